Context: an optimization exercise on an open-source flow, tuned for small area. The choices shown serve that exercise and are no tape-out recipe. At most, simulation tests tie the RTL to the original design; equivalence was not proved. Order is by start time. A run may have started before the one above it ended, and the first run may already hold edits. Some runs may be left out. An edit can pass the tests and still lose a function that they never use. The RTL of runs 1, 3, 4, 7 and 8 was laid out without a check of its function.

$ cat design/flow/design.v
module fir_fa (input a, input b, input c, output s, output co);
   assign s = a ^ b ^ c;
   assign co = (a & b) | (a & c) | (b & c);
endmodule
module fir_ha (input a, input b, output s, output co);
   assign s = a ^ b;
   assign co = a & b;
endmodule
module FIR_pipeline #(
   parameter N_taps = 33
)(
   input  clk,
   input  reset_n,
   input  [23:0] data_in,
   output [23:0] data_out
);
   reg [23:0] h0;
   reg [23:0] h1;
   reg [23:0] h2;
   reg [23:0] h3;
   reg [23:0] h4;
   reg [23:0] h5;
   reg [23:0] h6;
   reg [23:0] h7;
   reg [23:0] h8;
   reg [23:0] h9;
   reg [23:0] h10;
   reg [23:0] h11;
   reg [23:0] h12;
   reg [23:0] h13;
   reg [23:0] h14;
   reg [23:0] h15;
   reg [23:0] h16;
   reg [23:0] h17;
   reg [23:0] h18;
   reg [23:0] h19;
   reg [23:0] h20;
   reg [23:0] h21;
   reg [23:0] h22;
   reg [23:0] h23;
   reg [23:0] h24;
   reg [23:0] h25;
   reg [23:0] h26;
   reg [23:0] h27;
   reg [23:0] h28;
   reg [23:0] h29;
   reg [23:0] h30;
   reg [23:0] h31;
   reg [23:0] h32;
   wire [23:0] sum_hi;
  wire s1, c2;
  fir_ha us1 (h0[0], h32[0], s1, c2);
  wire s3, c4;
  fir_fa us3 (h0[1], h32[1], c2, s3, c4);
  wire s5, c6;
  fir_fa us5 (h0[2], h32[2], c4, s5, c6);
  wire s7, c8;
  fir_fa us7 (h0[3], h32[3], c6, s7, c8);
  wire s9, c10;
  fir_fa us9 (h0[4], h32[4], c8, s9, c10);
  wire s11, c12;
  fir_fa us11 (h0[5], h32[5], c10, s11, c12);
  wire s13, c14;
  fir_fa us13 (h0[6], h32[6], c12, s13, c14);
  wire s15, c16;
  fir_fa us15 (h0[7], h32[7], c14, s15, c16);
  wire s17, c18;
  fir_ha us17 (h0[8], h32[8], s17, c18);
  wire s19, c20;
  fir_fa us19 (h0[9], h32[9], c18, s19, c20);
  wire s21, c22;
  fir_fa us21 (h0[10], h32[10], c20, s21, c22);
  wire s23, c24;
  fir_fa us23 (h0[11], h32[11], c22, s23, c24);
  wire s25, c26;
  fir_fa us25 (h0[12], h32[12], c24, s25, c26);
  wire s27, c28;
  fir_fa us27 (h0[13], h32[13], c26, s27, c28);
  wire s29, c30;
  fir_fa us29 (h0[14], h32[14], c28, s29, c30);
  wire s31, c32;
  fir_fa us31 (h0[15], h32[15], c30, s31, c32);
  wire s33, c34;
  fir_ha us33 (h0[16], h32[16], s33, c34);
  wire s35, c36;
  fir_fa us35 (h0[17], h32[17], c34, s35, c36);
  wire s37, c38;
  fir_fa us37 (h0[18], h32[18], c36, s37, c38);
  wire s39, c40;
  fir_fa us39 (h0[19], h32[19], c38, s39, c40);
  wire s41, c42;
  fir_fa us41 (h0[20], h32[20], c40, s41, c42);
  wire s43, c44;
  fir_fa us43 (h0[21], h32[21], c42, s43, c44);
  wire s45, c46;
  fir_fa us45 (h0[22], h32[22], c44, s45, c46);
  wire s47, c48;
  fir_fa us47 (h0[23], h32[23], c46, s47, c48);
  wire s49, c50;
  fir_ha us49 (h1[0], h31[0], s49, c50);
  wire s51, c52;
  fir_fa us51 (h1[1], h31[1], c50, s51, c52);
  wire s53, c54;
  fir_fa us53 (h1[2], h31[2], c52, s53, c54);
  wire s55, c56;
  fir_fa us55 (h1[3], h31[3], c54, s55, c56);
  wire s57, c58;
  fir_fa us57 (h1[4], h31[4], c56, s57, c58);
  wire s59, c60;
  fir_fa us59 (h1[5], h31[5], c58, s59, c60);
  wire s61, c62;
  fir_fa us61 (h1[6], h31[6], c60, s61, c62);
  wire s63, c64;
  fir_fa us63 (h1[7], h31[7], c62, s63, c64);
  wire s65, c66;
  fir_ha us65 (h1[8], h31[8], s65, c66);
  wire s67, c68;
  fir_fa us67 (h1[9], h31[9], c66, s67, c68);
  wire s69, c70;
  fir_fa us69 (h1[10], h31[10], c68, s69, c70);
  wire s71, c72;
  fir_fa us71 (h1[11], h31[11], c70, s71, c72);
  wire s73, c74;
  fir_fa us73 (h1[12], h31[12], c72, s73, c74);
  wire s75, c76;
  fir_fa us75 (h1[13], h31[13], c74, s75, c76);
  wire s77, c78;
  fir_fa us77 (h1[14], h31[14], c76, s77, c78);
  wire s79, c80;
  fir_fa us79 (h1[15], h31[15], c78, s79, c80);
  wire s81, c82;
  fir_ha us81 (h1[16], h31[16], s81, c82);
  wire s83, c84;
  fir_fa us83 (h1[17], h31[17], c82, s83, c84);
  wire s85, c86;
  fir_fa us85 (h1[18], h31[18], c84, s85, c86);
  wire s87, c88;
  fir_fa us87 (h1[19], h31[19], c86, s87, c88);
  wire s89, c90;
  fir_fa us89 (h1[20], h31[20], c88, s89, c90);
  wire s91, c92;
  fir_fa us91 (h1[21], h31[21], c90, s91, c92);
  wire s93, c94;
  fir_fa us93 (h1[22], h31[22], c92, s93, c94);
  wire s95, c96;
  fir_fa us95 (h1[23], h31[23], c94, s95, c96);
  wire s97, c98;
  fir_ha us97 (h2[0], h30[0], s97, c98);
  wire s99, c100;
  fir_fa us99 (h2[1], h30[1], c98, s99, c100);
  wire s101, c102;
  fir_fa us101 (h2[2], h30[2], c100, s101, c102);
  wire s103, c104;
  fir_fa us103 (h2[3], h30[3], c102, s103, c104);
  wire s105, c106;
  fir_fa us105 (h2[4], h30[4], c104, s105, c106);
  wire s107, c108;
  fir_fa us107 (h2[5], h30[5], c106, s107, c108);
  wire s109, c110;
  fir_fa us109 (h2[6], h30[6], c108, s109, c110);
  wire s111, c112;
  fir_fa us111 (h2[7], h30[7], c110, s111, c112);
  wire s113, c114;
  fir_ha us113 (h2[8], h30[8], s113, c114);
  wire s115, c116;
  fir_fa us115 (h2[9], h30[9], c114, s115, c116);
  wire s117, c118;
  fir_fa us117 (h2[10], h30[10], c116, s117, c118);
  wire s119, c120;
  fir_fa us119 (h2[11], h30[11], c118, s119, c120);
  wire s121, c122;
  fir_fa us121 (h2[12], h30[12], c120, s121, c122);
  wire s123, c124;
  fir_fa us123 (h2[13], h30[13], c122, s123, c124);
  wire s125, c126;
  fir_fa us125 (h2[14], h30[14], c124, s125, c126);
  wire s127, c128;
  fir_fa us127 (h2[15], h30[15], c126, s127, c128);
  wire s129, c130;
  fir_ha us129 (h2[16], h30[16], s129, c130);
  wire s131, c132;
  fir_fa us131 (h2[17], h30[17], c130, s131, c132);
  wire s133, c134;
  fir_fa us133 (h2[18], h30[18], c132, s133, c134);
  wire s135, c136;
  fir_fa us135 (h2[19], h30[19], c134, s135, c136);
  wire s137, c138;
  fir_fa us137 (h2[20], h30[20], c136, s137, c138);
  wire s139, c140;
  fir_fa us139 (h2[21], h30[21], c138, s139, c140);
  wire s141, c142;
  fir_fa us141 (h2[22], h30[22], c140, s141, c142);
  wire s143, c144;
  fir_fa us143 (h2[23], h30[23], c142, s143, c144);
  wire s145, c146;
  fir_ha us145 (h3[0], h29[0], s145, c146);
  wire s147, c148;
  fir_fa us147 (h3[1], h29[1], c146, s147, c148);
  wire s149, c150;
  fir_fa us149 (h3[2], h29[2], c148, s149, c150);
  wire s151, c152;
  fir_fa us151 (h3[3], h29[3], c150, s151, c152);
  wire s153, c154;
  fir_fa us153 (h3[4], h29[4], c152, s153, c154);
  wire s155, c156;
  fir_fa us155 (h3[5], h29[5], c154, s155, c156);
  wire s157, c158;
  fir_fa us157 (h3[6], h29[6], c156, s157, c158);
  wire s159, c160;
  fir_fa us159 (h3[7], h29[7], c158, s159, c160);
  wire s161, c162;
  fir_ha us161 (h3[8], h29[8], s161, c162);
  wire s163, c164;
  fir_fa us163 (h3[9], h29[9], c162, s163, c164);
  wire s165, c166;
  fir_fa us165 (h3[10], h29[10], c164, s165, c166);
  wire s167, c168;
  fir_fa us167 (h3[11], h29[11], c166, s167, c168);
  wire s169, c170;
  fir_fa us169 (h3[12], h29[12], c168, s169, c170);
  wire s171, c172;
  fir_fa us171 (h3[13], h29[13], c170, s171, c172);
  wire s173, c174;
  fir_fa us173 (h3[14], h29[14], c172, s173, c174);
  wire s175, c176;
  fir_fa us175 (h3[15], h29[15], c174, s175, c176);
  wire s177, c178;
  fir_ha us177 (h3[16], h29[16], s177, c178);
  wire s179, c180;
  fir_fa us179 (h3[17], h29[17], c178, s179, c180);
  wire s181, c182;
  fir_fa us181 (h3[18], h29[18], c180, s181, c182);
  wire s183, c184;
  fir_fa us183 (h3[19], h29[19], c182, s183, c184);
  wire s185, c186;
  fir_fa us185 (h3[20], h29[20], c184, s185, c186);
  wire s187, c188;
  fir_fa us187 (h3[21], h29[21], c186, s187, c188);
  wire s189, c190;
  fir_fa us189 (h3[22], h29[22], c188, s189, c190);
  wire s191, c192;
  fir_fa us191 (h3[23], h29[23], c190, s191, c192);
  wire s193, c194;
  fir_ha us193 (h4[0], h28[0], s193, c194);
  wire s195, c196;
  fir_fa us195 (h4[1], h28[1], c194, s195, c196);
  wire s197, c198;
  fir_fa us197 (h4[2], h28[2], c196, s197, c198);
  wire s199, c200;
  fir_fa us199 (h4[3], h28[3], c198, s199, c200);
  wire s201, c202;
  fir_fa us201 (h4[4], h28[4], c200, s201, c202);
  wire s203, c204;
  fir_fa us203 (h4[5], h28[5], c202, s203, c204);
  wire s205, c206;
  fir_fa us205 (h4[6], h28[6], c204, s205, c206);
  wire s207, c208;
  fir_fa us207 (h4[7], h28[7], c206, s207, c208);
  wire s209, c210;
  fir_ha us209 (h4[8], h28[8], s209, c210);
  wire s211, c212;
  fir_fa us211 (h4[9], h28[9], c210, s211, c212);
  wire s213, c214;
  fir_fa us213 (h4[10], h28[10], c212, s213, c214);
  wire s215, c216;
  fir_fa us215 (h4[11], h28[11], c214, s215, c216);
  wire s217, c218;
  fir_fa us217 (h4[12], h28[12], c216, s217, c218);
  wire s219, c220;
  fir_fa us219 (h4[13], h28[13], c218, s219, c220);
  wire s221, c222;
  fir_fa us221 (h4[14], h28[14], c220, s221, c222);
  wire s223, c224;
  fir_fa us223 (h4[15], h28[15], c222, s223, c224);
  wire s225, c226;
  fir_ha us225 (h4[16], h28[16], s225, c226);
  wire s227, c228;
  fir_fa us227 (h4[17], h28[17], c226, s227, c228);
  wire s229, c230;
  fir_fa us229 (h4[18], h28[18], c228, s229, c230);
  wire s231, c232;
  fir_fa us231 (h4[19], h28[19], c230, s231, c232);
  wire s233, c234;
  fir_fa us233 (h4[20], h28[20], c232, s233, c234);
  wire s235, c236;
  fir_fa us235 (h4[21], h28[21], c234, s235, c236);
  wire s237, c238;
  fir_fa us237 (h4[22], h28[22], c236, s237, c238);
  wire s239, c240;
  fir_fa us239 (h4[23], h28[23], c238, s239, c240);
  wire s241, c242;
  fir_ha us241 (h5[0], h27[0], s241, c242);
  wire s243, c244;
  fir_fa us243 (h5[1], h27[1], c242, s243, c244);
  wire s245, c246;
  fir_fa us245 (h5[2], h27[2], c244, s245, c246);
  wire s247, c248;
  fir_fa us247 (h5[3], h27[3], c246, s247, c248);
  wire s249, c250;
  fir_fa us249 (h5[4], h27[4], c248, s249, c250);
  wire s251, c252;
  fir_fa us251 (h5[5], h27[5], c250, s251, c252);
  wire s253, c254;
  fir_fa us253 (h5[6], h27[6], c252, s253, c254);
  wire s255, c256;
  fir_fa us255 (h5[7], h27[7], c254, s255, c256);
  wire s257, c258;
  fir_ha us257 (h5[8], h27[8], s257, c258);
  wire s259, c260;
  fir_fa us259 (h5[9], h27[9], c258, s259, c260);
  wire s261, c262;
  fir_fa us261 (h5[10], h27[10], c260, s261, c262);
  wire s263, c264;
  fir_fa us263 (h5[11], h27[11], c262, s263, c264);
  wire s265, c266;
  fir_fa us265 (h5[12], h27[12], c264, s265, c266);
  wire s267, c268;
  fir_fa us267 (h5[13], h27[13], c266, s267, c268);
  wire s269, c270;
  fir_fa us269 (h5[14], h27[14], c268, s269, c270);
  wire s271, c272;
  fir_fa us271 (h5[15], h27[15], c270, s271, c272);
  wire s273, c274;
  fir_ha us273 (h5[16], h27[16], s273, c274);
  wire s275, c276;
  fir_fa us275 (h5[17], h27[17], c274, s275, c276);
  wire s277, c278;
  fir_fa us277 (h5[18], h27[18], c276, s277, c278);
  wire s279, c280;
  fir_fa us279 (h5[19], h27[19], c278, s279, c280);
  wire s281, c282;
  fir_fa us281 (h5[20], h27[20], c280, s281, c282);
  wire s283, c284;
  fir_fa us283 (h5[21], h27[21], c282, s283, c284);
  wire s285, c286;
  fir_fa us285 (h5[22], h27[22], c284, s285, c286);
  wire s287, c288;
  fir_fa us287 (h5[23], h27[23], c286, s287, c288);
  wire s289, c290;
  fir_ha us289 (h6[0], h26[0], s289, c290);
  wire s291, c292;
  fir_fa us291 (h6[1], h26[1], c290, s291, c292);
  wire s293, c294;
  fir_fa us293 (h6[2], h26[2], c292, s293, c294);
  wire s295, c296;
  fir_fa us295 (h6[3], h26[3], c294, s295, c296);
  wire s297, c298;
  fir_fa us297 (h6[4], h26[4], c296, s297, c298);
  wire s299, c300;
  fir_fa us299 (h6[5], h26[5], c298, s299, c300);
  wire s301, c302;
  fir_fa us301 (h6[6], h26[6], c300, s301, c302);
  wire s303, c304;
  fir_fa us303 (h6[7], h26[7], c302, s303, c304);
  wire s305, c306;
  fir_ha us305 (h6[8], h26[8], s305, c306);
  wire s307, c308;
  fir_fa us307 (h6[9], h26[9], c306, s307, c308);
  wire s309, c310;
  fir_fa us309 (h6[10], h26[10], c308, s309, c310);
  wire s311, c312;
  fir_fa us311 (h6[11], h26[11], c310, s311, c312);
  wire s313, c314;
  fir_fa us313 (h6[12], h26[12], c312, s313, c314);
  wire s315, c316;
  fir_fa us315 (h6[13], h26[13], c314, s315, c316);
  wire s317, c318;
  fir_fa us317 (h6[14], h26[14], c316, s317, c318);
  wire s319, c320;
  fir_fa us319 (h6[15], h26[15], c318, s319, c320);
  wire s321, c322;
  fir_ha us321 (h6[16], h26[16], s321, c322);
  wire s323, c324;
  fir_fa us323 (h6[17], h26[17], c322, s323, c324);
  wire s325, c326;
  fir_fa us325 (h6[18], h26[18], c324, s325, c326);
  wire s327, c328;
  fir_fa us327 (h6[19], h26[19], c326, s327, c328);
  wire s329, c330;
  fir_fa us329 (h6[20], h26[20], c328, s329, c330);
  wire s331, c332;
  fir_fa us331 (h6[21], h26[21], c330, s331, c332);
  wire s333, c334;
  fir_fa us333 (h6[22], h26[22], c332, s333, c334);
  wire s335, c336;
  fir_fa us335 (h6[23], h26[23], c334, s335, c336);
  wire s337, c338;
  fir_ha us337 (h7[0], h25[0], s337, c338);
  wire s339, c340;
  fir_fa us339 (h7[1], h25[1], c338, s339, c340);
  wire s341, c342;
  fir_fa us341 (h7[2], h25[2], c340, s341, c342);
  wire s343, c344;
  fir_fa us343 (h7[3], h25[3], c342, s343, c344);
  wire s345, c346;
  fir_fa us345 (h7[4], h25[4], c344, s345, c346);
  wire s347, c348;
  fir_fa us347 (h7[5], h25[5], c346, s347, c348);
  wire s349, c350;
  fir_fa us349 (h7[6], h25[6], c348, s349, c350);
  wire s351, c352;
  fir_fa us351 (h7[7], h25[7], c350, s351, c352);
  wire s353, c354;
  fir_ha us353 (h7[8], h25[8], s353, c354);
  wire s355, c356;
  fir_fa us355 (h7[9], h25[9], c354, s355, c356);
  wire s357, c358;
  fir_fa us357 (h7[10], h25[10], c356, s357, c358);
  wire s359, c360;
  fir_fa us359 (h7[11], h25[11], c358, s359, c360);
  wire s361, c362;
  fir_fa us361 (h7[12], h25[12], c360, s361, c362);
  wire s363, c364;
  fir_fa us363 (h7[13], h25[13], c362, s363, c364);
  wire s365, c366;
  fir_fa us365 (h7[14], h25[14], c364, s365, c366);
  wire s367, c368;
  fir_fa us367 (h7[15], h25[15], c366, s367, c368);
  wire s369, c370;
  fir_ha us369 (h7[16], h25[16], s369, c370);
  wire s371, c372;
  fir_fa us371 (h7[17], h25[17], c370, s371, c372);
  wire s373, c374;
  fir_fa us373 (h7[18], h25[18], c372, s373, c374);
  wire s375, c376;
  fir_fa us375 (h7[19], h25[19], c374, s375, c376);
  wire s377, c378;
  fir_fa us377 (h7[20], h25[20], c376, s377, c378);
  wire s379, c380;
  fir_fa us379 (h7[21], h25[21], c378, s379, c380);
  wire s381, c382;
  fir_fa us381 (h7[22], h25[22], c380, s381, c382);
  wire s383, c384;
  fir_fa us383 (h7[23], h25[23], c382, s383, c384);
  wire s385, c386;
  fir_ha us385 (h8[0], h24[0], s385, c386);
  wire s387, c388;
  fir_fa us387 (h8[1], h24[1], c386, s387, c388);
  wire s389, c390;
  fir_fa us389 (h8[2], h24[2], c388, s389, c390);
  wire s391, c392;
  fir_fa us391 (h8[3], h24[3], c390, s391, c392);
  wire s393, c394;
  fir_fa us393 (h8[4], h24[4], c392, s393, c394);
  wire s395, c396;
  fir_fa us395 (h8[5], h24[5], c394, s395, c396);
  wire s397, c398;
  fir_fa us397 (h8[6], h24[6], c396, s397, c398);
  wire s399, c400;
  fir_fa us399 (h8[7], h24[7], c398, s399, c400);
  wire s401, c402;
  fir_ha us401 (h8[8], h24[8], s401, c402);
  wire s403, c404;
  fir_fa us403 (h8[9], h24[9], c402, s403, c404);
  wire s405, c406;
  fir_fa us405 (h8[10], h24[10], c404, s405, c406);
  wire s407, c408;
  fir_fa us407 (h8[11], h24[11], c406, s407, c408);
  wire s409, c410;
  fir_fa us409 (h8[12], h24[12], c408, s409, c410);
  wire s411, c412;
  fir_fa us411 (h8[13], h24[13], c410, s411, c412);
  wire s413, c414;
  fir_fa us413 (h8[14], h24[14], c412, s413, c414);
  wire s415, c416;
  fir_fa us415 (h8[15], h24[15], c414, s415, c416);
  wire s417, c418;
  fir_ha us417 (h8[16], h24[16], s417, c418);
  wire s419, c420;
  fir_fa us419 (h8[17], h24[17], c418, s419, c420);
  wire s421, c422;
  fir_fa us421 (h8[18], h24[18], c420, s421, c422);
  wire s423, c424;
  fir_fa us423 (h8[19], h24[19], c422, s423, c424);
  wire s425, c426;
  fir_fa us425 (h8[20], h24[20], c424, s425, c426);
  wire s427, c428;
  fir_fa us427 (h8[21], h24[21], c426, s427, c428);
  wire s429, c430;
  fir_fa us429 (h8[22], h24[22], c428, s429, c430);
  wire s431, c432;
  fir_fa us431 (h8[23], h24[23], c430, s431, c432);
  wire s433, c434;
  fir_ha us433 (h9[0], h23[0], s433, c434);
  wire s435, c436;
  fir_fa us435 (h9[1], h23[1], c434, s435, c436);
  wire s437, c438;
  fir_fa us437 (h9[2], h23[2], c436, s437, c438);
  wire s439, c440;
  fir_fa us439 (h9[3], h23[3], c438, s439, c440);
  wire s441, c442;
  fir_fa us441 (h9[4], h23[4], c440, s441, c442);
  wire s443, c444;
  fir_fa us443 (h9[5], h23[5], c442, s443, c444);
  wire s445, c446;
  fir_fa us445 (h9[6], h23[6], c444, s445, c446);
  wire s447, c448;
  fir_fa us447 (h9[7], h23[7], c446, s447, c448);
  wire s449, c450;
  fir_ha us449 (h9[8], h23[8], s449, c450);
  wire s451, c452;
  fir_fa us451 (h9[9], h23[9], c450, s451, c452);
  wire s453, c454;
  fir_fa us453 (h9[10], h23[10], c452, s453, c454);
  wire s455, c456;
  fir_fa us455 (h9[11], h23[11], c454, s455, c456);
  wire s457, c458;
  fir_fa us457 (h9[12], h23[12], c456, s457, c458);
  wire s459, c460;
  fir_fa us459 (h9[13], h23[13], c458, s459, c460);
  wire s461, c462;
  fir_fa us461 (h9[14], h23[14], c460, s461, c462);
  wire s463, c464;
  fir_fa us463 (h9[15], h23[15], c462, s463, c464);
  wire s465, c466;
  fir_ha us465 (h9[16], h23[16], s465, c466);
  wire s467, c468;
  fir_fa us467 (h9[17], h23[17], c466, s467, c468);
  wire s469, c470;
  fir_fa us469 (h9[18], h23[18], c468, s469, c470);
  wire s471, c472;
  fir_fa us471 (h9[19], h23[19], c470, s471, c472);
  wire s473, c474;
  fir_fa us473 (h9[20], h23[20], c472, s473, c474);
  wire s475, c476;
  fir_fa us475 (h9[21], h23[21], c474, s475, c476);
  wire s477, c478;
  fir_fa us477 (h9[22], h23[22], c476, s477, c478);
  wire s479, c480;
  fir_fa us479 (h9[23], h23[23], c478, s479, c480);
  wire s481, c482;
  fir_ha us481 (h10[0], h22[0], s481, c482);
  wire s483, c484;
  fir_fa us483 (h10[1], h22[1], c482, s483, c484);
  wire s485, c486;
  fir_fa us485 (h10[2], h22[2], c484, s485, c486);
  wire s487, c488;
  fir_fa us487 (h10[3], h22[3], c486, s487, c488);
  wire s489, c490;
  fir_fa us489 (h10[4], h22[4], c488, s489, c490);
  wire s491, c492;
  fir_fa us491 (h10[5], h22[5], c490, s491, c492);
  wire s493, c494;
  fir_fa us493 (h10[6], h22[6], c492, s493, c494);
  wire s495, c496;
  fir_fa us495 (h10[7], h22[7], c494, s495, c496);
  wire s497, c498;
  fir_ha us497 (h10[8], h22[8], s497, c498);
  wire s499, c500;
  fir_fa us499 (h10[9], h22[9], c498, s499, c500);
  wire s501, c502;
  fir_fa us501 (h10[10], h22[10], c500, s501, c502);
  wire s503, c504;
  fir_fa us503 (h10[11], h22[11], c502, s503, c504);
  wire s505, c506;
  fir_fa us505 (h10[12], h22[12], c504, s505, c506);
  wire s507, c508;
  fir_fa us507 (h10[13], h22[13], c506, s507, c508);
  wire s509, c510;
  fir_fa us509 (h10[14], h22[14], c508, s509, c510);
  wire s511, c512;
  fir_fa us511 (h10[15], h22[15], c510, s511, c512);
  wire s513, c514;
  fir_ha us513 (h10[16], h22[16], s513, c514);
  wire s515, c516;
  fir_fa us515 (h10[17], h22[17], c514, s515, c516);
  wire s517, c518;
  fir_fa us517 (h10[18], h22[18], c516, s517, c518);
  wire s519, c520;
  fir_fa us519 (h10[19], h22[19], c518, s519, c520);
  wire s521, c522;
  fir_fa us521 (h10[20], h22[20], c520, s521, c522);
  wire s523, c524;
  fir_fa us523 (h10[21], h22[21], c522, s523, c524);
  wire s525, c526;
  fir_fa us525 (h10[22], h22[22], c524, s525, c526);
  wire s527, c528;
  fir_fa us527 (h10[23], h22[23], c526, s527, c528);
  wire s529, c530;
  fir_ha us529 (h11[0], h21[0], s529, c530);
  wire s531, c532;
  fir_fa us531 (h11[1], h21[1], c530, s531, c532);
  wire s533, c534;
  fir_fa us533 (h11[2], h21[2], c532, s533, c534);
  wire s535, c536;
  fir_fa us535 (h11[3], h21[3], c534, s535, c536);
  wire s537, c538;
  fir_fa us537 (h11[4], h21[4], c536, s537, c538);
  wire s539, c540;
  fir_fa us539 (h11[5], h21[5], c538, s539, c540);
  wire s541, c542;
  fir_fa us541 (h11[6], h21[6], c540, s541, c542);
  wire s543, c544;
  fir_fa us543 (h11[7], h21[7], c542, s543, c544);
  wire s545, c546;
  fir_ha us545 (h11[8], h21[8], s545, c546);
  wire s547, c548;
  fir_fa us547 (h11[9], h21[9], c546, s547, c548);
  wire s549, c550;
  fir_fa us549 (h11[10], h21[10], c548, s549, c550);
  wire s551, c552;
  fir_fa us551 (h11[11], h21[11], c550, s551, c552);
  wire s553, c554;
  fir_fa us553 (h11[12], h21[12], c552, s553, c554);
  wire s555, c556;
  fir_fa us555 (h11[13], h21[13], c554, s555, c556);
  wire s557, c558;
  fir_fa us557 (h11[14], h21[14], c556, s557, c558);
  wire s559, c560;
  fir_fa us559 (h11[15], h21[15], c558, s559, c560);
  wire s561, c562;
  fir_ha us561 (h11[16], h21[16], s561, c562);
  wire s563, c564;
  fir_fa us563 (h11[17], h21[17], c562, s563, c564);
  wire s565, c566;
  fir_fa us565 (h11[18], h21[18], c564, s565, c566);
  wire s567, c568;
  fir_fa us567 (h11[19], h21[19], c566, s567, c568);
  wire s569, c570;
  fir_fa us569 (h11[20], h21[20], c568, s569, c570);
  wire s571, c572;
  fir_fa us571 (h11[21], h21[21], c570, s571, c572);
  wire s573, c574;
  fir_fa us573 (h11[22], h21[22], c572, s573, c574);
  wire s575, c576;
  fir_fa us575 (h11[23], h21[23], c574, s575, c576);
  wire s577, c578;
  fir_ha us577 (h12[0], h20[0], s577, c578);
  wire s579, c580;
  fir_fa us579 (h12[1], h20[1], c578, s579, c580);
  wire s581, c582;
  fir_fa us581 (h12[2], h20[2], c580, s581, c582);
  wire s583, c584;
  fir_fa us583 (h12[3], h20[3], c582, s583, c584);
  wire s585, c586;
  fir_fa us585 (h12[4], h20[4], c584, s585, c586);
  wire s587, c588;
  fir_fa us587 (h12[5], h20[5], c586, s587, c588);
  wire s589, c590;
  fir_fa us589 (h12[6], h20[6], c588, s589, c590);
  wire s591, c592;
  fir_fa us591 (h12[7], h20[7], c590, s591, c592);
  wire s593, c594;
  fir_ha us593 (h12[8], h20[8], s593, c594);
  wire s595, c596;
  fir_fa us595 (h12[9], h20[9], c594, s595, c596);
  wire s597, c598;
  fir_fa us597 (h12[10], h20[10], c596, s597, c598);
  wire s599, c600;
  fir_fa us599 (h12[11], h20[11], c598, s599, c600);
  wire s601, c602;
  fir_fa us601 (h12[12], h20[12], c600, s601, c602);
  wire s603, c604;
  fir_fa us603 (h12[13], h20[13], c602, s603, c604);
  wire s605, c606;
  fir_fa us605 (h12[14], h20[14], c604, s605, c606);
  wire s607, c608;
  fir_fa us607 (h12[15], h20[15], c606, s607, c608);
  wire s609, c610;
  fir_ha us609 (h12[16], h20[16], s609, c610);
  wire s611, c612;
  fir_fa us611 (h12[17], h20[17], c610, s611, c612);
  wire s613, c614;
  fir_fa us613 (h12[18], h20[18], c612, s613, c614);
  wire s615, c616;
  fir_fa us615 (h12[19], h20[19], c614, s615, c616);
  wire s617, c618;
  fir_fa us617 (h12[20], h20[20], c616, s617, c618);
  wire s619, c620;
  fir_fa us619 (h12[21], h20[21], c618, s619, c620);
  wire s621, c622;
  fir_fa us621 (h12[22], h20[22], c620, s621, c622);
  wire s623, c624;
  fir_fa us623 (h12[23], h20[23], c622, s623, c624);
  wire s625, c626;
  fir_ha us625 (h13[0], h19[0], s625, c626);
  wire s627, c628;
  fir_fa us627 (h13[1], h19[1], c626, s627, c628);
  wire s629, c630;
  fir_fa us629 (h13[2], h19[2], c628, s629, c630);
  wire s631, c632;
  fir_fa us631 (h13[3], h19[3], c630, s631, c632);
  wire s633, c634;
  fir_fa us633 (h13[4], h19[4], c632, s633, c634);
  wire s635, c636;
  fir_fa us635 (h13[5], h19[5], c634, s635, c636);
  wire s637, c638;
  fir_fa us637 (h13[6], h19[6], c636, s637, c638);
  wire s639, c640;
  fir_fa us639 (h13[7], h19[7], c638, s639, c640);
  wire s641, c642;
  fir_ha us641 (h13[8], h19[8], s641, c642);
  wire s643, c644;
  fir_fa us643 (h13[9], h19[9], c642, s643, c644);
  wire s645, c646;
  fir_fa us645 (h13[10], h19[10], c644, s645, c646);
  wire s647, c648;
  fir_fa us647 (h13[11], h19[11], c646, s647, c648);
  wire s649, c650;
  fir_fa us649 (h13[12], h19[12], c648, s649, c650);
  wire s651, c652;
  fir_fa us651 (h13[13], h19[13], c650, s651, c652);
  wire s653, c654;
  fir_fa us653 (h13[14], h19[14], c652, s653, c654);
  wire s655, c656;
  fir_fa us655 (h13[15], h19[15], c654, s655, c656);
  wire s657, c658;
  fir_ha us657 (h13[16], h19[16], s657, c658);
  wire s659, c660;
  fir_fa us659 (h13[17], h19[17], c658, s659, c660);
  wire s661, c662;
  fir_fa us661 (h13[18], h19[18], c660, s661, c662);
  wire s663, c664;
  fir_fa us663 (h13[19], h19[19], c662, s663, c664);
  wire s665, c666;
  fir_fa us665 (h13[20], h19[20], c664, s665, c666);
  wire s667, c668;
  fir_fa us667 (h13[21], h19[21], c666, s667, c668);
  wire s669, c670;
  fir_fa us669 (h13[22], h19[22], c668, s669, c670);
  wire s671, c672;
  fir_fa us671 (h13[23], h19[23], c670, s671, c672);
  wire s673, c674;
  fir_ha us673 (h14[0], h18[0], s673, c674);
  wire s675, c676;
  fir_fa us675 (h14[1], h18[1], c674, s675, c676);
  wire s677, c678;
  fir_fa us677 (h14[2], h18[2], c676, s677, c678);
  wire s679, c680;
  fir_fa us679 (h14[3], h18[3], c678, s679, c680);
  wire s681, c682;
  fir_fa us681 (h14[4], h18[4], c680, s681, c682);
  wire s683, c684;
  fir_fa us683 (h14[5], h18[5], c682, s683, c684);
  wire s685, c686;
  fir_fa us685 (h14[6], h18[6], c684, s685, c686);
  wire s687, c688;
  fir_fa us687 (h14[7], h18[7], c686, s687, c688);
  wire s689, c690;
  fir_ha us689 (h14[8], h18[8], s689, c690);
  wire s691, c692;
  fir_fa us691 (h14[9], h18[9], c690, s691, c692);
  wire s693, c694;
  fir_fa us693 (h14[10], h18[10], c692, s693, c694);
  wire s695, c696;
  fir_fa us695 (h14[11], h18[11], c694, s695, c696);
  wire s697, c698;
  fir_fa us697 (h14[12], h18[12], c696, s697, c698);
  wire s699, c700;
  fir_fa us699 (h14[13], h18[13], c698, s699, c700);
  wire s701, c702;
  fir_fa us701 (h14[14], h18[14], c700, s701, c702);
  wire s703, c704;
  fir_fa us703 (h14[15], h18[15], c702, s703, c704);
  wire s705, c706;
  fir_ha us705 (h14[16], h18[16], s705, c706);
  wire s707, c708;
  fir_fa us707 (h14[17], h18[17], c706, s707, c708);
  wire s709, c710;
  fir_fa us709 (h14[18], h18[18], c708, s709, c710);
  wire s711, c712;
  fir_fa us711 (h14[19], h18[19], c710, s711, c712);
  wire s713, c714;
  fir_fa us713 (h14[20], h18[20], c712, s713, c714);
  wire s715, c716;
  fir_fa us715 (h14[21], h18[21], c714, s715, c716);
  wire s717, c718;
  fir_fa us717 (h14[22], h18[22], c716, s717, c718);
  wire s719, c720;
  fir_fa us719 (h14[23], h18[23], c718, s719, c720);
  wire s721, c722;
  fir_ha us721 (h15[0], h17[0], s721, c722);
  wire s723, c724;
  fir_fa us723 (h15[1], h17[1], c722, s723, c724);
  wire s725, c726;
  fir_fa us725 (h15[2], h17[2], c724, s725, c726);
  wire s727, c728;
  fir_fa us727 (h15[3], h17[3], c726, s727, c728);
  wire s729, c730;
  fir_fa us729 (h15[4], h17[4], c728, s729, c730);
  wire s731, c732;
  fir_fa us731 (h15[5], h17[5], c730, s731, c732);
  wire s733, c734;
  fir_fa us733 (h15[6], h17[6], c732, s733, c734);
  wire s735, c736;
  fir_fa us735 (h15[7], h17[7], c734, s735, c736);
  wire s737, c738;
  fir_ha us737 (h15[8], h17[8], s737, c738);
  wire s739, c740;
  fir_fa us739 (h15[9], h17[9], c738, s739, c740);
  wire s741, c742;
  fir_fa us741 (h15[10], h17[10], c740, s741, c742);
  wire s743, c744;
  fir_fa us743 (h15[11], h17[11], c742, s743, c744);
  wire s745, c746;
  fir_fa us745 (h15[12], h17[12], c744, s745, c746);
  wire s747, c748;
  fir_fa us747 (h15[13], h17[13], c746, s747, c748);
  wire s749, c750;
  fir_fa us749 (h15[14], h17[14], c748, s749, c750);
  wire s751, c752;
  fir_fa us751 (h15[15], h17[15], c750, s751, c752);
  wire s753, c754;
  fir_ha us753 (h15[16], h17[16], s753, c754);
  wire s755, c756;
  fir_fa us755 (h15[17], h17[17], c754, s755, c756);
  wire s757, c758;
  fir_fa us757 (h15[18], h17[18], c756, s757, c758);
  wire s759, c760;
  fir_fa us759 (h15[19], h17[19], c758, s759, c760);
  wire s761, c762;
  fir_fa us761 (h15[20], h17[20], c760, s761, c762);
  wire s763, c764;
  fir_fa us763 (h15[21], h17[21], c762, s763, c764);
  wire s765, c766;
  fir_fa us765 (h15[22], h17[22], c764, s765, c766);
  wire s767, c768;
  fir_fa us767 (h15[23], h17[23], c766, s767, c768);
  wire s769, c770;
  fir_fa us769 (s241, s337, s49, s769, c770);
  wire s771, c772;
  fir_fa us771 (s529, s577, s97, s771, c772);
  wire s773, c774;
  fir_fa us773 (s385, c770, c772, s773, c774);
  wire s775, c776;
  fir_fa us775 (s243, s339, s51, s775, c776);
  wire s777, c778;
  fir_fa us777 (s531, s579, s99, s777, c778);
  wire s779, c780;
  fir_fa us779 (s773, s775, s777, s779, c780);
  wire s781, c782;
  fir_fa us781 (h16[0], s193, s49, s781, c782);
  wire s783, c784;
  fir_fa us783 (s387, s781, c774, s783, c784);
  wire s785, c786;
  fir_fa us785 (c776, c778, s101, s785, c786);
  wire s787, c788;
  fir_fa us787 (s245, s341, s53, s787, c788);
  wire s789, c790;
  fir_fa us789 (s533, s581, s783, s789, c790);
  wire s791, c792;
  fir_fa us791 (c780, s785, s787, s791, c792);
  wire s793, c794;
  fir_fa us793 (h16[1], s145, s241, s793, c794);
  wire s795, c796;
  fir_fa us795 (s721, s97, c782, s795, c796);
  wire s797, c798;
  fir_fa us797 (s195, s51, s793, s797, c798);
  wire s799, c800;
  fir_fa us799 (s389, s795, s797, s799, c800);
  wire s801, c802;
  fir_fa us801 (c784, s103, s247, s801, c802);
  wire s803, c804;
  fir_fa us803 (s343, s535, s55, s803, c804);
  wire s805, c806;
  fir_fa us805 (s583, c786, c788, s805, c806);
  wire s807, c808;
  fir_fa us807 (s799, c790, s801, s807, c808);
  wire s809, c810;
  fir_fa us809 (s803, c792, s805, s809, c810);
  wire s811, c812;
  fir_fa us811 (h16[2], s193, s433, s811, c812);
  wire s813, c814;
  fir_fa us813 (c794, s147, s243, s813, c814);
  wire s815, c816;
  fir_fa us815 (s723, s99, s811, s815, c816);
  wire s817, c818;
  fir_fa us817 (c796, s197, s53, s817, c818);
  wire s819, c820;
  fir_fa us819 (c798, s813, s815, s819, c820);
  wire s821, c822;
  fir_fa us821 (s391, s817, c800, s821, c822);
  wire s823, c824;
  fir_fa us823 (s819, c802, c804, s823, c824);
  wire s825, c826;
  fir_fa us825 (s105, s249, s345, s825, c826);
  wire s827, c828;
  fir_fa us827 (s537, s57, s585, s827, c828);
  wire s829, c830;
  fir_fa us829 (c806, s821, c808, s829, c830);
  wire s831, c832;
  fir_fa us831 (s823, s825, s827, s831, c832);
  wire s833, c834;
  fir_fa us833 (c810, s829, s831, s833, c834);
  wire s835, c836;
  fir_fa us835 (h16[0], h16[3], s241, s835, c836);
  wire s837, c838;
  fir_fa us837 (s529, c812, s195, s837, c838);
  wire s839, c840;
  fir_fa us839 (s435, s835, c814, s839, c840);
  wire s841, c842;
  fir_fa us841 (s101, s149, s245, s841, c842);
  wire s843, c844;
  fir_fa us843 (s725, c816, s837, s843, c844);
  wire s845, c846;
  fir_fa us845 (s199, s55, c818, s845, c846);
  wire s847, c848;
  fir_fa us847 (s839, s841, c820, s847, c848);
  wire s849, c850;
  fir_fa us849 (s843, s393, s845, s849, c850);
  wire s851, c852;
  fir_fa us851 (c822, s847, c824, s851, c852);
  wire s853, c854;
  fir_fa us853 (c826, c828, s107, s853, c854);
  wire s855, c856;
  fir_fa us855 (s251, s347, s539, s855, c856);
  wire s857, c858;
  fir_fa us857 (s587, s59, s849, s857, c858);
  wire s859, c860;
  fir_fa us859 (c830, c832, s851, s859, c860);
  wire s861, c862;
  fir_fa us861 (s853, s855, s857, s861, c862);
  wire s863, c864;
  fir_fa us863 (c834, s859, s861, s863, c864);
  wire s865, c866;
  fir_fa us865 (h16[1], h16[4], s193, s865, c866);
  wire s867, c868;
  fir_fa us867 (c836, s243, s531, s867, c868);
  wire s869, c870;
  fir_fa us869 (s865, c838, s197, s869, c870);
  wire s871, c872;
  fir_fa us871 (s437, s867, s103, s871, c872);
  wire s873, c874;
  fir_fa us873 (s151, s247, s727, s873, c874);
  wire s875, c876;
  fir_fa us875 (c840, c842, c844, s875, c876);
  wire s877, c878;
  fir_fa us877 (s869, s201, s57, s877, c878);
  wire s879, c880;
  fir_fa us879 (c846, s871, s873, s879, c880);
  wire s881, c882;
  fir_fa us881 (c848, s875, s395, s881, c882);
  wire s883, c884;
  fir_fa us883 (s877, c850, s879, s883, c884);
  wire s885, c886;
  fir_fa us885 (c852, c854, c856, s885, c886);
  wire s887, c888;
  fir_fa us887 (s109, s253, s349, s887, c888);
  wire s889, c890;
  fir_fa us889 (s541, s589, s61, s889, c890);
  wire s891, c892;
  fir_fa us891 (s881, c858, s883, s891, c892);
  wire s893, c894;
  fir_fa us893 (c860, s885, s887, s893, c894);
  wire s895, c896;
  fir_fa us895 (s889, c862, s891, s895, c896);
  wire s897, c898;
  fir_fa us897 (s893, c864, s895, s897, c898);
  wire s899, c900;
  fir_fa us899 (h16[2], h16[5], s337, s899, c900);
  wire s901, c902;
  fir_fa us901 (s673, s721, c866, s901, c902);
  wire s903, c904;
  fir_fa us903 (s195, s899, c868, s903, c904);
  wire s905, c906;
  fir_fa us905 (s245, s533, s901, s905, c906);
  wire s907, c908;
  fir_fa us907 (s199, s439, c870, s907, c908);
  wire s909, c910;
  fir_fa us909 (s903, s905, c872, s909, c910);
  wire s911, c912;
  fir_fa us911 (c874, s105, s153, s911, c912);
  wire s913, c914;
  fir_fa us913 (s249, s729, c876, s913, c914);
  wire s915, c916;
  fir_fa us915 (s907, c878, s203, s915, c916);
  wire s917, c918;
  fir_fa us917 (s59, c880, s909, s917, c918);
  wire s919, c920;
  fir_fa us919 (s911, s913, c882, s919, c920);
  wire s921, c922;
  fir_fa us921 (s397, s915, c884, s921, c922);
  wire s923, c924;
  fir_fa us923 (s917, c886, c888, s923, c924);
  wire s925, c926;
  fir_fa us925 (c890, s111, s255, s925, c926);
  wire s927, c928;
  fir_fa us927 (s351, s543, s591, s927, c928);
  wire s929, c930;
  fir_fa us929 (s63, s919, c892, s929, c930);
  wire s931, c932;
  fir_fa us931 (s921, c894, s923, s931, c932);
  wire s933, c934;
  fir_fa us933 (s925, s927, c896, s933, c934);
  wire s935, c936;
  fir_fa us935 (s929, s931, c898, s935, c936);
  wire s937, c938;
  fir_fa us937 (h16[0], h16[3], h16[6], s937, c938);
  wire s939, c940;
  fir_fa us939 (s113, s241, s257, s939, c940);
  wire s941, c942;
  fir_fa us941 (s353, s433, s481, s941, c942);
  wire s943, c944;
  fir_fa us943 (s545, s593, s65, s943, c944);
  wire s945, c946;
  fir_fa us945 (s937, c900, s339, s945, c946);
  wire s947, c948;
  fir_fa us947 (s675, s723, s939, s947, c948);
  wire s949, c950;
  fir_fa us949 (s941, s943, c902, s949, c950);
  wire s951, c952;
  fir_fa us951 (s197, s945, s947, s951, c952);
  wire s953, c954;
  fir_fa us953 (s247, s535, c904, s953, c954);
  wire s955, c956;
  fir_fa us955 (c906, s949, s951, s955, c956);
  wire s957, c958;
  fir_fa us957 (s201, s441, c908, s957, c958);
  wire s959, c960;
  fir_fa us959 (s953, s955, c910, s959, c960);
  wire s961, c962;
  fir_fa us961 (c912, s107, s155, s961, c962);
  wire s963, c964;
  fir_fa us963 (s251, s731, c914, s963, c964);
  wire s965, c966;
  fir_fa us965 (s957, c916, s205, s965, c966);
  wire s967, c968;
  fir_fa us967 (s61, c918, s959, s967, c968);
  wire s969, c970;
  fir_fa us969 (s961, s963, c112, s969, c970);
  wire s971, c972;
  fir_fa us971 (c256, c352, c544, s971, c972);
  wire s973, c974;
  fir_fa us973 (c592, c64, c920, s973, c974);
  wire s975, c976;
  fir_fa us975 (s399, s965, c922, s975, c976);
  wire s977, c978;
  fir_fa us977 (s967, c924, c926, s977, c978);
  wire s979, c980;
  fir_fa us979 (c928, s969, s971, s979, c980);
  wire s981, c982;
  fir_fa us981 (s973, c930, s975, s981, c982);
  wire s983, c984;
  fir_fa us983 (c932, s977, s979, s983, c984);
  wire s985, c986;
  fir_fa us985 (c934, s981, s983, s985, c986);
  wire s987, c988;
  fir_fa us987 (h16[1], h16[4], h16[7], s987, c988);
  wire s989, c990;
  fir_fa us989 (s401, c938, s987, s989, c990);
  wire s991, c992;
  fir_fa us991 (c940, c942, c944, s991, c992);
  wire s993, c994;
  fir_fa us993 (s115, s243, s259, s993, c994);
  wire s995, c996;
  fir_fa us995 (s355, s435, s483, s995, c996);
  wire s997, c998;
  fir_fa us997 (s547, s595, s67, s997, c998);
  wire s999, c1000;
  fir_fa us999 (s989, c946, s341, s999, c1000);
  wire s1001, c1002;
  fir_fa us1001 (s677, s725, c948, s1001, c1002);
  wire s1003, c1004;
  fir_fa us1003 (s991, s993, s995, s1003, c1004);
  wire s1005, c1006;
  fir_fa us1005 (s997, c950, s199, s1005, c1006);
  wire s1007, c1008;
  fir_fa us1007 (s999, s1001, c952, s1007, c1008);
  wire s1009, c1010;
  fir_fa us1009 (s1003, s249, s537, s1009, c1010);
  wire s1011, c1012;
  fir_fa us1011 (c954, s1005, c956, s1011, c1012);
  wire s1013, c1014;
  fir_fa us1013 (s1007, s203, s443, s1013, c1014);
  wire s1015, c1016;
  fir_fa us1015 (c958, s1009, s1011, s1015, c1016);
  wire s1017, c1018;
  fir_fa us1017 (c960, c962, s109, s1017, c1018);
  wire s1019, c1020;
  fir_fa us1019 (s157, s253, s733, s1019, c1020);
  wire s1021, c1022;
  fir_fa us1021 (s1013, c964, s1015, s1021, c1022);
  wire s1023, c1024;
  fir_fa us1023 (c400, c966, s207, s1023, c1024);
  wire s1025, c1026;
  fir_fa us1025 (s63, c968, s1017, s1025, c1026);
  wire s1027, c1028;
  fir_fa us1027 (s1019, c970, c972, s1027, c1028);
  wire s1029, c1030;
  fir_fa us1029 (s1021, c974, s1023, s1029, c1030);
  wire s1031, c1032;
  fir_fa us1031 (c976, s1025, c978, s1031, c1032);
  wire s1033, c1034;
  fir_fa us1033 (c980, s1027, s1029, s1033, c1034);
  wire s1035, c1036;
  fir_fa us1035 (c982, s1031, c984, s1035, c1036);
  wire s1037, c1038;
  fir_fa us1037 (s1033, c986, s1035, s1037, c1038);
  wire s1039, c1040;
  fir_fa us1039 (h16[2], h16[5], h16[8], s1039, c1040);
  wire s1041, c1042;
  fir_fa us1041 (s1, s209, s337, s1041, c1042);
  wire s1043, c1044;
  fir_fa us1043 (s433, s529, s65, s1043, c1044);
  wire s1045, c1046;
  fir_fa us1045 (c988, s1039, s403, s1045, c1046);
  wire s1047, c1048;
  fir_fa us1047 (s1041, s1043, c990, s1047, c1048);
  wire s1049, c1050;
  fir_fa us1049 (c992, c994, c996, s1049, c1050);
  wire s1051, c1052;
  fir_fa us1051 (c998, s117, s245, s1051, c1052);
  wire s1053, c1054;
  fir_fa us1053 (s261, s357, s437, s1053, c1054);
  wire s1055, c1056;
  fir_fa us1055 (s485, s549, s597, s1055, c1056);
  wire s1057, c1058;
  fir_fa us1057 (s69, s1045, s1047, s1057, c1058);
  wire s1059, c1060;
  fir_fa us1059 (s343, s679, s727, s1059, c1060);
  wire s1061, c1062;
  fir_fa us1061 (c1000, c1002, c1004, s1061, c1062);
  wire s1063, c1064;
  fir_fa us1063 (s1049, s1051, s1053, s1063, c1064);
  wire s1065, c1066;
  fir_fa us1065 (s1055, s1057, c1006, s1065, c1066);
  wire s1067, c1068;
  fir_fa us1067 (s201, s1059, c1008, s1067, c1068);
  wire s1069, c1070;
  fir_fa us1069 (s1061, s1063, c1010, s1069, c1070);
  wire s1071, c1072;
  fir_fa us1071 (s251, s539, s1065, s1071, c1072);
  wire s1073, c1074;
  fir_fa us1073 (c1012, s1067, c1014, s1073, c1074);
  wire s1075, c1076;
  fir_fa us1075 (s205, s445, s1069, s1075, c1076);
  wire s1077, c1078;
  fir_fa us1077 (s1071, c1016, c208, s1077, c1078);
  wire s1079, c1080;
  fir_fa us1079 (c64, c1018, c1020, s1079, c1080);
  wire s1081, c1082;
  fir_fa us1081 (s111, s159, s255, s1081, c1082);
  wire s1083, c1084;
  fir_fa us1083 (s735, s1073, s1075, s1083, c1084);
  wire s1085, c1086;
  fir_fa us1085 (c1022, c1024, s1077, s1085, c1086);
  wire s1087, c1088;
  fir_fa us1087 (c1026, s1079, s1081, s1087, c1088);
  wire s1089, c1090;
  fir_fa us1089 (s1083, c1028, c1030, s1089, c1090);
  wire s1091, c1092;
  fir_fa us1091 (s1085, s1087, c1032, s1091, c1092);
  wire s1093, c1094;
  fir_fa us1093 (c1034, s1089, s1091, s1093, c1094);
  wire s1095, c1096;
  fir_fa us1095 (c1036, s1093, c1038, s1095, c1096);
  wire s1097, c1098;
  fir_fa us1097 (h16[3], h16[6], h16[9], s1097, c1098);
  wire s1099, c1100;
  fir_fa us1099 (s113, s161, s257, s1099, c1100);
  wire s1101, c1102;
  fir_fa us1101 (s481, s49, s625, s1101, c1102);
  wire s1103, c1104;
  fir_fa us1103 (s673, s737, c1040, s1103, c1104);
  wire s1105, c1106;
  fir_fa us1105 (s1097, c1042, c1044, s1105, c1106);
  wire s1107, c1108;
  fir_fa us1107 (s211, s3, s339, s1107, c1108);
  wire s1109, c1110;
  fir_fa us1109 (s435, s531, s67, s1109, c1110);
  wire s1111, c1112;
  fir_fa us1111 (s1099, s1101, s1103, s1111, c1112);
  wire s1113, c1114;
  fir_fa us1113 (c1046, s405, s1105, s1113, c1114);
  wire s1115, c1116;
  fir_fa us1115 (s1107, s1109, c1048, s1115, c1116);
  wire s1117, c1118;
  fir_fa us1117 (s1111, s119, s247, s1117, c1118);
  wire s1119, c1120;
  fir_fa us1119 (s263, s359, s439, s1119, c1120);
  wire s1121, c1122;
  fir_fa us1121 (s487, s551, s599, s1121, c1122);
  wire s1123, c1124;
  fir_fa us1123 (s71, c1050, c1052, s1123, c1124);
  wire s1125, c1126;
  fir_fa us1125 (c1054, c1056, s1113, s1125, c1126);
  wire s1127, c1128;
  fir_fa us1127 (s1115, c1058, c1060, s1127, c1128);
  wire s1129, c1130;
  fir_fa us1129 (s345, s681, s729, s1129, c1130);
  wire s1131, c1132;
  fir_fa us1131 (s1117, s1119, s1121, s1131, c1132);
  wire s1133, c1134;
  fir_fa us1133 (c1062, c1064, s1123, s1133, c1134);
  wire s1135, c1136;
  fir_fa us1135 (s1125, c1066, s203, s1135, c1136);
  wire s1137, c1138;
  fir_fa us1137 (s1127, s1129, c1068, s1137, c1138);
  wire s1139, c1140;
  fir_fa us1139 (s1131, s1133, c1070, s1139, c1140);
  wire s1141, c1142;
  fir_fa us1141 (s253, s541, c1072, s1141, c1142);
  wire s1143, c1144;
  fir_fa us1143 (s1135, s1137, c112, s1143, c1144);
  wire s1145, c1146;
  fir_fa us1145 (c160, c256, c736, s1145, c1146);
  wire s1147, c1148;
  fir_fa us1147 (c1074, s207, s447, s1147, c1148);
  wire s1149, c1150;
  fir_fa us1149 (c1076, s1139, s1141, s1149, c1150);
  wire s1151, c1152;
  fir_fa us1151 (c1078, c1080, c1082, s1151, c1152);
  wire s1153, c1154;
  fir_fa us1153 (s1143, s1145, s1147, s1153, c1154);
  wire s1155, c1156;
  fir_fa us1155 (c1084, s1149, c1086, s1155, c1156);
  wire s1157, c1158;
  fir_fa us1157 (c1088, s1151, s1153, s1157, c1158);
  wire s1159, c1160;
  fir_fa us1159 (c1090, s1155, s1157, s1159, c1160);
  wire s1161, c1162;
  fir_fa us1161 (c1092, s1159, c1094, s1161, c1162);
  wire s1163, c1164;
  fir_fa us1163 (h16[10], h16[4], h16[7], s1163, c1164);
  wire s1165, c1166;
  fir_fa us1165 (s145, s209, s449, s1165, c1166);
  wire s1167, c1168;
  fir_fa us1167 (s529, s577, c1098, s1167, c1168);
  wire s1169, c1170;
  fir_fa us1169 (s1163, c1100, c1102, s1169, c1170);
  wire s1171, c1172;
  fir_fa us1171 (s115, s163, s259, s1171, c1172);
  wire s1173, c1174;
  fir_fa us1173 (s483, s51, s627, s1173, c1174);
  wire s1175, c1176;
  fir_fa us1175 (s675, s739, s1165, s1175, c1176);
  wire s1177, c1178;
  fir_fa us1177 (c1104, s1167, c1106, s1177, c1178);
  wire s1179, c1180;
  fir_fa us1179 (c1108, c1110, s213, s1179, c1180);
  wire s1181, c1182;
  fir_fa us1181 (s341, s437, s5, s1181, c1182);
  wire s1183, c1184;
  fir_fa us1183 (s533, s69, s1169, s1183, c1184);
  wire s1185, c1186;
  fir_fa us1185 (s1171, s1173, s1175, s1185, c1186);
  wire s1187, c1188;
  fir_fa us1187 (c1112, s407, c1114, s1187, c1188);
  wire s1189, c1190;
  fir_fa us1189 (s1177, s1179, s1181, s1189, c1190);
  wire s1191, c1192;
  fir_fa us1191 (s1183, c1116, s1185, s1191, c1192);
  wire s1193, c1194;
  fir_fa us1193 (c1118, c1120, c1122, s1193, c1194);
  wire s1195, c1196;
  fir_fa us1195 (s121, s249, s265, s1195, c1196);
  wire s1197, c1198;
  fir_fa us1197 (s361, s441, s489, s1197, c1198);
  wire s1199, c1200;
  fir_fa us1199 (s553, s601, s73, s1199, c1200);
  wire s1201, c1202;
  fir_fa us1201 (c1124, c1126, s1187, s1201, c1202);
  wire s1203, c1204;
  fir_fa us1203 (s1189, s1191, c1128, s1203, c1204);
  wire s1205, c1206;
  fir_fa us1205 (c1130, s347, s683, s1205, c1206);
  wire s1207, c1208;
  fir_fa us1207 (s731, c1132, s1193, s1207, c1208);
  wire s1209, c1210;
  fir_fa us1209 (s1195, s1197, s1199, s1209, c1210);
  wire s1211, c1212;
  fir_fa us1211 (c1134, s1201, c1136, s1211, c1212);
  wire s1213, c1214;
  fir_fa us1213 (s205, s1203, s1205, s1213, c1214);
  wire s1215, c1216;
  fir_fa us1215 (c1138, s1207, s1209, s1215, c1216);
  wire s1217, c1218;
  fir_fa us1217 (c208, c448, c1140, s1217, c1218);
  wire s1219, c1220;
  fir_fa us1219 (s255, s543, c1142, s1219, c1220);
  wire s1221, c1222;
  fir_fa us1221 (s1211, s1213, s1215, s1221, c1222);
  wire s1223, c1224;
  fir_fa us1223 (c1144, c1146, c1148, s1223, c1224);
  wire s1225, c1226;
  fir_fa us1225 (s1217, c1150, s1219, s1225, c1226);
  wire s1227, c1228;
  fir_fa us1227 (s1221, c1152, c1154, s1227, c1228);
  wire s1229, c1230;
  fir_fa us1229 (s1223, s1225, c1156, s1229, c1230);
  wire s1231, c1232;
  fir_fa us1231 (c1158, s1227, s1229, s1231, c1232);
  wire s1233, c1234;
  fir_fa us1233 (c1160, s1231, c1162, s1233, c1234);
  wire s1235, c1236;
  fir_fa us1235 (h16[11], h16[5], h16[8], s1235, c1236);
  wire s1237, c1238;
  fir_fa us1237 (s257, s337, s481, s1237, c1238);
  wire s1239, c1240;
  fir_fa us1239 (s545, s721, s97, s1239, c1240);
  wire s1241, c1242;
  fir_fa us1241 (c1164, s1235, c1166, s1241, c1242);
  wire s1243, c1244;
  fir_fa us1243 (s147, s211, s451, s1243, c1244);
  wire s1245, c1246;
  fir_fa us1245 (s531, s579, s1237, s1245, c1246);
  wire s1247, c1248;
  fir_fa us1247 (s1239, c1168, c1170, s1247, c1248);
  wire s1249, c1250;
  fir_fa us1249 (c1172, c1174, s117, s1249, c1250);
  wire s1251, c1252;
  fir_fa us1251 (s165, s261, s485, s1251, c1252);
  wire s1253, c1254;
  fir_fa us1253 (s53, s629, s677, s1253, c1254);
  wire s1255, c1256;
  fir_fa us1255 (s741, c1176, s1241, s1255, c1256);
  wire s1257, c1258;
  fir_fa us1257 (s1243, s1245, c1178, s1257, c1258);
  wire s1259, c1260;
  fir_fa us1259 (s215, s343, s439, s1259, c1260);
  wire s1261, c1262;
  fir_fa us1261 (s535, s7, s71, s1261, c1262);
  wire s1263, c1264;
  fir_fa us1263 (c1180, c1182, c1184, s1263, c1264);
  wire s1265, c1266;
  fir_fa us1265 (s1247, s1249, s1251, s1265, c1266);
  wire s1267, c1268;
  fir_fa us1267 (s1253, s1255, c1186, s1267, c1268);
  wire s1269, c1270;
  fir_fa us1269 (s409, c1188, s1257, s1269, c1270);
  wire s1271, c1272;
  fir_fa us1271 (s1259, s1261, c1190, s1271, c1272);
  wire s1273, c1274;
  fir_fa us1273 (s1263, s1265, c1192, s1273, c1274);
  wire s1275, c1276;
  fir_fa us1275 (s1267, c1194, c1196, s1275, c1276);
  wire s1277, c1278;
  fir_fa us1277 (c1198, c1200, s123, s1277, c1278);
  wire s1279, c1280;
  fir_fa us1279 (s251, s267, s363, s1279, c1280);
  wire s1281, c1282;
  fir_fa us1281 (s443, s491, s555, s1281, c1282);
  wire s1283, c1284;
  fir_fa us1283 (s603, s75, c1202, s1283, c1284);
  wire s1285, c1286;
  fir_fa us1285 (s1269, s1271, s1273, s1285, c1286);
  wire s1287, c1288;
  fir_fa us1287 (c1204, c1206, s349, s1287, c1288);
  wire s1289, c1290;
  fir_fa us1289 (s685, s733, c1208, s1289, c1290);
  wire s1291, c1292;
  fir_fa us1291 (c1210, s1275, s1277, s1291, c1292);
  wire s1293, c1294;
  fir_fa us1293 (s1279, s1281, s1283, s1293, c1294);
  wire s1295, c1296;
  fir_fa us1295 (s1285, c256, c544, s1295, c1296);
  wire s1297, c1298;
  fir_fa us1297 (c1212, s207, c1214, s1297, c1298);
  wire s1299, c1300;
  fir_fa us1299 (s1287, c1216, s1289, s1299, c1300);
  wire s1301, c1302;
  fir_fa us1301 (s1291, s1293, c1218, s1301, c1302);
  wire s1303, c1304;
  fir_fa us1303 (s1295, c1220, s1297, s1303, c1304);
  wire s1305, c1306;
  fir_fa us1305 (c1222, s1299, c1224, s1305, c1306);
  wire s1307, c1308;
  fir_fa us1307 (s1301, c1226, s1303, s1307, c1308);
  wire s1309, c1310;
  fir_fa us1309 (c1228, s1305, s1307, s1309, c1310);
  wire s1311, c1312;
  fir_fa us1311 (c1230, s1309, c1232, s1311, c1312);
  wire s1313, c1314;
  fir_fa us1313 (h16[12], h16[6], h16[9], s1313, c1314);
  wire s1315, c1316;
  fir_fa us1315 (s145, s209, c1236, s1315, c1316);
  wire s1317, c1318;
  fir_fa us1317 (s1313, c1238, c1240, s1317, c1318);
  wire s1319, c1320;
  fir_fa us1319 (s259, s339, s483, s1319, c1320);
  wire s1321, c1322;
  fir_fa us1321 (s547, s723, s99, s1321, c1322);
  wire s1323, c1324;
  fir_fa us1323 (s1315, c1242, c1244, s1323, c1324);
  wire s1325, c1326;
  fir_fa us1325 (s149, s213, s453, s1325, c1326);
  wire s1327, c1328;
  fir_fa us1327 (s533, s581, c1246, s1327, c1328);
  wire s1329, c1330;
  fir_fa us1329 (s1317, s1319, s1321, s1329, c1330);
  wire s1331, c1332;
  fir_fa us1331 (c1248, s119, s167, s1331, c1332);
  wire s1333, c1334;
  fir_fa us1333 (s263, s487, s55, s1333, c1334);
  wire s1335, c1336;
  fir_fa us1335 (s631, s679, s743, s1335, c1336);
  wire s1337, c1338;
  fir_fa us1337 (c1250, c1252, c1254, s1337, c1338);
  wire s1339, c1340;
  fir_fa us1339 (c1256, s1323, s1325, s1339, c1340);
  wire s1341, c1342;
  fir_fa us1341 (s1327, s1329, c1258, s1341, c1342);
  wire s1343, c1344;
  fir_fa us1343 (c1260, c1262, s217, s1343, c1344);
  wire s1345, c1346;
  fir_fa us1345 (s345, s441, s537, s1345, c1346);
  wire s1347, c1348;
  fir_fa us1347 (s73, s9, c1264, s1347, c1348);
  wire s1349, c1350;
  fir_fa us1349 (s1331, s1333, s1335, s1349, c1350);
  wire s1351, c1352;
  fir_fa us1351 (c1266, s1337, c1268, s1351, c1352);
  wire s1353, c1354;
  fir_fa us1353 (s1339, s411, c1270, s1353, c1354);
  wire s1355, c1356;
  fir_fa us1355 (s1341, s1343, s1345, s1355, c1356);
  wire s1357, c1358;
  fir_fa us1357 (c1272, s1347, s1349, s1357, c1358);
  wire s1359, c1360;
  fir_fa us1359 (c1274, s1351, c1276, s1359, c1360);
  wire s1361, c1362;
  fir_fa us1361 (c1278, c1280, c1282, s1361, c1362);
  wire s1363, c1364;
  fir_fa us1363 (s125, s253, s269, s1363, c1364);
  wire s1365, c1366;
  fir_fa us1365 (s365, s445, s493, s1365, c1366);
  wire s1367, c1368;
  fir_fa us1367 (s557, s605, s77, s1367, c1368);
  wire s1369, c1370;
  fir_fa us1369 (c1284, s1353, s1355, s1369, c1370);
  wire s1371, c1372;
  fir_fa us1371 (s1357, c1286, c208, s1371, c1372);
  wire s1373, c1374;
  fir_fa us1373 (c1288, s351, s687, s1373, c1374);
  wire s1375, c1376;
  fir_fa us1375 (s735, c1290, c1292, s1375, c1376);
  wire s1377, c1378;
  fir_fa us1377 (s1359, s1361, s1363, s1377, c1378);
  wire s1379, c1380;
  fir_fa us1379 (s1365, s1367, c1294, s1379, c1380);
  wire s1381, c1382;
  fir_fa us1381 (s1369, c1296, s1371, s1381, c1382);
  wire s1383, c1384;
  fir_fa us1383 (c1298, s1373, c1300, s1383, c1384);
  wire s1385, c1386;
  fir_fa us1385 (s1375, s1377, s1379, s1385, c1386);
  wire s1387, c1388;
  fir_fa us1387 (c1302, s1381, c1304, s1387, c1388);
  wire s1389, c1390;
  fir_fa us1389 (s1383, s1385, c1306, s1389, c1390);
  wire s1391, c1392;
  fir_fa us1391 (c1308, s1387, s1389, s1391, c1392);
  wire s1393, c1394;
  fir_fa us1393 (c1310, s1391, c1312, s1393, c1394);
  wire s1395, c1396;
  fir_fa us1395 (h16[10], h16[13], h16[7], s1395, c1396);
  wire s1397, c1398;
  fir_fa us1397 (s241, s353, s385, s1397, c1398);
  wire s1399, c1400;
  fir_fa us1399 (s481, s625, s689, s1399, c1400);
  wire s1401, c1402;
  fir_fa us1401 (s737, c1314, s1395, s1401, c1402);
  wire s1403, c1404;
  fir_fa us1403 (s147, s211, s1397, s1403, c1404);
  wire s1405, c1406;
  fir_fa us1405 (s1399, c1316, s1401, s1405, c1406);
  wire s1407, c1408;
  fir_fa us1407 (c1318, c1320, c1322, s1407, c1408);
  wire s1409, c1410;
  fir_fa us1409 (s101, s261, s341, s1409, c1410);
  wire s1411, c1412;
  fir_fa us1411 (s485, s549, s725, s1411, c1412);
  wire s1413, c1414;
  fir_fa us1413 (s1403, s1405, s151, s1413, c1414);
  wire s1415, c1416;
  fir_fa us1415 (s215, s455, s535, s1415, c1416);
  wire s1417, c1418;
  fir_fa us1417 (s583, c1324, c1326, s1417, c1418);
  wire s1419, c1420;
  fir_fa us1419 (c1328, c1330, s1407, s1419, c1420);
  wire s1421, c1422;
  fir_fa us1421 (s1409, s1411, c1332, s1421, c1422);
  wire s1423, c1424;
  fir_fa us1423 (c1334, c1336, s121, s1423, c1424);
  wire s1425, c1426;
  fir_fa us1425 (s169, s265, s489, s1425, c1426);
  wire s1427, c1428;
  fir_fa us1427 (s57, s633, s681, s1427, c1428);
  wire s1429, c1430;
  fir_fa us1429 (s745, c1338, s1413, s1429, c1430);
  wire s1431, c1432;
  fir_fa us1431 (s1415, c1340, s1417, s1431, c1432);
  wire s1433, c1434;
  fir_fa us1433 (s1419, c1342, c1344, s1433, c1434);
  wire s1435, c1436;
  fir_fa us1435 (c1346, s11, s219, s1435, c1436);
  wire s1437, c1438;
  fir_fa us1437 (s347, s443, s539, s1437, c1438);
  wire s1439, c1440;
  fir_fa us1439 (s75, c1348, c1350, s1439, c1440);
  wire s1441, c1442;
  fir_fa us1441 (s1421, s1423, s1425, s1441, c1442);
  wire s1443, c1444;
  fir_fa us1443 (s1427, c1352, s1429, s1443, c1444);
  wire s1445, c1446;
  fir_fa us1445 (s1431, s413, c1354, s1445, c1446);
  wire s1447, c1448;
  fir_fa us1447 (c1356, s1433, s1435, s1447, c1448);
  wire s1449, c1450;
  fir_fa us1449 (s1437, c1358, s1439, s1449, c1450);
  wire s1451, c1452;
  fir_fa us1451 (s1441, s1443, c352, s1451, c1452);
  wire s1453, c1454;
  fir_fa us1453 (c688, c736, c1360, s1453, c1454);
  wire s1455, c1456;
  fir_fa us1455 (c1362, c1364, c1366, s1455, c1456);
  wire s1457, c1458;
  fir_fa us1457 (c1368, s127, s255, s1457, c1458);
  wire s1459, c1460;
  fir_fa us1459 (s271, s367, s447, s1459, c1460);
  wire s1461, c1462;
  fir_fa us1461 (s495, s559, s607, s1461, c1462);
  wire s1463, c1464;
  fir_fa us1463 (s79, s1445, c1370, s1463, c1464);
  wire s1465, c1466;
  fir_fa us1465 (s1447, s1449, c1372, s1465, c1466);
  wire s1467, c1468;
  fir_fa us1467 (c1374, s1451, c1376, s1467, c1468);
  wire s1469, c1470;
  fir_fa us1469 (c1378, s1453, s1455, s1469, c1470);
  wire s1471, c1472;
  fir_fa us1471 (s1457, s1459, s1461, s1471, c1472);
  wire s1473, c1474;
  fir_fa us1473 (c1380, s1463, c1382, s1473, c1474);
  wire s1475, c1476;
  fir_fa us1475 (s1465, c1384, s1467, s1475, c1476);
  wire s1477, c1478;
  fir_fa us1477 (s1469, s1471, c1386, s1477, c1478);
  wire s1479, c1480;
  fir_fa us1479 (s1473, c1388, s1475, s1479, c1480);
  wire s1481, c1482;
  fir_fa us1481 (s1477, c1390, s1479, s1481, c1482);
  wire s1483, c1484;
  fir_fa us1483 (c1392, s1481, c1394, s1483, c1484);
  wire s1485, c1486;
  fir_fa us1485 (h16[11], h16[14], h16[8], s1485, c1486);
  wire s1487, c1488;
  fir_fa us1487 (s129, s257, s273, s1487, c1488);
  wire s1489, c1490;
  fir_fa us1489 (s337, s369, s449, s1489, c1490);
  wire s1491, c1492;
  fir_fa us1491 (s497, s561, s577, s1491, c1492);
  wire s1493, c1494;
  fir_fa us1493 (s609, s81, c1396, s1493, c1494);
  wire s1495, c1496;
  fir_fa us1495 (s1485, c1398, c1400, s1495, c1496);
  wire s1497, c1498;
  fir_fa us1497 (s243, s355, s387, s1497, c1498);
  wire s1499, c1500;
  fir_fa us1499 (s483, s627, s691, s1499, c1500);
  wire s1501, c1502;
  fir_fa us1501 (s739, s1487, s1489, s1501, c1502);
  wire s1503, c1504;
  fir_fa us1503 (s1491, c1402, s1493, s1503, c1504);
  wire s1505, c1506;
  fir_fa us1505 (s149, s213, c1404, s1505, c1506);
  wire s1507, c1508;
  fir_fa us1507 (s1495, s1497, s1499, s1507, c1508);
  wire s1509, c1510;
  fir_fa us1509 (s1501, c1406, s1503, s1509, c1510);
  wire s1511, c1512;
  fir_fa us1511 (s103, s263, s343, s1511, c1512);
  wire s1513, c1514;
  fir_fa us1513 (s487, s551, s727, s1513, c1514);
  wire s1515, c1516;
  fir_fa us1515 (c1408, c1410, c1412, s1515, c1516);
  wire s1517, c1518;
  fir_fa us1517 (s1505, s1507, s1509, s1517, c1518);
  wire s1519, c1520;
  fir_fa us1519 (c1414, c1416, s153, s1519, c1520);
  wire s1521, c1522;
  fir_fa us1521 (s217, s457, s537, s1521, c1522);
  wire s1523, c1524;
  fir_fa us1523 (s585, c1418, s1511, s1523, c1524);
  wire s1525, c1526;
  fir_fa us1525 (s1513, c1420, s1515, s1525, c1526);
  wire s1527, c1528;
  fir_fa us1527 (s1517, c1422, c1424, s1527, c1528);
  wire s1529, c1530;
  fir_fa us1529 (c1426, c1428, s123, s1529, c1530);
  wire s1531, c1532;
  fir_fa us1531 (s171, s267, s491, s1531, c1532);
  wire s1533, c1534;
  fir_fa us1533 (s59, s635, s683, s1533, c1534);
  wire s1535, c1536;
  fir_fa us1535 (s747, c1430, s1519, s1535, c1536);
  wire s1537, c1538;
  fir_fa us1537 (s1521, c1432, s1523, s1537, c1538);
  wire s1539, c1540;
  fir_fa us1539 (s1525, c1434, c1436, s1539, c1540);
  wire s1541, c1542;
  fir_fa us1541 (c1438, s13, s221, s1541, c1542);
  wire s1543, c1544;
  fir_fa us1543 (s349, s445, s541, s1543, c1544);
  wire s1545, c1546;
  fir_fa us1545 (s77, c1440, c1442, s1545, c1546);
  wire s1547, c1548;
  fir_fa us1547 (s1527, s1529, s1531, s1547, c1548);
  wire s1549, c1550;
  fir_fa us1549 (s1533, c1444, s1535, s1549, c1550);
  wire s1551, c1552;
  fir_fa us1551 (s1537, c128, c256, s1551, c1552);
  wire s1553, c1554;
  fir_fa us1553 (c272, c368, c448, s1553, c1554);
  wire s1555, c1556;
  fir_fa us1555 (c496, c560, c608, s1555, c1556);
  wire s1557, c1558;
  fir_fa us1557 (c80, s415, c1446, s1557, c1558);
  wire s1559, c1560;
  fir_fa us1559 (c1448, s1539, s1541, s1559, c1560);
  wire s1561, c1562;
  fir_fa us1561 (s1543, c1450, s1545, s1561, c1562);
  wire s1563, c1564;
  fir_fa us1563 (s1547, s1549, c1452, s1563, c1564);
  wire s1565, c1566;
  fir_fa us1565 (c1454, c1456, c1458, s1565, c1566);
  wire s1567, c1568;
  fir_fa us1567 (c1460, c1462, s1551, s1567, c1568);
  wire s1569, c1570;
  fir_fa us1569 (s1553, s1555, s1557, s1569, c1570);
  wire s1571, c1572;
  fir_fa us1571 (c1464, s1559, s1561, s1571, c1572);
  wire s1573, c1574;
  fir_fa us1573 (c1466, s1563, c1468, s1573, c1574);
  wire s1575, c1576;
  fir_fa us1575 (c1470, c1472, s1565, s1575, c1576);
  wire s1577, c1578;
  fir_fa us1577 (s1567, s1569, s1571, s1577, c1578);
  wire s1579, c1580;
  fir_fa us1579 (c1474, c1476, s1573, s1579, c1580);
  wire s1581, c1582;
  fir_fa us1581 (s1575, c1478, s1577, s1581, c1582);
  wire s1583, c1584;
  fir_fa us1583 (c1480, s1579, s1581, s1583, c1584);
  wire s1585, c1586;
  fir_fa us1585 (c1482, s1583, c1484, s1585, c1586);
  wire s1587, c1588;
  fir_fa us1587 (h16[12], h16[15], h16[9], s1587, c1588);
  wire s1589, c1590;
  fir_fa us1589 (s417, s481, s529, s1589, c1590);
  wire s1591, c1592;
  fir_fa us1591 (c1486, s1587, c1488, s1591, c1592);
  wire s1593, c1594;
  fir_fa us1593 (c1490, c1492, s131, s1593, c1594);
  wire s1595, c1596;
  fir_fa us1595 (s259, s275, s339, s1595, c1596);
  wire s1597, c1598;
  fir_fa us1597 (s371, s451, s499, s1597, c1598);
  wire s1599, c1600;
  fir_fa us1599 (s563, s579, s611, s1599, c1600);
  wire s1601, c1602;
  fir_fa us1601 (s83, s1589, c1494, s1601, c1602);
  wire s1603, c1604;
  fir_fa us1603 (c1496, c1498, c1500, s1603, c1604);
  wire s1605, c1606;
  fir_fa us1605 (s245, s357, s389, s1605, c1606);
  wire s1607, c1608;
  fir_fa us1607 (s485, s629, s693, s1607, c1608);
  wire s1609, c1610;
  fir_fa us1609 (s741, c1502, s1591, s1609, c1610);
  wire s1611, c1612;
  fir_fa us1611 (s1593, s1595, s1597, s1611, c1612);
  wire s1613, c1614;
  fir_fa us1613 (s1599, c1504, s1601, s1613, c1614);
  wire s1615, c1616;
  fir_fa us1615 (s151, s215, c1506, s1615, c1616);
  wire s1617, c1618;
  fir_fa us1617 (c1508, s1603, s1605, s1617, c1618);
  wire s1619, c1620;
  fir_fa us1619 (s1607, s1609, s1611, s1619, c1620);
  wire s1621, c1622;
  fir_fa us1621 (c1510, s1613, c1512, s1621, c1622);
  wire s1623, c1624;
  fir_fa us1623 (c1514, s105, s265, s1623, c1624);
  wire s1625, c1626;
  fir_fa us1625 (s345, s489, s553, s1625, c1626);
  wire s1627, c1628;
  fir_fa us1627 (s729, c1516, s1615, s1627, c1628);
  wire s1629, c1630;
  fir_fa us1629 (s1617, s1619, c1518, s1629, c1630);
  wire s1631, c1632;
  fir_fa us1631 (c1520, c1522, s155, s1631, c1632);
  wire s1633, c1634;
  fir_fa us1633 (s219, s459, s539, s1633, c1634);
  wire s1635, c1636;
  fir_fa us1635 (s587, c1524, s1621, s1635, c1636);
  wire s1637, c1638;
  fir_fa us1637 (s1623, s1625, c1526, s1637, c1638);
  wire s1639, c1640;
  fir_fa us1639 (s1627, s1629, c1528, s1639, c1640);
  wire s1641, c1642;
  fir_fa us1641 (c1530, c1532, c1534, s1641, c1642);
  wire s1643, c1644;
  fir_fa us1643 (s125, s173, s269, s1643, c1644);
  wire s1645, c1646;
  fir_fa us1645 (s493, s61, s637, s1645, c1646);
  wire s1647, c1648;
  fir_fa us1647 (s685, s749, c1536, s1647, c1648);
  wire s1649, c1650;
  fir_fa us1649 (s1631, s1633, c1538, s1649, c1650);
  wire s1651, c1652;
  fir_fa us1651 (s1635, s1637, c416, s1651, c1652);
  wire s1653, c1654;
  fir_fa us1653 (c1540, c1542, c1544, s1653, c1654);
  wire s1655, c1656;
  fir_fa us1655 (s15, s223, s351, s1655, c1656);
  wire s1657, c1658;
  fir_fa us1657 (s447, s543, s79, s1657, c1658);
  wire s1659, c1660;
  fir_fa us1659 (c1546, c1548, s1639, s1659, c1660);
  wire s1661, c1662;
  fir_fa us1661 (s1641, s1643, s1645, s1661, c1662);
  wire s1663, c1664;
  fir_fa us1663 (c1550, s1647, s1649, s1663, c1664);
  wire s1665, c1666;
  fir_fa us1665 (c1552, c1554, c1556, s1665, c1666);
  wire s1667, c1668;
  fir_fa us1667 (s1651, c1558, c1560, s1667, c1668);
  wire s1669, c1670;
  fir_fa us1669 (s1653, s1655, s1657, s1669, c1670);
  wire s1671, c1672;
  fir_fa us1671 (c1562, s1659, s1661, s1671, c1672);
  wire s1673, c1674;
  fir_fa us1673 (s1663, c1564, c1566, s1673, c1674);
  wire s1675, c1676;
  fir_fa us1675 (c1568, s1665, c1570, s1675, c1676);
  wire s1677, c1678;
  fir_fa us1677 (s1667, s1669, c1572, s1677, c1678);
  wire s1679, c1680;
  fir_fa us1679 (s1671, c1574, c1576, s1679, c1680);
  wire s1681, c1682;
  fir_fa us1681 (s1673, s1675, c1578, s1681, c1682);
  wire s1683, c1684;
  fir_fa us1683 (s1677, c1580, s1679, s1683, c1684);
  wire s1685, c1686;
  fir_fa us1685 (c1582, s1681, s1683, s1685, c1686);
  wire s1687, c1688;
  fir_fa us1687 (c1584, s1685, c1586, s1687, c1688);
  wire s1689, c1690;
  fir_fa us1689 (h16[10], h16[13], h16[16], s1689, c1690);
  wire s1691, c1692;
  fir_fa us1691 (s17, s225, s353, s1691, c1692);
  wire s1693, c1694;
  fir_fa us1693 (s449, s545, s81, s1693, c1694);
  wire s1695, c1696;
  fir_fa us1695 (c1588, s1689, c1590, s1695, c1696);
  wire s1697, c1698;
  fir_fa us1697 (s419, s483, s531, s1697, c1698);
  wire s1699, c1700;
  fir_fa us1699 (s1691, s1693, c1592, s1699, c1700);
  wire s1701, c1702;
  fir_fa us1701 (c1594, c1596, c1598, s1701, c1702);
  wire s1703, c1704;
  fir_fa us1703 (c1600, s133, s261, s1703, c1704);
  wire s1705, c1706;
  fir_fa us1705 (s277, s341, s373, s1705, c1706);
  wire s1707, c1708;
  fir_fa us1707 (s453, s501, s565, s1707, c1708);
  wire s1709, c1710;
  fir_fa us1709 (s581, s613, s85, s1709, c1710);
  wire s1711, c1712;
  fir_fa us1711 (s1695, s1697, c1602, s1711, c1712);
  wire s1713, c1714;
  fir_fa us1713 (s247, s359, s391, s1713, c1714);
  wire s1715, c1716;
  fir_fa us1715 (s487, s631, s695, s1715, c1716);
  wire s1717, c1718;
  fir_fa us1717 (s743, c1604, c1606, s1717, c1718);
  wire s1719, c1720;
  fir_fa us1719 (c1608, c1610, s1699, s1719, c1720);
  wire s1721, c1722;
  fir_fa us1721 (c1612, s1701, s1703, s1721, c1722);
  wire s1723, c1724;
  fir_fa us1723 (s1705, s1707, s1709, s1723, c1724);
  wire s1725, c1726;
  fir_fa us1725 (c1614, s1711, s153, s1725, c1726);
  wire s1727, c1728;
  fir_fa us1727 (s217, c1616, s1713, s1727, c1728);
  wire s1729, c1730;
  fir_fa us1729 (s1715, c1618, s1717, s1729, c1730);
  wire s1731, c1732;
  fir_fa us1731 (s1719, s1721, s1723, s1731, c1732);
  wire s1733, c1734;
  fir_fa us1733 (c1620, c1622, c1624, s1733, c1734);
  wire s1735, c1736;
  fir_fa us1735 (c1626, s107, s267, s1735, c1736);
  wire s1737, c1738;
  fir_fa us1737 (s347, s491, s555, s1737, c1738);
  wire s1739, c1740;
  fir_fa us1739 (s731, s1725, c1628, s1739, c1740);
  wire s1741, c1742;
  fir_fa us1741 (s1727, s1729, s1731, s1741, c1742);
  wire s1743, c1744;
  fir_fa us1743 (c1630, c1632, c1634, s1743, c1744);
  wire s1745, c1746;
  fir_fa us1745 (s157, s221, s461, s1745, c1746);
  wire s1747, c1748;
  fir_fa us1747 (s541, s589, c1636, s1747, c1748);
  wire s1749, c1750;
  fir_fa us1749 (s1733, s1735, s1737, s1749, c1750);
  wire s1751, c1752;
  fir_fa us1751 (c1638, s1739, s1741, s1751, c1752);
  wire s1753, c1754;
  fir_fa us1753 (c16, c224, c352, s1753, c1754);
  wire s1755, c1756;
  fir_fa us1755 (c448, c544, c80, s1755, c1756);
  wire s1757, c1758;
  fir_fa us1757 (c1640, c1642, c1644, s1757, c1758);
  wire s1759, c1760;
  fir_fa us1759 (c1646, s127, s175, s1759, c1760);
  wire s1761, c1762;
  fir_fa us1761 (s271, s495, s63, s1761, c1762);
  wire s1763, c1764;
  fir_fa us1763 (s639, s687, s751, s1763, c1764);
  wire s1765, c1766;
  fir_fa us1765 (c1648, s1743, s1745, s1765, c1766);
  wire s1767, c1768;
  fir_fa us1767 (c1650, s1747, s1749, s1767, c1768);
  wire s1769, c1770;
  fir_fa us1769 (s1751, c1652, c1654, s1769, c1770);
  wire s1771, c1772;
  fir_fa us1771 (c1656, c1658, s1753, s1771, c1772);
  wire s1773, c1774;
  fir_fa us1773 (s1755, c1660, c1662, s1773, c1774);
  wire s1775, c1776;
  fir_fa us1775 (s1757, s1759, s1761, s1775, c1776);
  wire s1777, c1778;
  fir_fa us1777 (s1763, s1765, c1664, s1777, c1778);
  wire s1779, c1780;
  fir_fa us1779 (s1767, c1666, c1668, s1779, c1780);
  wire s1781, c1782;
  fir_fa us1781 (c1670, s1769, s1771, s1781, c1782);
  wire s1783, c1784;
  fir_fa us1783 (c1672, s1773, s1775, s1783, c1784);
  wire s1785, c1786;
  fir_fa us1785 (s1777, c1674, c1676, s1785, c1786);
  wire s1787, c1788;
  fir_fa us1787 (s1779, s1781, c1678, s1787, c1788);
  wire s1789, c1790;
  fir_fa us1789 (s1783, c1680, s1785, s1789, c1790);
  wire s1791, c1792;
  fir_fa us1791 (c1682, s1787, c1684, s1791, c1792);
  wire s1793, c1794;
  fir_fa us1793 (s1789, c1686, s1791, s1793, c1794);
  wire s1795, c1796;
  fir_fa us1795 (h16[11], h16[14], h16[17], s1795, c1796);
  wire s1797, c1798;
  fir_fa us1797 (s129, s177, s273, s1797, c1798);
  wire s1799, c1800;
  fir_fa us1799 (s497, s641, s65, s1799, c1800);
  wire s1801, c1802;
  fir_fa us1801 (s689, s753, c1690, s1801, c1802);
  wire s1803, c1804;
  fir_fa us1803 (s1795, c1692, c1694, s1803, c1804);
  wire s1805, c1806;
  fir_fa us1805 (s19, s227, s355, s1805, c1806);
  wire s1807, c1808;
  fir_fa us1807 (s451, s547, s83, s1807, c1808);
  wire s1809, c1810;
  fir_fa us1809 (s1797, s1799, s1801, s1809, c1810);
  wire s1811, c1812;
  fir_fa us1811 (c1696, c1698, s421, s1811, c1812);
  wire s1813, c1814;
  fir_fa us1813 (s485, s533, s1803, s1813, c1814);
  wire s1815, c1816;
  fir_fa us1815 (s1805, s1807, s1809, s1815, c1816);
  wire s1817, c1818;
  fir_fa us1817 (c1700, s135, s263, s1817, c1818);
  wire s1819, c1820;
  fir_fa us1819 (s279, s343, s375, s1819, c1820);
  wire s1821, c1822;
  fir_fa us1821 (s455, s503, s567, s1821, c1822);
  wire s1823, c1824;
  fir_fa us1823 (s583, s615, s87, s1823, c1824);
  wire s1825, c1826;
  fir_fa us1825 (c1702, c1704, c1706, s1825, c1826);
  wire s1827, c1828;
  fir_fa us1827 (c1708, c1710, s1811, s1827, c1828);
  wire s1829, c1830;
  fir_fa us1829 (c1712, s1813, s1815, s1829, c1830);
  wire s1831, c1832;
  fir_fa us1831 (c1714, c1716, s249, s1831, c1832);
  wire s1833, c1834;
  fir_fa us1833 (s361, s393, s489, s1833, c1834);
  wire s1835, c1836;
  fir_fa us1835 (s633, s697, s745, s1835, c1836);
  wire s1837, c1838;
  fir_fa us1837 (c1718, c1720, s1817, s1837, c1838);
  wire s1839, c1840;
  fir_fa us1839 (s1819, s1821, s1823, s1839, c1840);
  wire s1841, c1842;
  fir_fa us1841 (c1722, c1724, s1825, s1841, c1842);
  wire s1843, c1844;
  fir_fa us1843 (s1827, s1829, c1726, s1843, c1844);
  wire s1845, c1846;
  fir_fa us1845 (s155, s219, c1728, s1845, c1846);
  wire s1847, c1848;
  fir_fa us1847 (s1831, s1833, s1835, s1847, c1848);
  wire s1849, c1850;
  fir_fa us1849 (c1730, s1837, s1839, s1849, c1850);
  wire s1851, c1852;
  fir_fa us1851 (c1732, s1841, c1734, s1851, c1852);
  wire s1853, c1854;
  fir_fa us1853 (c1736, c1738, s109, s1853, c1854);
  wire s1855, c1856;
  fir_fa us1855 (s269, s349, s493, s1855, c1856);
  wire s1857, c1858;
  fir_fa us1857 (s557, s733, s1843, s1857, c1858);
  wire s1859, c1860;
  fir_fa us1859 (c1740, s1845, s1847, s1859, c1860);
  wire s1861, c1862;
  fir_fa us1861 (s1849, c1742, c128, s1861, c1862);
  wire s1863, c1864;
  fir_fa us1863 (c176, c272, c496, s1863, c1864);
  wire s1865, c1866;
  fir_fa us1865 (c64, c640, c688, s1865, c1866);
  wire s1867, c1868;
  fir_fa us1867 (c752, c1744, c1746, s1867, c1868);
  wire s1869, c1870;
  fir_fa us1869 (s159, s223, s463, s1869, c1870);
  wire s1871, c1872;
  fir_fa us1871 (s543, s591, c1748, s1871, c1872);
  wire s1873, c1874;
  fir_fa us1873 (c1750, s1851, s1853, s1873, c1874);
  wire s1875, c1876;
  fir_fa us1875 (s1855, s1857, s1859, s1875, c1876);
  wire s1877, c1878;
  fir_fa us1877 (c1752, c1754, c1756, s1877, c1878);
  wire s1879, c1880;
  fir_fa us1879 (c1758, c1760, c1762, s1879, c1880);
  wire s1881, c1882;
  fir_fa us1881 (c1764, s1861, s1863, s1881, c1882);
  wire s1883, c1884;
  fir_fa us1883 (s1865, c1766, s1867, s1883, c1884);
  wire s1885, c1886;
  fir_fa us1885 (s1869, c1768, s1871, s1885, c1886);
  wire s1887, c1888;
  fir_fa us1887 (s1873, s1875, c1770, s1887, c1888);
  wire s1889, c1890;
  fir_fa us1889 (c1772, s1877, c1774, s1889, c1890);
  wire s1891, c1892;
  fir_fa us1891 (c1776, s1879, s1881, s1891, c1892);
  wire s1893, c1894;
  fir_fa us1893 (s1883, c1778, s1885, s1893, c1894);
  wire s1895, c1896;
  fir_fa us1895 (c1780, s1887, c1782, s1895, c1896);
  wire s1897, c1898;
  fir_fa us1897 (c1784, s1889, s1891, s1897, c1898);
  wire s1899, c1900;
  fir_fa us1899 (s1893, c1786, s1895, s1899, c1900);
  wire s1901, c1902;
  fir_fa us1901 (c1788, s1897, c1790, s1901, c1902);
  wire s1903, c1904;
  fir_fa us1903 (s1899, c1792, s1901, s1903, c1904);
  wire s1905, c1906;
  fir_fa us1905 (h16[12], h16[15], h16[18], s1905, c1906);
  wire s1907, c1908;
  fir_fa us1907 (s161, s225, s465, s1907, c1908);
  wire s1909, c1910;
  fir_fa us1909 (s545, s593, c1796, s1909, c1910);
  wire s1911, c1912;
  fir_fa us1911 (s1905, c1798, c1800, s1911, c1912);
  wire s1913, c1914;
  fir_fa us1913 (s131, s179, s275, s1913, c1914);
  wire s1915, c1916;
  fir_fa us1915 (s499, s643, s67, s1915, c1916);
  wire s1917, c1918;
  fir_fa us1917 (s691, s755, s1907, s1917, c1918);
  wire s1919, c1920;
  fir_fa us1919 (c1802, s1909, c1804, s1919, c1920);
  wire s1921, c1922;
  fir_fa us1921 (c1806, c1808, s21, s1921, c1922);
  wire s1923, c1924;
  fir_fa us1923 (s229, s357, s453, s1923, c1924);
  wire s1925, c1926;
  fir_fa us1925 (s549, s85, s1911, s1925, c1926);
  wire s1927, c1928;
  fir_fa us1927 (s1913, s1915, s1917, s1927, c1928);
  wire s1929, c1930;
  fir_fa us1929 (c1810, s423, s487, s1929, c1930);
  wire s1931, c1932;
  fir_fa us1931 (s535, c1812, c1814, s1931, c1932);
  wire s1933, c1934;
  fir_fa us1933 (s1919, s1921, s1923, s1933, c1934);
  wire s1935, c1936;
  fir_fa us1935 (s1925, s1927, c1816, s1935, c1936);
  wire s1937, c1938;
  fir_fa us1937 (c1818, c1820, c1822, s1937, c1938);
  wire s1939, c1940;
  fir_fa us1939 (c1824, s137, s265, s1939, c1940);
  wire s1941, c1942;
  fir_fa us1941 (s281, s345, s377, s1941, c1942);
  wire s1943, c1944;
  fir_fa us1943 (s457, s505, s569, s1943, c1944);
  wire s1945, c1946;
  fir_fa us1945 (s585, s617, s89, s1945, c1946);
  wire s1947, c1948;
  fir_fa us1947 (c1826, s1929, c1828, s1947, c1948);
  wire s1949, c1950;
  fir_fa us1949 (s1931, s1933, c1830, s1949, c1950);
  wire s1951, c1952;
  fir_fa us1951 (s1935, c1832, c1834, s1951, c1952);
  wire s1953, c1954;
  fir_fa us1953 (c1836, s251, s363, s1953, c1954);
  wire s1955, c1956;
  fir_fa us1955 (s395, s491, s635, s1955, c1956);
  wire s1957, c1958;
  fir_fa us1957 (s699, s747, c1838, s1957, c1958);
  wire s1959, c1960;
  fir_fa us1959 (c1840, s1937, s1939, s1959, c1960);
  wire s1961, c1962;
  fir_fa us1961 (s1941, s1943, s1945, s1961, c1962);
  wire s1963, c1964;
  fir_fa us1963 (c1842, s1947, s1949, s1963, c1964);
  wire s1965, c1966;
  fir_fa us1965 (c1844, s157, s221, s1965, c1966);
  wire s1967, c1968;
  fir_fa us1967 (c1846, c1848, s1951, s1967, c1968);
  wire s1969, c1970;
  fir_fa us1969 (s1953, s1955, c1850, s1969, c1970);
  wire s1971, c1972;
  fir_fa us1971 (s1957, s1959, s1961, s1971, c1972);
  wire s1973, c1974;
  fir_fa us1973 (c160, c224, c464, s1973, c1974);
  wire s1975, c1976;
  fir_fa us1975 (c544, c592, c1852, s1975, c1976);
  wire s1977, c1978;
  fir_fa us1977 (c1854, c1856, s111, s1977, c1978);
  wire s1979, c1980;
  fir_fa us1979 (s271, s351, s495, s1979, c1980);
  wire s1981, c1982;
  fir_fa us1981 (s559, s735, s1963, s1981, c1982);
  wire s1983, c1984;
  fir_fa us1983 (c1858, s1965, c1860, s1983, c1984);
  wire s1985, c1986;
  fir_fa us1985 (s1967, s1969, s1971, s1985, c1986);
  wire s1987, c1988;
  fir_fa us1987 (c1862, c1864, c1866, s1987, c1988);
  wire s1989, c1990;
  fir_fa us1989 (c1868, c1870, s1973, s1989, c1990);
  wire s1991, c1992;
  fir_fa us1991 (c1872, c1874, s1975, s1991, c1992);
  wire s1993, c1994;
  fir_fa us1993 (s1977, s1979, s1981, s1993, c1994);
  wire s1995, c1996;
  fir_fa us1995 (c1876, s1983, s1985, s1995, c1996);
  wire s1997, c1998;
  fir_fa us1997 (c1878, c1880, c1882, s1997, c1998);
  wire s1999, c2000;
  fir_fa us1999 (s1987, c1884, s1989, s1999, c2000);
  wire s2001, c2002;
  fir_fa us2001 (c1886, s1991, s1993, s2001, c2002);
  wire s2003, c2004;
  fir_fa us2003 (s1995, c1888, c1890, s2003, c2004);
  wire s2005, c2006;
  fir_fa us2005 (c1892, s1997, s1999, s2005, c2006);
  wire s2007, c2008;
  fir_fa us2007 (c1894, s2001, c1896, s2007, c2008);
  wire s2009, c2010;
  fir_fa us2009 (s2003, c1898, s2005, s2009, c2010);
  wire s2011, c2012;
  fir_fa us2011 (c1900, s2007, s2009, s2011, c2012);
  wire s2013, c2014;
  fir_fa us2013 (c1902, s2011, c1904, s2013, c2014);
  wire s2015, c2016;
  fir_fa us2015 (h16[13], h16[16], h16[19], s2015, c2016);
  wire s2017, c2018;
  fir_fa us2017 (s113, s273, s353, s2017, c2018);
  wire s2019, c2020;
  fir_fa us2019 (s497, s561, s737, s2019, c2020);
  wire s2021, c2022;
  fir_fa us2021 (c1906, s2015, c1908, s2021, c2022);
  wire s2023, c2024;
  fir_fa us2023 (s163, s227, s467, s2023, c2024);
  wire s2025, c2026;
  fir_fa us2025 (s547, s595, s2017, s2025, c2026);
  wire s2027, c2028;
  fir_fa us2027 (s2019, c1910, c1912, s2027, c2028);
  wire s2029, c2030;
  fir_fa us2029 (c1914, c1916, s133, s2029, c2030);
  wire s2031, c2032;
  fir_fa us2031 (s181, s277, s501, s2031, c2032);
  wire s2033, c2034;
  fir_fa us2033 (s645, s69, s693, s2033, c2034);
  wire s2035, c2036;
  fir_fa us2035 (s757, c1918, s2021, s2035, c2036);
  wire s2037, c2038;
  fir_fa us2037 (s2023, s2025, c1920, s2037, c2038);
  wire s2039, c2040;
  fir_fa us2039 (s23, s231, s359, s2039, c2040);
  wire s2041, c2042;
  fir_fa us2041 (s455, s551, s87, s2041, c2042);
  wire s2043, c2044;
  fir_fa us2043 (c1922, c1924, c1926, s2043, c2044);
  wire s2045, c2046;
  fir_fa us2045 (s2027, s2029, s2031, s2045, c2046);
  wire s2047, c2048;
  fir_fa us2047 (s2033, s2035, c1928, s2047, c2048);
  wire s2049, c2050;
  fir_fa us2049 (c1930, s425, s489, s2049, c2050);
  wire s2051, c2052;
  fir_fa us2051 (s537, c1932, s2037, s2051, c2052);
  wire s2053, c2054;
  fir_fa us2053 (s2039, s2041, c1934, s2053, c2054);
  wire s2055, c2056;
  fir_fa us2055 (s2043, s2045, s2047, s2055, c2056);
  wire s2057, c2058;
  fir_fa us2057 (c1936, c1938, c1940, s2057, c2058);
  wire s2059, c2060;
  fir_fa us2059 (c1942, c1944, c1946, s2059, c2060);
  wire s2061, c2062;
  fir_fa us2061 (s139, s267, s283, s2061, c2062);
  wire s2063, c2064;
  fir_fa us2063 (s347, s379, s459, s2063, c2064);
  wire s2065, c2066;
  fir_fa us2065 (s507, s571, s587, s2065, c2066);
  wire s2067, c2068;
  fir_fa us2067 (s619, s91, s2049, s2067, c2068);
  wire s2069, c2070;
  fir_fa us2069 (c1948, s2051, s2053, s2069, c2070);
  wire s2071, c2072;
  fir_fa us2071 (s2055, c1950, c1952, s2071, c2072);
  wire s2073, c2074;
  fir_fa us2073 (c1954, c1956, s253, s2073, c2074);
  wire s2075, c2076;
  fir_fa us2075 (s365, s397, s493, s2075, c2076);
  wire s2077, c2078;
  fir_fa us2077 (s637, s701, s749, s2077, c2078);
  wire s2079, c2080;
  fir_fa us2079 (c1958, c1960, c1962, s2079, c2080);
  wire s2081, c2082;
  fir_fa us2081 (s2057, s2059, s2061, s2081, c2082);
  wire s2083, c2084;
  fir_fa us2083 (s2063, s2065, s2067, s2083, c2084);
  wire s2085, c2086;
  fir_fa us2085 (s2069, c112, c272, s2085, c2086);
  wire s2087, c2088;
  fir_fa us2087 (c352, c496, c560, s2087, c2088);
  wire s2089, c2090;
  fir_fa us2089 (c736, c1964, c1966, s2089, c2090);
  wire s2091, c2092;
  fir_fa us2091 (s159, s223, c1968, s2091, c2092);
  wire s2093, c2094;
  fir_fa us2093 (s2071, s2073, s2075, s2093, c2094);
  wire s2095, c2096;
  fir_fa us2095 (s2077, c1970, c1972, s2095, c2096);
  wire s2097, c2098;
  fir_fa us2097 (s2079, s2081, s2083, s2097, c2098);
  wire s2099, c2100;
  fir_fa us2099 (c1974, c1976, c1978, s2099, c2100);
  wire s2101, c2102;
  fir_fa us2101 (c1980, s2085, s2087, s2101, c2102);
  wire s2103, c2104;
  fir_fa us2103 (c1982, s2089, c1984, s2103, c2104);
  wire s2105, c2106;
  fir_fa us2105 (s2091, s2093, c1986, s2105, c2106);
  wire s2107, c2108;
  fir_fa us2107 (s2095, s2097, c1988, s2107, c2108);
  wire s2109, c2110;
  fir_fa us2109 (c1990, c1992, s2099, s2109, c2110);
  wire s2111, c2112;
  fir_fa us2111 (s2101, c1994, s2103, s2111, c2112);
  wire s2113, c2114;
  fir_fa us2113 (c1996, s2105, c1998, s2113, c2114);
  wire s2115, c2116;
  fir_fa us2115 (s2107, c2000, s2109, s2115, c2116);
  wire s2117, c2118;
  fir_fa us2117 (c2002, s2111, c2004, s2117, c2118);
  wire s2119, c2120;
  fir_fa us2119 (s2113, c2006, s2115, s2119, c2120);
  wire s2121, c2122;
  fir_fa us2121 (c2008, s2117, c2010, s2121, c2122);
  wire s2123, c2124;
  fir_fa us2123 (s2119, c2012, s2121, s2123, c2124);
  wire s2125, c2126;
  fir_fa us2125 (h16[14], h16[17], h16[20], s2125, c2126);
  wire s2127, c2128;
  fir_fa us2127 (s161, s225, c2016, s2127, c2128);
  wire s2129, c2130;
  fir_fa us2129 (s2125, c2018, c2020, s2129, c2130);
  wire s2131, c2132;
  fir_fa us2131 (s115, s275, s355, s2131, c2132);
  wire s2133, c2134;
  fir_fa us2133 (s499, s563, s739, s2133, c2134);
  wire s2135, c2136;
  fir_fa us2135 (s2127, c2022, c2024, s2135, c2136);
  wire s2137, c2138;
  fir_fa us2137 (s165, s229, s469, s2137, c2138);
  wire s2139, c2140;
  fir_fa us2139 (s549, s597, c2026, s2139, c2140);
  wire s2141, c2142;
  fir_fa us2141 (s2129, s2131, s2133, s2141, c2142);
  wire s2143, c2144;
  fir_fa us2143 (c2028, s135, s183, s2143, c2144);
  wire s2145, c2146;
  fir_fa us2145 (s279, s503, s647, s2145, c2146);
  wire s2147, c2148;
  fir_fa us2147 (s695, s71, s759, s2147, c2148);
  wire s2149, c2150;
  fir_fa us2149 (c2030, c2032, c2034, s2149, c2150);
  wire s2151, c2152;
  fir_fa us2151 (c2036, s2135, s2137, s2151, c2152);
  wire s2153, c2154;
  fir_fa us2153 (s2139, s2141, c2038, s2153, c2154);
  wire s2155, c2156;
  fir_fa us2155 (c2040, c2042, s233, s2155, c2156);
  wire s2157, c2158;
  fir_fa us2157 (s25, s361, s457, s2157, c2158);
  wire s2159, c2160;
  fir_fa us2159 (s553, s89, c2044, s2159, c2160);
  wire s2161, c2162;
  fir_fa us2161 (s2143, s2145, s2147, s2161, c2162);
  wire s2163, c2164;
  fir_fa us2163 (c2046, s2149, c2048, s2163, c2164);
  wire s2165, c2166;
  fir_fa us2165 (s2151, c2050, s427, s2165, c2166);
  wire s2167, c2168;
  fir_fa us2167 (s491, s539, c2052, s2167, c2168);
  wire s2169, c2170;
  fir_fa us2169 (s2153, s2155, s2157, s2169, c2170);
  wire s2171, c2172;
  fir_fa us2171 (c2054, s2159, s2161, s2171, c2172);
  wire s2173, c2174;
  fir_fa us2173 (c2056, s2163, c2058, s2173, c2174);
  wire s2175, c2176;
  fir_fa us2175 (c2060, c2062, c2064, s2175, c2176);
  wire s2177, c2178;
  fir_fa us2177 (c2066, s141, s269, s2177, c2178);
  wire s2179, c2180;
  fir_fa us2179 (s285, s349, s381, s2179, c2180);
  wire s2181, c2182;
  fir_fa us2181 (s461, s509, s573, s2181, c2182);
  wire s2183, c2184;
  fir_fa us2183 (s589, s621, s93, s2183, c2184);
  wire s2185, c2186;
  fir_fa us2185 (c2068, s2165, s2167, s2185, c2186);
  wire s2187, c2188;
  fir_fa us2187 (s2169, c2070, s2171, s2187, c2188);
  wire s2189, c2190;
  fir_fa us2189 (c160, c224, c2072, s2189, c2190);
  wire s2191, c2192;
  fir_fa us2191 (c2074, c2076, c2078, s2191, c2192);
  wire s2193, c2194;
  fir_fa us2193 (s255, s367, s399, s2193, c2194);
  wire s2195, c2196;
  fir_fa us2195 (s495, s639, s703, s2195, c2196);
  wire s2197, c2198;
  fir_fa us2197 (s751, c2080, c2082, s2197, c2198);
  wire s2199, c2200;
  fir_fa us2199 (s2173, s2175, s2177, s2199, c2200);
  wire s2201, c2202;
  fir_fa us2201 (s2179, s2181, s2183, s2201, c2202);
  wire s2203, c2204;
  fir_fa us2203 (c2084, s2185, s2187, s2203, c2204);
  wire s2205, c2206;
  fir_fa us2205 (c2086, c2088, c2090, s2205, c2206);
  wire s2207, c2208;
  fir_fa us2207 (c2092, c2094, s2189, s2207, c2208);
  wire s2209, c2210;
  fir_fa us2209 (s2191, s2193, s2195, s2209, c2210);
  wire s2211, c2212;
  fir_fa us2211 (c2096, s2197, s2199, s2211, c2212);
  wire s2213, c2214;
  fir_fa us2213 (s2201, c2098, s2203, s2213, c2214);
  wire s2215, c2216;
  fir_fa us2215 (c2100, c2102, s2205, s2215, c2216);
  wire s2217, c2218;
  fir_fa us2217 (c2104, s2207, s2209, s2217, c2218);
  wire s2219, c2220;
  fir_fa us2219 (c2106, s2211, c2108, s2219, c2220);
  wire s2221, c2222;
  fir_fa us2221 (s2213, c2110, s2215, s2221, c2222);
  wire s2223, c2224;
  fir_fa us2223 (c2112, s2217, c2114, s2223, c2224);
  wire s2225, c2226;
  fir_fa us2225 (s2219, c2116, s2221, s2225, c2226);
  wire s2227, c2228;
  fir_fa us2227 (c2118, s2223, c2120, s2227, c2228);
  wire s2229, c2230;
  fir_fa us2229 (s2225, c2122, s2227, s2229, c2230);
  wire s2231, c2232;
  fir_fa us2231 (h16[15], h16[18], h16[21], s2231, c2232);
  wire s2233, c2234;
  fir_fa us2233 (s257, s369, s401, s2233, c2234);
  wire s2235, c2236;
  fir_fa us2235 (s497, s641, s705, s2235, c2236);
  wire s2237, c2238;
  fir_fa us2237 (s753, c2126, s2231, s2237, c2238);
  wire s2239, c2240;
  fir_fa us2239 (s163, s227, s2233, s2239, c2240);
  wire s2241, c2242;
  fir_fa us2241 (s2235, c2128, s2237, s2241, c2242);
  wire s2243, c2244;
  fir_fa us2243 (c2130, c2132, c2134, s2243, c2244);
  wire s2245, c2246;
  fir_fa us2245 (s117, s277, s357, s2245, c2246);
  wire s2247, c2248;
  fir_fa us2247 (s501, s565, s741, s2247, c2248);
  wire s2249, c2250;
  fir_fa us2249 (s2239, s2241, s167, s2249, c2250);
  wire s2251, c2252;
  fir_fa us2251 (s231, s471, s551, s2251, c2252);
  wire s2253, c2254;
  fir_fa us2253 (s599, c2136, c2138, s2253, c2254);
  wire s2255, c2256;
  fir_fa us2255 (c2140, c2142, s2243, s2255, c2256);
  wire s2257, c2258;
  fir_fa us2257 (s2245, s2247, c2144, s2257, c2258);
  wire s2259, c2260;
  fir_fa us2259 (c2146, c2148, s137, s2259, c2260);
  wire s2261, c2262;
  fir_fa us2261 (s185, s281, s505, s2261, c2262);
  wire s2263, c2264;
  fir_fa us2263 (s649, s697, s73, s2263, c2264);
  wire s2265, c2266;
  fir_fa us2265 (s761, c2150, s2249, s2265, c2266);
  wire s2267, c2268;
  fir_fa us2267 (s2251, c2152, s2253, s2267, c2268);
  wire s2269, c2270;
  fir_fa us2269 (s2255, c2154, c2156, s2269, c2270);
  wire s2271, c2272;
  fir_fa us2271 (c2158, s235, s27, s2271, c2272);
  wire s2273, c2274;
  fir_fa us2273 (s363, s459, s555, s2273, c2274);
  wire s2275, c2276;
  fir_fa us2275 (s91, c2160, c2162, s2275, c2276);
  wire s2277, c2278;
  fir_fa us2277 (s2257, s2259, s2261, s2277, c2278);
  wire s2279, c2280;
  fir_fa us2279 (s2263, c2164, s2265, s2279, c2280);
  wire s2281, c2282;
  fir_fa us2281 (s2267, c2166, s429, s2281, c2282);
  wire s2283, c2284;
  fir_fa us2283 (s493, s541, c2168, s2283, c2284);
  wire s2285, c2286;
  fir_fa us2285 (c2170, s2269, s2271, s2285, c2286);
  wire s2287, c2288;
  fir_fa us2287 (s2273, c2172, s2275, s2287, c2288);
  wire s2289, c2290;
  fir_fa us2289 (s2277, s2279, c256, s2289, c2290);
  wire s2291, c2292;
  fir_fa us2291 (c368, c400, c496, s2291, c2292);
  wire s2293, c2294;
  fir_fa us2293 (c640, c704, c752, s2293, c2294);
  wire s2295, c2296;
  fir_fa us2295 (c2174, c2176, c2178, s2295, c2296);
  wire s2297, c2298;
  fir_fa us2297 (c2180, c2182, c2184, s2297, c2298);
  wire s2299, c2300;
  fir_fa us2299 (s143, s271, s287, s2299, c2300);
  wire s2301, c2302;
  fir_fa us2301 (s351, s383, s463, s2301, c2302);
  wire s2303, c2304;
  fir_fa us2303 (s511, s575, s591, s2303, c2304);
  wire s2305, c2306;
  fir_fa us2305 (s623, s95, s2281, s2305, c2306);
  wire s2307, c2308;
  fir_fa us2307 (c2186, s2283, s2285, s2307, c2308);
  wire s2309, c2310;
  fir_fa us2309 (c2188, s2287, c2190, s2309, c2310);
  wire s2311, c2312;
  fir_fa us2311 (c2192, c2194, c2196, s2311, c2312);
  wire s2313, c2314;
  fir_fa us2313 (s2289, s2291, s2293, s2313, c2314);
  wire s2315, c2316;
  fir_fa us2315 (c2198, c2200, c2202, s2315, c2316);
  wire s2317, c2318;
  fir_fa us2317 (s2295, s2297, s2299, s2317, c2318);
  wire s2319, c2320;
  fir_fa us2319 (s2301, s2303, s2305, s2319, c2320);
  wire s2321, c2322;
  fir_fa us2321 (s2307, c2204, c2206, s2321, c2322);
  wire s2323, c2324;
  fir_fa us2323 (c2208, c2210, s2309, s2323, c2324);
  wire s2325, c2326;
  fir_fa us2325 (s2311, s2313, c2212, s2325, c2326);
  wire s2327, c2328;
  fir_fa us2327 (s2315, s2317, s2319, s2327, c2328);
  wire s2329, c2330;
  fir_fa us2329 (c2214, c2216, s2321, s2329, c2330);
  wire s2331, c2332;
  fir_fa us2331 (c2218, s2323, s2325, s2331, c2332);
  wire s2333, c2334;
  fir_fa us2333 (s2327, c2220, c2222, s2333, c2334);
  wire s2335, c2336;
  fir_fa us2335 (s2329, s2331, c2224, s2335, c2336);
  wire s2337, c2338;
  fir_fa us2337 (c2226, s2333, s2335, s2337, c2338);
  wire s2339, c2340;
  fir_fa us2339 (c2228, s2337, c2230, s2339, c2340);
  wire s2341, c2342;
  fir_fa us2341 (h16[16], h16[19], h16[22], s2341, c2342);
  wire s2343, c2344;
  fir_fa us2343 (s273, s353, s465, s2343, c2344);
  wire s2345, c2346;
  fir_fa us2345 (s513, s593, c2232, s2345, c2346);
  wire s2347, c2348;
  fir_fa us2347 (s2341, c2234, c2236, s2347, c2348);
  wire s2349, c2350;
  fir_fa us2349 (s259, s371, s403, s2349, c2350);
  wire s2351, c2352;
  fir_fa us2351 (s499, s643, s707, s2351, c2352);
  wire s2353, c2354;
  fir_fa us2353 (s755, s2343, c2238, s2353, c2354);
  wire s2355, c2356;
  fir_fa us2355 (s2345, s165, s229, s2355, c2356);
  wire s2357, c2358;
  fir_fa us2357 (c2240, s2347, s2349, s2357, c2358);
  wire s2359, c2360;
  fir_fa us2359 (s2351, c2242, s2353, s2359, c2360);
  wire s2361, c2362;
  fir_fa us2361 (s119, s279, s359, s2361, c2362);
  wire s2363, c2364;
  fir_fa us2363 (s503, s567, s743, s2363, c2364);
  wire s2365, c2366;
  fir_fa us2365 (c2244, c2246, c2248, s2365, c2366);
  wire s2367, c2368;
  fir_fa us2367 (s2355, s2357, s2359, s2367, c2368);
  wire s2369, c2370;
  fir_fa us2369 (c2250, c2252, s169, s2369, c2370);
  wire s2371, c2372;
  fir_fa us2371 (s233, s473, s553, s2371, c2372);
  wire s2373, c2374;
  fir_fa us2373 (s601, c2254, s2361, s2373, c2374);
  wire s2375, c2376;
  fir_fa us2375 (s2363, c2256, s2365, s2375, c2376);
  wire s2377, c2378;
  fir_fa us2377 (s2367, c2258, c2260, s2377, c2378);
  wire s2379, c2380;
  fir_fa us2379 (c2262, c2264, s139, s2379, c2380);
  wire s2381, c2382;
  fir_fa us2381 (s187, s283, s507, s2381, c2382);
  wire s2383, c2384;
  fir_fa us2383 (s651, s699, s75, s2383, c2384);
  wire s2385, c2386;
  fir_fa us2385 (s763, c2266, s2369, s2385, c2386);
  wire s2387, c2388;
  fir_fa us2387 (s2371, c2268, s2373, s2387, c2388);
  wire s2389, c2390;
  fir_fa us2389 (s2375, c2270, c2272, s2389, c2390);
  wire s2391, c2392;
  fir_fa us2391 (c2274, s237, s29, s2391, c2392);
  wire s2393, c2394;
  fir_fa us2393 (s365, s461, s557, s2393, c2394);
  wire s2395, c2396;
  fir_fa us2395 (s93, c2276, c2278, s2395, c2396);
  wire s2397, c2398;
  fir_fa us2397 (s2377, s2379, s2381, s2397, c2398);
  wire s2399, c2400;
  fir_fa us2399 (s2383, c2280, s2385, s2399, c2400);
  wire s2401, c2402;
  fir_fa us2401 (s2387, c144, c272, s2401, c2402);
  wire s2403, c2404;
  fir_fa us2403 (c288, c352, c384, s2403, c2404);
  wire s2405, c2406;
  fir_fa us2405 (c464, c512, c576, s2405, c2406);
  wire s2407, c2408;
  fir_fa us2407 (c592, c624, c96, s2407, c2408);
  wire s2409, c2410;
  fir_fa us2409 (c2282, s431, s495, s2409, c2410);
  wire s2411, c2412;
  fir_fa us2411 (s543, c2284, c2286, s2411, c2412);
  wire s2413, c2414;
  fir_fa us2413 (s2389, s2391, s2393, s2413, c2414);
  wire s2415, c2416;
  fir_fa us2415 (c2288, s2395, s2397, s2415, c2416);
  wire s2417, c2418;
  fir_fa us2417 (s2399, c2290, c2292, s2417, c2418);
  wire s2419, c2420;
  fir_fa us2419 (c2294, c2296, c2298, s2419, c2420);
  wire s2421, c2422;
  fir_fa us2421 (c2300, c2302, c2304, s2421, c2422);
  wire s2423, c2424;
  fir_fa us2423 (s2401, s2403, s2405, s2423, c2424);
  wire s2425, c2426;
  fir_fa us2425 (s2407, c2306, s2409, s2425, c2426);
  wire s2427, c2428;
  fir_fa us2427 (c2308, s2411, s2413, s2427, c2428);
  wire s2429, c2430;
  fir_fa us2429 (s2415, c2310, c2312, s2429, c2430);
  wire s2431, c2432;
  fir_fa us2431 (c2314, s2417, c2316, s2431, c2432);
  wire s2433, c2434;
  fir_fa us2433 (c2318, s2419, s2421, s2433, c2434);
  wire s2435, c2436;
  fir_fa us2435 (s2423, c2320, s2425, s2435, c2436);
  wire s2437, c2438;
  fir_fa us2437 (s2427, c2322, c2324, s2437, c2438);
  wire s2439, c2440;
  fir_fa us2439 (s2429, c2326, s2431, s2439, c2440);
  wire s2441, c2442;
  fir_fa us2441 (s2433, c2328, s2435, s2441, c2442);
  wire s2443, c2444;
  fir_fa us2443 (c2330, s2437, c2332, s2443, c2444);
  wire s2445, c2446;
  fir_fa us2445 (s2439, s2441, c2334, s2445, c2446);
  wire s2447, c2448;
  fir_fa us2447 (s2443, c2336, s2445, s2447, c2448);
  wire s2449, c2450;
  fir_fa us2449 (c2338, s2447, c2340, s2449, c2450);
  wire s2451, c2452;
  fir_fa us2451 (h16[17], h16[20], h16[23], s2451, c2452);
  wire s2453, c2454;
  fir_fa us2453 (s497, s545, c2342, s2453, c2454);
  wire s2455, c2456;
  fir_fa us2455 (s2451, c2344, s275, s2455, c2456);
  wire s2457, c2458;
  fir_fa us2457 (s355, s467, s515, s2457, c2458);
  wire s2459, c2460;
  fir_fa us2459 (s595, c2346, s2453, s2459, c2460);
  wire s2461, c2462;
  fir_fa us2461 (c2348, c2350, c2352, s2461, c2462);
  wire s2463, c2464;
  fir_fa us2463 (s261, s373, s405, s2463, c2464);
  wire s2465, c2466;
  fir_fa us2465 (s501, s645, s709, s2465, c2466);
  wire s2467, c2468;
  fir_fa us2467 (s757, s2455, s2457, s2467, c2468);
  wire s2469, c2470;
  fir_fa us2469 (c2354, s2459, s167, s2469, c2470);
  wire s2471, c2472;
  fir_fa us2471 (s231, c2356, c2358, s2471, c2472);
  wire s2473, c2474;
  fir_fa us2473 (s2461, s2463, s2465, s2473, c2474);
  wire s2475, c2476;
  fir_fa us2475 (s2467, c2360, c2362, s2475, c2476);
  wire s2477, c2478;
  fir_fa us2477 (c2364, s121, s281, s2477, c2478);
  wire s2479, c2480;
  fir_fa us2479 (s361, s505, s569, s2479, c2480);
  wire s2481, c2482;
  fir_fa us2481 (s745, c2366, s2469, s2481, c2482);
  wire s2483, c2484;
  fir_fa us2483 (s2471, s2473, c2368, s2483, c2484);
  wire s2485, c2486;
  fir_fa us2485 (c2370, c2372, s171, s2485, c2486);
  wire s2487, c2488;
  fir_fa us2487 (s235, s475, s555, s2487, c2488);
  wire s2489, c2490;
  fir_fa us2489 (s603, c2374, s2475, s2489, c2490);
  wire s2491, c2492;
  fir_fa us2491 (s2477, s2479, c2376, s2491, c2492);
  wire s2493, c2494;
  fir_fa us2493 (s2481, s2483, c2378, s2493, c2494);
  wire s2495, c2496;
  fir_fa us2495 (c2380, c2382, c2384, s2495, c2496);
  wire s2497, c2498;
  fir_fa us2497 (s141, s189, s285, s2497, c2498);
  wire s2499, c2500;
  fir_fa us2499 (s509, s653, s701, s2499, c2500);
  wire s2501, c2502;
  fir_fa us2501 (s765, s77, c2386, s2501, c2502);
  wire s2503, c2504;
  fir_fa us2503 (s2485, s2487, c2388, s2503, c2504);
  wire s2505, c2506;
  fir_fa us2505 (s2489, s2491, c432, s2505, c2506);
  wire s2507, c2508;
  fir_fa us2507 (c496, c544, c2390, s2507, c2508);
  wire s2509, c2510;
  fir_fa us2509 (c2392, c2394, s239, s2509, c2510);
  wire s2511, c2512;
  fir_fa us2511 (s31, s367, s463, s2511, c2512);
  wire s2513, c2514;
  fir_fa us2513 (s559, s95, c2396, s2513, c2514);
  wire s2515, c2516;
  fir_fa us2515 (c2398, s2493, s2495, s2515, c2516);
  wire s2517, c2518;
  fir_fa us2517 (s2497, s2499, c2400, s2517, c2518);
  wire s2519, c2520;
  fir_fa us2519 (s2501, s2503, c2402, s2519, c2520);
  wire s2521, c2522;
  fir_fa us2521 (c2404, c2406, c2408, s2521, c2522);
  wire s2523, c2524;
  fir_fa us2523 (c2410, s2505, c2412, s2523, c2524);
  wire s2525, c2526;
  fir_fa us2525 (c2414, s2507, s2509, s2525, c2526);
  wire s2527, c2528;
  fir_fa us2527 (s2511, c2416, s2513, s2527, c2528);
  wire s2529, c2530;
  fir_fa us2529 (s2515, s2517, c2418, s2529, c2530);
  wire s2531, c2532;
  fir_fa us2531 (c2420, c2422, c2424, s2531, c2532);
  wire s2533, c2534;
  fir_fa us2533 (s2519, s2521, c2426, s2533, c2534);
  wire s2535, c2536;
  fir_fa us2535 (c2428, s2523, s2525, s2535, c2536);
  wire s2537, c2538;
  fir_fa us2537 (s2527, c2430, s2529, s2537, c2538);
  wire s2539, c2540;
  fir_fa us2539 (c2432, c2434, s2531, s2539, c2540);
  wire s2541, c2542;
  fir_fa us2541 (c2436, s2533, s2535, s2541, c2542);
  wire s2543, c2544;
  fir_fa us2543 (c2438, s2537, c2440, s2543, c2544);
  wire s2545, c2546;
  fir_fa us2545 (s2539, c2442, s2541, s2545, c2546);
  wire s2547, c2548;
  fir_fa us2547 (c2444, s2543, s2545, s2547, c2548);
  wire s2549, c2550;
  fir_fa us2549 (c2446, s2547, c2448, s2549, c2550);
  wire s2551, c2552;
  fir_fa us2551 (h16[18], h16[21], s33, s2551, c2552);
  wire s2553, c2554;
  fir_fa us2553 (s369, s465, s561, s2553, c2554);
  wire s2555, c2556;
  fir_fa us2555 (c2452, s499, s547, s2555, c2556);
  wire s2557, c2558;
  fir_fa us2557 (s2551, s2553, c2454, s2557, c2558);
  wire s2559, c2560;
  fir_fa us2559 (c2456, c2458, s277, s2559, c2560);
  wire s2561, c2562;
  fir_fa us2561 (s357, s469, s517, s2561, c2562);
  wire s2563, c2564;
  fir_fa us2563 (s597, s2555, c2460, s2563, c2564);
  wire s2565, c2566;
  fir_fa us2565 (s2557, s263, s375, s2565, c2566);
  wire s2567, c2568;
  fir_fa us2567 (s407, s503, s647, s2567, c2568);
  wire s2569, c2570;
  fir_fa us2569 (s711, s759, c2462, s2569, c2570);
  wire s2571, c2572;
  fir_fa us2571 (c2464, c2466, c2468, s2571, c2572);
  wire s2573, c2574;
  fir_fa us2573 (s2559, s2561, s2563, s2573, c2574);
  wire s2575, c2576;
  fir_fa us2575 (c2470, s169, s233, s2575, c2576);
  wire s2577, c2578;
  fir_fa us2577 (s2565, s2567, c2472, s2577, c2578);
  wire s2579, c2580;
  fir_fa us2579 (c2474, s2569, s2571, s2579, c2580);
  wire s2581, c2582;
  fir_fa us2581 (s2573, c2476, c2478, s2581, c2582);
  wire s2583, c2584;
  fir_fa us2583 (c2480, s123, s283, s2583, c2584);
  wire s2585, c2586;
  fir_fa us2585 (s363, s507, s571, s2585, c2586);
  wire s2587, c2588;
  fir_fa us2587 (s747, c2482, s2575, s2587, c2588);
  wire s2589, c2590;
  fir_fa us2589 (s2577, s2579, c2484, s2589, c2590);
  wire s2591, c2592;
  fir_fa us2591 (c2486, c2488, s173, s2591, c2592);
  wire s2593, c2594;
  fir_fa us2593 (s237, s477, s557, s2593, c2594);
  wire s2595, c2596;
  fir_fa us2595 (s605, c2490, s2581, s2595, c2596);
  wire s2597, c2598;
  fir_fa us2597 (s2583, s2585, c2492, s2597, c2598);
  wire s2599, c2600;
  fir_fa us2599 (s2587, c240, c32, s2599, c2600);
  wire s2601, c2602;
  fir_fa us2601 (c368, c464, c560, s2601, c2602);
  wire s2603, c2604;
  fir_fa us2603 (c96, s2589, c2494, s2603, c2604);
  wire s2605, c2606;
  fir_fa us2605 (c2496, c2498, c2500, s2605, c2606);
  wire s2607, c2608;
  fir_fa us2607 (s143, s191, s287, s2607, c2608);
  wire s2609, c2610;
  fir_fa us2609 (s511, s655, s703, s2609, c2610);
  wire s2611, c2612;
  fir_fa us2611 (s767, s79, c2502, s2611, c2612);
  wire s2613, c2614;
  fir_fa us2613 (s2591, s2593, c2504, s2613, c2614);
  wire s2615, c2616;
  fir_fa us2615 (s2595, s2597, c2506, s2615, c2616);
  wire s2617, c2618;
  fir_fa us2617 (c2508, c2510, c2512, s2617, c2618);
  wire s2619, c2620;
  fir_fa us2619 (s2599, s2601, c2514, s2619, c2620);
  wire s2621, c2622;
  fir_fa us2621 (c2516, s2603, s2605, s2621, c2622);
  wire s2623, c2624;
  fir_fa us2623 (s2607, s2609, c2518, s2623, c2624);
  wire s2625, c2626;
  fir_fa us2625 (s2611, s2613, c2520, s2625, c2626);
  wire s2627, c2628;
  fir_fa us2627 (c2522, s2615, c2524, s2627, c2628);
  wire s2629, c2630;
  fir_fa us2629 (c2526, s2617, c2528, s2629, c2630);
  wire s2631, c2632;
  fir_fa us2631 (s2619, s2621, s2623, s2631, c2632);
  wire s2633, c2634;
  fir_fa us2633 (c2530, c2532, s2625, s2633, c2634);
  wire s2635, c2636;
  fir_fa us2635 (c2534, c2536, s2627, s2635, c2636);
  wire s2637, c2638;
  fir_fa us2637 (s2629, s2631, c2538, s2637, c2638);
  wire s2639, c2640;
  fir_fa us2639 (c2540, s2633, c2542, s2639, c2640);
  wire s2641, c2642;
  fir_fa us2641 (s2635, s2637, c2544, s2641, c2642);
  wire s2643, c2644;
  fir_fa us2643 (c2546, s2639, s2641, s2643, c2644);
  wire s2645, c2646;
  fir_fa us2645 (c2548, s2643, c2550, s2645, c2646);
  wire s2647, c2648;
  fir_fa us2647 (h16[19], h16[22], s513, s2647, c2648);
  wire s2649, c2650;
  fir_fa us2649 (s657, s705, s81, s2649, c2650);
  wire s2651, c2652;
  fir_fa us2651 (c2552, c2554, s35, s2651, c2652);
  wire s2653, c2654;
  fir_fa us2653 (s371, s467, s563, s2653, c2654);
  wire s2655, c2656;
  fir_fa us2655 (s2647, s2649, c2556, s2655, c2656);
  wire s2657, c2658;
  fir_fa us2657 (s501, s549, s2651, s2657, c2658);
  wire s2659, c2660;
  fir_fa us2659 (s2653, c2558, s279, s2659, c2660);
  wire s2661, c2662;
  fir_fa us2661 (s359, s471, s519, s2661, c2662);
  wire s2663, c2664;
  fir_fa us2663 (s599, c2560, c2562, s2663, c2664);
  wire s2665, c2666;
  fir_fa us2665 (s2655, s2657, c2564, s2665, c2666);
  wire s2667, c2668;
  fir_fa us2667 (c2566, c2568, s265, s2667, c2668);
  wire s2669, c2670;
  fir_fa us2669 (s377, s409, s505, s2669, c2670);
  wire s2671, c2672;
  fir_fa us2671 (s649, s713, s761, s2671, c2672);
  wire s2673, c2674;
  fir_fa us2673 (c2570, s2659, s2661, s2673, c2674);
  wire s2675, c2676;
  fir_fa us2675 (c2572, s2663, c2574, s2675, c2676);
  wire s2677, c2678;
  fir_fa us2677 (s2665, c2576, s171, s2677, c2678);
  wire s2679, c2680;
  fir_fa us2679 (s235, s2667, s2669, s2679, c2680);
  wire s2681, c2682;
  fir_fa us2681 (s2671, c2578, s2673, s2681, c2682);
  wire s2683, c2684;
  fir_fa us2683 (c2580, s2675, c2582, s2683, c2684);
  wire s2685, c2686;
  fir_fa us2685 (c2584, c2586, s125, s2685, c2686);
  wire s2687, c2688;
  fir_fa us2687 (s285, s365, s509, s2687, c2688);
  wire s2689, c2690;
  fir_fa us2689 (s573, s749, c2588, s2689, c2690);
  wire s2691, c2692;
  fir_fa us2691 (s2677, s2679, s2681, s2691, c2692);
  wire s2693, c2694;
  fir_fa us2693 (c2590, c144, c192, s2693, c2694);
  wire s2695, c2696;
  fir_fa us2695 (c288, c512, c656, s2695, c2696);
  wire s2697, c2698;
  fir_fa us2697 (c704, c768, c80, s2697, c2698);
  wire s2699, c2700;
  fir_fa us2699 (c2592, c2594, s175, s2699, c2700);
  wire s2701, c2702;
  fir_fa us2701 (s239, s479, s559, s2701, c2702);
  wire s2703, c2704;
  fir_fa us2703 (s607, c2596, s2683, s2703, c2704);
  wire s2705, c2706;
  fir_fa us2705 (s2685, s2687, c2598, s2705, c2706);
  wire s2707, c2708;
  fir_fa us2707 (s2689, s2691, c2600, s2707, c2708);
  wire s2709, c2710;
  fir_fa us2709 (c2602, c2604, c2606, s2709, c2710);
  wire s2711, c2712;
  fir_fa us2711 (c2608, c2610, s2693, s2711, c2712);
  wire s2713, c2714;
  fir_fa us2713 (s2695, s2697, c2612, s2713, c2714);
  wire s2715, c2716;
  fir_fa us2715 (s2699, s2701, c2614, s2715, c2716);
  wire s2717, c2718;
  fir_fa us2717 (s2703, s2705, c2616, s2717, c2718);
  wire s2719, c2720;
  fir_fa us2719 (c2618, s2707, c2620, s2719, c2720);
  wire s2721, c2722;
  fir_fa us2721 (c2622, s2709, s2711, s2721, c2722);
  wire s2723, c2724;
  fir_fa us2723 (c2624, s2713, s2715, s2723, c2724);
  wire s2725, c2726;
  fir_fa us2725 (c2626, s2717, c2628, s2725, c2726);
  wire s2727, c2728;
  fir_fa us2727 (c2630, s2719, s2721, s2727, c2728);
  wire s2729, c2730;
  fir_fa us2729 (c2632, s2723, c2634, s2729, c2730);
  wire s2731, c2732;
  fir_fa us2731 (c2636, s2725, s2727, s2731, c2732);
  wire s2733, c2734;
  fir_fa us2733 (c2638, s2729, c2640, s2733, c2734);
  wire s2735, c2736;
  fir_fa us2735 (s2731, c2642, s2733, s2735, c2736);
  wire s2737, c2738;
  fir_fa us2737 (c2644, s2735, c2646, s2737, c2738);
  wire s2739, c2740;
  fir_fa us2739 (h16[20], h16[23], s177, s2739, c2740);
  wire s2741, c2742;
  fir_fa us2741 (s561, s609, c2648, s2741, c2742);
  wire s2743, c2744;
  fir_fa us2743 (c2650, s515, s659, s2743, c2744);
  wire s2745, c2746;
  fir_fa us2745 (s707, s83, s2739, s2745, c2746);
  wire s2747, c2748;
  fir_fa us2747 (c2652, c2654, s37, s2747, c2748);
  wire s2749, c2750;
  fir_fa us2749 (s373, s469, s565, s2749, c2750);
  wire s2751, c2752;
  fir_fa us2751 (s2741, s2743, s2745, s2751, c2752);
  wire s2753, c2754;
  fir_fa us2753 (s503, s551, c2656, s2753, c2754);
  wire s2755, c2756;
  fir_fa us2755 (c2658, s2747, s2749, s2755, c2756);
  wire s2757, c2758;
  fir_fa us2757 (s2751, c2660, c2662, s2757, c2758);
  wire s2759, c2760;
  fir_fa us2759 (s281, s361, s473, s2759, c2760);
  wire s2761, c2762;
  fir_fa us2761 (s521, s601, c2664, s2761, c2762);
  wire s2763, c2764;
  fir_fa us2763 (s2753, s2755, c2666, s2763, c2764);
  wire s2765, c2766;
  fir_fa us2765 (c2668, c2670, c2672, s2765, c2766);
  wire s2767, c2768;
  fir_fa us2767 (s267, s379, s411, s2767, c2768);
  wire s2769, c2770;
  fir_fa us2769 (s507, s651, s715, s2769, c2770);
  wire s2771, c2772;
  fir_fa us2771 (s763, c2674, s2757, s2771, c2772);
  wire s2773, c2774;
  fir_fa us2773 (s2759, s2761, c2676, s2773, c2774);
  wire s2775, c2776;
  fir_fa us2775 (s2763, c2678, s173, s2775, c2776);
  wire s2777, c2778;
  fir_fa us2777 (s237, c2680, s2765, s2777, c2778);
  wire s2779, c2780;
  fir_fa us2779 (s2767, s2769, c2682, s2779, c2780);
  wire s2781, c2782;
  fir_fa us2781 (s2771, s2773, c176, s2781, c2782);
  wire s2783, c2784;
  fir_fa us2783 (c240, c480, c560, s2783, c2784);
  wire s2785, c2786;
  fir_fa us2785 (c608, c2684, c2686, s2785, c2786);
  wire s2787, c2788;
  fir_fa us2787 (c2688, s127, s287, s2787, c2788);
  wire s2789, c2790;
  fir_fa us2789 (s367, s511, s575, s2789, c2790);
  wire s2791, c2792;
  fir_fa us2791 (s751, c2690, s2775, s2791, c2792);
  wire s2793, c2794;
  fir_fa us2793 (s2777, c2692, s2779, s2793, c2794);
  wire s2795, c2796;
  fir_fa us2795 (c2694, c2696, c2698, s2795, c2796);
  wire s2797, c2798;
  fir_fa us2797 (c2700, c2702, s2781, s2797, c2798);
  wire s2799, c2800;
  fir_fa us2799 (s2783, c2704, c2706, s2799, c2800);
  wire s2801, c2802;
  fir_fa us2801 (s2785, s2787, s2789, s2801, c2802);
  wire s2803, c2804;
  fir_fa us2803 (s2791, s2793, c2708, s2803, c2804);
  wire s2805, c2806;
  fir_fa us2805 (c2710, c2712, s2795, s2805, c2806);
  wire s2807, c2808;
  fir_fa us2807 (c2714, s2797, c2716, s2807, c2808);
  wire s2809, c2810;
  fir_fa us2809 (s2799, s2801, c2718, s2809, c2810);
  wire s2811, c2812;
  fir_fa us2811 (s2803, c2720, c2722, s2811, c2812);
  wire s2813, c2814;
  fir_fa us2813 (s2805, c2724, s2807, s2813, c2814);
  wire s2815, c2816;
  fir_fa us2815 (s2809, c2726, c2728, s2815, c2816);
  wire s2817, c2818;
  fir_fa us2817 (s2811, s2813, c2730, s2817, c2818);
  wire s2819, c2820;
  fir_fa us2819 (c2732, s2815, s2817, s2819, c2820);
  wire s2821, c2822;
  fir_fa us2821 (c2734, s2819, c2736, s2821, c2822);
  wire s2823, c2824;
  fir_fa us2823 (h16[21], s129, s369, s2823, c2824);
  wire s2825, c2826;
  fir_fa us2825 (s513, s753, c2740, s2825, c2826);
  wire s2827, c2828;
  fir_fa us2827 (s179, s563, s611, s2827, c2828);
  wire s2829, c2830;
  fir_fa us2829 (s2823, c2742, c2744, s2829, c2830);
  wire s2831, c2832;
  fir_fa us2831 (s517, s661, s709, s2831, c2832);
  wire s2833, c2834;
  fir_fa us2833 (s85, c2746, s2825, s2833, c2834);
  wire s2835, c2836;
  fir_fa us2835 (s2827, s375, s39, s2835, c2836);
  wire s2837, c2838;
  fir_fa us2837 (s471, s567, c2748, s2837, c2838);
  wire s2839, c2840;
  fir_fa us2839 (c2750, s2829, s2831, s2839, c2840);
  wire s2841, c2842;
  fir_fa us2841 (s2833, c2752, s505, s2841, c2842);
  wire s2843, c2844;
  fir_fa us2843 (s553, c2754, s2835, s2843, c2844);
  wire s2845, c2846;
  fir_fa us2845 (c2756, s2837, s2839, s2845, c2846);
  wire s2847, c2848;
  fir_fa us2847 (c2758, c2760, s283, s2847, c2848);
  wire s2849, c2850;
  fir_fa us2849 (s363, s475, s523, s2849, c2850);
  wire s2851, c2852;
  fir_fa us2851 (s603, c2762, s2841, s2851, c2852);
  wire s2853, c2854;
  fir_fa us2853 (s2843, c2764, s2845, s2853, c2854);
  wire s2855, c2856;
  fir_fa us2855 (c2766, c2768, c2770, s2855, c2856);
  wire s2857, c2858;
  fir_fa us2857 (s269, s381, s413, s2857, c2858);
  wire s2859, c2860;
  fir_fa us2859 (s509, s653, s717, s2859, c2860);
  wire s2861, c2862;
  fir_fa us2861 (s765, c2772, s2847, s2861, c2862);
  wire s2863, c2864;
  fir_fa us2863 (s2849, s2851, c2774, s2863, c2864);
  wire s2865, c2866;
  fir_fa us2865 (s2853, c128, c288, s2865, c2866);
  wire s2867, c2868;
  fir_fa us2867 (c368, c512, c576, s2867, c2868);
  wire s2869, c2870;
  fir_fa us2869 (c752, c2776, s175, s2869, c2870);
  wire s2871, c2872;
  fir_fa us2871 (s239, c2778, s2855, s2871, c2872);
  wire s2873, c2874;
  fir_fa us2873 (s2857, s2859, c2780, s2873, c2874);
  wire s2875, c2876;
  fir_fa us2875 (s2861, s2863, c2782, s2875, c2876);
  wire s2877, c2878;
  fir_fa us2877 (c2784, c2786, c2788, s2877, c2878);
  wire s2879, c2880;
  fir_fa us2879 (c2790, s2865, s2867, s2879, c2880);
  wire s2881, c2882;
  fir_fa us2881 (c2792, s2869, s2871, s2881, c2882);
  wire s2883, c2884;
  fir_fa us2883 (c2794, s2873, c2796, s2883, c2884);
  wire s2885, c2886;
  fir_fa us2885 (c2798, s2875, c2800, s2885, c2886);
  wire s2887, c2888;
  fir_fa us2887 (c2802, s2877, s2879, s2887, c2888);
  wire s2889, c2890;
  fir_fa us2889 (s2881, c2804, c2806, s2889, c2890);
  wire s2891, c2892;
  fir_fa us2891 (s2883, c2808, s2885, s2891, c2892);
  wire s2893, c2894;
  fir_fa us2893 (s2887, c2810, c2812, s2893, c2894);
  wire s2895, c2896;
  fir_fa us2895 (s2889, c2814, s2891, s2895, c2896);
  wire s2897, c2898;
  fir_fa us2897 (c2816, s2893, s2895, s2897, c2898);
  wire s2899, c2900;
  fir_fa us2899 (c2818, s2897, c2820, s2899, c2900);
  wire s2901, c2902;
  fir_fa us2901 (h16[22], s177, c2824, s2901, c2902);
  wire s2903, c2904;
  fir_fa us2903 (s131, s371, s515, s2903, c2904);
  wire s2905, c2906;
  fir_fa us2905 (s755, c2826, c2828, s2905, c2906);
  wire s2907, c2908;
  fir_fa us2907 (s181, s565, s613, s2907, c2908);
  wire s2909, c2910;
  fir_fa us2909 (s2901, s2903, s519, s2909, c2910);
  wire s2911, c2912;
  fir_fa us2911 (s663, s711, s87, s2911, c2912);
  wire s2913, c2914;
  fir_fa us2913 (c2830, c2832, c2834, s2913, c2914);
  wire s2915, c2916;
  fir_fa us2915 (s2905, s2907, c2836, s2915, c2916);
  wire s2917, c2918;
  fir_fa us2917 (s377, s41, s473, s2917, c2918);
  wire s2919, c2920;
  fir_fa us2919 (s569, c2838, s2909, s2919, c2920);
  wire s2921, c2922;
  fir_fa us2921 (s2911, c2840, s2913, s2921, c2922);
  wire s2923, c2924;
  fir_fa us2923 (c2842, s507, s555, s2923, c2924);
  wire s2925, c2926;
  fir_fa us2925 (c2844, s2915, s2917, s2925, c2926);
  wire s2927, c2928;
  fir_fa us2927 (s2919, c2846, s2921, s2927, c2928);
  wire s2929, c2930;
  fir_fa us2929 (c2848, c2850, s285, s2929, c2930);
  wire s2931, c2932;
  fir_fa us2931 (s365, s477, s525, s2931, c2932);
  wire s2933, c2934;
  fir_fa us2933 (s605, c2852, s2923, s2933, c2934);
  wire s2935, c2936;
  fir_fa us2935 (s2925, c2854, s2927, s2935, c2936);
  wire s2937, c2938;
  fir_fa us2937 (c176, c240, c2856, s2937, c2938);
  wire s2939, c2940;
  fir_fa us2939 (c2858, c2860, s271, s2939, c2940);
  wire s2941, c2942;
  fir_fa us2941 (s383, s415, s511, s2941, c2942);
  wire s2943, c2944;
  fir_fa us2943 (s655, s719, s767, s2943, c2944);
  wire s2945, c2946;
  fir_fa us2945 (c2862, s2929, s2931, s2945, c2946);
  wire s2947, c2948;
  fir_fa us2947 (s2933, c2864, s2935, s2947, c2948);
  wire s2949, c2950;
  fir_fa us2949 (c2866, c2868, c2870, s2949, c2950);
  wire s2951, c2952;
  fir_fa us2951 (c2872, s2937, s2939, s2951, c2952);
  wire s2953, c2954;
  fir_fa us2953 (s2941, s2943, c2874, s2953, c2954);
  wire s2955, c2956;
  fir_fa us2955 (s2945, c2876, s2947, s2955, c2956);
  wire s2957, c2958;
  fir_fa us2957 (c2878, c2880, s2949, s2957, c2958);
  wire s2959, c2960;
  fir_fa us2959 (c2882, s2951, s2953, s2959, c2960);
  wire s2961, c2962;
  fir_fa us2961 (c2884, s2955, c2886, s2961, c2962);
  wire s2963, c2964;
  fir_fa us2963 (c2888, s2957, s2959, s2963, c2964);
  wire s2965, c2966;
  fir_fa us2965 (c2890, c2892, s2961, s2965, c2966);
  wire s2967, c2968;
  fir_fa us2967 (s2963, c2894, c2896, s2967, c2968);
  wire s2969, c2970;
  fir_fa us2969 (s2965, c2898, s2967, s2969, c2970);
  wire s2971, c2972;
  fir_fa us2971 (h16[23], s273, s417, s2971, c2972);
  wire s2973, c2974;
  fir_fa us2973 (s513, s657, s179, s2973, c2974);
  wire s2975, c2976;
  fir_fa us2975 (s2971, c2902, c2904, s2975, c2976);
  wire s2977, c2978;
  fir_fa us2977 (s133, s373, s517, s2977, c2978);
  wire s2979, c2980;
  fir_fa us2979 (s757, s2973, s183, s2979, c2980);
  wire s2981, c2982;
  fir_fa us2981 (s567, s615, c2906, s2981, c2982);
  wire s2983, c2984;
  fir_fa us2983 (c2908, s2975, s2977, s2983, c2984);
  wire s2985, c2986;
  fir_fa us2985 (c2910, c2912, s521, s2985, c2986);
  wire s2987, c2988;
  fir_fa us2987 (s665, s713, s89, s2987, c2988);
  wire s2989, c2990;
  fir_fa us2989 (c2914, s2979, s2981, s2989, c2990);
  wire s2991, c2992;
  fir_fa us2991 (s2983, c2916, c2918, s2991, c2992);
  wire s2993, c2994;
  fir_fa us2993 (s379, s43, s475, s2993, c2994);
  wire s2995, c2996;
  fir_fa us2995 (s571, c2920, s2985, s2995, c2996);
  wire s2997, c2998;
  fir_fa us2997 (s2987, c2922, s2989, s2997, c2998);
  wire s2999, c3000;
  fir_fa us2999 (c2924, s509, s557, s2999, c3000);
  wire s3001, c3002;
  fir_fa us3001 (c2926, s2991, s2993, s3001, c3002);
  wire s3003, c3004;
  fir_fa us3003 (s2995, c2928, s2997, s3003, c3004);
  wire s3005, c3006;
  fir_fa us3005 (c272, c384, c416, s3005, c3006);
  wire s3007, c3008;
  fir_fa us3007 (c512, c656, c720, s3007, c3008);
  wire s3009, c3010;
  fir_fa us3009 (c768, c2930, c2932, s3009, c3010);
  wire s3011, c3012;
  fir_fa us3011 (s287, s367, s479, s3011, c3012);
  wire s3013, c3014;
  fir_fa us3013 (s527, s607, c2934, s3013, c3014);
  wire s3015, c3016;
  fir_fa us3015 (s2999, s3001, c2936, s3015, c3016);
  wire s3017, c3018;
  fir_fa us3017 (s3003, c2938, c2940, s3017, c3018);
  wire s3019, c3020;
  fir_fa us3019 (c2942, c2944, s3005, s3019, c3020);
  wire s3021, c3022;
  fir_fa us3021 (s3007, c2946, s3009, s3021, c3022);
  wire s3023, c3024;
  fir_fa us3023 (s3011, s3013, c2948, s3023, c3024);
  wire s3025, c3026;
  fir_fa us3025 (s3015, c2950, c2952, s3025, c3026);
  wire s3027, c3028;
  fir_fa us3027 (s3017, s3019, c2954, s3027, c3028);
  wire s3029, c3030;
  fir_fa us3029 (s3021, c2956, s3023, s3029, c3030);
  wire s3031, c3032;
  fir_fa us3031 (c2958, s3025, c2960, s3031, c3032);
  wire s3033, c3034;
  fir_fa us3033 (s3027, s3029, c2962, s3033, c3034);
  wire s3035, c3036;
  fir_fa us3035 (c2964, s3031, c2966, s3035, c3036);
  wire s3037, c3038;
  fir_fa us3037 (s3033, c2968, s3035, s3037, c3038);
  wire s3039, c3040;
  fir_fa us3039 (s369, s609, c2972, s3039, c3040);
  wire s3041, c3042;
  fir_fa us3041 (s275, s419, s515, s3041, c3042);
  wire s3043, c3044;
  fir_fa us3043 (s659, c2974, s181, s3043, c3044);
  wire s3045, c3046;
  fir_fa us3045 (s3039, s3041, s135, s3045, c3046);
  wire s3047, c3048;
  fir_fa us3047 (s375, s519, s759, s3047, c3048);
  wire s3049, c3050;
  fir_fa us3049 (c2976, c2978, s3043, s3049, c3050);
  wire s3051, c3052;
  fir_fa us3051 (c2980, s185, s569, s3051, c3052);
  wire s3053, c3054;
  fir_fa us3053 (s617, c2982, s3045, s3053, c3054);
  wire s3055, c3056;
  fir_fa us3055 (s3047, c2984, s3049, s3055, c3056);
  wire s3057, c3058;
  fir_fa us3057 (c2986, c2988, s523, s3057, c3058);
  wire s3059, c3060;
  fir_fa us3059 (s667, s715, s91, s3059, c3060);
  wire s3061, c3062;
  fir_fa us3061 (s3051, c2990, s3053, s3061, c3062);
  wire s3063, c3064;
  fir_fa us3063 (s3055, c2992, c2994, s3063, c3064);
  wire s3065, c3066;
  fir_fa us3065 (s381, s45, s477, s3065, c3066);
  wire s3067, c3068;
  fir_fa us3067 (s573, c2996, s3057, s3067, c3068);
  wire s3069, c3070;
  fir_fa us3069 (s3059, c2998, s3061, s3069, c3070);
  wire s3071, c3072;
  fir_fa us3071 (c288, c368, c480, s3071, c3072);
  wire s3073, c3074;
  fir_fa us3073 (c528, c608, c3000, s3073, c3074);
  wire s3075, c3076;
  fir_fa us3075 (s511, s559, c3002, s3075, c3076);
  wire s3077, c3078;
  fir_fa us3077 (s3063, s3065, s3067, s3077, c3078);
  wire s3079, c3080;
  fir_fa us3079 (c3004, s3069, c3006, s3079, c3080);
  wire s3081, c3082;
  fir_fa us3081 (c3008, c3010, c3012, s3081, c3082);
  wire s3083, c3084;
  fir_fa us3083 (s3071, c3014, s3073, s3083, c3084);
  wire s3085, c3086;
  fir_fa us3085 (s3075, s3077, c3016, s3085, c3086);
  wire s3087, c3088;
  fir_fa us3087 (c3018, c3020, s3079, s3087, c3088);
  wire s3089, c3090;
  fir_fa us3089 (c3022, s3081, s3083, s3089, c3090);
  wire s3091, c3092;
  fir_fa us3091 (c3024, s3085, c3026, s3091, c3092);
  wire s3093, c3094;
  fir_fa us3093 (s3087, c3028, s3089, s3093, c3094);
  wire s3095, c3096;
  fir_fa us3095 (c3030, s3091, c3032, s3095, c3096);
  wire s3097, c3098;
  fir_fa us3097 (s3093, c3034, s3095, s3097, c3098);
  wire s3099, c3100;
  fir_fa us3099 (c3036, s3097, c3038, s3099, c3100);
  wire s3101, c3102;
  fir_fa us3101 (s513, s561, s371, s3101, c3102);
  wire s3103, c3104;
  fir_fa us3103 (s611, c3040, c3042, s3103, c3104);
  wire s3105, c3106;
  fir_fa us3105 (s277, s421, s517, s3105, c3106);
  wire s3107, c3108;
  fir_fa us3107 (s661, s3101, s183, s3107, c3108);
  wire s3109, c3110;
  fir_fa us3109 (c3044, s3103, s3105, s3109, c3110);
  wire s3111, c3112;
  fir_fa us3111 (c3046, c3048, s137, s3111, c3112);
  wire s3113, c3114;
  fir_fa us3113 (s377, s521, s761, s3113, c3114);
  wire s3115, c3116;
  fir_fa us3115 (s3107, c3050, s3109, s3115, c3116);
  wire s3117, c3118;
  fir_fa us3117 (c3052, s187, s571, s3117, c3118);
  wire s3119, c3120;
  fir_fa us3119 (s619, c3054, s3111, s3119, c3120);
  wire s3121, c3122;
  fir_fa us3121 (s3113, c3056, s3115, s3121, c3122);
  wire s3123, c3124;
  fir_fa us3123 (c3058, c3060, s525, s3123, c3124);
  wire s3125, c3126;
  fir_fa us3125 (s669, s717, s93, s3125, c3126);
  wire s3127, c3128;
  fir_fa us3127 (s3117, c3062, s3119, s3127, c3128);
  wire s3129, c3130;
  fir_fa us3129 (s3121, c512, c560, s3129, c3130);
  wire s3131, c3132;
  fir_fa us3131 (c3064, c3066, s383, s3131, c3132);
  wire s3133, c3134;
  fir_fa us3133 (s47, s479, s575, s3133, c3134);
  wire s3135, c3136;
  fir_fa us3135 (c3068, s3123, s3125, s3135, c3136);
  wire s3137, c3138;
  fir_fa us3137 (c3070, s3127, c3072, s3137, c3138);
  wire s3139, c3140;
  fir_fa us3139 (c3074, s3129, c3076, s3139, c3140);
  wire s3141, c3142;
  fir_fa us3141 (s3131, s3133, c3078, s3141, c3142);
  wire s3143, c3144;
  fir_fa us3143 (s3135, c3080, c3082, s3143, c3144);
  wire s3145, c3146;
  fir_fa us3145 (s3137, c3084, s3139, s3145, c3146);
  wire s3147, c3148;
  fir_fa us3147 (s3141, c3086, c3088, s3147, c3148);
  wire s3149, c3150;
  fir_fa us3149 (s3143, c3090, s3145, s3149, c3150);
  wire s3151, c3152;
  fir_fa us3151 (c3092, s3147, c3094, s3151, c3152);
  wire s3153, c3154;
  fir_fa us3153 (s3149, c3096, s3151, s3153, c3154);
  wire s3155, c3156;
  fir_fa us3155 (c3098, s3153, c3100, s3155, c3156);
  wire s3157, c3158;
  fir_fa us3157 (s515, s563, c3102, s3157, c3158);
  wire s3159, c3160;
  fir_fa us3159 (s373, s613, s279, s3159, c3160);
  wire s3161, c3162;
  fir_fa us3161 (s423, s519, s663, s3161, c3162);
  wire s3163, c3164;
  fir_fa us3163 (c3104, c3106, s3157, s3163, c3164);
  wire s3165, c3166;
  fir_fa us3165 (c3108, s185, s3159, s3165, c3166);
  wire s3167, c3168;
  fir_fa us3167 (s3161, c3110, s3163, s3167, c3168);
  wire s3169, c3170;
  fir_fa us3169 (c3112, c3114, s139, s3169, c3170);
  wire s3171, c3172;
  fir_fa us3171 (s379, s523, s763, s3171, c3172);
  wire s3173, c3174;
  fir_fa us3173 (s3165, c3116, s3167, s3173, c3174);
  wire s3175, c3176;
  fir_fa us3175 (c3118, s189, s573, s3175, c3176);
  wire s3177, c3178;
  fir_fa us3177 (s621, c3120, s3169, s3177, c3178);
  wire s3179, c3180;
  fir_fa us3179 (s3171, c3122, s3173, s3179, c3180);
  wire s3181, c3182;
  fir_fa us3181 (c384, c48, c480, s3181, c3182);
  wire s3183, c3184;
  fir_fa us3183 (c576, c3124, c3126, s3183, c3184);
  wire s3185, c3186;
  fir_fa us3185 (s527, s671, s719, s3185, c3186);
  wire s3187, c3188;
  fir_fa us3187 (s95, s3175, c3128, s3187, c3188);
  wire s3189, c3190;
  fir_fa us3189 (s3177, s3179, c3130, s3189, c3190);
  wire s3191, c3192;
  fir_fa us3191 (c3132, c3134, s3181, s3191, c3192);
  wire s3193, c3194;
  fir_fa us3193 (c3136, s3183, s3185, s3193, c3194);
  wire s3195, c3196;
  fir_fa us3195 (s3187, c3138, s3189, s3195, c3196);
  wire s3197, c3198;
  fir_fa us3197 (c3140, s3191, c3142, s3197, c3198);
  wire s3199, c3200;
  fir_fa us3199 (s3193, c3144, s3195, s3199, c3200);
  wire s3201, c3202;
  fir_fa us3201 (c3146, s3197, c3148, s3201, c3202);
  wire s3203, c3204;
  fir_fa us3203 (s3199, c3150, s3201, s3203, c3204);
  wire s3205, c3206;
  fir_fa us3205 (c3152, s3203, c3154, s3205, c3206);
  wire s3207, c3208;
  fir_fa us3207 (s517, s565, s375, s3207, c3208);
  wire s3209, c3210;
  fir_fa us3209 (s615, c3158, c3160, s3209, c3210);
  wire s3211, c3212;
  fir_fa us3211 (c3162, s281, s425, s3211, c3212);
  wire s3213, c3214;
  fir_fa us3213 (s521, s665, s3207, s3213, c3214);
  wire s3215, c3216;
  fir_fa us3215 (c3164, s187, c3166, s3215, c3216);
  wire s3217, c3218;
  fir_fa us3217 (s3209, s3211, s3213, s3217, c3218);
  wire s3219, c3220;
  fir_fa us3219 (c3168, c3170, c3172, s3219, c3220);
  wire s3221, c3222;
  fir_fa us3221 (s141, s381, s525, s3221, c3222);
  wire s3223, c3224;
  fir_fa us3223 (s765, s3215, s3217, s3223, c3224);
  wire s3225, c3226;
  fir_fa us3225 (c3174, c528, c672, s3225, c3226);
  wire s3227, c3228;
  fir_fa us3227 (c720, c96, c3176, s3227, c3228);
  wire s3229, c3230;
  fir_fa us3229 (s191, s575, s623, s3229, c3230);
  wire s3231, c3232;
  fir_fa us3231 (c3178, s3219, s3221, s3231, c3232);
  wire s3233, c3234;
  fir_fa us3233 (c3180, s3223, c3182, s3233, c3234);
  wire s3235, c3236;
  fir_fa us3235 (c3184, c3186, s3225, s3235, c3236);
  wire s3237, c3238;
  fir_fa us3237 (s3227, s3229, c3188, s3237, c3238);
  wire s3239, c3240;
  fir_fa us3239 (s3231, c3190, c3192, s3239, c3240);
  wire s3241, c3242;
  fir_fa us3241 (s3233, c3194, s3235, s3241, c3242);
  wire s3243, c3244;
  fir_fa us3243 (s3237, c3196, s3239, s3243, c3244);
  wire s3245, c3246;
  fir_fa us3245 (c3198, s3241, c3200, s3245, c3246);
  wire s3247, c3248;
  fir_fa us3247 (s3243, c3202, s3245, s3247, c3248);
  wire s3249, c3250;
  fir_fa us3249 (c3204, s3247, c3206, s3249, c3250);
  wire s3251, c3252;
  fir_fa us3251 (s519, s567, c3208, s3251, c3252);
  wire s3253, c3254;
  fir_fa us3253 (s377, s617, c3210, s3253, c3254);
  wire s3255, c3256;
  fir_fa us3255 (c3212, s283, s427, s3255, c3256);
  wire s3257, c3258;
  fir_fa us3257 (s523, s667, c3214, s3257, c3258);
  wire s3259, c3260;
  fir_fa us3259 (s3251, s189, c3216, s3259, c3260);
  wire s3261, c3262;
  fir_fa us3261 (s3253, s3255, c3218, s3261, c3262);
  wire s3263, c3264;
  fir_fa us3263 (s3257, c192, c576, s3263, c3264);
  wire s3265, c3266;
  fir_fa us3265 (c624, c3220, c3222, s3265, c3266);
  wire s3267, c3268;
  fir_fa us3267 (s143, s383, s527, s3267, c3268);
  wire s3269, c3270;
  fir_fa us3269 (s767, s3259, c3224, s3269, c3270);
  wire s3271, c3272;
  fir_fa us3271 (s3261, c3226, c3228, s3271, c3272);
  wire s3273, c3274;
  fir_fa us3273 (c3230, s3263, c3232, s3273, c3274);
  wire s3275, c3276;
  fir_fa us3275 (s3265, s3267, s3269, s3275, c3276);
  wire s3277, c3278;
  fir_fa us3277 (c3234, c3236, s3271, s3277, c3278);
  wire s3279, c3280;
  fir_fa us3279 (c3238, s3273, s3275, s3279, c3280);
  wire s3281, c3282;
  fir_fa us3281 (c3240, c3242, s3277, s3281, c3282);
  wire s3283, c3284;
  fir_fa us3283 (s3279, c3244, s3281, s3283, c3284);
  wire s3285, c3286;
  fir_fa us3285 (c3246, s3283, c3248, s3285, c3286);
  wire s3287, c3288;
  fir_fa us3287 (s521, s569, c3252, s3287, c3288);
  wire s3289, c3290;
  fir_fa us3289 (s379, s619, c3254, s3289, c3290);
  wire s3291, c3292;
  fir_fa us3291 (c3256, s285, s429, s3291, c3292);
  wire s3293, c3294;
  fir_fa us3293 (s525, s669, c3258, s3293, c3294);
  wire s3295, c3296;
  fir_fa us3295 (s3287, c144, c384, s3295, c3296);
  wire s3297, c3298;
  fir_fa us3297 (c528, c768, s191, s3297, c3298);
  wire s3299, c3300;
  fir_fa us3299 (c3260, s3289, s3291, s3299, c3300);
  wire s3301, c3302;
  fir_fa us3301 (c3262, s3293, c3264, s3301, c3302);
  wire s3303, c3304;
  fir_fa us3303 (c3266, c3268, s3295, s3303, c3304);
  wire s3305, c3306;
  fir_fa us3305 (s3297, s3299, c3270, s3305, c3306);
  wire s3307, c3308;
  fir_fa us3307 (c3272, s3301, c3274, s3307, c3308);
  wire s3309, c3310;
  fir_fa us3309 (s3303, c3276, s3305, s3309, c3310);
  wire s3311, c3312;
  fir_fa us3311 (c3278, s3307, c3280, s3311, c3312);
  wire s3313, c3314;
  fir_fa us3313 (s3309, c3282, s3311, s3313, c3314);
  wire s3315, c3316;
  fir_fa us3315 (c3284, s3313, c3286, s3315, c3316);
  wire s3317, c3318;
  fir_fa us3317 (s523, s571, c3288, s3317, c3318);
  wire s3319, c3320;
  fir_fa us3319 (s381, s621, c192, s3319, c3320);
  wire s3321, c3322;
  fir_fa us3321 (c3290, c3292, s287, s3321, c3322);
  wire s3323, c3324;
  fir_fa us3323 (s431, s527, s671, s3323, c3324);
  wire s3325, c3326;
  fir_fa us3325 (c3294, s3317, c3296, s3325, c3326);
  wire s3327, c3328;
  fir_fa us3327 (c3298, s3319, c3300, s3327, c3328);
  wire s3329, c3330;
  fir_fa us3329 (s3321, s3323, c3302, s3329, c3330);
  wire s3331, c3332;
  fir_fa us3331 (c3304, s3325, s3327, s3331, c3332);
  wire s3333, c3334;
  fir_fa us3333 (c3306, s3329, c3308, s3333, c3334);
  wire s3335, c3336;
  fir_fa us3335 (s3331, c3310, s3333, s3335, c3336);
  wire s3337, c3338;
  fir_fa us3337 (c3312, s3335, c3314, s3337, c3338);
  wire s3339, c3340;
  fir_fa us3339 (s525, s573, c288, s3339, c3340);
  wire s3341, c3342;
  fir_fa us3341 (c432, c528, c672, s3341, c3342);
  wire s3343, c3344;
  fir_fa us3343 (c3318, s383, s623, s3343, c3344);
  wire s3345, c3346;
  fir_fa us3345 (c3320, c3322, c3324, s3345, c3346);
  wire s3347, c3348;
  fir_fa us3347 (s3339, s3341, s3343, s3347, c3348);
  wire s3349, c3350;
  fir_fa us3349 (c3326, c3328, s3345, s3349, c3350);
  wire s3351, c3352;
  fir_fa us3351 (s3347, c3330, c3332, s3351, c3352);
  wire s3353, c3354;
  fir_fa us3353 (s3349, c3334, s3351, s3353, c3354);
  wire s3355, c3356;
  fir_fa us3355 (c3336, s3353, c3338, s3355, c3356);
  wire s3357, c3358;
  fir_fa us3357 (c384, c624, s527, s3357, c3358);
  wire s3359, c3360;
  fir_fa us3359 (s575, c3340, c3342, s3359, c3360);
  wire s3361, c3362;
  fir_fa us3361 (c3344, s3357, c3346, s3361, c3362);
  wire s3363, c3364;
  fir_fa us3363 (s3359, c3348, c3350, s3363, c3364);
  wire s3365, c3366;
  fir_fa us3365 (s3361, c3352, s3363, s3365, c3366);
  wire s3367, c3368;
  fir_fa us3367 (c3354, s3365, c3356, s3367, c3368);
  wire s3369, c3370;
  fir_fa us3369 (c528, c576, c3358, s3369, c3370);
  wire s3371, c3372;
  fir_fa us3371 (c3360, s3369, c3362, s3371, c3372);
  wire s3373, c3374;
  fir_fa us3373 (c3364, s3371, c3366, s3373, c3374);
  wire s3375, c3376;
  fir_fa us3375 (c3370, c3372, c3374, s3375, c3376);
  wire s3377, c3378;
  fir_fa us3377 (s145, s193, s289, s3377, c3378);
  wire s3379, c3380;
  fir_fa us3379 (s433, s3377, ~s769, s3379, c3380);
  wire s3381, c3382;
  fir_fa us3381 (s481, s625, s673, s3381, c3382);
  wire s3383, c3384;
  fir_fa us3383 (s721, c3378, s147, s3383, c3384);
  wire s3385, c3386;
  fir_fa us3385 (s195, s291, s435, s3385, c3386);
  wire s3387, c3388;
  fir_fa us3387 (s3381, s3383, s3385, s3387, c3388);
  wire s3389, c3390;
  fir_fa us3389 (c3380, s3387, ~s779, s3389, c3390);
  wire s3391, c3392;
  fir_fa us3391 (1'b1, s1, s337, s3391, c3392);
  wire s3393, c3394;
  fir_fa us3393 (c3382, s483, s627, s3393, c3394);
  wire s3395, c3396;
  fir_fa us3395 (s675, s723, s3391, s3395, c3396);
  wire s3397, c3398;
  fir_fa us3397 (c3384, c3386, s149, s3397, c3398);
  wire s3399, c3400;
  fir_fa us3399 (s197, s293, s437, s3399, c3400);
  wire s3401, c3402;
  fir_fa us3401 (s3393, s3395, c3388, s3401, c3402);
  wire s3403, c3404;
  fir_fa us3403 (s3397, s3399, s3401, s3403, c3404);
  wire s3405, c3406;
  fir_fa us3405 (~s789, ~s791, c3390, s3405, c3406);
  wire s3407, c3408;
  fir_fa us3407 (s289, s481, s577, s3407, c3408);
  wire s3409, c3410;
  fir_fa us3409 (c3392, s3, s339, s3409, c3410);
  wire s3411, c3412;
  fir_fa us3411 (s3407, c3394, s485, s3411, c3412);
  wire s3413, c3414;
  fir_fa us3413 (s629, s677, s725, s3413, c3414);
  wire s3415, c3416;
  fir_fa us3415 (c3396, s3409, s151, s3415, c3416);
  wire s3417, c3418;
  fir_fa us3417 (s199, s295, s439, s3417, c3418);
  wire s3419, c3420;
  fir_fa us3419 (c3398, c3400, s3411, s3419, c3420);
  wire s3421, c3422;
  fir_fa us3421 (s3413, s3415, s3417, s3421, c3422);
  wire s3423, c3424;
  fir_fa us3423 (c3402, s3419, s3421, s3423, c3424);
  wire s3425, c3426;
  fir_fa us3425 (c3404, ~s807, ~s809, s3425, c3426);
  wire s3427, c3428;
  fir_fa us3427 (c3406, s3423, s3425, s3427, c3428);
  wire s3429, c3430;
  fir_fa us3429 (1'b1, s49, s673, s3429, c3430);
  wire s3431, c3432;
  fir_fa us3431 (c3408, s291, s483, s3431, c3432);
  wire s3433, c3434;
  fir_fa us3433 (s579, s3429, c3410, s3433, c3434);
  wire s3435, c3436;
  fir_fa us3435 (s341, s5, s3431, s3435, c3436);
  wire s3437, c3438;
  fir_fa us3437 (s487, s631, s679, s3437, c3438);
  wire s3439, c3440;
  fir_fa us3439 (s727, c3412, c3414, s3439, c3440);
  wire s3441, c3442;
  fir_fa us3441 (s3433, s3435, c3416, s3441, c3442);
  wire s3443, c3444;
  fir_fa us3443 (c3418, s153, s201, s3443, c3444);
  wire s3445, c3446;
  fir_fa us3445 (s297, s441, s3437, s3445, c3446);
  wire s3447, c3448;
  fir_fa us3447 (c3420, s3439, c3422, s3447, c3448);
  wire s3449, c3450;
  fir_fa us3449 (s3441, s3443, s3445, s3449, c3450);
  wire s3451, c3452;
  fir_fa us3451 (c3424, s3447, s3449, s3451, c3452);
  wire s3453, c3454;
  fir_fa us3453 (c3426, s3451, c3428, s3453, c3454);
  wire s3455, c3456;
  fir_fa us3455 (1'b1, s289, s721, s3455, c3456);
  wire s3457, c3458;
  fir_fa us3457 (s97, c3430, s51, s3457, c3458);
  wire s3459, c3460;
  fir_fa us3459 (s675, s3455, c3432, s3459, c3460);
  wire s3461, c3462;
  fir_fa us3461 (s293, s485, s581, s3461, c3462);
  wire s3463, c3464;
  fir_fa us3463 (s3457, s343, s7, s3463, c3464);
  wire s3465, c3466;
  fir_fa us3465 (c3434, c3436, s3459, s3465, c3466);
  wire s3467, c3468;
  fir_fa us3467 (s3461, c3438, s489, s3467, c3468);
  wire s3469, c3470;
  fir_fa us3469 (s633, s681, s729, s3469, c3470);
  wire s3471, c3472;
  fir_fa us3471 (c3440, s3463, s3465, s3471, c3472);
  wire s3473, c3474;
  fir_fa us3473 (c3442, c3444, s155, s3473, c3474);
  wire s3475, c3476;
  fir_fa us3475 (s203, s299, s443, s3475, c3476);
  wire s3477, c3478;
  fir_fa us3477 (c3446, s3467, s3469, s3477, c3478);
  wire s3479, c3480;
  fir_fa us3479 (s3471, c3448, s3473, s3479, c3480);
  wire s3481, c3482;
  fir_fa us3481 (s3475, c3450, s3477, s3481, c3482);
  wire s3483, c3484;
  fir_fa us3483 (s3479, c3452, s3481, s3483, c3484);
  wire s3485, c3486;
  fir_fa us3485 (s3483, c3454, ~s863, s3485, c3486);
  wire s3487, c3488;
  fir_fa us3487 (1'b1, s385, s433, s3487, c3488);
  wire s3489, c3490;
  fir_fa us3489 (c3456, s291, s723, s3489, c3490);
  wire s3491, c3492;
  fir_fa us3491 (s99, s3487, c3458, s3491, c3492);
  wire s3493, c3494;
  fir_fa us3493 (s53, s677, s3489, s3493, c3494);
  wire s3495, c3496;
  fir_fa us3495 (s295, s487, s583, s3495, c3496);
  wire s3497, c3498;
  fir_fa us3497 (c3460, c3462, s3491, s3497, c3498);
  wire s3499, c3500;
  fir_fa us3499 (s3493, c3464, s345, s3499, c3500);
  wire s3501, c3502;
  fir_fa us3501 (s9, s3495, c3466, s3501, c3502);
  wire s3503, c3504;
  fir_fa us3503 (s3497, c3468, c3470, s3503, c3504);
  wire s3505, c3506;
  fir_fa us3505 (s491, s635, s683, s3505, c3506);
  wire s3507, c3508;
  fir_fa us3507 (s731, s3499, c3472, s3507, c3508);
  wire s3509, c3510;
  fir_fa us3509 (s3501, c3474, c3476, s3509, c3510);
  wire s3511, c3512;
  fir_fa us3511 (s157, s205, s301, s3511, c3512);
  wire s3513, c3514;
  fir_fa us3513 (s445, c3478, s3503, s3513, c3514);
  wire s3515, c3516;
  fir_fa us3515 (s3505, s3507, c3480, s3515, c3516);
  wire s3517, c3518;
  fir_fa us3517 (s3509, s3511, c3482, s3517, c3518);
  wire s3519, c3520;
  fir_fa us3519 (s3513, s3515, c3484, s3519, c3520);
  wire s3521, c3522;
  fir_fa us3521 (s3517, s3519, c3486, s3521, c3522);
  wire s3523, c3524;
  fir_fa us3523 (s145, c3488, s387, s3523, c3524);
  wire s3525, c3526;
  fir_fa us3525 (s435, c3490, s101, s3525, c3526);
  wire s3527, c3528;
  fir_fa us3527 (s293, s725, s3523, s3527, c3528);
  wire s3529, c3530;
  fir_fa us3529 (s55, s679, c3492, s3529, c3530);
  wire s3531, c3532;
  fir_fa us3531 (c3494, s3525, s3527, s3531, c3532);
  wire s3533, c3534;
  fir_fa us3533 (c3496, s297, s489, s3533, c3534);
  wire s3535, c3536;
  fir_fa us3535 (s585, c3498, s3529, s3535, c3536);
  wire s3537, c3538;
  fir_fa us3537 (s3531, c3500, s11, s3537, c3538);
  wire s3539, c3540;
  fir_fa us3539 (s347, s3533, c3502, s3539, c3540);
  wire s3541, c3542;
  fir_fa us3541 (s3535, c3504, c3506, s3541, c3542);
  wire s3543, c3544;
  fir_fa us3543 (s493, s637, s685, s3543, c3544);
  wire s3545, c3546;
  fir_fa us3545 (s733, s3537, c3508, s3545, c3546);
  wire s3547, c3548;
  fir_fa us3547 (s3539, c3510, c3512, s3547, c3548);
  wire s3549, c3550;
  fir_fa us3549 (s159, s207, s303, s3549, c3550);
  wire s3551, c3552;
  fir_fa us3551 (s447, c3514, s3541, s3551, c3552);
  wire s3553, c3554;
  fir_fa us3553 (s3543, s3545, c3516, s3553, c3554);
  wire s3555, c3556;
  fir_fa us3555 (s3547, s3549, c3518, s3555, c3556);
  wire s3557, c3558;
  fir_fa us3557 (s3551, s3553, c3520, s3557, c3558);
  wire s3559, c3560;
  fir_fa us3559 (s3555, ~s933, s3557, s3559, c3560);
  wire s3561, c3562;
  fir_fa us3561 (c3522, ~s935, s3559, s3561, c3562);
  wire s3563, c3564;
  fir_fa us3563 (s1, s161, s209, s3563, c3564);
  wire s3565, c3566;
  fir_fa us3565 (s305, s449, s529, s3565, c3566);
  wire s3567, c3568;
  fir_fa us3567 (s577, s97, s147, s3567, c3568);
  wire s3569, c3570;
  fir_fa us3569 (s3563, s3565, c3524, s3569, c3570);
  wire s3571, c3572;
  fir_fa us3571 (s389, s437, s3567, s3571, c3572);
  wire s3573, c3574;
  fir_fa us3573 (s103, s295, s727, s3573, c3574);
  wire s3575, c3576;
  fir_fa us3575 (c3526, c3528, s3569, s3575, c3576);
  wire s3577, c3578;
  fir_fa us3577 (s3571, s57, s681, s3577, c3578);
  wire s3579, c3580;
  fir_fa us3579 (c3530, s3573, s3575, s3579, c3580);
  wire s3581, c3582;
  fir_fa us3581 (c3532, c3534, s299, s3581, c3582);
  wire s3583, c3584;
  fir_fa us3583 (s491, s587, s3577, s3583, c3584);
  wire s3585, c3586;
  fir_fa us3585 (c3536, s3579, c3538, s3585, c3586);
  wire s3587, c3588;
  fir_fa us3587 (s13, s349, s3581, s3587, c3588);
  wire s3589, c3590;
  fir_fa us3589 (c3540, s3583, c160, s3589, c3590);
  wire s3591, c3592;
  fir_fa us3591 (c208, c304, c448, s3591, c3592);
  wire s3593, c3594;
  fir_fa us3593 (c3542, c3544, s495, s3593, c3594);
  wire s3595, c3596;
  fir_fa us3595 (s639, s687, s735, s3595, c3596);
  wire s3597, c3598;
  fir_fa us3597 (s3585, s3587, c3546, s3597, c3598);
  wire s3599, c3600;
  fir_fa us3599 (c3548, c3550, s3589, s3599, c3600);
  wire s3601, c3602;
  fir_fa us3601 (s3591, c3552, s3593, s3601, c3602);
  wire s3603, c3604;
  fir_fa us3603 (s3595, s3597, c3554, s3603, c3604);
  wire s3605, c3606;
  fir_fa us3605 (s3599, c3556, s3601, s3605, c3606);
  wire s3607, c3608;
  fir_fa us3607 (s3603, c3558, s3605, s3607, c3608);
  wire s3609, c3610;
  fir_fa us3609 (~c936, c3560, s3607, s3609, c3610);
  wire s3611, c3612;
  fir_fa us3611 (~s985, c3562, s3609, s3611, c3612);
  wire s3613, c3614;
  fir_fa us3613 (1'b1, s193, s497, s3613, c3614);
  wire s3615, c3616;
  fir_fa us3615 (s641, s689, s737, s3615, c3616);
  wire s3617, c3618;
  fir_fa us3617 (c3564, c3566, s163, s3617, c3618);
  wire s3619, c3620;
  fir_fa us3619 (s211, s3, s307, s3619, c3620);
  wire s3621, c3622;
  fir_fa us3621 (s451, s531, s579, s3621, c3622);
  wire s3623, c3624;
  fir_fa us3623 (s99, s3613, s3615, s3623, c3624);
  wire s3625, c3626;
  fir_fa us3625 (c3568, s149, s3617, s3625, c3626);
  wire s3627, c3628;
  fir_fa us3627 (s3619, s3621, s3623, s3627, c3628);
  wire s3629, c3630;
  fir_fa us3629 (s391, s439, c3570, s3629, c3630);
  wire s3631, c3632;
  fir_fa us3631 (c3572, s3625, s3627, s3631, c3632);
  wire s3633, c3634;
  fir_fa us3633 (c3574, s105, s297, s3633, c3634);
  wire s3635, c3636;
  fir_fa us3635 (s729, c3576, s3629, s3635, c3636);
  wire s3637, c3638;
  fir_fa us3637 (s3631, c3578, s59, s3637, c3638);
  wire s3639, c3640;
  fir_fa us3639 (s683, s3633, c3580, s3639, c3640);
  wire s3641, c3642;
  fir_fa us3641 (s3635, c3582, s301, s3641, c3642);
  wire s3643, c3644;
  fir_fa us3643 (s493, s589, c3584, s3643, c3644);
  wire s3645, c3646;
  fir_fa us3645 (s3637, s3639, c496, s3645, c3646);
  wire s3647, c3648;
  fir_fa us3647 (c640, c688, c736, s3647, c3648);
  wire s3649, c3650;
  fir_fa us3649 (c3586, s15, s351, s3649, c3650);
  wire s3651, c3652;
  fir_fa us3651 (c3588, s3641, s3643, s3651, c3652);
  wire s3653, c3654;
  fir_fa us3653 (c3590, c3592, c3594, s3653, c3654);
  wire s3655, c3656;
  fir_fa us3655 (c3596, s3645, s3647, s3655, c3656);
  wire s3657, c3658;
  fir_fa us3657 (s3649, c3598, s3651, s3657, c3658);
  wire s3659, c3660;
  fir_fa us3659 (c3600, c3602, s3653, s3659, c3660);
  wire s3661, c3662;
  fir_fa us3661 (s3655, s3657, c3604, s3661, c3662);
  wire s3663, c3664;
  fir_fa us3663 (c3606, s3659, s3661, s3663, c3664);
  wire s3665, c3666;
  fir_fa us3665 (c3608, s3663, c3610, s3665, c3666);
  wire s3667, c3668;
  fir_fa us3667 (~s1037, c3612, s3665, s3667, c3668);
  wire s3669, c3670;
  fir_fa us3669 (1'b1, h16[0], s17, s3669, c3670);
  wire s3671, c3672;
  fir_fa us3671 (s353, s385, c3614, s3671, c3672);
  wire s3673, c3674;
  fir_fa us3673 (c3616, s195, s499, s3673, c3674);
  wire s3675, c3676;
  fir_fa us3675 (s643, s691, s739, s3675, c3676);
  wire s3677, c3678;
  fir_fa us3677 (s3669, c3618, c3620, s3677, c3678);
  wire s3679, c3680;
  fir_fa us3679 (c3622, s101, s165, s3679, c3680);
  wire s3681, c3682;
  fir_fa us3681 (s213, s309, s453, s3681, c3682);
  wire s3683, c3684;
  fir_fa us3683 (s5, s533, s581, s3683, c3684);
  wire s3685, c3686;
  fir_fa us3685 (c3624, s3671, s3673, s3685, c3686);
  wire s3687, c3688;
  fir_fa us3687 (s3675, s151, c3626, s3687, c3688);
  wire s3689, c3690;
  fir_fa us3689 (s3677, s3679, s3681, s3689, c3690);
  wire s3691, c3692;
  fir_fa us3691 (s3683, c3628, s3685, s3691, c3692);
  wire s3693, c3694;
  fir_fa us3693 (s393, s441, c3630, s3693, c3694);
  wire s3695, c3696;
  fir_fa us3695 (s3687, s3689, c3632, s3695, c3696);
  wire s3697, c3698;
  fir_fa us3697 (s3691, c3634, s107, s3697, c3698);
  wire s3699, c3700;
  fir_fa us3699 (s299, s731, c3636, s3699, c3700);
  wire s3701, c3702;
  fir_fa us3701 (s3693, s3695, c3638, s3701, c3702);
  wire s3703, c3704;
  fir_fa us3703 (s61, s685, s3697, s3703, c3704);
  wire s3705, c3706;
  fir_fa us3705 (c3640, s3699, c16, s3705, c3706);
  wire s3707, c3708;
  fir_fa us3707 (c352, c3642, s303, s3707, c3708);
  wire s3709, c3710;
  fir_fa us3709 (s495, s591, c3644, s3709, c3710);
  wire s3711, c3712;
  fir_fa us3711 (s3701, s3703, c3646, s3711, c3712);
  wire s3713, c3714;
  fir_fa us3713 (c3648, c3650, s3705, s3713, c3714);
  wire s3715, c3716;
  fir_fa us3715 (s3707, c3652, s3709, s3715, c3716);
  wire s3717, c3718;
  fir_fa us3717 (c3654, c3656, s3711, s3717, c3718);
  wire s3719, c3720;
  fir_fa us3719 (s3713, c3658, s3715, s3719, c3720);
  wire s3721, c3722;
  fir_fa us3721 (c3660, s3717, s3719, s3721, c3722);
  wire s3723, c3724;
  fir_fa us3723 (c3662, s3721, c3664, s3723, c3724);
  wire s3725, c3726;
  fir_fa us3725 (s3723, c3666, ~s1095, s3725, c3726);
  wire s3727, c3728;
  fir_fa us3727 (h16[1], s289, s305, s3727, c3728);
  wire s3729, c3730;
  fir_fa us3729 (s497, s593, s721, s3729, c3730);
  wire s3731, c3732;
  fir_fa us3731 (s97, c3670, s19, s3731, c3732);
  wire s3733, c3734;
  fir_fa us3733 (s355, s387, s3727, s3733, c3734);
  wire s3735, c3736;
  fir_fa us3735 (s3729, c3672, c3674, s3735, c3736);
  wire s3737, c3738;
  fir_fa us3737 (c3676, s197, s501, s3737, c3738);
  wire s3739, c3740;
  fir_fa us3739 (s645, s693, s741, s3739, c3740);
  wire s3741, c3742;
  fir_fa us3741 (s3731, s3733, s103, s3741, c3742);
  wire s3743, c3744;
  fir_fa us3743 (s167, s215, s311, s3743, c3744);
  wire s3745, c3746;
  fir_fa us3745 (s455, s535, s583, s3745, c3746);
  wire s3747, c3748;
  fir_fa us3747 (s7, c3678, c3680, s3747, c3748);
  wire s3749, c3750;
  fir_fa us3749 (c3682, c3684, c3686, s3749, c3750);
  wire s3751, c3752;
  fir_fa us3751 (s3735, s3737, s3739, s3751, c3752);
  wire s3753, c3754;
  fir_fa us3753 (s153, s3741, s3743, s3753, c3754);
  wire s3755, c3756;
  fir_fa us3755 (s3745, c3688, c3690, s3755, c3756);
  wire s3757, c3758;
  fir_fa us3757 (s3747, s3749, s3751, s3757, c3758);
  wire s3759, c3760;
  fir_fa us3759 (c3692, s395, s443, s3759, c3760);
  wire s3761, c3762;
  fir_fa us3761 (c3694, s3753, s3755, s3761, c3762);
  wire s3763, c3764;
  fir_fa us3763 (c3696, s3757, c3698, s3763, c3764);
  wire s3765, c3766;
  fir_fa us3765 (s109, s301, s733, s3765, c3766);
  wire s3767, c3768;
  fir_fa us3767 (s3759, c3700, s3761, s3767, c3768);
  wire s3769, c3770;
  fir_fa us3769 (c304, c496, c592, s3769, c3770);
  wire s3771, c3772;
  fir_fa us3771 (c3702, s63, s687, s3771, c3772);
  wire s3773, c3774;
  fir_fa us3773 (c3704, s3763, s3765, s3773, c3774);
  wire s3775, c3776;
  fir_fa us3775 (s3767, c3706, c3708, s3775, c3776);
  wire s3777, c3778;
  fir_fa us3777 (s3769, c3710, s3771, s3777, c3778);
  wire s3779, c3780;
  fir_fa us3779 (s3773, c3712, c3714, s3779, c3780);
  wire s3781, c3782;
  fir_fa us3781 (s3775, c3716, s3777, s3781, c3782);
  wire s3783, c3784;
  fir_fa us3783 (c3718, s3779, c3720, s3783, c3784);
  wire s3785, c3786;
  fir_fa us3785 (s3781, c3722, s3783, s3785, c3786);
  wire s3787, c3788;
  fir_fa us3787 (s3785, c3724, ~s1161, s3787, c3788);
  wire s3789, c3790;
  fir_fa us3789 (~c1096, s3787, c3726, s3789, c3790);
  wire s3791, c3792;
  fir_fa us3791 (1'b1, h16[2], s193, s3791, c3792);
  wire s3793, c3794;
  fir_fa us3793 (s241, s65, s689, s3793, c3794);
  wire s3795, c3796;
  fir_fa us3795 (c3728, c3730, s291, s3795, c3796);
  wire s3797, c3798;
  fir_fa us3797 (s307, s499, s595, s3797, c3798);
  wire s3799, c3800;
  fir_fa us3799 (s723, s99, s3791, s3799, c3800);
  wire s3801, c3802;
  fir_fa us3801 (s3793, c3732, s21, s3801, c3802);
  wire s3803, c3804;
  fir_fa us3803 (s357, s389, c3734, s3803, c3804);
  wire s3805, c3806;
  fir_fa us3805 (s3795, s3797, s3799, s3805, c3806);
  wire s3807, c3808;
  fir_fa us3807 (s199, s503, s647, s3807, c3808);
  wire s3809, c3810;
  fir_fa us3809 (s695, s743, c3736, s3809, c3810);
  wire s3811, c3812;
  fir_fa us3811 (c3738, c3740, s3801, s3811, c3812);
  wire s3813, c3814;
  fir_fa us3813 (s3803, s3805, c3742, s3813, c3814);
  wire s3815, c3816;
  fir_fa us3815 (c3744, c3746, s105, s3815, c3816);
  wire s3817, c3818;
  fir_fa us3817 (s169, s217, s313, s3817, c3818);
  wire s3819, c3820;
  fir_fa us3819 (s457, s537, s585, s3819, c3820);
  wire s3821, c3822;
  fir_fa us3821 (s9, c3748, s3807, s3821, c3822);
  wire s3823, c3824;
  fir_fa us3823 (c3750, c3752, s3809, s3823, c3824);
  wire s3825, c3826;
  fir_fa us3825 (s3811, s155, c3754, s3825, c3826);
  wire s3827, c3828;
  fir_fa us3827 (s3813, s3815, s3817, s3827, c3828);
  wire s3829, c3830;
  fir_fa us3829 (s3819, c3756, s3821, s3829, c3830);
  wire s3831, c3832;
  fir_fa us3831 (c3758, s3823, c3760, s3831, c3832);
  wire s3833, c3834;
  fir_fa us3833 (s397, s445, s3825, s3833, c3834);
  wire s3835, c3836;
  fir_fa us3835 (s3827, c3762, s3829, s3835, c3836);
  wire s3837, c3838;
  fir_fa us3837 (c64, c688, c3764, s3837, c3838);
  wire s3839, c3840;
  fir_fa us3839 (c3766, s111, s303, s3839, c3840);
  wire s3841, c3842;
  fir_fa us3841 (s735, s3831, s3833, s3841, c3842);
  wire s3843, c3844;
  fir_fa us3843 (c3768, s3835, c3770, s3843, c3844);
  wire s3845, c3846;
  fir_fa us3845 (c3772, c3774, s3837, s3845, c3846);
  wire s3847, c3848;
  fir_fa us3847 (s3839, s3841, c3776, s3847, c3848);
  wire s3849, c3850;
  fir_fa us3849 (s3843, c3778, s3845, s3849, c3850);
  wire s3851, c3852;
  fir_fa us3851 (c3780, s3847, c3782, s3851, c3852);
  wire s3853, c3854;
  fir_fa us3853 (s3849, c3784, s3851, s3853, c3854);
  wire s3855, c3856;
  fir_fa us3855 (c3786, s3853, c3788, s3855, c3856);
  wire s3857, c3858;
  fir_fa us3857 (~s1233, s3855, c3790, s3857, c3858);
  wire s3859, c3860;
  fir_fa us3859 (h16[3], s1, s113, s3859, c3860);
  wire s3861, c3862;
  fir_fa us3861 (s289, s305, s385, s3861, c3862);
  wire s3863, c3864;
  fir_fa us3863 (s625, s673, s737, s3863, c3864);
  wire s3865, c3866;
  fir_fa us3865 (c3792, c3794, s195, s3865, c3866);
  wire s3867, c3868;
  fir_fa us3867 (s243, s67, s691, s3867, c3868);
  wire s3869, c3870;
  fir_fa us3869 (s3859, s3861, s3863, s3869, c3870);
  wire s3871, c3872;
  fir_fa us3871 (c3796, c3798, s101, s3871, c3872);
  wire s3873, c3874;
  fir_fa us3873 (s293, s309, s501, s3873, c3874);
  wire s3875, c3876;
  fir_fa us3875 (s597, s725, c3800, s3875, c3876);
  wire s3877, c3878;
  fir_fa us3877 (s3865, s3867, s3869, s3877, c3878);
  wire s3879, c3880;
  fir_fa us3879 (s23, s359, s391, s3879, c3880);
  wire s3881, c3882;
  fir_fa us3881 (c3802, c3804, s3871, s3881, c3882);
  wire s3883, c3884;
  fir_fa us3883 (s3873, s3875, c3806, s3883, c3884);
  wire s3885, c3886;
  fir_fa us3885 (s3877, c3808, s201, s3885, c3886);
  wire s3887, c3888;
  fir_fa us3887 (s505, s649, s697, s3887, c3888);
  wire s3889, c3890;
  fir_fa us3889 (s745, c3810, s3879, s3889, c3890);
  wire s3891, c3892;
  fir_fa us3891 (c3812, s3881, s3883, s3891, c3892);
  wire s3893, c3894;
  fir_fa us3893 (c3814, c3816, c3818, s3893, c3894);
  wire s3895, c3896;
  fir_fa us3895 (c3820, s107, s11, s3895, c3896);
  wire s3897, c3898;
  fir_fa us3897 (s171, s219, s315, s3897, c3898);
  wire s3899, c3900;
  fir_fa us3899 (s459, s539, s587, s3899, c3900);
  wire s3901, c3902;
  fir_fa us3901 (c3822, s3885, s3887, s3901, c3902);
  wire s3903, c3904;
  fir_fa us3903 (c3824, s3889, s3891, s3903, c3904);
  wire s3905, c3906;
  fir_fa us3905 (s157, c3826, c3828, s3905, c3906);
  wire s3907, c3908;
  fir_fa us3907 (s3893, s3895, s3897, s3907, c3908);
  wire s3909, c3910;
  fir_fa us3909 (s3899, c3830, s3901, s3909, c3910);
  wire s3911, c3912;
  fir_fa us3911 (s3903, c112, c304, s3911, c3912);
  wire s3913, c3914;
  fir_fa us3913 (c736, c3832, s399, s3913, c3914);
  wire s3915, c3916;
  fir_fa us3915 (s447, c3834, s3905, s3915, c3916);
  wire s3917, c3918;
  fir_fa us3917 (s3907, c3836, s3909, s3917, c3918);
  wire s3919, c3920;
  fir_fa us3919 (c3838, c3840, s3911, s3919, c3920);
  wire s3921, c3922;
  fir_fa us3921 (s3913, c3842, s3915, s3921, c3922);
  wire s3923, c3924;
  fir_fa us3923 (s3917, c3844, c3846, s3923, c3924);
  wire s3925, c3926;
  fir_fa us3925 (s3919, s3921, c3848, s3925, c3926);
  wire s3927, c3928;
  fir_fa us3927 (c3850, s3923, s3925, s3927, c3928);
  wire s3929, c3930;
  fir_fa us3929 (c3852, s3927, c3854, s3929, c3930);
  wire s3931, c3932;
  fir_fa us3931 (~s1311, s3929, ~c1234, s3931, c3932);
  wire s3933, c3934;
  fir_fa us3933 (c3856, s3931, c3858, s3933, c3934);
  wire s3935, c3936;
  fir_fa us3935 (1'b1, h16[4], s401, s3935, c3936);
  wire s3937, c3938;
  fir_fa us3937 (s449, s49, s529, s3937, c3938);
  wire s3939, c3940;
  fir_fa us3939 (c3860, c3862, c3864, s3939, c3940);
  wire s3941, c3942;
  fir_fa us3941 (s115, s291, s3, s3941, c3942);
  wire s3943, c3944;
  fir_fa us3943 (s307, s387, s627, s3943, c3944);
  wire s3945, c3946;
  fir_fa us3945 (s675, s739, s3935, s3945, c3946);
  wire s3947, c3948;
  fir_fa us3947 (s3937, c3866, c3868, s3947, c3948);
  wire s3949, c3950;
  fir_fa us3949 (s197, s245, s69, s3949, c3950);
  wire s3951, c3952;
  fir_fa us3951 (s693, c3870, s3939, s3951, c3952);
  wire s3953, c3954;
  fir_fa us3953 (s3941, s3943, s3945, s3953, c3954);
  wire s3955, c3956;
  fir_fa us3955 (s103, s295, s311, s3955, c3956);
  wire s3957, c3958;
  fir_fa us3957 (s503, s599, s727, s3957, c3958);
  wire s3959, c3960;
  fir_fa us3959 (c3872, c3874, c3876, s3959, c3960);
  wire s3961, c3962;
  fir_fa us3961 (s3947, s3949, s3951, s3961, c3962);
  wire s3963, c3964;
  fir_fa us3963 (c3878, s3953, c3880, s3963, c3964);
  wire s3965, c3966;
  fir_fa us3965 (s25, s361, s393, s3965, c3966);
  wire s3967, c3968;
  fir_fa us3967 (s3955, s3957, c3882, s3967, c3968);
  wire s3969, c3970;
  fir_fa us3969 (s3959, c3884, s3961, s3969, c3970);
  wire s3971, c3972;
  fir_fa us3971 (c3886, c3888, s203, s3971, c3972);
  wire s3973, c3974;
  fir_fa us3973 (s507, s651, s699, s3973, c3974);
  wire s3975, c3976;
  fir_fa us3975 (s747, c3890, s3963, s3975, c3976);
  wire s3977, c3978;
  fir_fa us3977 (s3965, s3967, c3892, s3977, c3978);
  wire s3979, c3980;
  fir_fa us3979 (s3969, c3894, c3896, s3979, c3980);
  wire s3981, c3982;
  fir_fa us3981 (c3898, c3900, s109, s3981, c3982);
  wire s3983, c3984;
  fir_fa us3983 (s13, s173, s221, s3983, c3984);
  wire s3985, c3986;
  fir_fa us3985 (s317, s461, s541, s3985, c3986);
  wire s3987, c3988;
  fir_fa us3987 (s589, c3902, s3971, s3987, c3988);
  wire s3989, c3990;
  fir_fa us3989 (s3973, s3975, c3904, s3989, c3990);
  wire s3991, c3992;
  fir_fa us3991 (s3977, c400, c448, s3991, c3992);
  wire s3993, c3994;
  fir_fa us3993 (s159, c3906, c3908, s3993, c3994);
  wire s3995, c3996;
  fir_fa us3995 (s3979, s3981, s3983, s3995, c3996);
  wire s3997, c3998;
  fir_fa us3997 (s3985, c3910, s3987, s3997, c3998);
  wire s3999, c4000;
  fir_fa us3999 (s3989, c3912, c3914, s3999, c4000);
  wire s4001, c4002;
  fir_fa us4001 (s3991, c3916, s3993, s4001, c4002);
  wire s4003, c4004;
  fir_fa us4003 (s3995, c3918, s3997, s4003, c4004);
  wire s4005, c4006;
  fir_fa us4005 (c3920, s3999, c3922, s4005, c4006);
  wire s4007, c4008;
  fir_fa us4007 (s4001, s4003, c3924, s4007, c4008);
  wire s4009, c4010;
  fir_fa us4009 (s4005, c3926, s4007, s4009, c4010);
  wire s4011, c4012;
  fir_fa us4011 (c3928, s4009, c3930, s4011, c4012);
  wire s4013, c4014;
  fir_fa us4013 (~s1393, s4011, c3932, s4013, c4014);
  wire s4015, c4016;
  fir_fa us4015 (1'b1, h16[0], h16[5], s4015, c4016);
  wire s4017, c4018;
  fir_fa us4017 (s161, s433, s721, s4017, c4018);
  wire s4019, c4020;
  fir_fa us4019 (s97, s4015, c3936, s4019, c4020);
  wire s4021, c4022;
  fir_fa us4021 (c3938, s403, s451, s4021, c4022);
  wire s4023, c4024;
  fir_fa us4023 (s51, s531, s4017, s4023, c4024);
  wire s4025, c4026;
  fir_fa us4025 (c3940, c3942, c3944, s4025, c4026);
  wire s4027, c4028;
  fir_fa us4027 (s117, s293, s309, s4027, c4028);
  wire s4029, c4030;
  fir_fa us4029 (s389, s5, s629, s4029, c4030);
  wire s4031, c4032;
  fir_fa us4031 (s677, s741, c3946, s4031, c4032);
  wire s4033, c4034;
  fir_fa us4033 (s4019, s4021, s4023, s4033, c4034);
  wire s4035, c4036;
  fir_fa us4035 (s199, s247, s695, s4035, c4036);
  wire s4037, c4038;
  fir_fa us4037 (s71, c3948, c3950, s4037, c4038);
  wire s4039, c4040;
  fir_fa us4039 (c3952, s4025, s4027, s4039, c4040);
  wire s4041, c4042;
  fir_fa us4041 (s4029, s4031, c3954, s4041, c4042);
  wire s4043, c4044;
  fir_fa us4043 (s4033, c3956, c3958, s4043, c4044);
  wire s4045, c4046;
  fir_fa us4045 (s105, s297, s313, s4045, c4046);
  wire s4047, c4048;
  fir_fa us4047 (s505, s601, s729, s4047, c4048);
  wire s4049, c4050;
  fir_fa us4049 (c3960, s4035, s4037, s4049, c4050);
  wire s4051, c4052;
  fir_fa us4051 (c3962, s4039, s4041, s4051, c4052);
  wire s4053, c4054;
  fir_fa us4053 (c3964, c3966, s27, s4053, c4054);
  wire s4055, c4056;
  fir_fa us4055 (s363, s395, s4043, s4055, c4056);
  wire s4057, c4058;
  fir_fa us4057 (s4045, s4047, c3968, s4057, c4058);
  wire s4059, c4060;
  fir_fa us4059 (s4049, c3970, s4051, s4059, c4060);
  wire s4061, c4062;
  fir_fa us4061 (c3972, c3974, s205, s4061, c4062);
  wire s4063, c4064;
  fir_fa us4063 (s509, s653, s701, s4063, c4064);
  wire s4065, c4066;
  fir_fa us4065 (s749, c3976, s4053, s4065, c4066);
  wire s4067, c4068;
  fir_fa us4067 (s4055, s4057, c3978, s4067, c4068);
  wire s4069, c4070;
  fir_fa us4069 (s4059, c160, c3980, s4069, c4070);
  wire s4071, c4072;
  fir_fa us4071 (c3982, c3984, c3986, s4071, c4072);
  wire s4073, c4074;
  fir_fa us4073 (s111, s15, s175, s4073, c4074);
  wire s4075, c4076;
  fir_fa us4075 (s223, s319, s463, s4075, c4076);
  wire s4077, c4078;
  fir_fa us4077 (s543, s591, c3988, s4077, c4078);
  wire s4079, c4080;
  fir_fa us4079 (s4061, s4063, s4065, s4079, c4080);
  wire s4081, c4082;
  fir_fa us4081 (c3990, s4067, c3992, s4081, c4082);
  wire s4083, c4084;
  fir_fa us4083 (c3994, c3996, s4069, s4083, c4084);
  wire s4085, c4086;
  fir_fa us4085 (s4071, s4073, s4075, s4085, c4086);
  wire s4087, c4088;
  fir_fa us4087 (c3998, s4077, s4079, s4087, c4088);
  wire s4089, c4090;
  fir_fa us4089 (c4000, s4081, c4002, s4089, c4090);
  wire s4091, c4092;
  fir_fa us4091 (s4083, s4085, c4004, s4091, c4092);
  wire s4093, c4094;
  fir_fa us4093 (s4087, c4006, s4089, s4093, c4094);
  wire s4095, c4096;
  fir_fa us4095 (s4091, c4008, s4093, s4095, c4096);
  wire s4097, c4098;
  fir_fa us4097 (c4010, s4095, c4012, s4097, c4098);
  wire s4099, c4100;
  fir_fa us4099 (~s1483, s4097, c4014, s4099, c4100);
  wire s4101, c4102;
  fir_fa us4101 (1'b1, h16[1], h16[6], s4101, c4102);
  wire s4103, c4104;
  fir_fa us4103 (s113, s145, s17, s4103, c4104);
  wire s4105, c4106;
  fir_fa us4105 (s177, s193, s225, s4105, c4106);
  wire s4107, c4108;
  fir_fa us4107 (s321, s465, s545, s4107, c4108);
  wire s4109, c4110;
  fir_fa us4109 (s593, c4016, s4101, s4109, c4110);
  wire s4111, c4112;
  fir_fa us4111 (c4018, s163, s435, s4111, c4112);
  wire s4113, c4114;
  fir_fa us4113 (s723, s99, s4103, s4113, c4114);
  wire s4115, c4116;
  fir_fa us4115 (s4105, s4107, s4109, s4115, c4116);
  wire s4117, c4118;
  fir_fa us4117 (c4020, c4022, s405, s4117, c4118);
  wire s4119, c4120;
  fir_fa us4119 (s453, s53, s533, s4119, c4120);
  wire s4121, c4122;
  fir_fa us4121 (c4024, s4111, s4113, s4121, c4122);
  wire s4123, c4124;
  fir_fa us4123 (s4115, s119, s295, s4123, c4124);
  wire s4125, c4126;
  fir_fa us4125 (s311, s391, s631, s4125, c4126);
  wire s4127, c4128;
  fir_fa us4127 (s679, s7, s743, s4127, c4128);
  wire s4129, c4130;
  fir_fa us4129 (c4026, c4028, c4030, s4129, c4130);
  wire s4131, c4132;
  fir_fa us4131 (c4032, s4117, s4119, s4131, c4132);
  wire s4133, c4134;
  fir_fa us4133 (c4034, s4121, c4036, s4133, c4134);
  wire s4135, c4136;
  fir_fa us4135 (s201, s249, s697, s4135, c4136);
  wire s4137, c4138;
  fir_fa us4137 (s73, c4038, s4123, s4137, c4138);
  wire s4139, c4140;
  fir_fa us4139 (s4125, s4127, c4040, s4139, c4140);
  wire s4141, c4142;
  fir_fa us4141 (s4129, c4042, s4131, s4141, c4142);
  wire s4143, c4144;
  fir_fa us4143 (c4044, c4046, c4048, s4143, c4144);
  wire s4145, c4146;
  fir_fa us4145 (s107, s299, s315, s4145, c4146);
  wire s4147, c4148;
  fir_fa us4147 (s507, s603, s731, s4147, c4148);
  wire s4149, c4150;
  fir_fa us4149 (s4133, s4135, c4050, s4149, c4150);
  wire s4151, c4152;
  fir_fa us4151 (s4137, s4139, c4052, s4151, c4152);
  wire s4153, c4154;
  fir_fa us4153 (s4141, c4054, s29, s4153, c4154);
  wire s4155, c4156;
  fir_fa us4155 (s365, s397, c4056, s4155, c4156);
  wire s4157, c4158;
  fir_fa us4157 (s4143, s4145, s4147, s4157, c4158);
  wire s4159, c4160;
  fir_fa us4159 (c4058, s4149, c4060, s4159, c4160);
  wire s4161, c4162;
  fir_fa us4161 (s4151, c112, c16, s4161, c4162);
  wire s4163, c4164;
  fir_fa us4163 (c176, c224, c320, s4163, c4164);
  wire s4165, c4166;
  fir_fa us4165 (c464, c544, c592, s4165, c4166);
  wire s4167, c4168;
  fir_fa us4167 (c4062, c4064, s207, s4167, c4168);
  wire s4169, c4170;
  fir_fa us4169 (s511, s655, s703, s4169, c4170);
  wire s4171, c4172;
  fir_fa us4171 (s751, c4066, s4153, s4171, c4172);
  wire s4173, c4174;
  fir_fa us4173 (s4155, s4157, c4068, s4173, c4174);
  wire s4175, c4176;
  fir_fa us4175 (s4159, c4070, c4072, s4175, c4176);
  wire s4177, c4178;
  fir_fa us4177 (c4074, c4076, s4161, s4177, c4178);
  wire s4179, c4180;
  fir_fa us4179 (s4163, s4165, c4078, s4179, c4180);
  wire s4181, c4182;
  fir_fa us4181 (s4167, s4169, c4080, s4181, c4182);
  wire s4183, c4184;
  fir_fa us4183 (s4171, s4173, c4082, s4183, c4184);
  wire s4185, c4186;
  fir_fa us4185 (c4084, c4086, s4175, s4185, c4186);
  wire s4187, c4188;
  fir_fa us4187 (s4177, s4179, c4088, s4187, c4188);
  wire s4189, c4190;
  fir_fa us4189 (s4181, s4183, c4090, s4189, c4190);
  wire s4191, c4192;
  fir_fa us4191 (s4185, c4092, s4187, s4191, c4192);
  wire s4193, c4194;
  fir_fa us4193 (c4094, s4189, s4191, s4193, c4194);
  wire s4195, c4196;
  fir_fa us4195 (c4096, s4193, c4098, s4195, c4196);
  wire s4197, c4198;
  fir_fa us4197 (~s1585, s4195, c4100, s4197, c4198);
  wire s4199, c4200;
  fir_fa us4199 (1'b1, h16[2], h16[7], s4199, c4200);
  wire s4201, c4202;
  fir_fa us4201 (s209, s241, s289, s4201, c4202);
  wire s4203, c4204;
  fir_fa us4203 (s513, s657, s705, s4203, c4204);
  wire s4205, c4206;
  fir_fa us4205 (s753, c4102, s4199, s4205, c4206);
  wire s4207, c4208;
  fir_fa us4207 (c4104, c4106, c4108, s4207, c4208);
  wire s4209, c4210;
  fir_fa us4209 (s115, s147, s179, s4209, c4210);
  wire s4211, c4212;
  fir_fa us4211 (s19, s195, s227, s4211, c4212);
  wire s4213, c4214;
  fir_fa us4213 (s323, s467, s547, s4213, c4214);
  wire s4215, c4216;
  fir_fa us4215 (s595, s4201, s4203, s4215, c4216);
  wire s4217, c4218;
  fir_fa us4217 (c4110, s4205, c4112, s4217, c4218);
  wire s4219, c4220;
  fir_fa us4219 (s101, s165, s437, s4219, c4220);
  wire s4221, c4222;
  fir_fa us4221 (s725, c4114, s4207, s4221, c4222);
  wire s4223, c4224;
  fir_fa us4223 (s4209, s4211, s4213, s4223, c4224);
  wire s4225, c4226;
  fir_fa us4225 (s4215, c4116, s407, s4225, c4226);
  wire s4227, c4228;
  fir_fa us4227 (s455, s535, s55, s4227, c4228);
  wire s4229, c4230;
  fir_fa us4229 (c4118, c4120, s4217, s4229, c4230);
  wire s4231, c4232;
  fir_fa us4231 (s4219, s4221, c4122, s4231, c4232);
  wire s4233, c4234;
  fir_fa us4233 (s4223, c4124, c4126, s4233, c4234);
  wire s4235, c4236;
  fir_fa us4235 (c4128, s121, s297, s4235, c4236);
  wire s4237, c4238;
  fir_fa us4237 (s313, s393, s633, s4237, c4238);
  wire s4239, c4240;
  fir_fa us4239 (s681, s745, s9, s4239, c4240);
  wire s4241, c4242;
  fir_fa us4241 (c4130, s4225, s4227, s4241, c4242);
  wire s4243, c4244;
  fir_fa us4243 (c4132, s4229, s4231, s4243, c4244);
  wire s4245, c4246;
  fir_fa us4245 (c4134, c4136, s203, s4245, c4246);
  wire s4247, c4248;
  fir_fa us4247 (s251, s699, s75, s4247, c4248);
  wire s4249, c4250;
  fir_fa us4249 (c4138, s4233, s4235, s4249, c4250);
  wire s4251, c4252;
  fir_fa us4251 (s4237, s4239, c4140, s4251, c4252);
  wire s4253, c4254;
  fir_fa us4253 (s4241, c4142, s4243, s4253, c4254);
  wire s4255, c4256;
  fir_fa us4255 (c4144, c4146, c4148, s4255, c4256);
  wire s4257, c4258;
  fir_fa us4257 (s109, s301, s317, s4257, c4258);
  wire s4259, c4260;
  fir_fa us4259 (s509, s605, s733, s4259, c4260);
  wire s4261, c4262;
  fir_fa us4261 (s4245, s4247, c4150, s4261, c4262);
  wire s4263, c4264;
  fir_fa us4263 (s4249, s4251, c4152, s4263, c4264);
  wire s4265, c4266;
  fir_fa us4265 (s4253, c208, c512, s4265, c4266);
  wire s4267, c4268;
  fir_fa us4267 (c656, c704, c752, s4267, c4268);
  wire s4269, c4270;
  fir_fa us4269 (c4154, s31, s367, s4269, c4270);
  wire s4271, c4272;
  fir_fa us4271 (s399, c4156, c4158, s4271, c4272);
  wire s4273, c4274;
  fir_fa us4273 (s4255, s4257, s4259, s4273, c4274);
  wire s4275, c4276;
  fir_fa us4275 (s4261, c4160, s4263, s4275, c4276);
  wire s4277, c4278;
  fir_fa us4277 (c4162, c4164, c4166, s4277, c4278);
  wire s4279, c4280;
  fir_fa us4279 (c4168, c4170, s4265, s4279, c4280);
  wire s4281, c4282;
  fir_fa us4281 (s4267, c4172, s4269, s4281, c4282);
  wire s4283, c4284;
  fir_fa us4283 (s4271, s4273, c4174, s4283, c4284);
  wire s4285, c4286;
  fir_fa us4285 (s4275, c4176, c4178, s4285, c4286);
  wire s4287, c4288;
  fir_fa us4287 (s4277, c4180, s4279, s4287, c4288);
  wire s4289, c4290;
  fir_fa us4289 (c4182, s4281, s4283, s4289, c4290);
  wire s4291, c4292;
  fir_fa us4291 (c4184, c4186, s4285, s4291, c4292);
  wire s4293, c4294;
  fir_fa us4293 (s4287, c4188, s4289, s4293, c4294);
  wire s4295, c4296;
  fir_fa us4295 (c4190, s4291, c4192, s4295, c4296);
  wire s4297, c4298;
  fir_fa us4297 (s4293, c4194, s4295, s4297, c4298);
  wire s4299, c4300;
  fir_fa us4299 (s4297, c4196, ~s1687, s4299, c4300);
  wire s4301, c4302;
  fir_fa us4301 (h16[3], h16[8], s33, s4301, c4302);
  wire s4303, c4304;
  fir_fa us4303 (s337, s369, s385, s4303, c4304);
  wire s4305, c4306;
  fir_fa us4305 (s401, s433, c4200, s4305, c4306);
  wire s4307, c4308;
  fir_fa us4307 (c4202, c4204, s211, s4307, c4308);
  wire s4309, c4310;
  fir_fa us4309 (s243, s291, s515, s4309, c4310);
  wire s4311, c4312;
  fir_fa us4311 (s659, s707, s755, s4311, c4312);
  wire s4313, c4314;
  fir_fa us4313 (s4301, s4303, c4206, s4313, c4314);
  wire s4315, c4316;
  fir_fa us4315 (s4305, c4208, c4210, s4315, c4316);
  wire s4317, c4318;
  fir_fa us4317 (c4212, c4214, s117, s4317, c4318);
  wire s4319, c4320;
  fir_fa us4319 (s149, s181, s197, s4319, c4320);
  wire s4321, c4322;
  fir_fa us4321 (s21, s229, s325, s4321, c4322);
  wire s4323, c4324;
  fir_fa us4323 (s469, s549, s597, s4323, c4324);
  wire s4325, c4326;
  fir_fa us4325 (c4216, s4307, s4309, s4325, c4326);
  wire s4327, c4328;
  fir_fa us4327 (s4311, s4313, s103, s4327, c4328);
  wire s4329, c4330;
  fir_fa us4329 (s167, s439, s727, s4329, c4330);
  wire s4331, c4332;
  fir_fa us4331 (c4218, c4220, c4222, s4331, c4332);
  wire s4333, c4334;
  fir_fa us4333 (c4224, s4315, s4317, s4333, c4334);
  wire s4335, c4336;
  fir_fa us4335 (s4319, s4321, s4323, s4335, c4336);
  wire s4337, c4338;
  fir_fa us4337 (s4325, c4226, c4228, s4337, c4338);
  wire s4339, c4340;
  fir_fa us4339 (s409, s457, s537, s4339, c4340);
  wire s4341, c4342;
  fir_fa us4341 (s57, s4327, s4329, s4341, c4342);
  wire s4343, c4344;
  fir_fa us4343 (c4230, s4331, c4232, s4343, c4344);
  wire s4345, c4346;
  fir_fa us4345 (s4333, s4335, c4234, s4345, c4346);
  wire s4347, c4348;
  fir_fa us4347 (c4236, c4238, c4240, s4347, c4348);
  wire s4349, c4350;
  fir_fa us4349 (s11, s123, s299, s4349, c4350);
  wire s4351, c4352;
  fir_fa us4351 (s315, s395, s635, s4351, c4352);
  wire s4353, c4354;
  fir_fa us4353 (s683, s747, c4242, s4353, c4354);
  wire s4355, c4356;
  fir_fa us4355 (s4337, s4339, s4341, s4355, c4356);
  wire s4357, c4358;
  fir_fa us4357 (c4244, s4343, c4246, s4357, c4358);
  wire s4359, c4360;
  fir_fa us4359 (c4248, s205, s253, s4359, c4360);
  wire s4361, c4362;
  fir_fa us4361 (s701, s77, c4250, s4361, c4362);
  wire s4363, c4364;
  fir_fa us4363 (s4345, s4347, s4349, s4363, c4364);
  wire s4365, c4366;
  fir_fa us4365 (s4351, c4252, s4353, s4365, c4366);
  wire s4367, c4368;
  fir_fa us4367 (s4355, c4254, c32, s4367, c4368);
  wire s4369, c4370;
  fir_fa us4369 (c368, c400, c4256, s4369, c4370);
  wire s4371, c4372;
  fir_fa us4371 (c4258, c4260, s111, s4371, c4372);
  wire s4373, c4374;
  fir_fa us4373 (s303, s319, s511, s4373, c4374);
  wire s4375, c4376;
  fir_fa us4375 (s607, s735, s4357, s4375, c4376);
  wire s4377, c4378;
  fir_fa us4377 (s4359, c4262, s4361, s4377, c4378);
  wire s4379, c4380;
  fir_fa us4379 (s4363, c4264, s4365, s4379, c4380);
  wire s4381, c4382;
  fir_fa us4381 (c4266, c4268, c4270, s4381, c4382);
  wire s4383, c4384;
  fir_fa us4383 (s4367, c4272, c4274, s4383, c4384);
  wire s4385, c4386;
  fir_fa us4385 (s4369, s4371, s4373, s4385, c4386);
  wire s4387, c4388;
  fir_fa us4387 (s4375, s4377, c4276, s4387, c4388);
  wire s4389, c4390;
  fir_fa us4389 (s4379, c4278, c4280, s4389, c4390);
  wire s4391, c4392;
  fir_fa us4391 (c4282, s4381, s4383, s4391, c4392);
  wire s4393, c4394;
  fir_fa us4393 (s4385, c4284, s4387, s4393, c4394);
  wire s4395, c4396;
  fir_fa us4395 (c4286, c4288, s4389, s4395, c4396);
  wire s4397, c4398;
  fir_fa us4397 (s4391, c4290, s4393, s4397, c4398);
  wire s4399, c4400;
  fir_fa us4399 (c4292, s4395, c4294, s4399, c4400);
  wire s4401, c4402;
  fir_fa us4401 (s4397, c4296, s4399, s4401, c4402);
  wire s4403, c4404;
  fir_fa us4403 (c4298, s4401, ~s1793, s4403, c4404);
  wire s4405, c4406;
  fir_fa us4405 (s4403, ~c1688, c4300, s4405, c4406);
  wire s4407, c4408;
  fir_fa us4407 (h16[0], h16[4], h16[9], s4407, c4408);
  wire s4409, c4410;
  fir_fa us4409 (s113, s305, s321, s4409, c4410);
  wire s4411, c4412;
  fir_fa us4411 (s481, s513, s529, s4411, c4412);
  wire s4413, c4414;
  fir_fa us4413 (s577, s609, s625, s4413, c4414);
  wire s4415, c4416;
  fir_fa us4415 (s673, s721, s737, s4415, c4416);
  wire s4417, c4418;
  fir_fa us4417 (s4407, c4302, c4304, s4417, c4418);
  wire s4419, c4420;
  fir_fa us4419 (s339, s35, s371, s4419, c4420);
  wire s4421, c4422;
  fir_fa us4421 (s387, s403, s435, s4421, c4422);
  wire s4423, c4424;
  fir_fa us4423 (s4409, s4411, s4413, s4423, c4424);
  wire s4425, c4426;
  fir_fa us4425 (s4415, c4306, c4308, s4425, c4426);
  wire s4427, c4428;
  fir_fa us4427 (c4310, c4312, s213, s4427, c4428);
  wire s4429, c4430;
  fir_fa us4429 (s245, s293, s517, s4429, c4430);
  wire s4431, c4432;
  fir_fa us4431 (s661, s709, s757, s4431, c4432);
  wire s4433, c4434;
  fir_fa us4433 (s4417, s4419, s4421, s4433, c4434);
  wire s4435, c4436;
  fir_fa us4435 (s4423, c4314, s119, s4435, c4436);
  wire s4437, c4438;
  fir_fa us4437 (s151, s183, s199, s4437, c4438);
  wire s4439, c4440;
  fir_fa us4439 (s23, s231, s327, s4439, c4440);
  wire s4441, c4442;
  fir_fa us4441 (s471, s551, s599, s4441, c4442);
  wire s4443, c4444;
  fir_fa us4443 (c4316, c4318, c4320, s4443, c4444);
  wire s4445, c4446;
  fir_fa us4445 (c4322, c4324, c4326, s4445, c4446);
  wire s4447, c4448;
  fir_fa us4447 (s4425, s4427, s4429, s4447, c4448);
  wire s4449, c4450;
  fir_fa us4449 (s4431, s4433, c4328, s4449, c4450);
  wire s4451, c4452;
  fir_fa us4451 (c4330, s105, s169, s4451, c4452);
  wire s4453, c4454;
  fir_fa us4453 (s441, s729, c4332, s4453, c4454);
  wire s4455, c4456;
  fir_fa us4455 (s4435, s4437, s4439, s4455, c4456);
  wire s4457, c4458;
  fir_fa us4457 (s4441, c4334, c4336, s4457, c4458);
  wire s4459, c4460;
  fir_fa us4459 (s4443, s4445, s4447, s4459, c4460);
  wire s4461, c4462;
  fir_fa us4461 (c4338, c4340, s411, s4461, c4462);
  wire s4463, c4464;
  fir_fa us4463 (s459, s539, s59, s4463, c4464);
  wire s4465, c4466;
  fir_fa us4465 (c4342, s4449, s4451, s4465, c4466);
  wire s4467, c4468;
  fir_fa us4467 (s4453, c4344, s4455, s4467, c4468);
  wire s4469, c4470;
  fir_fa us4469 (s4457, s4459, c4346, s4469, c4470);
  wire s4471, c4472;
  fir_fa us4471 (c4348, c4350, c4352, s4471, c4472);
  wire s4473, c4474;
  fir_fa us4473 (s125, s13, s301, s4473, c4474);
  wire s4475, c4476;
  fir_fa us4475 (s317, s397, s637, s4475, c4476);
  wire s4477, c4478;
  fir_fa us4477 (s685, s749, c4354, s4477, c4478);
  wire s4479, c4480;
  fir_fa us4479 (s4461, s4463, c4356, s4479, c4480);
  wire s4481, c4482;
  fir_fa us4481 (s4465, s4467, c112, s4481, c4482);
  wire s4483, c4484;
  fir_fa us4483 (c304, c320, c512, s4483, c4484);
  wire s4485, c4486;
  fir_fa us4485 (c608, c736, c4358, s4485, c4486);
  wire s4487, c4488;
  fir_fa us4487 (c4360, s207, s255, s4487, c4488);
  wire s4489, c4490;
  fir_fa us4489 (s703, s79, c4362, s4489, c4490);
  wire s4491, c4492;
  fir_fa us4491 (c4364, s4469, s4471, s4491, c4492);
  wire s4493, c4494;
  fir_fa us4493 (s4473, s4475, c4366, s4493, c4494);
  wire s4495, c4496;
  fir_fa us4495 (s4477, s4479, c4368, s4495, c4496);
  wire s4497, c4498;
  fir_fa us4497 (c4370, c4372, c4374, s4497, c4498);
  wire s4499, c4500;
  fir_fa us4499 (s4481, s4483, c4376, s4499, c4500);
  wire s4501, c4502;
  fir_fa us4501 (s4485, s4487, c4378, s4501, c4502);
  wire s4503, c4504;
  fir_fa us4503 (s4489, s4491, c4380, s4503, c4504);
  wire s4505, c4506;
  fir_fa us4505 (s4493, c4382, s4495, s4505, c4506);
  wire s4507, c4508;
  fir_fa us4507 (c4384, c4386, s4497, s4507, c4508);
  wire s4509, c4510;
  fir_fa us4509 (s4499, s4501, c4388, s4509, c4510);
  wire s4511, c4512;
  fir_fa us4511 (s4503, c4390, s4505, s4511, c4512);
  wire s4513, c4514;
  fir_fa us4513 (c4392, s4507, c4394, s4513, c4514);
  wire s4515, c4516;
  fir_fa us4515 (s4509, c4396, s4511, s4515, c4516);
  wire s4517, c4518;
  fir_fa us4517 (c4398, s4513, s4515, s4517, c4518);
  wire s4519, c4520;
  fir_fa us4519 (c4400, s4517, c4402, s4519, c4520);
  wire s4521, c4522;
  fir_fa us4521 (~c1794, ~s1903, s4519, s4521, c4522);
  wire s4523, c4524;
  fir_fa us4523 (c4404, s4521, c4406, s4523, c4524);
  wire s4525, c4526;
  fir_fa us4525 (1'b1, h16[10], h16[1], s4525, c4526);
  wire s4527, c4528;
  fir_fa us4527 (h16[5], s209, s257, s4527, c4528);
  wire s4529, c4530;
  fir_fa us4529 (s705, s81, c4408, s4529, c4530);
  wire s4531, c4532;
  fir_fa us4531 (s4525, c4410, c4412, s4531, c4532);
  wire s4533, c4534;
  fir_fa us4533 (c4414, c4416, s115, s4533, c4534);
  wire s4535, c4536;
  fir_fa us4535 (s307, s323, s483, s4535, c4536);
  wire s4537, c4538;
  fir_fa us4537 (s515, s531, s579, s4537, c4538);
  wire s4539, c4540;
  fir_fa us4539 (s611, s627, s675, s4539, c4540);
  wire s4541, c4542;
  fir_fa us4541 (s723, s739, s4527, s4541, c4542);
  wire s4543, c4544;
  fir_fa us4543 (s4529, c4418, c4420, s4543, c4544);
  wire s4545, c4546;
  fir_fa us4545 (c4422, s341, s37, s4545, c4546);
  wire s4547, c4548;
  fir_fa us4547 (s373, s389, s405, s4547, c4548);
  wire s4549, c4550;
  fir_fa us4549 (s437, c4424, s4531, s4549, c4550);
  wire s4551, c4552;
  fir_fa us4551 (s4533, s4535, s4537, s4551, c4552);
  wire s4553, c4554;
  fir_fa us4553 (s4539, s4541, s215, s4553, c4554);
  wire s4555, c4556;
  fir_fa us4555 (s247, s295, s519, s4555, c4556);
  wire s4557, c4558;
  fir_fa us4557 (s663, s711, s759, s4557, c4558);
  wire s4559, c4560;
  fir_fa us4559 (c4426, c4428, c4430, s4559, c4560);
  wire s4561, c4562;
  fir_fa us4561 (c4432, c4434, s4543, s4561, c4562);
  wire s4563, c4564;
  fir_fa us4563 (s4545, s4547, s4549, s4563, c4564);
  wire s4565, c4566;
  fir_fa us4565 (s4551, c4436, c4438, s4565, c4566);
  wire s4567, c4568;
  fir_fa us4567 (c4440, c4442, s121, s4567, c4568);
  wire s4569, c4570;
  fir_fa us4569 (s153, s185, s201, s4569, c4570);
  wire s4571, c4572;
  fir_fa us4571 (s233, s25, s329, s4571, c4572);
  wire s4573, c4574;
  fir_fa us4573 (s473, s553, s601, s4573, c4574);
  wire s4575, c4576;
  fir_fa us4575 (c4444, s4553, s4555, s4575, c4576);
  wire s4577, c4578;
  fir_fa us4577 (s4557, c4446, c4448, s4577, c4578);
  wire s4579, c4580;
  fir_fa us4579 (s4559, s4561, s4563, s4579, c4580);
  wire s4581, c4582;
  fir_fa us4581 (c4450, c4452, s107, s4581, c4582);
  wire s4583, c4584;
  fir_fa us4583 (s171, s443, s731, s4583, c4584);
  wire s4585, c4586;
  fir_fa us4585 (c4454, c4456, s4565, s4585, c4586);
  wire s4587, c4588;
  fir_fa us4587 (s4567, s4569, s4571, s4587, c4588);
  wire s4589, c4590;
  fir_fa us4589 (s4573, c4458, s4575, s4589, c4590);
  wire s4591, c4592;
  fir_fa us4591 (c4460, s4577, s4579, s4591, c4592);
  wire s4593, c4594;
  fir_fa us4593 (c4462, c4464, s413, s4593, c4594);
  wire s4595, c4596;
  fir_fa us4595 (s461, s541, s61, s4595, c4596);
  wire s4597, c4598;
  fir_fa us4597 (c4466, s4581, s4583, s4597, c4598);
  wire s4599, c4600;
  fir_fa us4599 (c4468, s4585, s4587, s4599, c4600);
  wire s4601, c4602;
  fir_fa us4601 (s4589, s4591, c208, s4601, c4602);
  wire s4603, c4604;
  fir_fa us4603 (c256, c704, c80, s4603, c4604);
  wire s4605, c4606;
  fir_fa us4605 (c4470, c4472, c4474, s4605, c4606);
  wire s4607, c4608;
  fir_fa us4607 (c4476, s127, s15, s4607, c4608);
  wire s4609, c4610;
  fir_fa us4609 (s303, s319, s399, s4609, c4610);
  wire s4611, c4612;
  fir_fa us4611 (s639, s687, s751, s4611, c4612);
  wire s4613, c4614;
  fir_fa us4613 (c4478, s4593, s4595, s4613, c4614);
  wire s4615, c4616;
  fir_fa us4615 (c4480, s4597, s4599, s4615, c4616);
  wire s4617, c4618;
  fir_fa us4617 (c4482, c4484, c4486, s4617, c4618);
  wire s4619, c4620;
  fir_fa us4619 (c4488, s4601, s4603, s4619, c4620);
  wire s4621, c4622;
  fir_fa us4621 (c4490, c4492, s4605, s4621, c4622);
  wire s4623, c4624;
  fir_fa us4623 (s4607, s4609, s4611, s4623, c4624);
  wire s4625, c4626;
  fir_fa us4625 (c4494, s4613, s4615, s4625, c4626);
  wire s4627, c4628;
  fir_fa us4627 (c4496, c4498, c4500, s4627, c4628);
  wire s4629, c4630;
  fir_fa us4629 (s4617, s4619, c4502, s4629, c4630);
  wire s4631, c4632;
  fir_fa us4631 (s4621, s4623, c4504, s4631, c4632);
  wire s4633, c4634;
  fir_fa us4633 (s4625, c4506, c4508, s4633, c4634);
  wire s4635, c4636;
  fir_fa us4635 (s4627, s4629, c4510, s4635, c4636);
  wire s4637, c4638;
  fir_fa us4637 (s4631, c4512, s4633, s4637, c4638);
  wire s4639, c4640;
  fir_fa us4639 (c4514, s4635, c4516, s4639, c4640);
  wire s4641, c4642;
  fir_fa us4641 (s4637, c4518, s4639, s4641, c4642);
  wire s4643, c4644;
  fir_fa us4643 (s4641, c4520, ~s2013, s4643, c4644);
  wire s4645, c4646;
  fir_fa us4645 (c4522, s4643, c4524, s4645, c4646);
  wire s4647, c4648;
  fir_fa us4647 (h16[11], h16[2], h16[6], s4647, c4648);
  wire s4649, c4650;
  fir_fa us4649 (s129, s17, s305, s4649, c4650);
  wire s4651, c4652;
  fir_fa us4651 (s321, s401, s641, s4651, c4652);
  wire s4653, c4654;
  fir_fa us4653 (s689, s753, c4526, s4653, c4654);
  wire s4655, c4656;
  fir_fa us4655 (s4647, c4528, s211, s4655, c4656);
  wire s4657, c4658;
  fir_fa us4657 (s259, s707, s83, s4657, c4658);
  wire s4659, c4660;
  fir_fa us4659 (s4649, s4651, c4530, s4659, c4660);
  wire s4661, c4662;
  fir_fa us4661 (s4653, c4532, c4534, s4661, c4662);
  wire s4663, c4664;
  fir_fa us4663 (c4536, c4538, c4540, s4663, c4664);
  wire s4665, c4666;
  fir_fa us4665 (s117, s309, s325, s4665, c4666);
  wire s4667, c4668;
  fir_fa us4667 (s485, s517, s533, s4667, c4668);
  wire s4669, c4670;
  fir_fa us4669 (s581, s613, s629, s4669, c4670);
  wire s4671, c4672;
  fir_fa us4671 (s677, s725, s741, s4671, c4672);
  wire s4673, c4674;
  fir_fa us4673 (c4542, s4655, s4657, s4673, c4674);
  wire s4675, c4676;
  fir_fa us4675 (s4659, s343, s375, s4675, c4676);
  wire s4677, c4678;
  fir_fa us4677 (s39, s391, s407, s4677, c4678);
  wire s4679, c4680;
  fir_fa us4679 (s439, c4544, c4546, s4679, c4680);
  wire s4681, c4682;
  fir_fa us4681 (c4548, c4550, c4552, s4681, c4682);
  wire s4683, c4684;
  fir_fa us4683 (s4661, s4663, s4665, s4683, c4684);
  wire s4685, c4686;
  fir_fa us4685 (s4667, s4669, s4671, s4685, c4686);
  wire s4687, c4688;
  fir_fa us4687 (s4673, c4554, c4556, s4687, c4688);
  wire s4689, c4690;
  fir_fa us4689 (c4558, s217, s249, s4689, c4690);
  wire s4691, c4692;
  fir_fa us4691 (s297, s521, s665, s4691, c4692);
  wire s4693, c4694;
  fir_fa us4693 (s713, s761, c4560, s4693, c4694);
  wire s4695, c4696;
  fir_fa us4695 (s4675, s4677, c4562, s4695, c4696);
  wire s4697, c4698;
  fir_fa us4697 (s4679, c4564, s4681, s4697, c4698);
  wire s4699, c4700;
  fir_fa us4699 (s4683, s4685, c4566, s4699, c4700);
  wire s4701, c4702;
  fir_fa us4701 (c4568, c4570, c4572, s4701, c4702);
  wire s4703, c4704;
  fir_fa us4703 (c4574, s123, s155, s4703, c4704);
  wire s4705, c4706;
  fir_fa us4705 (s187, s203, s235, s4705, c4706);
  wire s4707, c4708;
  fir_fa us4707 (s27, s331, s475, s4707, c4708);
  wire s4709, c4710;
  fir_fa us4709 (s555, s603, c4576, s4709, c4710);
  wire s4711, c4712;
  fir_fa us4711 (s4687, s4689, s4691, s4711, c4712);
  wire s4713, c4714;
  fir_fa us4713 (c4578, s4693, s4695, s4713, c4714);
  wire s4715, c4716;
  fir_fa us4715 (c4580, s4697, c4582, s4715, c4716);
  wire s4717, c4718;
  fir_fa us4717 (c4584, s109, s173, s4717, c4718);
  wire s4719, c4720;
  fir_fa us4719 (s445, s733, c4586, s4719, c4720);
  wire s4721, c4722;
  fir_fa us4721 (c4588, s4699, s4701, s4721, c4722);
  wire s4723, c4724;
  fir_fa us4723 (s4703, s4705, s4707, s4723, c4724);
  wire s4725, c4726;
  fir_fa us4725 (c4590, s4709, s4711, s4725, c4726);
  wire s4727, c4728;
  fir_fa us4727 (s4713, c4592, c128, s4727, c4728);
  wire s4729, c4730;
  fir_fa us4729 (c16, c304, c320, s4729, c4730);
  wire s4731, c4732;
  fir_fa us4731 (c400, c640, c688, s4731, c4732);
  wire s4733, c4734;
  fir_fa us4733 (c752, c4594, c4596, s4733, c4734);
  wire s4735, c4736;
  fir_fa us4735 (s415, s463, s543, s4735, c4736);
  wire s4737, c4738;
  fir_fa us4737 (s63, c4598, s4715, s4737, c4738);
  wire s4739, c4740;
  fir_fa us4739 (s4717, c4600, s4719, s4739, c4740);
  wire s4741, c4742;
  fir_fa us4741 (s4721, s4723, s4725, s4741, c4742);
  wire s4743, c4744;
  fir_fa us4743 (c4602, c4604, c4606, s4743, c4744);
  wire s4745, c4746;
  fir_fa us4745 (c4608, c4610, c4612, s4745, c4746);
  wire s4747, c4748;
  fir_fa us4747 (s4727, s4729, s4731, s4747, c4748);
  wire s4749, c4750;
  fir_fa us4749 (c4614, s4733, s4735, s4749, c4750);
  wire s4751, c4752;
  fir_fa us4751 (s4737, c4616, s4739, s4751, c4752);
  wire s4753, c4754;
  fir_fa us4753 (s4741, c4618, c4620, s4753, c4754);
  wire s4755, c4756;
  fir_fa us4755 (c4622, c4624, s4743, s4755, c4756);
  wire s4757, c4758;
  fir_fa us4757 (s4745, s4747, s4749, s4757, c4758);
  wire s4759, c4760;
  fir_fa us4759 (c4626, s4751, c4628, s4759, c4760);
  wire s4761, c4762;
  fir_fa us4761 (s4753, c4630, s4755, s4761, c4762);
  wire s4763, c4764;
  fir_fa us4763 (c4632, s4757, c4634, s4763, c4764);
  wire s4765, c4766;
  fir_fa us4765 (s4759, s4761, c4636, s4765, c4766);
  wire s4767, c4768;
  fir_fa us4767 (c4638, s4763, s4765, s4767, c4768);
  wire s4769, c4770;
  fir_fa us4769 (c4640, s4767, c4642, s4769, c4770);
  wire s4771, c4772;
  fir_fa us4771 (~s2123, s4769, ~c2014, s4771, c4772);
  wire s4773, c4774;
  fir_fa us4773 (c4644, s4771, c4646, s4773, c4774);
  wire s4775, c4776;
  fir_fa us4775 (h16[12], h16[3], h16[7], s4775, c4776);
  wire s4777, c4778;
  fir_fa us4777 (s417, s465, s545, s4777, c4778);
  wire s4779, c4780;
  fir_fa us4779 (s65, c4648, s4775, s4779, c4780);
  wire s4781, c4782;
  fir_fa us4781 (c4650, c4652, s131, s4781, c4782);
  wire s4783, c4784;
  fir_fa us4783 (s19, s307, s323, s4783, c4784);
  wire s4785, c4786;
  fir_fa us4785 (s403, s643, s691, s4785, c4786);
  wire s4787, c4788;
  fir_fa us4787 (s755, s4777, c4654, s4787, c4788);
  wire s4789, c4790;
  fir_fa us4789 (s4779, c4656, c4658, s4789, c4790);
  wire s4791, c4792;
  fir_fa us4791 (s213, s261, s709, s4791, c4792);
  wire s4793, c4794;
  fir_fa us4793 (s85, s4781, s4783, s4793, c4794);
  wire s4795, c4796;
  fir_fa us4795 (s4785, c4660, s4787, s4795, c4796);
  wire s4797, c4798;
  fir_fa us4797 (s119, s311, s327, s4797, c4798);
  wire s4799, c4800;
  fir_fa us4799 (s487, s519, s535, s4799, c4800);
  wire s4801, c4802;
  fir_fa us4801 (s583, s615, s631, s4801, c4802);
  wire s4803, c4804;
  fir_fa us4803 (s679, s727, s743, s4803, c4804);
  wire s4805, c4806;
  fir_fa us4805 (c4662, c4664, c4666, s4805, c4806);
  wire s4807, c4808;
  fir_fa us4807 (c4668, c4670, c4672, s4807, c4808);
  wire s4809, c4810;
  fir_fa us4809 (c4674, s4789, s4791, s4809, c4810);
  wire s4811, c4812;
  fir_fa us4811 (s4793, s4795, c4676, s4811, c4812);
  wire s4813, c4814;
  fir_fa us4813 (c4678, s345, s377, s4813, c4814);
  wire s4815, c4816;
  fir_fa us4815 (s393, s409, s41, s4815, c4816);
  wire s4817, c4818;
  fir_fa us4817 (s441, c4680, s4797, s4817, c4818);
  wire s4819, c4820;
  fir_fa us4819 (s4799, s4801, s4803, s4819, c4820);
  wire s4821, c4822;
  fir_fa us4821 (c4682, c4684, c4686, s4821, c4822);
  wire s4823, c4824;
  fir_fa us4823 (s4805, s4807, s4809, s4823, c4824);
  wire s4825, c4826;
  fir_fa us4825 (c4688, c4690, c4692, s4825, c4826);
  wire s4827, c4828;
  fir_fa us4827 (s219, s251, s299, s4827, c4828);
  wire s4829, c4830;
  fir_fa us4829 (s523, s667, s715, s4829, c4830);
  wire s4831, c4832;
  fir_fa us4831 (s763, c4694, s4811, s4831, c4832);
  wire s4833, c4834;
  fir_fa us4833 (s4813, s4815, c4696, s4833, c4834);
  wire s4835, c4836;
  fir_fa us4835 (s4817, s4819, c4698, s4835, c4836);
  wire s4837, c4838;
  fir_fa us4837 (s4821, s4823, c4700, s4837, c4838);
  wire s4839, c4840;
  fir_fa us4839 (c4702, c4704, c4706, s4839, c4840);
  wire s4841, c4842;
  fir_fa us4841 (c4708, s125, s157, s4841, c4842);
  wire s4843, c4844;
  fir_fa us4843 (s189, s205, s237, s4843, c4844);
  wire s4845, c4846;
  fir_fa us4845 (s29, s333, s477, s4845, c4846);
  wire s4847, c4848;
  fir_fa us4847 (s557, s605, c4710, s4847, c4848);
  wire s4849, c4850;
  fir_fa us4849 (c4712, s4825, s4827, s4849, c4850);
  wire s4851, c4852;
  fir_fa us4851 (s4829, s4831, c4714, s4851, c4852);
  wire s4853, c4854;
  fir_fa us4853 (s4833, s4835, c416, s4853, c4854);
  wire s4855, c4856;
  fir_fa us4855 (c464, c544, c64, s4855, c4856);
  wire s4857, c4858;
  fir_fa us4857 (c4716, c4718, s111, s4857, c4858);
  wire s4859, c4860;
  fir_fa us4859 (s175, s447, s735, s4859, c4860);
  wire s4861, c4862;
  fir_fa us4861 (c4720, c4722, c4724, s4861, c4862);
  wire s4863, c4864;
  fir_fa us4863 (s4837, s4839, s4841, s4863, c4864);
  wire s4865, c4866;
  fir_fa us4865 (s4843, s4845, c4726, s4865, c4866);
  wire s4867, c4868;
  fir_fa us4867 (s4847, s4849, s4851, s4867, c4868);
  wire s4869, c4870;
  fir_fa us4869 (c4728, c4730, c4732, s4869, c4870);
  wire s4871, c4872;
  fir_fa us4871 (c4734, c4736, s4853, s4871, c4872);
  wire s4873, c4874;
  fir_fa us4873 (s4855, c4738, s4857, s4873, c4874);
  wire s4875, c4876;
  fir_fa us4875 (s4859, c4740, s4861, s4875, c4876);
  wire s4877, c4878;
  fir_fa us4877 (s4863, c4742, s4865, s4877, c4878);
  wire s4879, c4880;
  fir_fa us4879 (s4867, c4744, c4746, s4879, c4880);
  wire s4881, c4882;
  fir_fa us4881 (c4748, s4869, c4750, s4881, c4882);
  wire s4883, c4884;
  fir_fa us4883 (s4871, s4873, c4752, s4883, c4884);
  wire s4885, c4886;
  fir_fa us4885 (s4875, s4877, c4754, s4885, c4886);
  wire s4887, c4888;
  fir_fa us4887 (c4756, s4879, c4758, s4887, c4888);
  wire s4889, c4890;
  fir_fa us4889 (s4881, s4883, c4760, s4889, c4890);
  wire s4891, c4892;
  fir_fa us4891 (s4885, c4762, s4887, s4891, c4892);
  wire s4893, c4894;
  fir_fa us4893 (c4764, s4889, c4766, s4893, c4894);
  wire s4895, c4896;
  fir_fa us4895 (s4891, c4768, s4893, s4895, c4896);
  wire s4897, c4898;
  fir_fa us4897 (~c2124, s4895, ~s2229, s4897, c4898);
  wire s4899, c4900;
  fir_fa us4899 (c4770, s4897, c4772, s4899, c4900);
  wire s4901, c4902;
  fir_fa us4901 (1'b1, h16[13], h16[4], s4901, c4902);
  wire s4903, c4904;
  fir_fa us4903 (h16[8], s113, s177, s4903, c4904);
  wire s4905, c4906;
  fir_fa us4905 (s449, s737, c4776, s4905, c4906);
  wire s4907, c4908;
  fir_fa us4907 (s4901, c4778, s419, s4907, c4908);
  wire s4909, c4910;
  fir_fa us4909 (s467, s547, s67, s4909, c4910);
  wire s4911, c4912;
  fir_fa us4911 (s4903, c4780, s4905, s4911, c4912);
  wire s4913, c4914;
  fir_fa us4913 (c4782, c4784, c4786, s4913, c4914);
  wire s4915, c4916;
  fir_fa us4915 (s133, s21, s309, s4915, c4916);
  wire s4917, c4918;
  fir_fa us4917 (s325, s405, s645, s4917, c4918);
  wire s4919, c4920;
  fir_fa us4919 (s693, s757, s4907, s4919, c4920);
  wire s4921, c4922;
  fir_fa us4921 (s4909, c4788, s4911, s4921, c4922);
  wire s4923, c4924;
  fir_fa us4923 (s215, s263, s711, s4923, c4924);
  wire s4925, c4926;
  fir_fa us4925 (s87, c4790, c4792, s4925, c4926);
  wire s4927, c4928;
  fir_fa us4927 (c4794, s4913, s4915, s4927, c4928);
  wire s4929, c4930;
  fir_fa us4929 (s4917, s4919, c4796, s4929, c4930);
  wire s4931, c4932;
  fir_fa us4931 (s4921, c4798, c4800, s4931, c4932);
  wire s4933, c4934;
  fir_fa us4933 (c4802, c4804, s121, s4933, c4934);
  wire s4935, c4936;
  fir_fa us4935 (s313, s329, s489, s4935, c4936);
  wire s4937, c4938;
  fir_fa us4937 (s521, s537, s585, s4937, c4938);
  wire s4939, c4940;
  fir_fa us4939 (s617, s633, s681, s4939, c4940);
  wire s4941, c4942;
  fir_fa us4941 (s729, s745, c4806, s4941, c4942);
  wire s4943, c4944;
  fir_fa us4943 (c4808, s4923, c4810, s4943, c4944);
  wire s4945, c4946;
  fir_fa us4945 (s4925, s4927, s4929, s4945, c4946);
  wire s4947, c4948;
  fir_fa us4947 (c4812, c4814, c4816, s4947, c4948);
  wire s4949, c4950;
  fir_fa us4949 (s347, s379, s395, s4949, c4950);
  wire s4951, c4952;
  fir_fa us4951 (s411, s43, s443, s4951, c4952);
  wire s4953, c4954;
  fir_fa us4953 (c4818, c4820, s4931, s4953, c4954);
  wire s4955, c4956;
  fir_fa us4955 (s4933, s4935, s4937, s4955, c4956);
  wire s4957, c4958;
  fir_fa us4957 (s4939, c4822, s4941, s4957, c4958);
  wire s4959, c4960;
  fir_fa us4959 (c4824, s4943, s4945, s4959, c4960);
  wire s4961, c4962;
  fir_fa us4961 (c4826, c4828, c4830, s4961, c4962);
  wire s4963, c4964;
  fir_fa us4963 (s221, s253, s301, s4963, c4964);
  wire s4965, c4966;
  fir_fa us4965 (s525, s669, s717, s4965, c4966);
  wire s4967, c4968;
  fir_fa us4967 (s765, c4832, s4947, s4967, c4968);
  wire s4969, c4970;
  fir_fa us4969 (s4949, s4951, c4834, s4969, c4970);
  wire s4971, c4972;
  fir_fa us4971 (s4953, s4955, c4836, s4971, c4972);
  wire s4973, c4974;
  fir_fa us4973 (s4957, c112, c176, s4973, c4974);
  wire s4975, c4976;
  fir_fa us4975 (c448, c736, s4959, s4975, c4976);
  wire s4977, c4978;
  fir_fa us4977 (c4838, c4840, c4842, s4977, c4978);
  wire s4979, c4980;
  fir_fa us4979 (c4844, c4846, s127, s4979, c4980);
  wire s4981, c4982;
  fir_fa us4981 (s159, s191, s207, s4981, c4982);
  wire s4983, c4984;
  fir_fa us4983 (s239, s31, s335, s4983, c4984);
  wire s4985, c4986;
  fir_fa us4985 (s479, s559, s607, s4985, c4986);
  wire s4987, c4988;
  fir_fa us4987 (c4848, c4850, s4961, s4987, c4988);
  wire s4989, c4990;
  fir_fa us4989 (s4963, s4965, s4967, s4989, c4990);
  wire s4991, c4992;
  fir_fa us4991 (c4852, s4969, s4971, s4991, c4992);
  wire s4993, c4994;
  fir_fa us4993 (c4854, c4856, c4858, s4993, c4994);
  wire s4995, c4996;
  fir_fa us4995 (c4860, s4973, s4975, s4995, c4996);
  wire s4997, c4998;
  fir_fa us4997 (c4862, c4864, s4977, s4997, c4998);
  wire s4999, c5000;
  fir_fa us4999 (s4979, s4981, s4983, s4999, c5000);
  wire s5001, c5002;
  fir_fa us5001 (s4985, c4866, s4987, s5001, c5002);
  wire s5003, c5004;
  fir_fa us5003 (c4868, s4989, s4991, s5003, c5004);
  wire s5005, c5006;
  fir_fa us5005 (c4870, c4872, c4874, s5005, c5006);
  wire s5007, c5008;
  fir_fa us5007 (s4993, s4995, c4876, s5007, c5008);
  wire s5009, c5010;
  fir_fa us5009 (s4997, s4999, c4878, s5009, c5010);
  wire s5011, c5012;
  fir_fa us5011 (s5001, s5003, c4880, s5011, c5012);
  wire s5013, c5014;
  fir_fa us5013 (c4882, s5005, c4884, s5013, c5014);
  wire s5015, c5016;
  fir_fa us5015 (s5007, s5009, c4886, s5015, c5016);
  wire s5017, c5018;
  fir_fa us5017 (s5011, c4888, s5013, s5017, c5018);
  wire s5019, c5020;
  fir_fa us5019 (c4890, s5015, c4892, s5019, c5020);
  wire s5021, c5022;
  fir_fa us5021 (s5017, c4894, s5019, s5021, c5022);
  wire s5023, c5024;
  fir_fa us5023 (c4896, s5021, c4898, s5023, c5024);
  wire s5025, c5026;
  fir_fa us5025 (~s2339, s5023, c4900, s5025, c5026);
  wire s5027, c5028;
  fir_fa us5027 (1'b1, h16[14], h16[5], s5027, c5028);
  wire s5029, c5030;
  fir_fa us5029 (h16[9], s129, s161, s5029, c5030);
  wire s5031, c5032;
  fir_fa us5031 (s209, s33, s561, s5031, c5032);
  wire s5033, c5034;
  fir_fa us5033 (s609, c4902, s5027, s5033, c5034);
  wire s5035, c5036;
  fir_fa us5035 (c4904, s115, s179, s5035, c5036);
  wire s5037, c5038;
  fir_fa us5037 (s451, s739, s5029, s5037, c5038);
  wire s5039, c5040;
  fir_fa us5039 (s5031, c4906, s5033, s5039, c5040);
  wire s5041, c5042;
  fir_fa us5041 (c4908, c4910, s421, s5041, c5042);
  wire s5043, c5044;
  fir_fa us5043 (s469, s549, s69, s5043, c5044);
  wire s5045, c5046;
  fir_fa us5045 (s5035, s5037, c4912, s5045, c5046);
  wire s5047, c5048;
  fir_fa us5047 (s5039, s135, s23, s5047, c5048);
  wire s5049, c5050;
  fir_fa us5049 (s311, s327, s407, s5049, c5050);
  wire s5051, c5052;
  fir_fa us5051 (s647, s695, s759, s5051, c5052);
  wire s5053, c5054;
  fir_fa us5053 (c4914, c4916, c4918, s5053, c5054);
  wire s5055, c5056;
  fir_fa us5055 (c4920, s5041, s5043, s5055, c5056);
  wire s5057, c5058;
  fir_fa us5057 (s5045, c4922, c4924, s5057, c5058);
  wire s5059, c5060;
  fir_fa us5059 (s217, s265, s713, s5059, c5060);
  wire s5061, c5062;
  fir_fa us5061 (s89, c4926, s5047, s5061, c5062);
  wire s5063, c5064;
  fir_fa us5063 (s5049, s5051, c4928, s5063, c5064);
  wire s5065, c5066;
  fir_fa us5065 (s5053, s5055, c4930, s5065, c5066);
  wire s5067, c5068;
  fir_fa us5067 (c4932, c4934, c4936, s5067, c5068);
  wire s5069, c5070;
  fir_fa us5069 (c4938, c4940, s123, s5069, c5070);
  wire s5071, c5072;
  fir_fa us5071 (s315, s331, s491, s5071, c5072);
  wire s5073, c5074;
  fir_fa us5073 (s523, s539, s587, s5073, c5074);
  wire s5075, c5076;
  fir_fa us5075 (s619, s635, s683, s5075, c5076);
  wire s5077, c5078;
  fir_fa us5077 (s731, s747, c4942, s5077, c5078);
  wire s5079, c5080;
  fir_fa us5079 (s5057, s5059, c4944, s5079, c5080);
  wire s5081, c5082;
  fir_fa us5081 (s5061, s5063, c4946, s5081, c5082);
  wire s5083, c5084;
  fir_fa us5083 (s5065, c4948, c4950, s5083, c5084);
  wire s5085, c5086;
  fir_fa us5085 (c4952, s349, s381, s5085, c5086);
  wire s5087, c5088;
  fir_fa us5087 (s397, s413, s445, s5087, c5088);
  wire s5089, c5090;
  fir_fa us5089 (s45, c4954, c4956, s5089, c5090);
  wire s5091, c5092;
  fir_fa us5091 (s5067, s5069, s5071, s5091, c5092);
  wire s5093, c5094;
  fir_fa us5093 (s5073, s5075, c4958, s5093, c5094);
  wire s5095, c5096;
  fir_fa us5095 (s5077, s5079, c4960, s5095, c5096);
  wire s5097, c5098;
  fir_fa us5097 (s5081, c128, c160, s5097, c5098);
  wire s5099, c5100;
  fir_fa us5099 (c192, c208, c240, s5099, c5100);
  wire s5101, c5102;
  fir_fa us5101 (c32, c336, c480, s5101, c5102);
  wire s5103, c5104;
  fir_fa us5103 (c560, c608, c4962, s5103, c5104);
  wire s5105, c5106;
  fir_fa us5105 (c4964, c4966, s223, s5105, c5106);
  wire s5107, c5108;
  fir_fa us5107 (s255, s303, s527, s5107, c5108);
  wire s5109, c5110;
  fir_fa us5109 (s671, s719, s767, s5109, c5110);
  wire s5111, c5112;
  fir_fa us5111 (c4968, s5083, s5085, s5111, c5112);
  wire s5113, c5114;
  fir_fa us5113 (s5087, c4970, s5089, s5113, c5114);
  wire s5115, c5116;
  fir_fa us5115 (s5091, c4972, s5093, s5115, c5116);
  wire s5117, c5118;
  fir_fa us5117 (c4974, c4976, s5095, s5117, c5118);
  wire s5119, c5120;
  fir_fa us5119 (c4978, c4980, c4982, s5119, c5120);
  wire s5121, c5122;
  fir_fa us5121 (c4984, c4986, s5097, s5121, c5122);
  wire s5123, c5124;
  fir_fa us5123 (s5099, s5101, c4988, s5123, c5124);
  wire s5125, c5126;
  fir_fa us5125 (s5103, s5105, s5107, s5125, c5126);
  wire s5127, c5128;
  fir_fa us5127 (s5109, c4990, s5111, s5127, c5128);
  wire s5129, c5130;
  fir_fa us5129 (c4992, s5113, s5115, s5129, c5130);
  wire s5131, c5132;
  fir_fa us5131 (c4994, c4996, s5117, s5131, c5132);
  wire s5133, c5134;
  fir_fa us5133 (c4998, c5000, s5119, s5133, c5134);
  wire s5135, c5136;
  fir_fa us5135 (s5121, c5002, s5123, s5135, c5136);
  wire s5137, c5138;
  fir_fa us5137 (s5125, s5127, c5004, s5137, c5138);
  wire s5139, c5140;
  fir_fa us5139 (s5129, c5006, s5131, s5139, c5140);
  wire s5141, c5142;
  fir_fa us5141 (c5008, s5133, c5010, s5141, c5142);
  wire s5143, c5144;
  fir_fa us5143 (s5135, s5137, c5012, s5143, c5144);
  wire s5145, c5146;
  fir_fa us5145 (s5139, c5014, s5141, s5145, c5146);
  wire s5147, c5148;
  fir_fa us5147 (c5016, s5143, c5018, s5147, c5148);
  wire s5149, c5150;
  fir_fa us5149 (s5145, c5020, s5147, s5149, c5150);
  wire s5151, c5152;
  fir_fa us5151 (c5022, s5149, c5024, s5151, c5152);
  wire s5153, c5154;
  fir_fa us5153 (~s2449, s5151, c5026, s5153, c5154);
  wire s5155, c5156;
  fir_fa us5155 (1'b1, h16[10], h16[15], s5155, c5156);
  wire s5157, c5158;
  fir_fa us5157 (h16[6], s225, s257, s5157, c5158);
  wire s5159, c5160;
  fir_fa us5159 (s305, c5028, s5155, s5159, c5160);
  wire s5161, c5162;
  fir_fa us5161 (c5030, c5032, s131, s5161, c5162);
  wire s5163, c5164;
  fir_fa us5163 (s163, s211, s35, s5163, c5164);
  wire s5165, c5166;
  fir_fa us5165 (s563, s611, s5157, s5165, c5166);
  wire s5167, c5168;
  fir_fa us5167 (c5034, s5159, c5036, s5167, c5168);
  wire s5169, c5170;
  fir_fa us5169 (s117, s181, s453, s5169, c5170);
  wire s5171, c5172;
  fir_fa us5171 (s741, c5038, s5161, s5171, c5172);
  wire s5173, c5174;
  fir_fa us5173 (s5163, s5165, c5040, s5173, c5174);
  wire s5175, c5176;
  fir_fa us5175 (s423, s471, s551, s5175, c5176);
  wire s5177, c5178;
  fir_fa us5177 (s71, c5042, c5044, s5177, c5178);
  wire s5179, c5180;
  fir_fa us5179 (s5167, s5169, s5171, s5179, c5180);
  wire s5181, c5182;
  fir_fa us5181 (c5046, s5173, c5048, s5181, c5182);
  wire s5183, c5184;
  fir_fa us5183 (c5050, c5052, s137, s5183, c5184);
  wire s5185, c5186;
  fir_fa us5185 (s25, s313, s329, s5185, c5186);
  wire s5187, c5188;
  fir_fa us5187 (s409, s649, s697, s5187, c5188);
  wire s5189, c5190;
  fir_fa us5189 (s761, c5054, s5175, s5189, c5190);
  wire s5191, c5192;
  fir_fa us5191 (c5056, s5177, s5179, s5191, c5192);
  wire s5193, c5194;
  fir_fa us5193 (c5058, c5060, s219, s5193, c5194);
  wire s5195, c5196;
  fir_fa us5195 (s267, s715, s91, s5195, c5196);
  wire s5197, c5198;
  fir_fa us5197 (c5062, s5181, s5183, s5197, c5198);
  wire s5199, c5200;
  fir_fa us5199 (s5185, s5187, c5064, s5199, c5200);
  wire s5201, c5202;
  fir_fa us5201 (s5189, c5066, s5191, s5201, c5202);
  wire s5203, c5204;
  fir_fa us5203 (c5068, c5070, c5072, s5203, c5204);
  wire s5205, c5206;
  fir_fa us5205 (c5074, c5076, s125, s5205, c5206);
  wire s5207, c5208;
  fir_fa us5207 (s317, s333, s493, s5207, c5208);
  wire s5209, c5210;
  fir_fa us5209 (s525, s541, s589, s5209, c5210);
  wire s5211, c5212;
  fir_fa us5211 (s621, s637, s685, s5211, c5212);
  wire s5213, c5214;
  fir_fa us5213 (s733, s749, c5078, s5213, c5214);
  wire s5215, c5216;
  fir_fa us5215 (s5193, s5195, c5080, s5215, c5216);
  wire s5217, c5218;
  fir_fa us5217 (s5197, s5199, c5082, s5217, c5218);
  wire s5219, c5220;
  fir_fa us5219 (s5201, c224, c256, s5219, c5220);
  wire s5221, c5222;
  fir_fa us5221 (c304, c528, c672, s5221, c5222);
  wire s5223, c5224;
  fir_fa us5223 (c720, c768, c5084, s5223, c5224);
  wire s5225, c5226;
  fir_fa us5225 (c5086, c5088, s351, s5225, c5226);
  wire s5227, c5228;
  fir_fa us5227 (s383, s399, s415, s5227, c5228);
  wire s5229, c5230;
  fir_fa us5229 (s447, s47, c5090, s5229, c5230);
  wire s5231, c5232;
  fir_fa us5231 (c5092, s5203, s5205, s5231, c5232);
  wire s5233, c5234;
  fir_fa us5233 (s5207, s5209, s5211, s5233, c5234);
  wire s5235, c5236;
  fir_fa us5235 (c5094, s5213, s5215, s5235, c5236);
  wire s5237, c5238;
  fir_fa us5237 (c5096, s5217, c5098, s5237, c5238);
  wire s5239, c5240;
  fir_fa us5239 (c5100, c5102, c5104, s5239, c5240);
  wire s5241, c5242;
  fir_fa us5241 (c5106, c5108, c5110, s5241, c5242);
  wire s5243, c5244;
  fir_fa us5243 (s5219, s5221, c5112, s5243, c5244);
  wire s5245, c5246;
  fir_fa us5245 (s5223, s5225, s5227, s5245, c5246);
  wire s5247, c5248;
  fir_fa us5247 (c5114, s5229, s5231, s5247, c5248);
  wire s5249, c5250;
  fir_fa us5249 (s5233, c5116, s5235, s5249, c5250);
  wire s5251, c5252;
  fir_fa us5251 (c5118, c5120, c5122, s5251, c5252);
  wire s5253, c5254;
  fir_fa us5253 (s5237, c5124, c5126, s5253, c5254);
  wire s5255, c5256;
  fir_fa us5255 (s5239, s5241, c5128, s5255, c5256);
  wire s5257, c5258;
  fir_fa us5257 (s5243, s5245, c5130, s5257, c5258);
  wire s5259, c5260;
  fir_fa us5259 (s5247, s5249, c5132, s5259, c5260);
  wire s5261, c5262;
  fir_fa us5261 (c5134, s5251, c5136, s5261, c5262);
  wire s5263, c5264;
  fir_fa us5263 (s5253, s5255, c5138, s5263, c5264);
  wire s5265, c5266;
  fir_fa us5265 (s5257, c5140, s5259, s5265, c5266);
  wire s5267, c5268;
  fir_fa us5267 (c5142, s5261, s5263, s5267, c5268);
  wire s5269, c5270;
  fir_fa us5269 (c5144, s5265, c5146, s5269, c5270);
  wire s5271, c5272;
  fir_fa us5271 (s5267, c5148, s5269, s5271, c5272);
  wire s5273, c5274;
  fir_fa us5273 (c5150, s5271, ~s2549, s5273, c5274);
  wire s5275, c5276;
  fir_fa us5275 (~c2450, s5273, c5152, s5275, c5276);
  wire s5277, c5278;
  fir_fa us5277 (h16[11], h16[16], h16[7], s5277, c5278);
  wire s5279, c5280;
  fir_fa us5279 (s353, s401, s417, s5279, c5280);
  wire s5281, c5282;
  fir_fa us5281 (s449, c5156, s5277, s5281, c5282);
  wire s5283, c5284;
  fir_fa us5283 (c5158, s227, s259, s5283, c5284);
  wire s5285, c5286;
  fir_fa us5285 (s307, s5279, c5160, s5285, c5286);
  wire s5287, c5288;
  fir_fa us5287 (s5281, c5162, c5164, s5287, c5288);
  wire s5289, c5290;
  fir_fa us5289 (s133, s165, s213, s5289, c5290);
  wire s5291, c5292;
  fir_fa us5291 (s37, s565, s613, s5291, c5292);
  wire s5293, c5294;
  fir_fa us5293 (c5166, s5283, s5285, s5293, c5294);
  wire s5295, c5296;
  fir_fa us5295 (s119, s183, s455, s5295, c5296);
  wire s5297, c5298;
  fir_fa us5297 (s743, c5168, c5170, s5297, c5298);
  wire s5299, c5300;
  fir_fa us5299 (c5172, s5287, s5289, s5299, c5300);
  wire s5301, c5302;
  fir_fa us5301 (s5291, c5174, s5293, s5301, c5302);
  wire s5303, c5304;
  fir_fa us5303 (c5176, s425, s473, s5303, c5304);
  wire s5305, c5306;
  fir_fa us5305 (s553, s73, c5178, s5305, c5306);
  wire s5307, c5308;
  fir_fa us5307 (s5295, s5297, s5299, s5307, c5308);
  wire s5309, c5310;
  fir_fa us5309 (c5180, s5301, c5182, s5309, c5310);
  wire s5311, c5312;
  fir_fa us5311 (c5184, c5186, c5188, s5311, c5312);
  wire s5313, c5314;
  fir_fa us5313 (s139, s27, s315, s5313, c5314);
  wire s5315, c5316;
  fir_fa us5315 (s331, s411, s651, s5315, c5316);
  wire s5317, c5318;
  fir_fa us5317 (s699, s763, c5190, s5317, c5318);
  wire s5319, c5320;
  fir_fa us5319 (s5303, s5305, s5307, s5319, c5320);
  wire s5321, c5322;
  fir_fa us5321 (c5192, c5194, c5196, s5321, c5322);
  wire s5323, c5324;
  fir_fa us5323 (s221, s269, s717, s5323, c5324);
  wire s5325, c5326;
  fir_fa us5325 (s93, c5198, s5309, s5325, c5326);
  wire s5327, c5328;
  fir_fa us5327 (s5311, s5313, s5315, s5327, c5328);
  wire s5329, c5330;
  fir_fa us5329 (c5200, s5317, s5319, s5329, c5330);
  wire s5331, c5332;
  fir_fa us5331 (c5202, c352, c384, s5331, c5332);
  wire s5333, c5334;
  fir_fa us5333 (c400, c416, c448, s5333, c5334);
  wire s5335, c5336;
  fir_fa us5335 (c48, c5204, c5206, s5335, c5336);
  wire s5337, c5338;
  fir_fa us5337 (c5208, c5210, c5212, s5337, c5338);
  wire s5339, c5340;
  fir_fa us5339 (s127, s319, s335, s5339, c5340);
  wire s5341, c5342;
  fir_fa us5341 (s495, s527, s543, s5341, c5342);
  wire s5343, c5344;
  fir_fa us5343 (s591, s623, s639, s5343, c5344);
  wire s5345, c5346;
  fir_fa us5345 (s687, s735, s751, s5345, c5346);
  wire s5347, c5348;
  fir_fa us5347 (c5214, s5321, s5323, s5347, c5348);
  wire s5349, c5350;
  fir_fa us5349 (c5216, s5325, s5327, s5349, c5350);
  wire s5351, c5352;
  fir_fa us5351 (c5218, s5329, c5220, s5351, c5352);
  wire s5353, c5354;
  fir_fa us5353 (c5222, c5224, c5226, s5353, c5354);
  wire s5355, c5356;
  fir_fa us5355 (c5228, s5331, s5333, s5355, c5356);
  wire s5357, c5358;
  fir_fa us5357 (c5230, c5232, c5234, s5357, c5358);
  wire s5359, c5360;
  fir_fa us5359 (s5335, s5337, s5339, s5359, c5360);
  wire s5361, c5362;
  fir_fa us5361 (s5341, s5343, s5345, s5361, c5362);
  wire s5363, c5364;
  fir_fa us5363 (s5347, c5236, s5349, s5363, c5364);
  wire s5365, c5366;
  fir_fa us5365 (c5238, c5240, c5242, s5365, c5366);
  wire s5367, c5368;
  fir_fa us5367 (s5351, c5244, c5246, s5367, c5368);
  wire s5369, c5370;
  fir_fa us5369 (s5353, s5355, c5248, s5369, c5370);
  wire s5371, c5372;
  fir_fa us5371 (s5357, s5359, s5361, s5371, c5372);
  wire s5373, c5374;
  fir_fa us5373 (c5250, s5363, c5252, s5373, c5374);
  wire s5375, c5376;
  fir_fa us5375 (c5254, s5365, c5256, s5375, c5376);
  wire s5377, c5378;
  fir_fa us5377 (s5367, c5258, s5369, s5377, c5378);
  wire s5379, c5380;
  fir_fa us5379 (s5371, c5260, s5373, s5379, c5380);
  wire s5381, c5382;
  fir_fa us5381 (c5262, s5375, c5264, s5381, c5382);
  wire s5383, c5384;
  fir_fa us5383 (s5377, c5266, s5379, s5383, c5384);
  wire s5385, c5386;
  fir_fa us5385 (c5268, s5381, s5383, s5385, c5386);
  wire s5387, c5388;
  fir_fa us5387 (c5270, s5385, c5272, s5387, c5388);
  wire s5389, c5390;
  fir_fa us5389 (s5387, c5274, ~s2645, s5389, c5390);
  wire s5391, c5392;
  fir_fa us5391 (h16[12], h16[17], h16[8], s5391, c5392);
  wire s5393, c5394;
  fir_fa us5393 (s129, s321, s497, s5393, c5394);
  wire s5395, c5396;
  fir_fa us5395 (s545, s593, s641, s5395, c5396);
  wire s5397, c5398;
  fir_fa us5397 (s689, s737, s753, s5397, c5398);
  wire s5399, c5400;
  fir_fa us5399 (c5278, s5391, c5280, s5399, c5400);
  wire s5401, c5402;
  fir_fa us5401 (s355, s403, s419, s5401, c5402);
  wire s5403, c5404;
  fir_fa us5403 (s451, s5393, s5395, s5403, c5404);
  wire s5405, c5406;
  fir_fa us5405 (s5397, c5282, c5284, s5405, c5406);
  wire s5407, c5408;
  fir_fa us5407 (s229, s261, s309, s5407, c5408);
  wire s5409, c5410;
  fir_fa us5409 (s5399, s5401, s5403, s5409, c5410);
  wire s5411, c5412;
  fir_fa us5411 (c5286, s135, s167, s5411, c5412);
  wire s5413, c5414;
  fir_fa us5413 (s215, s39, s567, s5413, c5414);
  wire s5415, c5416;
  fir_fa us5415 (s615, c5288, c5290, s5415, c5416);
  wire s5417, c5418;
  fir_fa us5417 (c5292, s5405, s5407, s5417, c5418);
  wire s5419, c5420;
  fir_fa us5419 (s5409, c5294, c5296, s5419, c5420);
  wire s5421, c5422;
  fir_fa us5421 (s121, s185, s457, s5421, c5422);
  wire s5423, c5424;
  fir_fa us5423 (s745, c5298, s5411, s5423, c5424);
  wire s5425, c5426;
  fir_fa us5425 (s5413, c5300, s5415, s5425, c5426);
  wire s5427, c5428;
  fir_fa us5427 (s5417, c5302, c5304, s5427, c5428);
  wire s5429, c5430;
  fir_fa us5429 (s427, s475, s555, s5429, c5430);
  wire s5431, c5432;
  fir_fa us5431 (s75, c5306, s5419, s5431, c5432);
  wire s5433, c5434;
  fir_fa us5433 (s5421, s5423, c5308, s5433, c5434);
  wire s5435, c5436;
  fir_fa us5435 (s5425, c5310, c5312, s5435, c5436);
  wire s5437, c5438;
  fir_fa us5437 (c5314, c5316, s141, s5437, c5438);
  wire s5439, c5440;
  fir_fa us5439 (s29, s317, s333, s5439, c5440);
  wire s5441, c5442;
  fir_fa us5441 (s413, s653, s701, s5441, c5442);
  wire s5443, c5444;
  fir_fa us5443 (s765, c5318, s5427, s5443, c5444);
  wire s5445, c5446;
  fir_fa us5445 (s5429, s5431, c5320, s5445, c5446);
  wire s5447, c5448;
  fir_fa us5447 (s5433, c128, c320, s5447, c5448);
  wire s5449, c5450;
  fir_fa us5449 (c336, c496, c528, s5449, c5450);
  wire s5451, c5452;
  fir_fa us5451 (c544, c592, c624, s5451, c5452);
  wire s5453, c5454;
  fir_fa us5453 (c640, c688, c736, s5453, c5454);
  wire s5455, c5456;
  fir_fa us5455 (c752, c5322, c5324, s5455, c5456);
  wire s5457, c5458;
  fir_fa us5457 (s223, s271, s719, s5457, c5458);
  wire s5459, c5460;
  fir_fa us5459 (s95, c5326, c5328, s5459, c5460);
  wire s5461, c5462;
  fir_fa us5461 (s5435, s5437, s5439, s5461, c5462);
  wire s5463, c5464;
  fir_fa us5463 (s5441, s5443, c5330, s5463, c5464);
  wire s5465, c5466;
  fir_fa us5465 (s5445, c5332, c5334, s5465, c5466);
  wire s5467, c5468;
  fir_fa us5467 (c5336, c5338, c5340, s5467, c5468);
  wire s5469, c5470;
  fir_fa us5469 (c5342, c5344, c5346, s5469, c5470);
  wire s5471, c5472;
  fir_fa us5471 (s5447, s5449, s5451, s5471, c5472);
  wire s5473, c5474;
  fir_fa us5473 (s5453, c5348, s5455, s5473, c5474);
  wire s5475, c5476;
  fir_fa us5475 (s5457, c5350, s5459, s5475, c5476);
  wire s5477, c5478;
  fir_fa us5477 (s5461, s5463, c5352, s5477, c5478);
  wire s5479, c5480;
  fir_fa us5479 (c5354, c5356, s5465, s5479, c5480);
  wire s5481, c5482;
  fir_fa us5481 (c5358, c5360, c5362, s5481, c5482);
  wire s5483, c5484;
  fir_fa us5483 (s5467, s5469, s5471, s5483, c5484);
  wire s5485, c5486;
  fir_fa us5485 (s5473, c5364, s5475, s5485, c5486);
  wire s5487, c5488;
  fir_fa us5487 (c5366, s5477, c5368, s5487, c5488);
  wire s5489, c5490;
  fir_fa us5489 (s5479, c5370, c5372, s5489, c5490);
  wire s5491, c5492;
  fir_fa us5491 (s5481, s5483, s5485, s5491, c5492);
  wire s5493, c5494;
  fir_fa us5493 (c5374, c5376, s5487, s5493, c5494);
  wire s5495, c5496;
  fir_fa us5495 (c5378, s5489, s5491, s5495, c5496);
  wire s5497, c5498;
  fir_fa us5497 (c5380, s5493, c5382, s5497, c5498);
  wire s5499, c5500;
  fir_fa us5499 (s5495, c5384, s5497, s5499, c5500);
  wire s5501, c5502;
  fir_fa us5501 (c5386, s5499, c5388, s5501, c5502);
  wire s5503, c5504;
  fir_fa us5503 (s5501, c5390, ~s2737, s5503, c5504);
  wire s5505, c5506;
  fir_fa us5505 (h16[13], h16[18], h16[9], s5505, c5506);
  wire s5507, c5508;
  fir_fa us5507 (s225, s273, c5392, s5507, c5508);
  wire s5509, c5510;
  fir_fa us5509 (s5505, c5394, c5396, s5509, c5510);
  wire s5511, c5512;
  fir_fa us5511 (c5398, s131, s323, s5511, c5512);
  wire s5513, c5514;
  fir_fa us5513 (s499, s547, s595, s5513, c5514);
  wire s5515, c5516;
  fir_fa us5515 (s643, s691, s739, s5515, c5516);
  wire s5517, c5518;
  fir_fa us5517 (s755, s5507, c5400, s5517, c5518);
  wire s5519, c5520;
  fir_fa us5519 (c5402, s357, s405, s5519, c5520);
  wire s5521, c5522;
  fir_fa us5521 (s421, s453, c5404, s5521, c5522);
  wire s5523, c5524;
  fir_fa us5523 (s5509, s5511, s5513, s5523, c5524);
  wire s5525, c5526;
  fir_fa us5525 (s5515, s231, s263, s5525, c5526);
  wire s5527, c5528;
  fir_fa us5527 (s311, c5406, c5408, s5527, c5528);
  wire s5529, c5530;
  fir_fa us5529 (s5517, s5519, s5521, s5529, c5530);
  wire s5531, c5532;
  fir_fa us5531 (c5410, s5523, c5412, s5531, c5532);
  wire s5533, c5534;
  fir_fa us5533 (c5414, s137, s169, s5533, c5534);
  wire s5535, c5536;
  fir_fa us5535 (s217, s41, s569, s5535, c5536);
  wire s5537, c5538;
  fir_fa us5537 (s617, c5416, s5525, s5537, c5538);
  wire s5539, c5540;
  fir_fa us5539 (c5418, s5527, s5529, s5539, c5540);
  wire s5541, c5542;
  fir_fa us5541 (c5420, c5422, s123, s5541, c5542);
  wire s5543, c5544;
  fir_fa us5543 (s187, s459, s747, s5543, c5544);
  wire s5545, c5546;
  fir_fa us5545 (c5424, s5531, s5533, s5545, c5546);
  wire s5547, c5548;
  fir_fa us5547 (s5535, c5426, s5537, s5547, c5548);
  wire s5549, c5550;
  fir_fa us5549 (s5539, c5428, c5430, s5549, c5550);
  wire s5551, c5552;
  fir_fa us5551 (s429, s477, s557, s5551, c5552);
  wire s5553, c5554;
  fir_fa us5553 (s77, c5432, s5541, s5553, c5554);
  wire s5555, c5556;
  fir_fa us5555 (s5543, s5545, c5434, s5555, c5556);
  wire s5557, c5558;
  fir_fa us5557 (s5547, c224, c272, s5557, c5558);
  wire s5559, c5560;
  fir_fa us5559 (c720, c96, c5436, s5559, c5560);
  wire s5561, c5562;
  fir_fa us5561 (c5438, c5440, c5442, s5561, c5562);
  wire s5563, c5564;
  fir_fa us5563 (s143, s31, s319, s5563, c5564);
  wire s5565, c5566;
  fir_fa us5565 (s335, s415, s655, s5565, c5566);
  wire s5567, c5568;
  fir_fa us5567 (s703, s767, c5444, s5567, c5568);
  wire s5569, c5570;
  fir_fa us5569 (s5549, s5551, s5553, s5569, c5570);
  wire s5571, c5572;
  fir_fa us5571 (c5446, s5555, c5448, s5571, c5572);
  wire s5573, c5574;
  fir_fa us5573 (c5450, c5452, c5454, s5573, c5574);
  wire s5575, c5576;
  fir_fa us5575 (c5456, c5458, s5557, s5575, c5576);
  wire s5577, c5578;
  fir_fa us5577 (c5460, c5462, s5559, s5577, c5578);
  wire s5579, c5580;
  fir_fa us5579 (s5561, s5563, s5565, s5579, c5580);
  wire s5581, c5582;
  fir_fa us5581 (s5567, s5569, c5464, s5581, c5582);
  wire s5583, c5584;
  fir_fa us5583 (c5466, c5468, c5470, s5583, c5584);
  wire s5585, c5586;
  fir_fa us5585 (c5472, s5571, s5573, s5585, c5586);
  wire s5587, c5588;
  fir_fa us5587 (c5474, s5575, c5476, s5587, c5588);
  wire s5589, c5590;
  fir_fa us5589 (s5577, s5579, s5581, s5589, c5590);
  wire s5591, c5592;
  fir_fa us5591 (c5478, c5480, c5482, s5591, c5592);
  wire s5593, c5594;
  fir_fa us5593 (s5583, c5484, s5585, s5593, c5594);
  wire s5595, c5596;
  fir_fa us5595 (c5486, s5587, s5589, s5595, c5596);
  wire s5597, c5598;
  fir_fa us5597 (c5488, c5490, s5591, s5597, c5598);
  wire s5599, c5600;
  fir_fa us5599 (s5593, c5492, s5595, s5599, c5600);
  wire s5601, c5602;
  fir_fa us5601 (c5494, s5597, c5496, s5601, c5602);
  wire s5603, c5604;
  fir_fa us5603 (s5599, c5498, s5601, s5603, c5604);
  wire s5605, c5606;
  fir_fa us5605 (c5500, s5603, ~s2821, s5605, c5606);
  wire s5607, c5608;
  fir_fa us5607 (c5502, s5605, ~c2738, s5607, c5608);
  wire s5609, c5610;
  fir_fa us5609 (h16[10], h16[14], h16[19], s5609, c5610);
  wire s5611, c5612;
  fir_fa us5611 (s321, s33, s417, s5611, c5612);
  wire s5613, c5614;
  fir_fa us5613 (s657, s705, c5506, s5613, c5614);
  wire s5615, c5616;
  fir_fa us5615 (s5609, s227, s275, s5615, c5616);
  wire s5617, c5618;
  fir_fa us5617 (s5611, c5508, s5613, s5617, c5618);
  wire s5619, c5620;
  fir_fa us5619 (c5510, c5512, c5514, s5619, c5620);
  wire s5621, c5622;
  fir_fa us5621 (c5516, s133, s325, s5621, c5622);
  wire s5623, c5624;
  fir_fa us5623 (s501, s549, s597, s5623, c5624);
  wire s5625, c5626;
  fir_fa us5625 (s645, s693, s741, s5625, c5626);
  wire s5627, c5628;
  fir_fa us5627 (s757, s5615, s5617, s5627, c5628);
  wire s5629, c5630;
  fir_fa us5629 (c5518, s359, s407, s5629, c5630);
  wire s5631, c5632;
  fir_fa us5631 (s423, s455, c5520, s5631, c5632);
  wire s5633, c5634;
  fir_fa us5633 (c5522, c5524, s5619, s5633, c5634);
  wire s5635, c5636;
  fir_fa us5635 (s5621, s5623, s5625, s5635, c5636);
  wire s5637, c5638;
  fir_fa us5637 (s5627, c5526, s233, s5637, c5638);
  wire s5639, c5640;
  fir_fa us5639 (s265, s313, c5528, s5639, c5640);
  wire s5641, c5642;
  fir_fa us5641 (s5629, s5631, c5530, s5641, c5642);
  wire s5643, c5644;
  fir_fa us5643 (s5633, s5635, c5532, s5643, c5644);
  wire s5645, c5646;
  fir_fa us5645 (c5534, c5536, s139, s5645, c5646);
  wire s5647, c5648;
  fir_fa us5647 (s171, s219, s43, s5647, c5648);
  wire s5649, c5650;
  fir_fa us5649 (s571, s619, c5538, s5649, c5650);
  wire s5651, c5652;
  fir_fa us5651 (s5637, s5639, c5540, s5651, c5652);
  wire s5653, c5654;
  fir_fa us5653 (s5641, c5542, c5544, s5653, c5654);
  wire s5655, c5656;
  fir_fa us5655 (s125, s189, s461, s5655, c5656);
  wire s5657, c5658;
  fir_fa us5657 (s749, c5546, s5643, s5657, c5658);
  wire s5659, c5660;
  fir_fa us5659 (s5645, s5647, c5548, s5659, c5660);
  wire s5661, c5662;
  fir_fa us5661 (s5649, s5651, c144, s5661, c5662);
  wire s5663, c5664;
  fir_fa us5663 (c32, c320, c336, s5663, c5664);
  wire s5665, c5666;
  fir_fa us5665 (c416, c656, c704, s5665, c5666);
  wire s5667, c5668;
  fir_fa us5667 (c768, c5550, c5552, s5667, c5668);
  wire s5669, c5670;
  fir_fa us5669 (s431, s479, s559, s5669, c5670);
  wire s5671, c5672;
  fir_fa us5671 (s79, c5554, s5653, s5671, c5672);
  wire s5673, c5674;
  fir_fa us5673 (s5655, s5657, c5556, s5673, c5674);
  wire s5675, c5676;
  fir_fa us5675 (s5659, c5558, c5560, s5675, c5676);
  wire s5677, c5678;
  fir_fa us5677 (c5562, c5564, c5566, s5677, c5678);
  wire s5679, c5680;
  fir_fa us5679 (s5661, s5663, s5665, s5679, c5680);
  wire s5681, c5682;
  fir_fa us5681 (c5568, s5667, s5669, s5681, c5682);
  wire s5683, c5684;
  fir_fa us5683 (c5570, s5671, s5673, s5683, c5684);
  wire s5685, c5686;
  fir_fa us5685 (c5572, c5574, c5576, s5685, c5686);
  wire s5687, c5688;
  fir_fa us5687 (c5578, c5580, s5675, s5687, c5688);
  wire s5689, c5690;
  fir_fa us5689 (s5677, s5679, s5681, s5689, c5690);
  wire s5691, c5692;
  fir_fa us5691 (c5582, s5683, c5584, s5691, c5692);
  wire s5693, c5694;
  fir_fa us5693 (c5586, s5685, c5588, s5693, c5694);
  wire s5695, c5696;
  fir_fa us5695 (s5687, s5689, c5590, s5695, c5696);
  wire s5697, c5698;
  fir_fa us5697 (c5592, s5691, c5594, s5697, c5698);
  wire s5699, c5700;
  fir_fa us5699 (s5693, c5596, s5695, s5699, c5700);
  wire s5701, c5702;
  fir_fa us5701 (c5598, s5697, c5600, s5701, c5702);
  wire s5703, c5704;
  fir_fa us5703 (s5699, c5602, s5701, s5703, c5704);
  wire s5705, c5706;
  fir_fa us5705 (c5604, s5703, ~s2899, s5705, c5706);
  wire s5707, c5708;
  fir_fa us5707 (~c2822, s5705, c5606, s5707, c5708);
  wire s5709, c5710;
  fir_fa us5709 (1'b1, h16[11], h16[15], s5709, c5710);
  wire s5711, c5712;
  fir_fa us5711 (h16[20], s561, s81, s5711, c5712);
  wire s5713, c5714;
  fir_fa us5713 (c5610, s5709, c5612, s5713, c5714);
  wire s5715, c5716;
  fir_fa us5715 (s323, s35, s419, s5715, c5716);
  wire s5717, c5718;
  fir_fa us5717 (s659, s707, s5711, s5717, c5718);
  wire s5719, c5720;
  fir_fa us5719 (c5614, c5616, s229, s5719, c5720);
  wire s5721, c5722;
  fir_fa us5721 (s277, s5713, s5715, s5721, c5722);
  wire s5723, c5724;
  fir_fa us5723 (s5717, c5618, s135, s5723, c5724);
  wire s5725, c5726;
  fir_fa us5725 (s327, s503, s551, s5725, c5726);
  wire s5727, c5728;
  fir_fa us5727 (s599, s647, s695, s5727, c5728);
  wire s5729, c5730;
  fir_fa us5729 (s743, s759, c5620, s5729, c5730);
  wire s5731, c5732;
  fir_fa us5731 (c5622, c5624, c5626, s5731, c5732);
  wire s5733, c5734;
  fir_fa us5733 (s5719, s5721, c5628, s5733, c5734);
  wire s5735, c5736;
  fir_fa us5735 (c5630, s361, s409, s5735, c5736);
  wire s5737, c5738;
  fir_fa us5737 (s425, s457, c5632, s5737, c5738);
  wire s5739, c5740;
  fir_fa us5739 (s5723, s5725, s5727, s5739, c5740);
  wire s5741, c5742;
  fir_fa us5741 (c5634, c5636, s5729, s5741, c5742);
  wire s5743, c5744;
  fir_fa us5743 (s5731, s5733, c5638, s5743, c5744);
  wire s5745, c5746;
  fir_fa us5745 (s235, s267, s315, s5745, c5746);
  wire s5747, c5748;
  fir_fa us5747 (c5640, s5735, s5737, s5747, c5748);
  wire s5749, c5750;
  fir_fa us5749 (c5642, s5739, s5741, s5749, c5750);
  wire s5751, c5752;
  fir_fa us5751 (c5644, c5646, c5648, s5751, c5752);
  wire s5753, c5754;
  fir_fa us5753 (s141, s173, s221, s5753, c5754);
  wire s5755, c5756;
  fir_fa us5755 (s45, s573, s621, s5755, c5756);
  wire s5757, c5758;
  fir_fa us5757 (c5650, s5743, s5745, s5757, c5758);
  wire s5759, c5760;
  fir_fa us5759 (s5747, c5652, s5749, s5759, c5760);
  wire s5761, c5762;
  fir_fa us5761 (c432, c480, c560, s5761, c5762);
  wire s5763, c5764;
  fir_fa us5763 (c80, c5654, c5656, s5763, c5764);
  wire s5765, c5766;
  fir_fa us5765 (s127, s191, s463, s5765, c5766);
  wire s5767, c5768;
  fir_fa us5767 (s751, c5658, s5751, s5767, c5768);
  wire s5769, c5770;
  fir_fa us5769 (s5753, s5755, c5660, s5769, c5770);
  wire s5771, c5772;
  fir_fa us5771 (s5757, s5759, c5662, s5771, c5772);
  wire s5773, c5774;
  fir_fa us5773 (c5664, c5666, c5668, s5773, c5774);
  wire s5775, c5776;
  fir_fa us5775 (c5670, s5761, c5672, s5775, c5776);
  wire s5777, c5778;
  fir_fa us5777 (s5763, s5765, s5767, s5777, c5778);
  wire s5779, c5780;
  fir_fa us5779 (c5674, s5769, c5676, s5779, c5780);
  wire s5781, c5782;
  fir_fa us5781 (c5678, c5680, s5771, s5781, c5782);
  wire s5783, c5784;
  fir_fa us5783 (c5682, s5773, s5775, s5783, c5784);
  wire s5785, c5786;
  fir_fa us5785 (c5684, s5777, c5686, s5785, c5786);
  wire s5787, c5788;
  fir_fa us5787 (c5688, s5779, s5781, s5787, c5788);
  wire s5789, c5790;
  fir_fa us5789 (c5690, s5783, c5692, s5789, c5790);
  wire s5791, c5792;
  fir_fa us5791 (s5785, c5694, s5787, s5791, c5792);
  wire s5793, c5794;
  fir_fa us5793 (c5696, s5789, c5698, s5793, c5794);
  wire s5795, c5796;
  fir_fa us5795 (s5791, c5700, s5793, s5795, c5796);
  wire s5797, c5798;
  fir_fa us5797 (c5702, s5795, ~s2969, s5797, c5798);
  wire s5799, c5800;
  fir_fa us5799 (c5704, ~c2900, s5797, s5799, c5800);
  wire s5801, c5802;
  fir_fa us5801 (c5706, s5799, c5708, s5801, c5802);
  wire s5803, c5804;
  fir_fa us5803 (h16[12], h16[16], h16[21], s5803, c5804);
  wire s5805, c5806;
  fir_fa us5805 (s129, s465, s753, s5805, c5806);
  wire s5807, c5808;
  fir_fa us5807 (c5710, s5803, c5712, s5807, c5808);
  wire s5809, c5810;
  fir_fa us5809 (s563, s83, s5805, s5809, c5810);
  wire s5811, c5812;
  fir_fa us5811 (c5714, c5716, s325, s5811, c5812);
  wire s5813, c5814;
  fir_fa us5813 (s37, s421, s661, s5813, c5814);
  wire s5815, c5816;
  fir_fa us5815 (s709, c5718, s5807, s5815, c5816);
  wire s5817, c5818;
  fir_fa us5817 (s5809, s231, s279, s5817, c5818);
  wire s5819, c5820;
  fir_fa us5819 (c5720, c5722, s5811, s5819, c5820);
  wire s5821, c5822;
  fir_fa us5821 (s5813, s5815, c5724, s5821, c5822);
  wire s5823, c5824;
  fir_fa us5823 (c5726, c5728, s137, s5823, c5824);
  wire s5825, c5826;
  fir_fa us5825 (s329, s505, s553, s5825, c5826);
  wire s5827, c5828;
  fir_fa us5827 (s601, s649, s697, s5827, c5828);
  wire s5829, c5830;
  fir_fa us5829 (s745, s761, c5730, s5829, c5830);
  wire s5831, c5832;
  fir_fa us5831 (c5732, s5817, s5819, s5831, c5832);
  wire s5833, c5834;
  fir_fa us5833 (c5734, c5736, s363, s5833, c5834);
  wire s5835, c5836;
  fir_fa us5835 (s411, s427, s459, s5835, c5836);
  wire s5837, c5838;
  fir_fa us5837 (c5738, c5740, s5821, s5837, c5838);
  wire s5839, c5840;
  fir_fa us5839 (s5823, s5825, s5827, s5839, c5840);
  wire s5841, c5842;
  fir_fa us5841 (c5742, s5829, s5831, s5841, c5842);
  wire s5843, c5844;
  fir_fa us5843 (c5744, c5746, s237, s5843, c5844);
  wire s5845, c5846;
  fir_fa us5845 (s269, s317, s5833, s5845, c5846);
  wire s5847, c5848;
  fir_fa us5847 (s5835, c5748, s5837, s5847, c5848);
  wire s5849, c5850;
  fir_fa us5849 (s5839, c5750, s5841, s5849, c5850);
  wire s5851, c5852;
  fir_fa us5851 (c128, c192, c464, s5851, c5852);
  wire s5853, c5854;
  fir_fa us5853 (c752, c5752, c5754, s5853, c5854);
  wire s5855, c5856;
  fir_fa us5855 (c5756, s143, s175, s5855, c5856);
  wire s5857, c5858;
  fir_fa us5857 (s223, s47, s575, s5857, c5858);
  wire s5859, c5860;
  fir_fa us5859 (s623, c5758, s5843, s5859, c5860);
  wire s5861, c5862;
  fir_fa us5861 (s5845, s5847, c5760, s5861, c5862);
  wire s5863, c5864;
  fir_fa us5863 (s5849, c5762, c5764, s5863, c5864);
  wire s5865, c5866;
  fir_fa us5865 (c5766, s5851, c5768, s5865, c5866);
  wire s5867, c5868;
  fir_fa us5867 (s5853, s5855, s5857, s5867, c5868);
  wire s5869, c5870;
  fir_fa us5869 (c5770, s5859, s5861, s5869, c5870);
  wire s5871, c5872;
  fir_fa us5871 (c5772, c5774, c5776, s5871, c5872);
  wire s5873, c5874;
  fir_fa us5873 (s5863, c5778, s5865, s5873, c5874);
  wire s5875, c5876;
  fir_fa us5875 (s5867, s5869, c5780, s5875, c5876);
  wire s5877, c5878;
  fir_fa us5877 (c5782, c5784, s5871, s5877, c5878);
  wire s5879, c5880;
  fir_fa us5879 (s5873, c5786, s5875, s5879, c5880);
  wire s5881, c5882;
  fir_fa us5881 (c5788, s5877, c5790, s5881, c5882);
  wire s5883, c5884;
  fir_fa us5883 (s5879, c5792, s5881, s5883, c5884);
  wire s5885, c5886;
  fir_fa us5885 (c5794, s5883, c5796, s5885, c5886);
  wire s5887, c5888;
  fir_fa us5887 (~c2970, ~s3037, s5885, s5887, c5888);
  wire s5889, c5890;
  fir_fa us5889 (c5798, s5887, c5800, s5889, c5890);
  wire s5891, c5892;
  fir_fa us5891 (1'b1, h16[13], h16[17], s5891, c5892);
  wire s5893, c5894;
  fir_fa us5893 (h16[22], s177, s225, s5893, c5894);
  wire s5895, c5896;
  fir_fa us5895 (c5804, s5891, c5806, s5895, c5896);
  wire s5897, c5898;
  fir_fa us5897 (s131, s467, s755, s5897, c5898);
  wire s5899, c5900;
  fir_fa us5899 (s5893, c5808, s565, s5899, c5900);
  wire s5901, c5902;
  fir_fa us5901 (s85, c5810, s5895, s5901, c5902);
  wire s5903, c5904;
  fir_fa us5903 (s5897, s327, s39, s5903, c5904);
  wire s5905, c5906;
  fir_fa us5905 (s423, s663, s711, s5905, c5906);
  wire s5907, c5908;
  fir_fa us5907 (c5812, c5814, c5816, s5907, c5908);
  wire s5909, c5910;
  fir_fa us5909 (s5899, s5901, c5818, s5909, c5910);
  wire s5911, c5912;
  fir_fa us5911 (s233, s281, s5903, s5911, c5912);
  wire s5913, c5914;
  fir_fa us5913 (s5905, c5820, s5907, s5913, c5914);
  wire s5915, c5916;
  fir_fa us5915 (c5822, c5824, c5826, s5915, c5916);
  wire s5917, c5918;
  fir_fa us5917 (c5828, s139, s331, s5917, c5918);
  wire s5919, c5920;
  fir_fa us5919 (s507, s555, s603, s5919, c5920);
  wire s5921, c5922;
  fir_fa us5921 (s651, s699, s747, s5921, c5922);
  wire s5923, c5924;
  fir_fa us5923 (s763, c5830, s5909, s5923, c5924);
  wire s5925, c5926;
  fir_fa us5925 (s5911, c5832, s5913, s5925, c5926);
  wire s5927, c5928;
  fir_fa us5927 (c5834, c5836, s365, s5927, c5928);
  wire s5929, c5930;
  fir_fa us5929 (s413, s429, s461, s5929, c5930);
  wire s5931, c5932;
  fir_fa us5931 (c5838, c5840, s5915, s5931, c5932);
  wire s5933, c5934;
  fir_fa us5933 (s5917, s5919, s5921, s5933, c5934);
  wire s5935, c5936;
  fir_fa us5935 (s5923, c5842, s5925, s5935, c5936);
  wire s5937, c5938;
  fir_fa us5937 (c144, c176, c224, s5937, c5938);
  wire s5939, c5940;
  fir_fa us5939 (c48, c576, c624, s5939, c5940);
  wire s5941, c5942;
  fir_fa us5941 (c5844, s239, s271, s5941, c5942);
  wire s5943, c5944;
  fir_fa us5943 (s319, c5846, s5927, s5943, c5944);
  wire s5945, c5946;
  fir_fa us5945 (s5929, c5848, s5931, s5945, c5946);
  wire s5947, c5948;
  fir_fa us5947 (s5933, c5850, s5935, s5947, c5948);
  wire s5949, c5950;
  fir_fa us5949 (c5852, c5854, c5856, s5949, c5950);
  wire s5951, c5952;
  fir_fa us5951 (c5858, s5937, s5939, s5951, c5952);
  wire s5953, c5954;
  fir_fa us5953 (c5860, s5941, s5943, s5953, c5954);
  wire s5955, c5956;
  fir_fa us5955 (c5862, s5945, s5947, s5955, c5956);
  wire s5957, c5958;
  fir_fa us5957 (c5864, c5866, c5868, s5957, c5958);
  wire s5959, c5960;
  fir_fa us5959 (s5949, s5951, s5953, s5959, c5960);
  wire s5961, c5962;
  fir_fa us5961 (c5870, s5955, c5872, s5961, c5962);
  wire s5963, c5964;
  fir_fa us5963 (c5874, s5957, s5959, s5963, c5964);
  wire s5965, c5966;
  fir_fa us5965 (c5876, c5878, s5961, s5965, c5966);
  wire s5967, c5968;
  fir_fa us5967 (s5963, c5880, s5965, s5967, c5968);
  wire s5969, c5970;
  fir_fa us5969 (c5882, s5967, c5884, s5969, c5970);
  wire s5971, c5972;
  fir_fa us5971 (s5969, c5886, ~s3099, s5971, c5972);
  wire s5973, c5974;
  fir_fa us5973 (c5888, s5971, c5890, s5973, c5974);
  wire s5975, c5976;
  fir_fa us5975 (1'b1, h16[14], h16[18], s5975, c5976);
  wire s5977, c5978;
  fir_fa us5977 (h16[23], s273, s321, s5977, c5978);
  wire s5979, c5980;
  fir_fa us5979 (c5892, s5975, c5894, s5979, c5980);
  wire s5981, c5982;
  fir_fa us5981 (s179, s227, s5977, s5981, c5982);
  wire s5983, c5984;
  fir_fa us5983 (c5896, c5898, s133, s5983, c5984);
  wire s5985, c5986;
  fir_fa us5985 (s469, s757, s5979, s5985, c5986);
  wire s5987, c5988;
  fir_fa us5987 (s5981, s567, s87, s5987, c5988);
  wire s5989, c5990;
  fir_fa us5989 (c5900, c5902, s5983, s5989, c5990);
  wire s5991, c5992;
  fir_fa us5991 (s5985, c5904, c5906, s5991, c5992);
  wire s5993, c5994;
  fir_fa us5993 (s329, s41, s425, s5993, c5994);
  wire s5995, c5996;
  fir_fa us5995 (s665, s713, c5908, s5995, c5996);
  wire s5997, c5998;
  fir_fa us5997 (s5987, s5989, c5910, s5997, c5998);
  wire s5999, c6000;
  fir_fa us5999 (s235, s283, c5912, s5999, c6000);
  wire s6001, c6002;
  fir_fa us6001 (s5991, s5993, c5914, s6001, c6002);
  wire s6003, c6004;
  fir_fa us6003 (s5995, c5916, c5918, s6003, c6004);
  wire s6005, c6006;
  fir_fa us6005 (c5920, c5922, s141, s6005, c6006);
  wire s6007, c6008;
  fir_fa us6007 (s333, s509, s557, s6007, c6008);
  wire s6009, c6010;
  fir_fa us6009 (s605, s653, s701, s6009, c6010);
  wire s6011, c6012;
  fir_fa us6011 (s749, s765, c5924, s6011, c6012);
  wire s6013, c6014;
  fir_fa us6013 (s5997, s5999, c5926, s6013, c6014);
  wire s6015, c6016;
  fir_fa us6015 (s6001, c240, c272, s6015, c6016);
  wire s6017, c6018;
  fir_fa us6017 (c320, c5928, c5930, s6017, c6018);
  wire s6019, c6020;
  fir_fa us6019 (s367, s415, s431, s6019, c6020);
  wire s6021, c6022;
  fir_fa us6021 (s463, c5932, c5934, s6021, c6022);
  wire s6023, c6024;
  fir_fa us6023 (s6003, s6005, s6007, s6023, c6024);
  wire s6025, c6026;
  fir_fa us6025 (s6009, s6011, c5936, s6025, c6026);
  wire s6027, c6028;
  fir_fa us6027 (s6013, c5938, c5940, s6027, c6028);
  wire s6029, c6030;
  fir_fa us6029 (c5942, s6015, c5944, s6029, c6030);
  wire s6031, c6032;
  fir_fa us6031 (s6017, s6019, c5946, s6031, c6032);
  wire s6033, c6034;
  fir_fa us6033 (s6021, s6023, c5948, s6033, c6034);
  wire s6035, c6036;
  fir_fa us6035 (s6025, c5950, c5952, s6035, c6036);
  wire s6037, c6038;
  fir_fa us6037 (s6027, c5954, s6029, s6037, c6038);
  wire s6039, c6040;
  fir_fa us6039 (s6031, c5956, s6033, s6039, c6040);
  wire s6041, c6042;
  fir_fa us6041 (c5958, s6035, c5960, s6041, c6042);
  wire s6043, c6044;
  fir_fa us6043 (s6037, s6039, c5962, s6043, c6044);
  wire s6045, c6046;
  fir_fa us6045 (c5964, s6041, c5966, s6045, c6046);
  wire s6047, c6048;
  fir_fa us6047 (s6043, c5968, s6045, s6047, c6048);
  wire s6049, c6050;
  fir_fa us6049 (s6047, c5970, c5972, s6049, c6050);
  wire s6051, c6052;
  fir_fa us6051 (~s3155, s6049, c5974, s6051, c6052);
  wire s6053, c6054;
  fir_fa us6053 (h16[15], h16[19], s369, s6053, c6054);
  wire s6055, c6056;
  fir_fa us6055 (s417, s465, c5976, s6055, c6056);
  wire s6057, c6058;
  fir_fa us6057 (c5978, s275, s323, s6057, c6058);
  wire s6059, c6060;
  fir_fa us6059 (s6053, s6055, c5980, s6059, c6060);
  wire s6061, c6062;
  fir_fa us6061 (s181, s229, c5982, s6061, c6062);
  wire s6063, c6064;
  fir_fa us6063 (s6057, s135, s471, s6063, c6064);
  wire s6065, c6066;
  fir_fa us6065 (s759, c5984, c5986, s6065, c6066);
  wire s6067, c6068;
  fir_fa us6067 (s6059, s6061, c5988, s6067, c6068);
  wire s6069, c6070;
  fir_fa us6069 (s569, s89, s6063, s6069, c6070);
  wire s6071, c6072;
  fir_fa us6071 (c5990, s6065, c5992, s6071, c6072);
  wire s6073, c6074;
  fir_fa us6073 (c5994, s331, s427, s6073, c6074);
  wire s6075, c6076;
  fir_fa us6075 (s43, s667, s715, s6075, c6076);
  wire s6077, c6078;
  fir_fa us6077 (c5996, s6067, s6069, s6077, c6078);
  wire s6079, c6080;
  fir_fa us6079 (c5998, s237, s285, s6079, c6080);
  wire s6081, c6082;
  fir_fa us6081 (c6000, s6071, s6073, s6081, c6082);
  wire s6083, c6084;
  fir_fa us6083 (s6075, c6002, s6077, s6083, c6084);
  wire s6085, c6086;
  fir_fa us6085 (c368, c416, c432, s6085, c6086);
  wire s6087, c6088;
  fir_fa us6087 (c464, c6004, c6006, s6087, c6088);
  wire s6089, c6090;
  fir_fa us6089 (c6008, c6010, s143, s6089, c6090);
  wire s6091, c6092;
  fir_fa us6091 (s335, s511, s559, s6091, c6092);
  wire s6093, c6094;
  fir_fa us6093 (s607, s655, s703, s6093, c6094);
  wire s6095, c6096;
  fir_fa us6095 (s751, s767, c6012, s6095, c6096);
  wire s6097, c6098;
  fir_fa us6097 (s6079, s6081, c6014, s6097, c6098);
  wire s6099, c6100;
  fir_fa us6099 (s6083, c6016, c6018, s6099, c6100);
  wire s6101, c6102;
  fir_fa us6101 (c6020, s6085, c6022, s6101, c6102);
  wire s6103, c6104;
  fir_fa us6103 (c6024, s6087, s6089, s6103, c6104);
  wire s6105, c6106;
  fir_fa us6105 (s6091, s6093, s6095, s6105, c6106);
  wire s6107, c6108;
  fir_fa us6107 (c6026, s6097, c6028, s6107, c6108);
  wire s6109, c6110;
  fir_fa us6109 (c6030, s6099, c6032, s6109, c6110);
  wire s6111, c6112;
  fir_fa us6111 (s6101, s6103, s6105, s6111, c6112);
  wire s6113, c6114;
  fir_fa us6113 (c6034, c6036, s6107, s6113, c6114);
  wire s6115, c6116;
  fir_fa us6115 (c6038, s6109, s6111, s6115, c6116);
  wire s6117, c6118;
  fir_fa us6117 (c6040, s6113, c6042, s6117, c6118);
  wire s6119, c6120;
  fir_fa us6119 (s6115, c6044, s6117, s6119, c6120);
  wire s6121, c6122;
  fir_fa us6121 (c6046, s6119, c6048, s6121, c6122);
  wire s6123, c6124;
  fir_fa us6123 (~s3205, s6121, ~c3156, s6123, c6124);
  wire s6125, c6126;
  fir_fa us6125 (s6123, c6050, c6052, s6125, c6126);
  wire s6127, c6128;
  fir_fa us6127 (1'b1, h16[16], h16[20], s6127, c6128);
  wire s6129, c6130;
  fir_fa us6129 (s513, s561, s609, s6129, c6130);
  wire s6131, c6132;
  fir_fa us6131 (s657, s705, s753, s6131, c6132);
  wire s6133, c6134;
  fir_fa us6133 (s6127, c6054, s371, s6133, c6134);
  wire s6135, c6136;
  fir_fa us6135 (s419, s467, s6129, s6135, c6136);
  wire s6137, c6138;
  fir_fa us6137 (s6131, c6056, c6058, s6137, c6138);
  wire s6139, c6140;
  fir_fa us6139 (s277, s325, s6133, s6139, c6140);
  wire s6141, c6142;
  fir_fa us6141 (s6135, c6060, s183, s6141, c6142);
  wire s6143, c6144;
  fir_fa us6143 (s231, c6062, s6137, s6143, c6144);
  wire s6145, c6146;
  fir_fa us6145 (s6139, c6064, s137, s6145, c6146);
  wire s6147, c6148;
  fir_fa us6147 (s473, s761, c6066, s6147, c6148);
  wire s6149, c6150;
  fir_fa us6149 (s6141, s6143, c6068, s6149, c6150);
  wire s6151, c6152;
  fir_fa us6151 (s571, s91, c6070, s6151, c6152);
  wire s6153, c6154;
  fir_fa us6153 (s6145, s6147, c6072, s6153, c6154);
  wire s6155, c6156;
  fir_fa us6155 (c6074, c6076, s333, s6155, c6156);
  wire s6157, c6158;
  fir_fa us6157 (s429, s45, s669, s6157, c6158);
  wire s6159, c6160;
  fir_fa us6159 (s717, s6149, c6078, s6159, c6160);
  wire s6161, c6162;
  fir_fa us6161 (s6151, c144, c336, s6161, c6162);
  wire s6163, c6164;
  fir_fa us6163 (c512, c560, c608, s6163, c6164);
  wire s6165, c6166;
  fir_fa us6165 (c656, c704, c752, s6165, c6166);
  wire s6167, c6168;
  fir_fa us6167 (c768, c6080, s239, s6167, c6168);
  wire s6169, c6170;
  fir_fa us6169 (s287, c6082, s6153, s6169, c6170);
  wire s6171, c6172;
  fir_fa us6171 (s6155, s6157, c6084, s6171, c6172);
  wire s6173, c6174;
  fir_fa us6173 (s6159, c6086, c6088, s6173, c6174);
  wire s6175, c6176;
  fir_fa us6175 (c6090, c6092, c6094, s6175, c6176);
  wire s6177, c6178;
  fir_fa us6177 (s6161, s6163, s6165, s6177, c6178);
  wire s6179, c6180;
  fir_fa us6179 (c6096, s6167, s6169, s6179, c6180);
  wire s6181, c6182;
  fir_fa us6181 (c6098, s6171, c6100, s6181, c6182);
  wire s6183, c6184;
  fir_fa us6183 (c6102, c6104, s6173, s6183, c6184);
  wire s6185, c6186;
  fir_fa us6185 (s6175, s6177, c6106, s6185, c6186);
  wire s6187, c6188;
  fir_fa us6187 (s6179, c6108, s6181, s6187, c6188);
  wire s6189, c6190;
  fir_fa us6189 (c6110, s6183, c6112, s6189, c6190);
  wire s6191, c6192;
  fir_fa us6191 (s6185, c6114, s6187, s6191, c6192);
  wire s6193, c6194;
  fir_fa us6193 (c6116, s6189, c6118, s6193, c6194);
  wire s6195, c6196;
  fir_fa us6195 (s6191, c6120, s6193, s6195, c6196);
  wire s6197, c6198;
  fir_fa us6197 (s6195, c6122, ~s3249, s6197, c6198);
  wire s6199, c6200;
  fir_fa us6199 (s6197, c6124, c6126, s6199, c6200);
  wire s6201, c6202;
  fir_fa us6201 (h16[17], h16[21], c6128, s6201, c6202);
  wire s6203, c6204;
  fir_fa us6203 (c6130, c6132, s515, s6203, c6204);
  wire s6205, c6206;
  fir_fa us6205 (s563, s611, s659, s6205, c6206);
  wire s6207, c6208;
  fir_fa us6207 (s707, s755, s6201, s6207, c6208);
  wire s6209, c6210;
  fir_fa us6209 (c6134, s373, s421, s6209, c6210);
  wire s6211, c6212;
  fir_fa us6211 (s469, c6136, s6203, s6211, c6212);
  wire s6213, c6214;
  fir_fa us6213 (s6205, s6207, s279, s6213, c6214);
  wire s6215, c6216;
  fir_fa us6215 (s327, c6138, c6140, s6215, c6216);
  wire s6217, c6218;
  fir_fa us6217 (s6209, s6211, c6142, s6217, c6218);
  wire s6219, c6220;
  fir_fa us6219 (s185, s233, s6213, s6219, c6220);
  wire s6221, c6222;
  fir_fa us6221 (c6144, s6215, c6146, s6221, c6222);
  wire s6223, c6224;
  fir_fa us6223 (s139, s475, s763, s6223, c6224);
  wire s6225, c6226;
  fir_fa us6225 (c6148, s6217, s6219, s6225, c6226);
  wire s6227, c6228;
  fir_fa us6227 (c6150, s573, s93, s6227, c6228);
  wire s6229, c6230;
  fir_fa us6229 (c6152, s6221, s6223, s6229, c6230);
  wire s6231, c6232;
  fir_fa us6231 (s6225, c240, c288, s6231, c6232);
  wire s6233, c6234;
  fir_fa us6233 (c6154, c6156, c6158, s6233, c6234);
  wire s6235, c6236;
  fir_fa us6235 (s335, s431, s47, s6235, c6236);
  wire s6237, c6238;
  fir_fa us6237 (s671, s719, s6227, s6237, c6238);
  wire s6239, c6240;
  fir_fa us6239 (c6160, s6229, c6162, s6239, c6240);
  wire s6241, c6242;
  fir_fa us6241 (c6164, c6166, c6168, s6241, c6242);
  wire s6243, c6244;
  fir_fa us6243 (s6231, c6170, s6233, s6243, c6244);
  wire s6245, c6246;
  fir_fa us6245 (s6235, s6237, c6172, s6245, c6246);
  wire s6247, c6248;
  fir_fa us6247 (c6174, c6176, c6178, s6247, c6248);
  wire s6249, c6250;
  fir_fa us6249 (s6239, s6241, c6180, s6249, c6250);
  wire s6251, c6252;
  fir_fa us6251 (s6243, s6245, c6182, s6251, c6252);
  wire s6253, c6254;
  fir_fa us6253 (c6184, s6247, c6186, s6253, c6254);
  wire s6255, c6256;
  fir_fa us6255 (s6249, c6188, s6251, s6255, c6256);
  wire s6257, c6258;
  fir_fa us6257 (c6190, s6253, c6192, s6257, c6258);
  wire s6259, c6260;
  fir_fa us6259 (s6255, c6194, s6257, s6259, c6260);
  wire s6261, c6262;
  fir_fa us6261 (c6196, s6259, ~s3285, s6261, c6262);
  wire s6263, c6264;
  fir_fa us6263 (~c3250, s6261, c6198, s6263, c6264);
  wire s6265, c6266;
  fir_fa us6265 (1'b1, h16[18], h16[22], s6265, c6266);
  wire s6267, c6268;
  fir_fa us6267 (s6265, c6202, c6204, s6267, c6268);
  wire s6269, c6270;
  fir_fa us6269 (c6206, s517, s565, s6269, c6270);
  wire s6271, c6272;
  fir_fa us6271 (s613, s661, s709, s6271, c6272);
  wire s6273, c6274;
  fir_fa us6273 (s757, c6208, s375, s6273, c6274);
  wire s6275, c6276;
  fir_fa us6275 (s423, s471, c6210, s6275, c6276);
  wire s6277, c6278;
  fir_fa us6277 (c6212, s6267, s6269, s6277, c6278);
  wire s6279, c6280;
  fir_fa us6279 (s6271, c6214, s281, s6279, c6280);
  wire s6281, c6282;
  fir_fa us6281 (s329, s6273, c6216, s6281, c6282);
  wire s6283, c6284;
  fir_fa us6283 (s6275, s6277, c6218, s6283, c6284);
  wire s6285, c6286;
  fir_fa us6285 (s187, s235, c6220, s6285, c6286);
  wire s6287, c6288;
  fir_fa us6287 (s6279, s6281, c6222, s6287, c6288);
  wire s6289, c6290;
  fir_fa us6289 (c6224, s141, s477, s6289, c6290);
  wire s6291, c6292;
  fir_fa us6291 (s765, s6283, c6226, s6291, c6292);
  wire s6293, c6294;
  fir_fa us6293 (s6285, c336, c432, s6293, c6294);
  wire s6295, c6296;
  fir_fa us6295 (c48, c672, c720, s6295, c6296);
  wire s6297, c6298;
  fir_fa us6297 (c6228, s575, s95, s6297, c6298);
  wire s6299, c6300;
  fir_fa us6299 (c6230, s6287, s6289, s6299, c6300);
  wire s6301, c6302;
  fir_fa us6301 (s6291, c6232, c6234, s6301, c6302);
  wire s6303, c6304;
  fir_fa us6303 (c6236, s6293, s6295, s6303, c6304);
  wire s6305, c6306;
  fir_fa us6305 (c6238, s6297, s6299, s6305, c6306);
  wire s6307, c6308;
  fir_fa us6307 (c6240, c6242, c6244, s6307, c6308);
  wire s6309, c6310;
  fir_fa us6309 (s6301, s6303, c6246, s6309, c6310);
  wire s6311, c6312;
  fir_fa us6311 (s6305, c6248, c6250, s6311, c6312);
  wire s6313, c6314;
  fir_fa us6313 (s6307, s6309, c6252, s6313, c6314);
  wire s6315, c6316;
  fir_fa us6315 (c6254, s6311, c6256, s6315, c6316);
  wire s6317, c6318;
  fir_fa us6317 (s6313, c6258, s6315, s6317, c6318);
  wire s6319, c6320;
  fir_fa us6319 (c6260, s6317, c6262, s6319, c6320);
  wire s6321, c6322;
  fir_fa us6321 (~s3315, s6319, c6264, s6321, c6322);
  wire s6323, c6324;
  fir_fa us6323 (h16[19], h16[23], c6266, s6323, c6324);
  wire s6325, c6326;
  fir_fa us6325 (s6323, s519, s567, s6325, c6326);
  wire s6327, c6328;
  fir_fa us6327 (s615, s663, s711, s6327, c6328);
  wire s6329, c6330;
  fir_fa us6329 (s759, c6268, c6270, s6329, c6330);
  wire s6331, c6332;
  fir_fa us6331 (c6272, c6274, s377, s6331, c6332);
  wire s6333, c6334;
  fir_fa us6333 (s425, s473, c6276, s6333, c6334);
  wire s6335, c6336;
  fir_fa us6335 (s6325, s6327, c6278, s6335, c6336);
  wire s6337, c6338;
  fir_fa us6337 (s6329, c6280, s283, s6337, c6338);
  wire s6339, c6340;
  fir_fa us6339 (s331, s6331, c6282, s6339, c6340);
  wire s6341, c6342;
  fir_fa us6341 (s6333, s6335, c6284, s6341, c6342);
  wire s6343, c6344;
  fir_fa us6343 (s189, s237, c6286, s6343, c6344);
  wire s6345, c6346;
  fir_fa us6345 (s6337, s6339, c576, s6345, c6346);
  wire s6347, c6348;
  fir_fa us6347 (c96, c6288, c6290, s6347, c6348);
  wire s6349, c6350;
  fir_fa us6349 (s143, s479, s767, s6349, c6350);
  wire s6351, c6352;
  fir_fa us6351 (s6341, c6292, s6343, s6351, c6352);
  wire s6353, c6354;
  fir_fa us6353 (c6294, c6296, c6298, s6353, c6354);
  wire s6355, c6356;
  fir_fa us6355 (s6345, c6300, s6347, s6355, c6356);
  wire s6357, c6358;
  fir_fa us6357 (s6349, s6351, c6302, s6357, c6358);
  wire s6359, c6360;
  fir_fa us6359 (c6304, s6353, c6306, s6359, c6360);
  wire s6361, c6362;
  fir_fa us6361 (s6355, c6308, s6357, s6361, c6362);
  wire s6363, c6364;
  fir_fa us6363 (c6310, s6359, c6312, s6363, c6364);
  wire s6365, c6366;
  fir_fa us6365 (s6361, c6314, s6363, s6365, c6366);
  wire s6367, c6368;
  fir_fa us6367 (c6316, s6365, c6318, s6367, c6368);
  wire s6369, c6370;
  fir_fa us6369 (~s3337, s6367, ~c3316, s6369, c6370);
  wire s6371, c6372;
  fir_fa us6371 (c6320, s6369, c6322, s6371, c6372);
  wire s6373, c6374;
  fir_fa us6373 (1'b1, h16[20], c6324, s6373, c6374);
  wire s6375, c6376;
  fir_fa us6375 (s6373, c6326, c6328, s6375, c6376);
  wire s6377, c6378;
  fir_fa us6377 (s521, s569, s617, s6377, c6378);
  wire s6379, c6380;
  fir_fa us6379 (s665, s713, s761, s6379, c6380);
  wire s6381, c6382;
  fir_fa us6381 (c6330, c6332, s379, s6381, c6382);
  wire s6383, c6384;
  fir_fa us6383 (s427, s475, c6334, s6383, c6384);
  wire s6385, c6386;
  fir_fa us6385 (s6375, s6377, s6379, s6385, c6386);
  wire s6387, c6388;
  fir_fa us6387 (c6336, c6338, s285, s6387, c6388);
  wire s6389, c6390;
  fir_fa us6389 (s333, s6381, c6340, s6389, c6390);
  wire s6391, c6392;
  fir_fa us6391 (s6383, s6385, c144, s6391, c6392);
  wire s6393, c6394;
  fir_fa us6393 (c480, c768, c6342, s6393, c6394);
  wire s6395, c6396;
  fir_fa us6395 (s191, s239, c6344, s6395, c6396);
  wire s6397, c6398;
  fir_fa us6397 (s6387, s6389, c6346, s6397, c6398);
  wire s6399, c6400;
  fir_fa us6399 (c6348, c6350, s6391, s6399, c6400);
  wire s6401, c6402;
  fir_fa us6401 (s6393, c6352, s6395, s6401, c6402);
  wire s6403, c6404;
  fir_fa us6403 (c6354, s6397, c6356, s6403, c6404);
  wire s6405, c6406;
  fir_fa us6405 (s6399, s6401, c6358, s6405, c6406);
  wire s6407, c6408;
  fir_fa us6407 (c6360, s6403, c6362, s6407, c6408);
  wire s6409, c6410;
  fir_fa us6409 (s6405, c6364, s6407, s6409, c6410);
  wire s6411, c6412;
  fir_fa us6411 (c6366, s6409, c6368, s6411, c6412);
  wire s6413, c6414;
  fir_fa us6413 (~s3355, s6411, c6370, s6413, c6414);
  wire s6415, c6416;
  fir_fa us6415 (1'b1, h16[21], c6374, s6415, c6416);
  wire s6417, c6418;
  fir_fa us6417 (s6415, c6376, c6378, s6417, c6418);
  wire s6419, c6420;
  fir_fa us6419 (c6380, s523, s571, s6419, c6420);
  wire s6421, c6422;
  fir_fa us6421 (s619, s667, s715, s6421, c6422);
  wire s6423, c6424;
  fir_fa us6423 (s763, c6382, s381, s6423, c6424);
  wire s6425, c6426;
  fir_fa us6425 (s429, s477, c6384, s6425, c6426);
  wire s6427, c6428;
  fir_fa us6427 (c6386, s6417, s6419, s6427, c6428);
  wire s6429, c6430;
  fir_fa us6429 (s6421, c192, c240, s6429, c6430);
  wire s6431, c6432;
  fir_fa us6431 (c6388, s287, s335, s6431, c6432);
  wire s6433, c6434;
  fir_fa us6433 (s6423, c6390, s6425, s6433, c6434);
  wire s6435, c6436;
  fir_fa us6435 (s6427, c6392, c6394, s6435, c6436);
  wire s6437, c6438;
  fir_fa us6437 (s6429, c6396, s6431, s6437, c6438);
  wire s6439, c6440;
  fir_fa us6439 (s6433, c6398, c6400, s6439, c6440);
  wire s6441, c6442;
  fir_fa us6441 (s6435, c6402, s6437, s6441, c6442);
  wire s6443, c6444;
  fir_fa us6443 (c6404, s6439, s6441, s6443, c6444);
  wire s6445, c6446;
  fir_fa us6445 (c6406, s6443, c6408, s6445, c6446);
  wire s6447, c6448;
  fir_fa us6447 (c6410, s6445, c6412, s6447, c6448);
  wire s6449, c6450;
  fir_fa us6449 (~s3367, s6447, c6414, s6449, c6450);
  wire s6451, c6452;
  fir_fa us6451 (h16[22], c6416, c6418, s6451, c6452);
  wire s6453, c6454;
  fir_fa us6453 (c6420, c6422, s525, s6453, c6454);
  wire s6455, c6456;
  fir_fa us6455 (s573, s621, s669, s6455, c6456);
  wire s6457, c6458;
  fir_fa us6457 (s717, s765, c288, s6457, c6458);
  wire s6459, c6460;
  fir_fa us6459 (c336, c6424, s383, s6459, c6460);
  wire s6461, c6462;
  fir_fa us6461 (s431, s479, c6426, s6461, c6462);
  wire s6463, c6464;
  fir_fa us6463 (c6428, s6451, s6453, s6463, c6464);
  wire s6465, c6466;
  fir_fa us6465 (s6455, c6430, c6432, s6465, c6466);
  wire s6467, c6468;
  fir_fa us6467 (s6457, c6434, s6459, s6467, c6468);
  wire s6469, c6470;
  fir_fa us6469 (s6461, s6463, c6436, s6469, c6470);
  wire s6471, c6472;
  fir_fa us6471 (c6438, s6465, s6467, s6471, c6472);
  wire s6473, c6474;
  fir_fa us6473 (c6440, s6469, c6442, s6473, c6474);
  wire s6475, c6476;
  fir_fa us6475 (s6471, c6444, s6473, s6475, c6476);
  wire s6477, c6478;
  fir_fa us6477 (s6475, c6446, ~s3373, s6477, c6478);
  wire s6479, c6480;
  fir_fa us6479 (s6477, ~c3368, c6448, s6479, c6480);
  wire s6481, c6482;
  fir_fa us6481 (1'b1, h16[23], c384, s6481, c6482);
  wire s6483, c6484;
  fir_fa us6483 (c432, c480, c6452, s6483, c6484);
  wire s6485, c6486;
  fir_fa us6485 (c6454, c6456, s527, s6485, c6486);
  wire s6487, c6488;
  fir_fa us6487 (s575, s623, s671, s6487, c6488);
  wire s6489, c6490;
  fir_fa us6489 (s719, s767, c6458, s6489, c6490);
  wire s6491, c6492;
  fir_fa us6491 (c6460, c6462, s6481, s6491, c6492);
  wire s6493, c6494;
  fir_fa us6493 (c6464, s6483, s6485, s6493, c6494);
  wire s6495, c6496;
  fir_fa us6495 (s6487, c6466, s6489, s6495, c6496);
  wire s6497, c6498;
  fir_fa us6497 (c6468, s6491, s6493, s6497, c6498);
  wire s6499, c6500;
  fir_fa us6499 (c6470, s6495, c6472, s6499, c6500);
  wire s6501, c6502;
  fir_fa us6501 (s6497, c6474, s6499, s6501, c6502);
  wire s6503, c6504;
  fir_fa us6503 (c6476, s6501, c6478, s6503, c6504);
  wire s6505, c6506;
  fir_fa us6505 (~s3375, s6503, c6480, s6505, c6506);
  wire s6507, c6508;
  fir_fa us6507 (1'b1, c528, c576, s6507, c6508);
  wire s6509, c6510;
  fir_fa us6509 (c624, c672, c720, s6509, c6510);
  wire s6511, c6512;
  fir_fa us6511 (c768, c6482, c6484, s6511, c6512);
  wire s6513, c6514;
  fir_fa us6513 (c6486, c6488, s6507, s6513, c6514);
  wire s6515, c6516;
  fir_fa us6515 (s6509, c6490, c6492, s6515, c6516);
  wire s6517, c6518;
  fir_fa us6517 (c6494, s6511, s6513, s6517, c6518);
  wire s6519, c6520;
  fir_fa us6519 (c6496, s6515, c6498, s6519, c6520);
  wire s6521, c6522;
  fir_fa us6521 (s6517, c6500, s6519, s6521, c6522);
  wire s6523, c6524;
  fir_fa us6523 (c6502, s6521, ~c3376, s6523, c6524);
  wire s6525, c6526;
  fir_fa us6525 (c6504, s6523, c6506, s6525, c6526);
  wire s6527, c6528;
  fir_fa us6527 (c6508, c6510, c6512, s6527, c6528);
  wire s6529, c6530;
  fir_fa us6529 (c6514, c6516, s6527, s6529, c6530);
  wire s6531, c6532;
  fir_fa us6531 (c6518, c6520, s6529, s6531, c6532);
  wire s6533, c6534;
  fir_fa us6533 (c6522, s6531, c6524, s6533, c6534);
  wire s6535, c6536;
  fir_fa us6535 (1'b1, c6528, c6530, s6535, c6536);
  wire s6537, c6538;
  fir_fa us6537 (c6532, s6535, c6534, s6537, c6538);
  wire [47:0] ra = {1'b1, c6536, s6537, s6533, s6525, s6505, s6479, s6449, s6413, s6371, s6321, s6263, s6199, s6125, s6051, s5973, s5889, s5801, s5707, c5504, s5503, s5389, s5275, s5153, s5025, s4899, s4773, s4645, s4523, s4405, c4198, s4197, s4099, s4013, s3933, s3857, s3789, c3668, s3667, s3611, s3561, ~s897, s3485, ~s833, s3427, s3403, s3389, ~s771};
  wire [47:0] rb = {1'b0, c6538, 1'b0, c6526, 1'b0, 1'b0, c6450, 1'b0, c6372, 1'b0, 1'b0, c6200, 1'b0, 1'b0, 1'b0, 1'b0, c5802, 1'b0, c5608, s5607, 1'b0, c5276, c5154, 1'b0, 1'b0, c4774, 1'b0, 1'b0, 1'b0, 1'b0, s4299, 1'b0, 1'b0, c3934, 1'b0, 1'b0, 1'b0, s3725, 1'b0, 1'b0, 1'b0, s3521, 1'b0, s3453, 1'b0, s3405, 1'b0, s3379};
  wire [47:0] rs = ra + rb + 1'b0;
   assign sum_hi = {rs[47], rs[46], rs[45], rs[44], rs[43], rs[42], rs[41], rs[40], rs[39], rs[38], rs[37], rs[36], rs[35], rs[34], rs[33], rs[32], rs[31], rs[30], rs[29], rs[28], rs[27], rs[26], rs[25], rs[24]};
   reg [23:0] out_r;
   always @(posedge clk or negedge reset_n) begin
      if (!reset_n) begin
         out_r <= 24'd0;
         h0 <= 24'h800000;
         h1 <= 24'h800000;
         h2 <= 24'h800000;
         h3 <= 24'h800000;
         h4 <= 24'h800000;
         h5 <= 24'h800000;
         h6 <= 24'h800000;
         h7 <= 24'h800000;
         h8 <= 24'h800000;
         h9 <= 24'h800000;
         h10 <= 24'h800000;
         h11 <= 24'h800000;
         h12 <= 24'h800000;
         h13 <= 24'h800000;
         h14 <= 24'h800000;
         h15 <= 24'h800000;
         h16 <= 24'h800000;
         h17 <= 24'h800000;
         h18 <= 24'h800000;
         h19 <= 24'h800000;
         h20 <= 24'h800000;
         h21 <= 24'h800000;
         h22 <= 24'h800000;
         h23 <= 24'h800000;
         h24 <= 24'h800000;
         h25 <= 24'h800000;
         h26 <= 24'h800000;
         h27 <= 24'h800000;
         h28 <= 24'h800000;
         h29 <= 24'h800000;
         h30 <= 24'h800000;
         h31 <= 24'h800000;
         h32 <= 24'h800000;
      end else begin
         out_r <= sum_hi;
         h0 <= {~data_in[23], data_in[22:0]};
         h1 <= h0;
         h2 <= h1;
         h3 <= h2;
         h4 <= h3;
         h5 <= h4;
         h6 <= h5;
         h7 <= h6;
         h8 <= h7;
         h9 <= h8;
         h10 <= h9;
         h11 <= h10;
         h12 <= h11;
         h13 <= h12;
         h14 <= h13;
         h15 <= h14;
         h16 <= h15;
         h17 <= h16;
         h18 <= h17;
         h19 <= h18;
         h20 <= h19;
         h21 <= h20;
         h22 <= h21;
         h23 <= h22;
         h24 <= h23;
         h25 <= h24;
         h26 <= h25;
         h27 <= h26;
         h28 <= h27;
         h29 <= h28;
         h30 <= h29;
         h31 <= h30;
         h32 <= h31;
      end
   end
   assign data_out = out_r;
endmodule
$ cat design/flow/run.sh
#!/bin/bash
# synth_recipe.tcl (not shown) runs the flow's synth.tcl, then flattens the netlist and writes it again
# the make line also repeats each setting of config.mk as NAME=value (left out here)
make -C /OpenROAD-flow-scripts/flow DESIGN_CONFIG=/design/flow/config.mk WORK_HOME=/design/flow/orfs CLKGATE_MAP_FILE= SYNTH_SCRIPT=/design/flow/synth_recipe.tcl finish
$ cat design/flow/config.mk
export PLATFORM = sky130hd
export DESIGN_NAME = FIR_pipeline
export DESIGN_NICKNAME = FIR_pipeline
export VERILOG_FILES = /design/flow/design.v
export SDC_FILE = /design/flow/constraint.sdc
export NUM_CORES = 4
export LEC_CHECK = 0
export CAP_MARGIN = 20
export CORE_MARGIN = 2
export CORE_UTILIZATION = 50
export SLEW_MARGIN = 20
export SYNTH_HIERARCHICAL = 1
export SYNTH_MINIMUM_KEEP_SIZE = 0
$ cat design/flow/constraint.sdc
create_clock -name core_clock -period 13.0 [get_ports {clk}]
set_input_delay 2.6000 -clock core_clock [delete_from_list [all_inputs] [get_ports {clk}]]
set_output_delay 2.6000 -clock core_clock [all_outputs]
set_load 0.01 [all_outputs]
==> reports/metrics.cfg, run 1 <==
[synthesis]
avgSynthCellArea_um2 = 20.1
synth_top_area_share_pct = 74.0
ys_seq_area_share_pct = 23.5
synth_flop_cell = dfrtp_1
yosys_register_bits = 816
synth_edf_count = 0
ys_types = 54
synthArstFlopShare_pct = 100
yosys-top-cells-area = fa_1 74%, dfrtp_1 22%, dfstp_2 1.0%
syn_inst = 4329
synth_top_area_cell = fa_1
yosys_warnings = 7
synth_area_um2 = 87100

[die]
dieHeight_um = 421
core_region_area_um2 = 173000
die_w_um = 421
std_cell_rows = 153
start_util_pct = 50.2
die-area_um2 = 178000
io_pins = 50

[sta]
fin_ws_ns = 0.223
drv_slew = 0
worst_pin_slew_ns = 1.19
period_needed_ns = 12.78
fin_crit_sh_pct = 98.3
fin_tns_setup_ns = 0
hold_viol = 0
setup_viol = 0
fin_skew_ns = 0.0812
rsz0062_at_grt = false
timing.fmax_ghz = 0.0783
max-slew-margin-rel_pct = 20.4

[setup_path]
slowest_delay_ns = 0.87
startpoint_type = register
critical_path_class = reg -> reg
rr_worst_depth = 32
setup.worst_path.end = out_r[18]
cpMostUsedCell = fa_1
timing.rr.start = h4[0]
cp_slowest_cell = fa_1
timing.rr.end = out_r[18]
worstPathArrival_ns = 13.44
r2r_setup_slack_ns = 0.22
crit_start = h4[0]
worstPathRequired_ns = 13.67
critPathMaxFanout = 4
worstSetupEndpointType = register

[clock_network]
path_clk_slew_ns = 0.06
cts_hold_buf = 0
cts_buffers = 93
cts_sinks = 816
clock-root-buffer = clkbuf_16
insertion_delay_ns = 0.81
post-cts-setup-buffers = 0
cts-htree-levels = 3
cts_repair_resize_count = 0
clockBufferDepth = 3
cts_tree = done

[routing]
dr.pass1.iters = 5
drt-total-wl_um = 378000
drt.antenna.violating_nets = 0
num_vias = 45800
drc = 0
drt_iter0_markers = 5058
vias_per_cell = 6.24
wl_per_cell_um = 51.6

[hold_path]
hp-class = reg -> reg

[outcome]
status = no timing/DRC/antenna violations

[final_layout]
final_cell_mix = 3220 x fa_1, 783 x dfrtp_1, 425 x buf_4
layout_commonest_cell = fa_1
fin_nets = 8240
nFillCells = 13500
area_growth_pct = 11.6
fin_area_um2 = 97200
layout-drive-gt1-share_pct = 12.8
fin_util_pct = 56.0

[placement]
routabilityCongestion = 1.05
dp_hpwl_um = 341000
post-place-ws_ns = 0.400
post_dp_cell_area_um2 = 94000
io_buffers = 49

[global_routing]
antenna_found_initial = 9
grt_pass1_vias = 56300
grt_pass1_wl_um = 502000
grt.total_usage_pct = 44.8
grt_max_degree = 166
globalRouteOverflowTotal = 0

[flow_run]
cap_violations = 0

## through the flow
stage | instances | hold slack [ns]
3_3_place_gp | 7158 | 0.361
5_1_grt | 7330 | 0.349
3_5_place_dp | 7158 | 0.364
2_1_floorplan | 4353 | 0.357
6_report | 7333 | 0.346
4_1_cts | 7330 | 0.354
## logic make-up (layout without fill, tap and decap cells)
family,count (synthesis),count (layout),synth area share (%)
other,1,28,0.00430
adder cells (fa/ha/maj),3286,3286,74.9
buffers and inverters,72,724,0.315
flip-flops,816,816,23.5
AND/OR/NAND/NOR,78,78,0.498
AO/OA/AOI/OAI,58,58,0.566
XOR/XNOR,18,18,0.181
## synth_stat cells, types with 7 or more instances
library cell / n
dfrtp_1: 783
nand2_1: 11
a21oi_1: 13
dfstp_2: 33
inv_1: 70
xor2_1: 9
o21ai_0: 7
nor2_1: 9
fa_1: 3221
nand4_1: 7
nand3_1: 15
xnor2_1: 9
ha_1: 65
and3_1: 7
## layout make-up
class | instances | area, µm² | area share (%)
multi-input combinational | 3465 | 66500 | 68.4
sequential | 816 | 20500 | 21.1
timing repair buffer | 482 | 3850 | 3.96
tap | 2325 | 2910 | 2.99
clock buffer | 133 | 2690 | 2.77
clock inverter | 39 | 544 | 0.560
inverter | 70 | 263 | 0.270
antenna | 3 | 7.51 | 0.00772
## worst max-delay path: cells and delay by family (launching register included)
kind                       cells  cell delay [ns]
adders and majority gates     23             9.91
AOI/OAI and AO/OA              3             0.92
and+or+nand+nor                3             0.77
buffers and inverters          3             0.64
DFF                            1             0.38
## Yosys stat by module, one instance, submodules excluded
module | cell area [µm²] | times used | flip-flops and latches
FIR_pipeline | 22000 | 1 | 816
fir_fa | 20.0 | 3221 | 0
fir_ha | 12.5 | 48 | 0
## worst min path at each step
stage / from / end / slack, ns / cells after the start
floorplan: h17[0] / h18[0] / 0.36 / 0
global placement: h28[8] / h29[8] / 0.36 / 0
detailed placement: h27[16] / h28[16] / 0.36 / 0
CTS: h13[23] / h14[23] / 0.35 / 0
global route: h26[23] / h27[23] / 0.35 / 0
finish: h13[23] / h14[23] / 0.35 / 0
## layer usage
layer,global-route usage (%),vias up,part of all wire (%)
li1,-,14500,-
met1,54.4,27300,34
met4,36.1,4,10
met5,0,-,0.0077
met3,9.50,1070,7.7
met2,70.3,2933,48
Power of run 1 is not shown: default switching activity piles up to over one toggle a cycle in this logic, so the estimate is an artifact.
--- run 2: outline of the changes from run 1 ---
design/flow/design.v: 6668 -> 6448 lines; modules unchanged: 2
  FIR_pipeline: edited, 6660 -> 6440 lines, shown in part
==> module FIR_pipeline, changes in run 2, first 58 of 8536 lines <==
@@ -59,3 +59,3 @@
   wire s17, c18;
-  fir_ha us17 (h0[8], h32[8], s17, c18);
+  fir_fa us17 (h0[8], h32[8], c16, s17, c18);
   wire s19, c20;
@@ -67,3 +67,3 @@
   wire s25, c26;
-  fir_fa us25 (h0[12], h32[12], c24, s25, c26);
+  fir_ha us25 (h0[12], h32[12], s25, c26);
   wire s27, c28;
@@ -75,3 +75,3 @@
   wire s33, c34;
-  fir_ha us33 (h0[16], h32[16], s33, c34);
+  fir_fa us33 (h0[16], h32[16], c32, s33, c34);
   wire s35, c36;
@@ -107,3 +107,3 @@
   wire s65, c66;
-  fir_ha us65 (h1[8], h31[8], s65, c66);
+  fir_fa us65 (h1[8], h31[8], c64, s65, c66);
   wire s67, c68;
@@ -115,3 +115,3 @@
   wire s73, c74;
-  fir_fa us73 (h1[12], h31[12], c72, s73, c74);
+  fir_ha us73 (h1[12], h31[12], s73, c74);
   wire s75, c76;
@@ -123,3 +123,3 @@
   wire s81, c82;
-  fir_ha us81 (h1[16], h31[16], s81, c82);
+  fir_fa us81 (h1[16], h31[16], c80, s81, c82);
   wire s83, c84;
@@ -155,3 +155,3 @@
   wire s113, c114;
-  fir_ha us113 (h2[8], h30[8], s113, c114);
+  fir_fa us113 (h2[8], h30[8], c112, s113, c114);
   wire s115, c116;
@@ -163,3 +163,3 @@
   wire s121, c122;
-  fir_fa us121 (h2[12], h30[12], c120, s121, c122);
+  fir_ha us121 (h2[12], h30[12], s121, c122);
   wire s123, c124;
@@ -171,3 +171,3 @@
   wire s129, c130;
-  fir_ha us129 (h2[16], h30[16], s129, c130);
+  fir_fa us129 (h2[16], h30[16], c128, s129, c130);
   wire s131, c132;
@@ -203,3 +203,3 @@
   wire s161, c162;
-  fir_ha us161 (h3[8], h29[8], s161, c162);
+  fir_fa us161 (h3[8], h29[8], c160, s161, c162);
   wire s163, c164;
@@ -211,3 +211,3 @@
   wire s169, c170;
-  fir_fa us169 (h3[12], h29[12], c168, s169, c170);
+  fir_ha us169 (h3[12], h29[12], s169, c170);
   wire s171, c172;
@@ -219,3 +219,3 @@
   wire s177, c178;
-  fir_ha us177 (h3[16], h29[16], s177, c178);
==> reports/metrics.cfg, run 2 <==
[final_layout]
final_cell_mix = 3067 x fa_1, 780 x dfrtp_1, 484 x buf_4
fin_nets = 8101
fin_util_pct = 56.7
layout-drive-gt1-share_pct = 15.9
area_growth_pct = 12.7
layout_commonest_cell = fa_1

[synthesis]
synth_flop_cell = dfrtp_1
synth_area_um2 = 85100
yosys-top-cells-area = fa_1 74%, dfrtp_1 23%, dfstp_2 1.0%
synth_edf_count = 0
yosys_warnings = 7
ys_seq_area_share_pct = 24.1
ys_types = 54
synthArstFlopShare_pct = 100
synth_top_area_share_pct = 73.6
synthTopCellsByCount = 3127 x fa_1, 783 x dfrtp_1, 70 x inv_1
yosys_register_bits = 816
synthMostInstantiatedCell = fa_1
syn_inst = 4224
avgSynthCellArea_um2 = 20.1
synth_top_area_cell = fa_1

[setup_path]
cp_slowest_cell = fa_1
worstSetupEndpointType = register
cpMostUsedCell = fa_1
crit_start = h14[0]
worstPathArrival_ns = 13.34
timing.rr.start = h14[0]
worstPathRequired_ns = 13.61
rr_worst_depth = 33
slowest_delay_ns = 1.03
setup.worst_path.end = out_r[22]
timing.rr.end = out_r[22]
r2r_setup_slack_ns = 0.27
critPathMaxFanout = 6
critical_path_class = reg -> reg
startpoint_type = register

[clock_network]
clockBufferDepth = 3
cts_sinks = 816
path_clk_slew_ns = 0.06
insertion_delay_ns = 0.76
cts_tree = done
cts_buffers = 92
clock-root-buffer = clkbuf_16
cts_hold_buf = 0
cts-htree-levels = 3

[die]
start_util_pct = 50.3
std_cell_rows = 151
io_pins = 50
core_region_area_um2 = 169000
dieHeight_um = 416
die_w_um = 416
die-area_um2 = 173000

[routing]
drt-total-wl_um = 325000
drt.antenna.violating_nets = 0
drc = 0
drt_iter0_markers = 4716
num_vias = 43300
wl_per_cell_um = 45.3
dr.pass1.iters = 7
vias_per_cell = 6.03

[global_routing]
grt_pass1_wl_um = 444000
grt_max_degree = 187
grt_pass1_vias = 53600
grt.total_usage_pct = 39.8
globalRouteOverflowTotal = 0
antenna_found_initial = 8

[sta]
drv_slew = 0
worst_pin_slew_ns = 1.10
fin_skew_ns = 0.0335
fin_tns_setup_ns = 0
max-slew-margin-rel_pct = 26.8
hold_viol = 0
setup_viol = 0
timing.fmax_ghz = 0.0786
fin_crit_sh_pct = 97.9
rsz0062_at_grt = false
period_needed_ns = 12.73

[placement]
dp_hpwl_um = 296000
routabilityCongestion = 1.01
io_buffers = 49

[flow_run]
cap_violations = 0

[outcome]
status = no timing/DRC/antenna violations

[hold_path]
hp-class = reg -> reg

[run 2: cell types whose count changed after synthesis, sizes merged, moves of 5 or more]
cell   delta
a21oi     +6
fa       -94
nor2      +5
nand2     +8
nand3     -6
ha        -7
[run 2: metal layers]
metal,vias up,track usage [%],share of wire (%)
li1,14300,-,-
met2,2323,62.9,49
met3,609,10.5,9.3
met4,14,14.3,4.6
met5,-,0,0.028
met1,26100,54.3,37
[run 2: cells by family (layout without fill, tap and decap cells)]
logic type / count (synthesis) / after routing / share of synthesized area (%)
simple gates: 68 / 68 / 0.412
other cells: 1 / 29 / 0.00441
buf+inv: 71 / 789 / 0.313
flops: 816 / 816 / 24.1
xor+xnor: 14 / 14 / 0.144
fa+ha+maj: 3185 / 3185 / 74.4
compound gates: 68 / 68 / 0.628
mux: 1 / 1 / 0.0118
[run 2: final cells by class]
cell class / instances / area (µm²)
Tap cell: 2218 / 2780
Antenna cell: 2 / 5.00
Multi-Input combinational cell: 3363 / 64700
Fill cell: 13000 / 73400
Clock buffer: 131 / 2670
Sequential cell: 816 / 20500
Inverter: 70 / 263
Timing Repair Buffer: 547 / 4410
Clock inverter: 41 / 621
[run 2: through the flow]
stage,hold slack [ns],instance area (µm²),instances,setup WS [ns]
after global placement,0.360,92300,7012,0.217
after global routing,0.376,95900,7186,0.00160
after floorplan,0.357,85200,4250,1.11
after detailed placement,0.364,92300,7012,0.112
after CTS,0.365,95600,7184,0.0742
final,0.372,95900,7188,0.270
[run 2: worst min-delay path by stage]
stage / from / to / slack, ns / cells after the start
finish: h27[23] / h28[23] / 0.37 / 0
global route: h27[23] / h28[23] / 0.38 / 0
CTS: h27[23] / h28[23] / 0.37 / 0
detailed placement: h21[12] / h22[12] / 0.36 / 0
global placement: h28[12] / h29[12] / 0.36 / 0
floorplan: h17[0] / h18[0] / 0.36 / 0
[run 2: critical path: cells and delay by family (launching register included)]
kind                       cells  cell delay [ns]
AOI/OAI and AO/OA              3             0.54
buffers and inverters          2             0.31
DFF                            1             0.38
adders and majority gates     24            10.86
and+or+nand+nor                4             0.49
[run 2: modules after synthesis (local to each module, per instance)]
module / cells / times used / flip-flops and latches
FIR_pipeline: 1065 / 1 / 816
fir_fa: 1 / 3127 / 0
fir_ha: 1 / 32 / 0
[run 2: timing repair]
action	4_1_cts	5_1_grt
buffers inserted	0	2
setup endpoints to repair	0	13
resized for setup	0	89
Power of run 2 is left out for the same reason.
## Run 3: large edit since run 2, in outline
design/flow/design.v: 6448 -> 5862 lines; modules unchanged: 2
  FIR_pipeline: edited, 6440 -> 5854 lines, shown in part
==> module FIR_pipeline, changes in run 3, first 59 of 8692 lines <==
@@ -41,3 +41,3 @@
    reg [23:0] h32;
-   wire [23:0] sum_hi;
+   reg [23:0] out_r;
   wire s1, c2;
@@ -59,3 +59,3 @@
   wire s17, c18;
-  fir_fa us17 (h0[8], h32[8], c16, s17, c18);
+  fir_ha us17 (h0[8], h32[8], s17, c18);
   wire s19, c20;
@@ -67,3 +67,3 @@
   wire s25, c26;
-  fir_ha us25 (h0[12], h32[12], s25, c26);
+  fir_fa us25 (h0[12], h32[12], c24, s25, c26);
   wire s27, c28;
@@ -75,3 +75,3 @@
   wire s33, c34;
-  fir_fa us33 (h0[16], h32[16], c32, s33, c34);
+  fir_ha us33 (h0[16], h32[16], s33, c34);
   wire s35, c36;
@@ -107,3 +107,3 @@
   wire s65, c66;
-  fir_fa us65 (h1[8], h31[8], c64, s65, c66);
+  fir_ha us65 (h1[8], h31[8], s65, c66);
   wire s67, c68;
@@ -115,3 +115,3 @@
   wire s73, c74;
-  fir_ha us73 (h1[12], h31[12], s73, c74);
+  fir_fa us73 (h1[12], h31[12], c72, s73, c74);
   wire s75, c76;
@@ -123,3 +123,3 @@
   wire s81, c82;
-  fir_fa us81 (h1[16], h31[16], c80, s81, c82);
+  fir_ha us81 (h1[16], h31[16], s81, c82);
   wire s83, c84;
@@ -155,3 +155,3 @@
   wire s113, c114;
-  fir_fa us113 (h2[8], h30[8], c112, s113, c114);
+  fir_ha us113 (h2[8], h30[8], s113, c114);
   wire s115, c116;
@@ -163,3 +163,3 @@
   wire s121, c122;
-  fir_ha us121 (h2[12], h30[12], s121, c122);
+  fir_fa us121 (h2[12], h30[12], c120, s121, c122);
   wire s123, c124;
@@ -171,3 +171,3 @@
   wire s129, c130;
-  fir_fa us129 (h2[16], h30[16], c128, s129, c130);
+  fir_ha us129 (h2[16], h30[16], s129, c130);
   wire s131, c132;
@@ -187,337 +187,337 @@
   wire s145, c146;
-  fir_ha us145 (h3[0], h29[0], s145, c146);
+  fir_ha us145 (h29[0], h3[0], s145, c146);
   wire s147, c148;
-  fir_fa us147 (h3[1], h29[1], c146, s147, c148);
+  fir_fa us147 (h29[1], h3[1], c146, s147, c148);
   wire s149, c150;
-  fir_fa us149 (h3[2], h29[2], c148, s149, c150);
==> reports/metrics.cfg, run 3 <==
[outcome]
status = no timing/DRC/antenna violations

[placement]
post_dp_cell_area_um2 = 82900
io_buffers = 49
dp_hpwl_um = 308000
routabilityCongestion = 1.08
placed_cells = 6199

[sta]
setup_viol = 0
hold_viol = 0
period_needed_ns = 12.47
worst_pin_slew_ns = 1.22
timing.fmax_ghz = 0.0802
fin_crit_sh_pct = 95.9
fin_tns_setup_ns = 0
rsz0062_at_grt = false
drv_slew = 0
max-slew-margin-rel_pct = 18.2
fin_skew_ns = 0.0721

[synthesis]
yosys_warnings = 7
synthArstFlopShare_pct = 100
yosys-top-cells-area = fa_1 70%, dfrtp_1 25%, ha_1 2.0%
ys_seq_area_share_pct = 26.1
synthTopCellsByCount = 2761 x fa_1, 783 x dfrtp_1, 126 x ha_1
synth_top_area_cell = fa_1
synth_flop_cell = dfrtp_1
synth_top_area_share_pct = 70.4
syn_inst = 3916
yosys_register_bits = 816
synth_area_um2 = 78500
ys_types = 48
synthMostInstantiatedCell = fa_1
synth_edf_count = 0
avgSynthCellArea_um2 = 20.1

[global_routing]
grt_max_degree = 183
grt.total_usage_pct = 44.8
globalRouteOverflowTotal = 0
antenna_found_initial = 5
grt_pass1_wl_um = 450000
grt_pass1_vias = 49300

[clock_network]
insertion_delay_ns = 0.77
post-cts-setup-buffers = 0
path_clk_slew_ns = 0.07
cts_repair_resize_count = 0
clock-root-buffer = clkbuf_16
cts_buffers = 94
cts_tree = done
cts_sinks = 816
cts_hold_buf = 0
cts-htree-levels = 3
clockBufferDepth = 3

[setup_path]
critical_path_class = reg -> reg
slowest_delay_ns = 0.69
worstPathArrival_ns = 13.10
cp_num_buf_inv = 1
startpoint_type = register
cpMostUsedCell = fa_1
worstPathRequired_ns = 13.64
critPathTopFamily = adder cells
worstSetupEndpointType = register
cp_slowest_cell = fa_1
critPathMaxFanout = 10

[routing]
dr.pass1.iters = 7
drt_iter0_markers = 4811
drt-met1-wl_um = 114000
drt.antenna.violating_nets = 0
vias_per_cell = 6.32
drc = 0
wl_per_cell_um = 53.6
routed-wl-met2_um = 161000
met3RoutedLength_um = 30200
num_vias = 40300
drt-total-wl_um = 342000
dr.max_layer_used = met5

[final_layout]
nFillCells = 12100
fin_nets = 7150
instances_no_fill = 6376
fin_area_um2 = 86200
fin_util_pct = 55.3
layout_commonest_cell = fa_1
final_cell_mix = 2760 x fa_1, 783 x dfrtp_1, 152 x buf_4
layout-drive-gt1-share_pct = 8.41
area_growth_pct = 9.82

[flow_run]
cap_violations = 0

[die]
std_cell_rows = 145
dieHeight_um = 400
core_region_area_um2 = 156000
die_w_um = 400
die-area_um2 = 160000
io_pins = 50
start_util_pct = 50.3

[hold_path]
hp-class = reg -> reg

## run 3: area by class of cell
class                      instances  area [µm²]  share of cell area [%]
clock inverter                    52         706                   0.818
inverter                          76         285                   0.331
tap                             2058        2570                    2.99
clock buffer                     123        2620                    3.04
antenna                            2        5.00                 0.00580
sequential                       816       20500                    23.7
multi-input combinational       3043       57800                    67.1
timing repair buffer             206        1730                    2.00
## run 3: Yosys stat by module (local to each module, per instance)
module        cells inside  flip-flops and latches
FIR_pipeline          1049                     816
fir_ha                   1                       0
fir_fa                   1                       0
## run 3: cells by family after synthesis
family                   Yosys count  synth area share, %
AO/OA/AOI/OAI                     54                0.545
XOR/XNOR                          20                0.223
adder cells (fa/ha/maj)         2887                 72.4
buffers and inverters             80                0.382
flip-flops                       816                 26.1
other                              1              0.00478
AND/OR/NAND/NOR                   58                0.387
## run 3: per-stage QoR
step	hold slack, ns	setup WS (ns)
after floorplan	0.357	1.93
after global placement	0.360	0.692
after detailed placement	0.364	0.590
after CTS	0.370	0.559
after global routing	0.373	0.212
final	0.368	0.533
## run 3: path summary, 6_finish.rpt
| check | cells after the start | endpoint | slack, ns | startpoint |
|---|---|---|---|---|
| setup / recovery | 30 | out_r[18] | 0.53 | h2[8] |
| hold / removal | 0 | h32[23] | 0.37 | h31[23] |
| setup reg to reg | 30 | out_r[18] | 0.53 | h2[8] |
| hold reg to reg | 0 | h32[23] | 0.37 | h31[23] |
| max in group asynchronous | 3 | h9[9] | 8.86 | reset_n |
| min in group asynchronous | 1 | out_r[7] | 1.90 | reset_n |
## run 3: per-layer routing
metal | global-route usage (%) | up-vias
li1 | - | 12700
met1 | 54.2 | 23800
met2 | 68.7 | 2694
met3 | 11.3 | 1037
met4 | 37.2 | 6
met5 | 0 | -
Power of run 3 is left out for the same reason.
==> run 4, diff against run 3 <==
--- a/design/flow/config.mk
+++ b/design/flow/config.mk
@@ -9,3 +9,5 @@
 export CORE_MARGIN = 2
-export CORE_UTILIZATION = 50
+export CORE_UTILIZATION = 60
+export CTS_BUF_LIST = sky130_fd_sc_hd__clkbuf_4 sky130_fd_sc_hd__clkbuf_8
+export GPL_TIMING_DRIVEN = 0
 export SLEW_MARGIN = 20
==> reports/metrics.cfg, run 4 <==
[outcome]
status = no timing/DRC/antenna violations

[hold_path]
hold_depth = 0
worstHoldEndpoint = h22[12]
hp-start = h21[12]
hp-class = reg -> reg

[routing]
drt-total-wl_um = 336000
dr.pass1.iters = 7
drt.antenna.violating_nets = 0
wl_per_cell_um = 56.2
vias_per_cell = 7.12
num_vias = 42600
drt_iter0_markers = 5756
drc = 0

[die]
die-area_um2 = 134000
std_cell_rows = 132
dieHeight_um = 366
core_region_area_um2 = 130000
die_w_um = 366
start_util_pct = 60.6
io_pins = 50

[synthesis]
synth_fa_ha_area_share_pct = 72.4
synth_edf_count = 0
synth_top_area_cell = fa_1
ys_types = 48
yosys_warnings = 7
synthArstFlopShare_pct = 100
synthMostInstantiatedCell = fa_1
synth_flop_cell = dfrtp_1
synth_area_um2 = 78500
yosys_register_bits = 816
yosys.area_share.simple_pct = 0.387
avgSynthCellArea_um2 = 20.1
ys_seq_area_share_pct = 26.1
yosys-top-cells-area = fa_1 70%, dfrtp_1 25%, ha_1 2.0%
syn_inst = 3916
synth_xor_area_share_pct = 0.223
synthMuxAreaShare_pct = 0
synth_top_family_by_area = adder cells
synthTopCellsByCount = 2761 x fa_1, 783 x dfrtp_1, 126 x ha_1
synth-compound-area-share_pct = 0.545
synth_top_area_share_pct = 70.4

[setup_path]
startpoint_type = register
timing.rr.end = out_r[14]
critical_path_class = reg -> reg
rr_worst_depth = 25
timing.rr.start = h17[16]
worstSetupEndpointType = register
worstPathRequired_ns = 13.83
critPathMaxFanout = 10
worstPathArrival_ns = 13.71
r2r_setup_slack_ns = 0.12

[sta]
rsz0062_at_grt = false
setup_viol = 0
drv_slew = 0
hold_viol = 0
timing.fmax_ghz = 0.0776
worst_pin_slew_ns = 1.27
fin_skew_ns = 0.0638
fin_crit_sh_pct = 99.1
period_needed_ns = 12.88
fin_tns_setup_ns = 0
max-slew-margin-rel_pct = 15.0

[clock_network]
clock-root-buffer = clkbuf_8
clockBufferDepth = 3
path_clk_slew_ns = 0.07
cts-htree-levels = 4
cts_buffers = 139
cts_sinks = 816
cts_tree = done
cts_hold_buf = 0
insertion_delay_ns = 0.98
post-cts-setup-buffers = 0

[final_layout]
fin_util_pct = 65.2
layout_commonest_cell = fa_1
area_growth_pct = 7.73
layout-drive-gt1-share_pct = 7.23
final_cell_mix = 2745 x fa_1, 782 x dfrtp_1, 159 x clkbuf_8
fin_nets = 7051

[global_routing]
antenna_found_initial = 13
globalRouteOverflowTotal = 0
grt_pass1_vias = 52300
grt_pass1_wl_um = 451000
grt.total_usage_pct = 53.5
grt_max_degree = 115

[flow_run]
cap_violations = 0

[placement]
dp_hpwl_um = 286000
routabilityCongestion = 1.07
io_buffers = 49

## run 4: cell counts after synthesis
No cell type changed its count.
## run 4: logic make-up (layout without fill, tap and decap cells)
| family | after synthesis | count (layout) |
|---|---|---|
| adder cells (fa/ha/maj) | 2887 | 2887 |
| flip-flops | 816 | 816 |
| buffers and inverters | 80 | 372 |
| AND/OR/NAND/NOR | 58 | 58 |
| AO/OA/AOI/OAI | 54 | 54 |
| XOR/XNOR | 20 | 20 |
| other | 1 | 29 |
## run 4: worst max-delay path by stage
stage	startpoint	end	depth (start not counted)	slack, ns
6_report	h17[16]	out_r[14]	25	0.12
3_3_place_gp	reset_n	h25[16]	1	-24.04
3_5_place_dp	h15[8]	out_r[18]	30	0.02
2_1_floorplan	h15[8]	out_r[14]	29	1.93
4_1_cts	h17[8]	out_r[18]	30	0.03
5_1_grt	h15[8]	out_r[14]	29	0.06
## run 4: per-module statistics from Yosys (local to each module, per instance)
module        cells  times used
FIR_pipeline   1049           1
fir_fa            1        2761
fir_ha            1         106
## run 4: worst max-delay path, stage by stage, from the launching register on
cell	delay (ns)
dfrtp_1	0.43
ha_1	0.22
fa_1	0.40
fa_1	0.47
fa_1	0.45
fa_1	1.18
fa_1	0.74
fa_1	1.10
fa_1	0.67
fa_1	0.52
fa_1	0.47
fa_1	0.51
fa_1	0.48
fa_1	0.43
fa_1	0.41
fa_1	0.47
inv_1	0.10
fa_1	0.43
fa_1	0.40
fa_1	0.78
ha_1	0.35
a311o_1	0.40
a221o_2	0.48
a32oi_4	0.42
o21ai_0	0.22
xor2_1	0.18
## run 4: through the flow
| stage | worst slack [ns] | cell area (µm²) | hold slack, ns | std cells |
|---|---|---|---|---|
| finish | 0.119 | 84600 | 0.351 | 5978 |
| global route | 0.0620 | 84600 | 0.371 | 5974 |
| CTS | 0.0349 | 84500 | 0.352 | 5973 |
| detailed placement | 0.0168 | 81500 | 0.364 | 5739 |
| global placement | -24.04 | 81300 | 0.362 | 5730 |
| floorplan | 1.93 | 78600 | 0.357 | 3939 |
## run 4: area by class of cell
type	instances	area, µm²
flip-flops and latches	816	20500
multi-input cells	3043	57900
clock buffers	202	2510
clock inverters	32	502
plain buffers	4	15.0
diodes	5	12.5
inverters	76	285
fillers	8317	45100
repair buffers	58	736
well taps	1742	2180
## run 4: layer usage
layer	global-route usage [%]	wire, µm
met2	76.6	149000
met4	52.2	45000
met5	0.712	139
met1	60.2	99100
met3	22.0	42800
## run 4: timing repair
action,in CTS,in global routing
cloned,0,0
setup endpoints to repair,1,14
gates resized for setup,1,6
Power of run 4 is left out for the same reason.
## Run 5: large edit since run 4, in outline
design/flow/design.v: 5862 -> 5370 lines; modules unchanged: 2
  FIR_pipeline: edited, 5854 -> 5362 lines, shown in part
==> module FIR_pipeline, changes in run 5, first 61 of 7480 lines <==
@@ -41,3 +41,4 @@
    reg [23:0] h32;
-   reg [23:0] out_r;
+   reg [23:0] out_a, out_b;
+   reg out_c;
   wire s1, c2;
@@ -59,3 +60,3 @@
   wire s17, c18;
-  fir_ha us17 (h0[8], h32[8], s17, c18);
+  fir_fa us17 (h0[8], h32[8], c16, s17, c18);
   wire s19, c20;
@@ -67,3 +68,3 @@
   wire s25, c26;
-  fir_fa us25 (h0[12], h32[12], c24, s25, c26);
+  fir_ha us25 (h0[12], h32[12], s25, c26);
   wire s27, c28;
@@ -75,3 +76,3 @@
   wire s33, c34;
-  fir_ha us33 (h0[16], h32[16], s33, c34);
+  fir_fa us33 (h0[16], h32[16], c32, s33, c34);
   wire s35, c36;
@@ -107,3 +108,3 @@
   wire s65, c66;
-  fir_ha us65 (h1[8], h31[8], s65, c66);
+  fir_fa us65 (h1[8], h31[8], c64, s65, c66);
   wire s67, c68;
@@ -115,3 +116,3 @@
   wire s73, c74;
-  fir_fa us73 (h1[12], h31[12], c72, s73, c74);
+  fir_ha us73 (h1[12], h31[12], s73, c74);
   wire s75, c76;
@@ -123,3 +124,3 @@
   wire s81, c82;
-  fir_ha us81 (h1[16], h31[16], s81, c82);
+  fir_fa us81 (h1[16], h31[16], c80, s81, c82);
   wire s83, c84;
@@ -155,3 +156,3 @@
   wire s113, c114;
-  fir_ha us113 (h2[8], h30[8], s113, c114);
+  fir_fa us113 (h2[8], h30[8], c112, s113, c114);
   wire s115, c116;
@@ -163,3 +164,3 @@
   wire s121, c122;
-  fir_fa us121 (h2[12], h30[12], c120, s121, c122);
+  fir_ha us121 (h2[12], h30[12], s121, c122);
   wire s123, c124;
@@ -171,3 +172,3 @@
   wire s129, c130;
-  fir_ha us129 (h2[16], h30[16], s129, c130);
+  fir_fa us129 (h2[16], h30[16], c128, s129, c130);
   wire s131, c132;
@@ -203,3 +204,3 @@
   wire s161, c162;
-  fir_ha us161 (h29[8], h3[8], s161, c162);
+  fir_fa us161 (h29[8], h3[8], c160, s161, c162);
   wire s163, c164;
@@ -211,3 +212,3 @@
   wire s169, c170;
-  fir_fa us169 (h29[12], h3[12], c168, s169, c170);
+  fir_ha us169 (h29[12], h3[12], s169, c170);
   wire s171, c172;
--- a/design/flow/config.mk
+++ b/design/flow/config.mk
@@ -10,3 +10,5 @@
 export CORE_UTILIZATION = 60
-export CTS_BUF_LIST = sky130_fd_sc_hd__clkbuf_4 sky130_fd_sc_hd__clkbuf_8
+export CTS_BUF_LIST = sky130_fd_sc_hd__clkbuf_8
+export CTS_CLUSTER_DIAMETER = 60
+export CTS_CLUSTER_SIZE = 14
 export GPL_TIMING_DRIVEN = 0
==> reports/metrics.cfg, run 5 <==
[clock_network]
cts_buffers = 85
clock-root-buffer = clkbuf_8
path_clk_slew_ns = 0.09
cts_sinks = 829
cts_repair_resize_count = 0
clockBufferDepth = 3
insertion_delay_ns = 0.91
cts_hold_buf = 0
cts-htree-levels = 3
post-cts-setup-buffers = 0
cts_tree = done

[die]
core_region_area_um2 = 122000
io_pins = 50
die-area_um2 = 126000
dieHeight_um = 354
std_cell_rows = 128
start_util_pct = 60.5
die_w_um = 354

[final_layout]
layout_commonest_cell = fa_1
instances_no_fill = 5650
area_growth_pct = 6.25
nFillCells = 8069
fin_nets = 6618
fin_area_um2 = 78300
layout-drive-gt1-share_pct = 4.61
final_cell_mix = 2441 x fa_1, 796 x dfrtp_1, 217 x inv_1

[sta]
timing.fmax_ghz = 0.0800
drv_slew = 0
fin_crit_sh_pct = 96.1
worst_pin_slew_ns = 1.26
setup_viol = 0
fin_skew_ns = 0.0804
hold_viol = 0
fin_tns_setup_ns = 0
max-slew-margin-rel_pct = 15.5
rsz0062_at_grt = false
fin_ws_ns = 0.503
period_needed_ns = 12.50

[flow_run]
cap_violations = 0

[global_routing]
globalRouteOverflowTotal = 0
grt.total_usage_pct = 47.2
antenna_found_initial = 10
grt_pass1_vias = 45900
grt_pass1_wl_um = 380000
grt_max_degree = 119

[routing]
vias_per_cell = 6.71
dr.pass1.iters = 5
met3RoutedLength_um = 32700
drt_iter0_markers = 5052
num_vias = 37900
dr.max_layer_used = met5
wl_per_cell_um = 49.1
routed-wl-met2_um = 127000
drt-met1-wl_um = 93500
drt.antenna.violating_nets = 0
drc = 0
drt-total-wl_um = 277000

[synthesis]
synthArstFlopShare_pct = 100
synthMostInstantiatedCell = fa_1
synth_top_area_cell = fa_1
yosys_warnings = 7
yosys-top-cells-area = fa_1 66%, dfrtp_1 27%, ha_1 3.2%
synth_area_um2 = 73700
avgSynthCellArea_um2 = 19.4
synth_edf_count = 0
synth_flop_cell = dfrtp_1
synthTopCellsByCount = 2441 x fa_1, 796 x dfrtp_1, 210 x inv_1
syn_inst = 3795
yosys_register_bits = 829
ys_seq_area_share_pct = 28.2
ys_types = 52
synth_top_area_share_pct = 66.3

[placement]
post-place-ws_ns = 0.598
placed_cells = 5502
routabilityCongestion = 1.08
post_dp_cell_area_um2 = 76500
io_buffers = 49
dp_hpwl_um = 249000

[setup_path]
critical_path_class = reg -> reg
worstPathRequired_ns = 13.79
startpoint_type = register
worstPathArrival_ns = 13.29
worstSetupEndpointType = register
critPathMaxFanout = 4

[hold_path]
hp-class = reg -> reg

[outcome]
status = no timing/DRC/antenna violations

run 5: cell types whose count changed in the layout (fill, tap and decap cells not counted), moves of 9 or more:
| cell | change |
|---|---|
| clkbuf_4 | -43 |
| inv_8 | +10 |
| dfrtp_1 | +14 |
| fa_2 | -16 |
| nand2_1 | -9 |
| fa_1 | -304 |
| clkbuf_8 | -71 |
| ha_1 | +61 |
| inv_1 | +141 |
| diode_2 | +11 |
run 5: layer usage:
layer / vias to the layer above / track usage [%]
met5: - / 0
met4: 6 / 31.2
met3: 1028 / 16.3
met2: 3022 / 69.5
met1: 21900 / 60.5
li1: 12000 / -
run 5: path summary, 6_finish.rpt:
check | slack, ns | from | endpoint | cells after the start
min | 0.35 | h29[20] | h30[20] | 0
max in group asynchronous | 9.11 | reset_n | h7[15] | 5
min reg2reg | 0.35 | h29[20] | h30[20] | 0
max | 0.50 | h12[12] | out_c | 27
min in group asynchronous | 1.52 | reset_n | h0[11] | 1
max reg2reg | 0.50 | h12[12] | out_c | 27
run 5: worst max-delay path, stage by stage, from the launching register on:
cell and delay, ns:
dfrtp_1 0.39, ha_1 0.22, fa_1 0.73, fa_1 0.53, fa_1 1.08, fa_1 0.57
fa_1 0.42, fa_1 0.50, fa_1 0.74, fa_1 0.50, fa_1 0.48, fa_1 0.53
fa_1 0.50, fa_1 0.56, fa_1 0.45, fa_1 0.42, fa_1 0.43, fa_1 0.40
inv_1 0.09, fa_1 0.43, fa_1 0.39, fa_1 0.38, fa_1 0.50, o211ai_1 0.21
nor2_1 0.24, o21a_1 0.25, nand4_1 0.28, nand3_1 0.21
run 5: layout make-up:
| class | instances | area [µm²] | area share, % |
|---|---|---|---|
| Multi-Input combinational cell | 2778 | 52200 | 66.7 |
| Sequential cell | 829 | 20800 | 26.5 |
| Timing Repair Buffer | 57 | 716 | 0.914 |
| Inverter | 210 | 788 | 1.01 |
| Tap cell | 1625 | 2030 | 2.60 |
| Clock buffer | 88 | 1210 | 1.55 |
| Antenna cell | 16 | 40.0 | 0.0511 |
| Buffer | 3 | 21.3 | 0.0272 |
| Clock inverter | 44 | 507 | 0.647 |
run 5: logic make-up (layout without fill, tap and decap cells):
kind of cell	after synthesis	count (layout)	share of synthesized area, %
AO/OA/AOI/OAI	50	50	0.567
buffers and inverters	213	402	1.10
AND/OR/NAND/NOR	53	53	0.394
flip-flops	829	829	28.2
adder cells (fa/ha/maj)	2628	2628	69.5
other	1	42	0.00509
XOR/XNOR	21	21	0.250
run 5: per-stage QoR:
step,utilization (%),hold WS [ns]
2_1_floorplan,-,0.357
3_3_place_gp,62.6,0.363
3_5_place_dp,62.8,0.368
4_1_cts,64.2,0.360
5_1_grt,64.2,0.358
6_report,64.3,0.353
run 5: modules after synthesis (local to each module, per instance):
module,flops+latches,area [µm²],cells,copies in the design
fir_fa,0,20.0,1,2441
FIR_pipeline,829,22700,1185,1
fir_ha,0,12.5,1,169
Power of run 5 is left out for the same reason.
==> run 6, diff against run 5 <==
--- a/design/flow/config.mk
+++ b/design/flow/config.mk
@@ -10,5 +10,5 @@
 export CORE_UTILIZATION = 60
-export CTS_BUF_LIST = sky130_fd_sc_hd__clkbuf_8
-export CTS_CLUSTER_DIAMETER = 60
-export CTS_CLUSTER_SIZE = 14
+export CTS_BUF_LIST = sky130_fd_sc_hd__clkbuf_16
+export CTS_CLUSTER_DIAMETER = 100
+export CTS_CLUSTER_SIZE = 25
 export GPL_TIMING_DRIVEN = 0
==> reports/metrics.cfg, run 6 <==
[outcome]
status = no timing/DRC/antenna violations

[synthesis]
yosys_warnings = 7
yosys-top-cells-area = fa_1 66%, dfrtp_1 27%, ha_1 3.2%
synth_flop_cell = dfrtp_1
ys_types = 52
synth_top_area_share_pct = 66.3
avgSynthCellArea_um2 = 19.4
synthTopCellsByCount = 2441 x fa_1, 796 x dfrtp_1, 210 x inv_1
synth_edf_count = 0
ys_seq_area_share_pct = 28.2
synthArstFlopShare_pct = 100
synth_top_area_cell = fa_1
syn_inst = 3795
synth_area_um2 = 73700
yosys_register_bits = 829
synthMostInstantiatedCell = fa_1

[die]
die_w_um = 354
dieHeight_um = 354
start_util_pct = 60.5
die-area_um2 = 126000
core_region_area_um2 = 122000
std_cell_rows = 128
io_pins = 50

[placement]
post_dp_cell_area_um2 = 76500
dp_hpwl_um = 249000
io_buffers = 49
routabilityCongestion = 1.08

[routing]
met3RoutedLength_um = 33600
routed-wl-met2_um = 127000
dr.max_layer_used = met5
drt-total-wl_um = 278000
drc = 0
drt-met1-wl_um = 92100
wl_per_cell_um = 49.7
drt.antenna.violating_nets = 0
dr.pass1.iters = 6
drt_iter0_markers = 4688
vias_per_cell = 6.73
num_vias = 37600

[setup_path]
critical_path_class = reg -> reg
cp_slowest_cell = fa_1
r2r_setup_slack_ns = 0.45
worstPathArrival_ns = 13.16
timing.rr.start = h12[12]
slowest_delay_ns = 1.12
rr_worst_depth = 27
worstSetupEndpointType = register
cpMostUsedCell = fa_1
timing.rr.end = out_c
cp_num_buf_inv = 1
startpoint_type = register
path_depth = 27
critPathTopFamily = adder cells
worstPathRequired_ns = 13.61
critPathMaxFanout = 3

[sta]
hold_viol = 0
timing.fmax_ghz = 0.0797
setup_viol = 0
drv_slew = 0
fin_tns_setup_ns = 0
worst_pin_slew_ns = 1.22
rsz0062_at_grt = false
fin_crit_sh_pct = 96.6
max-slew-margin-rel_pct = 18.4
fin_skew_ns = 0.0536
period_needed_ns = 12.55

[global_routing]
grt_pass1_vias = 45600
grt_max_degree = 119
grt_pass1_wl_um = 380000
antenna_found_initial = 10
grt.total_usage_pct = 47.1
globalRouteOverflowTotal = 0

[clock_network]
insertion_delay_ns = 0.73
path_clk_slew_ns = 0.09
cts_tree = done
cts_repair_resize_count = 0
cts-htree-levels = 2
cts_buffers = 45
cts_sinks = 829
post-cts-setup-buffers = 0
cts_hold_buf = 0
clockBufferDepth = 3
clock-root-buffer = clkbuf_16

[hold_path]
hp-class = reg -> reg
worstHoldEndpoint = h25[23]
hold_depth = 0
hp-start = h24[23]

[flow_run]
cap_violations = 0

[final_layout]
area_growth_pct = 5.91
fin_area_um2 = 78100
final_cell_mix = 2441 x fa_1, 796 x dfrtp_1, 224 x inv_1
fin_nets = 6578
layout-drive-gt1-share_pct = 3.09
layout_commonest_cell = fa_1

## run 6: cell counts after synthesis
Identical to the previous run, type by type.
## run 6: area by class of cell
class                           count  area, µm²
Clock inverter                     31        362
Timing Repair Buffer               57        716
Buffer                              3       21.3
Tap cell                         1625       2030
Antenna cell                        7       17.5
Sequential cell                   829      20800
Inverter                          210        788
Clock buffer                       45       1130
Multi-Input combinational cell   2778      52200
Fill cell                        8086      43800
## run 6: layer usage
metal  vias to the layer above  GRT usage, %
met4                        14          31.3
met3                      1060          17.2
li1                      11900             -
met5                         -         0.642
met1                     21700          59.6
met2                      2929          69.6
## run 6: cell families after synthesis
family / Yosys count / share of synthesized area (%)
and+or+nand+nor: 53 / 0.394
DFF: 829 / 28.2
buffers and inverters: 213 / 1.10
AOI/OAI and AO/OA: 50 / 0.567
xor gates and xnor gates: 21 / 0.250
adders and majority gates: 2628 / 69.5
other: 1 / 0.00509
## run 6: stage by stage
stage	util, %	instances	setup WS [ns]	hold WS, ns
after floorplan	-	3820	1.81	0.357
after global placement	62.6	5494	-24.37	0.363
after detailed placement	62.8	5502	0.598	0.368
after CTS	64.0	5578	0.538	0.374
after global routing	64.0	5580	0.393	0.373
final	64.0	5585	0.446	0.369
## run 6: per-module statistics from Yosys (local to each module, per instance)
module        copies in the design  cells inside  cell area (µm²)  flops+latches
fir_fa                        2441             1             20.0              0
fir_ha                         169             1             12.5              0
FIR_pipeline                     1          1185            22700            829
## run 6: worst max path at each step
stage / from / endpoint / slack (ns)
CTS: h11[0] / out_a[12] / 0.54
global route: h12[0] / out_a[12] / 0.39
floorplan: h12[0] / out_a[12] / 1.81
global placement: reset_n / h12[12] / -24.37
detailed placement: h11[0] / out_a[12] / 0.60
finish: h12[12] / out_c / 0.45
Power of run 6 is left out for the same reason.
## Run 7: large edit since run 6, in outline
design/flow/design.v: 5370 -> 5198 lines; modules unchanged: 2
  FIR_pipeline: edited, 5362 -> 5190 lines, shown in part
==> module FIR_pipeline, changes in run 7, first 47 of 6559 lines <==
@@ -860,3817 +860,3817 @@
   wire s817, c818;
-  fir_ha us817 (s529, s577, s817, c818);
+  fir_ha us817 (s625, s673, s817, c818);
   wire s819, c820;
-  fir_fa us819 (c818, s531, s579, s819, c820);
+  fir_fa us819 (c818, s627, s675, s819, c820);
   wire s821, c822;
-  fir_fa us821 (c820, s533, s581, s821, c822);
+  fir_fa us821 (c820, s629, s677, s821, c822);
   wire s823, c824;
-  fir_fa us823 (s535, s583, c822, s823, c824);
+  fir_fa us823 (s631, s679, c822, s823, c824);
   wire s825, c826;
-  fir_fa us825 (s537, s585, c824, s825, c826);
+  fir_fa us825 (s633, s681, c824, s825, c826);
   wire s827, c828;
-  fir_fa us827 (s539, s587, c826, s827, c828);
+  fir_fa us827 (s635, s683, c826, s827, c828);
   wire s829, c830;
-  fir_fa us829 (s541, s589, c828, s829, c830);
+  fir_fa us829 (s637, s685, c828, s829, c830);
   wire s831, c832;
-  fir_fa us831 (s543, s591, c830, s831, c832);
+  fir_fa us831 (s639, s687, c830, s831, c832);
   wire s833, c834;
-  fir_fa us833 (c832, s545, s593, s833, c834);
+  fir_fa us833 (c832, s641, s689, s833, c834);
   wire s835, c836;
-  fir_fa us835 (c834, s547, s595, s835, c836);
+  fir_fa us835 (c834, s643, s691, s835, c836);
   wire s837, c838;
-  fir_fa us837 (c836, s549, s597, s837, c838);
+  fir_fa us837 (c836, s645, s693, s837, c838);
   wire s839, c840;
-  fir_fa us839 (c838, s551, s599, s839, c840);
+  fir_fa us839 (c838, s647, s695, s839, c840);
   wire s841, c842;
-  fir_ha us841 (s553, s601, s841, c842);
+  fir_ha us841 (s649, s697, s841, c842);
   wire s843, c844;
-  fir_fa us843 (c842, s555, s603, s843, c844);
+  fir_fa us843 (c842, s651, s699, s843, c844);
   wire s845, c846;
-  fir_fa us845 (c844, s557, s605, s845, c846);
+  fir_fa us845 (c844, s653, s701, s845, c846);
   wire s847, c848;
==> reports/metrics.cfg, run 7 <==
[outcome]
status = no timing/DRC/antenna violations

[final_layout]
fin_util_pct = 63.7
final_cell_mix = 2415 x fa_1, 800 x dfrtp_1, 290 x inv_1
fin_nets = 6540
layout-drive-gt1-share_pct = 3.09
layout_commonest_cell = fa_1
nFillCells = 8368
fin_area_um2 = 77400
regArea_um2 = 20900
area_growth_pct = 5.88
multi_input_area_um2 = 51200

[routing]
dr.pass1.iters = 5
drc = 0
drt_iter0_markers = 4148
drt.antenna.violating_nets = 0
drt-total-wl_um = 256000
wl_per_cell_um = 45.6
vias_per_cell = 6.46
num_vias = 36200

[synthesis]
synthMostInstantiatedCell = fa_1
ys_seq_area_share_pct = 28.6
syn_inst = 3834
yosys-top-cells-area = fa_1 66%, dfrtp_1 27%, ha_1 2.3%
yosys_warnings = 7
synthTopCellsByCount = 2415 x fa_1, 800 x dfrtp_1, 286 x inv_1
synthArstFlopShare_pct = 100
synth_top_area_share_pct = 66.2
ys_types = 50
synth_edf_count = 0
yosys_register_bits = 833
synth_flop_cell = dfrtp_1
synth_area_um2 = 73100
synth_top_area_cell = fa_1
avgSynthCellArea_um2 = 19.1

[setup_path]
timing.rr.start = h25[0]
startpoint_type = register
critPathMaxFanout = 3
worstPathRequired_ns = 13.55
worstSetupEndpointType = register
critical_path_class = reg -> reg
worstPathArrival_ns = 13.23
crit_start = h25[0]

[hold_path]
hp-start = h11[23]
hp-class = reg -> reg

[sta]
worst_pin_slew_ns = 1.22
drv_slew = 0
rsz0062_at_grt = false
fin_crit_sh_pct = 97.5
period_needed_ns = 12.68
timing.fmax_ghz = 0.0789
fin_tns_setup_ns = 0
fin_skew_ns = 0.0739
hold_viol = 0
max-slew-margin-rel_pct = 18.6
setup_viol = 0
fin_ws_ns = 0.323

[clock_network]
cts_tree = done
cts_buffers = 46
cts-htree-levels = 2
path_clk_slew_ns = 0.09
cts_hold_buf = 0
cts_repair_resize_count = 0
post-cts-setup-buffers = 0
insertion_delay_ns = 0.73
clock-root-buffer = clkbuf_16
cts_sinks = 833
clockBufferDepth = 3

[placement]
routabilityCongestion = 1.04
post_dp_cell_area_um2 = 75900
post-place-ws_ns = 0.472
io_buffers = 49
dp_hpwl_um = 231000

[global_routing]
grt_max_degree = 111
grt_pass1_wl_um = 356000
globalRouteOverflowTotal = 0
grt_pass1_vias = 44600
grt.total_usage_pct = 43.9
antenna_found_initial = 2

[die]
die_w_um = 353
die-area_um2 = 125000
core_region_area_um2 = 121000
dieHeight_um = 353
start_util_pct = 60.2
io_pins = 50
std_cell_rows = 128

[flow_run]
cap_violations = 0

## run 7: cell type report
| class | count | area share, % |
|---|---|---|
| Multi-Input combinational cell | 2736 | 66.1 |
| Inverter | 286 | 1.39 |
| Antenna cell | 1 | 0.00323 |
| Clock inverter | 20 | 0.390 |
| Sequential cell | 833 | 27.0 |
| Tap cell | 1625 | 2.63 |
| Buffer | 4 | 0.0404 |
| Timing Repair Buffer | 57 | 0.925 |
| Clock buffer | 46 | 1.49 |
## run 7: logic make-up after synthesis
logic type	after synthesis	synth area share, %
adders and majority gates	2550	68.5
DFF	833	28.6
buffers and inverters	290	1.51
and+or+nand+nor	74	0.568
AOI/OAI and AO/OA	66	0.632
xor gates and xnor gates	20	0.240
other	1	0.00513
## run 7: metal layers
metal / vias up / global-route usage (%) / share of wire (%)
met5: - / 0 / 0.0086
met4: 4 / 24.1 / 7.2
met3: 682 / 12.2 / 10
met2: 2395 / 66.5 / 47
met1: 21300 / 59.2 / 35
li1: 11900 / - / -
## run 7: worst paths after layout
| check | to | slack, ns | depth (start not counted) |
|---|---|---|---|
| max | out_c | 0.32 | 27 |
| min | h12[23] | 0.37 | 0 |
| max reg2reg | out_c | 0.32 | 27 |
| min reg2reg | h12[23] | 0.37 | 0 |
| max in group asynchronous | h11[12] | 8.66 | 5 |
| min in group asynchronous | h0[10] | 1.85 | 1 |
## run 7: per-stage QoR
stage	hold WS, ns	std cells
2_1_floorplan	0.357	3859
3_3_place_gp	0.364	5533
3_5_place_dp	0.370	5541
4_1_cts	0.375	5607
5_1_grt	0.369	5607
6_report	0.372	5608
## run 7: worst max-delay path, cell delays in order (launching register included)
cell and delay [ns]:
dfrtp_1 0.41, ha_1 0.22, fa_1 0.38, fa_1 0.48, fa_1 0.43, fa_1 0.43, fa_1 0.45, fa_1 0.73
fa_1 0.53, fa_1 0.41, fa_1 0.47, fa_1 0.46, fa_1 0.44, fa_1 0.86, inv_1 0.11, fa_1 0.63
inv_1 0.09, fa_1 0.67, fa_1 0.50, fa_1 0.47, fa_1 0.42, fa_1 0.46, ha_1 0.22, or3_1 0.30
a221oi_1 0.74, o21ai_0 0.20, a21oi_1 0.80, o31ai_1 0.18
## run 7: Yosys stat by module (local to each module, per instance)
module | times used | cells inside
fir_fa | 2414 | 1
fir_ha | 112 | 1
FIR_pipeline | 1 | 1308
Power of run 7 is left out for the same reason.
==> run 8, diff against run 7 <==
==> design/flow/flow/run.sh (new file) <==
#!/bin/bash
set -euo pipefail
cat >> config.mk <<'EOT'
export BUFFER_PORTS_ARGS = -buffer_cell sky130_fd_sc_hd__buf_1
export CTS_ARGS = -sink_clustering_enable -repair_clock_nets -dont_use_dummy_load -sink_clustering_size 25 -sink_clustering_max_diameter 100 -buf_list sky130_fd_sc_hd__clkbuf_16
EOT
bash standard.sh > standard.log 2>&1
==> design/flow/standard.sh (new file) <==
#!/bin/bash
# synth_recipe.tcl (not shown) runs the flow's synth.tcl, then flattens the netlist and writes it again
# the make line also repeats each setting of config.mk as NAME=value (left out here)
make -C /OpenROAD-flow-scripts/flow DESIGN_CONFIG=/design/flow/config.mk WORK_HOME=/design/flow/orfs CLKGATE_MAP_FILE= SYNTH_SCRIPT=/design/flow/synth_recipe.tcl "${@:-finish}"
--- a/design/flow/config.mk
+++ b/design/flow/config.mk
@@ -17 +17,3 @@
 export SYNTH_MINIMUM_KEEP_SIZE = 0
+export BUFFER_PORTS_ARGS = -buffer_cell sky130_fd_sc_hd__buf_1
+export CTS_ARGS = -sink_clustering_enable -repair_clock_nets -dont_use_dummy_load -sink_clustering_size 25 -sink_clustering_max_diameter 100 -buf_list sky130_fd_sc_hd__clkbuf_16
removed: design/flow/run.sh
==> reports/metrics.cfg, run 8 <==
[outcome]
status = no timing/DRC/antenna violations

[global_routing]
antenna_found_initial = 5
grt_max_degree = 39
grt_pass1_vias = 45400
grt_pass1_wl_um = 364000
grt.total_usage_pct = 44.8
globalRouteOverflowTotal = 0

[die]
die-area_um2 = 125000
core_region_area_um2 = 121000
die_w_um = 353
dieHeight_um = 353
std_cell_rows = 128
io_pins = 50
start_util_pct = 60.2

[final_layout]
layout_commonest_cell = fa_1
regArea_um2 = 20900
multi_input_area_um2 = 51200
layout-drive-gt1-share_pct = 3.14
area_growth_pct = 5.47
final_cell_mix = 2414 x fa_1, 800 x dfrtp_1, 286 x inv_1
fin_nets = 6557
nFillCells = 8393

[sta]
setup_viol = 0
hold_viol = 0
timing.fmax_ghz = 0.0789
period_needed_ns = 12.68
worst_pin_slew_ns = 1.16
drv_slew = 0
rsz0062_at_grt = false
fin_tns_setup_ns = 0
max-slew-margin-rel_pct = 22.4
fin_skew_ns = 0.0832
fin_crit_sh_pct = 97.5

[clock_network]
insertion_delay_ns = 0.67
cts_hold_buf = 0
cts-htree-levels = 2
cts_tree = done
cts_buffers = 44
post-cts-setup-buffers = 0
cts_repair_resize_count = 0
clockBufferDepth = 3
cts_sinks = 833
path_clk_slew_ns = 0.10
clock-root-buffer = clkbuf_16

[placement]
dp_hpwl_um = 235000
routabilityCongestion = 1.05
io_buffers = 49

[routing]
drt_iter0_markers = 4415
drc = 0
drt.antenna.violating_nets = 0
wl_per_cell_um = 46.5
vias_per_cell = 6.53
num_vias = 36600
drt-total-wl_um = 261000
dr.pass1.iters = 8

[synthesis]
synthMostInstantiatedCell = fa_1
synth_top_area_cell = fa_1
synth_top_family_by_area = adder cells
synth_area_um2 = 73100
synth_fa_ha_area_share_pct = 68.5
synth_top_area_share_pct = 66.2
ys_seq_area_share_pct = 28.6
syn_inst = 3834
synth-compound-area-share_pct = 0.632
synth_edf_count = 0
synthArstFlopShare_pct = 100
ys_types = 50
synthTopCellsByCount = 2415 x fa_1, 800 x dfrtp_1, 286 x inv_1
avgSynthCellArea_um2 = 19.1
yosys_register_bits = 833
synth_flop_cell = dfrtp_1
synth_xor_area_share_pct = 0.240
synthMuxAreaShare_pct = 0
yosys-top-cells-area = fa_1 66%, dfrtp_1 27%, ha_1 2.3%
yosys.area_share.simple_pct = 0.568
yosys_warnings = 7

[setup_path]
critPathMaxFanout = 3
worstSetupEndpointType = register
slowest_delay_ns = 0.96
cpMostUsedCell = fa_1
cp_num_buf_inv = 1
worstPathArrival_ns = 13.14
cp_slowest_cell = fa_1
critical_path_class = reg -> reg
startpoint_type = register
critPathTopFamily = adder cells
worstPathRequired_ns = 13.46

[hold_path]
hp-class = reg -> reg

[flow_run]
cap_violations = 0

## run 8: kinds of logic (layout without fill, tap and decap cells)
logic type | after synthesis | in the layout
AO/OA/AOI/OAI | 66 | 66
AND/OR/NAND/NOR | 74 | 74
adder cells (fa/ha/maj) | 2550 | 2550
buffers and inverters | 290 | 410
XOR/XNOR | 20 | 20
other | 1 | 27
flip-flops | 833 | 833
## run 8: worst reg2reg max path, cell delays in order (launching register included)
cell and delay (ns):
dfrtp_1 0.40, ha_1 0.22, fa_1 0.41, fa_1 0.44, fa_1 0.42, fa_1 0.70, fa_1 0.74, inv_1 0.10
fa_1 0.49, fa_1 0.48, fa_1 0.44, fa_1 0.43, fa_1 0.47, fa_1 0.46, fa_1 0.62, fa_1 0.96
fa_1 0.58, fa_1 0.54, fa_1 0.44, fa_1 0.41, fa_1 0.44, ha_1 0.20, or3_1 0.31, a221oi_1 0.67
o21ai_0 0.21, a21oi_1 0.66, o31ai_1 0.22
## run 8: metrics by stage
stage / worst slack [ns] / cell area, µm² / hold WS, ns / utilization [%] / std cells
global route: 0.109 / 77100 / 0.334 / 63.5 / 5604
floorplan: 1.75 / 73200 / 0.357 / - / 3859
global placement: -31.04 / 75400 / 0.362 / 62.1 / 5533
finish: 0.320 / 77100 / 0.328 / 63.5 / 5605
detailed placement: 0.443 / 76000 / 0.368 / 62.6 / 5560
CTS: 0.360 / 77100 / 0.337 / 63.5 / 5604
## run 8: modules after synthesis, one instance, submodules excluded
| module | times used | cells | flip-flops and latches |
|---|---|---|---|
| fir_ha | 112 | 1 | 0 |
| fir_fa | 2414 | 1 | 0 |
| FIR_pipeline | 1 | 1308 | 833 |
## run 8: worst paths after layout
path                       slack, ns  cells after the start  endpoint  startpoint
max                             0.32                     26     out_c      h27[0]
min                             0.33                      0   h13[23]     h12[23]
max reg2reg                     0.32                     26     out_c      h27[0]
min reg2reg                     0.33                      0   h13[23]     h12[23]
max in group asynchronous       8.25                     11    h3[12]     reset_n
min in group asynchronous       1.90                      1   h31[11]     reset_n
## run 8: metal layers
layer	wire length [µm]	global-route usage, %	vias to the layer above
met3	28200	13.1	773
met1	90300	59.5	21400
met5	36	0	-
li1	-	-	11900
met2	123000	68.3	2542
met4	19200	24.5	6
## run 8: final cells by class
class / count / share of cell area (%)
antenna: 1 / 0.00325
clock buffer: 44 / 1.43
inverter: 286 / 1.39
timing repair buffer: 76 / 0.990
multi-input combinational: 2736 / 66.4
tap: 1625 / 2.64
sequential: 833 / 27.1
buffer: 4 / 0.0406
Power of run 8 is left out for the same reason.
==> run 9: too many edits to list; what changed since run 8 <==
design/flow/design.v: 5198 -> 5126 lines; modules unchanged: 2
  FIR_pipeline: edited, 5190 -> 5118 lines, shown in part
==> module FIR_pipeline, changes in run 9, first 47 of 6374 lines <==
@@ -860,4253 +860,4181 @@
   wire s817, c818;
-  fir_ha us817 (s625, s673, s817, c818);
+  fir_ha us817 (s193, s99, s817, c818);
   wire s819, c820;
-  fir_fa us819 (c818, s627, s675, s819, c820);
+  fir_fa us819 (s195, c818, s101, s819, c820);
   wire s821, c822;
-  fir_fa us821 (c820, s629, s677, s821, c822);
+  fir_fa us821 (s197, s103, c820, s821, c822);
   wire s823, c824;
-  fir_fa us823 (s631, s679, c822, s823, c824);
+  fir_fa us823 (s199, s105, c822, s823, c824);
   wire s825, c826;
-  fir_fa us825 (s633, s681, c824, s825, c826);
+  fir_fa us825 (s201, s107, c824, s825, c826);
   wire s827, c828;
-  fir_fa us827 (s635, s683, c826, s827, c828);
+  fir_fa us827 (s203, s109, c826, s827, c828);
   wire s829, c830;
-  fir_fa us829 (s637, s685, c828, s829, c830);
+  fir_fa us829 (s205, s111, c828, s829, c830);
   wire s831, c832;
-  fir_fa us831 (s639, s687, c830, s831, c832);
+  fir_fa us831 (s207, c830, s113, s831, c832);
   wire s833, c834;
-  fir_fa us833 (c832, s641, s689, s833, c834);
+  fir_fa us833 (s209, c832, s115, s833, c834);
   wire s835, c836;
-  fir_fa us835 (c834, s643, s691, s835, c836);
+  fir_fa us835 (s211, c834, s117, s835, c836);
   wire s837, c838;
-  fir_fa us837 (c836, s645, s693, s837, c838);
+  fir_fa us837 (s213, c836, s119, s837, c838);
   wire s839, c840;
-  fir_fa us839 (c838, s647, s695, s839, c840);
+  fir_ha us839 (s217, s123, s839, c840);
   wire s841, c842;
-  fir_ha us841 (s649, s697, s841, c842);
+  fir_fa us841 (s219, c840, s125, s841, c842);
   wire s843, c844;
-  fir_fa us843 (c842, s651, s699, s843, c844);
+  fir_fa us843 (s221, s127, c842, s843, c844);
   wire s845, c846;
-  fir_fa us845 (c844, s653, s701, s845, c846);
+  fir_fa us845 (s223, s129, c844, s845, c846);
   wire s847, c848;
removed: design/flow/flow/run.sh
removed: design/flow/standard.sh
==> design/flow/run.sh (new file) <==
#!/bin/bash
# synth_recipe.tcl (not shown) runs the flow's synth.tcl, then flattens the netlist and writes it again
# the make line also repeats each setting of config.mk as NAME=value (left out here)
make -C /OpenROAD-flow-scripts/flow DESIGN_CONFIG=/design/flow/config.mk WORK_HOME=/design/flow/orfs CLKGATE_MAP_FILE= SYNTH_SCRIPT=/design/flow/synth_recipe.tcl finish
--- a/design/flow/config.mk
+++ b/design/flow/config.mk
@@ -17,3 +17 @@
 export SYNTH_MINIMUM_KEEP_SIZE = 0
-export BUFFER_PORTS_ARGS = -buffer_cell sky130_fd_sc_hd__buf_1
-export CTS_ARGS = -sink_clustering_enable -repair_clock_nets -dont_use_dummy_load -sink_clustering_size 25 -sink_clustering_max_diameter 100 -buf_list sky130_fd_sc_hd__clkbuf_16
==> reports/metrics.cfg, run 9 <==
[placement]
post-place-ws_ns = 0.925
io_buffers = 49
dp_hpwl_um = 223000
routabilityCongestion = 1.04

[synthesis]
synthArstFlopShare_pct = 100
synth_flop_cell = dfrtp_1
syn_inst = 3772
synth_edf_count = 0
synth_area_um2 = 71800
ys_seq_area_share_pct = 29.0
yosys-top-cells-area = fa_1 65%, dfrtp_1 28%, ha_1 2.8%
avgSynthCellArea_um2 = 19.0
synthMostInstantiatedCell = fa_1
ys_types = 50
synth_top_area_cell = fa_1
yosys_warnings = 7
yosys_register_bits = 830
synthTopCellsByCount = 2346 x fa_1, 797 x dfrtp_1, 296 x inv_1
synth_top_area_share_pct = 65.4

[sta]
fin_ws_ns = 0.826
period_needed_ns = 12.17
max-slew-margin-rel_pct = 23.9
hold_viol = 0
fin_crit_sh_pct = 93.6
drv_slew = 0
worst_pin_slew_ns = 1.14
rsz0062_at_grt = false
setup_viol = 0
timing.fmax_ghz = 0.0821
fin_skew_ns = 0.0344
fin_tns_setup_ns = 0

[die]
die_w_um = 350
core_region_area_um2 = 118000
dieHeight_um = 350
std_cell_rows = 126
io_pins = 50
start_util_pct = 60.7
die-area_um2 = 123000

[setup_path]
critPathMaxFanout = 4
critical_path_class = reg -> reg
worstPathRequired_ns = 13.54
worstPathArrival_ns = 12.71
startpoint_type = register
worstSetupEndpointType = register

[clock_network]
cts_buffers = 45
post-cts-setup-buffers = 0
insertion_delay_ns = 0.69
cts_tree = done
cts-htree-levels = 2
clock-root-buffer = clkbuf_16
path_clk_slew_ns = 0.10
cts_repair_resize_count = 0
cts_sinks = 830
clockBufferDepth = 3
cts_hold_buf = 0

[routing]
dr.pass1.iters = 6
drc = 0
drt.antenna.violating_nets = 0
drt-total-wl_um = 250000
wl_per_cell_um = 45.5
drt_iter0_markers = 4256
vias_per_cell = 6.48
num_vias = 35600

[hold_path]
hp-class = reg -> reg

[global_routing]
grt.total_usage_pct = 44.1
grt_pass1_wl_um = 350000
grt_max_degree = 111
grt_pass1_vias = 44000
globalRouteOverflowTotal = 0
antenna_found_initial = 3

[final_layout]
diodes = 0
fin_util_pct = 64.2
layout_commonest_cell = fa_1
layout-drive-gt1-share_pct = 2.85
area_growth_pct = 5.77
final_cell_mix = 2346 x fa_1, 797 x dfrtp_1, 301 x inv_1
fin_nets = 6413

[outcome]
status = no timing/DRC/antenna violations

[flow_run]
cap_violations = 0

[run 9: changes by cell type after synthesis, sizes merged, moves of 4 or more]
cell	before	now
a21oi	15	7
nand2b	2	6
fa	2415	2346
xor2	9	5
ha	135	163
nor2	14	9
inv	286	296
[run 9: logic make-up after synthesis]
group / Yosys count / synth area share (%)
buf+inv: 298 / 1.57
fa+ha+maj: 2511 / 68.3
flops: 830 / 29.0
xor+xnor: 19 / 0.232
compound gates: 60 / 0.566
other cells: 1 / 0.00522
simple gates: 53 / 0.401
[run 9: layout make-up]
cell class,instances,area (µm²)
repair buffers,59,758
clock inverters,21,260
fillers,7931,42400
clock buffers,45,1130
inverters,296,1110
plain buffers,2,18.8
flip-flops and latches,830,20800
multi-input cells,2644,49900
well taps,1600,2000
[run 9: stage by stage]
step / hold WS, ns / area [µm²] / instances
global placement: 0.364 / 74300 / 5421
global route: 0.386 / 76000 / 5497
detailed placement: 0.364 / 74600 / 5430
finish: 0.378 / 76000 / 5497
floorplan: 0.357 / 71800 / 3772
CTS: 0.386 / 76000 / 5496
[run 9: worst max-delay path, cell delays in order, from the launching register on]
cell and delay, ns:
dfrtp_1 0.40, ha_1 0.21, fa_1 0.38, fa_1 0.45
fa_1 0.43, fa_1 0.42, fa_1 0.44, fa_1 0.44
fa_1 0.43, fa_1 0.99, inv_1 0.13, fa_1 0.44
fa_1 0.49, fa_1 0.44, fa_1 0.62, fa_1 0.49
fa_1 0.40, fa_1 0.45, fa_1 0.42, fa_1 0.40
fa_1 0.45, fa_1 0.52, inv_1 0.05, fa_1 0.46
fa_1 0.40, fa_1 0.41, fa_1 0.39, fa_1 0.45
[run 9: metal layers]
| layer | GRT usage [%] | part of all wire (%) | vias to the layer above |
|---|---|---|---|
| met5 | 0 | 0.010 | - |
| met2 | 65.9 | 47 | 2517 |
| met4 | 21.6 | 6.4 | 4 |
| met1 | 59.9 | 36 | 20700 |
| met3 | 14.2 | 12 | 721 |
| li1 | - | - | 11600 |
[run 9: Yosys stat by module, one instance, submodules excluded]
module        times used  cells inside  cell area [µm²]  flops+latches
fir_fa              2345             1             20.0              0
FIR_pipeline           1          1305            23400            830
fir_ha               122             1             12.5              0
[run 9: path summary, 6_finish.rpt]
kind                       startpoint  endpoint  slack, ns  cells past startpoint
max                            h26[0]  out_a[8]       0.83                     27
min                           h30[23]   h31[23]       0.38                      0
max reg2reg                    h26[0]  out_a[8]       0.83                     27
min reg2reg                   h30[23]   h31[23]       0.38                      0
max in group asynchronous     reset_n    h9[12]       8.72                      6
min in group asynchronous     reset_n     h0[9]       1.68                      1
Power of run 9 is left out for the same reason.
--- run 10: outline of the changes from run 9 ---
design/flow/design.v: 5126 -> 5028 lines; modules unchanged: 2
  FIR_pipeline: edited, 5118 -> 5020 lines, shown in part
==> module FIR_pipeline, changes in run 10, first 47 of 6271 lines <==
@@ -860,4181 +860,4083 @@
   wire s817, c818;
-  fir_ha us817 (s193, s99, s817, c818);
+  fir_ha us817 (s529, s577, s817, c818);
   wire s819, c820;
-  fir_fa us819 (s195, c818, s101, s819, c820);
+  fir_fa us819 (c818, s531, s579, s819, c820);
   wire s821, c822;
-  fir_fa us821 (s197, s103, c820, s821, c822);
+  fir_fa us821 (c820, s533, s581, s821, c822);
   wire s823, c824;
-  fir_fa us823 (s199, s105, c822, s823, c824);
+  fir_fa us823 (s535, s583, c822, s823, c824);
   wire s825, c826;
-  fir_fa us825 (s201, s107, c824, s825, c826);
+  fir_fa us825 (s537, s585, c824, s825, c826);
   wire s827, c828;
-  fir_fa us827 (s203, s109, c826, s827, c828);
+  fir_fa us827 (s539, s587, c826, s827, c828);
   wire s829, c830;
-  fir_fa us829 (s205, s111, c828, s829, c830);
+  fir_fa us829 (s541, s589, c828, s829, c830);
   wire s831, c832;
-  fir_fa us831 (s207, c830, s113, s831, c832);
+  fir_fa us831 (s543, s591, c830, s831, c832);
   wire s833, c834;
-  fir_fa us833 (s209, c832, s115, s833, c834);
+  fir_fa us833 (c832, s545, s593, s833, c834);
   wire s835, c836;
-  fir_fa us835 (s211, c834, s117, s835, c836);
+  fir_fa us835 (c834, s547, s595, s835, c836);
   wire s837, c838;
-  fir_fa us837 (s213, c836, s119, s837, c838);
+  fir_fa us837 (c836, s549, s597, s837, c838);
   wire s839, c840;
-  fir_ha us839 (s217, s123, s839, c840);
+  fir_fa us839 (c838, s551, s599, s839, c840);
   wire s841, c842;
-  fir_fa us841 (s219, c840, s125, s841, c842);
+  fir_ha us841 (s553, s601, s841, c842);
   wire s843, c844;
-  fir_fa us843 (s221, s127, c842, s843, c844);
+  fir_fa us843 (c842, s555, s603, s843, c844);
   wire s845, c846;
-  fir_fa us845 (s223, s129, c844, s845, c846);
+  fir_fa us845 (c844, s557, s605, s845, c846);
   wire s847, c848;
removed: design/flow/run.sh
==> design/flow/flow/run.sh (new file) <==
#!/bin/bash
set -euo pipefail
cat >> config.mk <<'EOT'
export BUFFER_PORTS_ARGS = -buffer_cell sky130_fd_sc_hd__buf_1
export CTS_ARGS = -sink_clustering_enable -repair_clock_nets -dont_use_dummy_load -sink_clustering_size 25 -sink_clustering_max_diameter 100 -buf_list sky130_fd_sc_hd__clkbuf_16
EOT
bash standard.sh > standard.log 2>&1
==> design/flow/standard.sh (new file) <==
#!/bin/bash
# synth_recipe.tcl (not shown) runs the flow's synth.tcl, then flattens the netlist and writes it again
# the make line also repeats each setting of config.mk as NAME=value (left out here)
make -C /OpenROAD-flow-scripts/flow DESIGN_CONFIG=/design/flow/config.mk WORK_HOME=/design/flow/orfs CLKGATE_MAP_FILE= SYNTH_SCRIPT=/design/flow/synth_recipe.tcl "${@:-finish}"
--- a/design/flow/config.mk
+++ b/design/flow/config.mk
@@ -17 +17,3 @@
 export SYNTH_MINIMUM_KEEP_SIZE = 0
+export BUFFER_PORTS_ARGS = -buffer_cell sky130_fd_sc_hd__buf_1
+export CTS_ARGS = -sink_clustering_enable -repair_clock_nets -dont_use_dummy_load -sink_clustering_size 25 -sink_clustering_max_diameter 100 -buf_list sky130_fd_sc_hd__clkbuf_16
==> reports/metrics.cfg, run 10 <==
[routing]
dr.pass1.iters = 5
drt_iter0_markers = 4140
wl_per_cell_um = 45.0
drt.antenna.violating_nets = 0
vias_per_cell = 6.43
drc = 0
drt-total-wl_um = 240000
num_vias = 34400

[final_layout]
fin_nets = 6312
layout-drive-gt1-share_pct = 3.09
final_cell_mix = 2301 x fa_1, 795 x dfrtp_1, 316 x inv_1
area_growth_pct = 5.38
layout_commonest_cell = fa_1
diodes = 0

[clock_network]
path_clk_slew_ns = 0.09
cts-htree-levels = 2
cts_tree = done
post-cts-setup-buffers = 0
cts_repair_resize_count = 0
clockBufferDepth = 3
cts_sinks = 828
cts_buffers = 46
insertion_delay_ns = 0.70
clock-root-buffer = clkbuf_16
cts_hold_buf = 0

[synthesis]
synth_area_um2 = 70700
yosys_register_bits = 828
avgSynthCellArea_um2 = 19.1
ys_types = 40
synth_edf_count = 0
syn_inst = 3702
synthTopCellsByCount = 2303 x fa_1, 795 x dfrtp_1, 316 x inv_1
synth_top_area_cell = fa_1
synthMostInstantiatedCell = fa_1
yosys-top-cells-area = fa_1 65%, dfrtp_1 28%, ha_1 2.8%
yosys_warnings = 7
synthArstFlopShare_pct = 100
ys_seq_area_share_pct = 29.4
synth_flop_cell = dfrtp_1
synth_top_area_share_pct = 65.2

[global_routing]
antenna_found_initial = 1
grt_pass1_wl_um = 337000
grt_max_degree = 39
grt.total_usage_pct = 43.0
globalRouteOverflowTotal = 0
grt_pass1_vias = 43000

[sta]
max-slew-margin-rel_pct = 28.4
hold_viol = 0
fin_skew_ns = 0.0809
worst_pin_slew_ns = 1.07
setup_viol = 0
timing.fmax_ghz = 0.0801
rsz0062_at_grt = false
period_needed_ns = 12.48
fin_tns_setup_ns = 0
drv_slew = 0
fin_crit_sh_pct = 96.0

[setup_path]
critPathMaxFanout = 4
critPathTopFamily = adder cells
worstSetupEndpointType = register
startpoint_type = register
worstPathArrival_ns = 12.97
critical_path_class = reg -> reg
slowest_delay_ns = 1.05
cp_num_buf_inv = 1
cp_slowest_cell = fa_1
cpMostUsedCell = fa_1
worstPathRequired_ns = 13.49
r2r_setup_slack_ns = 0.52

[die]
die_w_um = 347
std_cell_rows = 125
die-area_um2 = 121000
io_pins = 50
dieHeight_um = 347
start_util_pct = 60.7
core_region_area_um2 = 117000

[placement]
io_buffers = 49
routabilityCongestion = 1.04
dp_hpwl_um = 219000

[outcome]
status = no timing/DRC/antenna violations

[flow_run]
cap_violations = 0

[hold_path]
hp-class = reg -> reg

run 10: cell count changes after synthesis, moves of 3 or more:
cell	delta
fa_1	-43
inv_1	+20
o21ai_0	-9
a21o_1	-6
ha_1	-6
nand2b_1	-5
a31oi_1	-4
a211oi_1	-3
and3_1	+3
nand3_1	-3
o22ai_1	-3
run 10: worst paths after layout:
kind / start / endpoint / cells after the start
setup / recovery: h15[0] / out_a[7] / 26
hold / removal: h17[2] / h18[2] / 0
setup reg to reg: h15[0] / out_a[7] / 26
hold reg to reg: h17[2] / h18[2] / 0
max in group asynchronous: reset_n / h22[12] / 9
min in group asynchronous: reset_n / h31[9] / 1
run 10: layout make-up:
cell class,instances,area [µm²]
fill,7887,42000
sequential,828,20800
inverter,316,1190
multi-input combinational,2558,48800
clock buffer,46,1150
tap,1524,1910
timing repair buffer,76,741
run 10: logic make-up (layout without fill, tap and decap cells):
logic type	count (synthesis)	count (layout)	share of synthesized area [%]
AOI/OAI and AO/OA	34	34	0.386
DFF	828	828	29.4
xor gates and xnor gates	22	22	0.273
adders and majority gates	2461	2461	68.0
buffers and inverters	316	438	1.68
and+or+nand+nor	40	40	0.296
other	1	1	0.00530
run 10: modules after synthesis, one instance, submodules excluded:
| module | cells | copies in the design | area [µm²] | flip-flops and latches |
|---|---|---|---|---|
| fir_ha | 1 | 118 | 12.5 | 0 |
| fir_fa | 1 | 2302 | 20.0 | 0 |
| FIR_pipeline | 1282 | 1 | 23100 | 828 |
run 10: layer usage:
| metal | part of all wire (%) | GRT usage, % | vias up |
|---|---|---|---|
| met3 | 11 | 12.5 | 603 |
| met1 | 35 | 58.5 | 20200 |
| met4 | 6.3 | 20.1 | 2 |
| li1 | - | - | 11400 |
| met5 | 0.0033 | 0 | - |
| met2 | 47 | 65.5 | 2245 |
run 10: through the flow:
step | cell area [µm²] | instances | worst slack (ns) | utilization (%) | hold slack [ns]
floorplan | 70700 | 3702 | 1.77 | - | 0.357
global placement | 72800 | 5275 | -31.06 | 62.5 | 0.362
detailed placement | 73400 | 5302 | 0.580 | 63.0 | 0.363
CTS | 74500 | 5348 | 0.484 | 63.9 | 0.356
global route | 74500 | 5348 | 0.218 | 63.9 | 0.358
finish | 74500 | 5348 | 0.516 | 63.9 | 0.346
Power of run 10 is left out for the same reason.
==> run 11, diff against run 10 <==
==> design/flow/run.sh (new file) <==
#!/bin/bash
# synth_recipe.tcl (not shown) runs the flow's synth.tcl, then flattens the netlist and writes it again
# the make line also repeats each setting of config.mk as NAME=value (left out here)
make -C /OpenROAD-flow-scripts/flow DESIGN_CONFIG=/design/flow/config.mk WORK_HOME=/design/flow/orfs CLKGATE_MAP_FILE= SYNTH_SCRIPT=/design/flow/synth_recipe.tcl finish
--- a/design/flow/config.mk
+++ b/design/flow/config.mk
@@ -17,3 +17 @@
 export SYNTH_MINIMUM_KEEP_SIZE = 0
-export BUFFER_PORTS_ARGS = -buffer_cell sky130_fd_sc_hd__buf_1
-export CTS_ARGS = -sink_clustering_enable -repair_clock_nets -dont_use_dummy_load -sink_clustering_size 25 -sink_clustering_max_diameter 100 -buf_list sky130_fd_sc_hd__clkbuf_16
removed: design/flow/flow/run.sh
removed: design/flow/standard.sh
==> reports/metrics.cfg, run 11 <==
[synthesis]
ys_seq_area_share_pct = 29.4
synthMostInstantiatedCell = fa_1
synthMuxAreaShare_pct = 0
synth_edf_count = 0
synth_fa_ha_area_share_pct = 68.0
ys_types = 40
yosys_warnings = 7
synth_flop_cell = dfrtp_1
synth_top_family_by_area = adder cells
yosys.area_share.simple_pct = 0.296
synth_top_area_share_pct = 65.2
synth_area_um2 = 70700
yosys_register_bits = 828
avgSynthCellArea_um2 = 19.1
syn_inst = 3702
synth_top_area_cell = fa_1
synth-compound-area-share_pct = 0.386
synthArstFlopShare_pct = 100
synthTopCellsByCount = 2303 x fa_1, 795 x dfrtp_1, 316 x inv_1
synth_xor_area_share_pct = 0.273
yosys-top-cells-area = fa_1 65%, dfrtp_1 28%, ha_1 2.8%

[clock_network]
cts_tree = done
insertion_delay_ns = 0.69
clock-root-buffer = clkbuf_16
cts-htree-levels = 2
cts_buffers = 44
clockBufferDepth = 3
cts_sinks = 828
cts_hold_buf = 0
path_clk_slew_ns = 0.11
post-cts-setup-buffers = 0
cts_repair_resize_count = 0

[final_layout]
area_growth_pct = 5.67
multi_input_area_um2 = 48800
fin_util_pct = 64.1
final_cell_mix = 2302 x fa_1, 795 x dfrtp_1, 319 x inv_1
layout-drive-gt1-share_pct = 2.96
layout_commonest_cell = fa_1
regArea_um2 = 20800
diodes = 0
fin_nets = 6291
nFillCells = 7883
instances_no_fill = 5348

[sta]
hold_viol = 0
drv_slew = 0
fin_tns_setup_ns = 0
timing.fmax_ghz = 0.0801
fin_skew_ns = 0.0413
fin_crit_sh_pct = 96.0
period_needed_ns = 12.48
setup_viol = 0
fin_ws_ns = 0.519
worst_pin_slew_ns = 1.18
max-slew-margin-rel_pct = 21.0
rsz0062_at_grt = false

[setup_path]
cp_slowest_cell = dfrtp_1
worstSetupEndpointType = register
startpoint_type = register
worstPathArrival_ns = 13.01
cp_num_buf_inv = 2
cpMostUsedCell = fa_1
critPathMaxFanout = 7
path_depth = 27
critPathTopFamily = adder cells
slowest_delay_ns = 1.03
critical_path_class = reg -> reg
rr_worst_depth = 27
worstPathRequired_ns = 13.52

[placement]
routabilityCongestion = 1.04
post-place-ws_ns = 0.563
dp_hpwl_um = 216000
io_buffers = 49
placed_cells = 5283

[global_routing]
antenna_found_initial = 1
grt_pass1_vias = 42600
grt_pass1_wl_um = 335000
globalRouteOverflowTotal = 0
grt.total_usage_pct = 42.7
grt_max_degree = 111

[die]
io_pins = 50
std_cell_rows = 125
die-area_um2 = 121000
core_region_area_um2 = 117000
die_w_um = 347
dieHeight_um = 347
start_util_pct = 60.7

[routing]
drc = 0
num_vias = 34200
met3RoutedLength_um = 23400
routed-wl-met2_um = 113000
vias_per_cell = 6.40
dr.pass1.iters = 5
drt_iter0_markers = 4018
drt.antenna.violating_nets = 0
dr.max_layer_used = met5
drt-met1-wl_um = 87000
wl_per_cell_um = 44.7
drt-total-wl_um = 239000

[hold_path]
hold_depth = 0
hp-class = reg -> reg

[outcome]
status = no timing/DRC/antenna violations

[flow_run]
cap_violations = 0

==> run 11: cell type report <==
class	instances	area share (%)
Multi-Input combinational cell	2558	65.3
Sequential cell	828	27.8
Clock buffer	45	1.51
Timing Repair Buffer	57	0.958
Inverter	316	1.59
Tap cell	1524	2.55
Clock inverter	20	0.345
==> run 11: worst register-to-register path, cell delays in order, from the launching register on <==
cell and delay (ns):
dfrtp_1 1.03, inv_1 0.12, ha_1 0.33, inv_1 0.05
fa_1 0.40, fa_1 0.39, fa_1 0.41, fa_1 0.43
fa_1 0.41, fa_1 0.44, fa_1 0.50, fa_1 0.43
fa_1 0.47, fa_1 0.48, fa_1 0.58, fa_1 0.45
fa_1 0.51, fa_1 0.45, fa_1 0.44, fa_1 0.58
fa_1 0.44, fa_1 0.42, fa_1 0.40, fa_1 0.49
fa_1 0.41, fa_1 0.42, fa_1 0.42, fa_1 0.45
==> run 11: worst paths after layout <==
kind | slack [ns] | start | endpoint
setup / recovery | 0.52 | h16[10] | out_a[18]
hold / removal | 0.36 | h30[23] | h31[23]
setup reg to reg | 0.52 | h16[10] | out_a[18]
hold reg to reg | 0.36 | h30[23] | h31[23]
max in group asynchronous | 8.60 | reset_n | h7[13]
min in group asynchronous | 1.69 | reset_n | h0[10]
==> run 11: per-layer routing <==
layer  track usage, %  vias up
li1                 -    11400
met1             58.7    20100
met2             64.7     2160
met3             11.2      569
met4             21.5        2
met5                0        -
==> run 11: Yosys stat by module, one instance, submodules excluded <==
module,flops+latches,cells,cell area (µm²),copies in the design
fir_fa,0,1,20.0,2302
fir_ha,0,1,12.5,118
FIR_pipeline,828,1282,23100,1
==> run 11: cells by family (layout without fill, tap and decap cells) <==
kind of cell               count (synthesis)  after routing
buffers and inverters                    316            438
DFF                                      828            828
xor gates and xnor gates                  22             22
and+or+nand+nor                           40             40
AOI/OAI and AO/OA                         34             34
adders and majority gates               2461           2461
other                                      1              1
==> run 11: per-stage QoR <==
| step | hold slack (ns) | cell area [µm²] |
|---|---|---|
| after detailed placement | 0.368 | 73300 |
| after CTS | 0.370 | 74700 |
| after global placement | 0.363 | 73100 |
| after floorplan | 0.357 | 70700 |
| final | 0.365 | 74700 |
| after global routing | 0.377 | 74700 |
Power of run 11 is left out for the same reason.
==> run 12, diff against run 11 <==
==> design/flow/flow/run.sh (new file) <==
#!/bin/bash
set -euo pipefail
cat >> config.mk <<'EOT'
export CTS_ARGS = -sink_clustering_enable -repair_clock_nets -dont_use_dummy_load -sink_clustering_size 25 -sink_clustering_max_diameter 100 -buf_list sky130_fd_sc_hd__clkbuf_16
EOT
bash standard.sh > standard.log 2>&1
==> design/flow/standard.sh (new file) <==
#!/bin/bash
# synth_recipe.tcl (not shown) runs the flow's synth.tcl, then flattens the netlist and writes it again
# the make line also repeats each setting of config.mk as NAME=value (left out here)
make -C /OpenROAD-flow-scripts/flow DESIGN_CONFIG=/design/flow/config.mk WORK_HOME=/design/flow/orfs CLKGATE_MAP_FILE= SYNTH_SCRIPT=/design/flow/synth_recipe.tcl "${@:-finish}"
--- a/design/flow/config.mk
+++ b/design/flow/config.mk
@@ -17 +17,2 @@
 export SYNTH_MINIMUM_KEEP_SIZE = 0
+export CTS_ARGS = -sink_clustering_enable -repair_clock_nets -dont_use_dummy_load -sink_clustering_size 25 -sink_clustering_max_diameter 100 -buf_list sky130_fd_sc_hd__clkbuf_16
removed: design/flow/run.sh
==> reports/metrics.cfg, run 12 <==
[outcome]
status = no timing/DRC/antenna violations

[flow_run]
cap_violations = 0

[sta]
setup_viol = 0
rsz0062_at_grt = false
hold_viol = 0
timing.fmax_ghz = 0.0803
worst_pin_slew_ns = 1.21
period_needed_ns = 12.46
max-slew-margin-rel_pct = 19.0
fin_skew_ns = 0.0733
fin_crit_sh_pct = 95.8
drv_slew = 0
fin_tns_setup_ns = 0

[global_routing]
antenna_found_initial = 1
grt.total_usage_pct = 42.7
grt_max_degree = 111
grt_pass1_wl_um = 335000
globalRouteOverflowTotal = 0
grt_pass1_vias = 42500

[setup_path]
worstPathArrival_ns = 12.95
r2r_setup_slack_ns = 0.54
startpoint_type = register
critical_path_class = reg -> reg
critPathMaxFanout = 7
worstSetupEndpointType = register
worstPathRequired_ns = 13.49

[clock_network]
clock-root-buffer = clkbuf_16
cts_sinks = 828
path_clk_slew_ns = 0.10
post-cts-setup-buffers = 0
cts_repair_resize_count = 0
cts_hold_buf = 0
insertion_delay_ns = 0.67
cts-htree-levels = 2
clockBufferDepth = 3
cts_buffers = 44
cts_tree = done

[hold_path]
hp-class = reg -> reg

[synthesis]
ys_seq_area_share_pct = 29.4
synthArstFlopShare_pct = 100
yosys_register_bits = 828
ys_types = 40
yosys_warnings = 7
synth_top_area_share_pct = 65.2
synth_area_um2 = 70700
synth_flop_cell = dfrtp_1
yosys-top-cells-area = fa_1 65%, dfrtp_1 28%, ha_1 2.8%
avgSynthCellArea_um2 = 19.1
synth_edf_count = 0
synthTopCellsByCount = 2303 x fa_1, 795 x dfrtp_1, 316 x inv_1
synth_top_area_cell = fa_1
synthMostInstantiatedCell = fa_1
syn_inst = 3702

[routing]
drt_iter0_markers = 3723
drc = 0
wl_per_cell_um = 44.9
dr.pass1.iters = 5
vias_per_cell = 6.44
num_vias = 34300
drt.antenna.violating_nets = 0
drt-total-wl_um = 239000

[final_layout]
layout-drive-gt1-share_pct = 2.52
diodes = 0
final_cell_mix = 2302 x fa_1, 795 x dfrtp_1, 316 x inv_1
fin_nets = 6291
layout_commonest_cell = fa_1
area_growth_pct = 5.27
nFillCells = 7912

[die]
std_cell_rows = 125
die-area_um2 = 121000
dieHeight_um = 347
die_w_um = 347
io_pins = 50
start_util_pct = 60.7
core_region_area_um2 = 117000

[placement]
routabilityCongestion = 1.04
dp_hpwl_um = 216000
io_buffers = 49

==> run 12: cell counts after synthesis <==
Identical to the previous run, type by type.
==> run 12: stage by stage <==
step           setup WS (ns)  utilization, %  std cells  hold slack [ns]  instance area (µm²)
5_1_grt                0.232            63.9       5327            0.351                74400
6_report               0.543            63.9       5327            0.338                74400
4_1_cts                0.562            63.9       5327            0.338                74400
3_5_place_dp           0.563            62.9       5283            0.368                73300
3_3_place_gp          -24.62            62.7       5275            0.363                73100
2_1_floorplan           1.77               -       3702            0.357                70700
==> run 12: layout make-up <==
cell class | instances | area, µm² | area share [%]
clock buffers | 44 | 1100 | 1.48
inverters | 316 | 1190 | 1.59
multi-input cells | 2558 | 48800 | 65.5
flip-flops and latches | 828 | 20800 | 27.9
well taps | 1524 | 1910 | 2.56
repair buffers | 57 | 716 | 0.962
==> run 12: final timing paths <==
kind | start | end | depth (start not counted)
worst max register to register | h16[10] | out_a[18] | 27
max in group asynchronous | reset_n | h10[14] | 6
worst max-delay path | h16[10] | out_a[18] | 27
worst min register to register | h17[9] | h18[9] | 0
worst min-delay path | h17[9] | h18[9] | 0
min in group asynchronous | reset_n | h0[10] | 1
==> run 12: routing by layer <==
| layer | wire, µm | global-route usage, % | vias to the layer above |
|---|---|---|---|
| met2 | 113000 | 65.2 | 2176 |
| li1 | - | - | 11300 |
| met4 | 16000 | 21.0 | 2 |
| met5 | 17 | 0 | - |
| met1 | 87000 | 58.7 | 20200 |
| met3 | 23200 | 11.1 | 625 |
==> run 12: modules after synthesis, one instance, submodules excluded <==
module,copies in the design,cell area [µm²],flip-flops and latches,cells
FIR_pipeline,1,23100,828,1282
fir_fa,2302,20.0,0,1
fir_ha,118,12.5,0,1
==> run 12: critical path, stage by stage (launching register included) <==
cell     delay, ns
dfrtp_1       1.02
inv_1         0.11
ha_1          0.33
inv_1         0.05
fa_1          0.40
fa_1          0.39
fa_1          0.41
fa_1          0.43
fa_1          0.41
fa_1          0.45
fa_1          0.50
fa_1          0.44
fa_1          0.48
fa_1          0.48
fa_1          0.58
fa_1          0.45
fa_1          0.51
fa_1          0.45
fa_1          0.44
fa_1          0.59
fa_1          0.44
fa_1          0.42
fa_1          0.40
fa_1          0.49
fa_1          0.41
fa_1          0.42
fa_1          0.41
fa_1          0.43
==> run 12: logic make-up (layout without fill, tap and decap cells) <==
logic type                 after synthesis  count (layout)  share of synthesized area, %
adders and majority gates             2461            2461                          68.0
AOI/OAI and AO/OA                       34              34                         0.386
DFF                                    828             828                          29.4
other                                    1               1                       0.00530
and+or+nand+nor                         40              40                         0.296
buffers and inverters                  316             417                          1.68
xor gates and xnor gates                22              22                         0.273
Power of run 12 is left out for the same reason.
==> run 13, diff against run 12 <==
==> design/flow/flow/run.sh (replaced) <==
#!/bin/bash
set -euo pipefail
cat >> config.mk <<'EOT'
export BUFFER_PORTS_ARGS = -buffer_cell sky130_fd_sc_hd__buf_2
export CTS_ARGS = -sink_clustering_enable -repair_clock_nets -dont_use_dummy_load -sink_clustering_size 25 -sink_clustering_max_diameter 100 -buf_list sky130_fd_sc_hd__clkbuf_16
EOT
bash standard.sh > standard.log 2>&1
--- a/design/flow/config.mk
+++ b/design/flow/config.mk
@@ -17,2 +17,3 @@
 export SYNTH_MINIMUM_KEEP_SIZE = 0
+export BUFFER_PORTS_ARGS = -buffer_cell sky130_fd_sc_hd__buf_2
 export CTS_ARGS = -sink_clustering_enable -repair_clock_nets -dont_use_dummy_load -sink_clustering_size 25 -sink_clustering_max_diameter 100 -buf_list sky130_fd_sc_hd__clkbuf_16
==> reports/metrics.cfg, run 13 <==
[outcome]
status = no timing/DRC/antenna violations

[global_routing]
globalRouteOverflowTotal = 0
grt_max_degree = 118
grt_pass1_wl_um = 333000
antenna_found_initial = 3
grt.total_usage_pct = 42.6
grt_pass1_vias = 42000

[die]
die-area_um2 = 121000
std_cell_rows = 125
die_w_um = 347
io_pins = 50
dieHeight_um = 347
start_util_pct = 60.7
core_region_area_um2 = 117000

[final_layout]
layout-drive-gt1-share_pct = 3.84
area_growth_pct = 4.97
layout_commonest_cell = fa_1
final_cell_mix = 2301 x fa_1, 795 x dfrtp_1, 316 x inv_1
fin_util_pct = 63.7
fin_nets = 6292

[routing]
wl_per_cell_um = 44.8
vias_per_cell = 6.42
drc = 0
num_vias = 34200
drt.antenna.violating_nets = 0
dr.pass1.iters = 5
drt-total-wl_um = 239000
drt_iter0_markers = 3799

[setup_path]
critical_path_class = reg -> reg
worstPathRequired_ns = 13.48
cpMostUsedCell = fa_1
worstSetupEndpointType = register
slowest_delay_ns = 0.93
cp_slowest_cell = dfrtp_1
startpoint_type = register
timing.rr.start = h16[10]
crit_start = h16[10]
r2r_setup_slack_ns = 0.54
critPathMaxFanout = 7
worstPathArrival_ns = 12.94

[placement]
dp_hpwl_um = 216000
post-place-ws_ns = 0.488
routabilityCongestion = 1.03
io_buffers = 49

[sta]
drv_slew = 0
setup_viol = 0
timing.fmax_ghz = 0.0802
fin_ws_ns = 0.537
hold_viol = 0
fin_crit_sh_pct = 95.9
worst_pin_slew_ns = 1.15
rsz0062_at_grt = false
fin_skew_ns = 0.0832
max-slew-margin-rel_pct = 22.8
period_needed_ns = 12.46

[synthesis]
synthMostInstantiatedCell = fa_1
synthTopCellsByCount = 2303 x fa_1, 795 x dfrtp_1, 316 x inv_1
yosys_warnings = 7
ys_seq_area_share_pct = 29.4
synth_flop_cell = dfrtp_1
yosys-top-cells-area = fa_1 65%, dfrtp_1 28%, ha_1 2.8%
synth_top_area_share_pct = 65.2
ys_types = 40
synthArstFlopShare_pct = 100
synth_edf_count = 0
avgSynthCellArea_um2 = 19.1
yosys_register_bits = 828
synth_area_um2 = 70700
synth_top_area_cell = fa_1
syn_inst = 3702

[clock_network]
post-cts-setup-buffers = 0
cts_tree = done
insertion_delay_ns = 0.68
clock-root-buffer = clkbuf_16
cts_buffers = 45
cts_repair_resize_count = 0
clockBufferDepth = 3
path_clk_slew_ns = 0.11
cts_hold_buf = 0
cts_sinks = 828
cts-htree-levels = 2

[hold_path]
hp-class = reg -> reg
hp-start = h29[23]

[flow_run]
cap_violations = 0

-- run 13: cell counts after synthesis --
No cell type changed its count.
-- run 13: per-layer routing --
layer | track usage (%) | part of all wire (%) | wire (µm)
met4 | 20.2 | 6.3 | 15000
met2 | 65.3 | 48 | 114000
met5 | 0 | 0.012 | 28
met3 | 10.7 | 9.7 | 23200
met1 | 58.6 | 36 | 86200
-- run 13: final timing paths --
| path | to | depth (start not counted) |
|---|---|---|
| min in group asynchronous | h0[10] | 1 |
| setup / recovery | out_a[18] | 27 |
| max in group asynchronous | h2[14] | 4 |
| setup reg to reg | out_a[18] | 27 |
| hold reg to reg | h30[23] | 0 |
| hold / removal | h30[23] | 0 |
-- run 13: critical path, delay by kind of cell, from the launching register on --
family,cells,cell delay [ns]
fa+ha+maj,25,11.17
flops,1,0.93
buf+inv,2,0.17
-- run 13: cells by family after synthesis --
kind of cell	Yosys count	share of synthesized area, %
adders and majority gates	2461	68.0
DFF	828	29.4
buffers and inverters	316	1.68
and+or+nand+nor	40	0.296
AOI/OAI and AO/OA	34	0.386
xor gates and xnor gates	22	0.273
other	1	0.00530
-- run 13: final cells by class --
| type | count | area [µm²] |
|---|---|---|
| diodes | 1 | 2.50 |
| repair buffers | 57 | 475 |
| fillers | 7904 | 42300 |
| flip-flops and latches | 828 | 20800 |
| multi-input cells | 2558 | 48800 |
| clock buffers | 45 | 1130 |
| inverters | 316 | 1190 |
| well taps | 1524 | 1910 |
-- run 13: modules after synthesis (local to each module, per instance) --
module        cells  times used
fir_fa            1        2302
FIR_pipeline   1282           1
fir_ha            1         118
-- run 13: stage by stage --
stage,hold WS [ns],setup TNS (ns),cells,instance area [µm²]
after detailed placement,0.366,0,5283,73100
after CTS,0.341,0,5328,74200
after global routing,0.335,0,5328,74200
after floorplan,0.357,0,3702,70700
final,0.342,0,5329,74200
after global placement,0.364,-5246.23,5275,72900
Power of run 13 is left out for the same reason.
==> run 14, diff against run 13 <==
--- a/design/flow/config.mk
+++ b/design/flow/config.mk
@@ -9,3 +9,3 @@
 export CORE_MARGIN = 2
-export CORE_UTILIZATION = 60
+export CORE_UTILIZATION = 70
 export CTS_BUF_LIST = sky130_fd_sc_hd__clkbuf_16
==> reports/metrics.cfg, run 14 <==
[setup_path]
critical_path_class = reg -> reg
worstPathArrival_ns = 13.03
cpMostUsedCell = fa_1
worstPathRequired_ns = 13.49
critPathMaxFanout = 3
worstSetupEndpointType = register
startpoint_type = register
slowest_delay_ns = 0.87
cp_slowest_cell = fa_1
rr_worst_depth = 26

[sta]
fin_tns_setup_ns = 0
drv_slew = 0
max-slew-margin-rel_pct = 23.6
timing.fmax_ghz = 0.0797
rsz0062_at_grt = false
setup_viol = 0
fin_crit_sh_pct = 96.5
worst_pin_slew_ns = 1.14
fin_skew_ns = 0.0916
hold_viol = 0
period_needed_ns = 12.55

[die]
io_pins = 50
std_cell_rows = 116
die_w_um = 322
core_region_area_um2 = 100000
dieHeight_um = 322
die-area_um2 = 104000
start_util_pct = 70.6

[flow_run]
cap_violations = 0

[synthesis]
synthMuxAreaShare_pct = 0
yosys_register_bits = 828
synth_top_family_by_area = adder cells
yosys-top-cells-area = fa_1 65%, dfrtp_1 28%, ha_1 2.8%
yosys_warnings = 7
synth_top_area_share_pct = 65.2
synthTopCellsByCount = 2303 x fa_1, 795 x dfrtp_1, 316 x inv_1
syn_inst = 3702
ys_seq_area_share_pct = 29.4
avgSynthCellArea_um2 = 19.1
ys_types = 40
synth-compound-area-share_pct = 0.386
synth_fa_ha_area_share_pct = 68.0
synth_top_area_cell = fa_1
synth_area_um2 = 70700
synth_xor_area_share_pct = 0.273
synthArstFlopShare_pct = 100
synthMostInstantiatedCell = fa_1
synth_edf_count = 0
yosys.area_share.simple_pct = 0.296
synth_flop_cell = dfrtp_1

[clock_network]
path_clk_slew_ns = 0.09
cts_buffers = 44
post-cts-setup-buffers = 0
clockBufferDepth = 3
clock-root-buffer = clkbuf_16
cts-htree-levels = 2
cts_tree = done
cts_repair_resize_count = 0
insertion_delay_ns = 0.71
cts_hold_buf = 0
cts_sinks = 828

[global_routing]
grt_max_degree = 116
grt_pass1_vias = 43800
grt_pass1_wl_um = 333000
grt.total_usage_pct = 49.9
globalRouteOverflowTotal = 0
antenna_found_initial = 1

[routing]
drc = 0
num_vias = 35700
drt-total-wl_um = 236000
drt-met1-wl_um = 74600
dr.pass1.iters = 6
vias_per_cell = 7.00
wl_per_cell_um = 46.3
dr.max_layer_used = met5
drt.antenna.violating_nets = 0
drt_iter0_markers = 4889
met3RoutedLength_um = 31800
routed-wl-met2_um = 108000

[placement]
routabilityCongestion = 1.13
post_dp_cell_area_um2 = 72800
io_buffers = 49
dp_hpwl_um = 209000

[final_layout]
layout-drive-gt1-share_pct = 3.79
fin_area_um2 = 73900
diodes = 0
area_growth_pct = 4.53
nFillCells = 5628
fin_nets = 6291
layout_commonest_cell = fa_1
final_cell_mix = 2302 x fa_1, 795 x dfrtp_1, 316 x inv_1

[outcome]
status = no timing/DRC/antenna violations

[hold_path]
hp-class = reg -> reg
hold_depth = 0

run 14: final cells by class:
type | count | area, µm² | area share [%]
clock buffers | 44 | 1100 | 1.49
repair buffers | 57 | 475 | 0.643
flip-flops and latches | 828 | 20800 | 28.1
well taps | 1298 | 1620 | 2.20
multi-input cells | 2558 | 48800 | 66.0
inverters | 316 | 1190 | 1.60
run 14: through the flow:
| stage | setup WS (ns) | util (%) | hold slack (ns) | std cells |
|---|---|---|---|---|
| after floorplan | 1.77 | - | 0.357 | 3702 |
| after global placement | -6.82 | 72.5 | 0.364 | 5049 |
| after detailed placement | 0.692 | 72.7 | 0.366 | 5057 |
| after CTS | 0.614 | 73.8 | 0.349 | 5101 |
| after global routing | 0.252 | 73.8 | 0.351 | 5101 |
| final | 0.452 | 73.8 | 0.351 | 5101 |
run 14: path summary, 6_finish.rpt:
check,end,startpoint,slack (ns)
max,out_a[18],h25[12],0.45
min,h18[0],h17[0],0.35
max reg2reg,out_a[18],h25[12],0.45
min reg2reg,h18[0],h17[0],0.35
max in group asynchronous,h1[12],reset_n,9.32
min in group asynchronous,h31[11],reset_n,1.78
run 14: Yosys stat by module (local to each module, per instance):
module	times used	area [µm²]	flip-flops and latches
fir_fa	2302	20.0	0
fir_ha	118	12.5	0
FIR_pipeline	1	23100	828
run 14: layer usage:
layer  GRT usage [%]  up-vias
met1            63.7    20300
met5               0        -
met4            33.3        2
met2            73.0     3084
li1                -    11300
met3            19.0     1036
run 14: kinds of logic after synthesis:
family | Yosys count
DFF | 828
AOI/OAI and AO/OA | 34
xor gates and xnor gates | 22
and+or+nand+nor | 40
adders and majority gates | 2461
buffers and inverters | 316
other | 1
run 14: worst max-delay path, delay by kind of cell, from the launching register on:
family | cells | cell delay, ns
adder cells (fa/ha/maj) | 25 | 11.84
buffers and inverters | 1 | 0.11
flip-flops | 1 | 0.40
Power of run 14 is left out for the same reason.
## Run 15: large edit since run 14, in outline
design/flow/design.v: 5028 -> 4966 lines; modules unchanged: 2
  FIR_pipeline: edited, 5020 -> 4958 lines, shown in part
==> module FIR_pipeline, changes in run 15, first 48 of 6144 lines <==
@@ -856,1861 +856,1861 @@
   wire s813, c814;
-  fir_ha us813 (c384, s527, s813, c814);
+  fir_fa us813 (c384, s527, c812, s813, c814);
   wire s815, c816;
-  fir_ha us815 (c528, c814, s815, c816);
+  fir_ha us815 (s529, s577, s815, c816);
   wire s817, c818;
-  fir_ha us817 (s529, s577, s817, c818);
+  fir_fa us817 (c816, s531, s579, s817, c818);
   wire s819, c820;
-  fir_fa us819 (c818, s531, s579, s819, c820);
+  fir_fa us819 (c818, s533, s581, s819, c820);
   wire s821, c822;
-  fir_fa us821 (c820, s533, s581, s821, c822);
+  fir_fa us821 (s535, s583, c820, s821, c822);
   wire s823, c824;
-  fir_fa us823 (s535, s583, c822, s823, c824);
+  fir_fa us823 (s537, s585, c822, s823, c824);
   wire s825, c826;
-  fir_fa us825 (s537, s585, c824, s825, c826);
+  fir_fa us825 (s539, s587, c824, s825, c826);
   wire s827, c828;
-  fir_fa us827 (s539, s587, c826, s827, c828);
+  fir_fa us827 (s541, s589, c826, s827, c828);
   wire s829, c830;
-  fir_fa us829 (s541, s589, c828, s829, c830);
+  fir_fa us829 (s543, s591, c828, s829, c830);
   wire s831, c832;
-  fir_fa us831 (s543, s591, c830, s831, c832);
+  fir_fa us831 (c830, s545, s593, s831, c832);
   wire s833, c834;
-  fir_fa us833 (c832, s545, s593, s833, c834);
+  fir_fa us833 (c832, s547, s595, s833, c834);
   wire s835, c836;
-  fir_fa us835 (c834, s547, s595, s835, c836);
+  fir_fa us835 (c834, s549, s597, s835, c836);
   wire s837, c838;
-  fir_fa us837 (c836, s549, s597, s837, c838);
+  fir_fa us837 (c836, s551, s599, s837, c838);
   wire s839, c840;
-  fir_fa us839 (c838, s551, s599, s839, c840);
+  fir_fa us839 (s553, s601, c838, s839, c840);
   wire s841, c842;
-  fir_ha us841 (s553, s601, s841, c842);
+  fir_ha us841 (s555, s603, s841, c842);
   wire s843, c844;
-  fir_fa us843 (c842, s555, s603, s843, c844);
--- a/design/flow/config.mk
+++ b/design/flow/config.mk
@@ -9,3 +9,3 @@
 export CORE_MARGIN = 2
-export CORE_UTILIZATION = 70
+export CORE_UTILIZATION = 60
 export CTS_BUF_LIST = sky130_fd_sc_hd__clkbuf_16
==> reports/metrics.cfg, run 15 <==
[outcome]
status = no timing/DRC/antenna violations

[die]
dieHeight_um = 348
die_w_um = 348
core_region_area_um2 = 118000
start_util_pct = 60.2
io_pins = 50
std_cell_rows = 126
die-area_um2 = 121000

[clock_network]
post-cts-setup-buffers = 0
path_clk_slew_ns = 0.09
cts_sinks = 834
cts_tree = done
cts_buffers = 44
cts_hold_buf = 0
insertion_delay_ns = 0.67
cts-htree-levels = 2
clockBufferDepth = 3
clock-root-buffer = clkbuf_16
cts_repair_resize_count = 0

[setup_path]
critical_path_class = reg -> reg
startpoint_type = register
crit_start = h6[12]
cp_slowest_cell = fa_1
worstSetupEndpointType = register
critPathMaxFanout = 4
cpMostUsedCell = fa_1
slowest_delay_ns = 0.90
worstPathArrival_ns = 12.97
timing.rr.start = h6[12]
worstPathRequired_ns = 13.48

[synthesis]
ys_types = 51
yosys-top-cells-area = fa_1 65%, dfrtp_1 28%, ha_1 2.7%
synth_area_um2 = 70800
synthArstFlopShare_pct = 100
synth_top_area_cell = fa_1
yosys_register_bits = 834
synthMostInstantiatedCell = fa_1
synthTopCellsByCount = 2284 x fa_1, 801 x dfrtp_1, 318 x inv_1
yosys_warnings = 7
ys_seq_area_share_pct = 29.5
syn_inst = 3752
synth_top_area_share_pct = 64.6
synth_flop_cell = dfrtp_1
avgSynthCellArea_um2 = 18.9
synth_edf_count = 0

[placement]
placed_cells = 5345
io_buffers = 49
dp_hpwl_um = 219000
routabilityCongestion = 1.04

[final_layout]
fin_nets = 6320
instances_no_fill = 5389
fin_util_pct = 63.2
layout-drive-gt1-share_pct = 3.79
area_growth_pct = 4.96
diodes = 0
final_cell_mix = 2282 x fa_1, 801 x dfrtp_1, 318 x inv_1
layout_commonest_cell = fa_1

[sta]
period_needed_ns = 12.49
timing.fmax_ghz = 0.0801
hold_viol = 0
fin_tns_setup_ns = 0
hold_slack_ns = 0.351
worst_pin_slew_ns = 1.20
setup_viol = 0
max-slew-margin-rel_pct = 19.6
fin_crit_sh_pct = 96.1
fin_skew_ns = 0.0813
rsz0062_at_grt = false
drv_slew = 0

[hold_path]
hp-class = reg -> reg
hp-start = h14[8]

[global_routing]
grt_pass1_wl_um = 337000
grt_max_degree = 115
antenna_found_initial = 4
grt_pass1_vias = 42600
globalRouteOverflowTotal = 0
grt.total_usage_pct = 43.0

[routing]
drt-total-wl_um = 242000
drt_iter0_markers = 4122
drc = 0
wl_per_cell_um = 44.8
drt.antenna.violating_nets = 0
num_vias = 34900
vias_per_cell = 6.48
dr.pass1.iters = 7

[flow_run]
cap_violations = 0

## run 15: cell count changes in the layout (fill, tap and decap cells not counted), moves of 5 or more
| cell | before | now |
|---|---|---|
| o31ai_1 | 0 | 6 |
| dfrtp_1 | 795 | 801 |
| xnor2_1 | 15 | 5 |
| nor2_1 | 9 | 14 |
| a21o_1 | 1 | 8 |
| fa_1 | 2302 | 2282 |
| a21oi_1 | 8 | 13 |
| nand2_1 | 9 | 19 |
## run 15: path summary, 6_finish.rpt
kind	end	slack, ns	depth (start not counted)
worst max-delay path	out_a[17]	0.51	27
worst min-delay path	h15[8]	0.35	0
worst max register to register	out_a[17]	0.51	27
worst min register to register	h15[8]	0.35	0
max in group asynchronous	h14[13]	8.89	5
min in group asynchronous	h0[9]	1.76	1
## run 15: through the flow
step           setup slack [ns]  area [µm²]
4_1_cts                   0.467       74300
2_1_floorplan              1.78       70800
3_5_place_dp              0.558       73200
5_1_grt                   0.264       74300
3_3_place_gp              -6.84       73000
6_report                  0.509       74300
## run 15: area by class of cell
type | instances | area, µm²
Buffer | 4 | 23.8
Multi-Input combinational cell | 2596 | 48700
Tap cell | 1536 | 1920
Sequential cell | 834 | 20900
Clock buffer | 44 | 1100
Timing Repair Buffer | 57 | 475
Fill cell | 8179 | 43300
Inverter | 318 | 1190
## run 15: modules after synthesis (local to each module, per instance)
module        cells  flops+latches  times used
fir_fa            1              0        2282
fir_ha            1              0         108
FIR_pipeline   1362            834           1
## run 15: worst max-delay path, delay by kind of cell (launching register included)
kind | cells | cell delay, ns
buffers and inverters | 2 | 0.19
adder cells (fa/ha/maj) | 25 | 11.72
flip-flops | 1 | 0.41
## run 15: cells by family after synthesis
group           Yosys count  synth area share, %
compound gates           75                0.756
mux                       1               0.0159
simple gates             67                0.488
buf+inv                 322                 1.72
xor+xnor                 13                0.161
flops                   834                 29.5
other cells               1              0.00530
fa+ha+maj              2439                 67.3
## run 15: routing by layer
layer / track usage (%) / share of wire [%] / vias up
met5: 0 / 0.0095 / -
met4: 23.5 / 7.2 / 4
met3: 11.7 / 10 / 632
met2: 64.6 / 47 / 2152
met1: 58.5 / 36 / 20600
li1: - / - / 11600
Power of run 15 is left out for the same reason.

-- re-timing with driven ports --
Ports are ideal in the flow. The routed layouts listed here were re-timed in OpenROAD.
Step 1: set_driving_cell puts a clkbuf_16 on clk and a buf_2 on each other input, an assumption about the parent block.
Step 2 moves the port delays by t, midway between the first and last clock arrival at a register: inputs arrive t later, outputs are due t later. That takes back most of the time a late clock gives input paths.
Three values: ideal ports, drivers, drivers and shift; two values: the first two.
run | shift t [ns] | setup slack, ns | worst register clock-pin slew, ns
run 1 | 0.872 | 0.223 / 0.223 / 0.223 | 0.08 / 0.08
run 2 | 0.848 | 0.270 / 0.270 / 0.270 | 0.07 / 0.07
run 3 | 0.825 | 0.533 / 0.533 / 0.533 | 0.07 / 0.07
run 4 | 1.028 | 0.119 / 0.119 / 0.119 | 0.07 / 0.07
run 5 | 0.943 | 0.503 / 0.503 / 0.503 | 0.11 / 0.11
run 6 | 0.782 | 0.446 / 0.446 / 0.446 | 0.12 / 0.12
run 7 | 0.781 | 0.323 / 0.323 / 0.323 | 0.12 / 0.12
run 8 | 0.707 | 0.320 / 0.320 / 0.320 | 0.11 / 0.11
run 9 | 0.756 | 0.826 / 0.826 / 0.826 | 0.10 / 0.10
run 10 | 0.738 | 0.516 / 0.516 / 0.516 | 0.11 / 0.11
run 11 | 0.746 | 0.519 / 0.519 / 0.519 | 0.11 / 0.11
run 12 | 0.713 | 0.543 / 0.543 / 0.543 | 0.11 / 0.11
run 13 | 0.720 | 0.537 / 0.537 / 0.537 | 0.11 / 0.11
run 14 | 0.739 | 0.452 / 0.452 / 0.452 | 0.11 / 0.11
run 15 | 0.720 | 0.509 / 0.509 / 0.509 | 0.11 / 0.11
After both steps every run listed still meets setup and hold.
